Source: an optimization exercise on an open RTL-to-GDS flow (aim: small area, a short achievable clock period and few clock cycles). Production flows keep margins and buffers that such runs may drop.
Where RTL was checked, it was by simulation tests only, not by an equivalence proof against the original.
The runs stand in the order in which they began. Some may have run side by side, so a run need not build on the results above it, and the first need not be the original design.
Not every run is shown, and edits may drop behaviour that the tests do not exercise.
The RTL of runs 6, 7, 9, 17, 22 and 26 to 28 was laid out without a check of its function.
The clock cells of runs 7 to 19 and 21 to 63 come from the design's own scripts or RTL, not from TritonCTS.
The flow treats the clock pin as an ideal source. Dropping or thinning the clock tree relies on that and would not hold on a real chip.
Power and IR drop assume default switching activity.

## design/flow/design.v

```verilog
module LZ77_Encoder(clk,reset,chardata,valid,encode,finish,offset,match_len,char_nxt);
input               clk;
input               reset;
input       [7:0]   chardata;
output  reg         valid;
output              encode;
output  reg         finish;
output  reg [3:0]   offset;
output  reg [2:0]   match_len;
output      [7:0]   char_nxt;
reg  [7:0] hist [0:9];
reg  [9:0] hv;
reg  [8:0] mask;
reg  [2:0] k;
integer j;
assign encode   = 1'b1;
assign char_nxt = hist[1];
wire [8:0] eq;
genvar g;
generate
    for (g = 1; g <= 9; g = g + 1) begin : cmp
        assign eq[g-1] = hv[g] & (hist[0] == hist[g]);
    end
endgenerate
wire [8:0] nm   = mask & eq;
wire       emit = hv[0] & ~finish & ((nm == 9'd0) | (k == 3'd7));
reg  [3:0] best;
always @(*) begin
    best = 4'd0;
    for (j = 0; j < 9; j = j + 1)
        if (mask[j]) best = j;
end
always @(posedge clk) begin
    hist[0] <= chardata;
    for (j = 1; j <= 9; j = j + 1)
        hist[j] <= hist[j-1];
    match_len <= k;
    offset    <= (k == 3'd0) ? 4'd0 : best;
end
always @(posedge clk or posedge reset) begin
    if (reset) begin
        hv     <= 10'd0;
        mask   <= 9'h1ff;
        k      <= 3'd0;
        valid  <= 1'b0;
        finish <= 1'b0;
    end else begin
        hv    <= {hv[8:0], 1'b1};
        valid <= emit;
        if (emit) begin
            mask <= 9'h1ff;
            k    <= 3'd0;
            if (hist[0] == 8'h24) finish <= 1'b1;
        end else if (hv[0]) begin
            mask <= nm;
            k    <= k + 3'd1;
        end
    end
end
endmodule
```

## design/flow/run.sh

```bash
#!/bin/bash
# synth_recipe.tcl (not shown) runs the flow's synth.tcl, then flattens the netlist and writes it again
# the make line also repeats each setting of config.mk as NAME=value (left out here)
make -C /OpenROAD-flow-scripts/flow DESIGN_CONFIG=/design/flow/config.mk WORK_HOME=/design/flow/orfs CLKGATE_MAP_FILE= SYNTH_SCRIPT=/design/flow/synth_recipe.tcl finish
```

## design/flow/config.mk

```make
export PLATFORM = sky130hd
export DESIGN_NAME = LZ77_Encoder
export DESIGN_NICKNAME = LZ77_Encoder
export VERILOG_FILES = /design/flow/design.v
export SDC_FILE = /design/flow/constraint.sdc
export NUM_CORES = 8
export LEC_CHECK = 0
export CAP_MARGIN = 20
export CORE_MARGIN = 2
export CORE_UTILIZATION = 50
export PLACE_DENSITY = 0.6
export SLEW_MARGIN = 20
```

## design/flow/constraint.sdc

```tcl
create_clock -name core_clock -period 10.0 [get_ports {clk}]
set_input_delay 2.0000 -clock core_clock [delete_from_list [all_inputs] [get_ports {clk}]]
set_output_delay 2.0000 -clock core_clock [all_outputs]
set_load 0.01 [all_outputs]
```

==> impl_metrics.tcl, run 1 <==
set metrics [dict create \
    outcome "complete, no violations" \
    ctsResizeCount 0 \
    final_common_cell "dfxtp_1" \
    crit_family "buffers and inverters" \
    hold_viol_final 0 \
    post_cts_buffers 0 \
    drtAntennaViolNets 0 \
    min_path_type "flip-flop to flip-flop" \
    syn_area_per_cell_um2 13.0 \
    portBuffers 26 \
    drt-met1-wl_um 2920 \
    multi_input_area_um2 1390 \
    post-route-drc-count 0 \
    antenna_found_initial 0 \
    dieHeight_um 92.0 \
    crit_chain "clkdlybuf4s50_1" \
    clk_pin_slew_ps 100 \
    critPathSlowestCell "clkdlybuf4s50_1" \
    power.density_nw_per_um2 187 \
    hold_ws_ps 363 \
    worst_pin_slew_ps 919 \
    crit_arrival_ps 1390 \
    p_leak_nw 1.58 \
    area_growth_pct 11.8 \
    htree_levels 3 \
    ys_types 36 \
    reg2reg_depth 6 \
    core-area_um2 7610 \
    fin_tns_setup_ps 0 \
    max_stage_delay_ps 570 \
    wl_met3_um 232 \
    max_slew_margin_pct 38.7 \
    via_per_inst 4.98 \
    holdPathStages 0 \
    dr_wl_met2_um 2920 \
    clock_skew_ps 11.5 \
    crit_path_max_fanout 6 \
    ys_seq_area_share_pct 60.8 \
    clk_latency_ps 360 \
    critPathCaptureType "primary output" \
    grt_pass1_wl_um 10700 \
    timing.final.crit_share_pct 33.9 \
    netlist_area_um2 3870 \
    layout_common_cells "dfxtp_1, xnor2_1, clkdlybuf4s50_1" \
    finalCoreUtilization_pct 56.9 \
    register_area_um2 2350 \
    r2r_setup_slack_ps 7830 \
    finalPower_mw 0.808 \
    n_fill_cell 634 \
    cts_tree "built" \
    routedWlPerCell_um 14.3 \
    antenna_cells 0 \
    crit_buf_inv 1 \
    nNetsFinal 337 \
    die_w_um 92.0 \
    drive_above_1_share_pct 10.9 \
    yosys_warnings 2 \
    place.detailed.hpwl_um 4540 \
    wl_um 6150 \
    grt_max_degree 25 \
    grt_pass1_vias 2262 \
    r2r-start "hist[0][3]" \
    critPathKind "flip-flop to primary output" \
    cts_buffers 9 \
    synth.ff_latch_count 111 \
    rows 32 \
    min_period_ps 3390 \
    gp_congestion 0.743 \
    drv_slew 0 \
    top_layer "met4" \
    maxCapViolCount 0 \
    postCtsHoldBufs 0 \
    dieArea_um2 8460 \
    cts-root-buf "clkbuf_8" \
    vias 2147 \
    dr.pass1.iters 4 \
    r2r_end "k[2]" \
    ir_worst_vdd_uv 95.9 \
    cp-start-kind "flip-flop" \
    cts_sinks 111 \
    hp-start "hist[6][1]" \
    drtIter0Drc 128 \
    max_freq_mhz 295 \
    setup_viol 0 \
    rsz0062_at_grt "no" \
    worstPathRequired_ps 8000 \
    ios 28 \
    initial_core_util_pct 50.9 \
    whs_endpoint "hist[7][1]" \
    clockBufferDepth 2 \
    grt_usage_pct 16.4 \
    overflow 0 \
    syn_inst 298 \
]
## Yosys cell counts, drive strengths merged
cell type  count  share of area (%)
dfxtp         87                 45
xnor2         72                 16
nand3         21                2.7
dfrtp         15                9.7
nor3          11                2.6
buf           10                2.8
dfstp          9                6.1
nand2b         9                1.5
nand4          9                1.5
o221a          9                2.6
o22a           9                2.0
inv            5               0.48
nor2           5               0.48
a31o           3               0.68
ha             3               0.97
a21oi          2               0.26
clkbuf         2               0.19
nor4b          2               0.45
o21ai          2               0.26
a21boi         1               0.19
a31oi          1               0.55
and2           1               0.23
conb           1              0.097
mux2i          1               0.26
nand2          1              0.097
nor2b          1               0.16
nor3b          1               0.19
nor4           1               0.55
o21a           1               0.19
o21bai         1               0.19
o31a           1               0.23
o41a           1               0.29
## power breakdown
group / total [mW] / internal (mW) / switching (mW)
logic: 0.0649 / 0.0395 / 0.0253
registers: 0.499 / 0.473 / 0.0263
clock network: 0.244 / 0.0948 / 0.149
total: 0.808 / 0.607 / 0.201
## through the flow
step	instances	worst slack, ps	cell area, um2
finish	431	6610	4330
global route	431	6550	4330
CTS	431	6610	4330
detailed placement	415	6840	4150
global placement	415	6830	4150
floorplan	299	7550	3870
## sequential cells by signal, summed over array words and instances, names as in the netlist
| register | count |
|---|---|
| hist | 80 |
| hv | 10 |
| mask | 9 |
| offset | 4 |
| k | 3 |
| match_len | 3 |
| finish | 1 |
| valid | 1 |
## per-layer routing
layer	track usage, %	vias up
met1	21.3	1031
met4	4.85	0
li1	-	1072
met5	0	-
met3	4.27	7
met2	27.2	37
## worst max path at each step
stage / from / to / depth (start not counted)
floorplan: reset / finish / 1
global placement: reset / hv[1] / 2
detailed placement: reset / hv[1] / 2
CTS: finish / finish / 1
global route: finish / finish / 1
finish: finish / finish / 1
## kinds of logic after synthesis
logic type               Yosys count  share of synthesized area (%)
AO/OA/AOI/OAI                     31                           7.50
XOR/XNOR                          72                           16.5
adder cells (fa/ha/maj)            3                          0.970
buffers and inverters             17                           3.49
flip-flops                       111                           60.8
multiplexers                       1                          0.259
other                              1                         0.0969
AND/OR/NAND/NOR                   62                           10.4
## final cells by class
| type | count | share of cell area, % |
|---|---|---|
| well taps | 102 | 2.95 |
| inverters | 5 | 0.434 |
| repair buffers | 26 | 6.02 |
| clock buffers | 10 | 2.95 |
| clock inverters | 6 | 1.21 |
| flip-flops and latches | 111 | 54.4 |
| multi-input cells | 171 | 32.0 |
Testbench counts, summed over its fixed seeds: cycles 49,224.
==> run 2: changes to the inputs <==
==> design/flow/flow/run.sh (new file) <==
#!/bin/bash
# Standard ORFS layout with small, fast port buffers and a tighter setup repair target.
set -euo pipefail
KNOBS=$(cat flow/knobs.txt)
eval bash standard.sh $KNOBS finish > standard_flow.log 2>&1
==> design/flow/flow/knobs.txt (new file) <==
BUFFER_PORTS_ARGS='-buffer_cell sky130_fd_sc_hd__buf_2' MATCH_CELL_FOOTPRINT=0 SETUP_SLACK_MARGIN=7.2
==> design/flow/standard.sh (new file) <==
#!/bin/bash
# synth_recipe.tcl (not shown) runs the flow's synth.tcl, then flattens the netlist and writes it again
# the make line also repeats each setting of config.mk as NAME=value (left out here)
make -C /OpenROAD-flow-scripts/flow DESIGN_CONFIG=/design/flow/config.mk WORK_HOME=/design/flow/orfs CLKGATE_MAP_FILE= SYNTH_SCRIPT=/design/flow/synth_recipe.tcl "${@:-finish}"
removed: design/flow/run.sh
==> impl_metrics.tcl, run 2 <==
set metrics [dict create \
    max_freq_mhz 345 \
    buffer_area_share_pct 6.30 \
    area_growth_pct 12.4 \
    vias 2131 \
    multi_input_area_share_pct 31.9 \
    fin_tns_setup_ps 0 \
    finalPower_mw 0.810 \
    worstPathRequired_ps 8000 \
    dr.pass1.iters 4 \
    crit_family "flip-flops" \
    signal_buffers 36 \
    cts-root-buf "clkbuf_8" \
    dieHeight_um 92.0 \
    cts_tree "built" \
    gp_congestion 0.718 \
    rsz0062_at_grt "yes" \
    grt_usage_pct 16.0 \
    worst_pin_slew_ps 894 \
    via_per_inst 4.84 \
    nNonClkInverters 5 \
    max_slew_margin_pct 40.4 \
    ir_worst_vdd_uv 113 \
    yosys.area.top_type "dfxtp_1" \
    place.detailed.hpwl_um 4480 \
    grt_max_degree 25 \
    synthTopCellsByArea "dfxtp_1, xnor2_1, dfrtp_1" \
    crit_chain "buf_6" \
    synth_commonest_cells "dfxtp_1, xnor2_1, nand3_1" \
    ys.flop_type "dfxtp_1" \
    crit_arrival_ps 900 \
    clk_latency_ps 360 \
    crit_buf_inv 1 \
    clkbuf_count 10 \
    nNetsFinal 347 \
    placed_area_um2 4020 \
    max_stage_delay_ps 420 \
    yosys_warnings 2 \
    hold_viol_final 0 \
    setup_viol 0 \
    place_worst_setup_slack_ps 7130 \
    critPathCaptureType "primary output" \
    syn_inst 298 \
    crit_path_max_fanout 2 \
    overflow 0 \
    endpoint "finish" \
    rows 32 \
    cp.depth 1 \
    top_regs "hist (80), hv (10), mask (9)" \
    multi_input_cells 171 \
    portBuffers 26 \
    critPathKind "flip-flop to primary output" \
    initial_core_util_pct 50.9 \
    dominant-cell-class "sequential cells" \
    antenna_cells 0 \
    final-clk-cell-share_pct 4.08 \
    die_w_um 92.0 \
    drive_above_1_share_pct 24.6 \
    maxCapViolCount 0 \
    layout_common_cells "dfxtp_1, xnor2_1, nand3_1" \
    top_register "hist" \
    htree_levels 3 \
    r2r_end "k[2]" \
    power.density_nw_per_um2 186 \
    outcome "complete, no violations" \
    drtIter0Drc 92 \
    cp-start-kind "flip-flop" \
    wl_um 6310 \
    startpoint "finish" \
    cts_buffers 9 \
    largest_reg_flops 80 \
    ys_types 36 \
    sh_seq_area_pct 54.4 \
    final_cell_area_um2 4350 \
    min_period_ps 2900 \
    routedWlPerCell_um 14.4 \
    r2r-start "hist[0][3]" \
    dieArea_um2 8460 \
    multi_input_area_um2 1390 \
    taps 102 \
    synth.ff_latch_count 111 \
    drv_slew 0 \
    seq_cells 111 \
    final_common_cell "dfxtp_1" \
    clock_skew_ps 12.8 \
    antenna_found_initial 0 \
    cts_sinks 111 \
    drtAntennaViolNets 0 \
    critPathSlowestCell "dfrtp_2" \
    syn_area_per_cell_um2 13.0 \
    grt_pass1_wl_um 10300 \
    core-area_um2 7610 \
    grt_pass1_vias 2082 \
    netlist_area_um2 3870 \
    ios 28 \
    ys_seq_area_share_pct 60.8 \
    post-route-drc-count 0 \
    n_fill_cell 679 \
    p_leak_nw 1.67 \
    r2r_setup_slack_ps 7860 \
    min_path_type "flip-flop to flip-flop" \
    clockBufferDepth 2 \
    synthMostInstantiatedCell "dfxtp_1" \
    timing.final.crit_share_pct 29.0 \
    synth_top_area_share_pct 45.0 \
    register_area_um2 2370 \
    reg2reg_depth 6 \
    clk_pin_slew_ps 100 \
    synth_edf_count 0 \
    setup_slack_ps 7100 \
    ys_async_sr_fraction_pct 21.6 \
]
-- run 2: worst min path at each step --
| stage | start | end | depth (start not counted) | slack (ps) |
|---|---|---|---|---|
| after floorplan | hist[2][0] | hist[3][0] | 0 | 350 |
| after global placement | hist[5][6] | hist[6][6] | 0 | 350 |
| after detailed placement | hist[2][5] | hist[3][5] | 0 | 360 |
| after CTS | hist[4][5] | hist[5][5] | 0 | 360 |
| after global routing | hist[4][5] | hist[5][5] | 0 | 360 |
| final | hist[4][4] | hist[5][4] | 0 | 360 |
-- run 2: power breakdown --
part           leakage, nW  internal [mW]  switching [mW]  total [mW]
sequential            1.01          0.474          0.0261       0.500
clock               0.0931         0.0984           0.145       0.244
combinational        0.567         0.0400          0.0263      0.0663
total                 1.67          0.612           0.198       0.810
-- run 2: what timing repair did --
action	CTS	global route
endpoints found under the hold margin	0	0
gates resized for setup	20	2
endpoints found under the setup margin	17	17
hold buffers	0	0
setup buffers	8	2
-- run 2: cells by family (layout without fill, tap and decap cells) --
logic type      Yosys count  after routing  synth area share (%)
compound gates           31             31                  7.50
xor+xnor                 72             72                  16.5
fa+ha+maj                 3              3                 0.970
buf+inv                  17             56                  3.49
flops                   111            111                  60.8
mux                       1              1                 0.259
other cells               1              2                0.0969
simple gates             62             62                  10.4
-- run 2: metal layers --
layer | routed length, um | GRT usage (%)
met5 | 0 | 0
met4 | 72 | 6.59
met3 | 198 | 3.62
met2 | 3030 | 25.1
met1 | 3010 | 21.6
-- run 2: per-stage QoR --
stage | instances | utilization, % | hold WS [ps]
2_1_floorplan | 299 | - | 350
3_3_place_gp | 415 | 52.8 | 354
3_5_place_dp | 415 | 52.8 | 356
4_1_cts | 438 | 56.9 | 357
5_1_grt | 440 | 57.2 | 363
6_report | 440 | 57.2 | 357
==> run 3: changes to the inputs <==
--- a/design/flow/config.mk
+++ b/design/flow/config.mk
@@ -8,5 +8,8 @@
 export CAP_MARGIN = 20
 export CORE_MARGIN = 2
 export CORE_UTILIZATION = 50
+export CTS_BUF_LIST = sky130_fd_sc_hd__clkbuf_16
+export CTS_CLUSTER_DIAMETER = 500
+export CTS_CLUSTER_SIZE = 100
 export PLACE_DENSITY = 0.6
 export SLEW_MARGIN = 20
==> impl_metrics.tcl, run 3 <==
set metrics [dict create \
    dr.pass1.iters 4 \
    ctsResizeCount 15 \
    place.detailed.hpwl_um 4480 \
    min_period_ps 2870 \
    top_register "hist" \
    drive_above_1_share_pct 24.0 \
    postCtsHoldBufs 0 \
    rows 32 \
    ys_async_sr_fraction_pct 21.6 \
    die_w_um 92.0 \
    post-route-drc-count 0 \
    via_per_inst 4.87 \
    hold_viol_final 0 \
    rsz0062_at_grt "yes" \
    cp-start-kind "flip-flop" \
    worst_pin_slew_ps 896 \
    p_comb_share_pct 7.4 \
    dieHeight_um 92.0 \
    min_path_type "flip-flop to flip-flop" \
    netlist_area_um2 3870 \
    drtIter0Drc 105 \
    r2r-start "hist[0][3]" \
    synthTopCellsByArea "dfxtp_1, xnor2_1, dfrtp_1" \
    critPathKind "flip-flop to primary output" \
    p_leak_nw 1.71 \
    critPathCaptureType "primary output" \
    setup_viol 0 \
    crit_path_max_fanout 2 \
    grt_usage_pct 16.2 \
    grt_pass1_wl_um 10300 \
    vias 2139 \
    crit_chain "buf_6" \
    cts-root-buf "clkbuf_16" \
    cts_tree "built" \
    ys_types 36 \
    outcome "complete, no violations" \
    largest_reg_flops 80 \
    initial_core_util_pct 50.9 \
    clock_power_share_pct 36.4 \
    finalCoreUtilization_pct 58.3 \
    max_slew_margin_pct 40.2 \
    grt_max_degree 25 \
    syn_area_per_cell_um2 13.0 \
    crit_family "flip-flops" \
    maxCapViolCount 0 \
    power.density_nw_per_um2 201 \
    synthMostInstantiatedCell "dfxtp_1" \
    gp_congestion 0.718 \
    core-area_um2 7610 \
    r2r_end "k[2]" \
    hold_ws_ps 358 \
    wl_um 6340 \
    n_fill_cell 661 \
    routedWlPerCell_um 14.4 \
    max_freq_mhz 348 \
    p_int_mw 0.682 \
    pwr-share-seq_pct 56.2 \
    crit_arrival_ps 870 \
    area_growth_pct 14.6 \
    reg2reg_depth 6 \
    portBuffers 26 \
    p_sw_mw 0.207 \
    critPathSlowestCell "dfrtp_2" \
    synth_commonest_cells "dfxtp_1, xnor2_1, nand3_1" \
    holdPathStages 0 \
    yosys_warnings 2 \
    drv_slew 0 \
    synth_top_area_share_pct 45.0 \
    clk_pin_slew_ps 70 \
    nNetsFinal 346 \
    grt_pass1_vias 2067 \
    antenna_found_initial 0 \
    post_cts_buffers 8 \
    switching_share_pct 23.3 \
    antenna_cells 0 \
    placed_area_um2 4020 \
    ys.flop_type "dfxtp_1" \
    clock_skew_ps 7.95 \
    dieArea_um2 8460 \
    drtAntennaViolNets 0 \
    worstPathRequired_ps 8000 \
    clk_latency_ps 340 \
    final_common_cell "dfxtp_1" \
    r2r_setup_slack_ps 7830 \
    ir_worst_vdd_uv 120 \
    final_cell_area_um2 4440 \
    cts_sinks 111 \
    clockBufferDepth 2 \
    max_stage_delay_ps 410 \
    htree_levels 3 \
    synth_edf_count 0 \
    whs_endpoint "hist[5][1]" \
    hp-start "hist[4][1]" \
    syn_inst 298 \
    cts_buffers 9 \
    crit_buf_inv 1 \
    synth.ff_latch_count 111 \
    ios 28 \
    yosys.area.top_type "dfxtp_1" \
    ys_seq_area_share_pct 60.8 \
    top_regs "hist (80), hv (10), mask (9)" \
    layout_common_cells "dfxtp_1, xnor2_1, nand3_1" \
    overflow 0 \
    fin_tns_setup_ps 0 \
    timing.final.crit_share_pct 28.7 \
]
==> run 3: kinds of logic (layout without fill, tap and decap cells) <==
logic type	after synthesis	after routing	share of synthesized area [%]
flip-flops	111	111	60.8
XOR/XNOR	72	72	16.5
AND/OR/NAND/NOR	62	62	10.4
AO/OA/AOI/OAI	31	31	7.50
buffers and inverters	17	55	3.49
adder cells (fa/ha/maj)	3	3	0.970
other	1	2	0.0969
multiplexers	1	1	0.259
==> run 3: through the flow <==
step	setup WS [ps]	total power [mW]	cells
CTS	7110	0.896	438
global route	7090	0.928	439
floorplan	7550	0.554	299
detailed placement	7130	0.570	415
finish	7130	0.890	439
global placement	7150	0.568	415
==> run 3: area by class of cell <==
class | instances | area (um2) | share of cell area [%]
Clock buffer | 9 | 225 | 5.08
Clock inverter | 6 | 43.8 | 0.987
Inverter | 5 | 18.8 | 0.423
Multi-Input combinational cell | 171 | 1390 | 31.3
Sequential cell | 111 | 2370 | 53.4
Tap cell | 102 | 128 | 2.88
Timing Repair Buffer | 35 | 267 | 6.01
==> run 3: metal layers <==
metal  routed length, um  track usage [%]  vias to the layer above
met1                2920             21.4                     1000
met4                 130             7.71                        0
met3                 214             3.62                       12
li1                    -                -                     1088
met2                3070             25.2                       39
met5                   0                0                        -
==> run 3: how the worst max path moves through the flow <==
stage                     startpoint      to  cells past startpoint
final                         finish  finish                      1
after global routing          finish  finish                      1
after CTS                     finish  finish                      1
after detailed placement       reset  finish                      2
after global placement         reset   hv[0]                      2
after floorplan                reset  finish                      1
==> run 3: power groups by stage <==
stage / registers (mW) / logic, mW / clock network (mW)
floorplan: 0.498 / 0.0559 / 0
global placement: 0.509 / 0.0591 / 0
detailed placement: 0.510 / 0.0600 / 0
CTS: 0.500 / 0.0652 / 0.331
global route: 0.504 / 0.0736 / 0.350
finish: 0.500 / 0.0663 / 0.324
==> run 4: changes to the inputs <==
--- a/design/flow/config.mk
+++ b/design/flow/config.mk
@@ -8,8 +8,8 @@
 export CAP_MARGIN = 20
 export CORE_MARGIN = 2
 export CORE_UTILIZATION = 50
-export CTS_BUF_LIST = sky130_fd_sc_hd__clkbuf_16
-export CTS_CLUSTER_DIAMETER = 500
-export CTS_CLUSTER_SIZE = 100
+export CTS_BUF_LIST = sky130_fd_sc_hd__clkbuf_8 sky130_fd_sc_hd__clkbuf_16
+export CTS_CLUSTER_DIAMETER = 200
+export CTS_CLUSTER_SIZE = 60
 export PLACE_DENSITY = 0.6
 export SLEW_MARGIN = 20
==> impl_metrics.tcl, run 4 <==
set metrics [dict create \
    outcome "complete, no violations" \
    htree_levels 3 \
    final_cell_area_um2 4350 \
    rows 32 \
    ys_async_sr_fraction_pct 21.6 \
    synth.ff_latch_count 111 \
    critPathKind "flip-flop to primary output" \
    maxCapViolCount 0 \
    setup_slack_ps 7100 \
    synth_commonest_cells "dfxtp_1, xnor2_1, nand3_1" \
    place_worst_setup_slack_ps 7130 \
    r2r_end "k[2]" \
    pwr-share-seq_pct 61.7 \
    drive_above_1_share_pct 24.6 \
    finalCoreUtilization_pct 57.2 \
    power.density_nw_per_um2 186 \
    cp.depth 1 \
    die_w_um 92.0 \
    cts-root-buf "clkbuf_8" \
    ys_types 36 \
    core-area_um2 7610 \
    min_path_type "flip-flop to flip-flop" \
    largest_reg_flops 80 \
    dr.pass1.iters 4 \
    hold_ws_ps 357 \
    critPathSlowestCell "dfrtp_2" \
    netlist_area_um2 3870 \
    syn_inst 298 \
    ios 28 \
    finalPower_mw 0.810 \
    instances_no_fill 440 \
    synthMostInstantiatedCell "dfxtp_1" \
    switching_share_pct 24.4 \
    drtAntennaViolNets 0 \
    postCtsHoldBufs 0 \
    rsz0062_at_grt "yes" \
    vias 2131 \
    portBuffers 26 \
    ys_seq_area_share_pct 60.8 \
    worst_pin_slew_ps 894 \
    dieHeight_um 92.0 \
    max_stage_delay_ps 420 \
    clk_latency_ps 360 \
    crit_buf_inv 1 \
    routedWlPerCell_um 14.4 \
    antenna_cells 0 \
    grt_max_degree 25 \
    final_common_cell "dfxtp_1" \
    crit_chain "buf_6" \
    max_slew_margin_pct 40.4 \
    crit_family "flip-flops" \
    clockBufferDepth 2 \
    placed_area_um2 4020 \
    syn_area_per_cell_um2 13.0 \
    post-route-drc-count 0 \
    worstPathRequired_ps 8000 \
    cts_tree "built" \
    r2r-start "hist[0][3]" \
    crit_arrival_ps 900 \
    timing.final.crit_share_pct 29.0 \
    via_per_inst 4.84 \
    min_period_ps 2900 \
    setup_viol 0 \
    place_inst 415 \
    initial_core_util_pct 50.9 \
    crit_path_max_fanout 2 \
    cp-start-kind "flip-flop" \
    drv_slew 0 \
    cts_sinks 111 \
    top_register "hist" \
    area_growth_pct 12.4 \
    clk_pin_slew_ps 100 \
    critPathCaptureType "primary output" \
    synth_top_area_share_pct 45.0 \
    overflow 0 \
    p_int_mw 0.612 \
    ir_worst_vdd_uv 113 \
    fin_tns_setup_ps 0 \
    yosys_warnings 2 \
    clock_skew_ps 12.8 \
    p_sw_mw 0.198 \
    synth_edf_count 0 \
    p_comb_share_pct 8.2 \
    wl_um 6310 \
    antenna_found_initial 0 \
    grt_pass1_vias 2082 \
    r2r_setup_slack_ps 7860 \
    grt_pass1_wl_um 10300 \
    place.detailed.hpwl_um 4480 \
    yosys.area.top_type "dfxtp_1" \
    cts_buffers 9 \
    gp_congestion 0.718 \
    nNetsFinal 347 \
    hold_viol_final 0 \
    grt_usage_pct 16.0 \
    endpoint "finish" \
    top_regs "hist (80), hv (10), mask (9)" \
    synthTopCellsByArea "dfxtp_1, xnor2_1, dfrtp_1" \
    ys.flop_type "dfxtp_1" \
    clock_power_share_pct 30.1 \
    max_freq_mhz 345 \
    drtIter0Drc 92 \
    startpoint "finish" \
    layout_common_cells "dfxtp_1, xnor2_1, nand3_1" \
    reg2reg_depth 6 \
    dieArea_um2 8460 \
    p_leak_nw 1.67 \
]
## run 4: timing repair
action | CTS | global route
resized for setup | 20 | 2
pin swaps | 0 | 0
setup buffers | 8 | 2
setup endpoints to repair | 17 | 17
## run 4: layer usage
| layer | vias to the layer above | share of wire [%] | track usage, % |
|---|---|---|---|
| met1 | 1000 | 48 | 21.6 |
| met4 | 0 | 1.1 | 6.59 |
| met2 | 28 | 48 | 25.1 |
| met5 | - | 0 | 0 |
| li1 | 1097 | - | - |
| met3 | 6 | 3.1 | 3.62 |
## run 4: worst min-delay path by stage
| stage | startpoint | to | cells after the start |
|---|---|---|---|
| 2_1_floorplan | hist[2][0] | hist[3][0] | 0 |
| 3_3_place_gp | hist[5][6] | hist[6][6] | 0 |
| 3_5_place_dp | hist[2][5] | hist[3][5] | 0 |
| 4_1_cts | hist[4][5] | hist[5][5] | 0 |
| 5_1_grt | hist[4][5] | hist[5][5] | 0 |
| 6_report | hist[4][4] | hist[5][4] | 0 |
## run 4: power by group through the flow
| stage | Sequential [mW] | Combinational, mW | Clock, mW |
|---|---|---|---|
| 2_1_floorplan | 0.498 | 0.0559 | 0 |
| 5_1_grt | 0.504 | 0.0738 | 0.268 |
| 3_5_place_dp | 0.510 | 0.0600 | 0 |
| 4_1_cts | 0.500 | 0.0664 | 0.250 |
| 6_report | 0.500 | 0.0663 | 0.244 |
| 3_3_place_gp | 0.509 | 0.0591 | 0 |
## run 4: area by class of cell
cell class	instances	area, um2
fillers	679	3260
flip-flops and latches	111	2370
clock inverters	5	40.0
repair buffers	36	274
well taps	102	128
clock buffers	10	138
inverters	5	18.8
multi-input cells	171	1390
## run 4: cell families after synthesis
family,share of synthesized area [%]
DFF,60.8
xor gates and xnor gates,16.5
and+or+nand+nor,10.4
AOI/OAI and AO/OA,7.50
buffers and inverters,3.49
adders and majority gates,0.970
other,0.0969
muxes,0.259
==> run 5: changes to the inputs <==
==> design/flow/flow/knobs.txt (replaced) <==
BUFFER_PORTS_ARGS='-buffer_cell sky130_fd_sc_hd__buf_2' MATCH_CELL_FOOTPRINT=0 SETUP_SLACK_MARGIN=7.2 CTS_ARGS='-sink_clustering_enable -repair_clock_nets -buf_list sky130_fd_sc_hd__clkbuf_16 -root_buf sky130_fd_sc_hd__clkbuf_16 -sink_clustering_size 150 -sink_clustering_max_diameter 500 -sink_clustering_levels 0'
--- a/design/flow/config.mk
+++ b/design/flow/config.mk
@@ -8,8 +8,5 @@
 export CAP_MARGIN = 20
 export CORE_MARGIN = 2
 export CORE_UTILIZATION = 50
-export CTS_BUF_LIST = sky130_fd_sc_hd__clkbuf_8 sky130_fd_sc_hd__clkbuf_16
-export CTS_CLUSTER_DIAMETER = 200
-export CTS_CLUSTER_SIZE = 60
 export PLACE_DENSITY = 0.6
 export SLEW_MARGIN = 20
==> impl_metrics.tcl, run 5 <==
set metrics [dict create \
    top_regs "hist (80), hv (10), mask (9)" \
    area_growth_pct 14.6 \
    max_stage_delay_ps 410 \
    min_period_ps 2870 \
    outcome "complete, no violations" \
    fin_tns_setup_ps 0 \
    crit_path_max_fanout 2 \
    synth_edf_count 0 \
    n_fill_cell 661 \
    vias 2139 \
    min_path_type "flip-flop to flip-flop" \
    synth_top_area_share_pct 45.0 \
    layout_common_cells "dfxtp_1, xnor2_1, nand3_1" \
    grt_pass1_wl_um 10300 \
    rows 32 \
    ys_async_sr_fraction_pct 21.6 \
    max_slew_margin_pct 40.2 \
    worstPathRequired_ps 8000 \
    postCtsHoldBufs 0 \
    syn_inst 298 \
    core-area_um2 7610 \
    cts_tree "built" \
    critPathCaptureType "primary output" \
    wl_met3_um 214 \
    initial_core_util_pct 50.9 \
    critPathKind "flip-flop to primary output" \
    maxCapViolCount 0 \
    rsz0062_at_grt "yes" \
    top_register "hist" \
    overflow 0 \
    htree_levels 3 \
    yosys.area.top_type "dfxtp_1" \
    post-route-drc-count 0 \
    drtIter0Drc 105 \
    cts-root-buf "clkbuf_16" \
    drt-met1-wl_um 2920 \
    largest_reg_flops 80 \
    antenna_found_initial 0 \
    met3_usage_pct 3.62 \
    crit_chain "buf_6" \
    via_per_inst 4.87 \
    ys_seq_area_share_pct 60.8 \
    hold_ws_ps 358 \
    nNetsFinal 346 \
    yosys_warnings 2 \
    dieArea_um2 8460 \
    dieHeight_um 92.0 \
    final_common_cell "dfxtp_1" \
    portBuffers 26 \
    finalPower_mw 0.890 \
    ys.flop_type "dfxtp_1" \
    clock_skew_ps 7.95 \
    cts_sinks 111 \
    use_met2_pct 25.2 \
    place.detailed.hpwl_um 4480 \
    clk_latency_ps 340 \
    timing.final.crit_share_pct 28.7 \
    drv_slew 0 \
    antenna_cells 0 \
    ys_types 36 \
    crit_arrival_ps 870 \
    dr_wl_met2_um 3070 \
    p_leak_nw 1.71 \
    cts_buffers 9 \
    ios 28 \
    drive_above_1_share_pct 24.0 \
    synthMostInstantiatedCell "dfxtp_1" \
    top_layer "met4" \
    cp-start-kind "flip-flop" \
    synth_commonest_cells "dfxtp_1, xnor2_1, nand3_1" \
    grt_usage_pct 16.2 \
    crit_family "flip-flops" \
    synth.ff_latch_count 111 \
    power.density_nw_per_um2 201 \
    grt_max_degree 25 \
    worst_pin_slew_ps 896 \
    routedWlPerCell_um 14.4 \
    gp_congestion 0.718 \
    dr.pass1.iters 4 \
    synthTopCellsByArea "dfxtp_1, xnor2_1, dfrtp_1" \
    setup_viol 0 \
    grtUsageMet1_pct 21.4 \
    die_w_um 92.0 \
    netlist_area_um2 3870 \
    syn_area_per_cell_um2 13.0 \
    hold_viol_final 0 \
    clk_pin_slew_ps 70 \
    critPathSlowestCell "dfrtp_2" \
    crit_buf_inv 1 \
    max_freq_mhz 348 \
    ir_worst_vdd_uv 120 \
    wl_um 6340 \
    grt_pass1_vias 2067 \
    top_usage_layer "met2" \
    clockBufferDepth 2 \
    drtAntennaViolNets 0 \
]
run 5: cell counts after synthesis:
No cell type changed its count.
run 5: worst paths after layout:
path	startpoint	to	slack (ps)	cells after the start
setup reg to reg	hist[0][3]	k[2]	7830	6
hold / removal	hist[4][1]	hist[5][1]	360	0
max in group asynchronous	reset	finish	7540	2
setup / recovery	finish	finish	7130	1
min in group asynchronous	reset	hv[9]	1850	2
hold reg to reg	hist[4][1]	hist[5][1]	360	0
run 5: cells by family after synthesis:
logic type                 count (synthesis)  share of synthesized area [%]
buffers and inverters                     17                           3.49
adders and majority gates                  3                          0.970
xor gates and xnor gates                  72                           16.5
other                                      1                         0.0969
muxes                                      1                          0.259
and+or+nand+nor                           62                           10.4
DFF                                      111                           60.8
AOI/OAI and AO/OA                         31                           7.50
run 5: area by class of cell:
| cell class | count | area [um2] | share of cell area, % |
|---|---|---|---|
| Sequential cell | 111 | 2370 | 53.4 |
| Multi-Input combinational cell | 171 | 1390 | 31.3 |
| Timing Repair Buffer | 35 | 267 | 6.01 |
| Clock buffer | 9 | 225 | 5.08 |
| Tap cell | 102 | 128 | 2.88 |
| Clock inverter | 6 | 43.8 | 0.987 |
| Inverter | 5 | 18.8 | 0.423 |
run 5: power breakdown:
part           switching [mW]  internal [mW]  total, mW
clock                   0.155          0.169      0.324
sequential             0.0262          0.474      0.500
combinational          0.0265         0.0398     0.0663
run 5: stage by stage:
stage | std cells | utilization (%) | area [um2] | worst slack (ps)
2_1_floorplan | 299 | - | 3870 | 7550
3_3_place_gp | 415 | 52.8 | 4020 | 7150
3_5_place_dp | 415 | 52.8 | 4020 | 7130
4_1_cts | 438 | 57.7 | 4390 | 7110
5_1_grt | 439 | 58.3 | 4440 | 7090
6_report | 439 | 58.3 | 4440 | 7130
run 5: what timing repair did:
action | 4_1_cts | 5_1_grt
setup endpoints to repair | 11 | 14
buffers inserted | 8 | 1
gates resized for setup | 15 | 7
endpoints found under the hold margin | 0 | 0
==> run 6: changes to the inputs <==
==> design/flow/design.v (replaced) <==
module LZ77_Encoder(clk,reset,chardata,valid,encode,finish,offset,match_len,char_nxt);
input               clk;
input               reset;
input       [7:0]   chardata;
output  reg         valid;
output              encode;
output  reg         finish;
output  reg [3:0]   offset;
output  reg [2:0]   match_len;
output      [7:0]   char_nxt;
reg  [7:0] hist [0:9];
reg  [3:0] age;
reg  [8:0] mask;
reg  [2:0] k;
integer j;
assign encode   = 1'b1;
assign char_nxt = hist[1];
wire [8:0] eq;
genvar g;
generate
    for (g = 1; g <= 9; g = g + 1) begin : cmp
        assign eq[g-1] = (age > g) & (hist[0] == hist[g]);
    end
endgenerate
wire [8:0] nm   = mask & eq;
wire       emit = (nm == 9'd0) | (k == 3'd7);
wire       live = (age != 4'd0);
wire       last = live & (hist[0] == 8'h24);
reg  [3:0] best;
always @(*) begin
    best = 4'd0;
    for (j = 0; j < 9; j = j + 1)
        if (mask[j]) best = j;
end
always @(posedge clk) begin
    hist[0] <= chardata;
    for (j = 1; j <= 9; j = j + 1)
        hist[j] <= hist[j-1];
    match_len <= k;
    offset    <= (k == 3'd0) ? 4'd0 : best;
    valid     <= ~reset & live & emit & ~finish;
    finish    <= ~reset & (finish | last);
end
always @(posedge clk or posedge reset) begin
    if (reset) begin
        age  <= 4'd0;
        mask <= 9'h1ff;
        k    <= 3'd0;
    end else begin
        if (age != 4'd10) age <= age + 4'd1;
        if (emit) begin
            mask <= 9'h1ff;
            k    <= 3'd0;
        end else begin
            mask <= nm;
            k    <= k + 3'd1;
        end
    end
end
endmodule
==> design/flow/flow/run.sh (replaced) <==
#!/bin/bash
# Standard ORFS layout, except: small fast port buffers, a tighter setup repair
# target, and a hand-built one-level clock tree (flow/manual_cts.tcl) in place of TritonCTS.
set -euo pipefail
KNOBS=$(cat flow/knobs.txt)
eval bash standard.sh $KNOBS PRE_CTS_TCL=$PWD/flow/manual_cts.tcl finish > standard_flow.log 2>&1
==> design/flow/flow/knobs.txt (replaced) <==
BUFFER_PORTS_ARGS='-buffer_cell sky130_fd_sc_hd__buf_2' MATCH_CELL_FOOTPRINT=0 SETUP_SLACK_MARGIN=7.6 MCTS_NBUF=4 MCTS_BUF=sky130_fd_sc_hd__clkbuf_16
==> design/flow/flow/manual_cts.tcl (new file) <==
set nbuf $::env(MCTS_NBUF)
set bufm $::env(MCTS_BUF)
set block [ord::get_db_block]
set db [ord::get_db]
set master [$db findMaster $bufm]
set clknet [$block findNet clk]
set sinks [$clknet getITerms]
puts "manual_cts: [llength $sinks] clock sinks, $nbuf x $bufm"

set pts {}
foreach it $sinks {
  set bb [[$it getInst] getBBox]
  lappend pts [list [expr {([$bb xMin] + [$bb xMax]) / 2}] [expr {([$bb yMin] + [$bb yMax]) / 2}]]
}

proc mcts_cmp {axis a b} {
  global mcts_pts
  return [expr {[lindex $mcts_pts $a $axis] - [lindex $mcts_pts $b $axis]}]
}

proc mcts_bisect {ids levels} {
  global mcts_pts
  if {$levels == 0} { return [list $ids] }
  set xs [lsort -integer [lmap i $ids {lindex $mcts_pts $i 0}]]
  set ys [lsort -integer [lmap i $ids {lindex $mcts_pts $i 1}]]
  set axis [expr {([lindex $xs end] - [lindex $xs 0]) >= ([lindex $ys end] - [lindex $ys 0]) ? 0 : 1}]
  set sorted [lsort -command [list mcts_cmp $axis] $ids]
  set h [expr {[llength $sorted] / 2}]
  return [concat [mcts_bisect [lrange $sorted 0 [expr {$h - 1}]] [expr {$levels - 1}]] \
                 [mcts_bisect [lrange $sorted $h end] [expr {$levels - 1}]]]
}

set mcts_pts $pts
set ids {}
for {set i 0} {$i < [llength $pts]} {incr i} { lappend ids $i }
set levels [expr {int(round(log($nbuf) / log(2)))}]
set groups [mcts_bisect $ids $levels]

set c 0
foreach grp $groups {
  set inst [odb::dbInst_create $block $master "mcts_buf_$c"]
  set net [odb::dbNet_create $block "mcts_clk_$c"]
  $net setSigType CLOCK
  [$inst findITerm A] connect $clknet
  [$inst findITerm X] connect $net
  set sx 0; set sy 0
  foreach i $grp {
    set it [lindex $sinks $i]
    $it disconnect
    $it connect $net
    incr sx [lindex $pts $i 0]; incr sy [lindex $pts $i 1]
  }
  set k [llength $grp]
  set x [expr {$sx / $k - [$master getWidth] / 2}]
  set y [expr {$sy / $k - [$master getHeight] / 2}]
  $inst setLocation $x $y
  $inst setPlacementStatus PLACED
  puts "manual_cts: buffer $c at ($x, $y) drives $k sinks"
  incr c
}
$clknet setSigType CLOCK

# TritonCTS is not run.
rename clock_tree_synthesis orig_clock_tree_synthesis
proc clock_tree_synthesis {args} { puts "manual_cts: TritonCTS skipped" }
==> impl_metrics.tcl, run 6 <==
set metrics [dict create \
    outcome "did not finish" \
    lastStage "clock tree synthesis" \
    tool.error "Error: cts.tcl, 6 can't read \"mcts_pts\": no such variable" \
    synth_commonest_cells "dfxtp_1, xnor2_1, xor2_1" \
    ys_async_sr_fraction_pct 15.2 \
    dieHeight_um 88.6 \
    place.detailed.hpwl_um 4430 \
    synthTopCellsByArea "dfxtp_1, xnor2_1, dfstp_2" \
    ys_types 39 \
    yosys_warnings 2 \
    syn_inst 287 \
    rows 30 \
    initial_core_util_pct 52.1 \
    synthMostInstantiatedCell "dfxtp_1" \
    portBuffers 26 \
    ios 28 \
    gp_congestion 0.773 \
    die_w_um 88.6 \
    synth_top_area_share_pct 49.8 \
    synth_edf_count 0 \
    ys_seq_area_share_pct 61.3 \
    yosys.area.top_type "dfxtp_1" \
    synth.ff_latch_count 105 \
    ys.flop_type "dfxtp_1" \
    netlist_area_um2 3580 \
    syn_area_per_cell_um2 12.5 \
]
==> run 6: metrics by stage <==
stage,hold slack [ps],setup slack (ps),instances,instance area [um2],utilization (%)
after detailed placement,354,7340,397,3710,54.1
after global placement,352,7490,397,3710,54.1
after floorplan,332,7630,287,3580,-
==> run 6: logic make-up after synthesis <==
logic type	after synthesis	synth area share, %
simple gates	63	10.1
flops	105	61.3
compound gates	14	2.94
xor+xnor	74	18.1
fa+ha+maj	8	2.80
other cells	1	0.105
mux	2	0.594
buf+inv	20	4.06
==> run 6: power by group through the flow <==
stage | sequential (mW) | combinational, mW | clock (mW)
after floorplan | 0.462 | 0.0407 | 0
after detailed placement | 0.470 | 0.0431 | 0
after global placement | 0.469 | 0.0425 | 0
==> run 6: worst max-delay path by stage <==
stage               slack, ps     endpoint  cells after the start
floorplan                7630  char_nxt[0]                      0
detailed placement       7340         k[1]                      8
global placement         7490         k[0]                      2
==> run 7: changes to the inputs <==
--- a/design/flow/flow/manual_cts.tcl
+++ b/design/flow/flow/manual_cts.tcl
@@ -30,7 +30,7 @@
                  [mcts_bisect [lrange $sorted $h end] [expr {$levels - 1}]]]
 }
 
-set mcts_pts $pts
+set ::mcts_pts $pts
 set ids {}
 for {set i 0} {$i < [llength $pts]} {incr i} { lappend ids $i }
 set levels [expr {int(round(log($nbuf) / log(2)))}]
==> impl_metrics.tcl, run 7 <==
set metrics [dict create \
    postCtsHoldBufs 0 \
    grt_usage_pct 16.2 \
    place.detailed.hpwl_um 4430 \
    finalPower_mw 0.684 \
    final_cell_area_um2 4060 \
    power.density_nw_per_um2 168 \
    antenna_found_initial 0 \
    hold_ws_ps 360 \
    setup_slack_ps 7370 \
    synthMuxAreaShare_pct 0.594 \
    synth-simple-area-share_pct 10.1 \
    grt_pass1_wl_um 9950 \
    ys_async_sr_fraction_pct 15.2 \
    dieArea_um2 7850 \
    place_inst 397 \
    register_area_um2 2220 \
    cp-start-kind "flip-flop" \
    clk_pin_slew_ps 100 \
    rsz0062_at_grt "yes" \
    grt_max_degree 28 \
    clk_latency_ps 160 \
    synth_top_area_share_pct 49.8 \
    synth_edf_count 0 \
    critPathSlowestCell "dfxtp_2" \
    synth_commonest_cells "dfxtp_1, xnor2_1, xor2_1" \
    ys_seq_area_share_pct 61.3 \
    yosys.area.top_type "dfxtp_1" \
    dr.pass1.iters 5 \
    overflow 0 \
    crit_buf_inv 1 \
    hp-start "hist[4][2]" \
    finalCoreUtilization_pct 59.1 \
    ys.flop_type "dfxtp_1" \
    syn_inst 287 \
    wl_um 5990 \
    post-route-drc-count 0 \
    largest_reg_flops 80 \
    critPathCaptureType "primary output" \
    synth.ff_latch_count 105 \
    crit_arrival_ps 630 \
    max_freq_mhz 381 \
    timing.final.crit_share_pct 26.3 \
    synthMostInstantiatedCell "dfxtp_1" \
    area_growth_pct 13.5 \
    rows 30 \
    clock_skew_ps 8.80 \
    ys_types 39 \
    drtIter0Drc 54 \
    worstPathRequired_ps 8000 \
    synth-xor-area-share_pct 18.1 \
    synth_top_family_by_area "XOR/XNOR gates" \
    yosys_warnings 2 \
    syn_area_per_cell_um2 12.5 \
    initial_core_util_pct 52.1 \
    min_path_type "flip-flop to flip-flop" \
    top_regs "hist (80), mask (9)" \
    crit_path_max_fanout 3 \
    place_worst_setup_slack_ps 7340 \
    netlist_area_um2 3580 \
    ir_worst_vdd_uv 143 \
    drive_above_1_share_pct 26.1 \
    startpoint "hist[1][7]" \
    drv_slew 0 \
    n_fill_cell 613 \
    portBuffers 26 \
    final_common_cell "dfxtp_1" \
    crit_family "flip-flops" \
    fin_tns_setup_ps 0 \
    setup_viol 0 \
    ios 28 \
    outcome "complete, no violations" \
    hold_viol_final 0 \
    critPathKind "flip-flop to primary output" \
    core-area_um2 6870 \
    synth_compound_area_share_pct 2.94 \
    drtAntennaViolNets 0 \
    grt_pass1_vias 2065 \
    maxCapViolCount 0 \
    synth_adder_area_share_pct 2.80 \
    dieHeight_um 88.6 \
    min_period_ps 2630 \
    placed_area_um2 3710 \
    p_leak_nw 1.60 \
    max_stage_delay_ps 360 \
    via_per_inst 4.83 \
    routedWlPerCell_um 14.5 \
    multi_input_area_um2 1280 \
    synthTopCellsByArea "dfxtp_1, xnor2_1, dfstp_2" \
    layout_common_cells "dfxtp_1, xnor2_1, dfxtp_2" \
    nNetsFinal 338 \
    r2r-start "age[1]" \
    die_w_um 88.6 \
    instances_no_fill 414 \
    crit_chain "buf_6" \
    antenna_cells 0 \
    vias 2000 \
    gp_congestion 0.773 \
    top_register "hist" \
]
==> run 7: cell counts after synthesis <==
No cell type changed its count.
==> run 7: power by group <==
| group | switching [mW] | internal (mW) | leakage, nW | total, mW |
|---|---|---|---|---|
| Sequential | 0.0191 | 0.442 | 0.929 | 0.461 |
| Combinational | 0.0199 | 0.0298 | 0.623 | 0.0497 |
| Clock | 0.0998 | 0.0736 | 0.0493 | 0.173 |
==> run 7: cell families (layout without fill, tap and decap cells) <==
| group | Yosys count | in the layout |
|---|---|---|
| DFF | 105 | 105 |
| xor gates and xnor gates | 74 | 74 |
| and+or+nand+nor | 63 | 63 |
| buffers and inverters | 20 | 51 |
| AOI/OAI and AO/OA | 14 | 14 |
| adders and majority gates | 8 | 8 |
| muxes | 2 | 2 |
| other | 1 | 1 |
==> run 7: repair_timing <==
item / 4_1_cts / 5_1_grt
resized for setup: 25 / 20
buffers inserted: 9 / 4
endpoints found under the setup margin: 40 / 29
pin swaps: 2 / 1
==> run 7: routing by layer <==
layer	up-vias	part of all wire (%)	GRT usage (%)
met5	-	0	0
met4	0	0.82	0.964
met3	5	4.2	1.49
met2	38	49	30.3
met1	955	46	21.3
li1	1002	-	-
==> run 7: final cells by class <==
class                           count  share of cell area (%)
Sequential cell                   105                    54.7
Timing Repair Buffer               39                    7.49
Inverter                            8                   0.832
Buffer                              4                    2.46
Tap cell                           96                    2.96
Multi-Input combinational cell    162                    31.6
==> run 7: worst paths after layout <==
kind | endpoint | slack [ps] | depth (start not counted)
worst max-delay path | char_nxt[7] | 7370 | 1
worst min-delay path | hist[5][2] | 360 | 0
worst max register to register | valid | 7710 | 9
worst min register to register | hist[5][2] | 360 | 0
max in group asynchronous | mask[2] | 7920 | 2
min in group asynchronous | k[1] | 1790 | 2
==> run 8: changes to the inputs <==
--- a/design/flow/design.v
+++ b/design/flow/design.v
@@ -10,19 +10,34 @@
 output      [7:0]   char_nxt;
 reg  [7:0] hist [0:9];
 reg  [3:0] age;
-reg  [8:0] mask;
+reg  [8:0] dead;
 reg  [2:0] k;
 integer j;
 assign encode   = 1'b1;
 assign char_nxt = hist[1];
+reg  [8:0] hv;
+always @(*) begin
+    case (age)
+        4'd0, 4'd1: hv = 9'b000000000;
+        4'd2:       hv = 9'b000000001;
+        4'd3:       hv = 9'b000000011;
+        4'd4:       hv = 9'b000000111;
+        4'd5:       hv = 9'b000001111;
+        4'd6:       hv = 9'b000011111;
+        4'd7:       hv = 9'b000111111;
+        4'd8:       hv = 9'b001111111;
+        4'd9:       hv = 9'b011111111;
+        default:    hv = 9'b111111111;
+    endcase
+end
 wire [8:0] eq;
 genvar g;
 generate
     for (g = 1; g <= 9; g = g + 1) begin : cmp
-        assign eq[g-1] = (age > g) & (hist[0] == hist[g]);
+        assign eq[g-1] = hv[g-1] & (hist[0] == hist[g]);
     end
 endgenerate
-wire [8:0] nm   = mask & eq;
+wire [8:0] nm   = ~dead & eq;
 wire       emit = (nm == 9'd0) | (k == 3'd7);
 wire       live = (age != 4'd0);
 wire       last = live & (hist[0] == 8'h24);
@@ -30,8 +45,12 @@
 always @(*) begin
     best = 4'd0;
     for (j = 0; j < 9; j = j + 1)
-        if (mask[j]) best = j;
+        if (!dead[j]) best = j;
 end
+wire [2:0] k_inc = {k[2] ^ (k[1] & k[0]), k[1] ^ k[0], ~k[0]};
+wire [3:0] age_inc = (age == 4'd10) ? age :
+                     {age[3] ^ (age[2] & age[1] & age[0]), age[2] ^ (age[1] & age[0]),
+                      age[1] ^ age[0], ~age[0]};
 always @(posedge clk) begin
     hist[0] <= chardata;
     for (j = 1; j <= 9; j = j + 1)
@@ -44,16 +63,16 @@
 always @(posedge clk or posedge reset) begin
     if (reset) begin
         age  <= 4'd0;
-        mask <= 9'h1ff;
+        dead <= 9'd0;
         k    <= 3'd0;
     end else begin
-        if (age != 4'd10) age <= age + 4'd1;
+        age <= age_inc;
         if (emit) begin
-            mask <= 9'h1ff;
+            dead <= 9'd0;
             k    <= 3'd0;
         end else begin
-            mask <= nm;
-            k    <= k + 3'd1;
+            dead <= ~nm;
+            k    <= k_inc;
         end
     end
 end
==> impl_metrics.tcl, run 8 <==
set metrics [dict create \
    hp-start "hist[4][0]" \
    fin_tns_setup_ps 0 \
    drv_slew 0 \
    vias 2035 \
    postCtsHoldBufs 0 \
    p_comb_share_pct 7.0 \
    final_common_cell "dfxtp_1" \
    synth_top_area_share_pct 49.5 \
    whs_endpoint "hist[5][0]" \
    clk_latency_ps 160 \
    r2r-start "hist[0][3]" \
    synth_edf_count 0 \
    min_path_type "flip-flop to flip-flop" \
    routedWlPerCell_um 14.5 \
    portBuffers 26 \
    nNetsFinal 348 \
    critPathSlowestCell "dfxtp_2" \
    ys_seq_area_share_pct 60.6 \
    grt_usage_pct 15.9 \
    drtIter0Drc 59 \
    layout_common_cells "dfxtp_1, xor2_1, xnor2_1" \
    final_cell_area_um2 4040 \
    antenna_cells 0 \
    dieHeight_um 88.9 \
    clock_power_share_pct 25.8 \
    place.detailed.hpwl_um 4510 \
    crit_buf_inv 1 \
    instances_no_fill 424 \
    crit_path_max_fanout 2 \
    synth-xor-area-share_pct 18.0 \
    syn_inst 295 \
    synthMuxAreaShare_pct 0 \
    yosys.area.top_type "dfxtp_1" \
    drive_above_1_share_pct 17.7 \
    r2r_setup_slack_ps 7740 \
    ios 28 \
    dieArea_um2 7900 \
    grt_pass1_wl_um 9690 \
    synth_compound_area_share_pct 3.41 \
    hold_viol_final 0 \
    p_int_mw 0.541 \
    synth_adder_area_share_pct 2.78 \
    worstPathRequired_ps 8000 \
    outcome "complete, no violations" \
    ys_async_sr_fraction_pct 15.2 \
    clock_skew_ps 12.6 \
    min_period_ps 2620 \
    dr.pass1.iters 4 \
    ys_types 33 \
    worst_pin_slew_ps 635 \
    overflow 0 \
    reg2reg_depth 7 \
    crit_chain "buf_6" \
    initial_core_util_pct 52.4 \
    pwr-share-seq_pct 67.2 \
    area_growth_pct 12.1 \
    rows 30 \
    top_regs "hist (80), dead (9)" \
    finalPower_mw 0.683 \
    cp-start-kind "flip-flop" \
    max_freq_mhz 382 \
    synthMostInstantiatedCell "dfxtp_1" \
    synthTopCellsByArea "dfxtp_1, dfrtp_1, xor2_1" \
    grt_pass1_vias 1972 \
    max_stage_delay_ps 360 \
    post-route-drc-count 0 \
    max_slew_margin_pct 57.6 \
    clk_pin_slew_ps 100 \
    synth-simple-area-share_pct 10.8 \
    antenna_found_initial 0 \
    largest_reg_flops 80 \
    die_w_um 88.9 \
    r2r_end "valid" \
    p_leak_nw 1.71 \
    placed_area_um2 3750 \
    grt_max_degree 28 \
    holdPathStages 0 \
    critPathCaptureType "primary output" \
    critPathKind "flip-flop to primary output" \
    timing.final.crit_share_pct 26.2 \
    via_per_inst 4.80 \
    gp_congestion 0.801 \
    wl_um 6140 \
    startpoint "hist[1][1]" \
    setup_viol 0 \
    drtAntennaViolNets 0 \
    place_inst 407 \
    synth_commonest_cells "dfxtp_1, xor2_1, xnor2_1" \
    syn_area_per_cell_um2 12.2 \
    p_sw_mw 0.143 \
    switching_share_pct 20.9 \
    synth.ff_latch_count 105 \
    ys.flop_type "dfxtp_1" \
    crit_family "flip-flops" \
    top_register "hist" \
    core-area_um2 6870 \
    maxCapViolCount 0 \
    rsz0062_at_grt "yes" \
    yosys_warnings 2 \
    netlist_area_um2 3600 \
    synth_top_family_by_area "XOR/XNOR gates" \
    power.density_nw_per_um2 169 \
    ir_worst_vdd_uv 138 \
    crit_arrival_ps 620 \
]
run 8: changes by cell type after synthesis, moves of 5 or more:
cell	change
dfrtp_1	+9
dfstp_2	-9
inv_1	+7
nand4_1	-5
nor2b_1	+6
nor3_1	+7
xnor2_1	-29
xor2_1	+29
run 8: what timing repair did:
| action | 4_1_cts | 5_1_grt |
|---|---|---|
| endpoints found under the setup margin | 28 | 27 |
| pin swaps | 2 | 1 |
| resized for setup | 21 | 2 |
| endpoints found under the hold margin | 0 | 0 |
| setup buffers | 9 | 4 |
run 8: cell type report:
cell class,instances,area [um2]
fill,582,2830
sequential,105,2190
multi-input combinational,165,1260
timing repair buffer,39,297
tap,96,120
buffer,4,100
inverter,15,60.1
run 8: cells by family (layout without fill, tap and decap cells):
family	count (synthesis)	after routing
flops	105	105
xor+xnor	74	74
simple gates	66	66
buf+inv	25	58
compound gates	16	16
fa+ha+maj	8	8
other cells	1	1
run 8: stage by stage:
stage               hold WS [ps]  setup WS (ps)  util, %
floorplan                    332           7630        -
global placement             352           7500     54.6
detailed placement           353           7440     54.6
CTS                          353           7580     58.2
global route                 370           7350     58.7
finish                       356           7380     58.7
run 8: metal layers:
| layer | global-route usage, % | share of wire [%] | vias to the layer above |
|---|---|---|---|
| li1 | - | - | 1023 |
| met1 | 21.2 | 47 | 970 |
| met2 | 29.0 | 48 | 33 |
| met3 | 1.03 | 2.7 | 9 |
| met4 | 2.20 | 2.0 | 0 |
| met5 | 0 | 0 | - |
run 8: worst max-delay path by stage:
stage | cells past startpoint | end
after CTS | 1 | char_nxt[3]
after global placement | 2 | dead[6]
after floorplan | 0 | char_nxt[0]
after global routing | 1 | char_nxt[1]
after detailed placement | 2 | k[0]
final | 1 | char_nxt[1]
run 8: power by group through the flow:
stage	clock, mW	combinational (mW)	sequential, mW
final	0.176	0.0480	0.459
after global routing	0.194	0.0533	0.463
after CTS	0.136	0.0481	0.469
after detailed placement	0	0.0425	0.469
after global placement	0	0.0420	0.468
after floorplan	0	0.0394	0.460
Testbench counts for the RTL of run 8, summed over its fixed seeds: cycles 49,224.
==> run 9: changes to the inputs <==
==> design/flow/design.v (replaced) <==
module LZ77_Encoder(clk,reset,chardata,valid,encode,finish,offset,match_len,char_nxt);
input               clk;
input               reset;
input       [7:0]   chardata;
output  reg         valid;
output              encode;
output  reg         finish;
output  reg [3:0]   offset;
output  reg [2:0]   match_len;
output      [7:0]   char_nxt;
reg  [7:0] hist [0:9];
reg  [3:0] age;
reg  [8:0] mask;
reg  [2:0] k;
integer j;
assign encode   = 1'b1;
assign char_nxt = hist[1];
wire [8:0] eq;
genvar g;
generate
    for (g = 1; g <= 9; g = g + 1) begin : cmp
        assign eq[g-1] = (age > g) & (hist[0] == hist[g]);
    end
endgenerate
wire [8:0] nm   = mask & eq;
wire       emit = (nm == 9'd0) | (k == 3'd7);
wire       live = (age != 4'd0);
wire       last = live & (hist[0] == 8'h24);
reg  [3:0] best;
always @(*) begin
    best = 4'd0;
    for (j = 0; j < 9; j = j + 1)
        if (mask[j]) best = j;
end
always @(posedge clk) begin
    hist[0] <= chardata;
    for (j = 1; j <= 9; j = j + 1)
        hist[j] <= hist[j-1];
    match_len <= k;
    offset    <= (k == 3'd0) ? 4'd0 : best;
    valid     <= ~reset & live & emit & ~finish;
    finish    <= ~reset & (finish | last);
end
always @(posedge clk or posedge reset) begin
    if (reset) begin
        age  <= 4'd0;
        mask <= 9'h1ff;
        k    <= 3'd0;
    end else begin
        if (age != 4'd10) age <= age + 4'd1;
        if (emit) begin
            mask <= 9'h1ff;
            k    <= 3'd0;
        end else begin
            mask <= nm;
            k    <= k + 3'd1;
        end
    end
end
endmodule
==> design/flow/flow/knobs.txt (replaced) <==
BUFFER_PORTS_ARGS='-buffer_cell sky130_fd_sc_hd__buf_2' MATCH_CELL_FOOTPRINT=0 SETUP_SLACK_MARGIN=7.3 MCTS_NBUF=4 MCTS_BUF=sky130_fd_sc_hd__clkbuf_16
==> impl_metrics.tcl, run 9 <==
set metrics [dict create \
    finalPower_mw 0.677 \
    place_inst 397 \
    critPathCaptureType "primary output" \
    drive_above_1_share_pct 17.6 \
    crit_family "flip-flops" \
    grt_pass1_vias 1998 \
    via_per_inst 4.81 \
    crit_buf_inv 1 \
    place.detailed.hpwl_um 4430 \
    antenna_cells 0 \
    synth.ff_latch_count 105 \
    rows 30 \
    critPathSlowestCell "dfxtp_2" \
    top_register "hist" \
    ys_seq_area_share_pct 61.3 \
    r2r-start "age[0]" \
    final_cell_area_um2 3850 \
    largest_reg_flops 80 \
    min_path_type "flip-flop to flip-flop" \
    cp-start-kind "flip-flop" \
    vias 1933 \
    grt_usage_pct 15.7 \
    setup_viol 0 \
    r2r_setup_slack_ps 7440 \
    power.density_nw_per_um2 176 \
    post-route-drc-count 0 \
    worst_pin_slew_ps 605 \
    drtIter0Drc 84 \
    rsz0062_at_grt "no" \
    fin_tns_setup_ps 0 \
    yosys.area.top_type "dfxtp_1" \
    synthTopCellsByArea "dfxtp_1, xnor2_1, dfstp_2" \
    setup_slack_ps 7340 \
    finalCoreUtilization_pct 56.1 \
    ys_async_sr_fraction_pct 15.2 \
    maxCapViolCount 0 \
    max_slew_margin_pct 59.6 \
    antenna_found_initial 0 \
    grt_max_degree 28 \
    max_stage_delay_ps 370 \
    gp_congestion 0.773 \
    synthMostInstantiatedCell "dfxtp_1" \
    die_w_um 88.6 \
    clk_latency_ps 160 \
    syn_area_per_cell_um2 12.5 \
    ir_worst_vdd_uv 139 \
    clock_skew_ps 8.60 \
    core-area_um2 6870 \
    critPathKind "flip-flop to primary output" \
    outcome "complete, no violations" \
    crit_chain "buf_2" \
    dieHeight_um 88.6 \
    overflow 0 \
    portBuffers 26 \
    dieArea_um2 7850 \
    routedWlPerCell_um 14.3 \
    ys_types 39 \
    placed_area_um2 3710 \
    dr.pass1.iters 4 \
    synth_top_area_share_pct 49.8 \
    n_fill_cell 633 \
    startpoint "hist[1][5]" \
    ios 28 \
    drv_slew 0 \
    worstPathRequired_ps 8000 \
    synth_edf_count 0 \
    crit_arrival_ps 660 \
    clk_pin_slew_ps 90 \
    hold_ws_ps 362 \
    min_period_ps 2660 \
    synth_commonest_cells "dfxtp_1, xnor2_1, xor2_1" \
    wl_um 5750 \
    p_leak_nw 1.51 \
    nNetsFinal 326 \
    instances_no_fill 402 \
    top_regs "hist (80), mask (9)" \
    final_common_cell "dfxtp_1" \
    hp-start "hist[4][2]" \
    crit_path_max_fanout 3 \
    place_worst_setup_slack_ps 7340 \
    syn_inst 287 \
    yosys_warnings 2 \
    netlist_area_um2 3580 \
    timing.final.crit_share_pct 26.6 \
    area_growth_pct 7.69 \
    ys.flop_type "dfxtp_1" \
    grt_pass1_wl_um 9630 \
    hold_viol_final 0 \
    drtAntennaViolNets 0 \
    max_freq_mhz 377 \
    initial_core_util_pct 52.1 \
    layout_common_cells "dfxtp_1, xnor2_1, buf_2" \
]
-- run 9: cell types whose count changed after synthesis, sizes merged, moves of 4 or more --
cell / change
xnor2: +29
nand2b: +4
nand4: +5
nor2b: -6
inv: -7
dfstp: +9
dfrtp: -9
nor3: -6
xor2: -29
-- run 9: logic make-up after synthesis --
kind of cell,after synthesis,share of synthesized area [%]
AO/OA/AOI/OAI,14,2.94
other,1,0.105
multiplexers,2,0.594
XOR/XNOR,74,18.1
flip-flops,105,61.3
buffers and inverters,20,4.06
AND/OR/NAND/NOR,63,10.1
adder cells (fa/ha/maj),8,2.80
-- run 9: report_power, final --
group,internal (mW),leakage [nW],switching (mW)
clock network,0.0736,0.0493,0.0993
logic,0.0252,0.533,0.0183
registers,0.441,0.931,0.0191
-- run 9: layer usage --
| metal | track usage [%] | up-vias | wire length [um] |
|---|---|---|---|
| met5 | 0 | - | 0 |
| met3 | 1.31 | 5 | 236 |
| met2 | 28.7 | 35 | 2760 |
| met4 | 0.964 | 0 | 49 |
| li1 | - | 979 | - |
| met1 | 21.3 | 914 | 2700 |
-- run 9: final timing paths --
kind,endpoint,cells past startpoint
setup reg to reg,k[1],9
min in group asynchronous,k[1],2
max in group asynchronous,age[2],2
setup / recovery,char_nxt[5],1
hold reg to reg,hist[5][2],0
hold / removal,hist[5][2],0
-- run 9: area by class of cell --
class | instances | area [um2] | area share (%)
flip-flops and latches | 105 | 2200 | 57.2
repair buffers | 27 | 150 | 3.90
well taps | 96 | 120 | 3.12
inverters | 8 | 30.0 | 0.779
multi-input cells | 162 | 1250 | 32.4
plain buffers | 4 | 100 | 2.60
-- run 9: worst reg2reg max path: stages (launching register included) --
cell	delay (ps)
dfrtp_1	500
inv_1	130
ha_1	220
nor2_1	220
a21oi_1	100
or4_1	560
and4_1	270
a31oi_4	230
buf_12	150
and2_1	140
-- run 9: what timing repair did --
item,CTS,global route
setup buffers,0,1
gates resized for setup,0,10
hold buffers,0,0
endpoints found under the setup margin,0,21
==> run 10: changes to the inputs <==
--- a/design/flow/design.v
+++ b/design/flow/design.v
@@ -10,19 +10,34 @@
 output      [7:0]   char_nxt;
 reg  [7:0] hist [0:9];
 reg  [3:0] age;
-reg  [8:0] mask;
+reg  [8:0] dead;
 reg  [2:0] k;
 integer j;
 assign encode   = 1'b1;
 assign char_nxt = hist[1];
+reg  [8:0] hv;
+always @(*) begin
+    case (age)
+        4'd0, 4'd1: hv = 9'b000000000;
+        4'd2:       hv = 9'b000000001;
+        4'd3:       hv = 9'b000000011;
+        4'd4:       hv = 9'b000000111;
+        4'd5:       hv = 9'b000001111;
+        4'd6:       hv = 9'b000011111;
+        4'd7:       hv = 9'b000111111;
+        4'd8:       hv = 9'b001111111;
+        4'd9:       hv = 9'b011111111;
+        default:    hv = 9'b111111111;
+    endcase
+end
 wire [8:0] eq;
 genvar g;
 generate
     for (g = 1; g <= 9; g = g + 1) begin : cmp
-        assign eq[g-1] = (age > g) & (hist[0] == hist[g]);
+        assign eq[g-1] = hv[g-1] & (hist[0] == hist[g]);
     end
 endgenerate
-wire [8:0] nm   = mask & eq;
+wire [8:0] nm   = ~dead & eq;
 wire       emit = (nm == 9'd0) | (k == 3'd7);
 wire       live = (age != 4'd0);
 wire       last = live & (hist[0] == 8'h24);
@@ -30,8 +45,12 @@
 always @(*) begin
     best = 4'd0;
     for (j = 0; j < 9; j = j + 1)
-        if (mask[j]) best = j;
+        if (!dead[j]) best = j;
 end
+wire [2:0] k_inc = {k[2] ^ (k[1] & k[0]), k[1] ^ k[0], ~k[0]};
+wire [3:0] age_inc = (age == 4'd10) ? age :
+                     {age[3] ^ (age[2] & age[1] & age[0]), age[2] ^ (age[1] & age[0]),
+                      age[1] ^ age[0], ~age[0]};
 always @(posedge clk) begin
     hist[0] <= chardata;
     for (j = 1; j <= 9; j = j + 1)
@@ -44,16 +63,16 @@
 always @(posedge clk or posedge reset) begin
     if (reset) begin
         age  <= 4'd0;
-        mask <= 9'h1ff;
+        dead <= 9'd0;
         k    <= 3'd0;
     end else begin
-        if (age != 4'd10) age <= age + 4'd1;
+        age <= age_inc;
         if (emit) begin
-            mask <= 9'h1ff;
+            dead <= 9'd0;
             k    <= 3'd0;
         end else begin
-            mask <= nm;
-            k    <= k + 3'd1;
+            dead <= ~nm;
+            k    <= k_inc;
         end
     end
 end
==> design/flow/flow/knobs.txt (replaced) <==
BUFFER_PORTS_ARGS='-buffer_cell sky130_fd_sc_hd__buf_2' MATCH_CELL_FOOTPRINT=0 SETUP_SLACK_MARGIN=0 MCTS_NBUF=4 MCTS_BUF=sky130_fd_sc_hd__clkbuf_16
==> impl_metrics.tcl, run 10 <==
set metrics [dict create \
    outcome "complete, no violations" \
    crit_arrival_ps 680 \
    p_leak_nw 1.63 \
    initial_core_util_pct 52.4 \
    die_w_um 88.9 \
    min_path_type "flip-flop to flip-flop" \
    crit_family "flip-flops" \
    synth_edf_count 0 \
    finalCoreUtilization_pct 56.1 \
    top_regs "hist (80), dead (9)" \
    place.detailed.hpwl_um 4510 \
    hold_viol_final 0 \
    drv_slew 0 \
    worst_pin_slew_ps 642 \
    final_common_cell "dfxtp_1" \
    power.density_nw_per_um2 175 \
    yosys.area.top_type "dfxtp_1" \
    grt_pass1_vias 1897 \
    grt_pass1_wl_um 9440 \
    cp-start-kind "flip-flop" \
    core-area_um2 6870 \
    post-route-drc-count 0 \
    syn_inst 295 \
    ys.flop_type "dfxtp_1" \
    timing.final.crit_share_pct 26.8 \
    ys_types 33 \
    clk_pin_slew_ps 100 \
    hp-start "hist[4][0]" \
    instances_no_fill 411 \
    critPathCaptureType "primary output" \
    rsz0062_at_grt "no" \
    whs_endpoint "hist[5][0]" \
    synthMostInstantiatedCell "dfxtp_1" \
    netlist_area_um2 3600 \
    crit_buf_inv 1 \
    ctsResizeCount 0 \
    placed_area_um2 3750 \
    syn_area_per_cell_um2 12.2 \
    routedWlPerCell_um 14.3 \
    nNetsFinal 335 \
    r2r-start "age[1]" \
    overflow 0 \
    drive_above_1_share_pct 10.8 \
    synthTopCellsByArea "dfxtp_1, dfrtp_1, xor2_1" \
    ys_async_sr_fraction_pct 15.2 \
    ys_seq_area_share_pct 60.6 \
    critPathKind "flip-flop to primary output" \
    largest_reg_flops 80 \
    rows 30 \
    area_growth_pct 6.98 \
    vias 1943 \
    setup_viol 0 \
    fin_tns_setup_ps 0 \
    post_cts_buffers 0 \
    r2r_end "valid" \
    crit_chain "buf_2" \
    ios 28 \
    drtIter0Drc 60 \
    portBuffers 26 \
    synth_commonest_cells "dfxtp_1, xor2_1, xnor2_1" \
    maxCapViolCount 0 \
    max_freq_mhz 373 \
    gp_congestion 0.801 \
    min_period_ps 2680 \
    antenna_cells 0 \
    dieHeight_um 88.9 \
    grt_usage_pct 15.5 \
    top_register "hist" \
    clk_latency_ps 160 \
    n_fill_cell 598 \
    synth_top_area_share_pct 49.5 \
    crit_path_max_fanout 3 \
    via_per_inst 4.73 \
    reg2reg_depth 8 \
    max_slew_margin_pct 57.1 \
    ir_worst_vdd_uv 137 \
    r2r_setup_slack_ps 7620 \
    antenna_found_initial 0 \
    clock_skew_ps 12.4 \
    final_cell_area_um2 3850 \
    dr.pass1.iters 4 \
    drtAntennaViolNets 0 \
    worstPathRequired_ps 8000 \
    postCtsHoldBufs 0 \
    wl_um 5880 \
    grt_max_degree 28 \
    dieArea_um2 7900 \
    synth.ff_latch_count 105 \
    hold_ws_ps 354 \
    place_inst 407 \
    max_stage_delay_ps 380 \
    critPathSlowestCell "dfxtp_1" \
    holdPathStages 0 \
    yosys_warnings 2 \
    layout_common_cells "dfxtp_1, xor2_1, xnor2_1" \
]
[run 10: cell count changes in the layout (fill, tap and decap cells not counted), sizes merged, moves of 7 or more]
cell / previous run / this run
dfstp: 9 / 0
xnor2: 59 / 30
inv: 8 / 15
dfrtp: 7 / 16
xor2: 15 / 44
[run 10: final cells by class]
cell class,count,area [um2],share of cell area (%)
multi-input combinational,165,1260,32.8
inverter,15,56.3,1.46
timing repair buffer,26,130,3.38
buffer,4,100,2.60
sequential,105,2180,56.6
tap,96,120,3.12
[run 10: where the power goes]
group / internal, mW / switching (mW)
clock network: 0.0737 / 0.102
logic: 0.0223 / 0.0191
registers: 0.439 / 0.0196
total: 0.535 / 0.140
[run 10: logic make-up after synthesis]
logic type / count (synthesis) / synth area share (%)
AOI/OAI and AO/OA: 16 / 3.41
xor gates and xnor gates: 74 / 18.0
adders and majority gates: 8 / 2.78
buffers and inverters: 25 / 4.31
DFF: 105 / 60.6
other: 1 / 0.104
and+or+nand+nor: 66 / 10.8
[run 10: stage by stage]
stage	worst slack [ps]	power [mW]
finish	7320	0.676
global route	7270	0.702
CTS	7440	0.648
detailed placement	7440	0.512
global placement	7500	0.511
floorplan	7630	0.500
[run 10: how the worst max path moves through the flow]
stage | start | end | slack, ps | cells past startpoint
2_1_floorplan | hist[1][0] | char_nxt[0] | 7630 | 0
3_3_place_gp | reset | dead[6] | 7500 | 2
3_5_place_dp | reset | k[0] | 7440 | 2
4_1_cts | reset | k[0] | 7440 | 2
5_1_grt | hist[1][5] | char_nxt[5] | 7270 | 1
6_report | hist[1][5] | char_nxt[5] | 7320 | 1
[run 10: routing by layer]
layer	routed length [um]	GRT usage (%)
met1	2810	21.1
met2	2790	28.0
met3	173	0.840
met4	105	2.20
met5	0	0
Testbench counts for the RTL of run 10, summed over its fixed seeds: cycles 49,224.
==> run 11: changes to the inputs <==
==> design/flow/flow/knobs.txt (replaced) <==
BUFFER_PORTS_ARGS='-buffer_cell sky130_fd_sc_hd__buf_2' MATCH_CELL_FOOTPRINT=0 SETUP_SLACK_MARGIN=7.0 MCTS_NBUF=4 MCTS_BUF=sky130_fd_sc_hd__clkbuf_16
==> impl_metrics.tcl, run 11 <==
set metrics [dict create \
    antenna_cells 0 \
    synth_top_area_share_pct 49.5 \
    ctsResizeCount 0 \
    ios 28 \
    critPathSlowestCell "dfxtp_1" \
    dr.pass1.iters 4 \
    ys_async_sr_fraction_pct 15.2 \
    synth_edf_count 0 \
    portBuffers 26 \
    dieArea_um2 7900 \
    setup_slack_ps 7320 \
    yosys.area.top_type "dfxtp_1" \
    r2r_setup_slack_ps 7620 \
    critPathKind "flip-flop to primary output" \
    clk_latency_ps 160 \
    drv_slew 0 \
    instances_no_fill 411 \
    r2r-start "age[1]" \
    postCtsHoldBufs 0 \
    drtAntennaViolNets 0 \
    clk_pin_slew_ps 100 \
    ys.flop_type "dfxtp_1" \
    dieHeight_um 88.9 \
    rows 30 \
    top_regs "hist (80), dead (9)" \
    timing.final.crit_share_pct 26.8 \
    hold_viol_final 0 \
    p_int_mw 0.535 \
    place.detailed.hpwl_um 4510 \
    synth.ff_latch_count 105 \
    crit_chain "buf_2" \
    cp.depth 1 \
    post-route-drc-count 0 \
    layout_common_cells "dfxtp_1, xor2_1, xnor2_1" \
    hold_ws_ps 354 \
    grt_max_degree 28 \
    pwr-share-seq_pct 67.9 \
    yosys_warnings 2 \
    synthMostInstantiatedCell "dfxtp_1" \
    placed_area_um2 3750 \
    crit_path_max_fanout 3 \
    fin_tns_setup_ps 0 \
    p_leak_nw 1.63 \
    n_fill_cell 598 \
    finalCoreUtilization_pct 56.1 \
    setup_viol 0 \
    ys_seq_area_share_pct 60.6 \
    max_slew_margin_pct 57.1 \
    antenna_found_initial 0 \
    startpoint "hist[1][5]" \
    drive_above_1_share_pct 10.8 \
    min_path_type "flip-flop to flip-flop" \
    min_period_ps 2680 \
    vias 1943 \
    r2r_end "valid" \
    p_sw_mw 0.140 \
    synth_commonest_cells "dfxtp_1, xor2_1, xnor2_1" \
    wl_um 5880 \
    crit_family "flip-flops" \
    crit_arrival_ps 680 \
    post_cts_buffers 0 \
    initial_core_util_pct 52.4 \
    cp-start-kind "flip-flop" \
    clock_power_share_pct 25.9 \
    netlist_area_um2 3600 \
    die_w_um 88.9 \
    grt_usage_pct 15.5 \
    nNetsFinal 335 \
    overflow 0 \
    power.density_nw_per_um2 175 \
    final_cell_area_um2 3850 \
    worstPathRequired_ps 8000 \
    area_growth_pct 6.98 \
    endpoint "char_nxt[5]" \
    worst_pin_slew_ps 642 \
    rsz0062_at_grt "no" \
    p_comb_share_pct 6.1 \
    maxCapViolCount 0 \
    outcome "complete, no violations" \
    synthTopCellsByArea "dfxtp_1, dfrtp_1, xor2_1" \
    ir_worst_vdd_uv 137 \
    max_stage_delay_ps 380 \
    reg2reg_depth 8 \
    clock_skew_ps 12.4 \
    top_register "hist" \
    grt_pass1_vias 1897 \
    finalPower_mw 0.676 \
    max_freq_mhz 373 \
    drtIter0Drc 60 \
    critPathCaptureType "primary output" \
    syn_area_per_cell_um2 12.2 \
    crit_buf_inv 1 \
    gp_congestion 0.801 \
    routedWlPerCell_um 14.3 \
    place_worst_setup_slack_ps 7440 \
    final_common_cell "dfxtp_1" \
    place_inst 407 \
    core-area_um2 6870 \
    largest_reg_flops 80 \
    ys_types 33 \
    switching_share_pct 20.8 \
    via_per_inst 4.73 \
    grt_pass1_wl_um 9440 \
    syn_inst 295 \
]
[run 11: worst min-delay path by stage]
| stage | from | endpoint | slack (ps) | cells after the start |
|---|---|---|---|---|
| finish | hist[4][0] | hist[5][0] | 350 | 0 |
| CTS | hist[2][5] | hist[3][5] | 350 | 0 |
| global route | hist[8][0] | hist[9][0] | 370 | 0 |
| detailed placement | hist[2][5] | hist[3][5] | 350 | 0 |
| global placement | hist[6][2] | hist[7][2] | 350 | 0 |
| floorplan | hist[0][5] | hist[1][5] | 330 | 0 |
[run 11: logic make-up (layout without fill, tap and decap cells)]
kind of cell / after synthesis / count (layout) / share of synthesized area (%)
DFF: 105 / 105 / 60.6
xor gates and xnor gates: 74 / 74 / 18.0
and+or+nand+nor: 66 / 66 / 10.8
buffers and inverters: 25 / 45 / 4.31
AOI/OAI and AO/OA: 16 / 16 / 3.41
adders and majority gates: 8 / 8 / 2.78
other: 1 / 1 / 0.104
[run 11: area by class of cell]
cell class                 instances  area (um2)  area share [%]
sequential                       105        2180            56.6
multi-input combinational        165        1260            32.8
timing repair buffer              26         130            3.38
tap                               96         120            3.12
buffer                             4         100            2.60
inverter                          15        56.3            1.46
[run 11: power groups by stage]
stage / logic (mW) / clock network [mW] / registers (mW)
detailed placement: 0.0425 / 0 / 0.469
global route: 0.0465 / 0.194 / 0.462
floorplan: 0.0394 / 0 / 0.460
global placement: 0.0420 / 0 / 0.468
CTS: 0.0427 / 0.136 / 0.469
finish: 0.0414 / 0.175 / 0.459
[run 11: metal layers]
metal | routed length [um] | vias to the layer above | track usage, %
li1 | - | 1001 | -
met1 | 2810 | 906 | 21.1
met2 | 2790 | 29 | 28.0
met3 | 173 | 7 | 0.840
met4 | 105 | 0 | 2.20
met5 | 0 | - | 0
==> run 12: changes to the inputs <==
==> design/flow/flow/knobs.txt (replaced) <==
BUFFER_PORTS_ARGS='-buffer_cell sky130_fd_sc_hd__buf_1' MATCH_CELL_FOOTPRINT=0 SETUP_SLACK_MARGIN=7.3 MCTS_NBUF=4 MCTS_BUF=sky130_fd_sc_hd__clkbuf_16
==> impl_metrics.tcl, run 12 <==
set metrics [dict create \
    grt_pass1_vias 1897 \
    core-area_um2 6870 \
    antenna_found_initial 0 \
    synthMostInstantiatedCell "dfxtp_1" \
    initial_core_util_pct 52.4 \
    area_growth_pct 6.64 \
    final_cell_area_um2 3840 \
    netlist_area_um2 3600 \
    ir_worst_vdd_uv 137 \
    clk_pin_slew_ps 90 \
    nNetsFinal 335 \
    grt_pass1_wl_um 9390 \
    power.density_nw_per_um2 176 \
    p_leak_nw 1.57 \
    max_freq_mhz 375 \
    post-route-drc-count 0 \
    portBuffers 26 \
    timing.final.crit_share_pct 26.7 \
    top_regs "hist (80), dead (9)" \
    drive_above_1_share_pct 7.62 \
    place.detailed.hpwl_um 4450 \
    yosys.area.top_type "dfxtp_1" \
    ys_seq_area_share_pct 60.6 \
    place_inst 407 \
    dieArea_um2 7900 \
    synth_edf_count 0 \
    wl_um 5930 \
    crit_path_max_fanout 3 \
    maxCapViolCount 0 \
    rows 30 \
    grt_usage_pct 15.5 \
    antenna_cells 0 \
    setup_slack_ps 7330 \
    critPathKind "flip-flop to primary output" \
    r2r_setup_slack_ps 7530 \
    crit_chain "buf_1" \
    critPathSlowestCell "dfxtp_2" \
    critPathCaptureType "primary output" \
    ios 28 \
    ys_types 33 \
    finalPower_mw 0.675 \
    min_path_type "flip-flop to flip-flop" \
    worstPathRequired_ps 8000 \
    hold_viol_final 0 \
    synth_commonest_cells "dfxtp_1, xor2_1, xnor2_1" \
    drtIter0Drc 50 \
    via_per_inst 4.82 \
    place_worst_setup_slack_ps 7470 \
    crit_arrival_ps 670 \
    postCtsHoldBufs 0 \
    top_register "hist" \
    synth.ff_latch_count 105 \
    synth_top_area_share_pct 49.5 \
    setup_viol 0 \
    synthTopCellsByArea "dfxtp_1, dfrtp_1, xor2_1" \
    n_fill_cell 627 \
    max_stage_delay_ps 360 \
    clock_skew_ps 9.53 \
    grt_max_degree 28 \
    max_slew_margin_pct 55.5 \
    drtAntennaViolNets 0 \
    overflow 0 \
    vias 1982 \
    crit_buf_inv 1 \
    post_cts_buffers 0 \
    dr.pass1.iters 4 \
    drv_slew 0 \
    layout_common_cells "dfxtp_1, xor2_1, xnor2_1" \
    placed_area_um2 3720 \
    outcome "complete, no violations" \
    routedWlPerCell_um 14.4 \
    final_common_cell "dfxtp_1" \
    fin_tns_setup_ps 0 \
    hold_ws_ps 366 \
    largest_reg_flops 80 \
    min_period_ps 2670 \
    die_w_um 88.9 \
    yosys_warnings 2 \
    ys_async_sr_fraction_pct 15.2 \
    gp_congestion 0.745 \
    worst_pin_slew_ps 666 \
    dieHeight_um 88.9 \
    finalCoreUtilization_pct 55.9 \
    syn_area_per_cell_um2 12.2 \
    clk_latency_ps 160 \
    crit_family "flip-flops" \
    syn_inst 295 \
    cp-start-kind "flip-flop" \
    instances_no_fill 411 \
    rsz0062_at_grt "yes" \
    ys.flop_type "dfxtp_1" \
]
[run 12: cell types whose count changed in the layout (fill, tap and decap cells not counted), sizes merged]
cell | before | now
clkbuf | 4 | 11
buf | 26 | 19
[run 12: kinds of logic after synthesis]
group | synth area share [%]
XOR/XNOR | 18.0
AO/OA/AOI/OAI | 3.41
adder cells (fa/ha/maj) | 2.78
buffers and inverters | 4.31
other | 0.104
AND/OR/NAND/NOR | 10.8
flip-flops | 60.6
[run 12: final cells by class]
type | instances | area [um2] | share of cell area (%)
Buffer | 4 | 100 | 2.61
Inverter | 15 | 56.3 | 1.47
Multi-Input combinational cell | 165 | 1260 | 32.9
Sequential cell | 105 | 2190 | 57.1
Tap cell | 96 | 120 | 3.13
Timing Repair Buffer | 26 | 106 | 2.77
[run 12: final timing paths]
kind | endpoint | start | cells after the start
min | hist[6][2] | hist[5][2] | 0
min in group asynchronous | k[0] | reset | 2
min reg2reg | hist[6][2] | hist[5][2] | 0
max in group asynchronous | age[2] | reset | 2
max reg2reg | valid | age[1] | 8
max | char_nxt[5] | hist[1][5] | 1
[run 12: routing by layer]
metal  vias up  GRT usage [%]  routed length, um
met4         0           1.24                 61
li1       1006              -                  -
met5         -              0                  0
met3         6           1.40                200
met1       933           20.8               2830
met2        37           28.3               2840
[run 12: timing repair]
item,in CTS,in global routing
endpoints found under the hold margin,0,0
setup endpoints to repair,0,9
resized for setup,0,16
[run 12: power breakdown]
| part | internal, mW | leakage (nW) | total (mW) | switching [mW] |
|---|---|---|---|---|
| registers | 0.440 | 0.960 | 0.459 | 0.0197 |
| clock network | 0.0737 | 0.0493 | 0.175 | 0.101 |
| logic | 0.0215 | 0.557 | 0.0408 | 0.0193 |
| total | 0.535 | 1.57 | 0.675 | 0.140 |
==> run 13: changes to the inputs <==
==> design/flow/flow/knobs.txt (replaced) <==
BUFFER_PORTS_ARGS='-buffer_cell sky130_fd_sc_hd__buf_2' MATCH_CELL_FOOTPRINT=0 SETUP_SLACK_MARGIN=7.3 MCTS_NBUF=4 MCTS_BUF=sky130_fd_sc_hd__clkbuf_16
==> impl_metrics.tcl, run 13 <==
set metrics [dict create \
    outcome "complete, no violations" \
    holdPathStages 0 \
    rsz0062_at_grt "no" \
    place.detailed.hpwl_um 4510 \
    gp_congestion 0.801 \
    worst_pin_slew_ps 642 \
    critPathKind "flip-flop to primary output" \
    vias 1939 \
    hold_ws_ps 353 \
    ir_worst_vdd_uv 136 \
    drv_slew 0 \
    via_per_inst 4.72 \
    r2r_setup_slack_ps 7640 \
    cp-start-kind "flip-flop" \
    critPathSlowestCell "dfxtp_2" \
    yosys_warnings 2 \
    synth_top_area_share_pct 49.5 \
    post_cts_buffers 0 \
    core-area_um2 6870 \
    ios 28 \
    wl_um 5930 \
    ys_seq_area_share_pct 60.6 \
    grt_usage_pct 15.5 \
    antenna_cells 0 \
    largest_reg_flops 80 \
    top_regs "hist (80), dead (9)" \
    timing.final.crit_share_pct 26.5 \
    worstPathRequired_ps 8000 \
    synth_commonest_cells "dfxtp_1, xor2_1, xnor2_1" \
    netlist_area_um2 3600 \
    yosys.area.top_type "dfxtp_1" \
    maxCapViolCount 0 \
    setup_viol 0 \
    dr.pass1.iters 4 \
    drtAntennaViolNets 0 \
    syn_inst 295 \
    clock_skew_ps 12.7 \
    r2r_end "valid" \
    cp.depth 1 \
    area_growth_pct 7.30 \
    dieArea_um2 7900 \
    crit_family "flip-flops" \
    r2r-start "age[1]" \
    clk_pin_slew_ps 100 \
    overflow 0 \
    max_freq_mhz 378 \
    top_register "hist" \
    max_stage_delay_ps 360 \
    initial_core_util_pct 52.4 \
    ys.flop_type "dfxtp_1" \
    max_slew_margin_pct 57.1 \
    ys_async_sr_fraction_pct 15.2 \
    synth_edf_count 0 \
    post-route-drc-count 0 \
    grt_pass1_wl_um 9440 \
    crit_buf_inv 1 \
    crit_chain "buf_2" \
    synth.ff_latch_count 105 \
    routedWlPerCell_um 14.4 \
    grt_max_degree 28 \
    syn_area_per_cell_um2 12.2 \
    antenna_found_initial 0 \
    min_path_type "flip-flop to flip-flop" \
    drtIter0Drc 49 \
    grt_pass1_vias 1897 \
    min_period_ps 2650 \
    nNetsFinal 335 \
    power.density_nw_per_um2 175 \
    layout_common_cells "dfxtp_1, xor2_1, xnor2_1" \
    crit_arrival_ps 650 \
    ys_types 33 \
    fin_tns_setup_ps 0 \
    whs_endpoint "hist[5][0]" \
    drive_above_1_share_pct 13.7 \
    die_w_um 88.9 \
    critPathCaptureType "primary output" \
    clk_latency_ps 160 \
    postCtsHoldBufs 0 \
    synthMostInstantiatedCell "dfxtp_1" \
    dieHeight_um 88.9 \
    synthTopCellsByArea "dfxtp_1, dfrtp_1, xor2_1" \
    reg2reg_depth 8 \
    p_leak_nw 1.63 \
    crit_path_max_fanout 3 \
    hp-start "hist[4][0]" \
    portBuffers 26 \
    hold_viol_final 0 \
    ctsResizeCount 0 \
    final_common_cell "dfxtp_1" \
    rows 30 \
]
[run 13: routing by layer]
layer  GRT usage, %  vias to the layer above  part of all wire (%)  routed length (um)
li1               -                      998                     -                   -
met1           21.1                      903                    48                2840
met2           28.0                       29                    47                2770
met3          0.840                        9                   2.6                 156
met4           2.20                        0                   2.6                 154
met5              0                        -                     0                   0
[run 13: worst max-delay path by stage]
stage,startpoint,endpoint
6_report,hist[1][5],char_nxt[5]
3_5_place_dp,reset,k[0]
2_1_floorplan,hist[1][0],char_nxt[0]
3_3_place_gp,reset,dead[6]
4_1_cts,reset,k[0]
5_1_grt,hist[1][5],char_nxt[5]
[run 13: logic make-up after synthesis]
kind of cell	Yosys count	share of synthesized area, %
flops	105	60.6
xor+xnor	74	18.0
simple gates	66	10.8
buf+inv	25	4.31
compound gates	16	3.41
fa+ha+maj	8	2.78
other cells	1	0.104
[run 13: power breakdown]
part           switching, mW  internal (mW)
Sequential            0.0196          0.440
Clock                  0.101         0.0737
Combinational         0.0195         0.0223
Total                  0.140          0.536
[run 13: area by class of cell]
class,count,area [um2]
timing repair buffer,26,130
tap,96,120
inverter,15,56.3
sequential,105,2190
multi-input combinational,165,1260
fill,595,3010
buffer,4,100
[run 13: stage by stage]
step	utilization (%)	worst slack (ps)	power (mW)	cell area, um2	cells
2_1_floorplan	-	7630	0.500	3600	295
3_3_place_gp	54.6	7500	0.511	3750	407
3_5_place_dp	54.6	7440	0.512	3750	407
4_1_cts	56.1	7440	0.648	3850	411
5_1_grt	56.2	7320	0.703	3860	411
6_report	56.2	7350	0.676	3860	411
==> run 14: changes to the inputs <==
==> design/flow/flow/knobs.txt (replaced) <==
BUFFER_PORTS_ARGS='-buffer_cell sky130_fd_sc_hd__buf_2' MATCH_CELL_FOOTPRINT=0 SETUP_SLACK_MARGIN=7.3 MCTS_NBUF=4 MCTS_BUF=sky130_fd_sc_hd__buf_12
--- a/design/flow/flow/manual_cts.tcl
+++ b/design/flow/flow/manual_cts.tcl
@@ -18,23 +18,23 @@
   return [expr {[lindex $mcts_pts $a $axis] - [lindex $mcts_pts $b $axis]}]
 }
 
-proc mcts_bisect {ids levels} {
+proc mcts_bisect {ids parts} {
   global mcts_pts
-  if {$levels == 0} { return [list $ids] }
+  if {$parts == 1} { return [list $ids] }
   set xs [lsort -integer [lmap i $ids {lindex $mcts_pts $i 0}]]
   set ys [lsort -integer [lmap i $ids {lindex $mcts_pts $i 1}]]
   set axis [expr {([lindex $xs end] - [lindex $xs 0]) >= ([lindex $ys end] - [lindex $ys 0]) ? 0 : 1}]
   set sorted [lsort -command [list mcts_cmp $axis] $ids]
-  set h [expr {[llength $sorted] / 2}]
-  return [concat [mcts_bisect [lrange $sorted 0 [expr {$h - 1}]] [expr {$levels - 1}]] \
-                 [mcts_bisect [lrange $sorted $h end] [expr {$levels - 1}]]]
+  set p1 [expr {$parts / 2}]
+  set h [expr {([llength $sorted] * $p1 + $parts / 2) / $parts}]
+  return [concat [mcts_bisect [lrange $sorted 0 [expr {$h - 1}]] $p1] \
+                 [mcts_bisect [lrange $sorted $h end] [expr {$parts - $p1}]]]
 }
 
 set ::mcts_pts $pts
 set ids {}
 for {set i 0} {$i < [llength $pts]} {incr i} { lappend ids $i }
-set levels [expr {int(round(log($nbuf) / log(2)))}]
-set groups [mcts_bisect $ids $levels]
+set groups [mcts_bisect $ids $nbuf]
 
 set c 0
 foreach grp $groups {
==> impl_metrics.tcl, run 14 <==
set metrics [dict create \
    clk_latency_ps 130 \
    fin_tns_setup_ps 0 \
    outcome "complete, no violations" \
    min_period_ps 2660 \
    hold_viol_final 0 \
    drive_above_1_share_pct 11.1 \
    final_cell_area_um2 3830 \
    power.density_nw_per_um2 174 \
    nNetsFinal 335 \
    clock_skew_ps 5.85 \
    n_fill_cell 604 \
    ys_types 33 \
    antenna_cells 0 \
    register_area_um2 2180 \
    max_freq_mhz 376 \
    overflow 0 \
    synth_edf_count 0 \
    routedWlPerCell_um 14.3 \
    crit_path_max_fanout 3 \
    vias 1937 \
    drv_slew 0 \
    multi_input_area_um2 1260 \
    largest_reg_flops 80 \
    drtIter0Drc 63 \
    synthTopCellsByArea "dfxtp_1, dfrtp_1, xor2_1" \
    post_cts_buffers 0 \
    grt_pass1_vias 1893 \
    ys_seq_area_share_pct 60.6 \
    ir_worst_vdd_uv 126 \
    placed_area_um2 3750 \
    dr.pass1.iters 4 \
    yosys.area.top_type "dfxtp_1" \
    place.detailed.hpwl_um 4510 \
    core-area_um2 6870 \
    crit_buf_inv 1 \
    ios 28 \
    finalPower_mw 0.666 \
    synth_top_area_share_pct 49.5 \
    grt_usage_pct 15.5 \
    synth_adder_area_share_pct 2.78 \
    ys.flop_type "dfxtp_1" \
    timing.final.crit_share_pct 26.6 \
    synth_commonest_cells "dfxtp_1, xor2_1, xnor2_1" \
    crit_chain "buf_2" \
    setup_viol 0 \
    synth-xor-area-share_pct 18.0 \
    postCtsHoldBufs 0 \
    top_register "hist" \
    antenna_found_initial 0 \
    crit_family "flip-flops" \
    initial_core_util_pct 52.4 \
    syn_inst 295 \
    syn_area_per_cell_um2 12.2 \
    layout_common_cells "dfxtp_1, xor2_1, xnor2_1" \
    dieHeight_um 88.9 \
    wl_um 5870 \
    synth.ff_latch_count 105 \
    dieArea_um2 7900 \
    place_worst_setup_slack_ps 7440 \
    max_stage_delay_ps 380 \
    grt_pass1_wl_um 9450 \
    worst_pin_slew_ps 645 \
    synthMostInstantiatedCell "dfxtp_1" \
    synthMuxAreaShare_pct 0 \
    top_regs "hist (80), dead (9)" \
    maxCapViolCount 0 \
    min_path_type "flip-flop to flip-flop" \
    gp_congestion 0.801 \
    ctsResizeCount 0 \
    ys_async_sr_fraction_pct 15.2 \
    synth-simple-area-share_pct 10.8 \
    setup_slack_ps 7340 \
    critPathKind "flip-flop to primary output" \
    p_leak_nw 1.62 \
    critPathSlowestCell "dfxtp_1" \
    finalCoreUtilization_pct 55.8 \
    synth_top_family_by_area "XOR/XNOR gates" \
    netlist_area_um2 3600 \
    max_slew_margin_pct 56.9 \
    post-route-drc-count 0 \
    critPathCaptureType "primary output" \
    rsz0062_at_grt "no" \
    worstPathRequired_ps 8000 \
    grt_max_degree 28 \
    drtAntennaViolNets 0 \
    cp-start-kind "flip-flop" \
    rows 30 \
    clk_pin_slew_ps 100 \
    crit_arrival_ps 660 \
    via_per_inst 4.71 \
    yosys_warnings 2 \
    area_growth_pct 6.46 \
    synth_compound_area_share_pct 3.41 \
    portBuffers 26 \
    final_common_cell "dfxtp_1" \
    die_w_um 88.9 \
]
==> run 14: cell counts after synthesis <==
No cell type changed its count.
==> run 14: per-layer routing <==
metal	track usage [%]	up-vias	share of wire [%]
met4	1.24	0	1.0
met1	21.0	906	48
met3	1.40	4	3.3
met2	28.0	27	48
li1	-	1000	-
met5	0	-	0
==> run 14: cell families (layout without fill, tap and decap cells) <==
family                   count (synthesis)  after routing
other                                    1              1
AND/OR/NAND/NOR                         66             66
flip-flops                             105            105
XOR/XNOR                                74             74
AO/OA/AOI/OAI                           16             16
adder cells (fa/ha/maj)                  8              8
buffers and inverters                   25             45
==> run 14: metrics by stage <==
| step | cells | hold slack [ps] |
|---|---|---|
| floorplan | 295 | 332 |
| global placement | 407 | 352 |
| detailed placement | 407 | 353 |
| CTS | 411 | 353 |
| global route | 411 | 371 |
| finish | 411 | 365 |
==> run 14: layout make-up <==
| class | instances | area share (%) |
|---|---|---|
| timing repair buffer | 26 | 3.39 |
| sequential | 105 | 57.0 |
| multi-input combinational | 165 | 33.0 |
| inverter | 15 | 1.47 |
| tap | 96 | 3.13 |
| buffer | 4 | 2.09 |
==> run 14: path summary, 6_finish.rpt <==
kind / startpoint / endpoint / slack (ps) / cells past startpoint
min in group asynchronous: reset / dead[0] / 1960 / 2
max: hist[1][3] / char_nxt[3] / 7340 / 1
max reg2reg: age[1] / valid / 7620 / 8
min reg2reg: hist[7][2] / hist[8][2] / 370 / 0
min: hist[7][2] / hist[8][2] / 370 / 0
max in group asynchronous: reset / age[3] / 7640 / 2
==> run 14: power breakdown <==
group          total, mW  internal (mW)  leakage (nW)  switching (mW)
sequential         0.459          0.439         0.960          0.0196
combinational     0.0414         0.0223         0.620          0.0191
clock              0.165         0.0652        0.0376           0.100
total              0.666          0.527          1.62           0.139
==> run 15: changes to the inputs <==
==> design/flow/flow/knobs.txt (replaced) <==
BUFFER_PORTS_ARGS='-buffer_cell sky130_fd_sc_hd__buf_2' MATCH_CELL_FOOTPRINT=0 SETUP_SLACK_MARGIN=7.3 MCTS_NBUF=3 MCTS_BUF=sky130_fd_sc_hd__clkbuf_16
==> impl_metrics.tcl, run 15 <==
set metrics [dict create \
    outcome "complete, no violations" \
    critPathCaptureType "primary output" \
    rows 30 \
    final_common_cell "dfxtp_1" \
    netlist_area_um2 3600 \
    min_period_ps 2670 \
    drtAntennaViolNets 0 \
    area_growth_pct 7.40 \
    overflow 0 \
    drive_above_1_share_pct 14.2 \
    p_sw_mw 0.139 \
    cp-start-kind "flip-flop" \
    via_per_inst 4.71 \
    clock_power_share_pct 23.8 \
    fin_tns_setup_ps 0 \
    placed_area_um2 3750 \
    crit_path_max_fanout 3 \
    core-area_um2 6870 \
    antenna_found_initial 0 \
    die_w_um 88.9 \
    p_leak_nw 1.63 \
    clock_skew_ps 8.63 \
    grt_max_degree 36 \
    pwr-share-seq_pct 69.8 \
    antenna_cells 0 \
    dieArea_um2 7900 \
    ios 28 \
    yosys_warnings 2 \
    finalCoreUtilization_pct 56.3 \
    gp_congestion 0.801 \
    dr.pass1.iters 4 \
    min_path_type "flip-flop to flip-flop" \
    maxCapViolCount 0 \
    setup_viol 0 \
    top_register "hist" \
    post-route-drc-count 0 \
    setup_slack_ps 7330 \
    grt_pass1_vias 1886 \
    synth_edf_count 0 \
    yosys.area.top_type "dfxtp_1" \
    clk_pin_slew_ps 120 \
    vias 1947 \
    max_stage_delay_ps 370 \
    ys_async_sr_fraction_pct 15.2 \
    synth_commonest_cells "dfxtp_1, xor2_1, xnor2_1" \
    worst_pin_slew_ps 644 \
    drtIter0Drc 72 \
    use_met2_pct 28.0 \
    power.density_nw_per_um2 170 \
    crit_family "flip-flops" \
    timing.final.crit_share_pct 26.7 \
    max_slew_margin_pct 57.0 \
    wl_um 5870 \
    grt_usage_pct 15.5 \
    initial_core_util_pct 52.4 \
    synth_top_area_share_pct 49.5 \
    ir_worst_vdd_uv 128 \
    place_worst_setup_slack_ps 7440 \
    largest_reg_flops 80 \
    switching_share_pct 21.1 \
    hold_viol_final 0 \
    worstPathRequired_ps 8000 \
    synth.ff_latch_count 105 \
    crit_arrival_ps 670 \
    critPathSlowestCell "dfxtp_2" \
    place.detailed.hpwl_um 4510 \
    nNetsFinal 337 \
    critPathKind "flip-flop to primary output" \
    synthTopCellsByArea "dfxtp_1, dfrtp_1, xor2_1" \
    clk_latency_ps 180 \
    syn_inst 295 \
    grtUsageMet1_pct 21.3 \
    p_int_mw 0.520 \
    ys_types 33 \
    rsz0062_at_grt "yes" \
    dieHeight_um 88.9 \
    p_comb_share_pct 6.5 \
    routedWlPerCell_um 14.2 \
    crit_chain "buf_2" \
    drv_slew 0 \
    crit_buf_inv 1 \
    final_cell_area_um2 3870 \
    met3_usage_pct 0.840 \
    syn_area_per_cell_um2 12.2 \
    top_usage_layer "met2" \
    n_fill_cell 600 \
    portBuffers 26 \
    top_regs "hist (80), dead (9)" \
    ys_seq_area_share_pct 60.6 \
    grt_pass1_wl_um 9440 \
    synthMostInstantiatedCell "dfxtp_1" \
    max_freq_mhz 374 \
    layout_common_cells "dfxtp_1, xor2_1, xnor2_1" \
    ys.flop_type "dfxtp_1" \
]
[run 15: timing repair]
action | in CTS | in global routing
hold buffers | 0 | 0
setup endpoints to repair | 0 | 9
setup buffers | 0 | 3
resized for setup | 0 | 10
[run 15: path summary, 6_finish.rpt]
path / start / end / slack (ps) / depth (start not counted)
max: hist[1][0] / char_nxt[0] / 7330 / 1
min: hist[4][1] / hist[5][1] / 370 / 0
max in group asynchronous: reset / age[2] / 7700 / 2
min reg2reg: hist[4][1] / hist[5][1] / 370 / 0
max reg2reg: age[1] / valid / 7620 / 8
min in group asynchronous: reset / dead[3] / 1900 / 2
[run 15: final cells by class]
cell class,count,area [um2],area share [%]
inverters,15,56.3,1.46
plain buffers,3,75.1,1.94
repair buffers,29,159,4.11
flip-flops and latches,105,2190,56.7
multi-input cells,165,1260,32.7
well taps,96,120,3.11
[run 15: power by group through the flow]
stage	clock, mW	combinational [mW]	sequential [mW]
floorplan	0	0.0394	0.460
detailed placement	0	0.0425	0.469
CTS	0.119	0.0427	0.469
global placement	0	0.0420	0.468
global route	0.176	0.0479	0.463
finish	0.156	0.0427	0.459
[run 15: kinds of logic (layout without fill, tap and decap cells)]
| kind of cell | after synthesis | in the layout | synth area share [%] |
|---|---|---|---|
| other | 1 | 1 | 0.104 |
| AOI/OAI and AO/OA | 16 | 16 | 3.41 |
| buffers and inverters | 25 | 47 | 4.31 |
| adders and majority gates | 8 | 8 | 2.78 |
| DFF | 105 | 105 | 60.6 |
| and+or+nand+nor | 66 | 66 | 10.8 |
| xor gates and xnor gates | 74 | 74 | 18.0 |
[run 15: per-layer routing]
metal,wire length (um),share of wire [%]
met4,63,1.1
met3,145,2.5
met5,0,0
met2,2810,48
met1,2850,48
[run 15: stage by stage]
stage	instances	hold WS [ps]	total power, mW
6_report	413	369	0.659
5_1_grt	413	374	0.687
4_1_cts	410	353	0.630
3_5_place_dp	407	353	0.512
3_3_place_gp	407	352	0.511
2_1_floorplan	295	332	0.500
==> run 16: changes to the inputs <==
==> design/flow/flow/knobs.txt (replaced) <==
BUFFER_PORTS_ARGS='-buffer_cell sky130_fd_sc_hd__buf_2' MATCH_CELL_FOOTPRINT=0 SETUP_SLACK_MARGIN=7.3 MCTS_NBUF=4 MCTS_BUF=sky130_fd_sc_hd__clkbuf_16
--- a/design/flow/config.mk
+++ b/design/flow/config.mk
@@ -7,6 +7,6 @@
 export LEC_CHECK = 0
 export CAP_MARGIN = 20
 export CORE_MARGIN = 2
-export CORE_UTILIZATION = 50
-export PLACE_DENSITY = 0.6
+export CORE_UTILIZATION = 70
+export PLACE_DENSITY = 0.75
 export SLEW_MARGIN = 20
==> impl_metrics.tcl, run 16 <==
set metrics [dict create \
    n_fill_cell 335 \
    ys_seq_area_share_pct 60.6 \
    largest_reg_flops 80 \
    syn_area_per_cell_um2 12.2 \
    drive_above_1_share_pct 12.7 \
    crit_path_max_fanout 3 \
    crit_family "flip-flops" \
    min_path_type "flip-flop to flip-flop" \
    overflow 0 \
    top_register "hist" \
    max_slew_margin_pct 57.4 \
    antenna_found_initial 0 \
    via_per_inst 5.09 \
    clk_pin_slew_ps 90 \
    syn_inst 295 \
    vias 1961 \
    routedWlPerCell_um 14.5 \
    grt_pass1_wl_um 8880 \
    initial_core_util_pct 71.4 \
    place.detailed.hpwl_um 4260 \
    met3_usage_pct 1.59 \
    p_leak_nw 1.63 \
    min_period_ps 2670 \
    area_growth_pct 6.29 \
    layout_common_cells "dfxtp_1, xor2_1, xnor2_1" \
    synth_edf_count 0 \
    crit_arrival_ps 670 \
    core-area_um2 5040 \
    critPathSlowestCell "dfxtp_1" \
    power.density_nw_per_um2 176 \
    drv_slew 0 \
    grt_pass1_vias 1880 \
    ir_worst_vdd_uv 195 \
    hold_viol_final 0 \
    post_cts_buffers 0 \
    ys.flop_type "dfxtp_1" \
    synth_top_area_share_pct 49.5 \
    die_w_um 75.7 \
    grtUsageMet1_pct 27.6 \
    max_stage_delay_ps 370 \
    yosys_warnings 2 \
    clock_skew_ps 10.9 \
    timing.final.crit_share_pct 26.7 \
    worstPathRequired_ps 8000 \
    drtAntennaViolNets 0 \
    crit_buf_inv 1 \
    wl_met3_um 204 \
    gp_congestion 0.869 \
    register_area_um2 2190 \
    finalCoreUtilization_pct 75.9 \
    post-route-drc-count 0 \
    top_usage_layer "met2" \
    dieArea_um2 5730 \
    grt_max_degree 28 \
    rsz0062_at_grt "no" \
    antenna_cells 0 \
    multi_input_area_um2 1260 \
    setup_viol 0 \
    hold_ws_ps 364 \
    dr.pass1.iters 4 \
    synth.ff_latch_count 105 \
    critPathKind "flip-flop to primary output" \
    drt-met1-wl_um 2540 \
    drtIter0Drc 84 \
    synthMostInstantiatedCell "dfxtp_1" \
    clk_latency_ps 160 \
    dr_wl_met2_um 2790 \
    maxCapViolCount 0 \
    outcome "complete, no violations" \
    use_met2_pct 38.0 \
    ios 28 \
    wl_um 5590 \
    final_common_cell "dfxtp_1" \
    placed_area_um2 3720 \
    netlist_area_um2 3600 \
    max_freq_mhz 375 \
    critPathCaptureType "primary output" \
    rows 26 \
    top_layer "met4" \
    synthTopCellsByArea "dfxtp_1, dfrtp_1, xor2_1" \
    synth_commonest_cells "dfxtp_1, xor2_1, xnor2_1" \
    ys_async_sr_fraction_pct 15.2 \
    grt_usage_pct 20.5 \
    crit_chain "buf_2" \
    ys_types 33 \
    yosys.area.top_type "dfxtp_1" \
    finalPower_mw 0.673 \
    top_regs "hist (80), dead (9)" \
    worst_pin_slew_ps 638 \
    portBuffers 26 \
    nNetsFinal 335 \
    fin_tns_setup_ps 0 \
    postCtsHoldBufs 0 \
    final_cell_area_um2 3830 \
    cp-start-kind "flip-flop" \
    dieHeight_um 75.7 \
]
==> run 16: cell types whose count changed in the layout (fill, tap and decap cells not counted) <==
cell and delta:
buf_2 +1, buf_4 -3, buf_6 -1, clkbuf_16 +1
dfxtp_1 +3, dfxtp_2 -3
==> run 16: repair_timing <==
action                                  CTS  global route
resized for setup                         0             6
hold endpoints to repair                  0             0
endpoints found under the setup margin    0             6
==> run 16: cell families (layout without fill, tap and decap cells) <==
family	count (synthesis)	count (layout)	share of synthesized area [%]
flip-flops	105	105	60.6
XOR/XNOR	74	74	18.0
AND/OR/NAND/NOR	66	66	10.8
buffers and inverters	25	45	4.31
AO/OA/AOI/OAI	16	16	3.41
adder cells (fa/ha/maj)	8	8	2.78
other	1	1	0.104
==> run 16: layout make-up <==
type / instances / share of cell area [%]
timing repair buffer: 26 / 3.40
buffer: 4 / 2.62
inverter: 15 / 1.47
tap: 70 / 2.29
multi-input combinational: 165 / 33.0
sequential: 105 / 57.2
==> run 16: stage by stage <==
step	setup WS, ps	instances
after floorplan	7630	295
after global placement	7450	381
after detailed placement	7450	381
after CTS	7440	385
after global routing	7310	385
final	7330	385
==> run 16: path summary, 6_finish.rpt <==
| kind | startpoint | end | slack, ps | cells past startpoint |
|---|---|---|---|---|
| setup / recovery | hist[1][3] | char_nxt[3] | 7330 | 1 |
| hold / removal | hist[8][5] | hist[9][5] | 360 | 0 |
| setup reg to reg | age[1] | valid | 7670 | 8 |
| hold reg to reg | hist[8][5] | hist[9][5] | 360 | 0 |
| max in group asynchronous | reset | dead[6] | 7680 | 2 |
| min in group asynchronous | reset | age[0] | 1910 | 2 |
==> run 16: power by group <==
group	internal (mW)	total, mW	switching, mW
combinational	0.0223	0.0419	0.0196
sequential	0.440	0.459	0.0197
clock	0.0735	0.172	0.0982
total	0.535	0.673	0.138
==> run 17: changes to the inputs <==
--- a/design/flow/design.v
+++ b/design/flow/design.v
@@ -61,19 +61,18 @@
     finish    <= ~reset & (finish | last);
 end
 always @(posedge clk or posedge reset) begin
-    if (reset) begin
-        age  <= 4'd0;
+    if (reset)
+        age <= 4'd0;
+    else
+        age <= age_inc;
+end
+always @(posedge clk) begin
+    if (emit) begin
         dead <= 9'd0;
         k    <= 3'd0;
     end else begin
-        age <= age_inc;
-        if (emit) begin
-            dead <= 9'd0;
-            k    <= 3'd0;
-        end else begin
-            dead <= ~nm;
-            k    <= k_inc;
-        end
+        dead <= ~nm;
+        k    <= k_inc;
     end
 end
 endmodule
==> design/flow/flow/knobs.txt (replaced) <==
BUFFER_PORTS_ARGS='-buffer_cell sky130_fd_sc_hd__buf_2' MATCH_CELL_FOOTPRINT=0 SETUP_SLACK_MARGIN=7.3 MCTS_NBUF=4 MCTS_BUF=sky130_fd_sc_hd__buf_12
--- a/design/flow/config.mk
+++ b/design/flow/config.mk
@@ -7,6 +7,6 @@
 export LEC_CHECK = 0
 export CAP_MARGIN = 20
 export CORE_MARGIN = 2
-export CORE_UTILIZATION = 70
-export PLACE_DENSITY = 0.75
+export CORE_UTILIZATION = 50
+export PLACE_DENSITY = 0.6
 export SLEW_MARGIN = 20
==> impl_metrics.tcl, run 17 <==
set metrics [dict create \
    outcome "complete, no violations" \
    p_leak_nw 1.52 \
    top_register "hist" \
    r2r_end "valid" \
    gp_congestion 0.748 \
    min_period_ps 2660 \
    crit_family "flip-flops" \
    overflow 0 \
    maxCapViolCount 0 \
    drtIter0Drc 41 \
    yosys_warnings 2 \
    nNetsFinal 331 \
    min_path_type "flip-flop to flip-flop" \
    placed_area_um2 3680 \
    top_regs "hist (80), dead (9)" \
    post_cts_buffers 0 \
    synth_commonest_cells "dfxtp_1, xnor2_1, xor2_1" \
    dieArea_um2 7770 \
    place.detailed.hpwl_um 4430 \
    rows 30 \
    instances_no_fill 407 \
    ios 28 \
    vias 1936 \
    critPathCaptureType "primary output" \
    setup_slack_ps 7340 \
    drv_slew 0 \
    clk_pin_slew_ps 100 \
    r2r-start "age[1]" \
    grt_pass1_vias 1889 \
    via_per_inst 4.76 \
    netlist_area_um2 3540 \
    p_comb_share_pct 6.2 \
    grt_max_degree 28 \
    ys_types 35 \
    whs_endpoint "hist[5][0]" \
    rsz0062_at_grt "no" \
    die_w_um 88.2 \
    wl_um 5830 \
    n_fill_cell 634 \
    ys.flop_type "dfxtp_1" \
    max_slew_margin_pct 38.9 \
    hold_viol_final 0 \
    fin_tns_setup_ps 0 \
    synth_edf_count 0 \
    post-route-drc-count 0 \
    reg2reg_depth 7 \
    hp-start "hist[4][0]" \
    max_freq_mhz 377 \
    worstPathRequired_ps 8000 \
    core-area_um2 6830 \
    dieHeight_um 88.2 \
    clock_skew_ps 6.17 \
    area_growth_pct 6.18 \
    critPathKind "flip-flop to primary output" \
    final_common_cell "dfxtp_1" \
    drive_above_1_share_pct 12.9 \
    finalCoreUtilization_pct 55.1 \
    drtAntennaViolNets 0 \
    ys_seq_area_share_pct 59.9 \
    postCtsHoldBufs 0 \
    p_sw_mw 0.139 \
    crit_chain "buf_2" \
    holdPathStages 0 \
    layout_common_cells "dfxtp_1, xnor2_1, xor2_1" \
    max_stage_delay_ps 380 \
    crit_path_max_fanout 3 \
    hold_ws_ps 363 \
    cp-start-kind "flip-flop" \
    yosys.area.top_type "dfxtp_1" \
    switching_share_pct 20.8 \
    place_worst_setup_slack_ps 7470 \
    ctsResizeCount 0 \
    setup_viol 0 \
    crit_buf_inv 1 \
    timing.final.crit_share_pct 26.6 \
    largest_reg_flops 80 \
    initial_core_util_pct 51.8 \
    synth_top_area_share_pct 57.1 \
    place_inst 403 \
    grt_pass1_wl_um 9370 \
    p_int_mw 0.528 \
    synthMostInstantiatedCell "dfxtp_1" \
    clk_latency_ps 130 \
    routedWlPerCell_um 14.3 \
    final_cell_area_um2 3760 \
    portBuffers 26 \
    r2r_setup_slack_ps 7480 \
    grt_usage_pct 15.3 \
    synth.ff_latch_count 105 \
    antenna_cells 0 \
    ys_async_sr_fraction_pct 3.81 \
    syn_area_per_cell_um2 12.1 \
    power.density_nw_per_um2 177 \
    worst_pin_slew_ps 908 \
    pwr-share-seq_pct 68.8 \
    critPathSlowestCell "dfxtp_1" \
    antenna_found_initial 0 \
    ir_worst_vdd_uv 141 \
    finalPower_mw 0.667 \
    syn_inst 292 \
    clock_power_share_pct 24.9 \
    dr.pass1.iters 4 \
    crit_arrival_ps 660 \
    synthTopCellsByArea "dfxtp_1, xnor2_1, xor2_1" \
]
==> run 17: cell type report <==
cell class              instances  area [um2]  share of cell area, %
flip-flops and latches        105        2120                   56.5
multi-input cells             162        1250                   33.3
repair buffers                 26         130                   3.46
well taps                      96         120                   3.19
plain buffers                   4        80.1                   2.13
inverters                      14        52.6                   1.40
==> run 17: logic make-up after synthesis <==
logic type,synth area share [%]
flip-flops,59.9
XOR/XNOR,18.5
AND/OR/NAND/NOR,10.6
buffers and inverters,4.70
AO/OA/AOI/OAI,3.36
adder cells (fa/ha/maj),2.83
other,0.106
==> run 17: how the worst max path moves through the flow <==
stage | from | end | slack (ps) | cells after the start
5_1_grt | hist[1][4] | char_nxt[4] | 7300 | 1
6_report | hist[1][4] | char_nxt[4] | 7340 | 1
2_1_floorplan | hist[1][0] | char_nxt[0] | 7630 | 0
4_1_cts | age[1] | valid | 7470 | 7
3_3_place_gp | hist[1][7] | char_nxt[7] | 7460 | 1
3_5_place_dp | age[1] | valid | 7470 | 7
==> run 17: layer usage <==
layer / up-vias / share of wire (%) / track usage, %
met5: - / 0 / 0
met4: 0 / 2.1 / 2.89
met3: 10 / 3.2 / 1.13
met2: 33 / 47 / 27.3
met1: 901 / 48 / 20.7
li1: 992 / - / -
==> run 17: worst register-to-register path, cell delays in order, from the launching register on <==
cell and delay [ps]:
dfrtp_1 460, inv_1 110, ha_1 250, a22oi_1 200
o2111ai_1 170, nor4_1 720, o41ai_4 250, and3_1 250
==> run 17: power by group through the flow <==
stage                     logic, mW  registers, mW  clock network [mW]
after floorplan              0.0401          0.460                   0
after global placement       0.0422          0.468                   0
after detailed placement     0.0423          0.469                   0
after CTS                    0.0426          0.469               0.129
after global routing         0.0467          0.462               0.183
final                        0.0415          0.459               0.166
==> run 18: changes to the inputs <==
==> design/flow/design.v (replaced) <==
module LZ77_Encoder(clk,reset,chardata,valid,encode,finish,offset,match_len,char_nxt);
input               clk;
input               reset;
input       [7:0]   chardata;
output  reg         valid;
output              encode;
output  reg         finish;
output  reg [3:0]   offset;
output  reg [2:0]   match_len;
output      [7:0]   char_nxt;
reg  [7:0] hist [0:9];
reg  [8:0] dead;
reg  [2:0] k;
integer j;
assign encode   = 1'b1;
assign char_nxt = hist[1];
reg  [9:0] hv;
wire [8:0] eq;
genvar g;
generate
    for (g = 1; g <= 9; g = g + 1) begin : cmp
        assign eq[g-1] = hv[g] & (hist[0] == hist[g]);
    end
endgenerate
wire [8:0] nm   = ~dead & eq;
wire       emit = (nm == 9'd0) | (k == 3'd7);
wire       live = hv[0];
wire       last = live & (hist[0] == 8'h24);
reg  [3:0] best;
always @(*) begin
    best = 4'd0;
    for (j = 0; j < 9; j = j + 1)
        if (!dead[j]) best = j;
end
wire [2:0] k_inc = {k[2] ^ (k[1] & k[0]), k[1] ^ k[0], ~k[0]};
always @(posedge clk) begin
    hist[0] <= chardata;
    for (j = 1; j <= 9; j = j + 1)
        hist[j] <= hist[j-1];
    match_len <= k;
    offset    <= (k == 3'd0) ? 4'd0 : best;
    valid     <= ~reset & live & emit & ~finish;
    finish    <= ~reset & (finish | last);
end
always @(posedge clk or posedge reset) begin
    if (reset)
        hv <= 10'd0;
    else
        hv <= {hv[8:0], 1'b1};
end
always @(posedge clk) begin
    if (emit) begin
        dead <= 9'd0;
        k    <= 3'd0;
    end else begin
        dead <= ~nm;
        k    <= k_inc;
    end
end
endmodule
==> design/flow/flow/knobs.txt (replaced) <==
BUFFER_PORTS_ARGS='-buffer_cell sky130_fd_sc_hd__buf_2' MATCH_CELL_FOOTPRINT=0 SETUP_SLACK_MARGIN=7.45 MCTS_NBUF=4 MCTS_BUF=sky130_fd_sc_hd__buf_12
==> design/flow/flow/size_out.tcl (new file) <==
# POST_CTS hook: registers that drive an output port and also other logic get
# a stronger drive (MOUT_CELL), then the placement is legalised again.
set block [ord::get_db_block]
set db [ord::get_db]
set strong [$db findMaster $::env(MOUT_CELL)]
foreach bt [$block getBTerms] {
  if {[$bt getIoType] ne "OUTPUT"} { continue }
  set pnet [$bt getNet]
  # the port's buffer
  foreach it [$pnet getITerms] {
    if {![$it isOutputSignal]} { continue }
    set buf [$it getInst]
    set a [$buf findITerm A]
    set n [$a getNet]
    if {$n eq "NULL"} { continue }
    foreach d [$n getITerms] {
      if {![$d isOutputSignal]} { continue }
      set inst [$d getInst]
      set m [[$inst getMaster] getName]
      if {[llength [$n getITerms]] > 2 && [string match "sky130_fd_sc_hd__dfxtp_*" $m]} {
        puts "size_out: [$inst getName] $m -> [$strong getName]"
        $inst swapMaster $strong
      }
    }
  }
}
detailed_placement
==> impl_metrics.tcl, run 18 <==
set metrics [dict create \
    outcome "complete, no violations" \
    r2r_setup_slack_ps 7590 \
    drtAntennaViolNets 0 \
    synthTopCellsByArea "dfxtp_1, xnor2_1, dfrtp_1" \
    place.detailed.hpwl_um 4420 \
    reg2reg_depth 6 \
    worstPathRequired_ps 8000 \
    ys.flop_type "dfxtp_1" \
    max_slew_margin_pct 46.8 \
    cp-start-kind "flip-flop" \
    r2r-start "hist[0][0]" \
    crit_arrival_ps 600 \
    rows 30 \
    ys_types 32 \
    synth_commonest_cells "dfxtp_1, xnor2_1, xor2_1" \
    top_register "hist" \
    critPathSlowestCell "dfxtp_2" \
    holdPathStages 0 \
    dieHeight_um 87.6 \
    initial_core_util_pct 51.4 \
    syn_inst 283 \
    grt_pass1_vias 1772 \
    min_period_ps 2600 \
    finalPower_mw 0.699 \
    synth_edf_count 0 \
    portBuffers 26 \
    synth_adder_area_share_pct 1.07 \
    synth_compound_area_share_pct 3.12 \
    grt_usage_pct 15.2 \
    largest_reg_flops 80 \
    final_cell_area_um2 3910 \
    die_w_um 87.6 \
    wl_um 5870 \
    clk_pin_slew_ps 100 \
    grt_pass1_wl_um 9090 \
    startpoint "hist[1][7]" \
    syn_area_per_cell_um2 12.3 \
    yosys.area.top_type "dfxtp_1" \
    synth-simple-area-share_pct 10.1 \
    r2r_end "valid" \
    antenna_cells 0 \
    ys_async_sr_fraction_pct 9.01 \
    antenna_found_initial 0 \
    synth-xor-area-share_pct 17.3 \
    area_growth_pct 12.0 \
    rsz0062_at_grt "yes" \
    max_freq_mhz 384 \
    ir_worst_vdd_uv 125 \
    synth_top_area_share_pct 57.9 \
    clk_latency_ps 140 \
    setup_slack_ps 7400 \
    place_worst_setup_slack_ps 7510 \
    vias 1909 \
    synth.ff_latch_count 111 \
    placed_area_um2 3680 \
    drtIter0Drc 59 \
    crit_chain "buf_6" \
    dieArea_um2 7670 \
    cp.depth 1 \
    yosys_warnings 2 \
    drive_above_1_share_pct 18.8 \
    timing.final.crit_share_pct 26.0 \
    core-area_um2 6790 \
    critPathCaptureType "primary output" \
    synth_top_family_by_area "XOR/XNOR gates" \
    hold_viol_final 0 \
    finalCoreUtilization_pct 57.6 \
    critPathKind "flip-flop to primary output" \
    post-route-drc-count 0 \
    p_leak_nw 1.58 \
    maxCapViolCount 0 \
    final_common_cell "dfxtp_1" \
    dr.pass1.iters 4 \
    via_per_inst 4.67 \
    crit_path_max_fanout 3 \
    ys_seq_area_share_pct 65.1 \
    synthMostInstantiatedCell "dfxtp_1" \
    power.density_nw_per_um2 179 \
    netlist_area_um2 3490 \
    overflow 0 \
    max_stage_delay_ps 370 \
    clock_skew_ps 7.94 \
    synthMuxAreaShare_pct 0 \
    min_path_type "flip-flop to flip-flop" \
    top_regs "hist (80), hv (10), dead (9)" \
    fin_tns_setup_ps 0 \
    endpoint "char_nxt[7]" \
    drv_slew 0 \
    gp_congestion 0.918 \
    routedWlPerCell_um 14.3 \
    layout_common_cells "dfxtp_1, xnor2_1, xor2_1" \
    setup_viol 0 \
    worst_pin_slew_ps 788 \
    crit_family "flip-flops" \
    nNetsFinal 328 \
    ios 28 \
    crit_buf_inv 1 \
    grt_max_degree 29 \
]
==> run 18: logic make-up (layout without fill, tap and decap cells) <==
logic type | Yosys count | count (layout)
AO/OA/AOI/OAI | 13 | 13
XOR/XNOR | 69 | 69
adder cells (fa/ha/maj) | 3 | 3
buffers and inverters | 21 | 50
flip-flops | 111 | 111
other | 1 | 2
AND/OR/NAND/NOR | 65 | 65
==> run 18: metrics by stage <==
step / hold slack [ps] / std cells
3_3_place_gp: 345 / 397
5_1_grt: 370 / 409
6_report: 366 / 409
2_1_floorplan: 331 / 284
3_5_place_dp: 353 / 397
==> run 18: metal layers <==
metal	vias up	share of wire (%)	global-route usage, %
met2	49	49	27.0
met4	0	2.4	2.38
li1	976	-	-
met1	874	45	20.8
met5	-	0	0
met3	10	3.7	1.32
==> run 18: how the worst min path moves through the flow <==
stage                           from  slack [ps]          to
after floorplan           hist[8][2]         330  hist[9][2]
after global placement    hist[8][2]         350  hist[9][2]
after detailed placement  hist[7][6]         350  hist[8][6]
after global routing      hist[5][1]         370  hist[6][1]
final                     hist[5][1]         370  hist[6][1]
==> run 18: cell type report <==
class,count,area [um2]
Fill cell,592,2880
Sequential cell,111,2290
Multi-Input combinational cell,152,1110
Timing Repair Buffer,34,259
Tap cell,96,120
Buffer,4,80.1
Inverter,12,45.0
==> run 18: report_power, final <==
| part | switching (mW) | total [mW] | leakage, nW | internal (mW) |
|---|---|---|---|---|
| logic | 0.0194 | 0.0465 | 0.578 | 0.0271 |
| registers | 0.0200 | 0.484 | 0.963 | 0.464 |
| clock network | 0.103 | 0.168 | 0.0376 | 0.0653 |
Testbench counts for the RTL of run 18, summed over its fixed seeds: cycles 49,224.
==> run 19: changes to the inputs <==
==> design/flow/flow/knobs.txt (replaced) <==
BUFFER_PORTS_ARGS='-buffer_cell sky130_fd_sc_hd__buf_2' MATCH_CELL_FOOTPRINT=0 SETUP_SLACK_MARGIN=7.6 MCTS_NBUF=4 MCTS_BUF=sky130_fd_sc_hd__buf_12
==> impl_metrics.tcl, run 19 <==
set metrics [dict create \
    clk_latency_ps 140 \
    synth_commonest_cells "dfxtp_1, xnor2_1, xor2_1" \
    drv_slew 0 \
    max_slew_margin_pct 46.5 \
    finalCoreUtilization_pct 58.0 \
    vias 1921 \
    outcome "complete, no violations" \
    rsz0062_at_grt "yes" \
    gp_congestion 0.918 \
    top_usage_layer "met2" \
    synthMostInstantiatedCell "dfxtp_1" \
    core-area_um2 6790 \
    area_growth_pct 12.8 \
    grt_pass1_wl_um 9380 \
    ys_async_sr_fraction_pct 9.01 \
    max_freq_mhz 384 \
    antenna_found_initial 0 \
    post-route-drc-count 0 \
    crit_path_max_fanout 3 \
    maxCapViolCount 0 \
    crit_buf_inv 1 \
    grtUsageMet1_pct 21.2 \
    p_leak_nw 1.59 \
    netlist_area_um2 3490 \
    finalPower_mw 0.701 \
    ios 28 \
    routedWlPerCell_um 14.3 \
    clk_pin_slew_ps 100 \
    via_per_inst 4.66 \
    nNetsFinal 331 \
    critPathKind "flip-flop to primary output" \
    rows 30 \
    grt_usage_pct 15.7 \
    instances_no_fill 412 \
    final_common_cell "dfxtp_1" \
    dieArea_um2 7670 \
    ir_worst_vdd_uv 125 \
    cp-start-kind "flip-flop" \
    top_regs "hist (80), hv (10), dead (9)" \
    overflow 0 \
    top_register "hist" \
    worstPathRequired_ps 8000 \
    layout_common_cells "dfxtp_1, xnor2_1, xor2_1" \
    synth_edf_count 0 \
    min_period_ps 2600 \
    critPathCaptureType "primary output" \
    dr.pass1.iters 4 \
    place.detailed.hpwl_um 4420 \
    setup_viol 0 \
    hold_viol_final 0 \
    syn_area_per_cell_um2 12.3 \
    met3_usage_pct 1.32 \
    use_met2_pct 28.2 \
    portBuffers 26 \
    grt_max_degree 29 \
    crit_arrival_ps 600 \
    dieHeight_um 87.6 \
    syn_inst 283 \
    drive_above_1_share_pct 19.9 \
    antenna_cells 0 \
    ys.flop_type "dfxtp_1" \
    wl_um 5890 \
    fin_tns_setup_ps 0 \
    power.density_nw_per_um2 178 \
    grt_pass1_vias 1840 \
    max_stage_delay_ps 370 \
    drtAntennaViolNets 0 \
    largest_reg_flops 80 \
    crit_family "flip-flops" \
    crit_chain "buf_6" \
    die_w_um 87.6 \
    clock_skew_ps 8.03 \
    drtIter0Drc 77 \
    hold_ws_ps 364 \
    ys_seq_area_share_pct 65.1 \
    synth.ff_latch_count 111 \
    place_inst 397 \
    synthTopCellsByArea "dfxtp_1, xnor2_1, dfrtp_1" \
    synth_top_area_share_pct 57.9 \
    ys_types 32 \
    min_path_type "flip-flop to flip-flop" \
    yosys.area.top_type "dfxtp_1" \
    yosys_warnings 2 \
    initial_core_util_pct 51.4 \
    worst_pin_slew_ps 792 \
    critPathSlowestCell "dfxtp_2" \
    timing.final.crit_share_pct 26.0 \
]
-- run 19: cell count changes in the layout (fill, tap and decap cells not counted) --
cell | before | now
dfxtp_2 | 18 | 19
buf_2 | 15 | 14
dfxtp_1 | 83 | 82
buf_4 | 8 | 11
buf_6 | 11 | 12
-- run 19: power breakdown --
| group | internal (mW) | switching, mW | leakage (nW) |
|---|---|---|---|
| registers | 0.464 | 0.0196 | 0.963 |
| clock network | 0.0653 | 0.104 | 0.0376 |
| logic | 0.0279 | 0.0198 | 0.594 |
| total | 0.558 | 0.143 | 1.59 |
-- run 19: per-layer routing --
layer | share of wire [%] | wire length (um)
met1 | 45 | 2660
met2 | 49 | 2900
met3 | 3.8 | 221
met4 | 1.8 | 106
met5 | 0 | 0
-- run 19: kinds of logic (layout without fill, tap and decap cells) --
family | Yosys count | in the layout | synth area share (%)
simple gates | 65 | 65 | 10.1
other cells | 1 | 2 | 0.107
fa+ha+maj | 3 | 3 | 1.07
compound gates | 13 | 13 | 3.12
buf+inv | 21 | 53 | 3.22
xor+xnor | 69 | 69 | 17.3
flops | 111 | 111 | 65.1
-- run 19: stage by stage --
stage                     worst slack [ps]  cell area, um2
after global placement                7480            3680
after detailed placement              7510            3680
after global routing                  7350            3940
after floorplan                       7630            3500
final                                 7400            3940
-- run 19: area by class of cell --
type / instances / area (um2)
plain buffers: 4 / 80.1
fillers: 592 / 2850
inverters: 12 / 45.0
multi-input cells: 152 / 1110
flip-flops and latches: 111 / 2300
well taps: 96 / 120
repair buffers: 37 / 288
-- run 19: worst paths after layout --
path                       startpoint           to  slack (ps)  depth (start not counted)
setup / recovery           hist[1][4]  char_nxt[4]        7400                          1
hold / removal             hist[5][1]   hist[6][1]         360                          0
max in group asynchronous       reset        hv[4]        7870                          2
setup reg to reg           hist[0][5]      dead[3]        7830                          7
hold reg to reg            hist[5][1]   hist[6][1]         360                          0
min in group asynchronous       reset        hv[9]        1830                          2
==> run 20: changes to the inputs <==
==> design/flow/flow/run.sh (replaced) <==
#!/bin/bash
# Standard ORFS layout, except: small fast port buffers, a tighter setup repair
# target, and a hand-built one-level clock tree (flow/manual_cts.tcl) in place of TritonCTS.
set -euo pipefail
KNOBS=$(cat flow/knobs.txt)
eval bash standard.sh $KNOBS PRE_CTS_TCL=$PWD/flow/manual_cts.tcl POST_CTS_TCL=$PWD/flow/size_out.tcl finish > standard_flow.log 2>&1
==> design/flow/flow/knobs.txt (replaced) <==
BUFFER_PORTS_ARGS='-buffer_cell sky130_fd_sc_hd__buf_2' MATCH_CELL_FOOTPRINT=0 SETUP_SLACK_MARGIN=7.3 MCTS_NBUF=4 MCTS_BUF=sky130_fd_sc_hd__buf_12 MOUT_CELL=sky130_fd_sc_hd__dfxtp_4
==> impl_metrics.tcl, run 20 <==
set metrics [dict create \
    outcome "did not finish" \
    lastStage "clock tree synthesis" \
    tool.error "Error: cts.tcl, 90 invalid command name \"NULL\"" \
    yosys_warnings 2 \
    syn_area_per_cell_um2 12.3 \
    synth_commonest_cells "dfxtp_1, xnor2_1, xor2_1" \
    synth_top_family_by_area "XOR/XNOR gates" \
    initial_core_util_pct 51.4 \
    rows 30 \
    synthTopCellsByArea "dfxtp_1, xnor2_1, dfrtp_1" \
    synth_adder_area_share_pct 1.07 \
    ys.flop_type "dfxtp_1" \
    ys_seq_area_share_pct 65.1 \
    ios 28 \
    ys_types 32 \
    die_w_um 87.6 \
    ys_async_sr_fraction_pct 9.01 \
    syn_inst 283 \
    synth.ff_latch_count 111 \
    portBuffers 26 \
    synth-xor-area-share_pct 17.3 \
    netlist_area_um2 3490 \
    synthMostInstantiatedCell "dfxtp_1" \
    yosys.area.top_type "dfxtp_1" \
    gp_congestion 0.918 \
    synthMuxAreaShare_pct 0 \
    place.detailed.hpwl_um 4420 \
    synth-simple-area-share_pct 10.1 \
    synth_edf_count 0 \
    synth_top_area_share_pct 57.9 \
    synth_compound_area_share_pct 3.12 \
    dieHeight_um 87.6 \
]
==> run 20: power groups by stage <==
stage                     Sequential, mW  Clock [mW]  Combinational [mW]
after detailed placement           0.494           0              0.0427
after floorplan                    0.485           0              0.0380
after global placement             0.493           0              0.0433
==> run 20: per-stage QoR <==
stage          utilization (%)  std cells  cell area (um2)  setup WS [ps]
3_3_place_gp              54.1        397             3680           7480
2_1_floorplan                -        284             3500           7630
3_5_place_dp              54.1        397             3680           7510
==> run 20: logic make-up after synthesis <==
family / after synthesis
AND/OR/NAND/NOR: 65
other: 1
AO/OA/AOI/OAI: 13
flip-flops: 111
XOR/XNOR: 69
buffers and inverters: 21
adder cells (fa/ha/maj): 3
==> run 20: worst min-delay path by stage <==
| stage | endpoint | cells after the start | slack (ps) |
|---|---|---|---|
| 3_3_place_gp | hist[9][2] | 0 | 350 |
| 2_1_floorplan | hist[9][2] | 0 | 330 |
| 3_5_place_dp | hist[8][6] | 0 | 350 |
==> run 21: changes to the inputs <==
--- a/design/flow/flow/size_out.tcl
+++ b/design/flow/flow/size_out.tcl
@@ -11,8 +11,9 @@
     if {![$it isOutputSignal]} { continue }
     set buf [$it getInst]
     set a [$buf findITerm A]
+    if {$a eq "NULL" || $a eq ""} { continue }
     set n [$a getNet]
-    if {$n eq "NULL"} { continue }
+    if {$n eq "NULL" || $n eq ""} { continue }
     foreach d [$n getITerms] {
       if {![$d isOutputSignal]} { continue }
       set inst [$d getInst]
==> impl_metrics.tcl, run 21 <==
set metrics [dict create \
    rsz0062_at_grt "no" \
    top_register "hist" \
    layout_common_cells "dfxtp_1, xnor2_1, buf_2" \
    rows 30 \
    yosys_warnings 2 \
    r2r_setup_slack_ps 7520 \
    ir_worst_vdd_uv 121 \
    grt_pass1_vias 1794 \
    max_stage_delay_ps 360 \
    post-route-drc-count 0 \
    dieArea_um2 7670 \
    multi_input_area_um2 1110 \
    clock_skew_ps 8.67 \
    hp-start "hist[5][1]" \
    portBuffers 26 \
    gp_congestion 0.918 \
    place_worst_setup_slack_ps 7510 \
    crit_chain "buf_2" \
    setup_viol 0 \
    reg2reg_depth 6 \
    worstPathRequired_ps 8000 \
    whs_endpoint "hist[6][1]" \
    timing.final.crit_share_pct 26.3 \
    ys_seq_area_share_pct 65.1 \
    p_leak_nw 1.52 \
    antenna_found_initial 0 \
    min_period_ps 2630 \
    grt_usage_pct 15.4 \
    drtIter0Drc 65 \
    largest_reg_flops 80 \
    hold_viol_final 0 \
    syn_inst 283 \
    core-area_um2 6790 \
    max_slew_margin_pct 49.1 \
    dieHeight_um 87.6 \
    syn_area_per_cell_um2 12.3 \
    ys_types 32 \
    maxCapViolCount 0 \
    die_w_um 87.6 \
    grt_max_degree 29 \
    routedWlPerCell_um 14.3 \
    r2r-start "hist[0][3]" \
    critPathKind "flip-flop to primary output" \
    synth.ff_latch_count 111 \
    synthTopCellsByArea "dfxtp_1, xnor2_1, dfrtp_1" \
    crit_path_max_fanout 3 \
    r2r_end "valid" \
    crit_arrival_ps 630 \
    holdPathStages 0 \
    clk_pin_slew_ps 100 \
    via_per_inst 4.69 \
    place.detailed.hpwl_um 4420 \
    yosys.area.top_type "dfxtp_1" \
    drtAntennaViolNets 0 \
    wl_um 5750 \
    fin_tns_setup_ps 0 \
    netlist_area_um2 3490 \
    overflow 0 \
    nNetsFinal 320 \
    top_regs "hist (80), hv (10), dead (9)" \
    setup_slack_ps 7370 \
    synth_edf_count 0 \
    dr.pass1.iters 4 \
    ys_async_sr_fraction_pct 9.01 \
    cp-start-kind "flip-flop" \
    worst_pin_slew_ps 754 \
    area_growth_pct 8.60 \
    power.density_nw_per_um2 183 \
    synth_commonest_cells "dfxtp_1, xnor2_1, xor2_1" \
    critPathCaptureType "primary output" \
    drv_slew 0 \
    grt_pass1_wl_um 9160 \
    synthMostInstantiatedCell "dfxtp_1" \
    final_common_cell "dfxtp_1" \
    ys.flop_type "dfxtp_1" \
    clk_latency_ps 140 \
    min_path_type "flip-flop to flip-flop" \
    outcome "complete, no violations" \
    max_freq_mhz 380 \
    n_fill_cell 607 \
    hold_ws_ps 362 \
    initial_core_util_pct 51.4 \
    critPathSlowestCell "dfxtp_4" \
    ios 28 \
    register_area_um2 2310 \
    crit_buf_inv 1 \
    drive_above_1_share_pct 13.8 \
    antenna_cells 0 \
    vias 1880 \
    synth_top_area_share_pct 57.9 \
    crit_family "flip-flops" \
]
## run 21: cells by family after synthesis
kind of cell             Yosys count  synth area share, %
XOR/XNOR                          69                 17.3
AO/OA/AOI/OAI                     13                 3.12
adder cells (fa/ha/maj)            3                 1.07
other                              1                0.107
buffers and inverters             21                 3.22
flip-flops                       111                 65.1
AND/OR/NAND/NOR                   65                 10.1
## run 21: metrics by stage
| step | instance area [um2] | cells | power [mW] | utilization, % |
|---|---|---|---|---|
| 5_1_grt | 3790 | 401 | 0.721 | 55.8 |
| 2_1_floorplan | 3500 | 284 | 0.523 | - |
| 3_3_place_gp | 3680 | 397 | 0.536 | 54.1 |
| 3_5_place_dp | 3680 | 397 | 0.537 | 54.1 |
| 6_report | 3790 | 401 | 0.692 | 55.8 |
## run 21: final cells by class
cell class | count | area share, %
tap | 96 | 3.17
multi-input combinational | 152 | 29.3
timing repair buffer | 26 | 3.43
inverter | 12 | 1.19
sequential | 111 | 60.8
buffer | 4 | 2.11
## run 21: worst register-to-register path, delay by kind of cell, from the launching register on
family,cells,cell delay (ps)
AO/OA/AOI/OAI,1,470
XOR/XNOR,1,190
flip-flops,1,750
AND/OR/NAND/NOR,4,1010
## run 21: worst max path at each step
stage               depth (start not counted)  slack, ps     endpoint        from
finish                                      1       7370  char_nxt[7]  hist[1][7]
global placement                            1       7480  char_nxt[1]  hist[1][1]
detailed placement                          1       7510  char_nxt[7]  hist[1][7]
floorplan                                   0       7630  char_nxt[0]  hist[1][0]
global route                                1       7330  char_nxt[7]  hist[1][7]
## run 21: metal layers
metal	vias to the layer above	wire (um)	global-route usage (%)
met2	50	2820	27.8
met3	10	206	1.32
met5	-	0	0
met4	0	110	2.38
li1	960	-	-
met1	860	2620	20.5
## run 21: where the power goes
part	internal [mW]	switching [mW]
logic	0.0232	0.0186
registers	0.462	0.0196
clock network	0.0653	0.103
==> run 22: changes to the inputs <==
--- a/design/flow/design.v
+++ b/design/flow/design.v
@@ -15,10 +15,13 @@
 assign encode   = 1'b1;
 assign char_nxt = hist[1];
 reg  [9:0] hv;
+reg        eq1;
+reg        done;
 wire [8:0] eq;
+assign eq[0] = hv[1] & eq1;
 genvar g;
 generate
-    for (g = 1; g <= 9; g = g + 1) begin : cmp
+    for (g = 2; g <= 9; g = g + 1) begin : cmp
         assign eq[g-1] = hv[g] & (hist[0] == hist[g]);
     end
 endgenerate
@@ -39,7 +42,9 @@
         hist[j] <= hist[j-1];
     match_len <= k;
     offset    <= (k == 3'd0) ? 4'd0 : best;
-    valid     <= ~reset & live & emit & ~finish;
+    eq1       <= (chardata == hist[0]);
+    valid     <= ~reset & live & emit & ~done;
+    done      <= ~reset & (done | last);
     finish    <= ~reset & (finish | last);
 end
 always @(posedge clk or posedge reset) begin
==> design/flow/flow/run.sh (replaced) <==
#!/bin/bash
# Standard ORFS layout, except: small fast port buffers, a tighter setup repair
# target, and a hand-built one-level clock tree (flow/manual_cts.tcl) in place of TritonCTS.
set -euo pipefail
KNOBS=$(cat flow/knobs.txt)
eval bash standard.sh $KNOBS PRE_CTS_TCL=$PWD/flow/manual_cts.tcl finish > standard_flow.log 2>&1
==> design/flow/flow/knobs.txt (replaced) <==
BUFFER_PORTS_ARGS='-buffer_cell sky130_fd_sc_hd__buf_2' MATCH_CELL_FOOTPRINT=0 SETUP_SLACK_MARGIN=7.3 MCTS_NBUF=4 MCTS_BUF=sky130_fd_sc_hd__buf_12
==> impl_metrics.tcl, run 22 <==
set metrics [dict create \
    reg2reg_depth 7 \
    synth_top_area_share_pct 57.9 \
    n_fill_cell 639 \
    setup_viol 0 \
    ys_seq_area_share_pct 64.9 \
    max_freq_mhz 382 \
    ios 28 \
    wl_met3_um 138 \
    maxCapViolCount 0 \
    dieHeight_um 88.4 \
    antenna_found_initial 0 \
    clock_skew_ps 9.12 \
    holdPathStages 0 \
    grt_max_degree 30 \
    top_usage_layer "met2" \
    overflow 0 \
    synth.ff_latch_count 113 \
    drtIter0Drc 69 \
    syn_inst 283 \
    ys.flop_type "dfxtp_1" \
    synthMostInstantiatedCell "dfxtp_1" \
    place.detailed.hpwl_um 4350 \
    syn_area_per_cell_um2 12.6 \
    core-area_um2 6830 \
    critPathSlowestCell "dfxtp_1" \
    max_stage_delay_ps 350 \
    synthTopCellsByArea "dfxtp_1, xnor2_1, dfrtp_1" \
    rsz0062_at_grt "no" \
    die_w_um 88.4 \
    cp-start-kind "flip-flop" \
    worstPathRequired_ps 8000 \
    dr_wl_met2_um 2800 \
    p_leak_nw 1.48 \
    routedWlPerCell_um 13.8 \
    clk_pin_slew_ps 110 \
    final_common_cell "dfxtp_1" \
    largest_reg_flops 80 \
    min_period_ps 2620 \
    critPathCaptureType "primary output" \
    synth_commonest_cells "dfxtp_1, xnor2_1, nor2_1" \
    portBuffers 26 \
    dr.pass1.iters 4 \
    outcome "complete, no violations" \
    ir_worst_vdd_uv 134 \
    layout_common_cells "dfxtp_1, xnor2_1, buf_2" \
    register_area_um2 2320 \
    p_comb_share_pct 6.1 \
    max_slew_margin_pct 55.1 \
    switching_share_pct 20.3 \
    yosys.area.top_type "dfxtp_1" \
    p_sw_mw 0.143 \
    drt-met1-wl_um 2530 \
    grt_pass1_wl_um 9360 \
    p_int_mw 0.562 \
    area_growth_pct 7.27 \
    met3_usage_pct 0.746 \
    crit_family "flip-flops" \
    initial_core_util_pct 52.1 \
    clk_latency_ps 140 \
    gp_congestion 0.830 \
    nNetsFinal 322 \
    drv_slew 0 \
    ys_types 30 \
    worst_pin_slew_ps 668 \
    timing.final.crit_share_pct 26.2 \
    grt_pass1_vias 2008 \
    hold_viol_final 0 \
    use_met2_pct 28.6 \
    via_per_inst 4.70 \
    ys_async_sr_fraction_pct 8.85 \
    clock_power_share_pct 24.4 \
    grt_usage_pct 15.3 \
    antenna_cells 0 \
    synth_edf_count 0 \
    pwr-share-seq_pct 69.6 \
    cp.depth 1 \
    post-route-drc-count 0 \
    crit_chain "buf_2" \
    wl_um 5570 \
    power.density_nw_per_um2 185 \
    crit_path_max_fanout 2 \
    rows 30 \
    critPathKind "flip-flop to primary output" \
    multi_input_area_um2 1110 \
    min_path_type "flip-flop to flip-flop" \
    grtUsageMet1_pct 20.1 \
    crit_arrival_ps 620 \
    drive_above_1_share_pct 13.4 \
    netlist_area_um2 3560 \
    top_register "hist" \
    dieArea_um2 7810 \
    drtAntennaViolNets 0 \
    finalPower_mw 0.705 \
    top_regs "hist (80), hv (10), dead (9)" \
    yosys_warnings 2 \
    crit_buf_inv 1 \
    top_layer "met4" \
    fin_tns_setup_ps 0 \
    vias 1896 \
]
run 22: cell count changes after synthesis, sizes merged, moves of 2 or more:
cell,previous run,this run
dfxtp,101,103
nand2b,2,0
nand4,6,10
nor3,12,9
xnor2,48,64
xor2,21,8
run 22: per-stage QoR:
stage	utilization, %	std cells	instance area (um2)	hold WS [ps]	setup WS, ps
after global routing	55.9	403	3820	365	7340
final	55.9	403	3820	354	7380
after detailed placement	54.4	397	3720	335	7260
after global placement	54.4	397	3720	328	7300
after floorplan	-	284	3560	350	7490
run 22: cells by family after synthesis:
| family | share of synthesized area, % |
|---|---|
| buffers and inverters | 3.90 |
| DFF | 64.9 |
| xor gates and xnor gates | 17.7 |
| other | 0.105 |
| AOI/OAI and AO/OA | 2.57 |
| adders and majority gates | 1.05 |
| and+or+nand+nor | 9.73 |
run 22: power groups by stage:
stage	sequential (mW)	combinational (mW)	clock (mW)
floorplan	0.492	0.0403	0
global route	0.494	0.0476	0.195
detailed placement	0.501	0.0433	0
global placement	0.500	0.0432	0
finish	0.491	0.0427	0.172
run 22: area by class of cell:
class	count	area share (%)
sequential	113	60.6
tap	96	3.14
timing repair buffer	28	3.80
multi-input combinational	151	29.2
inverter	11	1.18
buffer	4	2.10
run 22: worst register-to-register path, delay by kind of cell (launching register included):
family / cells / cell delay (ps)
xor+xnor: 1 / 150
flops: 1 / 720
compound gates: 1 / 290
simple gates: 4 / 920
buf+inv: 1 / 220
run 22: final timing paths:
| check | startpoint | endpoint | slack (ps) |
|---|---|---|---|
| worst max-delay path | hist[1][2] | char_nxt[2] | 7380 |
| worst min-delay path | hist[1][5] | hist[2][5] | 350 |
| worst max register to register | hist[0][3] | valid | 7660 |
| worst min register to register | hist[1][5] | hist[2][5] | 350 |
| max in group asynchronous | reset | hv[6] | 8000 |
| min in group asynchronous | reset | hv[1] | 1860 |
==> run 23: changes to the inputs <==
--- a/design/flow/design.v
+++ b/design/flow/design.v
@@ -15,13 +15,10 @@
 assign encode   = 1'b1;
 assign char_nxt = hist[1];
 reg  [9:0] hv;
-reg        eq1;
-reg        done;
 wire [8:0] eq;
-assign eq[0] = hv[1] & eq1;
 genvar g;
 generate
-    for (g = 2; g <= 9; g = g + 1) begin : cmp
+    for (g = 1; g <= 9; g = g + 1) begin : cmp
         assign eq[g-1] = hv[g] & (hist[0] == hist[g]);
     end
 endgenerate
@@ -42,9 +39,7 @@
         hist[j] <= hist[j-1];
     match_len <= k;
     offset    <= (k == 3'd0) ? 4'd0 : best;
-    eq1       <= (chardata == hist[0]);
-    valid     <= ~reset & live & emit & ~done;
-    done      <= ~reset & (done | last);
+    valid     <= ~reset & live & emit & ~finish;
     finish    <= ~reset & (finish | last);
 end
 always @(posedge clk or posedge reset) begin
removed: design/flow/flow/size_out.tcl
==> impl_metrics.tcl, run 23 <==
set metrics [dict create \
    worstPathRequired_ps 8000 \
    setup_viol 0 \
    worst_pin_slew_ps 777 \
    ys_async_sr_fraction_pct 9.01 \
    top_regs "hist (80), hv (10), dead (9)" \
    holdPathStages 0 \
    r2r_setup_slack_ps 7510 \
    finalPower_mw 0.695 \
    switching_share_pct 20.5 \
    critPathSlowestCell "dfxtp_1" \
    syn_inst 283 \
    drtAntennaViolNets 0 \
    via_per_inst 4.65 \
    ys.flop_type "dfxtp_1" \
    ios 28 \
    antenna_cells 0 \
    netlist_area_um2 3490 \
    clk_pin_slew_ps 110 \
    clk_latency_ps 140 \
    p_clk_mw 0.170 \
    drtIter0Drc 85 \
    routedWlPerCell_um 14.4 \
    r2r_end "valid" \
    dieArea_um2 7670 \
    min_period_ps 2650 \
    p_sw_mw 0.143 \
    final_common_cell "dfxtp_1" \
    power.density_nw_per_um2 185 \
    grt_max_degree 29 \
    max_freq_mhz 377 \
    crit_chain "buf_2" \
    yosys.area.top_type "dfxtp_1" \
    dr.pass1.iters 4 \
    grt_usage_pct 15.2 \
    critPathCaptureType "primary output" \
    rows 30 \
    grt_pass1_wl_um 9090 \
    drive_above_1_share_pct 12.8 \
    max_slew_margin_pct 47.6 \
    p_comb_share_pct 6.0 \
    r2r-start "hist[0][5]" \
    synth_edf_count 0 \
    timing.final.crit_share_pct 26.5 \
    gp_congestion 0.918 \
    wl_um 5760 \
    crit_buf_inv 1 \
    die_w_um 87.6 \
    whs_endpoint "hist[6][1]" \
    post_cts_buffers 0 \
    rsz0062_at_grt "no" \
    min_path_type "flip-flop to flip-flop" \
    antenna_found_initial 0 \
    crit_path_max_fanout 3 \
    p_int_mw 0.552 \
    hold_viol_final 0 \
    clock_power_share_pct 24.4 \
    n_fill_cell 609 \
    postCtsHoldBufs 0 \
    grt_pass1_vias 1772 \
    pwr-share-seq_pct 69.6 \
    comb_cell_power_mw 0.0416 \
    synthTopCellsByArea "dfxtp_1, xnor2_1, dfrtp_1" \
    p_seq_mw 0.484 \
    initial_core_util_pct 51.4 \
    cp-start-kind "flip-flop" \
    synth_top_area_share_pct 57.9 \
    reg2reg_depth 6 \
    synth.ff_latch_count 111 \
    post-route-drc-count 0 \
    area_growth_pct 7.85 \
    largest_reg_flops 80 \
    hp-start "hist[5][1]" \
    layout_common_cells "dfxtp_1, xnor2_1, buf_2" \
    max_stage_delay_ps 380 \
    p_leak_nw 1.52 \
    maxCapViolCount 0 \
    synthMostInstantiatedCell "dfxtp_1" \
    fin_tns_setup_ps 0 \
    outcome "complete, no violations" \
    drv_slew 0 \
    syn_area_per_cell_um2 12.3 \
    ctsResizeCount 0 \
    vias 1866 \
    critPathKind "flip-flop to primary output" \
    ys_seq_area_share_pct 65.1 \
    crit_arrival_ps 650 \
    synth_commonest_cells "dfxtp_1, xnor2_1, xor2_1" \
    overflow 0 \
    ir_worst_vdd_uv 122 \
    portBuffers 26 \
    yosys_warnings 2 \
    ys_types 32 \
    clock_skew_ps 9.97 \
    top_register "hist" \
    core-area_um2 6790 \
    dieHeight_um 87.6 \
    maxPowerGroup "registers" \
    place.detailed.hpwl_um 4420 \
    nNetsFinal 320 \
    crit_family "flip-flops" \
]
-- run 23: cell types whose count changed after synthesis, moves of 2 or more --
cell	change
and3_1	+2
buf_4	+8
buf_6	-8
dfxtp_1	-2
nand2b_1	+2
nand4_1	-4
nor3_1	+3
xnor2_1	-16
xor2_1	+13
-- run 23: kinds of logic after synthesis --
kind of cell / synth area share (%)
other: 0.107
adder cells (fa/ha/maj): 1.07
AO/OA/AOI/OAI: 3.12
flip-flops: 65.1
XOR/XNOR: 17.3
buffers and inverters: 3.22
AND/OR/NAND/NOR: 10.1
-- run 23: final cells by class --
type,count,area [um2],area share (%)
sequential,111,2280,60.5
multi-input combinational,152,1110,29.5
timing repair buffer,26,130,3.46
tap,96,120,3.19
buffer,4,80.1,2.13
inverter,12,45.0,1.20
-- run 23: per-layer routing --
layer	global-route usage (%)	part of all wire (%)
met5	0	0
met2	27.0	49
met4	2.38	1.8
met3	1.32	3.5
met1	20.8	46
-- run 23: worst max-delay path by stage --
stage | startpoint | depth (start not counted) | slack (ps) | to
3_3_place_gp | hist[1][1] | 1 | 7480 | char_nxt[1]
6_report | finish | 1 | 7350 | finish
2_1_floorplan | hist[1][0] | 0 | 7630 | char_nxt[0]
5_1_grt | hist[1][2] | 1 | 7300 | char_nxt[2]
4_1_cts | hist[1][7] | 1 | 7480 | char_nxt[7]
3_5_place_dp | hist[1][7] | 1 | 7510 | char_nxt[7]
-- run 23: metrics by stage --
| step | util [%] | instances | area, um2 | worst slack (ps) | hold WS (ps) |
|---|---|---|---|---|---|
| CTS | 55.3 | 401 | 3760 | 7480 | 353 |
| floorplan | - | 284 | 3500 | 7630 | 331 |
| detailed placement | 54.1 | 397 | 3680 | 7510 | 353 |
| global placement | 54.1 | 397 | 3680 | 7480 | 345 |
| global route | 55.4 | 401 | 3770 | 7300 | 369 |
| finish | 55.4 | 401 | 3770 | 7350 | 362 |
Testbench counts for the RTL of run 23, summed over its fixed seeds: cycles 49,224.
==> run 24: changes to the inputs <==
==> design/flow/flow/knobs.txt (replaced) <==
BUFFER_PORTS_ARGS='-buffer_cell sky130_fd_sc_hd__buf_2' MATCH_CELL_FOOTPRINT=0 SETUP_SLACK_MARGIN=0 MCTS_NBUF=4 MCTS_BUF=sky130_fd_sc_hd__buf_12
==> impl_metrics.tcl, run 24 <==
set metrics [dict create \
    crit_buf_inv 1 \
    die_w_um 87.6 \
    crit_arrival_ps 680 \
    synthTopCellsByArea "dfxtp_1, xnor2_1, dfrtp_1" \
    post_cts_buffers 0 \
    ys_async_sr_fraction_pct 9.01 \
    fin_tns_setup_ps 0 \
    r2r_setup_slack_ps 7510 \
    post-route-drc-count 0 \
    placed_area_um2 3680 \
    grt_pass1_vias 1772 \
    power.density_nw_per_um2 185 \
    grt_pass1_wl_um 9090 \
    holdPathStages 0 \
    clock_skew_ps 9.98 \
    rows 30 \
    critPathSlowestCell "dfxtp_1" \
    drtAntennaViolNets 0 \
    max_stage_delay_ps 390 \
    critPathCaptureType "primary output" \
    worstPathRequired_ps 8000 \
    final_common_cell "dfxtp_1" \
    ys_seq_area_share_pct 65.1 \
    routedWlPerCell_um 14.2 \
    postCtsHoldBufs 0 \
    overflow 0 \
    top_regs "hist (80), hv (10), dead (9)" \
    timing.final.crit_share_pct 26.8 \
    hp-start "hist[7][2]" \
    p_leak_nw 1.52 \
    via_per_inst 4.64 \
    antenna_found_initial 0 \
    antenna_cells 0 \
    crit_family "flip-flops" \
    dr.pass1.iters 4 \
    place.detailed.hpwl_um 4420 \
    syn_inst 283 \
    area_growth_pct 7.63 \
    dieArea_um2 7670 \
    vias 1859 \
    place_inst 397 \
    min_period_ps 2680 \
    max_slew_margin_pct 46.6 \
    reg2reg_depth 6 \
    synth_edf_count 0 \
    ys_types 32 \
    crit_chain "buf_2" \
    outcome "complete, no violations" \
    whs_endpoint "hist[8][2]" \
    synthMostInstantiatedCell "dfxtp_1" \
    ctsResizeCount 0 \
    clk_pin_slew_ps 100 \
    grt_max_degree 29 \
    gp_congestion 0.918 \
    synth_top_area_share_pct 57.9 \
    critPathKind "flip-flop to primary output" \
    drv_slew 0 \
    netlist_area_um2 3490 \
    finalPower_mw 0.695 \
    synth_commonest_cells "dfxtp_1, xnor2_1, xor2_1" \
    portBuffers 26 \
    finalCoreUtilization_pct 55.3 \
    maxCapViolCount 0 \
    grt_usage_pct 15.2 \
    r2r_end "valid" \
    ios 28 \
    drtIter0Drc 83 \
    clk_latency_ps 140 \
    wl_um 5700 \
    setup_viol 0 \
    layout_common_cells "dfxtp_1, xnor2_1, buf_2" \
    dieHeight_um 87.6 \
    instances_no_fill 401 \
    min_path_type "flip-flop to flip-flop" \
    ir_worst_vdd_uv 122 \
    core-area_um2 6790 \
    ys.flop_type "dfxtp_1" \
    r2r-start "hist[0][5]" \
    hold_viol_final 0 \
    max_freq_mhz 373 \
    place_worst_setup_slack_ps 7510 \
    final_cell_area_um2 3760 \
    initial_core_util_pct 51.4 \
    yosys_warnings 2 \
    syn_area_per_cell_um2 12.3 \
    largest_reg_flops 80 \
    nNetsFinal 320 \
    crit_path_max_fanout 3 \
    yosys.area.top_type "dfxtp_1" \
    rsz0062_at_grt "no" \
    cp-start-kind "flip-flop" \
    synth.ff_latch_count 111 \
    hold_ws_ps 366 \
    drive_above_1_share_pct 10.8 \
    worst_pin_slew_ps 791 \
    setup_slack_ps 7320 \
    top_register "hist" \
]
-- run 24: worst register-to-register path: stages, from the launching register on --
cell and delay, ps:
dfxtp_1 680, xor2_1 200, nor3_1 80, and4_1 200, or4_4 570, o31ai_4 480
and3_1 220
-- run 24: cell type report --
| cell class | count | area (um2) |
|---|---|---|
| buffer | 4 | 80.1 |
| fill | 611 | 3040 |
| inverter | 12 | 45.0 |
| multi-input combinational | 152 | 1110 |
| sequential | 111 | 2270 |
| tap | 96 | 120 |
| timing repair buffer | 26 | 130 |
-- run 24: kinds of logic (layout without fill, tap and decap cells) --
kind of cell,after synthesis,count (layout),share of synthesized area [%]
flip-flops,111,111,65.1
XOR/XNOR,69,69,17.3
AND/OR/NAND/NOR,65,65,10.1
buffers and inverters,21,42,3.22
AO/OA/AOI/OAI,13,13,3.12
adder cells (fa/ha/maj),3,3,1.07
other,1,2,0.107
-- run 24: worst max-delay path by stage --
stage | startpoint | endpoint | slack, ps | cells after the start
after detailed placement | hist[1][7] | char_nxt[7] | 7510 | 1
final | hist[1][7] | char_nxt[7] | 7320 | 1
after CTS | hist[1][7] | char_nxt[7] | 7480 | 1
after global placement | hist[1][1] | char_nxt[1] | 7480 | 1
after global routing | hist[1][7] | char_nxt[7] | 7270 | 1
after floorplan | hist[1][0] | char_nxt[0] | 7630 | 0
-- run 24: power breakdown --
part | internal (mW) | switching, mW
Clock | 0.0653 | 0.105
Sequential | 0.464 | 0.0196
Combinational | 0.0231 | 0.0184
-- run 24: metal layers --
metal / track usage, % / vias up / share of wire, %
li1: - / 963 / -
met1: 20.8 / 845 / 47
met2: 27.0 / 43 / 48
met3: 1.32 / 8 / 3.4
met4: 2.38 / 0 / 1.6
met5: 0 / - / 0
==> run 25: changes to the inputs <==
==> design/flow/flow/knobs.txt (replaced) <==
BUFFER_PORTS_ARGS='-buffer_cell sky130_fd_sc_hd__buf_2' MATCH_CELL_FOOTPRINT=0 SETUP_SLACK_MARGIN=7.3 MCTS_NBUF=4 MCTS_BUF=sky130_fd_sc_hd__buf_12
--- a/design/flow/config.mk
+++ b/design/flow/config.mk
@@ -7,6 +7,6 @@
 export LEC_CHECK = 0
 export CAP_MARGIN = 20
 export CORE_MARGIN = 2
-export CORE_UTILIZATION = 50
-export PLACE_DENSITY = 0.6
+export CORE_UTILIZATION = 35
+export PLACE_DENSITY = 0.5
 export SLEW_MARGIN = 20
==> impl_metrics.tcl, run 25 <==
set metrics [dict create \
    layout_common_cells "dfxtp_1, xnor2_1, buf_2" \
    yosys_warnings 2 \
    clk_pin_slew_ps 100 \
    timing.final.crit_share_pct 26.6 \
    dieArea_um2 10800 \
    place_inst 434 \
    drtIter0Drc 55 \
    largest_reg_flops 80 \
    syn_inst 283 \
    portBuffers 26 \
    r2r_setup_slack_ps 7530 \
    crit_buf_inv 1 \
    top_register "hist" \
    synth_commonest_cells "dfxtp_1, xnor2_1, xor2_1" \
    antenna_found_initial 0 \
    finalPower_mw 0.697 \
    crit_path_max_fanout 3 \
    maxCapViolCount 0 \
    hp-start "hist[5][6]" \
    post-route-drc-count 0 \
    ios 28 \
    n_fill_cell 985 \
    placed_area_um2 3720 \
    max_stage_delay_ps 380 \
    crit_arrival_ps 660 \
    place_worst_setup_slack_ps 7490 \
    hold_ws_ps 363 \
    setup_viol 0 \
    clk_latency_ps 140 \
    setup_slack_ps 7340 \
    overflow 0 \
    wl_um 6140 \
    min_period_ps 2660 \
    via_per_inst 4.34 \
    p_leak_nw 1.52 \
    yosys.area.top_type "dfxtp_1" \
    grt_pass1_wl_um 9860 \
    reg2reg_depth 6 \
    synth-simple-area-share_pct 10.1 \
    area_growth_pct 9.14 \
    critPathSlowestCell "dfxtp_1" \
    holdPathStages 0 \
    synth_edf_count 0 \
    power.density_nw_per_um2 183 \
    antenna_cells 0 \
    r2r_end "valid" \
    critPathKind "flip-flop to primary output" \
    synth_adder_area_share_pct 1.07 \
    hold_viol_final 0 \
    nNetsFinal 320 \
    grt_max_degree 29 \
    worst_pin_slew_ps 791 \
    dieHeight_um 104 \
    die_w_um 104 \
    drive_above_1_share_pct 12.5 \
    min_path_type "flip-flop to flip-flop" \
    top_regs "hist (80), hv (10), dead (9)" \
    instances_no_fill 438 \
    postCtsHoldBufs 0 \
    fin_tns_setup_ps 0 \
    place.detailed.hpwl_um 4680 \
    routedWlPerCell_um 14.0 \
    ys_async_sr_fraction_pct 9.01 \
    crit_family "flip-flops" \
    rows 36 \
    synthMuxAreaShare_pct 0 \
    final_cell_area_um2 3810 \
    max_freq_mhz 376 \
    whs_endpoint "hist[6][6]" \
    synth.ff_latch_count 111 \
    cp-start-kind "flip-flop" \
    synth_compound_area_share_pct 3.12 \
    drv_slew 0 \
    netlist_area_um2 3490 \
    synth_top_area_share_pct 57.9 \
    synth-xor-area-share_pct 17.3 \
    drtAntennaViolNets 0 \
    post_cts_buffers 0 \
    worstPathRequired_ps 8000 \
    grt_usage_pct 11.3 \
    clock_skew_ps 8.70 \
    core-area_um2 9730 \
    ys.flop_type "dfxtp_1" \
    grt_pass1_vias 1931 \
    crit_chain "buf_2" \
    ctsResizeCount 0 \
    ir_worst_vdd_uv 102 \
    syn_area_per_cell_um2 12.3 \
    final_common_cell "dfxtp_1" \
    synth_top_family_by_area "XOR/XNOR gates" \
    initial_core_util_pct 35.9 \
    outcome "complete, no violations" \
    vias 1901 \
    max_slew_margin_pct 46.6 \
    ys_types 32 \
    finalCoreUtilization_pct 39.2 \
    ys_seq_area_share_pct 65.1 \
    dr.pass1.iters 4 \
    gp_congestion 0.770 \
    rsz0062_at_grt "no" \
    critPathCaptureType "primary output" \
    r2r-start "hist[0][5]" \
    synthTopCellsByArea "dfxtp_1, xnor2_1, dfrtp_1" \
    synthMostInstantiatedCell "dfxtp_1" \
]
-- run 25: cell counts after synthesis --
No cell type changed its count.
-- run 25: layout make-up --
class / instances / area, um2 / area share, %
sequential: 111 / 2280 / 59.8
multi-input combinational: 152 / 1110 / 29.2
tap: 133 / 166 / 4.37
timing repair buffer: 26 / 130 / 3.41
buffer: 4 / 80.1 / 2.10
inverter: 12 / 45.0 / 1.18
-- run 25: cell families after synthesis --
logic type               after synthesis
other                                  1
XOR/XNOR                              69
adder cells (fa/ha/maj)                3
AO/OA/AOI/OAI                         13
flip-flops                           111
buffers and inverters                 21
AND/OR/NAND/NOR                       65
-- run 25: how the worst max path moves through the flow --
stage | end | start | slack (ps) | depth (start not counted)
final | char_nxt[2] | hist[1][2] | 7340 | 1
after CTS | char_nxt[5] | hist[1][5] | 7480 | 1
after detailed placement | char_nxt[5] | hist[1][5] | 7490 | 1
after global routing | char_nxt[2] | hist[1][2] | 7310 | 1
after floorplan | char_nxt[0] | hist[1][0] | 7630 | 0
after global placement | char_nxt[5] | hist[1][5] | 7490 | 1
-- run 25: routing by layer --
layer	vias to the layer above	GRT usage, %	routed length [um]
li1	964	-	-
met1	888	14.1	2750
met2	40	20.9	3000
met3	9	1.32	251
met4	0	2.22	144
met5	-	0	0
-- run 25: report_power, final --
part	switching, mW	total (mW)	internal (mW)
Clock	0.106	0.172	0.0653
Combinational	0.0187	0.0418	0.0231
Sequential	0.0198	0.484	0.464
Total	0.145	0.697	0.552
==> run 26: changes to the inputs <==
--- a/design/flow/design.v
+++ b/design/flow/design.v
@@ -19,7 +19,7 @@
 genvar g;
 generate
     for (g = 1; g <= 9; g = g + 1) begin : cmp
-        assign eq[g-1] = hv[g] & (hist[0] == hist[g]);
+        LZ77_eq8 u_eq (.a(hist[0]), .b(hist[g]), .en(hv[g]), .eq(eq[g-1]));
     end
 endgenerate
 wire [8:0] nm   = ~dead & eq;
@@ -58,3 +58,10 @@
     end
 end
 endmodule
+module LZ77_eq8(a, b, en, eq);
+input  [7:0] a;
+input  [7:0] b;
+input        en;
+output       eq;
+assign eq = en & (a == b);
+endmodule
--- a/design/flow/config.mk
+++ b/design/flow/config.mk
@@ -7,6 +7,7 @@
 export LEC_CHECK = 0
 export CAP_MARGIN = 20
 export CORE_MARGIN = 2
-export CORE_UTILIZATION = 35
-export PLACE_DENSITY = 0.5
+export CORE_UTILIZATION = 50
+export PLACE_DENSITY = 0.6
 export SLEW_MARGIN = 20
+export SYNTH_HIERARCHICAL = 1
==> impl_metrics.tcl, run 26 <==
set metrics [dict create \
    antenna_found_initial 0 \
    ys_async_sr_fraction_pct 9.01 \
    fin_tns_setup_ps 0 \
    dr.pass1.iters 4 \
    worstPathRequired_ps 8000 \
    drtIter0Drc 44 \
    finalPower_mw 0.694 \
    ys.flop_type "dfxtp_1" \
    grt_usage_pct 13.5 \
    crit_arrival_ps 660 \
    ys_seq_area_share_pct 65.5 \
    core-area_um2 6760 \
    rsz0062_at_grt "no" \
    post_cts_buffers 0 \
    ys_types 25 \
    outcome "complete, no violations" \
    top_layer "met4" \
    crit_chain "buf_2" \
    via_per_inst 4.65 \
    max_freq_mhz 376 \
    worst_pin_slew_ps 585 \
    min_period_ps 2660 \
    synthTopCellsByArea "dfxtp_1, xnor2_1, dfrtp_1" \
    synth_edf_count 0 \
    maxCapViolCount 0 \
    yosys_warnings 9 \
    clk_pin_slew_ps 100 \
    drive_above_1_share_pct 17.0 \
    instances_no_fill 385 \
    dr_wl_met2_um 2340 \
    grt_pass1_wl_um 8290 \
    synth.ff_latch_count 111 \
    overflow 0 \
    wl_met3_um 164 \
    met3_usage_pct 1.42 \
    dieArea_um2 7620 \
    initial_core_util_pct 51.4 \
    cp-start-kind "flip-flop" \
    crit_family "flip-flops" \
    ios 28 \
    max_slew_margin_pct 60.9 \
    max_stage_delay_ps 380 \
    routedWlPerCell_um 12.3 \
    hold_viol_final 0 \
    yosys.area.top_type "dfxtp_1" \
    critPathCaptureType "primary output" \
    wl_um 4720 \
    place_worst_setup_slack_ps 7510 \
    dieHeight_um 87.3 \
    synth_top_area_share_pct 58.3 \
    place_inst 381 \
    p_leak_nw 1.46 \
    antenna_cells 0 \
    largest_reg_flops 80 \
    critPathSlowestCell "dfxtp_1" \
    post-route-drc-count 0 \
    synthMostInstantiatedCell "dfxtp_1" \
    place.detailed.hpwl_um 3700 \
    top_usage_layer "met2" \
    drtAntennaViolNets 0 \
    nNetsFinal 320 \
    syn_area_per_cell_um2 12.6 \
    portBuffers 26 \
    use_met2_pct 23.6 \
    top_register "hist" \
    setup_viol 0 \
    crit_path_max_fanout 3 \
    layout_common_cells "dfxtp_1, xnor2_1, buf_2" \
    clk_latency_ps 140 \
    min_path_type "flip-flop to flip-flop" \
    vias 1792 \
    top_regs "hist (80), hv (10), dead (9)" \
    timing.final.crit_share_pct 26.6 \
    grt_max_degree 29 \
    finalCoreUtilization_pct 55.7 \
    clock_skew_ps 7.71 \
    netlist_area_um2 3470 \
    rows 30 \
    drt-met1-wl_um 2160 \
    setup_slack_ps 7340 \
    final_common_cell "dfxtp_1" \
    syn_inst 276 \
    drv_slew 0 \
    power.density_nw_per_um2 184 \
    grtUsageMet1_pct 18.9 \
    grt_pass1_vias 1748 \
    ir_worst_vdd_uv 167 \
    die_w_um 87.3 \
    synth_commonest_cells "dfxtp_1, xnor2_1" \
    area_growth_pct 8.47 \
    gp_congestion 0.739 \
    crit_buf_inv 1 \
    postCtsHoldBufs 0 \
    critPathKind "flip-flop to primary output" \
]
-- run 26: per-module statistics from Yosys, one instance, submodules excluded --
module	cell area (um2)	times used
LZ77_Encoder	2610	1
LZ77_eq8	95.1	9
-- run 26: worst paths after layout --
| check | start | endpoint | slack, ps | depth (start not counted) |
|---|---|---|---|---|
| max | hist[1][3] | char_nxt[3] | 7340 | 1 |
| min reg2reg | hist[5][7] | hist[6][7] | 370 | 0 |
| min | hist[5][7] | hist[6][7] | 370 | 0 |
| max reg2reg | hist[0][3] | valid | 7720 | 7 |
| min in group asynchronous | reset | hv[0] | 1840 | 2 |
| max in group asynchronous | reset | hv[9] | 7900 | 2 |
-- run 26: cell families (layout without fill, tap and decap cells) --
family | Yosys count | count (layout) | share of synthesized area [%]
DFF | 111 | 111 | 65.5
xor gates and xnor gates | 72 | 72 | 18.2
and+or+nand+nor | 69 | 69 | 11.8
buffers and inverters | 11 | 39 | 1.62
AOI/OAI and AO/OA | 9 | 9 | 1.69
adders and majority gates | 3 | 3 | 1.08
other | 1 | 2 | 0.108
-- run 26: through the flow --
stage,cell area (um2),hold WS [ps]
after global routing,3760,374
final,3760,366
after CTS,3760,354
after detailed placement,3680,354
after floorplan,3470,350
after global placement,3680,352
-- run 26: what timing repair did --
item / 4_1_cts / 5_1_grt
setup endpoints to repair: 0 / 2
resized for setup: 0 / 2
endpoints found under the hold margin: 0 / 0
-- run 26: final cells by class --
| cell class | instances | area [um2] |
|---|---|---|
| tap | 80 | 100 |
| multi-input combinational | 155 | 1140 |
| sequential | 111 | 2270 |
| buffer | 4 | 80.1 |
| inverter | 9 | 33.8 |
| timing repair buffer | 26 | 130 |
| fill | 610 | 2990 |
-- run 26: where the power goes --
| group | total, mW | internal [mW] | switching [mW] |
|---|---|---|---|
| logic | 0.0416 | 0.0244 | 0.0172 |
| registers | 0.482 | 0.464 | 0.0185 |
| clock network | 0.170 | 0.0653 | 0.105 |
==> run 27: changes to the inputs <==
--- a/design/flow/design.v
+++ b/design/flow/design.v
@@ -19,7 +19,7 @@
 genvar g;
 generate
     for (g = 1; g <= 9; g = g + 1) begin : cmp
-        LZ77_eq8 u_eq (.a(hist[0]), .b(hist[g]), .en(hv[g]), .eq(eq[g-1]));
+        assign eq[g-1] = hv[g] & (hist[0] == hist[g]);
     end
 endgenerate
 wire [8:0] nm   = ~dead & eq;
@@ -38,7 +38,7 @@
     for (j = 1; j <= 9; j = j + 1)
         hist[j] <= hist[j-1];
     match_len <= k;
-    offset    <= (k == 3'd0) ? 4'd0 : best;
+    offset    <= best & {4{|k}};
     valid     <= ~reset & live & emit & ~finish;
     finish    <= ~reset & (finish | last);
 end
@@ -58,10 +58,3 @@
     end
 end
 endmodule
-module LZ77_eq8(a, b, en, eq);
-input  [7:0] a;
-input  [7:0] b;
-input        en;
-output       eq;
-assign eq = en & (a == b);
-endmodule
--- a/design/flow/config.mk
+++ b/design/flow/config.mk
@@ -10,4 +10,3 @@
 export CORE_UTILIZATION = 50
 export PLACE_DENSITY = 0.6
 export SLEW_MARGIN = 20
-export SYNTH_HIERARCHICAL = 1
==> impl_metrics.tcl, run 27 <==
set metrics [dict create \
    outcome "complete, no violations" \
    ir_worst_vdd_uv 142 \
    grt_usage_pct 13.9 \
    startpoint "hist[1][5]" \
    max_stage_delay_ps 380 \
    holdPathStages 0 \
    synthMostInstantiatedCell "dfxtp_1" \
    hold_ws_ps 363 \
    n_fill_cell 579 \
    nNetsFinal 314 \
    cp-start-kind "flip-flop" \
    grt_max_degree 29 \
    max_freq_mhz 376 \
    yosys.area.top_type "dfxtp_1" \
    r2r_setup_slack_ps 7580 \
    largest_reg_flops 80 \
    ys_types 31 \
    antenna_found_initial 0 \
    synth_top_area_share_pct 57.8 \
    crit_arrival_ps 660 \
    yosys_warnings 2 \
    worst_pin_slew_ps 605 \
    place.detailed.hpwl_um 3910 \
    grt_pass1_wl_um 8490 \
    crit_buf_inv 1 \
    power.density_nw_per_um2 185 \
    top_regs "hist (80), hv (10), dead (9)" \
    final_common_cell "dfxtp_1" \
    dieArea_um2 7680 \
    timing.final.crit_share_pct 26.6 \
    routedWlPerCell_um 12.8 \
    drv_slew 0 \
    critPathCaptureType "primary output" \
    setup_viol 0 \
    clock_skew_ps 7.96 \
    drive_above_1_share_pct 12.0 \
    crit_path_max_fanout 3 \
    maxCapViolCount 0 \
    synthTopCellsByArea "dfxtp_1, xnor2_1, dfrtp_1" \
    crit_chain "buf_2" \
    netlist_area_um2 3500 \
    worstPathRequired_ps 8000 \
    ys_seq_area_share_pct 64.9 \
    grt_pass1_vias 1792 \
    syn_area_per_cell_um2 12.6 \
    overflow 0 \
    ys_async_sr_fraction_pct 9.01 \
    layout_common_cells "dfxtp_1, xnor2_1, buf_2" \
    r2r-start "hist[0][3]" \
    via_per_inst 4.63 \
    drtIter0Drc 52 \
    multi_input_area_um2 1100 \
    crit_family "flip-flops" \
    place_inst 391 \
    wl_um 5070 \
    critPathKind "flip-flop to primary output" \
    rows 30 \
    hold_viol_final 0 \
    min_period_ps 2660 \
    syn_inst 277 \
    antenna_cells 0 \
    portBuffers 26 \
    critPathSlowestCell "dfxtp_1" \
    dr.pass1.iters 4 \
    ctsResizeCount 0 \
    ios 28 \
    clk_pin_slew_ps 100 \
    endpoint "char_nxt[5]" \
    clk_latency_ps 140 \
    die_w_um 87.7 \
    cp.depth 1 \
    post-route-drc-count 0 \
    drtAntennaViolNets 0 \
    gp_congestion 0.748 \
    fin_tns_setup_ps 0 \
    post_cts_buffers 0 \
    initial_core_util_pct 51.5 \
    synth_edf_count 0 \
    instances_no_fill 395 \
    postCtsHoldBufs 0 \
    core-area_um2 6790 \
    reg2reg_depth 6 \
    r2r_end "valid" \
    rsz0062_at_grt "no" \
    dieHeight_um 87.7 \
    top_register "hist" \
    max_slew_margin_pct 59.6 \
    ys.flop_type "dfxtp_1" \
    area_growth_pct 6.83 \
    synth_commonest_cells "dfxtp_1, xnor2_1, nor2_1" \
    register_area_um2 2270 \
    synth.ff_latch_count 111 \
    p_leak_nw 1.46 \
    vias 1830 \
    min_path_type "flip-flop to flip-flop" \
]
==> run 27: changes by cell type after synthesis, sizes merged, moves of 2 or more <==
cell,delta
nand4,-2
nor4,+2
nand3b,+6
nor2b,-8
xor2,+12
nand2,-6
nor2,-4
buf,+7
xnor2,-12
==> run 27: where the power goes <==
group	internal, mW	switching [mW]	leakage [nW]
registers	0.464	0.0191	0.961
clock network	0.0653	0.105	0.0376
logic	0.0241	0.0159	0.465
==> run 27: logic make-up after synthesis <==
logic type / after synthesis / synth area share, %
XOR/XNOR: 72 / 18.0
AND/OR/NAND/NOR: 61 / 9.58
flip-flops: 111 / 64.9
buffers and inverters: 18 / 3.75
adder cells (fa/ha/maj): 3 / 1.07
AO/OA/AOI/OAI: 11 / 2.54
other: 1 / 0.107
==> run 27: how the worst min path moves through the flow <==
stage / start / end / slack [ps]
after floorplan: hv[1] / hv[2] / 350
after detailed placement: hist[8][6] / hist[9][6] / 350
final: hist[4][0] / hist[5][0] / 360
after CTS: hist[8][6] / hist[9][6] / 350
after global routing: hist[5][1] / hist[6][1] / 370
after global placement: hist[5][5] / hist[6][5] / 350
==> run 27: layout make-up <==
cell class                      count  area share (%)
Timing Repair Buffer               26            3.48
Sequential cell                   111            60.8
Multi-Input combinational cell    149            29.4
Buffer                              4            2.14
Tap cell                           96            3.21
Inverter                            9           0.904
==> run 27: per-layer routing <==
metal,vias to the layer above,GRT usage (%),share of wire (%)
li1,942,-,-
met2,40,24.4,47
met4,0,1.54,1.5
met3,6,0.848,3.8
met5,-,0,0
met1,842,19.6,48
==> run 27: metrics by stage <==
stage	setup slack [ps]	instance area, um2	power [mW]	utilization (%)
global placement	7530	3660	0.534	53.8
floorplan	7630	3500	0.525	-
detailed placement	7510	3660	0.535	53.8
finish	7340	3740	0.693	55.0
global route	7310	3740	0.724	55.0
CTS	7500	3740	0.667	55.0
==> run 28: changes to the inputs <==
--- a/design/flow/design.v
+++ b/design/flow/design.v
@@ -42,11 +42,16 @@
     valid     <= ~reset & live & emit & ~finish;
     finish    <= ~reset & (finish | last);
 end
-always @(posedge clk or posedge reset) begin
-    if (reset)
-        hv <= 10'd0;
-    else
-        hv <= {hv[8:0], 1'b1};
+reg  [9:0] hs;
+always @(*) begin
+    for (j = 0; j < 10; j = j + 1)
+        hv[j] = (j % 2) ? ~hs[j] : hs[j];
+end
+always @(posedge clk) begin
+    hs[0] <= ~reset;
+    for (j = 1; j < 10; j = j + 1)
+        if (j % 2) hs[j] <= ~(~reset & hs[j-1]);
+        else       hs[j] <= ~(reset | hs[j-1]);
 end
 always @(posedge clk) begin
     if (emit) begin
==> impl_metrics.tcl, run 28 <==
set metrics [dict create \
    initial_core_util_pct 51.4 \
    antenna_cells 0 \
    taps 96 \
    vias 1841 \
    p_leak_nw 1.49 \
    min_path_type "flip-flop to flip-flop" \
    synth_edf_count 0 \
    portBuffers 26 \
    synth_top_area_share_pct 63.6 \
    dieArea_um2 7670 \
    crit_buf_inv 1 \
    core-area_um2 6790 \
    overflow 0 \
    r2r_setup_slack_ps 7560 \
    critPathKind "flip-flop to primary output" \
    ios 28 \
    seq_cells 111 \
    largest_reg_flops 80 \
    yosys.area.top_type "dfxtp_1" \
    finalPower_mw 0.679 \
    power.density_nw_per_um2 182 \
    n_fill_cell 608 \
    setup_viol 0 \
    timing.final.crit_share_pct 26.6 \
    min_period_ps 2660 \
    r2r_end "valid" \
    rows 30 \
    multi_input_cells 155 \
    grt_pass1_wl_um 8660 \
    drv_slew 0 \
    area_growth_pct 6.84 \
    crit_chain "buf_2" \
    startpoint "hist[1][3]" \
    clk_pin_slew_ps 100 \
    antenna_found_initial 0 \
    max_stage_delay_ps 380 \
    outcome "complete, no violations" \
    syn_area_per_cell_um2 12.3 \
    drtAntennaViolNets 0 \
    via_per_inst 4.58 \
    placed_area_um2 3650 \
    nNonClkInverters 10 \
    synth.ff_latch_count 111 \
    top_register "hist" \
    ys_async_sr_fraction_pct 0 \
    rsz0062_at_grt "no" \
    dr.pass1.iters 3 \
    crit_family "flip-flops" \
    instances_no_fill 402 \
    wl_um 5120 \
    max_freq_mhz 376 \
    drive_above_1_share_pct 12.7 \
    multi_input_area_share_pct 30.5 \
    register_area_um2 2220 \
    crit_path_max_fanout 3 \
    layout_common_cells "dfxtp_1, xor2_1, xnor2_1" \
    drtIter0Drc 35 \
    maxCapViolCount 0 \
    final_cell_area_um2 3730 \
    synthMostInstantiatedCell "dfxtp_1" \
    die_w_um 87.6 \
    cp.depth 1 \
    r2r-start "hist[0][2]" \
    ys.flop_type "dfxtp_1" \
    grt_pass1_vias 1848 \
    synthTopCellsByArea "dfxtp_1, xor2_1, xnor2_1" \
    hold_viol_final 0 \
    crit_arrival_ps 660 \
    place_inst 398 \
    top_regs "hist (80), hs (10), dead (9)" \
    place.detailed.hpwl_um 4050 \
    fin_tns_setup_ps 0 \
    grt_usage_pct 14.2 \
    endpoint "char_nxt[3]" \
    holdPathStages 0 \
    yosys_warnings 2 \
    multi_input_area_um2 1140 \
    ys_types 30 \
    finalCoreUtilization_pct 54.9 \
    nNetsFinal 321 \
    gp_congestion 0.715 \
    ir_worst_vdd_uv 151 \
    reg2reg_depth 6 \
    worstPathRequired_ps 8000 \
    ys_seq_area_share_pct 63.6 \
    syn_inst 285 \
    dominant-cell-class "sequential cells" \
    max_slew_margin_pct 59.6 \
    sh_seq_area_pct 59.6 \
    clock_skew_ps 6.76 \
    critPathCaptureType "primary output" \
    dieHeight_um 87.6 \
    post-route-drc-count 0 \
    hold_ws_ps 364 \
    setup_slack_ps 7340 \
    grt_max_degree 29 \
    final_common_cell "dfxtp_1" \
    worst_pin_slew_ps 605 \
    routedWlPerCell_um 12.7 \
    synth_commonest_cells "dfxtp_1, xor2_1, xnor2_1" \
    clk_latency_ps 130 \
    netlist_area_um2 3490 \
    place_worst_setup_slack_ps 7350 \
    cp-start-kind "flip-flop" \
    critPathSlowestCell "dfxtp_1" \
]
run 28: changes by cell type in the layout (fill, tap and decap cells not counted), moves of 2 or more:
cell / previous run / this run
nor4_1: 3 / 6
nand3b_1: 6 / 2
nand2_1: 4 / 10
xor2_1: 12 / 39
dfxtp_1: 99 / 109
nor2b_1: 1 / 3
dfrtp_1: 10 / 0
xnor2_1: 60 / 33
nand4_1: 7 / 5
run 28: worst register-to-register path, stage by stage (launching register included):
cell and delay, ps:
dfxtp_1 690, xor2_1 180, or3_1 120, nor3_1 60, or4_4 580, o31ai_4 500, nor3b_2 250
run 28: routing by layer:
layer / global-route usage (%) / up-vias / share of wire, %
li1: - / 973 / -
met1: 18.7 / 842 / 47
met4: 1.26 / 0 / 1.2
met5: 0 / - / 0
met3: 1.23 / 5 / 2.8
met2: 26.5 / 21 / 49
run 28: logic make-up after synthesis:
| group | share of synthesized area, % |
|---|---|
| XOR/XNOR | 18.1 |
| buffers and inverters | 3.76 |
| adder cells (fa/ha/maj) | 1.07 |
| flip-flops | 63.6 |
| AO/OA/AOI/OAI | 3.19 |
| AND/OR/NAND/NOR | 10.2 |
| other | 0.107 |
run 28: how the worst min path moves through the flow:
stage	start	end	slack, ps
6_report	hist[4][6]	hist[5][6]	360
5_1_grt	hist[8][2]	hist[9][2]	370
4_1_cts	hist[8][5]	hist[9][5]	350
3_5_place_dp	hist[8][5]	hist[9][5]	350
3_3_place_gp	hist[6][5]	hist[7][5]	350
2_1_floorplan	hist[0][7]	hist[1][7]	330
run 28: repair_timing:
action,4_1_cts,5_1_grt
gates resized for setup,0,2
setup endpoints to repair,0,2
setup buffers,0,0
hold buffers,0,0
endpoints found under the hold margin,0,0
run 28: power by group:
group | leakage (nW) | switching, mW | total [mW] | internal, mW
logic | 0.527 | 0.0136 | 0.0331 | 0.0195
registers | 0.927 | 0.0177 | 0.478 | 0.461
clock network | 0.0376 | 0.102 | 0.167 | 0.0653
==> run 29: changes to the inputs <==
--- a/design/flow/design.v
+++ b/design/flow/design.v
@@ -38,7 +38,7 @@
     for (j = 1; j <= 9; j = j + 1)
         hist[j] <= hist[j-1];
     match_len <= k;
-    offset    <= best & {4{|k}};
+    offset    <= (k == 3'd0) ? 4'd0 : best;
     valid     <= ~reset & live & emit & ~finish;
     finish    <= ~reset & (finish | last);
 end
==> impl_metrics.tcl, run 29 <==
set metrics [dict create \
    die_w_um 87.5 \
    ys_async_sr_fraction_pct 0 \
    drv_slew 0 \
    synth_top_area_share_pct 63.7 \
    reg2reg_depth 6 \
    drive_above_1_share_pct 13.4 \
    yosys.area.top_type "dfxtp_1" \
    worstPathRequired_ps 8000 \
    maxCapViolCount 0 \
    largest_reg_flops 80 \
    via_per_inst 4.91 \
    instances_no_fill 385 \
    register_area_um2 2230 \
    clk_latency_ps 140 \
    drtAntennaViolNets 0 \
    hp-start "hist[4][5]" \
    nNetsFinal 320 \
    max_stage_delay_ps 380 \
    dieHeight_um 87.5 \
    max_slew_margin_pct 59.0 \
    grt_usage_pct 14.3 \
    ir_worst_vdd_uv 136 \
    hold_viol_final 0 \
    top_register "hist" \
    critPathSlowestCell "dfxtp_1" \
    dieArea_um2 7660 \
    max_freq_mhz 376 \
    core-area_um2 6760 \
    vias 1892 \
    layout_common_cells "dfxtp_1, xor2_1, xnor2_1" \
    place_worst_setup_slack_ps 7370 \
    routedWlPerCell_um 14.0 \
    clock_skew_ps 9.23 \
    netlist_area_um2 3490 \
    clk_pin_slew_ps 110 \
    holdPathStages 0 \
    rows 30 \
    final_cell_area_um2 3710 \
    place.detailed.hpwl_um 4070 \
    antenna_cells 0 \
    critPathKind "flip-flop to primary output" \
    synth_commonest_cells "dfxtp_1, xor2_1, xnor2_1" \
    ys.flop_type "dfxtp_1" \
    crit_path_max_fanout 3 \
    crit_family "flip-flops" \
    grt_pass1_wl_um 8670 \
    r2r_end "valid" \
    setup_slack_ps 7340 \
    gp_congestion 0.759 \
    placed_area_um2 3630 \
    synth_edf_count 0 \
    fin_tns_setup_ps 0 \
    n_fill_cell 611 \
    whs_endpoint "hist[5][5]" \
    post-route-drc-count 0 \
    critPathCaptureType "primary output" \
    power.density_nw_per_um2 184 \
    rsz0062_at_grt "no" \
    cp-start-kind "flip-flop" \
    syn_inst 284 \
    crit_chain "buf_2" \
    top_regs "hist (80), hs (10), dead (9)" \
    r2r_setup_slack_ps 7490 \
    post_cts_buffers 0 \
    timing.final.crit_share_pct 26.6 \
    antenna_found_initial 0 \
    grt_pass1_vias 1887 \
    min_path_type "flip-flop to flip-flop" \
    r2r-start "hist[0][2]" \
    wl_um 5400 \
    setup_viol 0 \
    crit_buf_inv 1 \
    ys_seq_area_share_pct 63.7 \
    grt_max_degree 29 \
    synthMostInstantiatedCell "dfxtp_1" \
    overflow 0 \
    yosys_warnings 2 \
    crit_arrival_ps 660 \
    area_growth_pct 6.46 \
    place_inst 381 \
    final_common_cell "dfxtp_1" \
    worst_pin_slew_ps 614 \
    drtIter0Drc 96 \
    ys_types 30 \
    syn_area_per_cell_um2 12.3 \
    ios 28 \
    p_leak_nw 1.49 \
    dr.pass1.iters 5 \
    initial_core_util_pct 51.6 \
    synthTopCellsByArea "dfxtp_1, xor2_1, xnor2_1" \
    synth.ff_latch_count 111 \
    multi_input_area_um2 1140 \
    outcome "complete, no violations" \
    portBuffers 26 \
    min_period_ps 2660 \
]
run 29: how the worst max path moves through the flow:
stage	depth (start not counted)	slack (ps)	to	start
global placement	4	7420	valid	reset
finish	1	7340	char_nxt[7]	hist[1][7]
CTS	4	7360	valid	reset
global route	6	7310	valid	hist[0][4]
floorplan	3	7610	valid	reset
detailed placement	4	7370	valid	reset
run 29: what timing repair did:
item | in CTS | in global routing
resized for setup | 0 | 4
setup endpoints to repair | 0 | 4
hold buffers | 0 | 0
run 29: power by group:
group | internal, mW | total (mW) | switching, mW | leakage [nW]
registers | 0.461 | 0.479 | 0.0180 | 0.927
logic | 0.0195 | 0.0331 | 0.0136 | 0.529
clock network | 0.0653 | 0.171 | 0.106 | 0.0376
run 29: metrics by stage:
stage / util, % / total power [mW] / hold WS, ps
floorplan: - / 0.514 / 332
global placement: 53.7 / 0.522 / 352
detailed placement: 53.7 / 0.523 / 354
CTS: 54.9 / 0.656 / 354
global route: 54.9 / 0.709 / 371
finish: 54.9 / 0.683 / 361
run 29: routing by layer:
| layer | wire length (um) | global-route usage, % | part of all wire, % |
|---|---|---|---|
| met4 | 114 | 1.96 | 2.1 |
| met2 | 2530 | 25.3 | 47 |
| met1 | 2530 | 19.4 | 47 |
| met3 | 231 | 1.33 | 4.3 |
| met5 | 0 | 0 | 0 |
run 29: layout make-up:
type	count	area share [%]
Buffer	4	2.16
Inverter	9	0.910
Multi-Input combinational cell	155	30.7
Sequential cell	111	60.0
Tap cell	80	2.70
Timing Repair Buffer	26	3.51
run 29: cell families (layout without fill, tap and decap cells):
| logic type | after synthesis | count (layout) | synth area share (%) |
|---|---|---|---|
| AO/OA/AOI/OAI | 12 | 12 | 3.19 |
| XOR/XNOR | 72 | 72 | 18.1 |
| adder cells (fa/ha/maj) | 3 | 3 | 1.08 |
| buffers and inverters | 18 | 39 | 3.55 |
| flip-flops | 111 | 111 | 63.7 |
| other | 1 | 1 | 0.108 |
| AND/OR/NAND/NOR | 67 | 67 | 10.2 |
Testbench counts for the RTL of run 29, summed over its fixed seeds: cycles 49,224.
==> run 30: changes to the inputs <==
--- a/design/flow/config.mk
+++ b/design/flow/config.mk
@@ -8,5 +8,5 @@
 export CAP_MARGIN = 20
 export CORE_MARGIN = 2
 export CORE_UTILIZATION = 50
-export PLACE_DENSITY = 0.6
+export PLACE_DENSITY = 0.8
 export SLEW_MARGIN = 20
==> impl_metrics.tcl, run 30 <==
set metrics [dict create \
    outcome "complete, no violations" \
    die_w_um 87.5 \
    synth.ff_latch_count 111 \
    p_clk_mw 0.167 \
    crit_buf_inv 1 \
    setup_slack_ps 7340 \
    timing.final.crit_share_pct 26.6 \
    wl_um 5300 \
    vias 1892 \
    dieHeight_um 87.5 \
    ys.flop_type "dfxtp_1" \
    max_stage_delay_ps 380 \
    min_path_type "flip-flop to flip-flop" \
    rows 30 \
    place_worst_setup_slack_ps 7340 \
    drive_above_1_share_pct 12.8 \
    p_seq_mw 0.479 \
    synthTopCellsByArea "dfxtp_1, xor2_1, xnor2_1" \
    top_register "hist" \
    critPathKind "flip-flop to primary output" \
    ys_types 30 \
    netlist_area_um2 3490 \
    fin_tns_setup_ps 0 \
    finalCoreUtilization_pct 54.9 \
    grt_max_degree 29 \
    syn_inst 284 \
    drtAntennaViolNets 0 \
    largest_reg_flops 80 \
    grt_usage_pct 14.3 \
    cp.depth 1 \
    drtIter0Drc 81 \
    endpoint "char_nxt[3]" \
    max_freq_mhz 376 \
    maxPowerGroup "registers" \
    min_period_ps 2660 \
    synth_edf_count 0 \
    crit_arrival_ps 660 \
    multi_input_area_um2 1140 \
    syn_area_per_cell_um2 12.3 \
    hold_viol_final 0 \
    gp_congestion 0.767 \
    reg2reg_depth 6 \
    ys_seq_area_share_pct 63.7 \
    core-area_um2 6760 \
    rsz0062_at_grt "no" \
    crit_family "flip-flops" \
    via_per_inst 4.91 \
    initial_core_util_pct 51.6 \
    clk_latency_ps 130 \
    p_leak_nw 1.49 \
    yosys_warnings 2 \
    synth_commonest_cells "dfxtp_1, xor2_1, xnor2_1" \
    instances_no_fill 385 \
    routedWlPerCell_um 13.8 \
    crit_chain "buf_2" \
    r2r_setup_slack_ps 7500 \
    switching_share_pct 19.7 \
    clock_power_share_pct 24.6 \
    worstPathRequired_ps 8000 \
    cp-start-kind "flip-flop" \
    setup_viol 0 \
    p_int_mw 0.545 \
    max_slew_margin_pct 58.1 \
    register_area_um2 2220 \
    area_growth_pct 6.39 \
    antenna_cells 0 \
    r2r_end "valid" \
    top_regs "hist (80), hs (10), dead (9)" \
    yosys.area.top_type "dfxtp_1" \
    maxCapViolCount 0 \
    nNetsFinal 320 \
    pwr-share-seq_pct 70.5 \
    p_comb_share_pct 4.8 \
    clock_skew_ps 4.63 \
    overflow 0 \
    critPathCaptureType "primary output" \
    p_sw_mw 0.134 \
    crit_path_max_fanout 3 \
    clk_pin_slew_ps 100 \
    ys_async_sr_fraction_pct 0 \
    antenna_found_initial 0 \
    power.density_nw_per_um2 183 \
    comb_cell_power_mw 0.0329 \
    final_common_cell "dfxtp_1" \
    place_inst 381 \
    portBuffers 26 \
    grt_pass1_vias 1918 \
    post-route-drc-count 0 \
    synth_top_area_share_pct 63.7 \
    r2r-start "hist[0][7]" \
    critPathSlowestCell "dfxtp_1" \
    grt_pass1_wl_um 8800 \
    ios 28 \
    ir_worst_vdd_uv 162 \
    synthMostInstantiatedCell "dfxtp_1" \
    worst_pin_slew_ps 627 \
    drv_slew 0 \
    layout_common_cells "dfxtp_1, xor2_1, xnor2_1" \
    dieArea_um2 7660 \
    post_cts_buffers 0 \
    dr.pass1.iters 4 \
    startpoint "hist[1][3]" \
    place.detailed.hpwl_um 4040 \
    n_fill_cell 573 \
]
[run 30: changes by cell type in the layout (fill, tap and decap cells not counted)]
cell	change
dfxtp_1	+2
dfxtp_2	-2
[run 30: stage by stage]
| stage | hold WS [ps] | power, mW | cell area (um2) |
|---|---|---|---|
| 5_1_grt | 367 | 0.704 | 3710 |
| 2_1_floorplan | 332 | 0.514 | 3490 |
| 6_report | 363 | 0.679 | 3710 |
| 3_3_place_gp | 350 | 0.521 | 3630 |
| 3_5_place_dp | 353 | 0.523 | 3630 |
| 4_1_cts | 353 | 0.656 | 3710 |
[run 30: cell type report]
cell class,count,share of cell area [%]
multi-input cells,155,30.7
inverters,9,0.911
well taps,80,2.70
repair buffers,26,3.51
plain buffers,4,2.16
flip-flops and latches,111,60.0
[run 30: worst min path at each step]
stage | depth (start not counted) | slack, ps | to | from
final | 0 | 360 | hist[5][7] | hist[4][7]
after global routing | 0 | 370 | hist[5][4] | hist[4][4]
after CTS | 0 | 350 | hist[5][7] | hist[4][7]
after detailed placement | 0 | 350 | hist[5][7] | hist[4][7]
after global placement | 0 | 350 | hist[4][2] | hist[3][2]
after floorplan | 0 | 330 | hist[1][5] | hist[0][5]
[run 30: cells by family after synthesis]
group / share of synthesized area [%]
other: 0.108
DFF: 63.7
adders and majority gates: 1.08
xor gates and xnor gates: 18.1
AOI/OAI and AO/OA: 3.19
and+or+nand+nor: 10.2
buffers and inverters: 3.55
[run 30: what timing repair did]
action                     4_1_cts  5_1_grt
gates resized for setup          0        2
hold buffers                     0        0
setup endpoints to repair        0        2
hold endpoints to repair         0        0
[run 30: worst reg2reg max path: cells and delay by family, from the launching register on]
family          cells  cell delay (ps)
simple gates        4             1030
flops               1              730
xor+xnor            1              170
compound gates      1              520
[run 30: routing by layer]
metal  share of wire, %  global-route usage, %  wire length (um)
met1                 44                   19.0              2350
met2                 51                   26.4              2690
met3                3.7                  0.758               195
met4                1.3                   1.68                71
met5                  0                      0                 0
==> run 31: changes to the inputs <==
--- a/design/flow/config.mk
+++ b/design/flow/config.mk
@@ -8,5 +8,6 @@
 export CAP_MARGIN = 20
 export CORE_MARGIN = 2
 export CORE_UTILIZATION = 50
-export PLACE_DENSITY = 0.8
+export GPL_TIMING_DRIVEN = 0
+export PLACE_DENSITY = 0.6
 export SLEW_MARGIN = 20
==> impl_metrics.tcl, run 31 <==
set metrics [dict create \
    crit_family "flip-flops" \
    crit_path_max_fanout 3 \
    min_path_type "flip-flop to flip-flop" \
    ys_types 30 \
    p_sw_mw 0.135 \
    synth_edf_count 0 \
    max_stage_delay_ps 380 \
    pwr-share-seq_pct 68.8 \
    timing.final.crit_share_pct 26.7 \
    antenna_cells 0 \
    clk_latency_ps 140 \
    cp-start-kind "flip-flop" \
    p_leak_nw 1.54 \
    top_register "hist" \
    synth-simple-area-share_pct 10.2 \
    hold_ws_ps 348 \
    synth_adder_area_share_pct 1.08 \
    yosys_warnings 2 \
    critPathSlowestCell "dfxtp_1" \
    register_area_um2 2230 \
    drtIter0Drc 63 \
    place.detailed.hpwl_um 3910 \
    yosys.area.top_type "dfxtp_1" \
    power.density_nw_per_um2 180 \
    core-area_um2 6760 \
    grt_pass1_vias 1847 \
    routedWlPerCell_um 12.8 \
    setup_viol 0 \
    synthMuxAreaShare_pct 0 \
    nNetsFinal 329 \
    drv_slew 0 \
    area_growth_pct 9.05 \
    via_per_inst 4.76 \
    clock_skew_ps 6.95 \
    synth_compound_area_share_pct 3.19 \
    grt_max_degree 29 \
    finalCoreUtilization_pct 56.3 \
    drtAntennaViolNets 0 \
    initial_core_util_pct 51.6 \
    rows 30 \
    final_common_cell "dfxtp_1" \
    synth_top_area_share_pct 63.7 \
    overflow 0 \
    critPathCaptureType "primary output" \
    outcome "complete, no violations" \
    synth-xor-area-share_pct 18.1 \
    syn_inst 284 \
    grt_usage_pct 13.7 \
    synthTopCellsByArea "dfxtp_1, xor2_1, xnor2_1" \
    synth.ff_latch_count 111 \
    crit_arrival_ps 670 \
    top_regs "hist (80), hs (10), dead (9)" \
    postCtsHoldBufs 0 \
    post_cts_buffers 0 \
    synthMostInstantiatedCell "dfxtp_1" \
    max_freq_mhz 375 \
    wl_um 5060 \
    ys_async_sr_fraction_pct 0 \
    n_fill_cell 593 \
    netlist_area_um2 3490 \
    hold_viol_final 0 \
    critPathKind "flip-flop to primary output" \
    grt_pass1_wl_um 8410 \
    maxCapViolCount 0 \
    crit_chain "buf_2" \
    synth_commonest_cells "dfxtp_1, xor2_1, xnor2_1" \
    p_int_mw 0.549 \
    fin_tns_setup_ps 0 \
    p_comb_share_pct 6.5 \
    dieHeight_um 87.5 \
    multi_input_area_um2 1140 \
    vias 1876 \
    clk_pin_slew_ps 100 \
    drive_above_1_share_pct 16.2 \
    clock_power_share_pct 24.7 \
    ios 28 \
    rsz0062_at_grt "no" \
    ys.flop_type "dfxtp_1" \
    ir_worst_vdd_uv 138 \
    min_period_ps 2670 \
    layout_common_cells "dfxtp_1, xor2_1, xnor2_1" \
    die_w_um 87.5 \
    dr.pass1.iters 4 \
    ys_seq_area_share_pct 63.7 \
    synth_top_family_by_area "XOR/XNOR gates" \
    crit_buf_inv 1 \
    syn_area_per_cell_um2 12.3 \
    post-route-drc-count 0 \
    largest_reg_flops 80 \
    gp_congestion 0.775 \
    switching_share_pct 19.8 \
    dieArea_um2 7660 \
    portBuffers 26 \
    worstPathRequired_ps 8000 \
    antenna_found_initial 0 \
]
[run 31: cell counts after synthesis]
Identical to the previous run, type by type.
[run 31: path summary, 6_finish.rpt]
| check | start | endpoint | slack, ps | cells past startpoint |
|---|---|---|---|---|
| min | hist[0][5] | hist[1][5] | 350 | 0 |
| max reg2reg | hist[0][2] | valid | 7730 | 7 |
| max | finish | finish | 7330 | 1 |
| min reg2reg | hist[0][5] | hist[1][5] | 350 | 0 |
[run 31: power groups by stage]
stage	Sequential [mW]	Clock, mW	Combinational, mW
global placement	0.481	0	0.0451
global route	0.473	0.189	0.0489
CTS	0.481	0.132	0.0456
finish	0.471	0.169	0.0442
floorplan	0.481	0	0.0338
detailed placement	0.481	0	0.0455
[run 31: layout make-up]
| cell class | count | share of cell area (%) |
|---|---|---|
| Buffer | 13 | 4.48 |
| Timing Repair Buffer | 26 | 3.42 |
| Sequential cell | 111 | 58.6 |
| Inverter | 9 | 0.889 |
| Multi-Input combinational cell | 155 | 30.0 |
| Tap cell | 80 | 2.63 |
[run 31: stage by stage]
stage / std cells / area (um2) / power [mW] / setup WS (ps)
final: 394 / 3800 / 0.684 / 7330
after detailed placement: 390 / 3720 / 0.527 / 7290
after CTS: 394 / 3800 / 0.660 / 7380
after floorplan: 284 / 3490 / 0.514 / 7610
after global placement: 390 / 3720 / 0.526 / 7310
after global routing: 394 / 3800 / 0.711 / 7300
[run 31: metal layers]
layer | vias to the layer above | track usage [%] | part of all wire [%]
li1 | 988 | - | -
met2 | 24 | 25.4 | 48
met4 | 0 | 1.82 | 1.6
met3 | 7 | 0.758 | 2.5
met1 | 857 | 18.0 | 48
met5 | - | 0 | 0
[run 31: repair_timing]
item / in CTS / in global routing
endpoints found under the setup margin: 1 / 4
gates cloned: 0 / 0
pin swaps: 0 / 0
gates resized for setup: 1 / 4
==> run 32: changes to the inputs <==
--- a/design/flow/design.v
+++ b/design/flow/design.v
@@ -8,23 +8,25 @@
 output  reg [3:0]   offset;
 output  reg [2:0]   match_len;
 output      [7:0]   char_nxt;
-reg  [7:0] hist [0:9];
+reg  [7:0] hist [0:8];
+reg  [8:0] hv;
+reg        eq9;
 reg  [8:0] dead;
 reg  [2:0] k;
 integer j;
 assign encode   = 1'b1;
 assign char_nxt = hist[1];
-reg  [9:0] hv;
 wire [8:0] eq;
 genvar g;
 generate
-    for (g = 1; g <= 9; g = g + 1) begin : cmp
+    for (g = 1; g <= 8; g = g + 1) begin : cmp
         assign eq[g-1] = hv[g] & (hist[0] == hist[g]);
     end
 endgenerate
+assign eq[8] = eq9;
+wire       live = hv[0];
 wire [8:0] nm   = ~dead & eq;
-wire       emit = (nm == 9'd0) | (k == 3'd7);
-wire       live = hv[0];
+wire       emit = (nm == 9'd0) | (k == 3'd7) | ~live;
 wire       last = live & (hist[0] == 8'h24);
 reg  [3:0] best;
 always @(*) begin
@@ -35,21 +37,22 @@
 wire [2:0] k_inc = {k[2] ^ (k[1] & k[0]), k[1] ^ k[0], ~k[0]};
 always @(posedge clk) begin
     hist[0] <= chardata;
-    for (j = 1; j <= 9; j = j + 1)
+    for (j = 1; j <= 8; j = j + 1)
         hist[j] <= hist[j-1];
+    eq9       <= hv[8] & (chardata == hist[8]);
     match_len <= k;
     offset    <= (k == 3'd0) ? 4'd0 : best;
     valid     <= ~reset & live & emit & ~finish;
     finish    <= ~reset & (finish | last);
 end
-reg  [9:0] hs;
+reg  [8:0] hs;
 always @(*) begin
-    for (j = 0; j < 10; j = j + 1)
+    for (j = 0; j < 9; j = j + 1)
         hv[j] = (j % 2) ? ~hs[j] : hs[j];
 end
 always @(posedge clk) begin
     hs[0] <= ~reset;
-    for (j = 1; j < 10; j = j + 1)
+    for (j = 1; j < 9; j = j + 1)
         if (j % 2) hs[j] <= ~(~reset & hs[j-1]);
         else       hs[j] <= ~(reset | hs[j-1]);
 end
--- a/design/flow/config.mk
+++ b/design/flow/config.mk
@@ -8,6 +8,5 @@
 export CAP_MARGIN = 20
 export CORE_MARGIN = 2
 export CORE_UTILIZATION = 50
-export GPL_TIMING_DRIVEN = 0
 export PLACE_DENSITY = 0.6
 export SLEW_MARGIN = 20
==> impl_metrics.tcl, run 32 <==
set metrics [dict create \
    dieHeight_um 85.2 \
    crit_buf_inv 1 \
    yosys.area.top_type "dfxtp_1" \
    synth_edf_count 0 \
    p_leak_nw 1.44 \
    p_comb_share_pct 5.8 \
    dr.pass1.iters 4 \
    drive_above_1_share_pct 13.1 \
    ios 28 \
    layout_common_cells "dfxtp_1, xnor2_1, xor2_1" \
    grt_max_degree 27 \
    post_cts_buffers 0 \
    register_area_um2 2070 \
    synthTopCellsByArea "dfxtp_1, xnor2_1, xor2_1" \
    nNetsFinal 313 \
    synth.ff_latch_count 103 \
    clk_pin_slew_ps 100 \
    ys_seq_area_share_pct 62.6 \
    clk_latency_ps 130 \
    ys_types 31 \
    critPathSlowestCell "dfxtp_1" \
    critPathCaptureType "primary output" \
    worstPathRequired_ps 8000 \
    timing.final.crit_share_pct 26.6 \
    maxCapViolCount 0 \
    portBuffers 26 \
    synth_top_area_share_pct 62.6 \
    dieArea_um2 7260 \
    ys_async_sr_fraction_pct 0 \
    switching_share_pct 20.8 \
    initial_core_util_pct 51.9 \
    grt_pass1_vias 1780 \
    n_fill_cell 549 \
    antenna_cells 0 \
    finalPower_mw 0.647 \
    top_regs "hist (72), dead (9), hs (9)" \
    rsz0062_at_grt "yes" \
    final_common_cell "dfxtp_1" \
    place.detailed.hpwl_um 4530 \
    hold_viol_final 0 \
    p_sw_mw 0.135 \
    grtUsageMet1_pct 24.9 \
    die_w_um 85.2 \
    fin_tns_setup_ps 0 \
    worst_pin_slew_ps 591 \
    power.density_nw_per_um2 183 \
    p_int_mw 0.512 \
    drtAntennaViolNets 0 \
    netlist_area_um2 3300 \
    rows 29 \
    max_freq_mhz 376 \
    via_per_inst 4.86 \
    setup_viol 0 \
    drv_slew 0 \
    finalCoreUtilization_pct 55.7 \
    area_growth_pct 7.37 \
    vias 1822 \
    top_register "hist" \
    top_usage_layer "met2" \
    critPathKind "flip-flop to primary output" \
    yosys_warnings 2 \
    crit_chain "buf_2" \
    clock_power_share_pct 25.4 \
    hold_ws_ps 362 \
    max_slew_margin_pct 60.2 \
    synth_commonest_cells "dfxtp_1, xnor2_1, xor2_1" \
    crit_family "flip-flops" \
    max_stage_delay_ps 380 \
    wl_um 5930 \
    grt_pass1_wl_um 9400 \
    use_met2_pct 26.6 \
    largest_reg_flops 72 \
    antenna_found_initial 0 \
    synthMostInstantiatedCell "dfxtp_1" \
    min_period_ps 2660 \
    syn_inst 276 \
    ys.flop_type "dfxtp_1" \
    multi_input_area_um2 1110 \
    clock_skew_ps 7.17 \
    pwr-share-seq_pct 68.7 \
    drtIter0Drc 81 \
    postCtsHoldBufs 0 \
    ir_worst_vdd_uv 145 \
    routedWlPerCell_um 15.8 \
    syn_area_per_cell_um2 11.9 \
    post-route-drc-count 0 \
    ctsResizeCount 0 \
    cp-start-kind "flip-flop" \
    min_path_type "flip-flop to flip-flop" \
    crit_arrival_ps 660 \
    core-area_um2 6350 \
    met3_usage_pct 0.778 \
    gp_congestion 0.789 \
    overflow 0 \
    grt_usage_pct 16.4 \
    outcome "complete, no violations" \
    crit_path_max_fanout 3 \
]
==> run 32: cell count changes in the layout (fill, tap and decap cells not counted), sizes merged, moves of 2 or more <==
cell / change
buf: -7
nand2b: +2
nor3: -2
xnor2: +3
dfxtp: -8
o311a: -2
xor2: -6
nor2b: +5
==> run 32: per-stage QoR <==
stage | cell area (um2) | instances | setup WS, ps
final | 3540 | 375 | 7340
after global routing | 3540 | 375 | 7290
after CTS | 3520 | 373 | 7170
after detailed placement | 3440 | 369 | 7170
after global placement | 3440 | 369 | 7200
after floorplan | 3300 | 276 | 7430
==> run 32: cell type report <==
class,count,area share [%]
Tap cell,77,2.72
Multi-Input combinational cell,153,31.5
Timing Repair Buffer,28,4.10
Sequential cell,103,58.4
Buffer,4,2.26
Inverter,10,1.06
==> run 32: routing by layer <==
metal,vias up,routed length [um]
met1,837,2970
met5,-,0
li1,933,-
met3,6,250
met2,46,2620
met4,0,97
==> run 32: final timing paths <==
path / slack [ps] / endpoint / cells after the start / from
setup / recovery: 7340 / char_nxt[5] / 1 / hist[1][5]
setup reg to reg: 7580 / dead[5] / 7 / hist[0][3]
hold / removal: 360 / hist[8][6] / 0 / hist[7][6]
hold reg to reg: 360 / hist[8][6] / 0 / hist[7][6]
==> run 32: cell families (layout without fill, tap and decap cells) <==
family          Yosys count  after routing  synth area share, %
fa+ha+maj                 3              3                 1.14
simple gates             70             70                 11.5
buf+inv                  20             42                 3.64
flops                   103            103                 62.6
xor+xnor                 69             69                 18.3
compound gates           10             10                 2.73
other cells               1              1                0.114
==> run 32: power groups by stage <==
stage | Combinational, mW | Sequential, mW | Clock [mW]
after floorplan | 0.0327 | 0.446 | 0
after global placement | 0.0389 | 0.454 | 0
after detailed placement | 0.0380 | 0.454 | 0
after CTS | 0.0383 | 0.455 | 0.127
after global routing | 0.0411 | 0.447 | 0.182
final | 0.0378 | 0.445 | 0.165
Testbench counts for the RTL of run 32, summed over its fixed seeds: cycles 49,224.
==> run 33: changes to the inputs <==
==> design/flow/flow/knobs.txt (replaced) <==
BUFFER_PORTS_ARGS='-buffer_cell sky130_fd_sc_hd__buf_2' MATCH_CELL_FOOTPRINT=0 SETUP_SLACK_MARGIN=7.3 MCTS_NBUF=3 MCTS_BUF=sky130_fd_sc_hd__buf_12
==> impl_metrics.tcl, run 33 <==
set metrics [dict create \
    post-route-drc-count 0 \
    wl_um 5870 \
    synth_edf_count 0 \
    outcome "complete, no violations" \
    portBuffers 26 \
    yosys.area.top_type "dfxtp_1" \
    r2r_end "dead[5]" \
    startpoint "finish" \
    worstPathRequired_ps 8000 \
    netlist_area_um2 3300 \
    crit_chain "buf_2" \
    synthMostInstantiatedCell "dfxtp_1" \
    syn_area_per_cell_um2 11.9 \
    layout_common_cells "dfxtp_1, xnor2_1, xor2_1" \
    ys_async_sr_fraction_pct 0 \
    gp_congestion 0.789 \
    max_slew_margin_pct 60.3 \
    area_growth_pct 7.21 \
    max_freq_mhz 375 \
    critPathCaptureType "primary output" \
    postCtsHoldBufs 0 \
    min_path_type "flip-flop to flip-flop" \
    antenna_cells 0 \
    grt_pass1_wl_um 9250 \
    grt_max_degree 36 \
    hold_ws_ps 370 \
    dieHeight_um 85.2 \
    p_int_mw 0.497 \
    rows 29 \
    p_leak_nw 1.43 \
    ys_seq_area_share_pct 62.6 \
    switching_share_pct 21.3 \
    ios 28 \
    max_stage_delay_ps 380 \
    top_regs "hist (72), dead (9), hs (9)" \
    core-area_um2 6350 \
    critPathSlowestCell "dfxtp_2" \
    timing.final.crit_share_pct 26.6 \
    crit_arrival_ps 660 \
    synthTopCellsByArea "dfxtp_1, xnor2_1, xor2_1" \
    p_sw_mw 0.134 \
    hold_viol_final 0 \
    fin_tns_setup_ps 0 \
    dieArea_um2 7260 \
    whs_endpoint "hist[7][0]" \
    crit_buf_inv 1 \
    ir_worst_vdd_uv 164 \
    r2r_setup_slack_ps 7560 \
    overflow 0 \
    via_per_inst 4.87 \
    syn_inst 276 \
    finalPower_mw 0.631 \
    drtAntennaViolNets 0 \
    worst_pin_slew_ps 590 \
    place.detailed.hpwl_um 4530 \
    min_period_ps 2660 \
    synth.ff_latch_count 103 \
    power.density_nw_per_um2 179 \
    largest_reg_flops 72 \
    initial_core_util_pct 51.9 \
    crit_path_max_fanout 3 \
    clock_power_share_pct 23.5 \
    p_comb_share_pct 6.1 \
    grt_pass1_vias 1767 \
    clk_pin_slew_ps 120 \
    placed_area_um2 3440 \
    synth_top_area_share_pct 62.6 \
    crit_family "flip-flops" \
    yosys_warnings 2 \
    synth_commonest_cells "dfxtp_1, xnor2_1, xor2_1" \
    setup_viol 0 \
    final_common_cell "dfxtp_1" \
    finalCoreUtilization_pct 55.6 \
    critPathKind "flip-flop to primary output" \
    grt_usage_pct 16.2 \
    nNetsFinal 313 \
    pwr-share-seq_pct 70.5 \
    vias 1827 \
    maxCapViolCount 0 \
    cp-start-kind "flip-flop" \
    clock_skew_ps 7.47 \
    antenna_found_initial 0 \
    routedWlPerCell_um 15.7 \
    drv_slew 0 \
    rsz0062_at_grt "no" \
    drtIter0Drc 75 \
    reg2reg_depth 7 \
    hp-start "hist[6][0]" \
    ys_types 31 \
    holdPathStages 0 \
    dr.pass1.iters 4 \
    ys.flop_type "dfxtp_1" \
    drive_above_1_share_pct 15.1 \
    r2r-start "hist[0][7]" \
    top_register "hist" \
    clk_latency_ps 150 \
    die_w_um 85.2 \
    final_cell_area_um2 3530 \
]
[run 33: kinds of logic after synthesis]
| group | synth area share [%] |
|---|---|
| compound gates | 2.73 |
| xor+xnor | 18.3 |
| fa+ha+maj | 1.14 |
| buf+inv | 3.64 |
| flops | 62.6 |
| other cells | 0.114 |
| simple gates | 11.5 |
[run 33: worst max path at each step]
stage / to / slack [ps] / cells after the start
after detailed placement: eq9 / 7170 / 5
after global routing: dead[5] / 7300 / 7
after floorplan: eq9 / 7430 / 3
final: finish / 7340 / 1
after CTS: eq9 / 7170 / 5
after global placement: eq9 / 7200 / 5
[run 33: per-stage QoR]
stage / instances / worst slack, ps
3_3_place_gp: 369 / 7200
4_1_cts: 372 / 7170
3_5_place_dp: 369 / 7170
2_1_floorplan: 276 / 7430
5_1_grt: 375 / 7300
6_report: 375 / 7340
[run 33: power groups by stage]
| stage | clock network [mW] | logic, mW | registers (mW) |
|---|---|---|---|
| detailed placement | 0 | 0.0380 | 0.454 |
| CTS | 0.111 | 0.0383 | 0.455 |
| global route | 0.163 | 0.0416 | 0.448 |
| floorplan | 0 | 0.0327 | 0.446 |
| global placement | 0 | 0.0389 | 0.454 |
| finish | 0.148 | 0.0382 | 0.445 |
[run 33: cell type report]
class	count	area [um2]
Buffer	3	60.1
Fill cell	552	2820
Inverter	10	37.5
Multi-Input combinational cell	153	1110
Sequential cell	103	2070
Tap cell	77	96.3
Timing Repair Buffer	29	153
[run 33: per-layer routing]
metal	track usage, %	share of wire (%)	vias up
li1	-	-	934
met1	24.6	51	856
met2	26.4	45	31
met3	0.778	3.0	6
met4	2.02	1.6	0
met5	0	0	-
[run 33: what timing repair did]
item                                    CTS  global route
endpoints found under the hold margin     0             0
gates cloned                              0             0
setup buffers                             0             3
pin swaps                                 0             1
endpoints found under the setup margin    1            22
gates resized for setup                   0             9
==> run 34: changes to the inputs <==
==> design/flow/flow/run.sh (replaced) <==
#!/bin/bash
# Standard ORFS layout, except: small fast port buffers, a tighter setup repair
# target, and a hand-built one-level clock tree (flow/manual_cts.tcl) in place of TritonCTS.
set -euo pipefail
KNOBS=$(cat flow/knobs.txt)
eval bash standard.sh $KNOBS PRE_CTS_TCL=$PWD/flow/manual_cts.tcl POST_CTS_TCL=$PWD/flow/post_cts.tcl finish > standard_flow.log 2>&1
==> design/flow/flow/knobs.txt (replaced) <==
BUFFER_PORTS_ARGS='-buffer_cell sky130_fd_sc_hd__buf_2' MATCH_CELL_FOOTPRINT=0 SETUP_SLACK_MARGIN=7.3 MCTS_NBUF=4 MCTS_BUF=sky130_fd_sc_hd__buf_12
==> design/flow/flow/post_cts.tcl (new file) <==
# POST_CTS hook: downsize cells whose paths have slack to spare (keeping the
# setup target of the timing repair), then legalise the placement again.
estimate_parasitics -placement
repair_timing -recover_power 100 -setup_margin $::env(SETUP_SLACK_MARGIN) -verbose
detailed_placement
==> impl_metrics.tcl, run 34 <==
set metrics [dict create \
    outcome "complete, no violations" \
    grt_usage_pct 16.4 \
    final_cell_area_um2 3510 \
    ios 28 \
    max_slew_margin_pct 60.6 \
    hp-start "hist[7][6]" \
    hold_ws_ps 362 \
    clock_skew_ps 7.03 \
    netlist_area_um2 3300 \
    synthTopCellsByArea "dfxtp_1, xnor2_1, xor2_1" \
    drtIter0Drc 79 \
    r2r_setup_slack_ps 7450 \
    max_freq_mhz 375 \
    maxCapViolCount 0 \
    yosys.area.top_type "dfxtp_1" \
    worstPathRequired_ps 10090 \
    place.detailed.hpwl_um 4530 \
    n_fill_cell 567 \
    gp_congestion 0.789 \
    routedWlPerCell_um 15.9 \
    critPathSlowestCell "nor4_1" \
    portBuffers 26 \
    synth_top_area_share_pct 62.6 \
    area_growth_pct 6.57 \
    timing.final.crit_share_pct 26.6 \
    antenna_cells 0 \
    rows 29 \
    worst_pin_slew_ps 586 \
    nNetsFinal 312 \
    max_stage_delay_ps 180 \
    setup_viol 0 \
    via_per_inst 4.87 \
    wl_um 5960 \
    synth_commonest_cells "dfxtp_1, xnor2_1, xor2_1" \
    drv_slew 0 \
    largest_reg_flops 72 \
    top_register "hist" \
    top_regs "hist (72), dead (9), hs (9)" \
    finalPower_mw 0.647 \
    grt_pass1_vias 1778 \
    ys_async_sr_fraction_pct 0 \
    die_w_um 85.2 \
    grt_max_degree 27 \
    ys_seq_area_share_pct 62.6 \
    syn_area_per_cell_um2 11.9 \
    overflow 0 \
    fin_tns_setup_ps 0 \
    dr.pass1.iters 6 \
    dieHeight_um 85.2 \
    min_period_ps 2660 \
    initial_core_util_pct 51.9 \
    rsz0062_at_grt "yes" \
    hold_viol_final 0 \
    clk_latency_ps 130 \
    final_common_cell "dfxtp_1" \
    crit_buf_inv 1 \
    drtAntennaViolNets 0 \
    instances_no_fill 374 \
    clk_pin_slew_ps 100 \
    ys.flop_type "dfxtp_1" \
    syn_inst 276 \
    antenna_found_initial 0 \
    synth.ff_latch_count 103 \
    synth_edf_count 0 \
    ys_types 31 \
    synthMostInstantiatedCell "dfxtp_1" \
    min_path_type "flip-flop to flip-flop" \
    critPathCaptureType "flip-flop" \
    crit_path_max_fanout 2 \
    p_leak_nw 1.37 \
    layout_common_cells "dfxtp_1, xnor2_1, xor2_1" \
    crit_arrival_ps 2750 \
    placed_area_um2 3440 \
    drive_above_1_share_pct 9.43 \
    dieArea_um2 7260 \
    post-route-drc-count 0 \
    ir_worst_vdd_uv 145 \
    r2r-start "hist[0][1]" \
    cp-start-kind "primary input" \
    core-area_um2 6350 \
    place_inst 369 \
    startpoint "chardata[1]" \
    crit_chain "clkbuf_1 > xnor2_1 > nand4_1 > nor4_1 > and3_1" \
    crit_family "simple AND/OR/NAND/NOR gates" \
    grt_pass1_wl_um 9380 \
    yosys_warnings 2 \
    critPathKind "primary input to flip-flop" \
    power.density_nw_per_um2 184 \
    vias 1820 \
]
==> run 34: cell types whose count changed in the layout (fill, tap and decap cells not counted) <==
cell	previous run	this run
buf_2	26	1
clkbuf_1	0	18
clkbuf_2	0	6
dfxtp_1	94	90
dfxtp_2	9	13
buf_4	3	1
buf_1	0	1
buf_12	3	4
nor3b_1	2	3
nor3b_2	1	0
or4_2	0	1
or4_4	1	0
==> run 34: cell families (layout without fill, tap and decap cells) <==
kind of cell,count (synthesis),after routing,synth area share (%)
AOI/OAI and AO/OA,10,10,2.73
xor gates and xnor gates,69,69,18.3
buffers and inverters,20,41,3.64
and+or+nand+nor,70,70,11.5
DFF,103,103,62.6
adders and majority gates,3,3,1.14
other,1,1,0.114
==> run 34: area by class of cell <==
type | count | area [um2] | share of cell area [%]
multi-input cells | 153 | 1110 | 31.5
repair buffers | 27 | 114 | 3.24
plain buffers | 4 | 80.1 | 2.28
inverters | 10 | 37.5 | 1.07
flip-flops and latches | 103 | 2080 | 59.2
well taps | 77 | 96.3 | 2.74
==> run 34: worst register-to-register path: stages (launching register included) <==
cell and delay (ps):
dfxtp_1 640, xnor2_1 140, nand4_1 130, nor3_1 70
or4_2 710, o41ai_4 450, buf_4 240, nor2_1 50
==> run 34: metal layers <==
layer	global-route usage, %	vias to the layer above	wire length (um)
met5	0	-	0
met3	0.778	6	184
met2	26.6	34	2590
met4	2.89	0	97
li1	-	932	-
met1	24.8	848	3080
==> run 34: worst paths after layout <==
| path | to | cells after the start |
|---|---|---|
| worst max-delay path | eq9 | 5 |
| worst min-delay path | hist[8][6] | 0 |
| worst max register to register | dead[4] | 7 |
| worst min register to register | hist[8][6] | 0 |
==> run 34: power by group <==
part           internal, mW  switching [mW]
clock                0.0652          0.0991
combinational        0.0193          0.0178
sequential            0.427          0.0177
==> run 34: through the flow <==
stage / setup WS [ps] / util (%)
final: 7340 / 55.3
after global placement: 7200 / 54.2
after floorplan: 7430 / -
after global routing: 7280 / 55.3
after detailed placement: 7170 / 54.2
==> run 35: changes to the inputs <==
--- a/design/flow/design.v
+++ b/design/flow/design.v
@@ -10,7 +10,8 @@
 output      [7:0]   char_nxt;
 reg  [7:0] hist [0:8];
 reg  [8:0] hv;
-reg        eq9;
+reg        eq9l, eq9h;
+reg        eq1;
 reg  [8:0] dead;
 reg  [2:0] k;
 integer j;
@@ -19,11 +20,12 @@
 wire [8:0] eq;
 genvar g;
 generate
-    for (g = 1; g <= 8; g = g + 1) begin : cmp
+    for (g = 2; g <= 8; g = g + 1) begin : cmp
         assign eq[g-1] = hv[g] & (hist[0] == hist[g]);
     end
 endgenerate
-assign eq[8] = eq9;
+assign eq[0] = hv[1] & eq1;
+assign eq[8] = eq9l & eq9h;
 wire       live = hv[0];
 wire [8:0] nm   = ~dead & eq;
 wire       emit = (nm == 9'd0) | (k == 3'd7) | ~live;
@@ -39,7 +41,9 @@
     hist[0] <= chardata;
     for (j = 1; j <= 8; j = j + 1)
         hist[j] <= hist[j-1];
-    eq9       <= hv[8] & (chardata == hist[8]);
+    eq1       <= (chardata == hist[0]);
+    eq9l      <= hv[8] & (chardata[3:0] == hist[8][3:0]);
+    eq9h      <= (chardata[7:4] == hist[8][7:4]);
     match_len <= k;
     offset    <= (k == 3'd0) ? 4'd0 : best;
     valid     <= ~reset & live & emit & ~finish;
==> impl_metrics.tcl, run 35 <==
set metrics [dict create \
    p_leak_nw 1.31 \
    ios 28 \
    grtUsageMet1_pct 25.2 \
    wl_met3_um 187 \
    nNetsFinal 314 \
    crit_family "flip-flops" \
    placed_area_um2 3490 \
    ys_seq_area_share_pct 63.0 \
    critPathKind "flip-flop to primary output" \
    worstPathRequired_ps 8000 \
    syn_inst 279 \
    final_common_cell "dfxtp_1" \
    antenna_cells 0 \
    layout_common_cells "dfxtp_1, xnor2_1, clkbuf_1" \
    hold_viol_final 0 \
    whs_endpoint "hist[2][7]" \
    met3_usage_pct 1.35 \
    ys.flop_type "dfxtp_1" \
    drive_above_1_share_pct 5.69 \
    maxCapViolCount 0 \
    clk_pin_slew_ps 100 \
    crit_path_max_fanout 2 \
    netlist_area_um2 3340 \
    cp-start-kind "flip-flop" \
    power.density_nw_per_um2 186 \
    clock_skew_ps 11.2 \
    yosys_warnings 2 \
    dieArea_um2 7340 \
    worst_pin_slew_ps 574 \
    critPathCaptureType "primary output" \
    top_register "hist" \
    dr.pass1.iters 4 \
    timing.final.crit_share_pct 26.3 \
    routedWlPerCell_um 15.2 \
    ir_worst_vdd_uv 164 \
    synthTopCellsByArea "dfxtp_1, xnor2_1, xor2_1" \
    rsz0062_at_grt "no" \
    crit_arrival_ps 630 \
    use_met2_pct 25.4 \
    setup_viol 0 \
    grt_usage_pct 16.1 \
    largest_reg_flops 72 \
    antenna_found_initial 0 \
    gp_congestion 0.813 \
    critPathSlowestCell "dfxtp_1" \
    synthMostInstantiatedCell "dfxtp_1" \
    reg2reg_depth 6 \
    max_freq_mhz 380 \
    grt_max_degree 28 \
    r2r-start "hist[0][1]" \
    outcome "complete, no violations" \
    hp-start "hist[1][7]" \
    min_path_type "flip-flop to flip-flop" \
    top_usage_layer "met2" \
    via_per_inst 4.77 \
    post-route-drc-count 0 \
    crit_chain "clkbuf_1" \
    rows 29 \
    r2r_end "dead[3]" \
    drt-met1-wl_um 3020 \
    max_stage_delay_ps 340 \
    synth_commonest_cells "dfxtp_1, xnor2_1, xor2_1" \
    grt_pass1_wl_um 9330 \
    wl_um 5720 \
    core-area_um2 6390 \
    top_regs "hist (72), dead (9), hs (9)" \
    portBuffers 26 \
    grt_pass1_vias 1767 \
    area_growth_pct 6.00 \
    max_slew_margin_pct 61.7 \
    ys_async_sr_fraction_pct 0 \
    holdPathStages 0 \
    fin_tns_setup_ps 0 \
    min_period_ps 2630 \
    crit_buf_inv 1 \
    drtAntennaViolNets 0 \
    ys_types 33 \
    top_layer "met4" \
    final_cell_area_um2 3540 \
    clk_latency_ps 140 \
    yosys.area.top_type "dfxtp_1" \
    dr_wl_met2_um 2500 \
    synth.ff_latch_count 105 \
    vias 1794 \
    drv_slew 0 \
    syn_area_per_cell_um2 12.0 \
    synth_top_area_share_pct 63.0 \
    synth_edf_count 0 \
    drtIter0Drc 87 \
    finalCoreUtilization_pct 55.4 \
    r2r_setup_slack_ps 7610 \
    overflow 0 \
    dieHeight_um 85.7 \
    place.detailed.hpwl_um 4310 \
    initial_core_util_pct 52.3 \
    die_w_um 85.7 \
]
-- run 35: changes by cell type after synthesis, sizes merged, moves of 3 or more --
cell   previous run  this run
nor3              8         5
nor2b             7         1
nand4             5         8
nor2             14        19
xnor2            36        53
xor2             33        16
nand3             9         6
-- run 35: final cells by class --
| class | instances | area (um2) |
|---|---|---|
| flip-flops and latches | 105 | 2100 |
| multi-input cells | 153 | 1120 |
| well taps | 77 | 96.3 |
| fillers | 591 | 2850 |
| plain buffers | 4 | 80.1 |
| repair buffers | 26 | 98.8 |
| inverters | 11 | 41.3 |
-- run 35: per-stage QoR --
| step | instances | worst slack [ps] | hold WS (ps) | total power [mW] |
|---|---|---|---|---|
| 2_1_floorplan | 279 | 7560 | 326 | 0.487 |
| 6_report | 376 | 7370 | 357 | 0.656 |
| 3_3_place_gp | 372 | 7350 | 329 | 0.501 |
| 5_1_grt | 376 | 7300 | 366 | 0.682 |
| 3_5_place_dp | 372 | 7370 | 332 | 0.501 |
-- run 35: where the power goes --
group	leakage, nW	internal [mW]	switching (mW)	total (mW)
logic	0.399	0.0201	0.0170	0.0371
registers	0.875	0.435	0.0167	0.452
clock network	0.0376	0.0652	0.102	0.167
total	1.31	0.520	0.136	0.656
-- run 35: worst max-delay path by stage --
stage	endpoint	startpoint	slack (ps)	cells after the start
2_1_floorplan	eq9h	chardata[5]	7560	2
3_3_place_gp	eq1	chardata[5]	7350	4
3_5_place_dp	eq9l	chardata[3]	7370	3
5_1_grt	dead[3]	hist[0][1]	7300	6
6_report	char_nxt[0]	hist[1][0]	7370	1
-- run 35: cells by family (layout without fill, tap and decap cells) --
| logic type | Yosys count | count (layout) | share of synthesized area [%] |
|---|---|---|---|
| compound gates | 10 | 10 | 2.18 |
| xor+xnor | 69 | 69 | 18.1 |
| fa+ha+maj | 3 | 3 | 1.12 |
| buf+inv | 21 | 41 | 3.34 |
| flops | 105 | 105 | 63.0 |
| other cells | 1 | 1 | 0.112 |
| simple gates | 70 | 70 | 12.1 |
Testbench counts for the RTL of run 35, summed over its fixed seeds: cycles 49,224.
==> run 36: changes to the inputs <==
==> design/flow/flow/knobs.txt (replaced) <==
BUFFER_PORTS_ARGS='-buffer_cell sky130_fd_sc_hd__buf_2' MATCH_CELL_FOOTPRINT=0 SETUP_SLACK_MARGIN=7.4 MCTS_NBUF=4 MCTS_BUF=sky130_fd_sc_hd__buf_12
==> impl_metrics.tcl, run 36 <==
set metrics [dict create \
    outcome "complete, no violations" \
    grt_max_degree 28 \
    min_period_ps 2610 \
    switching_share_pct 20.8 \
    grt_pass1_wl_um 9320 \
    crit_chain "clkbuf_2" \
    critPathCaptureType "primary output" \
    critPathKind "flip-flop to primary output" \
    worst_pin_slew_ps 538 \
    top_regs "hist (72), dead (9), hs (9)" \
    core-area_um2 6390 \
    fin_tns_setup_ps 0 \
    cp.depth 1 \
    finalCoreUtilization_pct 57.3 \
    rows 29 \
    netlist_area_um2 3340 \
    via_per_inst 4.79 \
    ios 28 \
    yosys.area.top_type "dfxtp_1" \
    n_fill_cell 575 \
    area_growth_pct 9.64 \
    holdPathStages 0 \
    antenna_found_initial 0 \
    clk_pin_slew_ps 100 \
    ys.flop_type "dfxtp_1" \
    clock_power_share_pct 25.4 \
    register_area_um2 2120 \
    max_freq_mhz 383 \
    drive_above_1_share_pct 16.3 \
    layout_common_cells "dfxtp_1, xnor2_1, xor2_1" \
    wl_um 5790 \
    dieHeight_um 85.7 \
    synth.ff_latch_count 105 \
    ys_types 33 \
    worstPathRequired_ps 8000 \
    multi_input_area_um2 1120 \
    p_int_mw 0.523 \
    p_sw_mw 0.137 \
    final_common_cell "dfxtp_1" \
    ys_seq_area_share_pct 63.0 \
    clock_skew_ps 10.6 \
    rsz0062_at_grt "yes" \
    place.detailed.hpwl_um 4310 \
    yosys_warnings 2 \
    synth_commonest_cells "dfxtp_1, xnor2_1, xor2_1" \
    crit_path_max_fanout 3 \
    drtIter0Drc 78 \
    antenna_cells 0 \
    grt_usage_pct 16.1 \
    crit_family "flip-flops" \
    max_slew_margin_pct 64.1 \
    hold_ws_ps 364 \
    setup_viol 0 \
    finalPower_mw 0.661 \
    overflow 0 \
    drv_slew 0 \
    vias 1804 \
    initial_core_util_pct 52.3 \
    reg2reg_depth 6 \
    nNetsFinal 315 \
    portBuffers 26 \
    dieArea_um2 7340 \
    p_leak_nw 1.40 \
    hold_viol_final 0 \
    synth_top_area_share_pct 63.0 \
    p_comb_share_pct 6.1 \
    cp-start-kind "flip-flop" \
    syn_area_per_cell_um2 12.0 \
    die_w_um 85.7 \
    synthTopCellsByArea "dfxtp_1, xnor2_1, xor2_1" \
    pwr-share-seq_pct 68.5 \
    ys_async_sr_fraction_pct 0 \
    syn_inst 279 \
    ir_worst_vdd_uv 164 \
    gp_congestion 0.813 \
    instances_no_fill 377 \
    crit_buf_inv 1 \
    critPathSlowestCell "dfxtp_2" \
    post-route-drc-count 0 \
    clk_latency_ps 140 \
    routedWlPerCell_um 15.4 \
    largest_reg_flops 72 \
    dr.pass1.iters 4 \
    top_register "hist" \
    synthMostInstantiatedCell "dfxtp_1" \
    drtAntennaViolNets 0 \
    max_stage_delay_ps 350 \
    place_inst 372 \
    min_path_type "flip-flop to flip-flop" \
    synth_edf_count 0 \
    power.density_nw_per_um2 181 \
    grt_pass1_vias 1767 \
    maxCapViolCount 0 \
    crit_arrival_ps 610 \
    timing.final.crit_share_pct 26.1 \
]
==> run 36: cell counts after synthesis <==
Identical to the previous run, type by type.
==> run 36: cell type report <==
type | count | area share (%)
inverter | 11 | 1.13
buffer | 4 | 2.19
tap | 77 | 2.63
sequential | 105 | 57.9
multi-input combinational | 153 | 30.7
timing repair buffer | 27 | 5.37
==> run 36: per-stage QoR <==
stage | setup WS, ps | area, um2
floorplan | 7560 | 3340
global placement | 7350 | 3490
detailed placement | 7370 | 3490
global route | 7360 | 3660
finish | 7390 | 3660
==> run 36: layer usage <==
layer	GRT usage (%)	part of all wire, %	wire length [um]	vias up
met5	0	0	0	-
met4	1.30	0.29	17	0
met3	1.35	3.6	207	2
met2	25.4	44	2520	33
met1	25.1	53	3050	832
li1	-	-	-	937
==> run 36: power groups by stage <==
stage	combinational, mW	sequential [mW]	clock (mW)
after floorplan	0.0335	0.454	0
after global placement	0.0392	0.462	0
after detailed placement	0.0388	0.462	0
after global routing	0.0443	0.456	0.185
final	0.0400	0.453	0.168
==> run 36: cell families (layout without fill, tap and decap cells) <==
kind of cell,Yosys count,in the layout,share of synthesized area [%]
flip-flops,105,105,63.0
AND/OR/NAND/NOR,70,70,12.1
XOR/XNOR,69,69,18.1
buffers and inverters,21,42,3.34
AO/OA/AOI/OAI,10,10,2.18
adder cells (fa/ha/maj),3,3,1.12
other,1,1,0.112
==> run 36: final timing paths <==
kind                     end  slack, ps        from
setup reg to reg     dead[3]       7640  hist[0][5]
hold reg to reg   hist[6][0]        360  hist[5][0]
hold / removal    hist[6][0]        360  hist[5][0]
setup / recovery      finish       7390      finish
==> run 37: changes to the inputs <==
==> design/flow/flow/knobs.txt (replaced) <==
BUFFER_PORTS_ARGS='-buffer_cell sky130_fd_sc_hd__buf_2' MATCH_CELL_FOOTPRINT=0 SETUP_SLACK_MARGIN=7.5 MCTS_NBUF=4 MCTS_BUF=sky130_fd_sc_hd__buf_12
==> impl_metrics.tcl, run 37 <==
set metrics [dict create \
    die_w_um 85.7 \
    synth_commonest_cells "dfxtp_1, xnor2_1, xor2_1" \
    crit_buf_inv 1 \
    gp_congestion 0.813 \
    nNetsFinal 317 \
    dr.pass1.iters 4 \
    dieArea_um2 7340 \
    crit_arrival_ps 590 \
    reg2reg_depth 6 \
    final_common_cell "dfxtp_1" \
    rows 29 \
    n_fill_cell 570 \
    largest_reg_flops 72 \
    clk_latency_ps 140 \
    post-route-drc-count 0 \
    synthTopCellsByArea "dfxtp_1, xnor2_1, xor2_1" \
    place.detailed.hpwl_um 4310 \
    critPathSlowestCell "dfxtp_2" \
    crit_path_max_fanout 3 \
    vias 1808 \
    worstPathRequired_ps 8000 \
    fin_tns_setup_ps 0 \
    timing.final.crit_share_pct 25.9 \
    syn_area_per_cell_um2 12.0 \
    instances_no_fill 379 \
    max_slew_margin_pct 64.0 \
    grt_pass1_wl_um 9330 \
    routedWlPerCell_um 15.2 \
    ys_types 33 \
    netlist_area_um2 3340 \
    antenna_cells 0 \
    clk_pin_slew_ps 100 \
    synthMostInstantiatedCell "dfxtp_1" \
    core-area_um2 6390 \
    synth_top_area_share_pct 63.0 \
    yosys.area.top_type "dfxtp_1" \
    drv_slew 0 \
    synth_edf_count 0 \
    crit_family "flip-flops" \
    setup_slack_ps 7410 \
    via_per_inst 4.77 \
    r2r-start "hist[0][5]" \
    portBuffers 26 \
    cp-start-kind "flip-flop" \
    whs_endpoint "hist[6][0]" \
    yosys_warnings 2 \
    ys.flop_type "dfxtp_1" \
    antenna_found_initial 0 \
    ir_worst_vdd_uv 163 \
    syn_inst 279 \
    synth.ff_latch_count 105 \
    min_period_ps 2590 \
    clock_skew_ps 11.3 \
    area_growth_pct 10.8 \
    ys_seq_area_share_pct 63.0 \
    hold_ws_ps 365 \
    r2r_end "dead[3]" \
    hp-start "hist[5][0]" \
    ys_async_sr_fraction_pct 0 \
    drtAntennaViolNets 0 \
    hold_viol_final 0 \
    outcome "complete, no violations" \
    grt_pass1_vias 1776 \
    initial_core_util_pct 52.3 \
    r2r_setup_slack_ps 7780 \
    power.density_nw_per_um2 179 \
    critPathCaptureType "primary output" \
    finalPower_mw 0.660 \
    drive_above_1_share_pct 19.9 \
    top_register "hist" \
    holdPathStages 0 \
    top_regs "hist (72), dead (9), hs (9)" \
    max_stage_delay_ps 360 \
    ios 28 \
    max_freq_mhz 386 \
    critPathKind "flip-flop to primary output" \
    min_path_type "flip-flop to flip-flop" \
    maxCapViolCount 0 \
    worst_pin_slew_ps 540 \
    grt_max_degree 28 \
    p_leak_nw 1.43 \
    overflow 0 \
    setup_viol 0 \
    layout_common_cells "dfxtp_1, xnor2_1, xor2_1" \
    dieHeight_um 85.7 \
    wl_um 5770 \
    grt_usage_pct 16.1 \
    drtIter0Drc 82 \
    place_worst_setup_slack_ps 7370 \
    rsz0062_at_grt "yes" \
    place_inst 372 \
    crit_chain "buf_6" \
]
run 37: cell counts after synthesis:
Identical to the previous run, type by type.
run 37: area by class of cell:
cell class / count / area, um2 / area share, %
inverter: 11 / 45.0 / 1.22
sequential: 105 / 2120 / 57.3
multi-input combinational: 153 / 1130 / 30.6
timing repair buffer: 29 / 225 / 6.09
buffer: 4 / 80.1 / 2.17
tap: 77 / 96.3 / 2.60
run 37: logic make-up after synthesis:
family | Yosys count | synth area share [%]
simple gates | 70 | 12.1
fa+ha+maj | 3 | 1.12
flops | 105 | 63.0
compound gates | 10 | 2.18
buf+inv | 21 | 3.34
other cells | 1 | 0.112
xor+xnor | 69 | 18.1
run 37: worst max-delay path by stage:
stage	startpoint	to	slack (ps)	depth (start not counted)
final	finish	finish	7410	1
after global routing	finish	finish	7380	1
after detailed placement	chardata[3]	eq9l	7370	3
after global placement	chardata[5]	eq1	7350	4
after floorplan	chardata[5]	eq9h	7560	2
run 37: report_power, final:
group | internal [mW] | total [mW] | switching, mW
clock | 0.0652 | 0.166 | 0.101
combinational | 0.0237 | 0.0412 | 0.0175
sequential | 0.435 | 0.453 | 0.0173
total | 0.524 | 0.660 | 0.136
run 37: stage by stage:
stage	utilization, %	cell area, um2
global route	57.9	3700
finish	57.9	3700
floorplan	-	3340
global placement	54.7	3490
detailed placement	54.7	3490
run 37: metal layers:
metal | routed length (um) | vias up | global-route usage, %
li1 | - | 944 | -
met1 | 2990 | 835 | 25.0
met2 | 2540 | 27 | 25.5
met3 | 229 | 2 | 1.35
met4 | 17 | 0 | 1.30
met5 | 0 | - | 0
==> run 38: changes to the inputs <==
==> design/flow/flow/knobs.txt (replaced) <==
BUFFER_PORTS_ARGS='-buffer_cell sky130_fd_sc_hd__buf_2' MATCH_CELL_FOOTPRINT=0 SETUP_SLACK_MARGIN=7.2 MCTS_NBUF=4 MCTS_BUF=sky130_fd_sc_hd__buf_12
==> impl_metrics.tcl, run 38 <==
set metrics [dict create \
    ys.flop_type "dfxtp_1" \
    n_fill_cell 593 \
    post-route-drc-count 0 \
    largest_reg_flops 72 \
    power.density_nw_per_um2 186 \
    hold_viol_final 0 \
    antenna_found_initial 0 \
    yosys.area.top_type "dfxtp_1" \
    core-area_um2 6390 \
    synth_edf_count 0 \
    dr.pass1.iters 4 \
    ys_async_sr_fraction_pct 0 \
    rows 29 \
    crit_buf_inv 1 \
    p_leak_nw 1.31 \
    clock_skew_ps 12.0 \
    drive_above_1_share_pct 5.02 \
    synth_commonest_cells "dfxtp_1, xnor2_1, xor2_1" \
    routedWlPerCell_um 15.2 \
    layout_common_cells "dfxtp_1, xnor2_1, clkbuf_1" \
    antenna_cells 0 \
    critPathKind "flip-flop to primary output" \
    clock_power_share_pct 25.5 \
    gp_congestion 0.813 \
    portBuffers 26 \
    overflow 0 \
    worstPathRequired_ps 8000 \
    vias 1795 \
    top_regs "hist (72), dead (9), hs (9)" \
    drv_slew 0 \
    outcome "complete, no violations" \
    final_common_cell "dfxtp_1" \
    rsz0062_at_grt "no" \
    crit_chain "clkbuf_1" \
    synthTopCellsByArea "dfxtp_1, xnor2_1, xor2_1" \
    place.detailed.hpwl_um 4310 \
    final_cell_area_um2 3530 \
    max_slew_margin_pct 61.7 \
    drtIter0Drc 87 \
    syn_inst 279 \
    fin_tns_setup_ps 0 \
    ios 28 \
    die_w_um 85.7 \
    dieArea_um2 7340 \
    critPathSlowestCell "dfxtp_1" \
    max_stage_delay_ps 380 \
    clk_pin_slew_ps 100 \
    multi_input_area_um2 1120 \
    synth_top_area_share_pct 63.0 \
    crit_arrival_ps 670 \
    drtAntennaViolNets 0 \
    p_comb_share_pct 5.7 \
    synth.ff_latch_count 105 \
    worst_pin_slew_ps 574 \
    critPathCaptureType "primary output" \
    cp-start-kind "flip-flop" \
    yosys_warnings 2 \
    hold_ws_ps 357 \
    clk_latency_ps 140 \
    setup_viol 0 \
    p_sw_mw 0.136 \
    setup_slack_ps 7330 \
    pwr-share-seq_pct 68.9 \
    grt_pass1_vias 1767 \
    ys_types 33 \
    register_area_um2 2100 \
    wl_um 5720 \
    grt_usage_pct 16.1 \
    crit_family "flip-flops" \
    synthMostInstantiatedCell "dfxtp_1" \
    placed_area_um2 3490 \
    finalCoreUtilization_pct 55.3 \
    via_per_inst 4.77 \
    netlist_area_um2 3340 \
    min_period_ps 2670 \
    syn_area_per_cell_um2 12.0 \
    p_int_mw 0.520 \
    switching_share_pct 20.7 \
    min_path_type "flip-flop to flip-flop" \
    timing.final.crit_share_pct 26.7 \
    grt_pass1_wl_um 9330 \
    place_worst_setup_slack_ps 7370 \
    crit_path_max_fanout 3 \
    max_freq_mhz 374 \
    ys_seq_area_share_pct 63.0 \
    initial_core_util_pct 52.3 \
    nNetsFinal 314 \
    maxCapViolCount 0 \
    dieHeight_um 85.7 \
    area_growth_pct 5.92 \
    ir_worst_vdd_uv 164 \
    top_register "hist" \
    grt_max_degree 28 \
]
-- run 38: cell counts after synthesis --
No cell type changed its count.
-- run 38: final timing paths --
path	from	end	slack (ps)	cells after the start
max	finish	finish	7330	1
max reg2reg	hist[0][1]	dead[3]	7600	6
min reg2reg	hist[1][7]	hist[2][7]	360	0
min	hist[1][7]	hist[2][7]	360	0
-- run 38: area by class of cell --
type / count / area share (%)
sequential: 105 / 59.5
tap: 77 / 2.73
multi-input combinational: 153 / 31.6
buffer: 4 / 2.27
timing repair buffer: 26 / 2.76
inverter: 11 / 1.17
-- run 38: power by group through the flow --
| stage | logic [mW] | registers, mW | clock network, mW |
|---|---|---|---|
| after global routing | 0.0415 | 0.455 | 0.186 |
| final | 0.0371 | 0.452 | 0.167 |
| after detailed placement | 0.0388 | 0.462 | 0 |
| after global placement | 0.0392 | 0.462 | 0 |
| after floorplan | 0.0335 | 0.454 | 0 |
-- run 38: kinds of logic after synthesis --
group | synth area share (%)
other cells | 0.112
fa+ha+maj | 1.12
compound gates | 2.18
buf+inv | 3.34
simple gates | 12.1
xor+xnor | 18.1
flops | 63.0
-- run 38: metrics by stage --
stage,cells,total power [mW]
2_1_floorplan,279,0.487
3_3_place_gp,372,0.501
3_5_place_dp,372,0.501
5_1_grt,376,0.682
6_report,376,0.656
-- run 38: per-layer routing --
metal  routed length, um  track usage [%]  up-vias
li1                    -                -      936
met1                3010             25.2      828
met2                2500             25.4       29
met3                 187             1.35        2
met4                  17             1.30        0
met5                   0                0        -
==> run 39: changes to the inputs <==
==> design/flow/flow/knobs.txt (replaced) <==
BUFFER_PORTS_ARGS='-buffer_cell sky130_fd_sc_hd__buf_2' MATCH_CELL_FOOTPRINT=0 SETUP_SLACK_MARGIN=7.0 MCTS_NBUF=4 MCTS_BUF=sky130_fd_sc_hd__buf_12
==> impl_metrics.tcl, run 39 <==
set metrics [dict create \
    maxCapViolCount 0 \
    gp_congestion 0.813 \
    clk_latency_ps 140 \
    ys_seq_area_share_pct 63.0 \
    drtIter0Drc 87 \
    setup_slack_ps 7330 \
    crit_buf_inv 1 \
    dieHeight_um 85.7 \
    vias 1795 \
    pwr-share-seq_pct 68.9 \
    ys.flop_type "dfxtp_1" \
    synth_compound_area_share_pct 2.17 \
    p_sw_mw 0.136 \
    antenna_found_initial 0 \
    synth_commonest_cells "dfxtp_1, xnor2_1, xor2_1" \
    antenna_cells 0 \
    place_inst 372 \
    ys_types 33 \
    drive_above_1_share_pct 5.02 \
    switching_share_pct 20.7 \
    nNetsFinal 314 \
    crit_chain "clkbuf_1" \
    drv_slew 0 \
    area_growth_pct 5.92 \
    max_slew_margin_pct 61.7 \
    p_comb_share_pct 5.7 \
    synth-xor-area-share_pct 18.1 \
    clock_power_share_pct 25.5 \
    synth_adder_area_share_pct 1.12 \
    crit_arrival_ps 670 \
    rows 29 \
    fin_tns_setup_ps 0 \
    yosys.area.top_type "dfxtp_1" \
    initial_core_util_pct 52.3 \
    p_leak_nw 1.31 \
    critPathKind "flip-flop to primary output" \
    top_register "hist" \
    synthMuxAreaShare_pct 0 \
    hold_viol_final 0 \
    synth_edf_count 0 \
    synthMostInstantiatedCell "dfxtp_1" \
    grt_pass1_wl_um 9330 \
    grt_pass1_vias 1767 \
    ios 28 \
    overflow 0 \
    max_freq_mhz 374 \
    via_per_inst 4.77 \
    synth_top_family_by_area "XOR/XNOR gates" \
    portBuffers 26 \
    min_path_type "flip-flop to flip-flop" \
    final_common_cell "dfxtp_1" \
    critPathSlowestCell "dfxtp_1" \
    dr.pass1.iters 4 \
    place.detailed.hpwl_um 4310 \
    largest_reg_flops 72 \
    finalPower_mw 0.656 \
    ys_async_sr_fraction_pct 0 \
    synth-simple-area-share_pct 12.1 \
    drtAntennaViolNets 0 \
    multi_input_area_um2 1120 \
    power.density_nw_per_um2 186 \
    rsz0062_at_grt "no" \
    cp-start-kind "flip-flop" \
    setup_viol 0 \
    worst_pin_slew_ps 574 \
    grt_usage_pct 16.1 \
    hold_ws_ps 357 \
    max_stage_delay_ps 380 \
    top_regs "hist (72), dead (9), hs (9)" \
    yosys_warnings 2 \
    instances_no_fill 376 \
    clk_pin_slew_ps 100 \
    layout_common_cells "dfxtp_1, xnor2_1, clkbuf_1" \
    crit_family "flip-flops" \
    netlist_area_um2 3340 \
    place_worst_setup_slack_ps 7370 \
    ir_worst_vdd_uv 164 \
    post-route-drc-count 0 \
    n_fill_cell 593 \
    timing.final.crit_share_pct 26.7 \
    syn_inst 279 \
    wl_um 5720 \
    dieArea_um2 7340 \
    register_area_um2 2100 \
    worstPathRequired_ps 8000 \
    clock_skew_ps 12.0 \
    die_w_um 85.7 \
    outcome "complete, no violations" \
    synth_top_area_share_pct 63.0 \
    critPathCaptureType "primary output" \
    crit_path_max_fanout 3 \
    routedWlPerCell_um 15.2 \
    synthTopCellsByArea "dfxtp_1, xnor2_1, xor2_1" \
    core-area_um2 6390 \
    grt_max_degree 28 \
    syn_area_per_cell_um2 12.0 \
    synth.ff_latch_count 105 \
    min_period_ps 2670 \
    p_int_mw 0.520 \
]
-- run 39: cell counts after synthesis --
No cell type changed its count.
-- run 39: layout make-up --
type	instances	area share [%]
flip-flops and latches	105	59.5
multi-input cells	153	31.6
repair buffers	26	2.76
well taps	77	2.73
plain buffers	4	2.27
inverters	11	1.17
-- run 39: metal layers --
layer / GRT usage [%] / vias to the layer above / part of all wire, %
li1: - / 936 / -
met1: 25.2 / 828 / 53
met2: 25.4 / 29 / 44
met3: 1.35 / 2 / 3.3
met4: 1.30 / 0 / 0.30
met5: 0 / - / 0
-- run 39: per-stage QoR --
stage,instance area (um2),util [%]
6_report,3530,55.3
2_1_floorplan,3340,-
5_1_grt,3530,55.3
3_3_place_gp,3490,54.7
3_5_place_dp,3490,54.7
-- run 39: final timing paths --
| check | end | cells after the start | slack [ps] | startpoint |
|---|---|---|---|---|
| hold / removal | hist[2][7] | 0 | 360 | hist[1][7] |
| setup / recovery | finish | 1 | 7330 | finish |
| hold reg to reg | hist[2][7] | 0 | 360 | hist[1][7] |
| setup reg to reg | dead[3] | 6 | 7600 | hist[0][1] |
-- run 39: cell families (layout without fill, tap and decap cells) --
kind of cell,count (synthesis),in the layout
other cells,1,1
xor+xnor,69,69
fa+ha+maj,3,3
buf+inv,21,41
simple gates,70,70
flops,105,105
compound gates,10,10
-- run 39: power groups by stage --
stage / logic [mW] / registers [mW] / clock network (mW)
finish: 0.0371 / 0.452 / 0.167
global route: 0.0415 / 0.455 / 0.186
detailed placement: 0.0388 / 0.462 / 0
global placement: 0.0392 / 0.462 / 0
floorplan: 0.0335 / 0.454 / 0
==> run 40: changes to the inputs <==
==> design/flow/flow/knobs.txt (replaced) <==
BUFFER_PORTS_ARGS='-buffer_cell sky130_fd_sc_hd__buf_2' MATCH_CELL_FOOTPRINT=0 SETUP_SLACK_MARGIN=7.27 MCTS_NBUF=4 MCTS_BUF=sky130_fd_sc_hd__buf_12
==> impl_metrics.tcl, run 40 <==
set metrics [dict create \
    outcome "complete, no violations" \
    final_common_cell "dfxtp_1" \
    p_int_mw 0.520 \
    yosys.area.top_type "dfxtp_1" \
    rsz0062_at_grt "no" \
    max_stage_delay_ps 380 \
    p_comb_share_pct 5.7 \
    maxCapViolCount 0 \
    hold_viol_final 0 \
    largest_reg_flops 72 \
    crit_path_max_fanout 3 \
    syn_area_per_cell_um2 12.0 \
    antenna_found_initial 0 \
    ys_async_sr_fraction_pct 0 \
    drtIter0Drc 87 \
    switching_share_pct 20.7 \
    grt_max_degree 28 \
    ir_worst_vdd_uv 164 \
    hold_ws_ps 357 \
    synth.ff_latch_count 105 \
    ios 28 \
    synth_compound_area_share_pct 2.17 \
    synth_top_family_by_area "XOR/XNOR gates" \
    pwr-share-seq_pct 68.9 \
    synth_commonest_cells "dfxtp_1, xnor2_1, xor2_1" \
    critPathKind "flip-flop to primary output" \
    vias 1795 \
    drive_above_1_share_pct 5.02 \
    power.density_nw_per_um2 186 \
    rows 29 \
    ys_seq_area_share_pct 63.0 \
    gp_congestion 0.813 \
    p_sw_mw 0.136 \
    fin_tns_setup_ps 0 \
    clock_skew_ps 12.0 \
    r2r-start "hist[0][1]" \
    setup_viol 0 \
    clk_latency_ps 140 \
    synth-simple-area-share_pct 12.1 \
    syn_inst 279 \
    overflow 0 \
    drtAntennaViolNets 0 \
    synth_edf_count 0 \
    critPathCaptureType "primary output" \
    worstPathRequired_ps 8000 \
    grt_pass1_vias 1767 \
    synth_top_area_share_pct 63.0 \
    grt_usage_pct 16.1 \
    min_period_ps 2670 \
    die_w_um 85.7 \
    antenna_cells 0 \
    synth-xor-area-share_pct 18.1 \
    top_regs "hist (72), dead (9), hs (9)" \
    netlist_area_um2 3340 \
    place.detailed.hpwl_um 4310 \
    initial_core_util_pct 52.3 \
    synth_adder_area_share_pct 1.12 \
    clk_pin_slew_ps 100 \
    register_area_um2 2100 \
    ys_types 33 \
    via_per_inst 4.77 \
    crit_chain "clkbuf_1" \
    grt_pass1_wl_um 9330 \
    cp-start-kind "flip-flop" \
    routedWlPerCell_um 15.2 \
    multi_input_area_um2 1120 \
    synthMuxAreaShare_pct 0 \
    drv_slew 0 \
    crit_family "flip-flops" \
    synthMostInstantiatedCell "dfxtp_1" \
    top_register "hist" \
    crit_buf_inv 1 \
    crit_arrival_ps 670 \
    dieHeight_um 85.7 \
    dieArea_um2 7340 \
    layout_common_cells "dfxtp_1, xnor2_1, clkbuf_1" \
    max_slew_margin_pct 61.7 \
    core-area_um2 6390 \
    max_freq_mhz 374 \
    dr.pass1.iters 4 \
    wl_um 5720 \
    post-route-drc-count 0 \
    worst_pin_slew_ps 574 \
    critPathSlowestCell "dfxtp_1" \
    startpoint "finish" \
    hp-start "hist[1][7]" \
    area_growth_pct 5.92 \
    ys.flop_type "dfxtp_1" \
    nNetsFinal 314 \
    portBuffers 26 \
    min_path_type "flip-flop to flip-flop" \
    synthTopCellsByArea "dfxtp_1, xnor2_1, xor2_1" \
    p_leak_nw 1.31 \
    n_fill_cell 593 \
    yosys_warnings 2 \
    clock_power_share_pct 25.5 \
    timing.final.crit_share_pct 26.7 \
]
==> run 40: cell counts in the layout (fill, tap and decap cells not counted) <==
Identical to the previous run, type by type.
==> run 40: through the flow <==
step / std cells / util (%) / power, mW / worst slack [ps] / instance area, um2
floorplan: 279 / - / 0.487 / 7560 / 3340
global placement: 372 / 54.7 / 0.501 / 7350 / 3490
detailed placement: 372 / 54.7 / 0.501 / 7370 / 3490
global route: 376 / 55.3 / 0.682 / 7270 / 3530
finish: 376 / 55.3 / 0.656 / 7330 / 3530
==> run 40: cell type report <==
type | instances | share of cell area (%)
Timing Repair Buffer | 26 | 2.76
Multi-Input combinational cell | 153 | 31.6
Sequential cell | 105 | 59.5
Tap cell | 77 | 2.73
Buffer | 4 | 2.27
Inverter | 11 | 1.17
==> run 40: logic make-up after synthesis <==
kind of cell	after synthesis
simple gates	70
compound gates	10
other cells	1
flops	105
buf+inv	21
xor+xnor	69
fa+ha+maj	3
==> run 40: final timing paths <==
| check | to | slack, ps | cells past startpoint |
|---|---|---|---|
| worst min register to register | hist[2][7] | 360 | 0 |
| worst max-delay path | finish | 7330 | 1 |
| worst min-delay path | hist[2][7] | 360 | 0 |
| worst max register to register | dead[3] | 7600 | 6 |
==> run 40: worst register-to-register path: stages (launching register included) <==
cell and delay, ps:
dfxtp_1 690, inv_1 100, a222oi_1 300, nor4b_1 420, nor3_1 110, a41o_1 440, and2b_2 280
==> run 40: layer usage <==
metal,up-vias,global-route usage (%),wire length [um]
li1,936,-,-
met1,828,25.2,3010
met2,29,25.4,2500
met3,2,1.35,187
met4,0,1.30,17
met5,-,0,0
==> run 40: power by group through the flow <==
stage	Combinational [mW]	Clock [mW]	Sequential (mW)
detailed placement	0.0388	0	0.462
floorplan	0.0335	0	0.454
global route	0.0415	0.186	0.455
finish	0.0371	0.167	0.452
global placement	0.0392	0	0.462
==> run 41: changes to the inputs <==
==> design/flow/flow/knobs.txt (replaced) <==
BUFFER_PORTS_ARGS='-buffer_cell sky130_fd_sc_hd__buf_2' MATCH_CELL_FOOTPRINT=0 SETUP_SLACK_MARGIN=7.35 MCTS_NBUF=4 MCTS_BUF=sky130_fd_sc_hd__buf_12
==> impl_metrics.tcl, run 41 <==
set metrics [dict create \
    min_path_type "flip-flop to flip-flop" \
    timing.final.crit_share_pct 26.2 \
    dieArea_um2 7340 \
    pwr-share-seq_pct 68.8 \
    switching_share_pct 20.7 \
    vias 1792 \
    yosys_warnings 2 \
    syn_inst 279 \
    portBuffers 26 \
    final_common_cell "dfxtp_1" \
    grt_max_degree 28 \
    p_leak_nw 1.34 \
    top_regs "hist (72), dead (9), hs (9)" \
    worstPathRequired_ps 8000 \
    crit_arrival_ps 620 \
    ir_worst_vdd_uv 164 \
    ios 28 \
    holdPathStages 0 \
    max_freq_mhz 381 \
    post-route-drc-count 0 \
    reg2reg_depth 6 \
    maxCapViolCount 0 \
    top_register "hist" \
    drtIter0Drc 84 \
    grt_usage_pct 16.1 \
    synthMostInstantiatedCell "dfxtp_1" \
    hp-start "hist[1][7]" \
    die_w_um 85.7 \
    via_per_inst 4.77 \
    ys_async_sr_fraction_pct 0 \
    p_sw_mw 0.136 \
    clk_pin_slew_ps 100 \
    crit_family "flip-flops" \
    drv_slew 0 \
    synth_top_area_share_pct 63.0 \
    synth.ff_latch_count 105 \
    critPathSlowestCell "dfxtp_2" \
    worst_pin_slew_ps 537 \
    syn_area_per_cell_um2 12.0 \
    p_int_mw 0.521 \
    gp_congestion 0.813 \
    overflow 0 \
    min_period_ps 2620 \
    core-area_um2 6390 \
    critPathKind "flip-flop to primary output" \
    whs_endpoint "hist[2][7]" \
    p_comb_share_pct 5.7 \
    wl_um 5720 \
    outcome "complete, no violations" \
    synthTopCellsByArea "dfxtp_1, xnor2_1, xor2_1" \
    layout_common_cells "dfxtp_1, xnor2_1, clkbuf_1" \
    drtAntennaViolNets 0 \
    max_slew_margin_pct 64.2 \
    r2r_end "dead[3]" \
    crit_buf_inv 1 \
    fin_tns_setup_ps 0 \
    largest_reg_flops 72 \
    place_worst_setup_slack_ps 7370 \
    yosys.area.top_type "dfxtp_1" \
    max_stage_delay_ps 360 \
    dieHeight_um 85.7 \
    cp-start-kind "flip-flop" \
    ys.flop_type "dfxtp_1" \
    rows 29 \
    grt_pass1_vias 1767 \
    synth_edf_count 0 \
    finalPower_mw 0.657 \
    r2r-start "hist[0][6]" \
    routedWlPerCell_um 15.2 \
    antenna_cells 0 \
    dr.pass1.iters 4 \
    crit_path_max_fanout 3 \
    synth_commonest_cells "dfxtp_1, xnor2_1, xor2_1" \
    initial_core_util_pct 52.3 \
    ys_types 33 \
    setup_slack_ps 7380 \
    rsz0062_at_grt "yes" \
    power.density_nw_per_um2 185 \
    setup_viol 0 \
    nNetsFinal 314 \
    ys_seq_area_share_pct 63.0 \
    place.detailed.hpwl_um 4310 \
    clock_skew_ps 11.1 \
    r2r_setup_slack_ps 7670 \
    antenna_found_initial 0 \
    netlist_area_um2 3340 \
    grt_pass1_wl_um 9330 \
    clock_power_share_pct 25.5 \
    area_growth_pct 6.41 \
    drive_above_1_share_pct 9.36 \
    clk_latency_ps 140 \
    hold_viol_final 0 \
    crit_chain "clkbuf_2" \
    critPathCaptureType "primary output" \
]
run 41: cell counts after synthesis:
No cell type changed its count.
run 41: cell type report:
cell class                 instances  area (um2)
buffer                             4        80.1
multi-input combinational        153        1120
sequential                       105        2110
fill                             589        2840
timing repair buffer              26         109
inverter                          11        41.3
tap                               77        96.3
run 41: per-stage QoR:
stage | area, um2 | cells | hold WS (ps) | util (%)
final | 3550 | 376 | 357 | 55.6
after global routing | 3550 | 376 | 366 | 55.6
after detailed placement | 3490 | 372 | 332 | 54.7
after global placement | 3490 | 372 | 329 | 54.7
after floorplan | 3340 | 279 | 326 | -
run 41: kinds of logic after synthesis:
family / after synthesis / synth area share (%)
flops: 105 / 63.0
xor+xnor: 69 / 18.1
simple gates: 70 / 12.1
other cells: 1 / 0.112
buf+inv: 21 / 3.34
compound gates: 10 / 2.18
fa+ha+maj: 3 / 1.12
run 41: worst max path at each step:
stage | cells after the start | from | slack, ps | end
after floorplan | 2 | chardata[5] | 7560 | eq9h
after global placement | 4 | chardata[5] | 7350 | eq1
after detailed placement | 3 | chardata[3] | 7370 | eq9l
after global routing | 1 | finish | 7340 | finish
final | 1 | finish | 7380 | finish
run 41: power by group through the flow:
stage | logic, mW | clock network [mW] | registers [mW]
after global placement | 0.0392 | 0 | 0.462
after global routing | 0.0419 | 0.186 | 0.455
final | 0.0375 | 0.167 | 0.452
after floorplan | 0.0335 | 0 | 0.454
after detailed placement | 0.0388 | 0 | 0.462
run 41: layer usage:
| metal | part of all wire (%) | up-vias | GRT usage, % | routed length (um) |
|---|---|---|---|---|
| met2 | 44 | 29 | 25.4 | 2490 |
| met5 | 0 | - | 0 | 0 |
| met4 | 0.30 | 0 | 1.30 | 17 |
| met1 | 53 | 826 | 25.2 | 3030 |
| li1 | - | 935 | - | - |
| met3 | 3.3 | 2 | 1.35 | 191 |
==> run 42: changes to the inputs <==
--- a/design/flow/design.v
+++ b/design/flow/design.v
@@ -45,7 +45,7 @@
     eq9l      <= hv[8] & (chardata[3:0] == hist[8][3:0]);
     eq9h      <= (chardata[7:4] == hist[8][7:4]);
     match_len <= k;
-    offset    <= (k == 3'd0) ? 4'd0 : best;
+    offset    <= best & {4{|k}};
     valid     <= ~reset & live & emit & ~finish;
     finish    <= ~reset & (finish | last);
 end
==> design/flow/flow/knobs.txt (replaced) <==
BUFFER_PORTS_ARGS='-buffer_cell sky130_fd_sc_hd__buf_2' MATCH_CELL_FOOTPRINT=0 SETUP_SLACK_MARGIN=7.3 MCTS_NBUF=4 MCTS_BUF=sky130_fd_sc_hd__buf_12
==> impl_metrics.tcl, run 42 <==
set metrics [dict create \
    yosys_warnings 2 \
    place_worst_setup_slack_ps 7360 \
    rsz0062_at_grt "no" \
    drtIter0Drc 53 \
    synthMostInstantiatedCell "dfxtp_1" \
    power.density_nw_per_um2 186 \
    top_regs "hist (72), dead (9), hs (9)" \
    hold_ws_ps 355 \
    ys_types 30 \
    dieArea_um2 7290 \
    drtAntennaViolNets 0 \
    largest_reg_flops 72 \
    netlist_area_um2 3310 \
    synthTopCellsByArea "dfxtp_1, xnor2_1, xor2_1" \
    pwr-share-seq_pct 69.3 \
    max_freq_mhz 379 \
    finalCoreUtilization_pct 55.0 \
    clock_skew_ps 8.99 \
    final_common_cell "dfxtp_1" \
    antenna_cells 0 \
    post-route-drc-count 0 \
    setup_viol 0 \
    critPathKind "flip-flop to primary output" \
    yosys.area.top_type "dfxtp_1" \
    grt_max_degree 28 \
    r2r_setup_slack_ps 7650 \
    critPathCaptureType "primary output" \
    ys.flop_type "dfxtp_1" \
    worstPathRequired_ps 8000 \
    outcome "complete, no violations" \
    ios 28 \
    crit_family "flip-flops" \
    switching_share_pct 20.3 \
    antenna_found_initial 0 \
    area_growth_pct 6.05 \
    p_sw_mw 0.132 \
    max_slew_margin_pct 61.5 \
    p_comb_share_pct 5.6 \
    dr.pass1.iters 4 \
    fin_tns_setup_ps 0 \
    crit_buf_inv 1 \
    nNetsFinal 311 \
    placed_area_um2 3470 \
    routedWlPerCell_um 15.3 \
    setup_slack_ps 7360 \
    p_int_mw 0.520 \
    ys_seq_area_share_pct 63.5 \
    layout_common_cells "dfxtp_1, xnor2_1, clkbuf_1" \
    crit_path_max_fanout 3 \
    crit_chain "clkbuf_1" \
    overflow 0 \
    crit_arrival_ps 640 \
    p_leak_nw 1.29 \
    synth_edf_count 0 \
    hold_viol_final 0 \
    syn_area_per_cell_um2 12.0 \
    dieHeight_um 85.4 \
    drv_slew 0 \
    via_per_inst 4.75 \
    rows 29 \
    place.detailed.hpwl_um 4290 \
    top_register "hist" \
    timing.final.crit_share_pct 26.4 \
    wl_um 5690 \
    die_w_um 85.4 \
    clock_power_share_pct 25.1 \
    drive_above_1_share_pct 4.73 \
    synth_commonest_cells "dfxtp_1, xnor2_1, xor2_1" \
    core-area_um2 6390 \
    min_path_type "flip-flop to flip-flop" \
    max_stage_delay_ps 360 \
    portBuffers 26 \
    synth_top_area_share_pct 63.5 \
    grt_pass1_wl_um 9320 \
    ir_worst_vdd_uv 153 \
    maxCapViolCount 0 \
    n_fill_cell 588 \
    ys_async_sr_fraction_pct 0 \
    grt_pass1_vias 1751 \
    worst_pin_slew_ps 573 \
    cp-start-kind "flip-flop" \
    initial_core_util_pct 51.8 \
    vias 1771 \
    critPathSlowestCell "dfxtp_2" \
    syn_inst 276 \
    grt_usage_pct 16.3 \
    clk_latency_ps 130 \
    synth.ff_latch_count 105 \
    clk_pin_slew_ps 100 \
    final_cell_area_um2 3510 \
    min_period_ps 2640 \
    gp_congestion 0.814 \
]
[run 42: changes by cell type after synthesis, moves of 2 or more]
cell / change
buf_4: -2
inv_1: -3
nand2b_1: -2
nand3b_1: +2
nor3_1: +4
xor2_1: +4
[run 42: per-stage QoR]
stage / total power, mW / std cells
global route: 0.677 / 373
global placement: 0.500 / 369
detailed placement: 0.500 / 369
floorplan: 0.487 / 276
finish: 0.653 / 373
[run 42: power by group through the flow]
stage	clock network, mW	logic (mW)	registers, mW
2_1_floorplan	0	0.0333	0.454
3_3_place_gp	0	0.0384	0.462
3_5_place_dp	0	0.0379	0.462
5_1_grt	0.182	0.0406	0.455
6_report	0.164	0.0365	0.452
[run 42: logic make-up (layout without fill, tap and decap cells)]
family          Yosys count  in the layout  share of synthesized area, %
fa+ha+maj                 3              3                          1.13
compound gates            8              8                          1.63
other cells               1              1                         0.113
xor+xnor                 72             72                          19.0
flops                   105            105                          63.5
simple gates             69             69                          11.5
buf+inv                  18             38                          3.06
[run 42: worst paths after layout]
path | start | end | cells after the start
max | finish | finish | 1
min | hist[1][6] | hist[2][6] | 0
max reg2reg | hist[0][2] | dead[4] | 6
min reg2reg | hist[1][6] | hist[2][6] | 0
[run 42: worst reg2reg max path: stages, from the launching register on]
cell and delay, ps:
dfxtp_2 510, xor2_1 100, or3_1 360, nor3_1 520, nor3_1 90, a41o_1 440
and2b_2 290
[run 42: final cells by class]
type	instances	area, um2	area share, %
sequential	105	2100	59.9
multi-input combinational	153	1100	31.4
timing repair buffer	26	97.6	2.78
tap	77	96.3	2.74
buffer	4	80.1	2.28
inverter	8	30.0	0.855
[run 42: routing by layer]
metal  vias up  global-route usage (%)  wire length, um
met3         4                    1.36              198
met1       815                    24.6             2860
met4         0                    1.15               52
li1        928                       -                -
met2        24                    26.7             2580
met5         -                       0                0
Testbench counts for the RTL of run 42, summed over its fixed seeds: cycles 49,224.
==> run 43: changes to the inputs <==
==> design/flow/flow/knobs.txt (replaced) <==
BUFFER_PORTS_ARGS='-buffer_cell sky130_fd_sc_hd__buf_2' MATCH_CELL_FOOTPRINT=0 SETUP_SLACK_MARGIN=7.35 MCTS_NBUF=4 MCTS_BUF=sky130_fd_sc_hd__buf_12
==> impl_metrics.tcl, run 43 <==
set metrics [dict create \
    outcome "complete, no violations" \
    portBuffers 26 \
    initial_core_util_pct 51.8 \
    ir_worst_vdd_uv 153 \
    worstPathRequired_ps 8000 \
    rsz0062_at_grt "no" \
    crit_path_max_fanout 2 \
    synth_top_family_by_area "XOR/XNOR gates" \
    routedWlPerCell_um 15.3 \
    crit_chain "clkbuf_1" \
    nNetsFinal 312 \
    top_regs "hist (72), dead (9), hs (9)" \
    clk_pin_slew_ps 100 \
    fin_tns_setup_ps 0 \
    synth-simple-area-share_pct 11.5 \
    ys.flop_type "dfxtp_1" \
    clk_latency_ps 130 \
    drtIter0Drc 59 \
    drv_slew 0 \
    syn_area_per_cell_um2 12.0 \
    instances_no_fill 374 \
    timing.final.crit_share_pct 26.1 \
    placed_area_um2 3470 \
    synthMuxAreaShare_pct 0 \
    grt_usage_pct 16.3 \
    via_per_inst 4.74 \
    yosys.area.top_type "dfxtp_1" \
    cp-start-kind "flip-flop" \
    synthTopCellsByArea "dfxtp_1, xnor2_1, xor2_1" \
    final_cell_area_um2 3530 \
    grt_pass1_wl_um 9320 \
    place.detailed.hpwl_um 4290 \
    rows 29 \
    finalCoreUtilization_pct 55.2 \
    ys_async_sr_fraction_pct 0 \
    dr.pass1.iters 4 \
    ys_types 30 \
    crit_arrival_ps 610 \
    layout_common_cells "dfxtp_1, xnor2_1, xor2_1" \
    critPathSlowestCell "dfxtp_1" \
    setup_viol 0 \
    synth_adder_area_share_pct 1.13 \
    post-route-drc-count 0 \
    synth-xor-area-share_pct 19.0 \
    core-area_um2 6390 \
    syn_inst 276 \
    ys_seq_area_share_pct 63.5 \
    antenna_found_initial 0 \
    dieHeight_um 85.4 \
    synth_top_area_share_pct 63.5 \
    p_leak_nw 1.32 \
    antenna_cells 0 \
    netlist_area_um2 3310 \
    drive_above_1_share_pct 7.41 \
    drtAntennaViolNets 0 \
    wl_um 5710 \
    area_growth_pct 6.54 \
    min_path_type "flip-flop to flip-flop" \
    critPathKind "flip-flop to primary output" \
    power.density_nw_per_um2 185 \
    vias 1771 \
    hold_viol_final 0 \
    max_stage_delay_ps 340 \
    synth_edf_count 0 \
    grt_max_degree 28 \
    synthMostInstantiatedCell "dfxtp_1" \
    gp_congestion 0.814 \
    clock_skew_ps 7.71 \
    final_common_cell "dfxtp_1" \
    synth_compound_area_share_pct 1.63 \
    n_fill_cell 585 \
    yosys_warnings 2 \
    worst_pin_slew_ps 586 \
    synth_commonest_cells "dfxtp_1, xnor2_1, xor2_1" \
    maxCapViolCount 0 \
    die_w_um 85.4 \
    dieArea_um2 7290 \
    min_period_ps 2610 \
    synth.ff_latch_count 105 \
    critPathCaptureType "primary output" \
    overflow 0 \
    ios 28 \
    grt_pass1_vias 1751 \
    largest_reg_flops 72 \
    place_inst 369 \
    top_register "hist" \
    max_slew_margin_pct 60.6 \
    max_freq_mhz 383 \
    crit_family "flip-flops" \
    crit_buf_inv 1 \
]
-- run 43: cell counts after synthesis --
Identical to the previous run, type by type.
-- run 43: logic make-up (layout without fill, tap and decap cells) --
family / Yosys count / in the layout
adders and majority gates: 3 / 3
DFF: 105 / 105
AOI/OAI and AO/OA: 8 / 8
buffers and inverters: 18 / 39
and+or+nand+nor: 69 / 69
other: 1 / 1
xor gates and xnor gates: 72 / 72
-- run 43: final cells by class --
class                           instances  area (um2)  share of cell area (%)
Buffer                                  4        80.1                    2.27
Inverter                                8        30.0                   0.851
Multi-Input combinational cell        153        1100                    31.3
Sequential cell                       105        2100                    59.7
Tap cell                               77        96.3                    2.73
Timing Repair Buffer                   27         114                    3.23
-- run 43: through the flow --
step | hold WS [ps] | setup slack (ps) | total power [mW]
2_1_floorplan | 326 | 7560 | 0.487
3_5_place_dp | 332 | 7360 | 0.500
5_1_grt | 365 | 7350 | 0.678
6_report | 355 | 7390 | 0.653
3_3_place_gp | 331 | 7370 | 0.500
-- run 43: path summary, 6_finish.rpt --
check / start / end / slack [ps] / cells past startpoint
hold / removal: hist[1][6] / hist[2][6] / 350 / 0
setup reg to reg: hist[0][2] / dead[4] / 7650 / 6
hold reg to reg: hist[1][6] / hist[2][6] / 350 / 0
setup / recovery: hist[1][7] / char_nxt[7] / 7390 / 1
-- run 43: metal layers --
| layer | up-vias | routed length (um) | GRT usage (%) |
|---|---|---|---|
| met5 | - | 0 | 0 |
| met2 | 28 | 2560 | 26.7 |
| met3 | 3 | 215 | 1.36 |
| li1 | 931 | - | - |
| met1 | 809 | 2880 | 24.6 |
| met4 | 0 | 52 | 1.15 |
-- run 43: power by group --
| group | switching (mW) | internal (mW) | total [mW] |
|---|---|---|---|
| logic | 0.0164 | 0.0203 | 0.0368 |
| clock network | 0.0991 | 0.0652 | 0.164 |
| registers | 0.0172 | 0.435 | 0.452 |
==> run 44: changes to the inputs <==
==> design/flow/flow/run.sh (replaced) <==
#!/bin/bash
# Standard ORFS layout (standard.sh, standard synthesis), except:
#  - port buffers are sky130_fd_sc_hd__buf_2 and may be resized across footprints;
#  - a tighter setup repair target (SETUP_SLACK_MARGIN in knobs.txt);
#  - a hand-built one-level clock tree (flow/manual_cts.tcl) in place of TritonCTS;
#  - after CTS, cells with slack to spare are downsized (flow/post_cts.tcl).
# The whole make output goes to standard_flow.log; ORFS keeps each step's log
# under orfs/logs/.
set -euo pipefail
KNOBS=$(cat flow/knobs.txt)
eval bash standard.sh $KNOBS PRE_CTS_TCL=$PWD/flow/manual_cts.tcl POST_CTS_TCL=$PWD/flow/post_cts.tcl finish > standard_flow.log 2>&1
==> impl_metrics.tcl, run 44 <==
set metrics [dict create \
    outcome "complete, no violations" \
    yosys.area.top_type "dfxtp_1" \
    critPathKind "flip-flop to primary output" \
    layout_common_cells "dfxtp_1, xnor2_1, xor2_1" \
    placed_area_um2 3470 \
    ys_seq_area_share_pct 63.5 \
    r2r_setup_slack_ps 7650 \
    ys_async_sr_fraction_pct 0 \
    maxCapViolCount 0 \
    top_register "hist" \
    drtAntennaViolNets 0 \
    final_cell_area_um2 3530 \
    post-route-drc-count 0 \
    critPathSlowestCell "dfxtp_1" \
    syn_inst 276 \
    p_comb_share_pct 5.6 \
    gp_congestion 0.814 \
    synth-simple-area-share_pct 11.5 \
    core-area_um2 6390 \
    grt_pass1_wl_um 9320 \
    clk_pin_slew_ps 100 \
    crit_path_max_fanout 2 \
    p_int_mw 0.521 \
    synth.ff_latch_count 105 \
    initial_core_util_pct 51.8 \
    max_freq_mhz 383 \
    clock_skew_ps 7.71 \
    pwr-share-seq_pct 69.2 \
    synthTopCellsByArea "dfxtp_1, xnor2_1, xor2_1" \
    worst_pin_slew_ps 586 \
    netlist_area_um2 3310 \
    max_slew_margin_pct 60.6 \
    wl_um 5710 \
    drtIter0Drc 59 \
    antenna_found_initial 0 \
    ys_types 30 \
    grt_pass1_vias 1751 \
    via_per_inst 4.74 \
    place_worst_setup_slack_ps 7360 \
    syn_area_per_cell_um2 12.0 \
    switching_share_pct 20.3 \
    dieHeight_um 85.4 \
    vias 1771 \
    synthMostInstantiatedCell "dfxtp_1" \
    drive_above_1_share_pct 7.41 \
    crit_arrival_ps 610 \
    rsz0062_at_grt "no" \
    synth_edf_count 0 \
    crit_chain "clkbuf_1" \
    min_path_type "flip-flop to flip-flop" \
    timing.final.crit_share_pct 26.1 \
    synth-xor-area-share_pct 19.0 \
    synth_top_area_share_pct 63.5 \
    power.density_nw_per_um2 185 \
    setup_slack_ps 7390 \
    final_common_cell "dfxtp_1" \
    largest_reg_flops 72 \
    area_growth_pct 6.54 \
    die_w_um 85.4 \
    max_stage_delay_ps 340 \
    ios 28 \
    portBuffers 26 \
    fin_tns_setup_ps 0 \
    yosys_warnings 2 \
    cp-start-kind "flip-flop" \
    worstPathRequired_ps 8000 \
    synth_compound_area_share_pct 1.63 \
    clk_latency_ps 130 \
    synthMuxAreaShare_pct 0 \
    synth_top_family_by_area "XOR/XNOR gates" \
    dr.pass1.iters 4 \
    place.detailed.hpwl_um 4290 \
    clock_power_share_pct 25.1 \
    drv_slew 0 \
    rows 29 \
    top_regs "hist (72), dead (9), hs (9)" \
    hold_viol_final 0 \
    synth_commonest_cells "dfxtp_1, xnor2_1, xor2_1" \
    min_period_ps 2610 \
    grt_max_degree 28 \
    crit_buf_inv 1 \
    nNetsFinal 312 \
    routedWlPerCell_um 15.3 \
    dieArea_um2 7290 \
    grt_usage_pct 16.3 \
    antenna_cells 0 \
    overflow 0 \
    synth_adder_area_share_pct 1.13 \
    setup_viol 0 \
    p_leak_nw 1.32 \
    ir_worst_vdd_uv 153 \
    crit_family "flip-flops" \
    ys.flop_type "dfxtp_1" \
    critPathCaptureType "primary output" \
    p_sw_mw 0.133 \
]
run 44: per-layer routing:
metal,share of wire [%],GRT usage (%)
met5,0,0
met4,0.91,1.15
met3,3.8,1.36
met2,45,26.7
met1,50,24.6
run 44: worst reg2reg max path: stages, from the launching register on:
cell and delay [ps]:
dfxtp_2 510, xor2_1 100, or3_1 360, nor3_1 530, nor3_1 90, a41o_1 440
and2b_2 290
run 44: per-stage QoR:
| stage | util [%] | std cells | hold WS [ps] | total power, mW |
|---|---|---|---|---|
| finish | 55.2 | 374 | 355 | 0.653 |
| global route | 55.2 | 374 | 365 | 0.678 |
| detailed placement | 54.3 | 369 | 332 | 0.500 |
| global placement | 54.3 | 369 | 331 | 0.500 |
| floorplan | - | 276 | 326 | 0.487 |
run 44: worst paths after layout:
path              startpoint     endpoint  cells after the start
setup / recovery  hist[1][7]  char_nxt[7]                      1
hold / removal    hist[1][6]   hist[2][6]                      0
setup reg to reg  hist[0][2]      dead[4]                      6
hold reg to reg   hist[1][6]   hist[2][6]                      0
run 44: cell type report:
| class | instances | area [um2] |
|---|---|---|
| fillers | 585 | 2860 |
| flip-flops and latches | 105 | 2100 |
| multi-input cells | 153 | 1100 |
| repair buffers | 27 | 114 |
| well taps | 77 | 96.3 |
| plain buffers | 4 | 80.1 |
| inverters | 8 | 30.0 |
run 44: cells by family after synthesis:
logic type               count (synthesis)
AO/OA/AOI/OAI                            8
XOR/XNOR                                72
adder cells (fa/ha/maj)                  3
buffers and inverters                   18
flip-flops                             105
other                                    1
AND/OR/NAND/NOR                         69
run 44: power groups by stage:
stage,sequential (mW),clock [mW],combinational (mW)
global placement,0.462,0,0.0384
global route,0.455,0.182,0.0409
detailed placement,0.462,0,0.0379
finish,0.452,0.164,0.0368
floorplan,0.454,0,0.0333
==> run 45: changes to the inputs <==
--- a/design/flow/config.mk
+++ b/design/flow/config.mk
@@ -7,6 +7,6 @@
 export LEC_CHECK = 0
 export CAP_MARGIN = 20
 export CORE_MARGIN = 2
-export CORE_UTILIZATION = 50
-export PLACE_DENSITY = 0.6
+export CORE_UTILIZATION = 65
+export PLACE_DENSITY = 0.7
 export SLEW_MARGIN = 20
==> impl_metrics.tcl, run 45 <==
set metrics [dict create \
    grt_pass1_vias 1806 \
    area_growth_pct 6.31 \
    yosys_warnings 2 \
    antenna_found_initial 0 \
    min_path_type "flip-flop to flip-flop" \
    drv_slew 0 \
    rows 25 \
    grt_pass1_wl_um 8980 \
    drtAntennaViolNets 0 \
    placed_area_um2 3450 \
    rsz0062_at_grt "yes" \
    p_sw_mw 0.131 \
    cp-start-kind "flip-flop" \
    initial_core_util_pct 68.7 \
    layout_common_cells "dfxtp_1, xnor2_1, xor2_1, clkbuf_1, nor2_1" \
    synth_edf_count 0 \
    p_leak_nw 1.32 \
    clock_skew_ps 5.83 \
    crit_buf_inv 1 \
    ios 28 \
    dr.pass1.iters 6 \
    critPathCaptureType "primary output" \
    antenna_cells 0 \
    synthTopCellsByArea "dfxtp_1, xnor2_1, xor2_1" \
    clk_latency_ps 130 \
    die_w_um 75.4 \
    clk_pin_slew_ps 100 \
    timing.final.crit_share_pct 26.3 \
    max_freq_mhz 380 \
    final_cell_area_um2 3520 \
    max_slew_margin_pct 60.1 \
    hold_ws_ps 356 \
    maxCapViolCount 0 \
    drt-met1-wl_um 2640 \
    crit_family "flip-flops" \
    wl_met3_um 258 \
    drive_above_1_share_pct 7.09 \
    worstPathRequired_ps 8000 \
    vias 1818 \
    overflow 0 \
    cp.depth 1 \
    via_per_inst 5.01 \
    synth_top_area_share_pct 63.5 \
    crit_path_max_fanout 3 \
    synth_commonest_cells "dfxtp_1, xnor2_1, xor2_1" \
    place.detailed.hpwl_um 4150 \
    dieArea_um2 5680 \
    crit_chain "clkbuf_2" \
    top_regs "hist (72), dead (9), hs (9)" \
    max_stage_delay_ps 360 \
    switching_share_pct 20.1 \
    min_period_ps 2630 \
    portBuffers 26 \
    yosys.area.top_type "dfxtp_1" \
    dr_wl_met2_um 2590 \
    final_common_cell "dfxtp_1" \
    syn_area_per_cell_um2 12.0 \
    ys_async_sr_fraction_pct 0 \
    top_layer "met4" \
    wl_um 5540 \
    place_worst_setup_slack_ps 7330 \
    synth.ff_latch_count 105 \
    critPathSlowestCell "dfxtp_2" \
    dieHeight_um 75.4 \
    gp_congestion 0.898 \
    pwr-share-seq_pct 69.3 \
    instances_no_fill 363 \
    p_comb_share_pct 5.8 \
    p_int_mw 0.521 \
    ys_seq_area_share_pct 63.5 \
    nNetsFinal 311 \
    setup_viol 0 \
    place_inst 359 \
    ys_types 30 \
    grt_usage_pct 21.1 \
    outcome "complete, no violations" \
    worst_pin_slew_ps 597 \
    fin_tns_setup_ps 0 \
    routedWlPerCell_um 15.3 \
    setup_slack_ps 7370 \
    critPathKind "flip-flop to primary output" \
    holdPathStages 0 \
    top_register "hist" \
    r2r_setup_slack_ps 7530 \
    synthMostInstantiatedCell "dfxtp_1" \
    syn_inst 276 \
    ys.flop_type "dfxtp_1" \
    hold_viol_final 0 \
    clock_power_share_pct 24.9 \
    drtIter0Drc 92 \
    grt_max_degree 28 \
    core-area_um2 4820 \
    power.density_nw_per_um2 185 \
    netlist_area_um2 3310 \
    crit_arrival_ps 630 \
    post-route-drc-count 0 \
    ir_worst_vdd_uv 197 \
    largest_reg_flops 72 \
    reg2reg_depth 6 \
]
-- run 45: cell counts after synthesis --
No cell type changed its count.
-- run 45: final timing paths --
| check | from | end |
|---|---|---|
| max | finish | finish |
| min | hist[1][0] | hist[2][0] |
| max reg2reg | hist[0][2] | dead[4] |
| min reg2reg | hist[1][0] | hist[2][0] |
-- run 45: logic make-up (layout without fill, tap and decap cells) --
kind of cell / Yosys count / in the layout / synth area share (%)
simple gates: 69 / 69 / 11.5
flops: 105 / 105 / 63.5
fa+ha+maj: 3 / 3 / 1.13
buf+inv: 18 / 38 / 3.06
xor+xnor: 72 / 72 / 19.0
other cells: 1 / 1 / 0.113
compound gates: 8 / 8 / 1.63
-- run 45: cell type report --
class / count / area, um2
fill: 368 / 1300
sequential: 105 / 2100
buffer: 4 / 80.1
tap: 67 / 83.8
inverter: 8 / 30.0
multi-input combinational: 153 / 1120
timing repair buffer: 26 / 105
-- run 45: metal layers --
layer | global-route usage (%) | vias up
met5 | 0 | -
met4 | 1.36 | 0
met3 | 1.59 | 4
met2 | 36.1 | 40
met1 | 31.0 | 848
li1 | - | 926
-- run 45: power groups by stage --
stage	Clock (mW)	Sequential, mW	Combinational (mW)
floorplan	0	0.454	0.0333
detailed placement	0	0.462	0.0382
global placement	0	0.461	0.0379
global route	0.178	0.455	0.0417
finish	0.162	0.452	0.0378
-- run 45: per-stage QoR --
step	util, %	total power [mW]
floorplan	-	0.487
global placement	71.7	0.499
detailed placement	71.7	0.500
global route	73.1	0.675
finish	73.1	0.652
==> run 46: changes to the inputs <==
--- a/design/flow/design.v
+++ b/design/flow/design.v
@@ -49,16 +49,21 @@
     valid     <= ~reset & live & emit & ~finish;
     finish    <= ~reset & (finish | last);
 end
-reg  [8:0] hs;
+reg  [3:0] c;
 always @(*) begin
-    for (j = 0; j < 9; j = j + 1)
-        hv[j] = (j % 2) ? ~hs[j] : hs[j];
+    hv[0] = c[3] | c[2] | c[1] | c[0];
+    hv[1] = c[3] | c[2] | c[1];
+    hv[2] = c[3] | c[2] | (c[1] & c[0]);
+    hv[3] = c[3] | c[2];
+    hv[4] = c[3] | (c[2] & (c[1] | c[0]));
+    hv[5] = c[3] | (c[2] & c[1]);
+    hv[6] = c[3] | (c[2] & c[1] & c[0]);
+    hv[7] = c[3];
+    hv[8] = c[3] & c[0];
 end
+wire [3:0] c_inc = {c[3] | (c[2] & c[1] & c[0]), c[2] ^ (c[1] & c[0]), c[1] ^ c[0], ~c[0] | c[3]};
 always @(posedge clk) begin
-    hs[0] <= ~reset;
-    for (j = 1; j < 9; j = j + 1)
-        if (j % 2) hs[j] <= ~(~reset & hs[j-1]);
-        else       hs[j] <= ~(reset | hs[j-1]);
+    c <= reset ? 4'd0 : c_inc;
 end
 always @(posedge clk) begin
     if (emit) begin
--- a/design/flow/config.mk
+++ b/design/flow/config.mk
@@ -7,6 +7,6 @@
 export LEC_CHECK = 0
 export CAP_MARGIN = 20
 export CORE_MARGIN = 2
-export CORE_UTILIZATION = 65
-export PLACE_DENSITY = 0.7
+export CORE_UTILIZATION = 50
+export PLACE_DENSITY = 0.6
 export SLEW_MARGIN = 20
==> impl_metrics.tcl, run 46 <==
set metrics [dict create \
    vias 1858 \
    yosys.area.top_type "dfxtp_1" \
    critPathKind "primary input to flip-flop" \
    rsz0062_at_grt "yes" \
    clock_skew_ps 8.89 \
    holdPathStages 0 \
    critPathCaptureType "flip-flop" \
    ys_async_sr_fraction_pct 0 \
    grt_pass1_wl_um 9740 \
    clk_latency_ps 130 \
    dr.pass1.iters 4 \
    crit_arrival_ps 2730 \
    ios 28 \
    antenna_found_initial 0 \
    drv_slew 0 \
    ys.flop_type "dfxtp_1" \
    drtAntennaViolNets 0 \
    syn_inst 279 \
    area_growth_pct 6.90 \
    max_slew_margin_pct 55.2 \
    overflow 0 \
    dieHeight_um 84.8 \
    setup_slack_ps 7330 \
    via_per_inst 4.97 \
    grt_usage_pct 16.9 \
    reg2reg_depth 5 \
    post-route-drc-count 0 \
    crit_buf_inv 1 \
    worst_pin_slew_ps 665 \
    ir_worst_vdd_uv 164 \
    hold_viol_final 0 \
    layout_common_cells "dfxtp_1, xnor2_1, clkbuf_1" \
    worstPathRequired_ps 10070 \
    place_worst_setup_slack_ps 7320 \
    final_common_cell "dfxtp_1" \
    p_leak_nw 1.29 \
    core-area_um2 6350 \
    synthTopCellsByArea "dfxtp_1, xnor2_1, xor2_1" \
    dieArea_um2 7190 \
    antenna_cells 0 \
    crit_chain "clkbuf_1 > xnor2_2 > nand4_1 > nor2_1" \
    crit_path_max_fanout 3 \
    timing.final.crit_share_pct 26.7 \
    cp-start-kind "primary input" \
    critPathSlowestCell "clkbuf_1" \
    setup_viol 0 \
    maxCapViolCount 0 \
    clk_pin_slew_ps 100 \
    ys_seq_area_share_pct 61.3 \
    final_cell_area_um2 3490 \
    whs_endpoint "hist[2][3]" \
    top_regs "hist (72), dead (9)" \
    outcome "complete, no violations" \
    synthMostInstantiatedCell "dfxtp_1" \
    synth.ff_latch_count 100 \
    synth_top_area_share_pct 61.3 \
    die_w_um 84.8 \
    grt_max_degree 26 \
    n_fill_cell 583 \
    grt_pass1_vias 1900 \
    initial_core_util_pct 51.4 \
    drive_above_1_share_pct 6.06 \
    syn_area_per_cell_um2 11.7 \
    max_freq_mhz 375 \
    place.detailed.hpwl_um 4540 \
    drtIter0Drc 64 \
    finalPower_mw 0.638 \
    hold_ws_ps 352 \
    max_stage_delay_ps 240 \
    placed_area_um2 3410 \
    rows 29 \
    wl_um 5950 \
    synth_commonest_cells "dfxtp_1, xnor2_1, xor2_1" \
    r2r-start "hist[0][2]" \
    netlist_area_um2 3270 \
    hp-start "hist[1][3]" \
    min_period_ps 2670 \
    top_register "hist" \
    nNetsFinal 314 \
    synth_edf_count 0 \
    min_path_type "flip-flop to flip-flop" \
    fin_tns_setup_ps 0 \
    largest_reg_flops 72 \
    crit_family "simple AND/OR/NAND/NOR gates" \
    yosys_warnings 2 \
    gp_congestion 0.889 \
    r2r_end "valid" \
    routedWlPerCell_um 15.9 \
    power.density_nw_per_um2 183 \
    portBuffers 26 \
    ys_types 28 \
    r2r_setup_slack_ps 7570 \
]
[run 46: changes by cell type after synthesis, moves of 5 or more]
cell,change
nor3_1,-5
xnor2_1,+5
nand2_1,-5
nor4_1,+6
dfxtp_1,-5
[run 46: kinds of logic (layout without fill, tap and decap cells)]
family | count (synthesis) | in the layout | synth area share [%]
other cells | 1 | 1 | 0.115
buf+inv | 24 | 42 | 3.75
xor+xnor | 73 | 73 | 19.6
compound gates | 17 | 17 | 3.30
fa+ha+maj | 5 | 5 | 1.92
flops | 100 | 100 | 61.3
simple gates | 59 | 59 | 10.0
[run 46: worst max-delay path by stage]
stage,from,end,depth (start not counted)
final,chardata[3],eq1,4
after global placement,chardata[3],eq1,4
after global routing,finish,finish,1
after floorplan,chardata[5],eq9h,2
after detailed placement,chardata[3],eq1,4
[run 46: layout make-up]
type / instances / area (um2) / share of cell area, %
plain buffers: 4 / 80.1 / 2.29
inverters: 12 / 45.0 / 1.29
well taps: 77 / 96.3 / 2.76
flip-flops and latches: 100 / 2000 / 57.4
repair buffers: 26 / 101 / 2.90
multi-input cells: 155 / 1160 / 33.4
[run 46: power breakdown]
group	switching (mW)	leakage, nW	internal, mW
Combinational	0.0203	0.414	0.0233
Sequential	0.0189	0.835	0.416
Clock	0.0943	0.0376	0.0651
[run 46: per-stage QoR]
step           instances  utilization, %
6_report             374            55.0
5_1_grt              374            55.0
3_5_place_dp         370            53.8
3_3_place_gp         370            53.8
2_1_floorplan        279               -
[run 46: layer usage]
layer  up-vias  GRT usage (%)  part of all wire, %
li1        948              -                    -
met1       875           23.8                   48
met2        30           29.6                   49
met3         5           1.36                  2.9
met4         0           1.73                 0.99
met5         -              0                    0
Testbench counts for the RTL of run 46, summed over its fixed seeds: cycles 49,224.
==> run 47: changes to the inputs <==
==> design/flow/flow/knobs.txt (replaced) <==
BUFFER_PORTS_ARGS='-buffer_cell sky130_fd_sc_hd__buf_2' MATCH_CELL_FOOTPRINT=0 SETUP_SLACK_MARGIN=7.35 MCTS_NBUF=4 MCTS_BUF=sky130_fd_sc_hd__buf_12 RECOVER_MARGIN=7.42
==> design/flow/flow/post_cts.tcl (replaced) <==
# POST_CTS hook: downsize cells whose paths have slack to spare (keeping the
# setup target of the timing repair), then legalise the placement again.
estimate_parasitics -placement
repair_timing -recover_power 100 -setup_margin $::env(RECOVER_MARGIN) -verbose
detailed_placement
==> impl_metrics.tcl, run 47 <==
set metrics [dict create \
    outcome "complete, no violations" \
    grt_pass1_vias 1900 \
    critPathCaptureType "flip-flop" \
    r2r-start "hist[0][2]" \
    top_register "hist" \
    core-area_um2 6350 \
    min_period_ps 2670 \
    instances_no_fill 374 \
    rsz0062_at_grt "yes" \
    syn_area_per_cell_um2 11.7 \
    max_freq_mhz 375 \
    ys_async_sr_fraction_pct 0 \
    dieHeight_um 84.8 \
    timing.final.crit_share_pct 26.7 \
    syn_inst 279 \
    largest_reg_flops 72 \
    hold_ws_ps 352 \
    die_w_um 84.8 \
    final_common_cell "dfxtp_1" \
    synthMostInstantiatedCell "dfxtp_1" \
    area_growth_pct 6.90 \
    drtAntennaViolNets 0 \
    critPathKind "primary input to flip-flop" \
    max_slew_margin_pct 55.2 \
    layout_common_cells "dfxtp_1, xnor2_1, clkbuf_1" \
    nNetsFinal 314 \
    hp-start "hist[1][3]" \
    crit_arrival_ps 2730 \
    synthTopCellsByArea "dfxtp_1, xnor2_1, xor2_1" \
    clk_pin_slew_ps 100 \
    power.density_nw_per_um2 183 \
    drive_above_1_share_pct 6.06 \
    maxCapViolCount 0 \
    routedWlPerCell_um 15.9 \
    via_per_inst 4.97 \
    drt-met1-wl_um 2830 \
    r2r_end "valid" \
    vias 1858 \
    place.detailed.hpwl_um 4540 \
    grt_max_degree 26 \
    ios 28 \
    whs_endpoint "hist[2][3]" \
    worst_pin_slew_ps 665 \
    r2r_setup_slack_ps 7570 \
    max_stage_delay_ps 240 \
    antenna_cells 0 \
    netlist_area_um2 3270 \
    crit_path_max_fanout 3 \
    ys.flop_type "dfxtp_1" \
    crit_chain "clkbuf_1 > xnor2_2 > nand4_1 > nor2_1" \
    place_inst 370 \
    critPathSlowestCell "clkbuf_1" \
    overflow 0 \
    crit_family "simple AND/OR/NAND/NOR gates" \
    top_regs "hist (72), dead (9)" \
    drv_slew 0 \
    ys_types 28 \
    min_path_type "flip-flop to flip-flop" \
    setup_viol 0 \
    crit_buf_inv 1 \
    ys_seq_area_share_pct 61.3 \
    reg2reg_depth 5 \
    fin_tns_setup_ps 0 \
    synth_commonest_cells "dfxtp_1, xnor2_1, xor2_1" \
    rows 29 \
    holdPathStages 0 \
    clock_skew_ps 8.89 \
    p_leak_nw 1.29 \
    dieArea_um2 7190 \
    post-route-drc-count 0 \
    grt_pass1_wl_um 9740 \
    grt_usage_pct 16.9 \
    synth_top_area_share_pct 61.3 \
    worstPathRequired_ps 10070 \
    wl_met3_um 172 \
    clk_latency_ps 130 \
    top_layer "met4" \
    hold_viol_final 0 \
    gp_congestion 0.889 \
    cp-start-kind "primary input" \
    dr.pass1.iters 4 \
    initial_core_util_pct 51.4 \
    yosys.area.top_type "dfxtp_1" \
    antenna_found_initial 0 \
    wl_um 5950 \
    dr_wl_met2_um 2890 \
    portBuffers 26 \
    synth.ff_latch_count 100 \
    synth_edf_count 0 \
    drtIter0Drc 64 \
    ir_worst_vdd_uv 164 \
    yosys_warnings 2 \
]
[run 47: cell counts in the layout (fill, tap and decap cells not counted)]
Identical to the previous run, type by type.
[run 47: worst register-to-register path: stages, from the launching register on]
cell,delay [ps]
dfxtp_1,650
xor2_1,170
nor4_1,620
a31oi_1,180
a311o_2,480
nor4b_1,200
[run 47: power breakdown]
part | leakage (nW) | switching [mW] | internal, mW | total, mW
Combinational | 0.414 | 0.0203 | 0.0233 | 0.0436
Sequential | 0.835 | 0.0189 | 0.416 | 0.435
Clock | 0.0376 | 0.0943 | 0.0651 | 0.159
Total | 1.29 | 0.133 | 0.504 | 0.638
[run 47: stage by stage]
step / util (%) / area, um2 / power, mW / worst slack (ps)
2_1_floorplan: - / 3270 / 0.472 / 7560
3_3_place_gp: 53.8 / 3410 / 0.488 / 7360
3_5_place_dp: 53.8 / 3410 / 0.488 / 7320
5_1_grt: 55.0 / 3490 / 0.662 / 7320
6_report: 55.0 / 3490 / 0.638 / 7330
[run 47: routing by layer]
metal / vias to the layer above / GRT usage, %
met4: 0 / 1.73
li1: 948 / -
met5: - / 0
met1: 875 / 23.8
met3: 5 / 1.36
met2: 30 / 29.6
[run 47: cell type report]
type	instances	area, um2
multi-input cells	155	1160
repair buffers	26	101
plain buffers	4	80.1
inverters	12	45.0
fillers	583	2860
flip-flops and latches	100	2000
well taps	77	96.3
[run 47: cells by family after synthesis]
kind of cell	after synthesis	share of synthesized area, %
compound gates	17	3.30
xor+xnor	73	19.6
fa+ha+maj	5	1.92
buf+inv	24	3.75
flops	100	61.3
other cells	1	0.115
simple gates	59	10.0
[run 47: worst max path at each step]
stage | start | endpoint | depth (start not counted) | slack, ps
2_1_floorplan | chardata[5] | eq9h | 2 | 7560
3_3_place_gp | chardata[3] | eq1 | 4 | 7360
3_5_place_dp | chardata[3] | eq1 | 4 | 7320
5_1_grt | finish | finish | 1 | 7320
6_report | chardata[3] | eq1 | 4 | 7330
==> run 48: changes to the inputs <==
==> design/flow/flow/knobs.txt (replaced) <==
BUFFER_PORTS_ARGS='-buffer_cell sky130_fd_sc_hd__buf_2' MATCH_CELL_FOOTPRINT=0 SETUP_SLACK_MARGIN=7.35 MCTS_NBUF=4 MCTS_BUF=sky130_fd_sc_hd__buf_12 RECOVER_MARGIN=7.5
==> impl_metrics.tcl, run 48 <==
set metrics [dict create \
    outcome "complete, no violations" \
    overflow 0 \
    drv_slew 0 \
    synth_top_area_share_pct 61.3 \
    clock_power_share_pct 25.0 \
    min_period_ps 2670 \
    p_int_mw 0.504 \
    syn_area_per_cell_um2 11.7 \
    core-area_um2 6350 \
    place_inst 370 \
    top_regs "hist (72), dead (9)" \
    layout_common_cells "dfxtp_1, xnor2_1, clkbuf_1" \
    critPathKind "primary input to flip-flop" \
    power.density_nw_per_um2 183 \
    ys_async_sr_fraction_pct 0 \
    setup_viol 0 \
    area_growth_pct 6.90 \
    yosys.area.top_type "dfxtp_1" \
    top_usage_layer "met2" \
    synth.ff_latch_count 100 \
    use_met2_pct 29.6 \
    critPathCaptureType "flip-flop" \
    via_per_inst 4.97 \
    grt_usage_pct 16.9 \
    fin_tns_setup_ps 0 \
    startpoint "chardata[3]" \
    die_w_um 84.8 \
    crit_path_max_fanout 3 \
    max_freq_mhz 375 \
    portBuffers 26 \
    grt_pass1_vias 1900 \
    dr.pass1.iters 4 \
    r2r-start "hist[0][2]" \
    worst_pin_slew_ps 665 \
    pwr-share-seq_pct 68.2 \
    hold_viol_final 0 \
    drive_above_1_share_pct 6.06 \
    final_common_cell "dfxtp_1" \
    wl_um 5950 \
    top_register "hist" \
    syn_inst 279 \
    ys_seq_area_share_pct 61.3 \
    antenna_cells 0 \
    grt_pass1_wl_um 9740 \
    synthTopCellsByArea "dfxtp_1, xnor2_1, xor2_1" \
    timing.final.crit_share_pct 26.7 \
    nNetsFinal 314 \
    post-route-drc-count 0 \
    p_comb_share_pct 6.8 \
    clk_pin_slew_ps 100 \
    gp_congestion 0.889 \
    synth_commonest_cells "dfxtp_1, xnor2_1, xor2_1" \
    largest_reg_flops 72 \
    p_leak_nw 1.29 \
    crit_arrival_ps 2730 \
    dieArea_um2 7190 \
    drtAntennaViolNets 0 \
    ys.flop_type "dfxtp_1" \
    worstPathRequired_ps 10070 \
    rsz0062_at_grt "yes" \
    vias 1858 \
    yosys_warnings 2 \
    hold_ws_ps 352 \
    place.detailed.hpwl_um 4540 \
    clk_latency_ps 130 \
    met3_usage_pct 1.36 \
    dieHeight_um 84.8 \
    max_slew_margin_pct 55.2 \
    grtUsageMet1_pct 23.8 \
    grt_max_degree 26 \
    maxCapViolCount 0 \
    hp-start "hist[1][3]" \
    min_path_type "flip-flop to flip-flop" \
    p_sw_mw 0.133 \
    cp-start-kind "primary input" \
    initial_core_util_pct 51.4 \
    drtIter0Drc 64 \
    instances_no_fill 374 \
    ys_types 28 \
    synthMostInstantiatedCell "dfxtp_1" \
    switching_share_pct 20.9 \
    synth_edf_count 0 \
    routedWlPerCell_um 15.9 \
    ir_worst_vdd_uv 164 \
    ios 28 \
    n_fill_cell 583 \
    netlist_area_um2 3270 \
    clock_skew_ps 8.89 \
    antenna_found_initial 0 \
    rows 29 \
]
==> run 48: worst paths after layout <==
kind / cells past startpoint / end / slack [ps]
hold / removal: 0 / hist[2][3] / 350
setup / recovery: 4 / eq1 / 7330
hold reg to reg: 0 / hist[2][3] / 350
setup reg to reg: 5 / valid / 7570
==> run 48: critical path: stages <==
cell	delay [ps]
clkbuf_1	240
xnor2_2	160
nand4_1	170
nor2_1	160
==> run 48: power by group through the flow <==
| stage | Clock, mW | Sequential (mW) | Combinational, mW |
|---|---|---|---|
| floorplan | 0 | 0.435 | 0.0374 |
| global placement | 0 | 0.443 | 0.0445 |
| detailed placement | 0 | 0.444 | 0.0442 |
| global route | 0.177 | 0.437 | 0.0481 |
| finish | 0.159 | 0.435 | 0.0436 |
==> run 48: kinds of logic after synthesis <==
family / share of synthesized area, %
AOI/OAI and AO/OA: 3.30
xor gates and xnor gates: 19.6
and+or+nand+nor: 10.0
buffers and inverters: 3.75
other: 0.115
DFF: 61.3
adders and majority gates: 1.92
==> run 48: routing by layer <==
metal,wire (um),share of wire (%)
met5,0,0
met4,59,0.99
met3,172,2.9
met1,2830,48
met2,2890,49
==> run 48: layout make-up <==
| type | instances | area, um2 | share of cell area [%] |
|---|---|---|---|
| Sequential cell | 100 | 2000 | 57.4 |
| Multi-Input combinational cell | 155 | 1160 | 33.4 |
| Timing Repair Buffer | 26 | 101 | 2.90 |
| Tap cell | 77 | 96.3 | 2.76 |
| Buffer | 4 | 80.1 | 2.29 |
| Inverter | 12 | 45.0 | 1.29 |
==> run 48: through the flow <==
step / cell area (um2) / power, mW / setup slack, ps / utilization, %
final: 3490 / 0.638 / 7330 / 55.0
after global placement: 3410 / 0.488 / 7360 / 53.8
after global routing: 3490 / 0.662 / 7320 / 55.0
after detailed placement: 3410 / 0.488 / 7320 / 53.8
after floorplan: 3270 / 0.472 / 7560 / -
==> run 49: changes to the inputs <==
==> design/flow/flow/knobs.txt (replaced) <==
BUFFER_PORTS_ARGS='-buffer_cell sky130_fd_sc_hd__buf_2' MATCH_CELL_FOOTPRINT=0 SETUP_SLACK_MARGIN=7.35 MCTS_NBUF=4 MCTS_BUF=sky130_fd_sc_hd__buf_12
==> design/flow/flow/post_cts.tcl (replaced) <==
# POST_CTS hook: downsize cells whose paths have slack to spare, then legalise
# the placement again. The port buffers are left as they are, since the paths
# through them set the clock period.
estimate_parasitics -placement
set port_cells {}
foreach bt [[ord::get_db_block] getBTerms] {
  set net [$bt getNet]
  if {$net eq "NULL" || $net eq ""} { continue }
  foreach it [$net getITerms] {
    lappend port_cells [[$it getInst] getName]
  }
}
set port_cells [lsort -unique $port_cells]
puts "post_cts: keeping [llength $port_cells] port cells"
foreach c $port_cells { set_dont_touch [get_cells $c] }
repair_timing -recover_power 100 -setup_margin $::env(SETUP_SLACK_MARGIN) -verbose
foreach c $port_cells { unset_dont_touch [get_cells $c] }
detailed_placement
==> impl_metrics.tcl, run 49 <==
set metrics [dict create \
    cp.depth 1 \
    min_period_ps 2610 \
    synth_top_area_share_pct 61.3 \
    initial_core_util_pct 51.4 \
    min_path_type "flip-flop to flip-flop" \
    ys_async_sr_fraction_pct 0 \
    worstPathRequired_ps 8000 \
    crit_arrival_ps 610 \
    place.detailed.hpwl_um 4540 \
    multi_input_area_um2 1160 \
    synth_edf_count 0 \
    dieArea_um2 7190 \
    netlist_area_um2 3270 \
    max_slew_margin_pct 55.1 \
    ir_worst_vdd_uv 165 \
    post-route-drc-count 0 \
    crit_family "flip-flops" \
    portBuffers 26 \
    nNetsFinal 314 \
    grt_usage_pct 17.0 \
    n_fill_cell 570 \
    synth_commonest_cells "dfxtp_1, xnor2_1, xor2_1" \
    largest_reg_flops 72 \
    max_stage_delay_ps 340 \
    ios 28 \
    synthMostInstantiatedCell "dfxtp_1" \
    outcome "complete, no violations" \
    grt_pass1_vias 1908 \
    rows 29 \
    clk_latency_ps 130 \
    critPathSlowestCell "dfxtp_1" \
    wl_um 5930 \
    endpoint "char_nxt[7]" \
    drv_slew 0 \
    core-area_um2 6350 \
    setup_viol 0 \
    routedWlPerCell_um 15.9 \
    clk_pin_slew_ps 100 \
    layout_common_cells "dfxtp_1, xnor2_1, buf_2" \
    die_w_um 84.8 \
    syn_area_per_cell_um2 11.7 \
    top_register "hist" \
    vias 1847 \
    grt_pass1_wl_um 9800 \
    crit_path_max_fanout 2 \
    grt_max_degree 26 \
    ys_types 28 \
    placed_area_um2 3410 \
    startpoint "hist[1][7]" \
    area_growth_pct 8.24 \
    syn_inst 279 \
    top_regs "hist (72), dead (9)" \
    max_freq_mhz 383 \
    drtIter0Drc 53 \
    maxCapViolCount 0 \
    yosys_warnings 2 \
    worst_pin_slew_ps 667 \
    fin_tns_setup_ps 0 \
    ys.flop_type "dfxtp_1" \
    critPathKind "flip-flop to primary output" \
    r2r_setup_slack_ps 7570 \
    r2r-start "hist[0][2]" \
    timing.final.crit_share_pct 26.1 \
    yosys.area.top_type "dfxtp_1" \
    antenna_found_initial 0 \
    dieHeight_um 84.8 \
    synth.ff_latch_count 100 \
    final_common_cell "dfxtp_1" \
    overflow 0 \
    r2r_end "valid" \
    gp_congestion 0.889 \
    clock_skew_ps 8.69 \
    drtAntennaViolNets 0 \
    drive_above_1_share_pct 13.8 \
    hold_viol_final 0 \
    register_area_um2 2000 \
    dr.pass1.iters 4 \
    crit_chain "buf_2" \
    via_per_inst 4.94 \
    reg2reg_depth 5 \
    rsz0062_at_grt "yes" \
    crit_buf_inv 1 \
    p_leak_nw 1.37 \
    cp-start-kind "flip-flop" \
    synthTopCellsByArea "dfxtp_1, xnor2_1, xor2_1" \
    antenna_cells 0 \
    power.density_nw_per_um2 181 \
    final_cell_area_um2 3530 \
    critPathCaptureType "primary output" \
    ys_seq_area_share_pct 61.3 \
]
==> run 49: cell counts after synthesis <==
Identical to the previous run, type by type.
==> run 49: cell type report <==
type                            count  share of cell area, %
Buffer                              4                   2.27
Sequential cell                   100                   56.7
Inverter                           12                   1.27
Tap cell                           77                   2.73
Multi-Input combinational cell    155                   33.0
Timing Repair Buffer               26                   4.11
==> run 49: per-stage QoR <==
step / worst slack [ps] / total power [mW] / hold WS, ps / utilization, % / std cells
after floorplan: 7560 / 0.472 / 326 / - / 279
after global placement: 7360 / 0.488 / 329 / 53.8 / 370
after detailed placement: 7320 / 0.488 / 335 / 53.8 / 370
after global routing: 7350 / 0.664 / 354 / 55.7 / 374
final: 7390 / 0.640 / 350 / 55.7 / 374
==> run 49: logic make-up (layout without fill, tap and decap cells) <==
family | count (synthesis) | in the layout | share of synthesized area, %
AO/OA/AOI/OAI | 17 | 17 | 3.30
XOR/XNOR | 73 | 73 | 19.6
buffers and inverters | 24 | 42 | 3.75
adder cells (fa/ha/maj) | 5 | 5 | 1.92
other | 1 | 1 | 0.115
AND/OR/NAND/NOR | 59 | 59 | 10.0
flip-flops | 100 | 100 | 61.3
==> run 49: worst min-delay path by stage <==
stage,from,to,slack [ps],cells after the start
3_5_place_dp,hist[1][3],hist[2][3],340,0
2_1_floorplan,hist[0][0],hist[1][0],330,0
5_1_grt,hist[1][3],hist[2][3],350,0
6_report,hist[1][3],hist[2][3],350,0
3_3_place_gp,hist[1][6],hist[2][6],330,0
==> run 49: per-layer routing <==
layer  GRT usage (%)  wire length [um]  vias to the layer above
li1                -                 -                      946
met1            24.1              2840                      869
met2            29.6              2870                       27
met3            1.36               167                        5
met4            1.73                59                        0
met5               0                 0                        -
==> run 49: where the power goes <==
part           total (mW)  internal (mW)  switching (mW)  leakage, nW
Combinational      0.0453         0.0250          0.0203        0.496
Clock               0.160         0.0651          0.0946       0.0376
Sequential          0.435          0.416          0.0188        0.835
==> run 50: changes to the inputs <==
==> design/flow/flow/post_cts.tcl (replaced) <==
# POST_CTS hook: downsize cells whose paths have slack to spare, then legalise
# the placement again. The input port buffers are left as they are: they
# drive the comparisons made as a character arrives.
estimate_parasitics -placement
set port_cells {}
foreach bt [[ord::get_db_block] getBTerms] {
  if {[$bt getIoType] ne "INPUT" || [$bt getSigType] eq "CLOCK"} { continue }
  set net [$bt getNet]
  if {$net eq "NULL" || $net eq ""} { continue }
  foreach it [$net getITerms] {
    lappend port_cells [[$it getInst] getName]
  }
}
set port_cells [lsort -unique $port_cells]
puts "post_cts: keeping [llength $port_cells] cells on input ports"
foreach c $port_cells { set_dont_touch [get_cells $c] }
repair_timing -recover_power 100 -setup_margin $::env(SETUP_SLACK_MARGIN) -verbose
foreach c $port_cells { unset_dont_touch [get_cells $c] }
detailed_placement
==> impl_metrics.tcl, run 50 <==
set metrics [dict create \
    rows 29 \
    antenna_cells 0 \
    drv_slew 0 \
    ys_async_sr_fraction_pct 0 \
    syn_inst 279 \
    grt_max_degree 26 \
    setup_slack_ps 7370 \
    synth-simple-area-share_pct 10.0 \
    rsz0062_at_grt "yes" \
    synthTopCellsByArea "dfxtp_1, xnor2_1, xor2_1" \
    largest_reg_flops 72 \
    post-route-drc-count 0 \
    min_period_ps 2630 \
    fin_tns_setup_ps 0 \
    clock_skew_ps 8.45 \
    die_w_um 84.8 \
    worstPathRequired_ps 8000 \
    initial_core_util_pct 51.4 \
    grt_pass1_wl_um 9780 \
    layout_common_cells "dfxtp_1, xnor2_1, xor2_1" \
    clk_pin_slew_ps 90 \
    crit_path_max_fanout 3 \
    hold_viol_final 0 \
    yosys_warnings 2 \
    hold_ws_ps 352 \
    critPathKind "flip-flop to primary output" \
    nNetsFinal 314 \
    drtAntennaViolNets 0 \
    r2r-start "hist[0][4]" \
    crit_arrival_ps 630 \
    startpoint "finish" \
    wl_um 5930 \
    worst_pin_slew_ps 666 \
    dr.pass1.iters 6 \
    place.detailed.hpwl_um 4540 \
    vias 1854 \
    crit_family "flip-flops" \
    drive_above_1_share_pct 9.09 \
    gp_congestion 0.889 \
    synth_adder_area_share_pct 1.92 \
    min_path_type "flip-flop to flip-flop" \
    syn_area_per_cell_um2 11.7 \
    core-area_um2 6350 \
    netlist_area_um2 3270 \
    portBuffers 26 \
    placed_area_um2 3410 \
    ir_worst_vdd_uv 165 \
    synth_top_family_by_area "XOR/XNOR gates" \
    synth_top_area_share_pct 61.3 \
    grt_pass1_vias 1904 \
    yosys.area.top_type "dfxtp_1" \
    ys_types 28 \
    synthMostInstantiatedCell "dfxtp_1" \
    clk_latency_ps 130 \
    place_inst 370 \
    dieHeight_um 84.8 \
    top_register "hist" \
    antenna_found_initial 0 \
    max_freq_mhz 380 \
    top_layer "met4" \
    outcome "complete, no violations" \
    synth_commonest_cells "dfxtp_1, xnor2_1, xor2_1" \
    synth-xor-area-share_pct 19.6 \
    overflow 0 \
    area_growth_pct 7.70 \
    maxCapViolCount 0 \
    critPathCaptureType "primary output" \
    instances_no_fill 374 \
    crit_chain "clkbuf_1" \
    grt_usage_pct 16.9 \
    synth_edf_count 0 \
    critPathSlowestCell "dfxtp_2" \
    finalPower_mw 0.639 \
    timing.final.crit_share_pct 26.3 \
    ios 28 \
    synthMuxAreaShare_pct 0 \
    dr_wl_met2_um 2890 \
    ys_seq_area_share_pct 61.3 \
    final_common_cell "dfxtp_1" \
    dieArea_um2 7190 \
    drt-met1-wl_um 2820 \
    setup_viol 0 \
    ys.flop_type "dfxtp_1" \
    crit_buf_inv 1 \
    cp-start-kind "flip-flop" \
    place_worst_setup_slack_ps 7320 \
    power.density_nw_per_um2 182 \
    wl_met3_um 164 \
    hp-start "hist[1][3]" \
    p_leak_nw 1.32 \
    synth.ff_latch_count 100 \
    max_slew_margin_pct 55.2 \
    synth_compound_area_share_pct 3.30 \
    finalCoreUtilization_pct 55.4 \
    routedWlPerCell_um 15.9 \
    final_cell_area_um2 3520 \
    drtIter0Drc 50 \
    via_per_inst 4.96 \
    top_regs "hist (72), dead (9)" \
    max_stage_delay_ps 350 \
]
## run 50: cell counts after synthesis
Identical to the previous run, type by type.
## run 50: cells by family (layout without fill, tap and decap cells)
kind of cell / Yosys count / in the layout
and+or+nand+nor: 59 / 59
AOI/OAI and AO/OA: 17 / 17
DFF: 100 / 100
buffers and inverters: 24 / 42
other: 1 / 1
adders and majority gates: 5 / 5
xor gates and xnor gates: 73 / 73
## run 50: cell type report
type	count	area, um2
Multi-Input combinational cell	155	1160
Tap cell	77	96.3
Inverter	12	45.0
Timing Repair Buffer	26	128
Sequential cell	100	2000
Buffer	4	80.1
Fill cell	576	2830
## run 50: final timing paths
check	cells past startpoint	endpoint	slack (ps)
max	1	finish	7370
max reg2reg	5	valid	7580
min reg2reg	0	hist[2][3]	350
min	0	hist[2][3]	350
## run 50: where the power goes
part	total [mW]	switching, mW	internal [mW]
sequential	0.435	0.0189	0.416
combinational	0.0448	0.0203	0.0245
clock	0.159	0.0942	0.0651
total	0.639	0.133	0.506
## run 50: routing by layer
metal / up-vias / track usage [%]
met1: 881 / 24.0
li1: 943 / -
met5: - / 0
met4: 0 / 1.73
met3: 5 / 1.36
met2: 25 / 29.6
==> run 51: changes to the inputs <==
==> design/flow/flow/knobs.txt (replaced) <==
BUFFER_PORTS_ARGS='-buffer_cell sky130_fd_sc_hd__buf_2' MATCH_CELL_FOOTPRINT=0 SETUP_SLACK_MARGIN=7.3 MCTS_NBUF=4 MCTS_BUF=sky130_fd_sc_hd__buf_12
==> impl_metrics.tcl, run 51 <==
set metrics [dict create \
    top_regs "hist (72), dead (9)" \
    synth_commonest_cells "dfxtp_1, xnor2_1, xor2_1" \
    synth_top_area_share_pct 61.3 \
    grt_max_degree 26 \
    drtAntennaViolNets 0 \
    grt_pass1_wl_um 9720 \
    initial_core_util_pct 51.4 \
    crit_chain "clkbuf_1" \
    core-area_um2 6350 \
    cp-start-kind "flip-flop" \
    worstPathRequired_ps 8000 \
    grt_usage_pct 16.9 \
    timing.final.crit_share_pct 26.4 \
    largest_reg_flops 72 \
    portBuffers 26 \
    synth.ff_latch_count 100 \
    maxCapViolCount 0 \
    dieArea_um2 7190 \
    min_path_type "flip-flop to flip-flop" \
    via_per_inst 4.94 \
    p_comb_share_pct 6.7 \
    dieHeight_um 84.8 \
    p_int_mw 0.504 \
    critPathSlowestCell "dfxtp_1" \
    clk_latency_ps 130 \
    rsz0062_at_grt "no" \
    vias 1849 \
    outcome "complete, no violations" \
    instances_no_fill 374 \
    synth_edf_count 0 \
    place_inst 370 \
    place.detailed.hpwl_um 4540 \
    post-route-drc-count 0 \
    antenna_cells 0 \
    critPathCaptureType "primary output" \
    syn_inst 279 \
    nNetsFinal 314 \
    switching_share_pct 20.8 \
    rows 29 \
    syn_area_per_cell_um2 11.7 \
    setup_viol 0 \
    synthMostInstantiatedCell "dfxtp_1" \
    max_slew_margin_pct 55.3 \
    crit_family "flip-flops" \
    synthTopCellsByArea "dfxtp_1, xnor2_1, xor2_1" \
    yosys_warnings 2 \
    grt_pass1_vias 1891 \
    p_leak_nw 1.28 \
    ys_seq_area_share_pct 61.3 \
    ys_async_sr_fraction_pct 0 \
    crit_arrival_ps 640 \
    min_period_ps 2640 \
    hold_viol_final 0 \
    p_sw_mw 0.132 \
    hold_ws_ps 352 \
    r2r_setup_slack_ps 7520 \
    max_freq_mhz 379 \
    crit_buf_inv 1 \
    power.density_nw_per_um2 183 \
    overflow 0 \
    worst_pin_slew_ps 665 \
    routedWlPerCell_um 15.7 \
    clock_skew_ps 8.39 \
    dr.pass1.iters 4 \
    netlist_area_um2 3270 \
    area_growth_pct 6.40 \
    max_stage_delay_ps 340 \
    clock_power_share_pct 25.0 \
    final_common_cell "dfxtp_1" \
    drtIter0Drc 45 \
    wl_um 5880 \
    fin_tns_setup_ps 0 \
    antenna_found_initial 0 \
    ys.flop_type "dfxtp_1" \
    ios 28 \
    crit_path_max_fanout 2 \
    ir_worst_vdd_uv 165 \
    n_fill_cell 584 \
    drive_above_1_share_pct 6.73 \
    drv_slew 0 \
    gp_congestion 0.889 \
    yosys.area.top_type "dfxtp_1" \
    ys_types 28 \
    pwr-share-seq_pct 68.3 \
    clk_pin_slew_ps 100 \
    die_w_um 84.8 \
    layout_common_cells "dfxtp_1, xnor2_1, clkbuf_1" \
    top_register "hist" \
    critPathKind "flip-flop to primary output" \
]
run 51: cell count changes in the layout (fill, tap and decap cells not counted), moves of 2 or more:
cell | previous run | this run
buf_4 | 2 | 0
xnor2_2 | 3 | 0
xnor2_1 | 54 | 57
clkbuf_1 | 14 | 17
buf_2 | 6 | 9
clkbuf_2 | 3 | 0
run 51: layout make-up:
class                      instances  area, um2  share of cell area [%]
buffer                             4       80.1                    2.30
inverter                          12       45.0                    1.30
multi-input combinational        155       1140                    32.8
sequential                       100       2000                    57.7
tap                               77       96.3                    2.77
timing repair buffer              26        109                    3.13
run 51: path summary, 6_finish.rpt:
path               from     endpoint  cells after the start
min          hist[1][3]   hist[2][3]                      0
max          hist[1][7]  char_nxt[7]                      1
max reg2reg  hist[0][4]        valid                      5
min reg2reg  hist[1][3]   hist[2][3]                      0
run 51: through the flow:
step	util, %	power (mW)	worst slack, ps	area [um2]
after floorplan	-	0.472	7560	3270
after global placement	53.8	0.488	7360	3410
after detailed placement	53.8	0.488	7320	3410
after global routing	54.7	0.661	7300	3470
final	54.7	0.636	7360	3470
run 51: cell families after synthesis:
| kind of cell | after synthesis | synth area share [%] |
|---|---|---|
| compound gates | 17 | 3.30 |
| xor+xnor | 73 | 19.6 |
| fa+ha+maj | 5 | 1.92 |
| buf+inv | 24 | 3.75 |
| flops | 100 | 61.3 |
| other cells | 1 | 0.115 |
| simple gates | 59 | 10.0 |
run 51: power by group through the flow:
stage / clock (mW) / combinational, mW / sequential [mW]
final: 0.159 / 0.0429 / 0.434
after global routing: 0.177 / 0.0475 / 0.437
after detailed placement: 0 / 0.0442 / 0.444
after global placement: 0 / 0.0445 / 0.443
after floorplan: 0 / 0.0374 / 0.435
run 51: routing by layer:
metal	vias up	routed length [um]	share of wire (%)	global-route usage, %
met2	27	2870	49	29.6
li1	945	-	-	-
met1	872	2780	47	23.8
met4	0	59	1.0	1.73
met5	-	0	0	0
met3	5	170	2.9	1.36
==> run 52: changes to the inputs <==
--- a/design/flow/design.v
+++ b/design/flow/design.v
@@ -49,21 +49,16 @@
     valid     <= ~reset & live & emit & ~finish;
     finish    <= ~reset & (finish | last);
 end
-reg  [3:0] c;
+reg  [8:0] hs;
 always @(*) begin
-    hv[0] = c[3] | c[2] | c[1] | c[0];
-    hv[1] = c[3] | c[2] | c[1];
-    hv[2] = c[3] | c[2] | (c[1] & c[0]);
-    hv[3] = c[3] | c[2];
-    hv[4] = c[3] | (c[2] & (c[1] | c[0]));
-    hv[5] = c[3] | (c[2] & c[1]);
-    hv[6] = c[3] | (c[2] & c[1] & c[0]);
-    hv[7] = c[3];
-    hv[8] = c[3] & c[0];
+    for (j = 0; j < 9; j = j + 1)
+        hv[j] = (j % 2) ? ~hs[j] : hs[j];
 end
-wire [3:0] c_inc = {c[3] | (c[2] & c[1] & c[0]), c[2] ^ (c[1] & c[0]), c[1] ^ c[0], ~c[0] | c[3]};
 always @(posedge clk) begin
-    c <= reset ? 4'd0 : c_inc;
+    hs[0] <= ~reset;
+    for (j = 1; j < 9; j = j + 1)
+        if (j % 2) hs[j] <= ~(~reset & hs[j-1]);
+        else       hs[j] <= ~(reset | hs[j-1]);
 end
 always @(posedge clk) begin
     if (emit) begin
==> design/flow/flow/knobs.txt (replaced) <==
BUFFER_PORTS_ARGS='-buffer_cell sky130_fd_sc_hd__buf_2' MATCH_CELL_FOOTPRINT=0 SETUP_SLACK_MARGIN=7.35 MCTS_NBUF=4 MCTS_BUF=sky130_fd_sc_hd__buf_12
==> impl_metrics.tcl, run 52 <==
set metrics [dict create \
    outcome "complete, no violations" \
    grt_pass1_wl_um 9320 \
    max_slew_margin_pct 60.6 \
    initial_core_util_pct 51.8 \
    min_period_ps 2610 \
    synth_commonest_cells "dfxtp_1, xnor2_1, xor2_1" \
    synthMostInstantiatedCell "dfxtp_1" \
    cp-start-kind "flip-flop" \
    ir_worst_vdd_uv 154 \
    drtAntennaViolNets 0 \
    max_freq_mhz 383 \
    largest_reg_flops 72 \
    overflow 0 \
    top_regs "hist (72), dead (9), hs (9)" \
    reg2reg_depth 6 \
    dr.pass1.iters 4 \
    dieArea_um2 7290 \
    hold_viol_final 0 \
    r2r-start "hist[0][2]" \
    drive_above_1_share_pct 10.4 \
    timing.final.crit_share_pct 26.1 \
    gp_congestion 0.814 \
    portBuffers 26 \
    maxCapViolCount 0 \
    ys.flop_type "dfxtp_1" \
    dieHeight_um 85.4 \
    clk_latency_ps 130 \
    max_stage_delay_ps 340 \
    nNetsFinal 312 \
    ys_async_sr_fraction_pct 0 \
    holdPathStages 0 \
    antenna_found_initial 0 \
    syn_area_per_cell_um2 12.0 \
    hold_ws_ps 355 \
    setup_viol 0 \
    yosys_warnings 2 \
    area_growth_pct 6.88 \
    layout_common_cells "dfxtp_1, xnor2_1, xor2_1" \
    p_leak_nw 1.35 \
    top_register "hist" \
    vias 1771 \
    die_w_um 85.4 \
    crit_arrival_ps 610 \
    clk_pin_slew_ps 100 \
    power.density_nw_per_um2 185 \
    synthTopCellsByArea "dfxtp_1, xnor2_1, xor2_1" \
    antenna_cells 0 \
    synth_edf_count 0 \
    synth.ff_latch_count 105 \
    via_per_inst 4.74 \
    grt_max_degree 28 \
    ys_seq_area_share_pct 63.5 \
    finalPower_mw 0.654 \
    worst_pin_slew_ps 586 \
    worstPathRequired_ps 8000 \
    netlist_area_um2 3310 \
    wl_um 5710 \
    hp-start "hist[1][6]" \
    crit_chain "clkbuf_1" \
    r2r_end "dead[4]" \
    rsz0062_at_grt "no" \
    crit_buf_inv 1 \
    ios 28 \
    r2r_setup_slack_ps 7650 \
    ys_types 30 \
    grt_pass1_vias 1751 \
    crit_family "flip-flops" \
    final_common_cell "dfxtp_1" \
    synth_top_area_share_pct 63.5 \
    yosys.area.top_type "dfxtp_1" \
    whs_endpoint "hist[2][6]" \
    syn_inst 276 \
    core-area_um2 6390 \
    min_path_type "flip-flop to flip-flop" \
    critPathCaptureType "primary output" \
    rows 29 \
    drv_slew 0 \
    grt_usage_pct 16.3 \
    critPathSlowestCell "dfxtp_1" \
    drtIter0Drc 60 \
    clock_skew_ps 7.57 \
    fin_tns_setup_ps 0 \
    crit_path_max_fanout 2 \
    post-route-drc-count 0 \
    critPathKind "flip-flop to primary output" \
    place.detailed.hpwl_um 4290 \
    routedWlPerCell_um 15.3 \
]
-- run 52: cell type report --
cell class                 instances  area [um2]
fill                             578        2850
buffer                             4        80.1
timing repair buffer              27         125
sequential                       105        2100
tap                               77        96.3
inverter                           8        30.0
multi-input combinational        153        1100
-- run 52: cells by family (layout without fill, tap and decap cells) --
logic type / Yosys count / after routing / share of synthesized area, %
compound gates: 8 / 8 / 1.63
xor+xnor: 72 / 72 / 19.0
fa+ha+maj: 3 / 3 / 1.13
buf+inv: 18 / 39 / 3.06
flops: 105 / 105 / 63.5
other cells: 1 / 1 / 0.113
simple gates: 69 / 69 / 11.5
-- run 52: worst max path at each step --
stage,from,end,slack [ps],cells past startpoint
after detailed placement,chardata[2],eq9l,7360,3
after global routing,hist[1][7],char_nxt[7],7350,1
final,hist[1][7],char_nxt[7],7390,1
after floorplan,chardata[5],eq9h,7560,2
after global placement,chardata[2],eq9l,7370,3
-- run 52: report_power, final --
part	switching (mW)	internal (mW)	total, mW
combinational	0.0165	0.0209	0.0374
sequential	0.0172	0.435	0.452
clock	0.0993	0.0652	0.165
-- run 52: routing by layer --
| metal | global-route usage, % | part of all wire (%) | up-vias |
|---|---|---|---|
| li1 | - | - | 931 |
| met5 | 0 | 0 | - |
| met1 | 24.6 | 50 | 809 |
| met3 | 1.36 | 3.7 | 3 |
| met2 | 26.7 | 45 | 28 |
| met4 | 1.15 | 0.91 | 0 |
-- run 52: metrics by stage --
| stage | util, % | cell area (um2) | std cells | setup slack, ps |
|---|---|---|---|---|
| 6_report | 55.4 | 3540 | 374 | 7390 |
| 5_1_grt | 55.4 | 3540 | 374 | 7350 |
| 3_5_place_dp | 54.3 | 3470 | 369 | 7360 |
| 3_3_place_gp | 54.3 | 3470 | 369 | 7370 |
| 2_1_floorplan | - | 3310 | 276 | 7560 |
Testbench counts for the RTL of run 52, summed over its fixed seeds: cycles 49,224.
==> run 53: changes to the inputs <==
--- a/design/flow/design.v
+++ b/design/flow/design.v
@@ -49,16 +49,21 @@
     valid     <= ~reset & live & emit & ~finish;
     finish    <= ~reset & (finish | last);
 end
-reg  [8:0] hs;
+reg  [3:0] c;
 always @(*) begin
-    for (j = 0; j < 9; j = j + 1)
-        hv[j] = (j % 2) ? ~hs[j] : hs[j];
+    hv[0] = c[3] | c[2] | c[1] | c[0];
+    hv[1] = c[3] | c[2] | c[1];
+    hv[2] = c[3] | c[2] | (c[1] & c[0]);
+    hv[3] = c[3] | c[2];
+    hv[4] = c[3] | (c[2] & (c[1] | c[0]));
+    hv[5] = c[3] | (c[2] & c[1]);
+    hv[6] = c[3] | (c[2] & c[1] & c[0]);
+    hv[7] = c[3];
+    hv[8] = c[3] & c[0];
 end
+wire [3:0] c_inc = {c[3] | (c[2] & c[1] & c[0]), c[2] ^ (c[1] & c[0]), c[1] ^ c[0], ~c[0] | c[3]};
 always @(posedge clk) begin
-    hs[0] <= ~reset;
-    for (j = 1; j < 9; j = j + 1)
-        if (j % 2) hs[j] <= ~(~reset & hs[j-1]);
-        else       hs[j] <= ~(reset | hs[j-1]);
+    c <= reset ? 4'd0 : c_inc;
 end
 always @(posedge clk) begin
     if (emit) begin
==> design/flow/flow/knobs.txt (replaced) <==
BUFFER_PORTS_ARGS='-buffer_cell sky130_fd_sc_hd__buf_2' MATCH_CELL_FOOTPRINT=0 SETUP_SLACK_MARGIN=7.3 MCTS_NBUF=4 MCTS_BUF=sky130_fd_sc_hd__buf_12
--- a/design/flow/flow/post_cts.tcl
+++ b/design/flow/flow/post_cts.tcl
@@ -4,7 +4,6 @@
 estimate_parasitics -placement
 set port_cells {}
 foreach bt [[ord::get_db_block] getBTerms] {
-  if {[$bt getIoType] ne "INPUT" || [$bt getSigType] eq "CLOCK"} { continue }
   set net [$bt getNet]
   if {$net eq "NULL" || $net eq ""} { continue }
   foreach it [$net getITerms] {
==> impl_metrics.tcl, run 53 <==
set metrics [dict create \
    outcome "complete, no violations" \
    clk_pin_slew_ps 100 \
    layout_common_cells "dfxtp_1, xnor2_1, buf_2" \
    worst_pin_slew_ps 674 \
    p_leak_nw 1.35 \
    routedWlPerCell_um 15.7 \
    drive_above_1_share_pct 12.5 \
    setup_viol 0 \
    area_growth_pct 7.05 \
    die_w_um 84.8 \
    synth_top_area_share_pct 61.3 \
    post-route-drc-count 0 \
    grt_max_degree 26 \
    dr.pass1.iters 4 \
    synth.ff_latch_count 100 \
    ys_async_sr_fraction_pct 0 \
    top_usage_layer "met2" \
    syn_area_per_cell_um2 11.7 \
    cp-start-kind "flip-flop" \
    min_period_ps 2610 \
    n_fill_cell 575 \
    dieHeight_um 84.8 \
    ios 28 \
    grt_pass1_wl_um 9750 \
    initial_core_util_pct 51.4 \
    synth_edf_count 0 \
    grt_usage_pct 16.9 \
    core-area_um2 6350 \
    drv_slew 0 \
    via_per_inst 4.92 \
    hold_viol_final 0 \
    crit_family "flip-flops" \
    yosys.area.top_type "dfxtp_1" \
    ys.flop_type "dfxtp_1" \
    portBuffers 26 \
    max_slew_margin_pct 54.7 \
    rows 29 \
    timing.final.crit_share_pct 26.1 \
    netlist_area_um2 3270 \
    top_register "hist" \
    vias 1839 \
    met3_usage_pct 1.36 \
    final_common_cell "dfxtp_1" \
    fin_tns_setup_ps 0 \
    gp_congestion 0.889 \
    crit_path_max_fanout 2 \
    synth_commonest_cells "dfxtp_1, xnor2_1, xor2_1" \
    syn_inst 279 \
    place.detailed.hpwl_um 4540 \
    ys_types 28 \
    critPathKind "flip-flop to primary output" \
    min_path_type "flip-flop to flip-flop" \
    ir_worst_vdd_uv 165 \
    maxCapViolCount 0 \
    grtUsageMet1_pct 23.9 \
    critPathSlowestCell "dfxtp_1" \
    rsz0062_at_grt "no" \
    use_met2_pct 29.6 \
    synthTopCellsByArea "dfxtp_1, xnor2_1, xor2_1" \
    grt_pass1_vias 1895 \
    hold_ws_ps 349 \
    crit_buf_inv 1 \
    drtIter0Drc 43 \
    worstPathRequired_ps 8000 \
    largest_reg_flops 72 \
    nNetsFinal 314 \
    max_freq_mhz 383 \
    antenna_cells 0 \
    wl_um 5890 \
    clk_latency_ps 130 \
    dieArea_um2 7190 \
    crit_arrival_ps 610 \
    synthMostInstantiatedCell "dfxtp_1" \
    top_regs "hist (72), dead (9)" \
    crit_chain "buf_2" \
    ys_seq_area_share_pct 61.3 \
    yosys_warnings 2 \
    antenna_found_initial 0 \
    clock_skew_ps 8.47 \
    critPathCaptureType "primary output" \
    power.density_nw_per_um2 182 \
    drtAntennaViolNets 0 \
    overflow 0 \
    max_stage_delay_ps 340 \
]
==> run 53: cell types whose count changed after synthesis, sizes merged, moves of 4 or more <==
cell and delta:
xnor2 +5, nor4 +6, a31oi +4, nor3 -5
xor2 -4, inv +4, nand2 -5, dfxtp -5
==> run 53: final timing paths <==
| check | startpoint | to | slack, ps | depth (start not counted) |
|---|---|---|---|---|
| setup / recovery | hist[1][7] | char_nxt[7] | 7390 | 1 |
| hold / removal | hist[1][3] | hist[2][3] | 350 | 0 |
| setup reg to reg | hist[0][2] | valid | 7520 | 5 |
| hold reg to reg | hist[1][3] | hist[2][3] | 350 | 0 |
==> run 53: per-stage QoR <==
stage | area, um2 | setup WS, ps | power (mW) | util [%] | cells
2_1_floorplan | 3270 | 7560 | 0.472 | - | 279
3_3_place_gp | 3410 | 7360 | 0.488 | 53.8 | 370
3_5_place_dp | 3410 | 7320 | 0.488 | 53.8 | 370
5_1_grt | 3500 | 7300 | 0.662 | 55.1 | 374
6_report | 3500 | 7390 | 0.638 | 55.1 | 374
==> run 53: power by group <==
group	internal (mW)	switching, mW	total [mW]
Sequential	0.416	0.0185	0.434
Clock	0.0651	0.0947	0.160
Combinational	0.0236	0.0200	0.0436
==> run 53: final cells by class <==
type	instances	area (um2)	area share, %
Buffer	4	80.1	2.29
Inverter	12	45.0	1.29
Multi-Input combinational cell	155	1140	32.6
Sequential cell	100	2000	57.3
Tap cell	77	96.3	2.76
Timing Repair Buffer	26	130	3.72
==> run 53: logic make-up after synthesis <==
kind of cell	synth area share [%]
adder cells (fa/ha/maj)	1.92
AO/OA/AOI/OAI	3.30
buffers and inverters	3.75
other	0.115
flip-flops	61.3
AND/OR/NAND/NOR	10.0
XOR/XNOR	19.6
==> run 53: per-layer routing <==
layer	vias up	part of all wire [%]
met5	-	0
met4	0	0.99
met3	4	2.7
met2	25	49
met1	864	48
li1	946	-
Testbench counts for the RTL of run 53, summed over its fixed seeds: cycles 49,224.
==> run 54: changes to the inputs <==
==> design/flow/flow/knobs.txt (replaced) <==
BUFFER_PORTS_ARGS='-buffer_cell sky130_fd_sc_hd__buf_2' MATCH_CELL_FOOTPRINT=0 SETUP_SLACK_MARGIN=7.25 MCTS_NBUF=4 MCTS_BUF=sky130_fd_sc_hd__buf_12
--- a/design/flow/flow/post_cts.tcl
+++ b/design/flow/flow/post_cts.tcl
@@ -4,6 +4,7 @@
 estimate_parasitics -placement
 set port_cells {}
 foreach bt [[ord::get_db_block] getBTerms] {
+  if {[$bt getIoType] ne "INPUT" || [$bt getSigType] eq "CLOCK"} { continue }
   set net [$bt getNet]
   if {$net eq "NULL" || $net eq ""} { continue }
   foreach it [$net getITerms] {
==> impl_metrics.tcl, run 54 <==
set metrics [dict create \
    outcome "complete, no violations" \
    crit_chain "clkbuf_1" \
    post-route-drc-count 0 \
    max_freq_mhz 375 \
    dieArea_um2 7190 \
    ir_worst_vdd_uv 165 \
    vias 1846 \
    grt_pass1_vias 1891 \
    place_worst_setup_slack_ps 7320 \
    clk_pin_slew_ps 100 \
    synth_commonest_cells "dfxtp_1, xnor2_1, xor2_1" \
    ys_async_sr_fraction_pct 0 \
    ys_types 28 \
    synth-xor-area-share_pct 19.6 \
    routedWlPerCell_um 15.7 \
    clk_latency_ps 140 \
    crit_arrival_ps 660 \
    synth_top_area_share_pct 61.3 \
    ys_seq_area_share_pct 61.3 \
    critPathKind "flip-flop to primary output" \
    reg2reg_depth 5 \
    min_period_ps 2660 \
    top_register "hist" \
    synthTopCellsByArea "dfxtp_1, xnor2_1, xor2_1" \
    dieHeight_um 84.8 \
    max_stage_delay_ps 370 \
    maxCapViolCount 0 \
    synth.ff_latch_count 100 \
    clock_skew_ps 8.85 \
    fin_tns_setup_ps 0 \
    layout_common_cells "dfxtp_1, xnor2_1, clkbuf_1" \
    hold_viol_final 0 \
    critPathSlowestCell "dfxtp_1" \
    drtAntennaViolNets 0 \
    drive_above_1_share_pct 6.40 \
    worstPathRequired_ps 8000 \
    cp-start-kind "flip-flop" \
    switching_share_pct 20.8 \
    ios 28 \
    power.density_nw_per_um2 183 \
    r2r_setup_slack_ps 7520 \
    overflow 0 \
    die_w_um 84.8 \
    rows 29 \
    crit_path_max_fanout 3 \
    pwr-share-seq_pct 68.3 \
    hp-start "hist[1][3]" \
    worst_pin_slew_ps 665 \
    p_int_mw 0.504 \
    drv_slew 0 \
    grtUsageMet1_pct 23.8 \
    area_growth_pct 6.36 \
    min_path_type "flip-flop to flip-flop" \
    yosys_warnings 2 \
    synth_compound_area_share_pct 3.30 \
    setup_viol 0 \
    crit_buf_inv 1 \
    max_slew_margin_pct 55.3 \
    top_usage_layer "met2" \
    nNetsFinal 314 \
    initial_core_util_pct 51.4 \
    syn_area_per_cell_um2 11.7 \
    gp_congestion 0.889 \
    synth_edf_count 0 \
    p_sw_mw 0.132 \
    synthMostInstantiatedCell "dfxtp_1" \
    clock_power_share_pct 25.0 \
    largest_reg_flops 72 \
    met3_usage_pct 1.36 \
    timing.final.crit_share_pct 26.6 \
    crit_family "flip-flops" \
    whs_endpoint "hist[2][3]" \
    drtIter0Drc 41 \
    antenna_cells 0 \
    setup_slack_ps 7340 \
    r2r_end "valid" \
    use_met2_pct 29.6 \
    top_regs "hist (72), dead (9)" \
    final_common_cell "dfxtp_1" \
    via_per_inst 4.94 \
    r2r-start "hist[0][4]" \
    dr.pass1.iters 4 \
    netlist_area_um2 3270 \
    antenna_found_initial 0 \
    place.detailed.hpwl_um 4540 \
    synthMuxAreaShare_pct 0 \
    yosys.area.top_type "dfxtp_1" \
    p_comb_share_pct 6.7 \
    synth-simple-area-share_pct 10.0 \
    portBuffers 26 \
    p_leak_nw 1.28 \
    ys.flop_type "dfxtp_1" \
    rsz0062_at_grt "no" \
    grt_usage_pct 16.9 \
    critPathCaptureType "primary output" \
    grt_max_degree 26 \
    syn_inst 279 \
    grt_pass1_wl_um 9720 \
    synth_adder_area_share_pct 1.92 \
    wl_um 5870 \
    holdPathStages 0 \
    synth_top_family_by_area "XOR/XNOR gates" \
    core-area_um2 6350 \
]
run 54: worst max path at each step:
stage,start,to,depth (start not counted)
finish,finish,finish,1
global route,finish,finish,1
detailed placement,chardata[3],eq1,4
global placement,chardata[3],eq1,4
floorplan,chardata[5],eq9h,2
run 54: metrics by stage:
step	total power [mW]	area, um2	std cells	utilization [%]	hold slack (ps)
finish	0.636	3470	374	54.7	352
floorplan	0.472	3270	279	-	326
global placement	0.488	3410	370	53.8	329
global route	0.661	3470	374	54.7	357
detailed placement	0.488	3410	370	53.8	335
run 54: power by group through the flow:
stage	logic (mW)	registers, mW	clock network, mW
after floorplan	0.0374	0.435	0
after global placement	0.0445	0.443	0
after detailed placement	0.0442	0.444	0
after global routing	0.0475	0.437	0.177
final	0.0428	0.434	0.159
run 54: kinds of logic (layout without fill, tap and decap cells):
group,count (synthesis),count (layout)
flops,100,100
simple gates,59,59
compound gates,17,17
buf+inv,24,42
fa+ha+maj,5,5
xor+xnor,73,73
other cells,1,1
run 54: area by class of cell:
type                            instances  area (um2)
Inverter                               12        45.0
Multi-Input combinational cell        155        1140
Buffer                                  4        80.1
Timing Repair Buffer                   26         109
Fill cell                             583        2880
Tap cell                               77        96.3
Sequential cell                       100        2000
run 54: per-layer routing:
| metal | wire length, um | vias up |
|---|---|---|
| li1 | - | 945 |
| met4 | 59 | 0 |
| met1 | 2770 | 870 |
| met5 | 0 | - |
| met2 | 2880 | 26 |
| met3 | 164 | 5 |
==> run 55: changes to the inputs <==
==> design/flow/flow/knobs.txt (replaced) <==
BUFFER_PORTS_ARGS='-buffer_cell sky130_fd_sc_hd__buf_2' MATCH_CELL_FOOTPRINT=0 SETUP_SLACK_MARGIN=7.3 MCTS_NBUF=4 MCTS_BUF=sky130_fd_sc_hd__buf_12
==> design/flow/flow/post_cts.tcl (replaced) <==
# POST_CTS hook: downsize cells whose paths have slack to spare, then legalise
# the placement again. The cells on the ports (port buffers, and the clock
# buffers on the clock port) are left as they are: the port paths set the
# clock period.
estimate_parasitics -placement
set port_cells {}
foreach bt [[ord::get_db_block] getBTerms] {
  set net [$bt getNet]
  if {$net eq "NULL" || $net eq ""} { continue }
  foreach it [$net getITerms] {
    lappend port_cells [[$it getInst] getName]
  }
}
set port_cells [lsort -unique $port_cells]
puts "post_cts: keeping [llength $port_cells] cells on ports"
foreach c $port_cells { set_dont_touch [get_cells $c] }
repair_timing -recover_power 100 -setup_margin $::env(SETUP_SLACK_MARGIN) -verbose
foreach c $port_cells { unset_dont_touch [get_cells $c] }
detailed_placement
==> impl_metrics.tcl, run 55 <==
set metrics [dict create \
    finalPower_mw 0.638 \
    timing.final.crit_share_pct 26.1 \
    r2r_end "valid" \
    layout_common_cells "dfxtp_1, xnor2_1, buf_2" \
    pwr-share-seq_pct 68.1 \
    drv_slew 0 \
    p_sw_mw 0.133 \
    grt_pass1_wl_um 9750 \
    r2r-start "hist[0][2]" \
    max_freq_mhz 383 \
    routedWlPerCell_um 15.7 \
    vias 1839 \
    power.density_nw_per_um2 182 \
    endpoint "char_nxt[7]" \
    grt_pass1_vias 1895 \
    top_regs "hist (72), dead (9)" \
    overflow 0 \
    crit_path_max_fanout 2 \
    p_comb_share_pct 6.8 \
    min_period_ps 2610 \
    syn_inst 279 \
    clk_latency_ps 130 \
    switching_share_pct 20.9 \
    crit_arrival_ps 610 \
    syn_area_per_cell_um2 11.7 \
    r2r_setup_slack_ps 7520 \
    worstPathRequired_ps 8000 \
    ys_async_sr_fraction_pct 0 \
    grt_max_degree 26 \
    drtAntennaViolNets 0 \
    ios 28 \
    dr.pass1.iters 4 \
    fin_tns_setup_ps 0 \
    initial_core_util_pct 51.4 \
    core-area_um2 6350 \
    ys.flop_type "dfxtp_1" \
    synthTopCellsByArea "dfxtp_1, xnor2_1, xor2_1" \
    dieHeight_um 84.8 \
    startpoint "hist[1][7]" \
    setup_slack_ps 7390 \
    min_path_type "flip-flop to flip-flop" \
    yosys.area.top_type "dfxtp_1" \
    synth_commonest_cells "dfxtp_1, xnor2_1, xor2_1" \
    outcome "complete, no violations" \
    hold_viol_final 0 \
    final_common_cell "dfxtp_1" \
    die_w_um 84.8 \
    post-route-drc-count 0 \
    maxCapViolCount 0 \
    place.detailed.hpwl_um 4540 \
    cp.depth 1 \
    antenna_cells 0 \
    nNetsFinal 314 \
    finalCoreUtilization_pct 55.1 \
    rsz0062_at_grt "no" \
    crit_buf_inv 1 \
    crit_chain "buf_2" \
    p_leak_nw 1.35 \
    drive_above_1_share_pct 12.5 \
    rows 29 \
    critPathCaptureType "primary output" \
    p_int_mw 0.505 \
    wl_um 5890 \
    area_growth_pct 7.05 \
    ys_seq_area_share_pct 61.3 \
    ir_worst_vdd_uv 165 \
    max_stage_delay_ps 340 \
    dieArea_um2 7190 \
    clk_pin_slew_ps 100 \
    top_register "hist" \
    synth_top_area_share_pct 61.3 \
    synthMostInstantiatedCell "dfxtp_1" \
    place_worst_setup_slack_ps 7320 \
    worst_pin_slew_ps 674 \
    synth_edf_count 0 \
    grt_usage_pct 16.9 \
    critPathSlowestCell "dfxtp_1" \
    synth.ff_latch_count 100 \
    portBuffers 26 \
    cp-start-kind "flip-flop" \
    crit_family "flip-flops" \
    gp_congestion 0.889 \
    reg2reg_depth 5 \
    critPathKind "flip-flop to primary output" \
    netlist_area_um2 3270 \
    yosys_warnings 2 \
    ys_types 28 \
    antenna_found_initial 0 \
    clock_skew_ps 8.47 \
    max_slew_margin_pct 54.7 \
    largest_reg_flops 72 \
    setup_viol 0 \
    via_per_inst 4.92 \
    clock_power_share_pct 25.1 \
    drtIter0Drc 43 \
]
## run 55: per-stage QoR
| stage | cells | instance area [um2] | hold WS, ps |
|---|---|---|---|
| 3_5_place_dp | 370 | 3410 | 335 |
| 2_1_floorplan | 279 | 3270 | 326 |
| 3_3_place_gp | 370 | 3410 | 329 |
| 6_report | 374 | 3500 | 349 |
| 5_1_grt | 374 | 3500 | 354 |
## run 55: how the worst min path moves through the flow
| stage | from | end | slack, ps | cells past startpoint |
|---|---|---|---|---|
| 2_1_floorplan | hist[0][0] | hist[1][0] | 330 | 0 |
| 3_3_place_gp | hist[1][6] | hist[2][6] | 330 | 0 |
| 3_5_place_dp | hist[1][3] | hist[2][3] | 340 | 0 |
| 5_1_grt | hist[1][3] | hist[2][3] | 350 | 0 |
| 6_report | hist[1][3] | hist[2][3] | 350 | 0 |
## run 55: power by group through the flow
stage	logic (mW)	clock network, mW	registers [mW]
detailed placement	0.0442	0	0.444
global route	0.0481	0.177	0.437
floorplan	0.0374	0	0.435
global placement	0.0445	0	0.443
finish	0.0436	0.160	0.434
## run 55: cells by family after synthesis
group	count (synthesis)	share of synthesized area, %
AOI/OAI and AO/OA	17	3.30
and+or+nand+nor	59	10.0
xor gates and xnor gates	73	19.6
DFF	100	61.3
buffers and inverters	24	3.75
adders and majority gates	5	1.92
other	1	0.115
## run 55: metal layers
metal | vias to the layer above | global-route usage, % | part of all wire [%]
li1 | 946 | - | -
met1 | 864 | 23.9 | 48
met2 | 25 | 29.6 | 49
met3 | 4 | 1.36 | 2.7
met4 | 0 | 1.73 | 0.99
met5 | - | 0 | 0
## run 55: cell type report
cell class	instances	area, um2
Fill cell	575	2850
Sequential cell	100	2000
Multi-Input combinational cell	155	1140
Timing Repair Buffer	26	130
Tap cell	77	96.3
Buffer	4	80.1
Inverter	12	45.0
==> run 56: changes to the inputs <==
==> design/flow/flow/knobs.txt (replaced) <==
BUFFER_PORTS_ARGS='-buffer_cell sky130_fd_sc_hd__buf_2' MATCH_CELL_FOOTPRINT=0 SETUP_SLACK_MARGIN=7.25 MCTS_NBUF=4 MCTS_BUF=sky130_fd_sc_hd__buf_12
==> impl_metrics.tcl, run 56 <==
set metrics [dict create \
    critPathKind "flip-flop to primary output" \
    portBuffers 26 \
    outcome "complete, no violations" \
    top_register "hist" \
    final_common_cell "dfxtp_1" \
    cp-start-kind "flip-flop" \
    largest_reg_flops 72 \
    holdPathStages 0 \
    max_slew_margin_pct 54.7 \
    maxCapViolCount 0 \
    routedWlPerCell_um 15.7 \
    top_regs "hist (72), dead (9)" \
    place.detailed.hpwl_um 4540 \
    power.density_nw_per_um2 183 \
    timing.final.crit_share_pct 26.4 \
    max_stage_delay_ps 370 \
    r2r-start "hist[0][2]" \
    syn_area_per_cell_um2 11.7 \
    crit_path_max_fanout 3 \
    ys_async_sr_fraction_pct 0 \
    ys.flop_type "dfxtp_1" \
    die_w_um 84.8 \
    layout_common_cells "dfxtp_1, xnor2_1, buf_2" \
    drtAntennaViolNets 0 \
    grt_pass1_wl_um 9750 \
    ys_seq_area_share_pct 61.3 \
    dieArea_um2 7190 \
    reg2reg_depth 5 \
    synthMostInstantiatedCell "dfxtp_1" \
    rows 29 \
    nNetsFinal 314 \
    setup_viol 0 \
    yosys_warnings 2 \
    min_path_type "flip-flop to flip-flop" \
    wl_um 5890 \
    critPathCaptureType "primary output" \
    whs_endpoint "hist[2][3]" \
    drv_slew 0 \
    p_leak_nw 1.35 \
    drive_above_1_share_pct 12.1 \
    max_freq_mhz 379 \
    synth_top_area_share_pct 61.3 \
    netlist_area_um2 3270 \
    rsz0062_at_grt "no" \
    syn_inst 279 \
    synth.ff_latch_count 100 \
    clk_latency_ps 130 \
    r2r_setup_slack_ps 7520 \
    grt_usage_pct 16.9 \
    ys_types 28 \
    ir_worst_vdd_uv 165 \
    yosys.area.top_type "dfxtp_1" \
    hp-start "hist[1][3]" \
    synth_edf_count 0 \
    min_period_ps 2640 \
    drtIter0Drc 43 \
    antenna_found_initial 0 \
    via_per_inst 4.92 \
    clk_pin_slew_ps 90 \
    post-route-drc-count 0 \
    initial_core_util_pct 51.4 \
    gp_congestion 0.889 \
    hold_ws_ps 350 \
    ios 28 \
    grt_max_degree 26 \
    crit_family "flip-flops" \
    vias 1839 \
    synthTopCellsByArea "dfxtp_1, xnor2_1, xor2_1" \
    r2r_end "valid" \
    dieHeight_um 84.8 \
    grt_pass1_vias 1895 \
    crit_buf_inv 1 \
    area_growth_pct 7.01 \
    antenna_cells 0 \
    clock_skew_ps 8.75 \
    crit_chain "buf_2" \
    synth_commonest_cells "dfxtp_1, xnor2_1, xor2_1" \
    hold_viol_final 0 \
    worstPathRequired_ps 8000 \
    overflow 0 \
    crit_arrival_ps 640 \
    critPathSlowestCell "dfxtp_1" \
    worst_pin_slew_ps 674 \
    dr.pass1.iters 4 \
    fin_tns_setup_ps 0 \
    core-area_um2 6350 \
]
run 56: power by group:
part,internal [mW],total (mW),switching [mW]
clock,0.0651,0.160,0.0948
combinational,0.0236,0.0435,0.0199
sequential,0.416,0.434,0.0185
total,0.505,0.638,0.133
run 56: cell type report:
class	instances	area, um2
multi-input combinational	155	1140
inverter	12	45.0
fill	574	2860
timing repair buffer	26	130
tap	77	96.3
sequential	100	2000
buffer	4	80.1
run 56: cell families (layout without fill, tap and decap cells):
logic type	after synthesis	in the layout	share of synthesized area (%)
AOI/OAI and AO/OA	17	17	3.30
and+or+nand+nor	59	59	10.0
buffers and inverters	24	42	3.75
adders and majority gates	5	5	1.92
xor gates and xnor gates	73	73	19.6
other	1	1	0.115
DFF	100	100	61.3
run 56: how the worst max path moves through the flow:
stage,startpoint,end,slack [ps],cells past startpoint
global placement,chardata[3],eq1,7360,4
detailed placement,chardata[3],eq1,7320,4
finish,finish,finish,7360,1
global route,finish,finish,7300,1
floorplan,chardata[5],eq9h,7560,2
run 56: per-layer routing:
metal  global-route usage (%)  vias up  share of wire (%)
li1                         -      946                  -
met1                     23.9      864                 48
met2                     29.6       25                 49
met3                     1.36        4                2.7
met4                     1.73        0               0.99
met5                        0        -                  0
run 56: through the flow:
stage | cell area, um2 | util (%) | instances | total power [mW] | worst slack [ps]
floorplan | 3270 | - | 279 | 0.472 | 7560
global placement | 3410 | 53.8 | 370 | 0.488 | 7360
detailed placement | 3410 | 53.8 | 370 | 0.488 | 7320
global route | 3490 | 55.0 | 374 | 0.662 | 7300
finish | 3490 | 55.0 | 374 | 0.638 | 7360
run 56: worst reg2reg max path, cell delays in order, from the launching register on:
cell and delay, ps:
dfxtp_1 640, xor2_1 170, nor4_1 630, a31oi_1 180, a311o_1 500, nor4b_1 240
==> run 57: changes to the inputs <==
==> design/flow/flow/knobs.txt (replaced) <==
BUFFER_PORTS_ARGS='-buffer_cell sky130_fd_sc_hd__buf_2' MATCH_CELL_FOOTPRINT=0 SETUP_SLACK_MARGIN=7.4 MCTS_NBUF=4 MCTS_BUF=sky130_fd_sc_hd__buf_12
==> impl_metrics.tcl, run 57 <==
set metrics [dict create \
    place_inst 370 \
    via_per_inst 5.03 \
    power.density_nw_per_um2 178 \
    maxCapViolCount 0 \
    clock_skew_ps 8.90 \
    clk_latency_ps 130 \
    layout_common_cells "dfxtp_1, xnor2_1, xor2_1" \
    final_common_cell "dfxtp_1" \
    vias 1880 \
    portBuffers 26 \
    max_freq_mhz 383 \
    hold_viol_final 0 \
    wl_um 6030 \
    ys_types 28 \
    synth_commonest_cells "dfxtp_1, xnor2_1, xor2_1" \
    timing.final.crit_share_pct 26.1 \
    ys_seq_area_share_pct 61.3 \
    rows 29 \
    dieArea_um2 7190 \
    synth_edf_count 0 \
    synth.ff_latch_count 100 \
    n_fill_cell 561 \
    top_regs "hist (72), dead (9)" \
    die_w_um 84.8 \
    netlist_area_um2 3270 \
    drive_above_1_share_pct 16.5 \
    crit_chain "buf_2" \
    clk_pin_slew_ps 100 \
    place.detailed.hpwl_um 4540 \
    p_leak_nw 1.39 \
    synthMostInstantiatedCell "dfxtp_1" \
    instances_no_fill 374 \
    critPathSlowestCell "dfxtp_2" \
    core-area_um2 6350 \
    antenna_cells 0 \
    worst_pin_slew_ps 666 \
    finalPower_mw 0.643 \
    area_growth_pct 10.5 \
    dieHeight_um 84.8 \
    syn_inst 279 \
    cp-start-kind "flip-flop" \
    top_register "hist" \
    gp_congestion 0.889 \
    fin_tns_setup_ps 0 \
    nNetsFinal 314 \
    finalCoreUtilization_pct 56.8 \
    max_stage_delay_ps 350 \
    yosys.area.top_type "dfxtp_1" \
    dr.pass1.iters 4 \
    overflow 0 \
    initial_core_util_pct 51.4 \
    synth_top_area_share_pct 61.3 \
    grt_pass1_wl_um 9860 \
    crit_arrival_ps 610 \
    routedWlPerCell_um 16.1 \
    crit_family "flip-flops" \
    synthTopCellsByArea "dfxtp_1, xnor2_1, xor2_1" \
    critPathCaptureType "primary output" \
    setup_viol 0 \
    ys.flop_type "dfxtp_1" \
    critPathKind "flip-flop to primary output" \
    grt_max_degree 26 \
    min_path_type "flip-flop to flip-flop" \
    drtAntennaViolNets 0 \
    crit_path_max_fanout 3 \
    rsz0062_at_grt "yes" \
    syn_area_per_cell_um2 11.7 \
    grt_pass1_vias 1912 \
    largest_reg_flops 72 \
    ir_worst_vdd_uv 166 \
    max_slew_margin_pct 55.2 \
    antenna_found_initial 0 \
    yosys_warnings 2 \
    drv_slew 0 \
    grt_usage_pct 17.1 \
    outcome "complete, no violations" \
    ys_async_sr_fraction_pct 0 \
    drtIter0Drc 67 \
    ios 28 \
    min_period_ps 2610 \
    worstPathRequired_ps 8000 \
    crit_buf_inv 1 \
    post-route-drc-count 0 \
]
run 57: area by class of cell:
class                      instances  area (um2)  share of cell area, %
tap                               77        96.3                   2.67
inverter                          12        45.0                   1.25
multi-input combinational        155        1170                   32.5
timing repair buffer              26         201                   5.58
buffer                             4        80.1                   2.22
sequential                       100        2010                   55.8
run 57: per-layer routing:
metal / vias to the layer above / GRT usage (%) / wire, um
li1: 943 / - / -
met1: 899 / 24.2 / 2810
met2: 33 / 30.1 / 2950
met3: 5 / 1.36 / 201
met4: 0 / 1.73 / 61
met5: - / 0 / 0
run 57: where the power goes:
group	switching (mW)	total, mW	internal [mW]
clock network	0.0941	0.159	0.0651
logic	0.0205	0.0478	0.0273
registers	0.0193	0.435	0.416
run 57: cell families after synthesis:
| kind of cell | synth area share (%) |
|---|---|
| buffers and inverters | 3.75 |
| XOR/XNOR | 19.6 |
| AND/OR/NAND/NOR | 10.0 |
| other | 0.115 |
| adder cells (fa/ha/maj) | 1.92 |
| AO/OA/AOI/OAI | 3.30 |
| flip-flops | 61.3 |
run 57: metrics by stage:
stage / hold slack (ps) / area (um2) / setup slack, ps
global placement: 329 / 3410 / 7360
floorplan: 326 / 3270 / 7560
finish: 350 / 3610 / 7390
global route: 354 / 3610 / 7350
detailed placement: 335 / 3410 / 7320
run 57: worst paths after layout:
path                                  from         end  slack (ps)  depth (start not counted)
worst min-delay path            hist[1][3]  hist[2][3]         350                          0
worst max-delay path                finish      finish        7390                          1
worst max register to register  hist[0][4]       valid        7580                          5
worst min register to register  hist[1][3]  hist[2][3]         350                          0
==> run 58: changes to the inputs <==
==> design/flow/flow/knobs.txt (replaced) <==
BUFFER_PORTS_ARGS='-buffer_cell sky130_fd_sc_hd__buf_2' MATCH_CELL_FOOTPRINT=0 SETUP_SLACK_MARGIN=7.3 MCTS_NBUF=4 MCTS_BUF=sky130_fd_sc_hd__buf_12
--- a/design/flow/config.mk
+++ b/design/flow/config.mk
@@ -10,3 +10,4 @@
 export CORE_UTILIZATION = 50
 export PLACE_DENSITY = 0.6
 export SLEW_MARGIN = 20
+export SYNTH_HIERARCHICAL = 1
==> impl_metrics.tcl, run 58 <==
set metrics [dict create \
    whs_endpoint "hist[2][3]" \
    r2r-start "hist[0][2]" \
    crit_chain "buf_2" \
    setup_viol 0 \
    clock_power_share_pct 25.1 \
    grt_max_degree 26 \
    p_int_mw 0.505 \
    crit_arrival_ps 610 \
    crit_path_max_fanout 2 \
    top_register "hist" \
    placed_area_um2 3410 \
    critPathCaptureType "primary output" \
    portBuffers 26 \
    reg2reg_depth 5 \
    ir_worst_vdd_uv 165 \
    register_area_um2 2000 \
    grt_usage_pct 16.9 \
    p_comb_share_pct 6.8 \
    timing.final.crit_share_pct 26.1 \
    grt_pass1_wl_um 9750 \
    rows 29 \
    synth_top_area_share_pct 61.3 \
    area_growth_pct 7.05 \
    p_leak_nw 1.35 \
    min_path_type "flip-flop to flip-flop" \
    drv_slew 0 \
    dieHeight_um 84.8 \
    r2r_setup_slack_ps 7520 \
    yosys_warnings 8 \
    switching_share_pct 20.9 \
    layout_common_cells "dfxtp_1, xnor2_1, buf_2" \
    final_common_cell "dfxtp_1" \
    ys_async_sr_fraction_pct 0 \
    top_regs "hist (72), dead (9)" \
    clk_latency_ps 130 \
    multi_input_area_um2 1140 \
    final_cell_area_um2 3500 \
    pwr-share-seq_pct 68.1 \
    instances_no_fill 374 \
    crit_family "flip-flops" \
    core-area_um2 6350 \
    antenna_found_initial 0 \
    maxCapViolCount 0 \
    drtIter0Drc 43 \
    via_per_inst 4.92 \
    wl_um 5890 \
    max_slew_margin_pct 54.7 \
    max_freq_mhz 383 \
    power.density_nw_per_um2 182 \
    yosys.area.top_type "dfxtp_1" \
    place_inst 370 \
    holdPathStages 0 \
    drtAntennaViolNets 0 \
    worstPathRequired_ps 8000 \
    synth_edf_count 0 \
    rsz0062_at_grt "no" \
    die_w_um 84.8 \
    post-route-drc-count 0 \
    initial_core_util_pct 51.4 \
    synth_commonest_cells "dfxtp_1, xnor2_1, xor2_1" \
    p_sw_mw 0.133 \
    min_period_ps 2610 \
    routedWlPerCell_um 15.7 \
    grt_pass1_vias 1895 \
    critPathKind "flip-flop to primary output" \
    n_fill_cell 575 \
    max_stage_delay_ps 340 \
    cp-start-kind "flip-flop" \
    ys_types 28 \
    largest_reg_flops 72 \
    synthMostInstantiatedCell "dfxtp_1" \
    hp-start "hist[1][3]" \
    ios 28 \
    outcome "complete, no violations" \
    crit_buf_inv 1 \
    worst_pin_slew_ps 674 \
    drive_above_1_share_pct 12.5 \
    r2r_end "valid" \
    antenna_cells 0 \
    overflow 0 \
    synth.ff_latch_count 100 \
    syn_inst 279 \
    dr.pass1.iters 4 \
    syn_area_per_cell_um2 11.7 \
    clk_pin_slew_ps 100 \
    vias 1839 \
    hold_viol_final 0 \
    ys.flop_type "dfxtp_1" \
    clock_skew_ps 8.47 \
    dieArea_um2 7190 \
    place.detailed.hpwl_um 4540 \
    gp_congestion 0.889 \
    ys_seq_area_share_pct 61.3 \
    fin_tns_setup_ps 0 \
    synthTopCellsByArea "dfxtp_1, xnor2_1, xor2_1" \
    netlist_area_um2 3270 \
    critPathSlowestCell "dfxtp_1" \
    nNetsFinal 314 \
]
## run 58: stage by stage
step	setup WS [ps]	util, %	hold slack [ps]	power, mW
final	7390	55.1	349	0.638
after global routing	7300	55.1	354	0.662
after detailed placement	7320	53.8	335	0.488
after global placement	7360	53.8	329	0.488
after floorplan	7560	-	326	0.472
## run 58: kinds of logic (layout without fill, tap and decap cells)
logic type	after synthesis	after routing	synth area share [%]
flip-flops	100	100	61.3
adder cells (fa/ha/maj)	5	5	1.92
XOR/XNOR	73	73	19.6
AND/OR/NAND/NOR	59	59	10.0
buffers and inverters	24	42	3.75
AO/OA/AOI/OAI	17	17	3.30
other	1	1	0.115
## run 58: final cells by class
type	count	area share, %
Sequential cell	100	57.3
Multi-Input combinational cell	155	32.6
Timing Repair Buffer	26	3.72
Tap cell	77	2.76
Buffer	4	2.29
Inverter	12	1.29
## run 58: how the worst max path moves through the flow
stage / from / end / slack [ps] / cells after the start
6_report: hist[1][7] / char_nxt[7] / 7390 / 1
5_1_grt: hist[0][2] / valid / 7300 / 6
3_5_place_dp: chardata[3] / eq1 / 7320 / 4
3_3_place_gp: chardata[3] / eq1 / 7360 / 4
2_1_floorplan: chardata[5] / eq9h / 7560 / 2
## run 58: power groups by stage
stage / Sequential (mW) / Clock (mW) / Combinational, mW
2_1_floorplan: 0.435 / 0 / 0.0374
3_3_place_gp: 0.443 / 0 / 0.0445
3_5_place_dp: 0.444 / 0 / 0.0442
5_1_grt: 0.437 / 0.177 / 0.0481
6_report: 0.434 / 0.160 / 0.0436
## run 58: routing by layer
| metal | up-vias | GRT usage, % | wire length (um) |
|---|---|---|---|
| li1 | 946 | - | - |
| met1 | 864 | 23.9 | 2800 |
| met2 | 25 | 29.6 | 2860 |
| met3 | 4 | 1.36 | 160 |
| met4 | 0 | 1.73 | 58 |
| met5 | - | 0 | 0 |
==> run 59: changes to the inputs <==
--- a/design/flow/flow/post_cts.tcl
+++ b/design/flow/flow/post_cts.tcl
@@ -17,3 +17,37 @@
 repair_timing -recover_power 100 -setup_margin $::env(SETUP_SLACK_MARGIN) -verbose
 foreach c $port_cells { unset_dont_touch [get_cells $c] }
 detailed_placement
+# Port buffers whose paths have at least 0.06 ns more slack than the worst
+# port path get the smallest buffer, if they still keep that lead.
+estimate_parasitics -placement
+set small [[ord::get_db] findMaster sky130_fd_sc_hd__buf_1]
+set worst 1e9
+foreach p [concat [all_inputs] [all_outputs]] {
+  if {[get_name $p] eq "clk"} { continue }
+  set s [get_property $p slack_max]
+  if {$s ne "INF" && $s < $worst} { set worst $s }
+}
+puts "post_cts: worst port slack $worst"
+foreach bt [[ord::get_db_block] getBTerms] {
+  if {[$bt getSigType] eq "CLOCK" || [$bt getName] eq "clk"} { continue }
+  set net [$bt getNet]
+  foreach it [$net getITerms] {
+    set inst [$it getInst]
+    set m [[$inst getMaster] getName]
+    if {$m ne "sky130_fd_sc_hd__buf_2"} { continue }
+    set s [get_property [get_ports [$bt getName]] slack_max]
+    if {$s eq "INF" || $s > $worst + 0.06} {
+      set old [$inst getMaster]
+      $inst swapMaster $small
+      estimate_parasitics -placement
+      set s2 [get_property [get_ports [$bt getName]] slack_max]
+      if {$s2 ne "INF" && $s2 < $worst + 0.03} {
+        $inst swapMaster $old
+        estimate_parasitics -placement
+      } else {
+        puts "post_cts: [$bt getName] buffer -> buf_1 (slack $s -> $s2)"
+      }
+    }
+  }
+}
+detailed_placement
--- a/design/flow/config.mk
+++ b/design/flow/config.mk
@@ -10,4 +10,3 @@
 export CORE_UTILIZATION = 50
 export PLACE_DENSITY = 0.6
 export SLEW_MARGIN = 20
-export SYNTH_HIERARCHICAL = 1
==> impl_metrics.tcl, run 59 <==
set metrics [dict create \
    max_stage_delay_ps 340 \
    yosys_warnings 2 \
    ir_worst_vdd_uv 165 \
    top_regs "hist (72), dead (9)" \
    overflow 0 \
    crit_family "flip-flops" \
    fin_tns_setup_ps 0 \
    min_path_type "flip-flop to flip-flop" \
    antenna_found_initial 0 \
    core-area_um2 6350 \
    r2r_end "valid" \
    crit_arrival_ps 640 \
    register_area_um2 2000 \
    whs_endpoint "hist[2][3]" \
    routedWlPerCell_um 15.7 \
    critPathKind "flip-flop to primary output" \
    ys_seq_area_share_pct 61.3 \
    die_w_um 84.8 \
    top_usage_layer "met2" \
    worst_pin_slew_ps 674 \
    critPathCaptureType "primary output" \
    multi_input_area_um2 1140 \
    ys_async_sr_fraction_pct 0 \
    dr.pass1.iters 4 \
    outcome "complete, no violations" \
    nNetsFinal 314 \
    via_per_inst 4.92 \
    wl_um 5890 \
    place_inst 370 \
    drv_slew 0 \
    netlist_area_um2 3270 \
    grt_usage_pct 16.9 \
    power.density_nw_per_um2 184 \
    synth_edf_count 0 \
    grt_max_degree 26 \
    area_growth_pct 6.25 \
    portBuffers 26 \
    max_freq_mhz 379 \
    r2r-start "hist[0][2]" \
    cp-start-kind "flip-flop" \
    synthTopCellsByArea "dfxtp_1, xnor2_1, xor2_1" \
    met3_usage_pct 1.36 \
    instances_no_fill 374 \
    synthMostInstantiatedCell "dfxtp_1" \
    n_fill_cell 586 \
    synth_top_area_share_pct 61.3 \
    rows 29 \
    crit_chain "buf_1" \
    vias 1839 \
    synth.ff_latch_count 100 \
    ios 28 \
    clk_latency_ps 130 \
    antenna_cells 0 \
    dieHeight_um 84.8 \
    rsz0062_at_grt "no" \
    largest_reg_flops 72 \
    layout_common_cells "dfxtp_1, xnor2_1, buf_1" \
    syn_area_per_cell_um2 11.7 \
    hold_viol_final 0 \
    syn_inst 279 \
    initial_core_util_pct 51.4 \
    crit_path_max_fanout 2 \
    drtAntennaViolNets 0 \
    yosys.area.top_type "dfxtp_1" \
    holdPathStages 0 \
    grt_pass1_vias 1895 \
    top_register "hist" \
    ys_types 28 \
    synth_commonest_cells "dfxtp_1, xnor2_1, xor2_1" \
    use_met2_pct 29.6 \
    place.detailed.hpwl_um 4540 \
    reg2reg_depth 5 \
    min_period_ps 2640 \
    clk_pin_slew_ps 100 \
    maxCapViolCount 0 \
    worstPathRequired_ps 8000 \
    ys.flop_type "dfxtp_1" \
    timing.final.crit_share_pct 26.4 \
    hp-start "hist[1][3]" \
    setup_viol 0 \
    drtIter0Drc 43 \
    final_common_cell "dfxtp_1" \
    grt_pass1_wl_um 9750 \
    dieArea_um2 7190 \
    max_slew_margin_pct 54.7 \
    post-route-drc-count 0 \
    grtUsageMet1_pct 23.9 \
    clock_skew_ps 8.47 \
    p_leak_nw 1.27 \
    r2r_setup_slack_ps 7520 \
    gp_congestion 0.889 \
    drive_above_1_share_pct 5.39 \
    critPathSlowestCell "dfxtp_1" \
    crit_buf_inv 1 \
]
-- run 59: cell counts after synthesis --
Identical to the previous run, type by type.
-- run 59: worst max path at each step --
| stage | depth (start not counted) | startpoint | to | slack, ps |
|---|---|---|---|---|
| floorplan | 2 | chardata[5] | eq9h | 7560 |
| global placement | 4 | chardata[3] | eq1 | 7360 |
| detailed placement | 4 | chardata[3] | eq1 | 7320 |
| global route | 6 | hist[0][2] | valid | 7300 |
| finish | 1 | hist[1][7] | char_nxt[7] | 7360 |
-- run 59: through the flow --
step / utilization (%) / setup slack, ps / hold WS, ps / total power, mW / area (um2)
2_1_floorplan: - / 7560 / 326 / 0.472 / 3270
5_1_grt: 54.6 / 7300 / 356 / 0.661 / 3470
3_3_place_gp: 53.8 / 7360 / 329 / 0.488 / 3410
6_report: 54.6 / 7360 / 352 / 0.637 / 3470
3_5_place_dp: 53.8 / 7320 / 335 / 0.488 / 3410
-- run 59: layout make-up --
class                      instances  share of cell area (%)
inverter                          12                    1.30
tap                               77                    2.78
timing repair buffer              26                    2.99
multi-input combinational        155                    32.9
sequential                       100                    57.7
buffer                             4                    2.31
-- run 59: cell families (layout without fill, tap and decap cells) --
logic type               after synthesis  in the layout  synth area share, %
other                                  1              1                0.115
buffers and inverters                 24             42                 3.75
flip-flops                           100            100                 61.3
AND/OR/NAND/NOR                       59             59                 10.0
adder cells (fa/ha/maj)                5              5                 1.92
XOR/XNOR                              73             73                 19.6
AO/OA/AOI/OAI                         17             17                 3.30
-- run 59: power breakdown --
group	total [mW]	switching, mW	internal, mW
registers	0.434	0.0186	0.416
logic	0.0427	0.0200	0.0228
clock network	0.160	0.0947	0.0651
-- run 59: routing by layer --
layer	vias to the layer above	part of all wire (%)
li1	946	-
met1	864	48
met2	25	49
met3	4	2.7
met4	0	0.99
met5	-	0
==> run 60: changes to the inputs <==
==> design/flow/flow/post_cts.tcl (replaced) <==
# POST_CTS hook: downsize cells whose paths have slack to spare, then legalise
# the placement again. The cells on the ports (port buffers, and the clock
# buffers on the clock port) are left as they are: the port paths set the
# clock period.
estimate_parasitics -placement
set port_cells {}
foreach bt [[ord::get_db_block] getBTerms] {
  set net [$bt getNet]
  if {$net eq "NULL" || $net eq ""} { continue }
  if {[$net getSigType] eq "POWER" || [$net getSigType] eq "GROUND"} { continue }
  foreach it [$net getITerms] {
    lappend port_cells [[$it getInst] getName]
  }
}
set port_cells [lsort -unique $port_cells]
puts "post_cts: keeping [llength $port_cells] cells on ports"
foreach c $port_cells { set_dont_touch [get_cells $c] }
repair_timing -recover_power 100 -setup_margin $::env(SETUP_SLACK_MARGIN) -verbose
foreach c $port_cells { unset_dont_touch [get_cells $c] }
detailed_placement
==> impl_metrics.tcl, run 60 <==
set metrics [dict create \
    rsz0062_at_grt "no" \
    core-area_um2 6350 \
    dieArea_um2 7190 \
    ir_worst_vdd_uv 165 \
    syn_area_per_cell_um2 11.7 \
    drv_slew 0 \
    nNetsFinal 314 \
    place_worst_setup_slack_ps 7320 \
    place.detailed.hpwl_um 4540 \
    grt_pass1_vias 1895 \
    ys.flop_type "dfxtp_1" \
    final_common_cell "dfxtp_1" \
    crit_family "flip-flops" \
    synth.ff_latch_count 100 \
    portBuffers 26 \
    synth_edf_count 0 \
    crit_arrival_ps 610 \
    max_stage_delay_ps 340 \
    largest_reg_flops 72 \
    setup_slack_ps 7390 \
    yosys_warnings 2 \
    netlist_area_um2 3270 \
    ys_seq_area_share_pct 61.3 \
    p_leak_nw 1.35 \
    grt_usage_pct 16.9 \
    wl_um 5890 \
    critPathSlowestCell "dfxtp_1" \
    min_path_type "flip-flop to flip-flop" \
    power.density_nw_per_um2 182 \
    synth_commonest_cells "dfxtp_1, xnor2_1, xor2_1" \
    reg2reg_depth 5 \
    r2r_setup_slack_ps 7520 \
    critPathCaptureType "primary output" \
    area_growth_pct 7.05 \
    overflow 0 \
    syn_inst 279 \
    synthTopCellsByArea "dfxtp_1, xnor2_1, xor2_1" \
    antenna_found_initial 0 \
    crit_path_max_fanout 2 \
    startpoint "hist[1][7]" \
    critPathKind "flip-flop to primary output" \
    worstPathRequired_ps 8000 \
    layout_common_cells "dfxtp_1, xnor2_1, buf_2" \
    antenna_cells 0 \
    r2r-start "hist[0][2]" \
    r2r_end "valid" \
    crit_chain "buf_2" \
    grt_max_degree 26 \
    maxCapViolCount 0 \
    rows 29 \
    min_period_ps 2610 \
    multi_input_area_um2 1140 \
    worst_pin_slew_ps 674 \
    timing.final.crit_share_pct 26.1 \
    hold_ws_ps 349 \
    max_slew_margin_pct 54.7 \
    vias 1839 \
    endpoint "char_nxt[7]" \
    ys_async_sr_fraction_pct 0 \
    n_fill_cell 575 \
    ios 28 \
    hold_viol_final 0 \
    dieHeight_um 84.8 \
    ys_types 28 \
    drtAntennaViolNets 0 \
    routedWlPerCell_um 15.7 \
    drive_above_1_share_pct 12.5 \
    yosys.area.top_type "dfxtp_1" \
    register_area_um2 2000 \
    outcome "complete, no violations" \
    synthMostInstantiatedCell "dfxtp_1" \
    synth_top_area_share_pct 61.3 \
    initial_core_util_pct 51.4 \
    setup_viol 0 \
    max_freq_mhz 383 \
    fin_tns_setup_ps 0 \
    via_per_inst 4.92 \
    cp.depth 1 \
    crit_buf_inv 1 \
    cp-start-kind "flip-flop" \
    clk_pin_slew_ps 100 \
    top_regs "hist (72), dead (9)" \
    clk_latency_ps 130 \
    clock_skew_ps 8.47 \
    gp_congestion 0.889 \
    grt_pass1_wl_um 9750 \
    top_register "hist" \
    drtIter0Drc 43 \
    post-route-drc-count 0 \
    dr.pass1.iters 4 \
    die_w_um 84.8 \
]
## run 60: cell counts after synthesis
Identical to the previous run, type by type.
## run 60: routing by layer
metal  vias to the layer above  global-route usage [%]  wire length (um)
met1                       864                    23.9              2800
met4                         0                    1.73                58
li1                        946                       -                 -
met2                        25                    29.6              2860
met5                         -                       0                 0
met3                         4                    1.36               160
## run 60: per-stage QoR
step,utilization [%],area (um2),cells,total power [mW]
global placement,53.8,3410,370,0.488
finish,55.1,3500,374,0.638
floorplan,-,3270,279,0.472
detailed placement,53.8,3410,370,0.488
global route,55.1,3500,374,0.662
## run 60: cell families (layout without fill, tap and decap cells)
| logic type | after synthesis | after routing | synth area share, % |
|---|---|---|---|
| compound gates | 17 | 17 | 3.30 |
| xor+xnor | 73 | 73 | 19.6 |
| fa+ha+maj | 5 | 5 | 1.92 |
| buf+inv | 24 | 42 | 3.75 |
| flops | 100 | 100 | 61.3 |
| other cells | 1 | 1 | 0.115 |
| simple gates | 59 | 59 | 10.0 |
## run 60: power by group
group	switching (mW)	leakage (nW)	internal, mW	total, mW
Sequential	0.0185	0.835	0.416	0.434
Combinational	0.0200	0.474	0.0236	0.0436
Clock	0.0947	0.0376	0.0651	0.160
Total	0.133	1.35	0.505	0.638
## run 60: final cells by class
| cell class | count | area share, % |
|---|---|---|
| sequential | 100 | 57.3 |
| multi-input combinational | 155 | 32.6 |
| buffer | 4 | 2.29 |
| tap | 77 | 2.76 |
| inverter | 12 | 1.29 |
| timing repair buffer | 26 | 3.72 |
## run 60: worst min-delay path by stage
stage / from / end / slack (ps) / cells past startpoint
3_3_place_gp: hist[1][6] / hist[2][6] / 330 / 0
5_1_grt: hist[1][3] / hist[2][3] / 350 / 0
2_1_floorplan: hist[0][0] / hist[1][0] / 330 / 0
3_5_place_dp: hist[1][3] / hist[2][3] / 340 / 0
6_report: hist[1][3] / hist[2][3] / 350 / 0
==> run 61: changes to the inputs <==
--- a/design/flow/flow/run.sh
+++ b/design/flow/flow/run.sh
@@ -8,4 +8,4 @@
 # under orfs/logs/.
 set -euo pipefail
 KNOBS=$(cat flow/knobs.txt)
-eval bash standard.sh $KNOBS PRE_CTS_TCL=$PWD/flow/manual_cts.tcl POST_CTS_TCL=$PWD/flow/post_cts.tcl finish > standard_flow.log 2>&1
+eval bash standard.sh $KNOBS PRE_CTS_TCL=$PWD/flow/manual_cts.tcl finish > standard_flow.log 2>&1
--- a/design/flow/flow/post_cts.tcl
+++ b/design/flow/flow/post_cts.tcl
@@ -7,7 +7,6 @@
 foreach bt [[ord::get_db_block] getBTerms] {
   set net [$bt getNet]
   if {$net eq "NULL" || $net eq ""} { continue }
-  if {[$net getSigType] eq "POWER" || [$net getSigType] eq "GROUND"} { continue }
   foreach it [$net getITerms] {
     lappend port_cells [[$it getInst] getName]
   }
==> impl_metrics.tcl, run 61 <==
set metrics [dict create \
    synth.ff_latch_count 100 \
    setup_slack_ps 7390 \
    outcome "complete, no violations" \
    crit_path_max_fanout 2 \
    critPathKind "flip-flop to primary output" \
    drtAntennaViolNets 0 \
    top_register "hist" \
    worst_pin_slew_ps 674 \
    power.density_nw_per_um2 182 \
    antenna_cells 0 \
    max_stage_delay_ps 340 \
    dieHeight_um 84.8 \
    ys_async_sr_fraction_pct 0 \
    hold_viol_final 0 \
    syn_area_per_cell_um2 11.7 \
    synth_edf_count 0 \
    grt_usage_pct 16.9 \
    critPathCaptureType "primary output" \
    timing.final.crit_share_pct 26.1 \
    crit_chain "buf_2" \
    min_path_type "flip-flop to flip-flop" \
    die_w_um 84.8 \
    synthMostInstantiatedCell "dfxtp_1" \
    dr_wl_met2_um 2860 \
    area_growth_pct 7.05 \
    yosys.area.top_type "dfxtp_1" \
    overflow 0 \
    grt_max_degree 26 \
    via_per_inst 4.92 \
    worstPathRequired_ps 8000 \
    critPathSlowestCell "dfxtp_1" \
    initial_core_util_pct 51.4 \
    synthTopCellsByArea "dfxtp_1, xnor2_1, xor2_1" \
    synth_top_area_share_pct 61.3 \
    place.detailed.hpwl_um 4540 \
    clock_skew_ps 8.47 \
    place_worst_setup_slack_ps 7320 \
    crit_buf_inv 1 \
    ys_seq_area_share_pct 61.3 \
    nNetsFinal 314 \
    p_leak_nw 1.35 \
    top_regs "hist (72), dead (9)" \
    portBuffers 26 \
    dieArea_um2 7190 \
    antenna_found_initial 0 \
    grt_pass1_wl_um 9750 \
    drtIter0Drc 43 \
    synth_commonest_cells "dfxtp_1, xnor2_1, xor2_1" \
    drt-met1-wl_um 2800 \
    ys.flop_type "dfxtp_1" \
    post-route-drc-count 0 \
    crit_family "flip-flops" \
    top_layer "met4" \
    wl_met3_um 160 \
    fin_tns_setup_ps 0 \
    drive_above_1_share_pct 12.5 \
    ys_types 28 \
    grt_pass1_vias 1895 \
    syn_inst 279 \
    routedWlPerCell_um 15.7 \
    min_period_ps 2610 \
    ios 28 \
    setup_viol 0 \
    max_freq_mhz 383 \
    rows 29 \
    core-area_um2 6350 \
    max_slew_margin_pct 54.7 \
    largest_reg_flops 72 \
    drv_slew 0 \
    rsz0062_at_grt "no" \
    dr.pass1.iters 4 \
    wl_um 5890 \
    netlist_area_um2 3270 \
    maxCapViolCount 0 \
    clk_pin_slew_ps 100 \
    layout_common_cells "dfxtp_1, xnor2_1, buf_2" \
    final_common_cell "dfxtp_1" \
    yosys_warnings 2 \
    cp-start-kind "flip-flop" \
    gp_congestion 0.889 \
    clk_latency_ps 130 \
    crit_arrival_ps 610 \
    ir_worst_vdd_uv 165 \
    vias 1839 \
]
[run 61: cell families (layout without fill, tap and decap cells)]
family | Yosys count | in the layout | synth area share, %
flip-flops | 100 | 100 | 61.3
AO/OA/AOI/OAI | 17 | 17 | 3.30
XOR/XNOR | 73 | 73 | 19.6
AND/OR/NAND/NOR | 59 | 59 | 10.0
buffers and inverters | 24 | 42 | 3.75
other | 1 | 1 | 0.115
adder cells (fa/ha/maj) | 5 | 5 | 1.92
[run 61: layer usage]
metal	GRT usage [%]	vias up
li1	-	946
met2	29.6	25
met1	23.9	864
met4	1.73	0
met5	0	-
met3	1.36	4
[run 61: per-stage QoR]
step | utilization, % | std cells | cell area [um2] | power, mW | hold slack, ps
after floorplan | - | 279 | 3270 | 0.472 | 326
after global placement | 53.8 | 370 | 3410 | 0.488 | 329
after detailed placement | 53.8 | 370 | 3410 | 0.488 | 335
after global routing | 55.1 | 374 | 3500 | 0.662 | 354
final | 55.1 | 374 | 3500 | 0.638 | 349
[run 61: cell type report]
cell class                      count  area [um2]
Buffer                              4        80.1
Fill cell                         575        2850
Inverter                           12        45.0
Multi-Input combinational cell    155        1140
Sequential cell                   100        2000
Tap cell                           77        96.3
Timing Repair Buffer               26         130
[run 61: path summary, 6_finish.rpt]
| check | start | to | slack (ps) | depth (start not counted) |
|---|---|---|---|---|
| worst max-delay path | hist[1][7] | char_nxt[7] | 7390 | 1 |
| worst min register to register | hist[1][3] | hist[2][3] | 350 | 0 |
| worst max register to register | hist[0][2] | valid | 7520 | 5 |
| worst min-delay path | hist[1][3] | hist[2][3] | 350 | 0 |
[run 61: report_power, final]
group	leakage, nW	switching [mW]	internal [mW]
clock	0.0376	0.0947	0.0651
sequential	0.835	0.0185	0.416
combinational	0.474	0.0200	0.0236
total	1.35	0.133	0.505
==> run 62: changes to the inputs <==
==> design/flow/flow/run.sh (replaced) <==
#!/bin/bash
# Standard ORFS layout (standard.sh, with the standard synthesis), except:
#  - port buffers are sky130_fd_sc_hd__buf_2, and timing repair may resize
#    cells across footprints;
#  - a tighter setup repair target (SETUP_SLACK_MARGIN in flow/knobs.txt);
#  - a hand-built one-level clock tree (flow/manual_cts.tcl) in place of
#    TritonCTS: the clock port drives 4 buffers, each driving a quarter of
#    the registers.
# The whole make output goes to standard_flow.log; ORFS keeps each step's
# own log under orfs/logs/.
set -euo pipefail
KNOBS=$(cat flow/knobs.txt)
eval bash standard.sh $KNOBS PRE_CTS_TCL=$PWD/flow/manual_cts.tcl finish > standard_flow.log 2>&1
removed: design/flow/flow/post_cts.tcl
==> impl_metrics.tcl, run 62 <==
set metrics [dict create \
    largest_reg_flops 72 \
    ys.flop_type "dfxtp_1" \
    via_per_inst 4.92 \
    synth-simple-area-share_pct 10.0 \
    synth_top_area_share_pct 61.3 \
    finalPower_mw 0.638 \
    yosys_warnings 2 \
    wl_um 5890 \
    place_inst 370 \
    gp_congestion 0.889 \
    ios 28 \
    overflow 0 \
    initial_core_util_pct 51.4 \
    synthTopCellsByArea "dfxtp_1, xnor2_1, xor2_1" \
    post-route-drc-count 0 \
    drv_slew 0 \
    post_cts_buffers 0 \
    routedWlPerCell_um 15.7 \
    area_growth_pct 7.05 \
    syn_inst 279 \
    min_period_ps 2610 \
    synth_edf_count 0 \
    synth.ff_latch_count 100 \
    dieArea_um2 7190 \
    place.detailed.hpwl_um 4540 \
    max_freq_mhz 383 \
    rsz0062_at_grt "no" \
    nNetsFinal 314 \
    die_w_um 84.8 \
    ys_async_sr_fraction_pct 0 \
    ctsResizeCount 0 \
    dieHeight_um 84.8 \
    instances_no_fill 374 \
    synthMuxAreaShare_pct 0 \
    netlist_area_um2 3270 \
    grt_pass1_vias 1895 \
    ys_types 28 \
    critPathKind "flip-flop to primary output" \
    core-area_um2 6350 \
    crit_arrival_ps 610 \
    max_slew_margin_pct 54.7 \
    grt_max_degree 26 \
    power.density_nw_per_um2 182 \
    timing.final.crit_share_pct 26.1 \
    clock_skew_ps 8.47 \
    crit_path_max_fanout 2 \
    top_regs "hist (72), dead (9)" \
    crit_family "flip-flops" \
    clk_latency_ps 130 \
    layout_common_cells "dfxtp_1, xnor2_1, buf_2" \
    synth_compound_area_share_pct 3.30 \
    drive_above_1_share_pct 12.5 \
    worstPathRequired_ps 8000 \
    hold_viol_final 0 \
    postCtsHoldBufs 0 \
    crit_buf_inv 1 \
    crit_chain "buf_2" \
    final_common_cell "dfxtp_1" \
    ys_seq_area_share_pct 61.3 \
    ir_worst_vdd_uv 165 \
    rows 29 \
    finalCoreUtilization_pct 55.1 \
    fin_tns_setup_ps 0 \
    vias 1839 \
    syn_area_per_cell_um2 11.7 \
    grt_pass1_wl_um 9750 \
    drtAntennaViolNets 0 \
    setup_viol 0 \
    min_path_type "flip-flop to flip-flop" \
    synthMostInstantiatedCell "dfxtp_1" \
    max_stage_delay_ps 340 \
    p_leak_nw 1.35 \
    maxCapViolCount 0 \
    outcome "complete, no violations" \
    synth_commonest_cells "dfxtp_1, xnor2_1, xor2_1" \
    yosys.area.top_type "dfxtp_1" \
    dr.pass1.iters 4 \
    synth-xor-area-share_pct 19.6 \
    clk_pin_slew_ps 100 \
    n_fill_cell 575 \
    worst_pin_slew_ps 674 \
    top_register "hist" \
    cp-start-kind "flip-flop" \
    synth_top_family_by_area "XOR/XNOR gates" \
    antenna_found_initial 0 \
    drtIter0Drc 43 \
    grt_usage_pct 16.9 \
    critPathSlowestCell "dfxtp_1" \
    antenna_cells 0 \
    portBuffers 26 \
    critPathCaptureType "primary output" \
    synth_adder_area_share_pct 1.92 \
    hold_ws_ps 349 \
]
## run 62: cell families (layout without fill, tap and decap cells)
group | Yosys count | after routing
flip-flops | 100 | 100
adder cells (fa/ha/maj) | 5 | 5
other | 1 | 1
XOR/XNOR | 73 | 73
buffers and inverters | 24 | 42
AND/OR/NAND/NOR | 59 | 59
AO/OA/AOI/OAI | 17 | 17
## run 62: final cells by class
cell class / instances / area (um2) / area share (%)
sequential: 100 / 2000 / 57.3
multi-input combinational: 155 / 1140 / 32.6
timing repair buffer: 26 / 130 / 3.72
tap: 77 / 96.3 / 2.76
buffer: 4 / 80.1 / 2.29
inverter: 12 / 45.0 / 1.29
## run 62: metal layers
layer / global-route usage [%] / vias to the layer above / share of wire [%]
li1: - / 946 / -
met1: 23.9 / 864 / 48
met2: 29.6 / 25 / 49
met3: 1.36 / 4 / 2.7
met4: 1.73 / 0 / 0.99
met5: 0 / - / 0
## run 62: stage by stage
| stage | instance area (um2) | worst slack, ps |
|---|---|---|
| 2_1_floorplan | 3270 | 7560 |
| 3_5_place_dp | 3410 | 7320 |
| 4_1_cts | 3490 | 7310 |
| 6_report | 3500 | 7390 |
| 5_1_grt | 3500 | 7300 |
| 3_3_place_gp | 3410 | 7360 |
## run 62: final timing paths
path                    from     endpoint  slack [ps]  depth (start not counted)
setup / recovery  hist[1][7]  char_nxt[7]        7390                          1
hold / removal    hist[1][3]   hist[2][3]         350                          0
setup reg to reg  hist[0][2]        valid        7520                          5
hold reg to reg   hist[1][3]   hist[2][3]         350                          0
## run 62: worst reg2reg max path, cell delays in order (launching register included)
cell and delay, ps:
dfxtp_1 640, xor2_1 170, nor4_1 630, a31oi_1 180, a311o_1 500, nor4b_1 240
## run 62: power by group
group          switching, mW  internal, mW  leakage [nW]
registers             0.0185         0.416         0.835
clock network         0.0947        0.0651        0.0376
logic                 0.0200        0.0236         0.474
total                  0.133         0.505          1.35
==> run 63: changes to the inputs <==
==> design/flow/flow/knobs.txt (replaced) <==
BUFFER_PORTS_ARGS='-buffer_cell sky130_fd_sc_hd__buf_1' MATCH_CELL_FOOTPRINT=0 SETUP_SLACK_MARGIN=7.3 MCTS_NBUF=4 MCTS_BUF=sky130_fd_sc_hd__buf_12
==> impl_metrics.tcl, run 63 <==
set metrics [dict create \
    ys_async_sr_fraction_pct 0 \
    netlist_area_um2 3270 \
    maxCapViolCount 0 \
    wl_um 5750 \
    max_slew_margin_pct 59.0 \
    clk_latency_ps 130 \
    synth_edf_count 0 \
    grt_pass1_vias 1801 \
    max_freq_mhz 377 \
    placed_area_um2 3380 \
    layout_common_cells "dfxtp_1, xnor2_1, buf_1" \
    n_fill_cell 586 \
    overflow 0 \
    startpoint "finish" \
    vias 1889 \
    multi_input_area_um2 1140 \
    grt_max_degree 26 \
    ys_types 28 \
    cp-start-kind "flip-flop" \
    via_per_inst 5.05 \
    critPathCaptureType "primary output" \
    power.density_nw_per_um2 183 \
    core-area_um2 6350 \
    grt_pass1_wl_um 9320 \
    synthTopCellsByArea "dfxtp_1, xnor2_1, xor2_1" \
    synthMostInstantiatedCell "dfxtp_1" \
    grt_usage_pct 16.3 \
    drtIter0Drc 91 \
    initial_core_util_pct 51.4 \
    post-route-drc-count 0 \
    r2r-start "hist[0][4]" \
    antenna_found_initial 0 \
    nNetsFinal 314 \
    critPathKind "flip-flop to primary output" \
    min_path_type "flip-flop to flip-flop" \
    gp_congestion 0.817 \
    rsz0062_at_grt "no" \
    dieHeight_um 84.8 \
    met3_usage_pct 1.46 \
    synth.ff_latch_count 100 \
    top_regs "hist (72), dead (9)" \
    ios 28 \
    portBuffers 26 \
    outcome "complete, no violations" \
    hold_viol_final 0 \
    top_usage_layer "met2" \
    drtAntennaViolNets 0 \
    area_growth_pct 6.05 \
    worstPathRequired_ps 8000 \
    register_area_um2 2000 \
    ys_seq_area_share_pct 61.3 \
    top_register "hist" \
    synth_top_area_share_pct 61.3 \
    clk_pin_slew_ps 90 \
    postCtsHoldBufs 0 \
    ys.flop_type "dfxtp_1" \
    dr.pass1.iters 4 \
    syn_inst 279 \
    crit_path_max_fanout 3 \
    critPathSlowestCell "dfxtp_1" \
    worst_pin_slew_ps 615 \
    syn_area_per_cell_um2 11.7 \
    crit_arrival_ps 650 \
    max_stage_delay_ps 370 \
    antenna_cells 0 \
    largest_reg_flops 72 \
    clock_skew_ps 8.36 \
    crit_chain "buf_1" \
    dieArea_um2 7190 \
    ctsResizeCount 1 \
    drive_above_1_share_pct 3.70 \
    ir_worst_vdd_uv 150 \
    crit_buf_inv 1 \
    fin_tns_setup_ps 0 \
    yosys.area.top_type "dfxtp_1" \
    setup_viol 0 \
    final_cell_area_um2 3460 \
    final_common_cell "dfxtp_1" \
    p_leak_nw 1.26 \
    min_period_ps 2650 \
    timing.final.crit_share_pct 26.5 \
    drv_slew 0 \
    place_inst 370 \
    use_met2_pct 27.2 \
    routedWlPerCell_um 15.4 \
    post_cts_buffers 0 \
    synth_commonest_cells "dfxtp_1, xnor2_1, xor2_1" \
    crit_family "flip-flops" \
    hp-start "hist[1][6]" \
    place.detailed.hpwl_um 4420 \
    die_w_um 84.8 \
    instances_no_fill 374 \
    yosys_warnings 2 \
    grtUsageMet1_pct 23.9 \
    rows 29 \
    finalPower_mw 0.634 \
]
==> run 63: cells by family after synthesis <==
group           share of synthesized area, %
compound gates                          3.30
xor+xnor                                19.6
fa+ha+maj                               1.92
buf+inv                                 3.75
flops                                   61.3
other cells                            0.115
simple gates                            10.0
==> run 63: final cells by class <==
cell class | instances | share of cell area [%]
Buffer | 4 | 2.31
Inverter | 12 | 1.30
Multi-Input combinational cell | 155 | 32.9
Sequential cell | 100 | 57.8
Tap cell | 77 | 2.78
Timing Repair Buffer | 26 | 2.85
==> run 63: final timing paths <==
check             slack, ps         end  cells past startpoint
setup reg to reg       7530       valid                      6
hold / removal          350  hist[2][6]                      0
setup / recovery       7350      finish                      1
hold reg to reg         350  hist[2][6]                      0
==> run 63: through the flow <==
| step | util (%) | hold slack (ps) | setup WS, ps |
|---|---|---|---|
| after floorplan | - | 326 | 7560 |
| after global placement | 53.3 | 331 | 7310 |
| after detailed placement | 53.3 | 334 | 7300 |
| after CTS | 54.5 | 342 | 7330 |
| after global routing | 54.5 | 364 | 7310 |
| final | 54.5 | 354 | 7350 |
==> run 63: report_power, final <==
group	leakage, nW	total [mW]	switching, mW	internal, mW
Sequential	0.834	0.434	0.0184	0.416
Combinational	0.391	0.0427	0.0202	0.0225
Clock	0.0376	0.157	0.0923	0.0651
==> run 63: metal layers <==
layer / vias to the layer above / part of all wire [%]
li1: 949 / -
met1: 875 / 45
met2: 55 / 47
met3: 10 / 6.6
met4: 0 / 1.8
met5: - / 0

-- static timing again, ports no longer ideal --
Ports are ideal in the flow. The routed layouts listed here were re-timed in OpenROAD. Step 1 assumes that a clkbuf_16 drives the clock port and a buf_2 every other input. Step 2 adds t to the input delays and takes it off the output delays; t is the mean of the earliest and latest rising clock arrival at the registers after step 1. Input paths then give back, and output paths get back, about the clock's delay inside the block. Three values: ideal ports, drivers, drivers and shift; two values: the first two.
run	shift t [ns]	slack for setup (ns)	worst setup path at the end	worst register clock-pin slew, ns
run 1	0.385	6.614 / 6.583 / 6.912	input, reset recovery	0.11 / 0.11
run 2	0.387	7.099 / 7.069 / 7.201	input, reset recovery	0.10 / 0.10
run 3	0.369	7.130 / 7.097 / 7.189	input, reset recovery	0.07 / 0.07
run 4	0.387	7.099 / 7.069 / 7.201	input, reset recovery	0.10 / 0.10
run 5	0.369	7.130 / 7.097 / 7.189	input, reset recovery	0.07 / 0.07
run 7	0.230	7.375 / 7.300 / 7.530	register to output	0.10 / 0.10
run 8	0.235	7.381 / 7.301 / 7.537	register to output	0.10 / 0.10
run 9	0.230	7.344 / 7.269 / 7.444	register to register	0.10 / 0.10
run 10	0.235	7.316 / 7.236 / 7.471	register to output	0.10 / 0.10
run 11	0.235	7.316 / 7.236 / 7.471	register to output	0.10 / 0.10
run 12	0.234	7.332 / 7.256 / 7.490	register to output	0.10 / 0.10
run 13	0.235	7.354 / 7.274 / 7.489	input, reset recovery	0.10 / 0.10
run 14	0.215	7.339 / 7.254 / 7.469	register to output	0.10 / 0.10
run 15	0.237	7.326 / 7.264 / 7.502	register to output	0.12 / 0.12
run 16	0.230	7.332 / 7.258 / 7.488	register to output	0.10 / 0.10
run 17	0.212	7.345 / 7.264 / 7.477	register to output	0.10 / 0.10
run 18	0.215	7.396 / 7.313 / 7.528	register to output	0.10 / 0.10
run 19	0.216	7.398 / 7.315 / 7.531	register to output	0.10 / 0.10
run 21	0.215	7.367 / 7.285 / 7.500	register to output	0.10 / 0.10
run 22	0.217	7.379 / 7.298 / 7.394	input to register	0.11 / 0.11
run 23	0.217	7.346 / 7.264 / 7.481	register to output	0.11 / 0.11
run 24	0.215	7.319 / 7.237 / 7.452	register to output	0.11 / 0.11
run 25	0.218	7.342 / 7.259 / 7.478	register to output	0.11 / 0.11
run 26	0.213	7.339 / 7.258 / 7.471	register to output	0.10 / 0.10
run 27	0.215	7.340 / 7.258 / 7.473	register to output	0.10 / 0.10
run 28	0.214	7.339 / 7.256 / 7.362	input to register	0.10 / 0.10
run 29	0.219	7.342 / 7.258 / 7.360	input to register	0.11 / 0.11
run 30	0.210	7.339 / 7.260 / 7.342	input to register	0.10 / 0.10
run 31	0.214	7.334 / 7.252 / 7.390	input to register	0.10 / 0.10
run 32	0.211	7.339 / 7.258 / 7.187	input to register	0.10 / 0.10
run 33	0.213	7.335 / 7.271 / 7.184	input to register	0.13 / 0.13
run 34	0.210	7.335 / 7.260 / 7.176	input to register	0.10 / 0.10
run 35	0.213	7.368 / 7.287 / 7.281	input to register	0.10 / 0.10
run 36	0.213	7.388 / 7.307 / 7.316	input to register	0.10 / 0.10
run 37	0.213	7.409 / 7.328 / 7.367	input to register	0.10 / 0.10
run 38	0.213	7.328 / 7.247 / 7.281	input to register	0.10 / 0.10
run 39	0.213	7.328 / 7.247 / 7.281	input to register	0.10 / 0.10
run 40	0.213	7.328 / 7.247 / 7.281	input to register	0.10 / 0.10
run 41	0.213	7.378 / 7.297 / 7.321	input to register	0.10 / 0.10
run 42	0.209	7.362 / 7.281 / 7.285	input to register	0.10 / 0.10
run 43	0.208	7.386 / 7.306 / 7.278	input to register	0.10 / 0.10
run 44	0.208	7.386 / 7.306 / 7.278	input to register	0.10 / 0.10
run 45	0.210	7.370 / 7.288 / 7.273	input to register	0.10 / 0.10
run 46	0.211	7.332 / 7.286 / 7.178	input to register	0.10 / 0.10
run 47	0.211	7.332 / 7.286 / 7.178	input to register	0.10 / 0.10
run 48	0.211	7.332 / 7.286 / 7.178	input to register	0.10 / 0.10
run 49	0.210	7.391 / 7.311 / 7.319	input to register	0.10 / 0.10
run 50	0.211	7.366 / 7.286 / 7.309	input to register	0.10 / 0.10
run 51	0.210	7.363 / 7.283 / 7.335	input to register	0.10 / 0.10
run 52	0.209	7.386 / 7.306 / 7.355	input to register	0.10 / 0.10
run 53	0.210	7.390 / 7.310 / 7.337	input to register	0.10 / 0.10
run 54	0.211	7.336 / 7.256 / 7.322	input to register	0.10 / 0.10
run 55	0.210	7.390 / 7.310 / 7.337	input to register	0.10 / 0.10
run 56	0.211	7.360 / 7.280 / 7.324	input to register	0.10 / 0.10
run 57	0.212	7.392 / 7.309 / 7.308	input to register	0.10 / 0.10
run 58	0.210	7.390 / 7.310 / 7.337	input to register	0.10 / 0.10
run 59	0.210	7.360 / 7.280 / 7.337	input to register	0.10 / 0.10
run 60	0.210	7.390 / 7.310 / 7.337	input to register	0.10 / 0.10
run 61	0.210	7.390 / 7.310 / 7.337	input to register	0.10 / 0.10
run 62	0.210	7.390 / 7.310 / 7.337	input to register	0.10 / 0.10
run 63	0.209	7.351 / 7.268 / 7.304	input to register	0.09 / 0.09
After both steps every run listed still meets setup and hold. For run 34, which loses most, drivers alone change the setup slack by -0.075 ns; drivers and shift together by -0.159 ns. Setup slack includes reset recovery checks.
